Background: an optimization exercise with open tools, aiming at small area and a short achievable clock period. Do not read the settings as production practice.
Where RTL was checked, it was by simulation tests only, not by an equivalence proof against the original.
Order is by start time. A run may have started before the one above it ended, and the first run may already hold edits.
The series may have gaps, and a smaller design here may also do less where the tests do not look.
No functional check of the RTL was part of runs 3 to 9, 11, 14 to 23, 35 to 37, 41, 44 and 46.

### run.sh
#!/bin/bash
# synth_recipe.tcl (not shown) runs the flow's synth.tcl, then flattens the netlist and writes it again
# the make line also repeats each setting of config.mk as NAME=value (left out here)
make -C /OpenROAD-flow-scripts/flow DESIGN_CONFIG=/design/flow/config.mk WORK_HOME=/design/flow/orfs CLKGATE_MAP_FILE= SYNTH_SCRIPT=/design/flow/synth_recipe.tcl finish
### config.mk
export PLATFORM = sky130hd
export DESIGN_NAME = thresholding
export DESIGN_NICKNAME = thresholding
export VERILOG_FILES = /design/flow/design.v
export SDC_FILE = /design/flow/constraint.sdc
export NUM_CORES = 4
export LEC_CHECK = 0
export CAP_MARGIN = 20
export CORE_MARGIN = 2
export CORE_UTILIZATION = 40
export SLEW_MARGIN = 20
### constraint.sdc
create_clock -name core_clock -period 14.0 [get_ports {clk}]
set_input_delay 2.8000 -clock core_clock [delete_from_list [all_inputs] [get_ports {clk}]]
set_output_delay 2.8000 -clock core_clock [all_outputs]
set_load 0.01 [all_outputs]
### design.v
`timescale 1ns / 1ps
module thresholding(
    input wire clk, reset, enable,
    input wire signed [11 : 0] sig,
    output reg signed [11 : 0] y,
    output reg done,
    output reg [11 : 0] id
    );
parameter N = 2048, W = 13, threshold = 84, MEAN = 958;
localparam IDLE = 1'b0,
           WAIT = 2'b1,
           WORKING = 1'b1;
reg signed [11 : 0] d [0 : W - 1];  
reg signed [11 : 0] th;
reg signed [16 : 0] sum;
reg signed [11 : 0] curr_avg;
wire signed [11 : 0] din_curr_avg;
wire signed [16 : 0] din_sum;
reg state;
wire signed [11 : 0] mean;
wire signed [11 : 0] sig_diff;
assign din_curr_avg = din_sum/W;
assign mean = MEAN;
assign sig_diff = sig - mean;
assign din_sum = (sum + sig_diff - d[W - 1]);
integer i, j;
always @ (posedge clk)
begin
    if(reset) begin
        for(i = 0; i < W; i = i + 1) begin
            d[i] <= 12'b0;
        end
        sum <= 17'b0;
        curr_avg <= 12'b0;
        th <= threshold;
        state <= IDLE;
        done <= 1'b0;
        id <= 12'b0;
    end
    else begin
        case(state)
        IDLE: begin
            if(enable == 1'b1) begin
                state <= WORKING;
                id <= 12'b111111111111;
            end
            done <= 1'b0;
        end
        WORKING: begin
            sum <= din_sum;
            curr_avg <= din_curr_avg;
            for(j = 1; j < W; j = j + 1) begin
                d[j] <= d[j - 1];
            end
            d[0] <= sig_diff;
            if(sig_diff >= th + curr_avg) begin
                y <= sig_diff;
            end
            else begin
                y <= 12'b0;
            end
            done <= 1'b1;
            id = id + 1;
            if(id == 2047)
                state <= IDLE;
        end
        endcase
    end
end
endmodule
==> flow_metrics.env, run 1 <==
export IMPL_outcome="no timing/DRC/antenna violations"
export IMPL_grt_usage=0.193
export IMPL_yosys_top_cells_area="dfxtp_1, mux2i_1, nor2_1"
export IMPL_yosys_most_used_dff="dfxtp_1"
export IMPL_yosysWarnings=2
export IMPL_cts_root_buffer="clkbuf_16"
export IMPL_place_congestion=0.890
export IMPL_endpoint="curr_avg[10]"
export IMPL_area_delta_synth_final_pct=30.9
export IMPL_met3_usage=0.0175
export IMPL_first_iter_violations=686
export IMPL_seq_area_um2=4350
export IMPL_cts_made_buffers=23
export IMPL_netlist_area_leader_share=0.299
export IMPL_synth_edff_count=12
export IMPL_fmax_ghz=0.0749
export IMPL_hpwlAfterDp_um=25800
export IMPL_fin_area_um2=17400
export IMPL_dieArea_um2=34800
export IMPL_cp_max_fo=9
export IMPL_worstSetupEndpointType="register"
export IMPL_row_count=66
export IMPL_place_area_um2=16000
export IMPL_gr_total_overflow=0
export IMPL_grt_pass1_wl_um=57300
export IMPL_slowest_stage="clkdlybuf4s50_1"
export IMPL_grt_pass1_vias=11325
export IMPL_timing_final_crit_share=0.954
export IMPL_syn_num_nets=1603
export IMPL_hold_viol=0
export IMPL_use_met1=0.269
export IMPL_cp_data_required_time_ps=14440
export IMPL_cts_tree="built"
export IMPL_n_fill_cell=3087
export IMPL_io_buffer_count=39
export IMPL_r2r_cells=53
export IMPL_synth_distinct_cells=109
export IMPL_dp_cells=2208
export IMPL_multi_input_area_um2=8910
export IMPL_max_stage_delay_ps=550
export IMPL_path_class="in -> reg"
export IMPL_cp_start_kind="primary input"
export IMPL_clk_pin_slew_ps=60
export IMPL_r2r_start="sum[1]"
export IMPL_clock_latency_ps=510
export IMPL_avgSynthCellArea_um2=8.69
export IMPL_relSlewSlack=0.189
export IMPL_startpoint="sig[8]"
export IMPL_wl_per_cell_um=15.6
export IMPL_top_usage_layer="met2"
export IMPL_drv_slew=0
export IMPL_grt_max_degree=153
export IMPL_yosys_area_top_type="dfxtp_1"
export IMPL_antenna_cells=0
export IMPL_wirelength_um=35200
export IMPL_cts_buffer_depth=3
export IMPL_yosysSeqAreaShare=0.326
export IMPL_die_height_um=187
export IMPL_hp_class="reg -> reg"
export IMPL_start_util=0.408
export IMPL_ys_seq_elements=211
export IMPL_vias=12017
export IMPL_layout_drive_gt1_share=0.251
export IMPL_detail_route_antenna_nets=0
export IMPL_arrival_ps=13790
export IMPL_worst_path_most_repeated_cell="buf_4"
export IMPL_netlist_area_um2=13300
export IMPL_nNetsFinal=1874
export IMPL_first_pass_iters=5
export IMPL_r2r_slack_ps=3160
export IMPL_grt_use_met2=0.331
export IMPL_antenna_found_initial=1
export IMPL_htree_num_levels=1
export IMPL_drv_cap=0
export IMPL_drcViolationCount=0
export IMPL_setup_violations=0
export IMPL_min_period_ps=13350
export IMPL_async_reset_ff_frac=0
export IMPL_die_w_um=187
export IMPL_ios=40
export IMPL_stdcell_count=2260
export IMPL_worst_pin_slew_ps=1210
export IMPL_design_core_area_um2=32700
export IMPL_reg2reg_to="curr_avg[10]"
export IMPL_fin_skew_ps=9.57
export IMPL_synthCells=1533
export IMPL_cts_sinks=211
export IMPL_vias_per_cell=5.32
==> worst max-delay path: cells and delay by family <==
kind	cells	cell delay [ps]
compound gates	20	4140
mux	3	590
xor+xnor	2	390
buf+inv	13	2340
simple gates	13	2200
fa+ha+maj	5	1310
==> worst min-delay path by stage <==
stage | end | depth (start not counted) | from
final | d[0][1] | 2 | d[0][1]
after floorplan | d[0][1] | 2 | d[0][1]
after detailed placement | d[0][1] | 2 | d[0][1]
after global routing | d[0][1] | 2 | d[0][1]
after global placement | d[0][1] | 2 | d[0][1]
after CTS | d[0][1] | 2 | d[0][1]
==> per-layer routing <==
layer / wire length, µm / up-vias
met5: 0 / -
met4: 504 / 0
met3: 1040 / 39
met2: 16900 / 176
met1: 16800 / 5725
li1: - / 6077
==> area by class of cell <==
class,count,area share
Tap cell,442,0.0317
Multi-Input combinational cell,1161,0.511
Clock buffer,35,0.0385
Inverter,75,0.0161
Sequential cell,211,0.249
Timing Repair Buffer,332,0.152
Clock inverter,4,0.00143
==> kinds of logic (layout without fill, tap and decap cells) <==
family,after synthesis,after routing,synth area share
compound gates,334,334,0.195
xor+xnor,74,74,0.0498
fa+ha+maj,58,58,0.0629
buf+inv,161,446,0.0487
flops,211,211,0.326
mux,186,186,0.140
simple gates,509,509,0.177
==> Yosys cell counts (5+ instances only) <==
master	number
nand2b_1	8
mux2i_1	180
nor2_1	256
a211oi_2	7
inv_1	75
a211oi_1	41
buf_1	20
nand3_1	45
a311oi_1	6
a21oi_1	49
o21ai_1	8
a221o_1	5
clkbuf_1	46
or3_1	9
nor2b_1	11
edfxtp_1	12
a211o_1	7
ha_1	39
nor3_1	32
nand2_1	60
a21o_1	12
dfxtp_1	199
o21a_1	9
nand4_1	13
buf_2	15
a31oi_1	17
o2111ai_1	7
o21ai_0	44
and3_1	12
fa_1	16
xnor2_1	41
or2_1	5
o211ai_1	17
nor3b_1	5
xor2_1	31
nor4_1	12
and2_1	19
==> per-stage QoR <==
| stage | utilization | TNS (ps) | setup slack (ps) | hold slack (ps) |
|---|---|---|---|---|
| 4_1_cts | 0.513 | 0 | 13.9 | 480 |
| 5_1_grt | 0.533 | -11.6 | -11.6 | 498 |
| 6_report | 0.533 | 0 | 649 | 482 |
| 3_5_place_dp | 0.490 | -3690 | -583 | 472 |
| 3_3_place_gp | 0.490 | -2190 | -411 | 470 |
| 2_1_floorplan | - | 0 | 161 | 456 |
==> cell usage in the layout, fill, tap and decap left out, types with 9 or more instances in the layout <==
| cell | count |
|---|---|
| o211ai_1 | 17 |
| nand3_1 | 42 |
| a211oi_1 | 37 |
| inv_1 | 75 |
| edfxtp_1 | 12 |
| and2_1 | 17 |
| xnor2_1 | 39 |
| ha_1 | 34 |
| nor2b_1 | 11 |
| o21a_1 | 9 |
| clkbuf_16 | 24 |
| and3_1 | 10 |
| or3_1 | 9 |
| o21ai_1 | 16 |
| a21oi_1 | 44 |
| mux2i_1 | 179 |
| nor3_1 | 26 |
| dfxtp_1 | 198 |
| nor2_1 | 249 |
| a211oi_2 | 10 |
| nand2_1 | 58 |
| a31oi_1 | 15 |
| xor2_1 | 25 |
| fa_1 | 16 |
| clkdlybuf4s50_1 | 31 |
| a21o_1 | 11 |
| nand4_1 | 13 |
| o21ai_0 | 35 |
| buf_4 | 286 |
==> registers in the layout, indices dropped and copies added (netlist names) <==
register / count
sum: 17
d: 156
done: 1
id: 12
y: 12
curr_avg: 12
state: 1
==> timing repair <==
item,CTS,global route
resized for setup,8,114
setup buffers,2,11
pin swaps,2,34
hold buffers,0,0
setup endpoints to repair,5,12
Power of run 1 is not shown: default switching activity piles up to over one toggle a cycle in this logic, so the estimate is an artifact.
==> run 2, diff against run 1 <==
==> design.v (replaced) <==
module thresholding(
    input wire clk, reset, enable,
    input wire signed [11 : 0] sig,
    output wire signed [11 : 0] y,
    output reg done,
    output reg [11 : 0] id
    );
localparam W = 13;
reg signed [11 : 0] d [0 : W - 1];    
reg signed [16 : 0] t;                
reg first;                            
reg ysel;                             
wire idle = (id == 12'd2047);
wire working = ~idle;
wire signed [11 : 0] x = sig - 12'sd958;
wire wrapx = (sig < -12'sd1090);
wire late = ~id[11] & (id[10 : 4] != 7'd0 || id[3 : 0] >= 4'd11);
wire valid = ~first | late;
wire signed [11 : 0] d12 = valid ? d[W - 1] : 12'sd0;
wire signed [16 : 0] s = t + d[0];
wire signed [19 : 0] s20 = s;
wire signed [19 : 0] k = (s >= 17'sd25532) ? s20 - 20'sd39714 :
                         (s >= 17'sd0)     ? s20 + 20'sd13534 :
                                             s20 + 20'sd13546;
wire signed [19 : 0] kw = wrapx ? k - 20'sd53248 : k;
wire signed [19 : 0] sig20 = sig;
wire signed [19 : 0] diff = (sig20 <<< 3) + (sig20 <<< 2) + sig20 - kw;
wire cond = ~diff[19];
assign y = ysel ? d[0] : 12'sd0;
integer j;
always @(posedge clk) begin
    if (reset) begin
        d[0] <= 12'sd0;
        t <= 17'sd0;
        first <= 1'b1;
        done <= 1'b0;
        id <= 12'd2047;
    end else begin
        done <= working;
        if (working) begin
            id <= id + 12'd1;
            t <= t + d[0] - d12;
            for (j = 1; j < W; j = j + 1)
                d[j] <= d[j - 1];
            d[0] <= x;
            if (late)
                first <= 1'b0;
        end else begin
            id <= {enable, 11'h7ff};
        end
    end
    ysel <= cond;
end
endmodule
==> flow_metrics.env, run 2 <==
export IMPL_synthCells=773
export IMPL_grt_usage=0.148
export IMPL_antenna_found_initial=0
export IMPL_gr_total_overflow=0
export IMPL_area_delta_synth_final_pct=14.3
export IMPL_yosysMostFrequentCell="edfxtp_1"
export IMPL_start_util=0.408
export IMPL_netlist_area_um2=9600
export IMPL_worst_pin_slew_ps=1000
export IMPL_multi_input_area_um2=4200
export IMPL_synth_edff_count=144
export IMPL_netlist_area_leader_share=0.450
export IMPL_synth_distinct_cells=80
export IMPL_clk_pin_slew_ps=70
export IMPL_cts_sinks=188
export IMPL_min_period_ps=7760
export IMPL_timing_final_crit_share=0.554
export IMPL_first_iter_violations=278
export IMPL_layout_drive_gt1_share=0.0958
export IMPL_hpwlAfterDp_um=12600
export IMPL_grt_max_degree=85
export IMPL_worst_path_most_repeated_cell="a21oi_1"
export IMPL_clock_latency_ps=430
export IMPL_vias_per_cell=5.00
export IMPL_yosys_top_cells_area="edfxtp_1, dfxtp_1, ha_1"
export IMPL_hp_class="reg -> reg"
export IMPL_worstSetupEndpointType="register"
export IMPL_outcome="no timing/DRC/antenna violations"
export IMPL_largest_reg_flops=156
export IMPL_relSlewSlack=0.332
export IMPL_layout_commonest_cell="edfxtp_1"
export IMPL_highest_signal_layer="met4"
export IMPL_syn_num_nets=881
export IMPL_first_pass_iters=5
export IMPL_max_stage_delay_ps=520
export IMPL_slowest_stage="fa_1"
export IMPL_hold_viol=0
export IMPL_wl_met3_um=587
export IMPL_n_fill_cell=2204
export IMPL_die_height_um=159
export IMPL_cp_max_fo=5
export IMPL_yosysWarnings=2
export IMPL_cts_root_buffer="clkbuf_16"
export IMPL_wl_per_cell_um=15.5
export IMPL_htree_num_levels=4
export IMPL_drv_slew=0
export IMPL_detail_route_antenna_nets=0
export IMPL_cts_buffer_depth=2
export IMPL_arrival_ps=8080
export IMPL_fmax_ghz=0.129
export IMPL_cts_resized=0
export IMPL_ios=40
export IMPL_wl_met1_um=9290
export IMPL_reg_top3="d: 156 flops, t: 17 flops, id: 12 flops"
export IMPL_grt_pass1_vias=5609
export IMPL_fin_skew_ps=8.99
export IMPL_cts_made_buffers=17
export IMPL_regMostFlops="d"
export IMPL_yosysSeqAreaShare=0.542
export IMPL_setup_violations=0
export IMPL_place_congestion=0.807
export IMPL_async_reset_ff_frac=0
export IMPL_yosys_most_used_dff="edfxtp_1"
export IMPL_row_count=56
export IMPL_design_core_area_um2=23500
export IMPL_ys_seq_elements=188
export IMPL_grt_pass1_wl_um=29600
export IMPL_cp_start_kind="register"
export IMPL_seq_area_um2=5200
export IMPL_most_common_layout_cells="edfxtp_1, nand2_1, ha_1"
export IMPL_dieArea_um2=25300
export IMPL_yosys_area_top_type="edfxtp_1"
export IMPL_drv_cap=0
export IMPL_io_buffer_count=39
export IMPL_vias=5775
export IMPL_holdBufCountCts=0
export IMPL_setup_tns_final_ps=0
export IMPL_nNetsFinal=930
export IMPL_holdWs_ps=416
export IMPL_drcViolationCount=0
export IMPL_cts_post_setup_buffers_inserted=0
export IMPL_cts_tree="built"
export IMPL_wirelength_um=17900
export IMPL_antenna_cells=0
export IMPL_synth_commonest_cells="edfxtp_1, nand2_1, ha_1"
export IMPL_path_class="reg -> reg"
export IMPL_route_met2_wl_um=7980
export IMPL_avgSynthCellArea_um2=12.4
export IMPL_rsz0062_at_grt="no"
export IMPL_die_w_um=159
export IMPL_cp_data_required_time_ps=14320
## run 2: kinds of logic (layout without fill, tap and decap cells)
| kind of cell | after synthesis | after routing | share of synthesized area |
|---|---|---|---|
| xor gates and xnor gates | 60 | 60 | 0.0632 |
| muxes | 2 | 2 | 0.00222 |
| and+or+nand+nor | 213 | 213 | 0.108 |
| adders and majority gates | 93 | 93 | 0.140 |
| buffers and inverters | 56 | 118 | 0.0220 |
| AOI/OAI and AO/OA | 161 | 161 | 0.123 |
| DFF | 188 | 188 | 0.542 |
## run 2: layer usage
metal | up-vias | global-route usage
met5 | - | 0
met4 | 0 | 0.0347
met3 | 6 | 0.0306
met2 | 92 | 0.219
met1 | 2756 | 0.223
li1 | 2921 | -
## run 2: metrics by stage
stage	cell area [µm²]	setup WS, ps	instances	util
6_report	11000	6240	1154	0.466
4_1_cts	11000	6190	1154	0.466
5_1_grt	11000	5570	1154	0.466
2_1_floorplan	9600	6270	773	-
3_3_place_gp	10400	6350	1122	0.441
3_5_place_dp	10400	6210	1122	0.441
## run 2: worst max-delay path, delay by kind of cell, from the launching register on
family / cells / cell delay, ps
AOI/OAI and AO/OA: 18 / 3140
adders and majority gates: 7 / 2390
xor gates and xnor gates: 5 / 950
and+or+nand+nor: 4 / 580
DFF: 1 / 360
buffers and inverters: 3 / 230
## run 2: cell type report
| cell class | instances | area share |
|---|---|---|
| Sequential cell | 188 | 0.474 |
| Multi-Input combinational cell | 529 | 0.382 |
| Clock buffer | 18 | 0.0400 |
| Timing Repair Buffer | 45 | 0.0397 |
| Tap cell | 319 | 0.0364 |
| Inverter | 41 | 0.0140 |
| Clock inverter | 14 | 0.0131 |
## run 2: path summary, 6_finish.rpt
check                           startpoint        to  slack [ps]  cells after the start
worst max-delay path               d[0][0]      ysel        6240                     37
worst min-delay path              d[7][11]  d[8][11]         420                      0
worst max register to register     d[0][0]      ysel        6240                     37
worst min register to register    d[7][11]  d[8][11]         420                      0
Power of run 2 is left out for the same reason.
==> run 3, diff against run 2 <==
==> design.v (replaced) <==
module thresholding(
    input wire clk, reset, enable,
    input wire signed [11 : 0] sig,
    output wire signed [11 : 0] y,
    output reg done,
    output reg [11 : 0] id
    );
localparam W = 13;
reg signed [11 : 0] d [0 : W - 1];    
reg signed [16 : 0] s;                
reg first;                            
reg ysel;                             
wire idle = (id == 12'd2047);
wire working = ~idle;
wire signed [11 : 0] x = sig - 12'sd958;
wire wrapx = (sig < -12'sd1090);
wire late = ~id[11] & (id[10 : 4] != 7'd0 || id[3 : 0] >= 4'd11);
wire valid = ~first | late;
wire signed [11 : 0] d12 = valid ? d[W - 1] : 12'sd0;
wire f0 = ~s[16];
wire fw = (s >= 17'sd25532);
wire signed [16 : 0] c = -17'sd13545 + (f0 ? 17'sd12 : 17'sd0)
                         + (fw ? 17'sd53248 : 17'sd0) + (wrapx ? 17'sd53248 : 17'sd0);
wire signed [16 : 0] sig17 = sig;
wire signed [16 : 0] diff = (sig17 <<< 3) + (sig17 <<< 2) + sig17 + ~s + c;
wire cond = ~diff[16];
assign y = ysel ? d[0] : 12'sd0;
integer j;
always @(posedge clk) begin
    if (reset) begin
        d[0] <= 12'sd0;
        s <= 17'sd0;
        first <= 1'b1;
        done <= 1'b0;
        id <= 12'd2047;
    end else begin
        done <= working;
        if (working) begin
            id <= id + 12'd1;
            s <= s + x - d12;
            for (j = 1; j < W; j = j + 1)
                d[j] <= d[j - 1];
            d[0] <= x;
            if (late)
                first <= 1'b0;
        end else begin
            id <= {enable, 11'h7ff};
        end
    end
    ysel <= cond;
end
endmodule
==> flow_metrics.env, run 3 <==
export IMPL_outcome="no timing/DRC/antenna violations"
export IMPL_netlist_area_um2=8930
export IMPL_relSlewSlack=0.407
export IMPL_grt_usage=0.144
export IMPL_arrival_ps=6970
export IMPL_cp_start_kind="primary input"
export IMPL_clock_latency_ps=430
export IMPL_hpwlAfterDp_um=10700
export IMPL_start_util=0.408
export IMPL_reg_top3="d: 156 flops, s: 17 flops, id: 12 flops"
export IMPL_fin_skew_ps=5.74
export IMPL_avgSynthCellArea_um2=13.6
export IMPL_async_reset_ff_frac=0
export IMPL_path_class="in -> reg"
export IMPL_io_buffer_count=39
export IMPL_crit_family="compound AO/OA/AOI/OAI gates"
export IMPL_first_iter_violations=336
export IMPL_synthCells=655
export IMPL_setup_violations=0
export IMPL_yosys_area_top_type="edfxtp_1"
export IMPL_layout_drive_gt1_share=0.0711
export IMPL_cts_root_buffer="clkbuf_16"
export IMPL_wirelength_um=15800
export IMPL_detail_route_antenna_nets=0
export IMPL_fmax_ghz=0.150
export IMPL_timing_final_crit_share=0.475
export IMPL_most_common_layout_cells="edfxtp_1, inv_1, ha_1"
export IMPL_row_count=54
export IMPL_cp_max_fo=7
export IMPL_first_pass_iters=4
export IMPL_ios=40
export IMPL_syn_num_nets=777
export IMPL_yosys_top_cells_area="edfxtp_1, dfxtp_1, fa_1"
export IMPL_htree_num_levels=4
export IMPL_holdBufCountCts=0
export IMPL_ys_seq_elements=188
export IMPL_yosysWarnings=2
export IMPL_yosysMostFrequentCell="edfxtp_1"
export IMPL_clk_pin_slew_ps=70
export IMPL_cts_made_buffers=17
export IMPL_drv_slew=0
export IMPL_grt_pass1_wl_um=26800
export IMPL_worst_pin_slew_ps=883
export IMPL_cts_resized=0
export IMPL_cts_buffer_depth=2
export IMPL_critPathBufInv=2
export IMPL_drv_cap=0
export IMPL_cp_num_cells=15
export IMPL_die_height_um=153
export IMPL_synth_edff_count=144
export IMPL_hold_viol=0
export IMPL_rsz0062_at_grt="no"
export IMPL_slowest_stage="xnor2_1"
export IMPL_synth_commonest_cells="edfxtp_1, inv_1, ha_1"
export IMPL_r2r_cells=15
export IMPL_yosysSeqAreaShare=0.583
export IMPL_grt_pass1_vias=5218
export IMPL_design_core_area_um2=21900
export IMPL_dieArea_um2=23500
export IMPL_vias=4862
export IMPL_area_delta_synth_final_pct=14.6
export IMPL_regMostFlops="d"
export IMPL_yosys_most_used_dff="edfxtp_1"
export IMPL_crit_chain="clkdlybuf4s50_1 -> ha_1 -> a31oi_1 -> nor2b_1 -> a21oi_1 -> xnor2_1 -> fa_1 -> inv_1 -> ha_1 -> a21o_1 -> a21o_1 -> a21oi_1 -> o21ai_1 -> xor2_1 -> a22o_1"
export IMPL_cts_sinks=188
export IMPL_vias_per_cell=4.88
export IMPL_antenna_cells=0
export IMPL_netlist_area_leader_share=0.484
export IMPL_min_path_cells=0
export IMPL_drcViolationCount=0
export IMPL_max_stage_delay_ps=720
export IMPL_largest_reg_flops=156
export IMPL_hp_class="reg -> reg"
export IMPL_wl_per_cell_um=15.8
export IMPL_grt_max_degree=95
export IMPL_antenna_found_initial=1
export IMPL_place_congestion=0.818
export IMPL_cp_data_required_time_ps=14320
export IMPL_synth_distinct_cells=54
export IMPL_worstSetupEndpointType="register"
export IMPL_gr_total_overflow=0
export IMPL_die_w_um=153
export IMPL_nNetsFinal=826
export IMPL_cts_tree="built"
export IMPL_cts_post_setup_buffers_inserted=0
export IMPL_setup_tns_final_ps=0
export IMPL_n_fill_cell=1966
export IMPL_layout_commonest_cell="edfxtp_1"
export IMPL_min_period_ps=6650
==> run 3: cell count changes after synthesis, sizes merged, moves of 8 or more <==
cell and delta:
inv +43, nor2 -13, nor3 -12, xnor2 -15, fa +19, a21oi -20, nand2 -39, xor2 -8
o21ai -17
==> run 3: cells by family (layout without fill, tap and decap cells) <==
group,Yosys count,count (layout),share of synthesized area
and+or+nand+nor,135,135,0.0771
xor gates and xnor gates,36,36,0.0353
adders and majority gates,107,107,0.186
DFF,188,188,0.583
buffers and inverters,97,159,0.0447
muxes,2,2,0.00224
AOI/OAI and AO/OA,90,90,0.0715
==> run 3: layout make-up <==
class / count / area, µm² / area share
clock buffer: 19 / 433 / 0.0423
clock inverter: 13 / 163 / 0.0159
sequential: 188 / 5200 / 0.509
inverter: 84 / 315 / 0.0308
tap: 280 / 350 / 0.0343
timing repair buffer: 43 / 424 / 0.0415
multi-input combinational: 370 / 3340 / 0.326
==> run 3: per-stage QoR <==
stage	setup slack, ps	hold slack, ps	cell area [µm²]	utilization	cells
final	7350	420	10200	0.467	997
after global routing	6900	420	10200	0.467	997
after CTS	7360	420	10200	0.467	997
after detailed placement	6910	405	9630	0.440	965
after global placement	7050	395	9630	0.440	965
after floorplan	6130	400	8930	-	655
==> run 3: worst paths after layout <==
check	from	endpoint	slack (ps)
worst min-delay path	d[4][6]	d[5][6]	420
worst max register to register	id[0]	s[16]	9760
worst max-delay path	sig[1]	s[16]	7350
worst min register to register	d[4][6]	d[5][6]	420
==> run 3: routing by layer <==
layer | GRT usage | wire (µm)
met5 | 0 | 0
met4 | 0.0424 | 212
met3 | 0.0329 | 509
met2 | 0.237 | 7750
met1 | 0.190 | 7300
Power of run 3 is not shown: the default activity estimate is doubtful for this run.
==> run 4, diff against run 3 <==
--- a/config.mk
+++ b/config.mk
@@ -6,4 +6,5 @@
 export NUM_CORES = 4
 export LEC_CHECK = 0
+export ABC_CLOCK_PERIOD_IN_PS = 4000
 export CAP_MARGIN = 20
 export CORE_MARGIN = 2
==> flow_metrics.env, run 4 <==
export IMPL_cts_buffer_depth=2
export IMPL_first_iter_violations=336
export IMPL_fin_skew_ps=5.74
export IMPL_largest_reg_flops=156
export IMPL_grt_usage=0.144
export IMPL_gr_total_overflow=0
export IMPL_nNetsFinal=826
export IMPL_ios=40
export IMPL_hold_viol=0
export IMPL_vias_per_cell=4.88
export IMPL_area_delta_synth_final_pct=14.6
export IMPL_start_util=0.408
export IMPL_drcViolationCount=0
export IMPL_cts_resized=0
export IMPL_max_stage_delay_ps=720
export IMPL_detail_route_antenna_nets=0
export IMPL_yosysMostFrequentCell="edfxtp_1"
export IMPL_dieArea_um2=23500
export IMPL_yosysSeqAreaShare=0.583
export IMPL_yosysWarnings=2
export IMPL_grt_pass1_wl_um=26800
export IMPL_wirelength_um=15800
export IMPL_outcome="no timing/DRC/antenna violations"
export IMPL_grt_max_degree=95
export IMPL_cts_sinks=188
export IMPL_synthCells=655
export IMPL_clock_latency_ps=430
export IMPL_netlist_area_um2=8930
export IMPL_synth_distinct_cells=54
export IMPL_cts_post_setup_buffers_inserted=0
export IMPL_drv_cap=0
export IMPL_arrival_ps=6970
export IMPL_cts_tree="built"
export IMPL_min_period_ps=6650
export IMPL_io_buffer_count=39
export IMPL_cp_max_fo=7
export IMPL_yosys_most_used_dff="edfxtp_1"
export IMPL_design_core_area_um2=21900
export IMPL_ys_seq_elements=188
export IMPL_htree_num_levels=4
export IMPL_cp_start_kind="primary input"
export IMPL_setup_violations=0
export IMPL_most_common_layout_cells="edfxtp_1, inv_1, ha_1"
export IMPL_slowest_stage="xnor2_1"
export IMPL_drv_slew=0
export IMPL_grt_pass1_vias=5218
export IMPL_place_congestion=0.818
export IMPL_timing_final_crit_share=0.475
export IMPL_cts_root_buffer="clkbuf_16"
export IMPL_cp_data_required_time_ps=14320
export IMPL_setup_tns_final_ps=0
export IMPL_clk_pin_slew_ps=70
export IMPL_antenna_found_initial=1
export IMPL_relSlewSlack=0.407
export IMPL_crit_family="compound AO/OA/AOI/OAI gates"
export IMPL_reg_top3="d: 156 flops, s: 17 flops, id: 12 flops"
export IMPL_synth_edff_count=144
export IMPL_avgSynthCellArea_um2=13.6
export IMPL_netlist_area_leader_share=0.484
export IMPL_row_count=54
export IMPL_cts_made_buffers=17
export IMPL_async_reset_ff_frac=0
export IMPL_yosys_area_top_type="edfxtp_1"
export IMPL_syn_num_nets=777
export IMPL_critPathBufInv=2
export IMPL_die_height_um=153
export IMPL_antenna_cells=0
export IMPL_yosys_top_cells_area="edfxtp_1, dfxtp_1, fa_1"
export IMPL_regMostFlops="d"
export IMPL_wl_per_cell_um=15.8
export IMPL_crit_chain="clkdlybuf4s50_1 -> ha_1 -> a31oi_1 -> nor2b_1 -> a21oi_1 -> xnor2_1 -> fa_1 -> inv_1 -> ha_1 -> a21o_1 -> a21o_1 -> a21oi_1 -> o21ai_1 -> xor2_1 -> a22o_1"
export IMPL_hpwlAfterDp_um=10700
export IMPL_fmax_ghz=0.150
export IMPL_synth_commonest_cells="edfxtp_1, inv_1, ha_1"
export IMPL_path_class="in -> reg"
export IMPL_rsz0062_at_grt="no"
export IMPL_worst_pin_slew_ps=883
export IMPL_layout_commonest_cell="edfxtp_1"
export IMPL_die_w_um=153
export IMPL_hp_class="reg -> reg"
export IMPL_vias=4862
export IMPL_layout_drive_gt1_share=0.0711
export IMPL_holdBufCountCts=0
export IMPL_worstSetupEndpointType="register"
export IMPL_first_pass_iters=4
[run 4: cell counts in the layout (fill, tap and decap cells not counted)]
No cell type changed its count.
[run 4: path summary, 6_finish.rpt]
check                  to  startpoint  cells past startpoint  slack [ps]
hold reg to reg   d[5][6]     d[4][6]                      0         420
setup reg to reg    s[16]       id[0]                     15        9760
setup / recovery    s[16]      sig[1]                     15        7350
hold / removal    d[5][6]     d[4][6]                      0         420
[run 4: cells by family after synthesis]
group	Yosys count	share of synthesized area
xor gates and xnor gates	36	0.0353
muxes	2	0.00224
buffers and inverters	97	0.0447
and+or+nand+nor	135	0.0771
adders and majority gates	107	0.186
DFF	188	0.583
AOI/OAI and AO/OA	90	0.0715
[run 4: final cells by class]
cell class | instances | area (µm²)
timing repair buffer | 43 | 424
clock inverter | 13 | 163
fill | 1966 | 11700
tap | 280 | 350
sequential | 188 | 5200
inverter | 84 | 315
multi-input combinational | 370 | 3340
clock buffer | 19 | 433
[run 4: stage by stage]
step	hold WS [ps]	worst slack [ps]	area [µm²]	cells	util
global placement	395	7050	9630	965	0.440
floorplan	400	6130	8930	655	-
global route	420	6900	10200	997	0.467
detailed placement	405	6910	9630	965	0.440
CTS	420	7360	10200	997	0.467
finish	420	7350	10200	997	0.467
[run 4: worst reg2reg max path, stage by stage, from the launching register on]
cell     delay [ps]
dfxtp_1         340
ha_1            260
o21ai_0         200
and3_1          210
o21ai_1         280
and2_1          320
fa_1            490
inv_1            80
fa_1            470
a211o_1         340
a21oi_2         200
o21ai_1         160
a21oi_2         270
o21ai_1         120
xor2_1          170
a22o_1          230
[run 4: per-layer routing]
metal / part of all wire / track usage
met5: 0 / 0
met4: 0.013 / 0.0424
met3: 0.032 / 0.0329
met2: 0.49 / 0.237
met1: 0.46 / 0.190
Power of run 4 is not shown: the default activity estimate is doubtful for this run.
==> run 5, diff against run 4 <==
--- a/config.mk
+++ b/config.mk
@@ -6,5 +6,5 @@
 export NUM_CORES = 4
 export LEC_CHECK = 0
-export ABC_CLOCK_PERIOD_IN_PS = 4000
+export ABC_CLOCK_PERIOD_IN_PS = 2000
 export CAP_MARGIN = 20
 export CORE_MARGIN = 2
==> flow_metrics.env, run 5 <==
export IMPL_route_met2_wl_um=7750
export IMPL_cts_sinks=188
export IMPL_cts_made_buffers=17
export IMPL_first_iter_violations=336
export IMPL_synth_distinct_cells=54
export IMPL_yosys_most_used_dff="edfxtp_1"
export IMPL_dpl_worst_slack_ps=6910
export IMPL_arrival_ps=6970
export IMPL_drv_slew=0
export IMPL_hp_class="reg -> reg"
export IMPL_ios=40
export IMPL_holdWs_ps=420
export IMPL_holdBufCountCts=0
export IMPL_yosys_area_top_type="edfxtp_1"
export IMPL_synthCells=655
export IMPL_cp_max_fo=7
export IMPL_drv_cap=0
export IMPL_hpwlAfterDp_um=10700
export IMPL_worstSetupEndpointType="register"
export IMPL_fin_skew_ps=5.74
export IMPL_layout_drive_gt1_share=0.0711
export IMPL_setup_tns_final_ps=0
export IMPL_grt_usage=0.144
export IMPL_rsz0062_at_grt="no"
export IMPL_antenna_cells=0
export IMPL_gr_total_overflow=0
export IMPL_largest_reg_flops=156
export IMPL_path_class="in -> reg"
export IMPL_wl_met3_um=509
export IMPL_cts_root_buffer="clkbuf_16"
export IMPL_yosysWarnings=2
export IMPL_cts_post_setup_buffers_inserted=0
export IMPL_outcome="no timing/DRC/antenna violations"
export IMPL_io_buffer_count=39
export IMPL_ys_seq_elements=188
export IMPL_yosysMostFrequentCell="edfxtp_1"
export IMPL_n_fill_cell=1966
export IMPL_place_congestion=0.818
export IMPL_multi_input_area_um2=3340
export IMPL_dieArea_um2=23500
export IMPL_fmax_ghz=0.150
export IMPL_cts_resized=0
export IMPL_reg_top3="d: 156 flops, s: 17 flops, id: 12 flops"
export IMPL_vias=4862
export IMPL_highest_signal_layer="met4"
export IMPL_clock_latency_ps=430
export IMPL_yosysSeqAreaShare=0.583
export IMPL_drcViolationCount=0
export IMPL_async_reset_ff_frac=0
export IMPL_grt_pass1_vias=5218
export IMPL_row_count=54
export IMPL_worst_pin_slew_ps=883
export IMPL_most_common_layout_cells="edfxtp_1, inv_1, ha_1"
export IMPL_htree_num_levels=4
export IMPL_synth_edff_count=144
export IMPL_yosys_top_cells_area="edfxtp_1, dfxtp_1, fa_1"
export IMPL_area_delta_synth_final_pct=14.6
export IMPL_fin_ws_ps=7350
export IMPL_die_w_um=153
export IMPL_clk_pin_slew_ps=70
export IMPL_cp_start_kind="primary input"
export IMPL_synth_commonest_cells="edfxtp_1, inv_1, ha_1"
export IMPL_cts_tree="built"
export IMPL_syn_num_nets=777
export IMPL_hold_viol=0
export IMPL_avgSynthCellArea_um2=13.6
export IMPL_cp_data_required_time_ps=14320
export IMPL_nNetsFinal=826
export IMPL_seq_area_um2=5200
export IMPL_grt_pass1_wl_um=26800
export IMPL_setup_violations=0
export IMPL_grt_max_degree=95
export IMPL_cts_buffer_depth=2
export IMPL_start_util=0.408
export IMPL_layout_commonest_cell="edfxtp_1"
export IMPL_regMostFlops="d"
export IMPL_antenna_found_initial=1
export IMPL_relSlewSlack=0.407
export IMPL_timing_final_crit_share=0.475
export IMPL_die_height_um=153
export IMPL_netlist_area_um2=8930
export IMPL_wl_met1_um=7300
export IMPL_design_core_area_um2=21900
export IMPL_wl_per_cell_um=15.8
export IMPL_min_period_ps=6650
export IMPL_first_pass_iters=4
export IMPL_wirelength_um=15800
export IMPL_detail_route_antenna_nets=0
export IMPL_netlist_area_leader_share=0.484
export IMPL_vias_per_cell=4.88
export IMPL_fin_area_um2=10200
export IMPL_place_area_um2=9630
[run 5: cell counts after synthesis]
Identical to the previous run, type by type.
[run 5: per-layer routing]
metal | GRT usage | vias up
li1 | - | 2361
met2 | 0.237 | 74
met4 | 0.0424 | 0
met5 | 0 | -
met1 | 0.190 | 2409
met3 | 0.0329 | 18
[run 5: path summary, 6_finish.rpt]
path | from | to | slack, ps | cells after the start
max | sig[1] | s[16] | 7350 | 15
min | d[4][6] | d[5][6] | 420 | 0
max reg2reg | id[0] | s[16] | 9760 | 15
min reg2reg | d[4][6] | d[5][6] | 420 | 0
[run 5: cell families after synthesis]
| kind of cell | share of synthesized area |
|---|---|
| xor+xnor | 0.0353 |
| mux | 0.00224 |
| compound gates | 0.0715 |
| simple gates | 0.0771 |
| fa+ha+maj | 0.186 |
| flops | 0.583 |
| buf+inv | 0.0447 |
[run 5: final cells by class]
class | instances | area share
clock inverter | 13 | 0.0159
clock buffer | 19 | 0.0423
sequential | 188 | 0.509
timing repair buffer | 43 | 0.0415
inverter | 84 | 0.0308
tap | 280 | 0.0343
multi-input combinational | 370 | 0.326
[run 5: metrics by stage]
stage,util,cells
6_report,0.467,997
5_1_grt,0.467,997
4_1_cts,0.467,997
3_5_place_dp,0.440,965
3_3_place_gp,0.440,965
2_1_floorplan,-,655
[run 5: critical path, cell delays in order]
cell	delay, ps
clkdlybuf4s50_1	690
ha_1	280
a31oi_1	140
nor2b_1	210
a21oi_1	140
xnor2_1	720
fa_1	550
inv_1	70
ha_1	290
a21o_1	210
a21o_1	180
a21oi_1	170
o21ai_1	110
xor2_1	170
a22o_1	230
Power of run 5 is not shown: the default activity estimate is doubtful for this run.
==> run 6, diff against run 5 <==
==> design.v (replaced) <==
module thresholding(
    input wire clk, reset, enable,
    input wire signed [11 : 0] sig,
    output wire signed [11 : 0] y,
    output reg done,
    output reg [11 : 0] id
    );
localparam W = 13;
reg signed [11 : 0] d [0 : W - 1];    
reg signed [15 : 0] s;                
reg first;                            
reg ysel;                             
wire idle = (id == 12'd2047);
wire working = ~idle;
wire signed [11 : 0] x = sig - 12'sd958;
wire wrapx = (sig < -12'sd1090);
wire u = sig[11] & ~wrapx;
wire signed [16 : 0] su = {{5{u}}, sig};
wire late = ~id[11] & (id[10 : 4] != 7'd0 || id[3 : 0] >= 4'd12);
wire valid = ~first | late;
wire signed [15 : 0] d12 = valid ? d[W - 1] : 12'sd0;
wire signed [15 : 0] p = s - d12 - 16'sd958;
wire signed [15 : 0] s_next = p + su[15 : 0];
wire f0 = ~s[15];
wire fw = (s >= 16'sd25532);
wire signed [16 : 0] c = -17'sd13545 + (f0 ? 17'sd12 : 17'sd0) + (fw ? 17'sd53248 : 17'sd0);
wire signed [16 : 0] v = {~s[15], ~s} + c;
wire signed [16 : 0] diff = (su <<< 3) + (su <<< 2) + su + v;
wire cond = ~diff[16];
assign y = ysel ? d[0] : 12'sd0;
integer j;
always @(posedge clk) begin
    if (working) begin
        for (j = 1; j < W; j = j + 1)
            d[j] <= d[j - 1];
        d[0] <= x;
    end
    if (reset) begin
        s <= 16'sd0;
        first <= 1'b1;
        done <= 1'b0;
        id <= 12'd2047;
    end else begin
        done <= working;
        if (working) begin
            id <= id + 12'd1;
            s <= s_next;
            if (late)
                first <= 1'b0;
        end else begin
            id <= {enable, 11'h7ff};
        end
    end
    ysel <= cond;
end
endmodule
--- a/config.mk
+++ b/config.mk
@@ -6,5 +6,4 @@
 export NUM_CORES = 4
 export LEC_CHECK = 0
-export ABC_CLOCK_PERIOD_IN_PS = 2000
 export CAP_MARGIN = 20
 export CORE_MARGIN = 2
==> flow_metrics.env, run 6 <==
export IMPL_outcome="no timing/DRC/antenna violations"
export IMPL_detail_route_antenna_nets=0
export IMPL_ios=40
export IMPL_slowest_stage="clkdlybuf4s50_1"
export IMPL_r2r_cells=16
export IMPL_cts_tree="built"
export IMPL_avgSynthCellArea_um2=14.6
export IMPL_synthCells=601
export IMPL_fin_skew_ps=22.3
export IMPL_yosysMostFrequentCell="edfxtp_1"
export IMPL_max_stage_delay_ps=760
export IMPL_cts_made_buffers=17
export IMPL_drv_slew=0
export IMPL_syn_num_nets=729
export IMPL_place_congestion=0.839
export IMPL_wirelength_um=15100
export IMPL_reg_top3="d: 156 flops, s: 16 flops, id: 12 flops"
export IMPL_setup_tns_final_ps=0
export IMPL_n_fill_cell=1898
export IMPL_timing_final_crit_share=0.502
export IMPL_yosys_top_cells_area="edfxtp_1, ha_1, fa_1"
export IMPL_path_class="in -> reg"
export IMPL_nNetsFinal=782
export IMPL_rsz0062_at_grt="no"
export IMPL_layout_drive_gt1_share=0.0645
export IMPL_first_iter_violations=240
export IMPL_wl_per_cell_um=16.0
export IMPL_design_core_area_um2=21700
export IMPL_synth_distinct_cells=52
export IMPL_min_period_ps=7030
export IMPL_htree_num_levels=4
export IMPL_cts_resized=0
export IMPL_grt_usage=0.139
export IMPL_vias_per_cell=4.89
export IMPL_reg2reg_to="s[9]"
export IMPL_synth_commonest_cells="edfxtp_1, ha_1, inv_1"
export IMPL_hpwlAfterDp_um=10600
export IMPL_grt_max_degree=100
export IMPL_r2r_slack_ps=9380
export IMPL_clk_pin_slew_ps=80
export IMPL_row_count=54
export IMPL_io_buffer_count=39
export IMPL_regMostFlops="d"
export IMPL_worst_path_most_repeated_cell="inv_1"
export IMPL_die_w_um=152
export IMPL_synth_edff_count=156
export IMPL_hp_class="reg -> reg"
export IMPL_setup_violations=0
export IMPL_hold_viol=0
export IMPL_holdBufCountCts=0
export IMPL_die_height_um=152
export IMPL_dieArea_um2=23100
export IMPL_clock_latency_ps=440
export IMPL_yosys_area_top_type="edfxtp_1"
export IMPL_gr_total_overflow=0
export IMPL_cp_data_required_time_ps=14330
export IMPL_grt_pass1_vias=4907
export IMPL_drv_cap=0
export IMPL_fmax_ghz=0.142
export IMPL_largest_reg_flops=156
export IMPL_r2r_start="id[8]"
export IMPL_netlist_area_um2=8760
export IMPL_worst_pin_slew_ps=884
export IMPL_yosys_most_used_dff="edfxtp_1"
export IMPL_most_common_layout_cells="edfxtp_1, ha_1, inv_1"
export IMPL_vias=4629
export IMPL_cts_buffer_depth=2
export IMPL_ys_seq_elements=187
export IMPL_arrival_ps=7360
export IMPL_start_util=0.404
export IMPL_async_reset_ff_frac=0
export IMPL_endpoint="ysel"
export IMPL_first_pass_iters=4
export IMPL_antenna_found_initial=0
export IMPL_cts_root_buffer="clkbuf_16"
export IMPL_area_delta_synth_final_pct=14.9
export IMPL_netlist_area_leader_share=0.534
export IMPL_relSlewSlack=0.408
export IMPL_cts_post_setup_buffers_inserted=0
export IMPL_drcViolationCount=0
export IMPL_cp_start_kind="primary input"
export IMPL_cp_max_fo=7
export IMPL_layout_commonest_cell="edfxtp_1"
export IMPL_grt_pass1_wl_um=25300
export IMPL_crit_chain="clkdlybuf4s50_1 -> ha_1 -> nand4_2 -> o211ai_4 -> inv_1 -> fa_1 -> inv_1 -> fa_1 -> inv_1 -> fa_1 -> inv_1 -> ha_1 -> a21o_1 -> a21o_1 -> a21oi_1 -> o21ai_0 -> a211oi_1"
export IMPL_startpoint="sig[3]"
export IMPL_yosysWarnings=2
export IMPL_yosysSeqAreaShare=0.605
export IMPL_antenna_cells=0
export IMPL_cts_sinks=187
export IMPL_worstSetupEndpointType="register"
==> run 6: cell types whose count changed in the layout (fill, tap and decap cells not counted), moves of 4 or more <==
cell	before	now
a211oi_2	7	0
nor2b_1	7	1
nor2_1	30	17
dfxtp_1	44	31
ha_1	64	72
inv_8	2	6
and2_1	23	17
a21o_1	9	14
and3_1	6	2
a21oi_1	29	21
inv_1	84	68
xnor2_1	27	22
edfxtp_1	144	156
==> run 6: worst min-delay path by stage <==
stage / start / end / slack (ps) / cells after the start
finish: d[10][6] / d[11][6] / 420 / 0
global route: d[9][1] / d[10][1] / 420 / 0
CTS: d[4][5] / d[5][5] / 420 / 0
detailed placement: d[10][4] / d[11][4] / 400 / 0
global placement: d[4][1] / d[5][1] / 400 / 0
floorplan: d[9][0] / d[10][0] / 400 / 0
==> run 6: kinds of logic after synthesis <==
family,synth area share
DFF,0.605
adders and majority gates,0.196
and+or+nand+nor,0.0640
AOI/OAI and AO/OA,0.0658
buffers and inverters,0.0334
xor gates and xnor gates,0.0340
muxes,0.00114
==> run 6: area by class of cell <==
cell class	instances	area [µm²]	share of cell area
Tap cell	280	350	0.0348
Clock inverter	15	150	0.0149
Inverter	69	264	0.0262
Multi-Input combinational cell	338	3170	0.315
Sequential cell	187	5310	0.527
Timing Repair Buffer	41	409	0.0406
Clock buffer	17	425	0.0422
==> run 6: layer usage <==
layer,vias up,wire length (µm),GRT usage,share of wire
met5,-,0,0,0
met2,78,7010,0.215,0.46
met1,2296,7290,0.194,0.48
met4,0,208,0.0490,0.014
met3,12,619,0.0331,0.041
li1,2243,-,-,-
==> run 6: per-stage QoR <==
| step | std cells | hold slack [ps] | setup slack, ps | util | area, µm² |
|---|---|---|---|---|---|
| after floorplan | 601 | 400 | 7670 | - | 8760 |
| after global placement | 915 | 401 | 6760 | 0.438 | 9490 |
| after detailed placement | 915 | 405 | 6520 | 0.438 | 9490 |
| after CTS | 947 | 418 | 6980 | 0.464 | 10100 |
| after global routing | 947 | 423 | 6680 | 0.464 | 10100 |
| final | 947 | 417 | 6970 | 0.464 | 10100 |
==> run 6: critical path: cells and delay by family <==
| family | cells | cell delay, ps |
|---|---|---|
| buffers and inverters | 5 | 1120 |
| and+or+nand+nor | 1 | 170 |
| AOI/OAI and AO/OA | 6 | 1260 |
| adders and majority gates | 5 | 2010 |
Power of run 6 is not shown: the default activity estimate is doubtful for this run.
==> run 7, diff against run 6 <==
--- a/config.mk
+++ b/config.mk
@@ -9,3 +9,4 @@
 export CORE_MARGIN = 2
 export CORE_UTILIZATION = 40
+export CTS_BUF_LIST = sky130_fd_sc_hd__clkbuf_8
 export SLEW_MARGIN = 20
==> flow_metrics.env, run 7 <==
export IMPL_min_period_ps=6970
export IMPL_grt_usage=0.138
export IMPL_first_pass_iters=4
export IMPL_synth_distinct_cells=52
export IMPL_hpwlAfterDp_um=10600
export IMPL_layout_drive_gt1_share=0.0645
export IMPL_crit_chain="clkdlybuf4s50_1 -> ha_1 -> nand4_2 -> o211ai_4 -> inv_1 -> fa_1 -> inv_1 -> fa_1 -> inv_1 -> fa_1 -> inv_1 -> ha_1 -> a21o_1 -> a21o_1 -> a21oi_1 -> o21ai_0 -> a211oi_1"
export IMPL_max_stage_delay_ps=760
export IMPL_fin_skew_ps=27.3
export IMPL_dieArea_um2=23100
export IMPL_wirelength_um=15200
export IMPL_drv_cap=0
export IMPL_async_reset_ff_frac=0
export IMPL_cp_data_required_time_ps=14370
export IMPL_worst_path_most_repeated_cell="inv_1"
export IMPL_yosys_top_cells_area="edfxtp_1, ha_1, fa_1"
export IMPL_largest_reg_flops=156
export IMPL_ys_seq_elements=187
export IMPL_yosysWarnings=2
export IMPL_grt_pass1_vias=4885
export IMPL_startpoint="sig[3]"
export IMPL_r2r_start="id[8]"
export IMPL_area_delta_synth_final_pct=12.7
export IMPL_yosysSeqAreaShare=0.605
export IMPL_grt_max_degree=100
export IMPL_io_buffer_count=39
export IMPL_syn_num_nets=729
export IMPL_r2r_slack_ps=9400
export IMPL_path_class="in -> reg"
export IMPL_worst_pin_slew_ps=896
export IMPL_synth_commonest_cells="edfxtp_1, ha_1, inv_1"
export IMPL_layout_commonest_cell="edfxtp_1"
export IMPL_netlist_area_um2=8760
export IMPL_r2r_cells=16
export IMPL_ios=40
export IMPL_cp_max_fo=7
export IMPL_cts_root_buffer="clkbuf_8"
export IMPL_holdBufCountCts=0
export IMPL_reg2reg_to="s[9]"
export IMPL_arrival_ps=7340
export IMPL_detail_route_antenna_nets=0
export IMPL_grt_pass1_wl_um=25300
export IMPL_clock_latency_ps=460
export IMPL_antenna_found_initial=0
export IMPL_hold_viol=0
export IMPL_timing_final_crit_share=0.498
export IMPL_vias=4665
export IMPL_die_height_um=152
export IMPL_place_congestion=0.839
export IMPL_wl_per_cell_um=16.0
export IMPL_setup_violations=0
export IMPL_multi_input_area_um2=3170
export IMPL_cts_sinks=187
export IMPL_n_fill_cell=1925
export IMPL_clk_pin_slew_ps=110
export IMPL_drcViolationCount=0
export IMPL_fmax_ghz=0.144
export IMPL_regMostFlops="d"
export IMPL_rsz0062_at_grt="no"
export IMPL_cts_made_buffers=17
export IMPL_synth_edff_count=156
export IMPL_start_util=0.404
export IMPL_drv_slew=0
export IMPL_nNetsFinal=782
export IMPL_synthCells=601
export IMPL_cp_start_kind="primary input"
export IMPL_avgSynthCellArea_um2=14.6
export IMPL_reg_top3="d: 156 flops, s: 16 flops, id: 12 flops"
export IMPL_relSlewSlack=0.401
export IMPL_setup_tns_final_ps=0
export IMPL_yosys_area_top_type="edfxtp_1"
export IMPL_gr_total_overflow=0
export IMPL_design_core_area_um2=21700
export IMPL_cts_buffer_depth=2
export IMPL_holdWs_ps=413
export IMPL_outcome="no timing/DRC/antenna violations"
export IMPL_row_count=54
export IMPL_vias_per_cell=4.93
export IMPL_yosys_most_used_dff="edfxtp_1"
export IMPL_slowest_stage="clkdlybuf4s50_1"
export IMPL_hp_class="reg -> reg"
export IMPL_antenna_cells=0
export IMPL_most_common_layout_cells="edfxtp_1, ha_1, inv_1"
export IMPL_yosysMostFrequentCell="edfxtp_1"
export IMPL_cts_tree="built"
export IMPL_first_iter_violations=295
export IMPL_seq_area_um2=5310
export IMPL_worstSetupEndpointType="register"
export IMPL_htree_num_levels=4
export IMPL_endpoint="ysel"
export IMPL_netlist_area_leader_share=0.534
export IMPL_cts_post_setup_buffers_inserted=0
export IMPL_die_w_um=152
export IMPL_cts_resized=0
==> run 7: cell counts after synthesis <==
Identical to the previous run, type by type.
==> run 7: worst max-delay path: cells and delay by family <==
family	cells	cell delay [ps]
adders and majority gates	5	2010
buffers and inverters	5	1120
and+or+nand+nor	1	170
AOI/OAI and AO/OA	6	1230
==> run 7: final cells by class <==
type,count,share of cell area
clock buffers,17,0.0237
flip-flops and latches,187,0.537
multi-input cells,338,0.321
well taps,280,0.0355
repair buffers,41,0.0414
inverters,69,0.0267
clock inverters,15,0.0152
==> run 7: cells by family (layout without fill, tap and decap cells) <==
family                   count (synthesis)  in the layout  share of synthesized area
buffers and inverters                   76            142                     0.0334
AO/OA/AOI/OAI                           81             81                     0.0658
AND/OR/NAND/NOR                        109            109                     0.0640
adder cells (fa/ha/maj)                113            113                      0.196
multiplexers                             1              1                    0.00114
XOR/XNOR                                34             34                     0.0340
flip-flops                             187            187                      0.605
==> run 7: how the worst min path moves through the flow <==
stage              from  endpoint  slack (ps)  cells past startpoint
2_1_floorplan   d[9][0]  d[10][0]         400                      0
3_3_place_gp    d[4][1]   d[5][1]         400                      0
3_5_place_dp   d[10][4]  d[11][4]         400                      0
4_1_cts        d[11][9]  d[12][9]         420                      0
5_1_grt        d[11][9]  d[12][9]         420                      0
6_report       d[11][9]  d[12][9]         410                      0
==> run 7: per-layer routing <==
metal | wire length (µm) | GRT usage | vias up | share of wire
met5 | 0 | 0 | - | 0
met4 | 263 | 0.0432 | 0 | 0.017
met3 | 572 | 0.0334 | 19 | 0.038
met2 | 6940 | 0.215 | 94 | 0.46
met1 | 7410 | 0.194 | 2313 | 0.49
li1 | - | - | 2239 | -
==> run 7: through the flow <==
step	util	std cells	setup slack, ps	area [µm²]
after floorplan	-	601	7670	8760
after global placement	0.438	915	6760	9490
after detailed placement	0.438	915	6520	9490
after CTS	0.455	947	7030	9880
after global routing	0.456	947	6740	9880
final	0.456	947	7030	9880
Power of run 7 is not shown: the default activity estimate is doubtful for this run.
==> run 8, diff against run 7 <==
==> flow/run.sh (new file) <==
#!/bin/bash
set -euo pipefail
bash standard.sh "BUFFER_PORTS_ARGS=-buffer_cell sky130_fd_sc_hd__buf_2" finish > standard.log 2>&1
==> standard.sh (new file) <==
#!/bin/bash
# synth_recipe.tcl (not shown) runs the flow's synth.tcl, then flattens the netlist and writes it again
# the make line also repeats each setting of config.mk as NAME=value (left out here)
make -C /OpenROAD-flow-scripts/flow DESIGN_CONFIG=/design/flow/config.mk WORK_HOME=/design/flow/orfs CLKGATE_MAP_FILE= SYNTH_SCRIPT=/design/flow/synth_recipe.tcl "${@:-finish}"
--- a/config.mk
+++ b/config.mk
@@ -9,4 +9,3 @@
 export CORE_MARGIN = 2
 export CORE_UTILIZATION = 40
-export CTS_BUF_LIST = sky130_fd_sc_hd__clkbuf_8
 export SLEW_MARGIN = 20
removed: run.sh
==> flow_metrics.env, run 8 <==
export IMPL_fin_ws_ps=7580
export IMPL_synth_distinct_cells=52
export IMPL_dpl_worst_slack_ps=7140
export IMPL_relSlewSlack=0.316
export IMPL_fin_skew_ps=15.5
export IMPL_outcome="no timing/DRC/antenna violations"
export IMPL_regMostFlops="d"
export IMPL_path_class="in -> reg"
export IMPL_cts_tree="built"
export IMPL_hpwlAfterDp_um=10700
export IMPL_yosysSeqAreaShare=0.605
export IMPL_netlist_area_um2=8760
export IMPL_cts_root_buffer="clkbuf_16"
export IMPL_setup_tns_final_ps=0
export IMPL_synth_commonest_cells="edfxtp_1, ha_1, inv_1"
export IMPL_io_buffer_count=39
export IMPL_ios=40
export IMPL_area_delta_synth_final_pct=13.2
export IMPL_reg2reg_to="s[9]"
export IMPL_cts_made_buffers=17
export IMPL_clk_pin_slew_ps=80
export IMPL_vias=4648
export IMPL_yosys_area_top_type="edfxtp_1"
export IMPL_post_route_util=0.458
export IMPL_hp_start="d[3][11]"
export IMPL_nNetsFinal=782
export IMPL_grt_pass1_vias=4788
export IMPL_fmax_ghz=0.156
export IMPL_ys_seq_elements=187
export IMPL_grt_usage=0.138
export IMPL_cp_start_kind="primary input"
export IMPL_max_stage_delay_ps=510
export IMPL_layout_commonest_cell="edfxtp_1"
export IMPL_antenna_found_initial=0
export IMPL_fin_area_um2=9920
export IMPL_antenna_cells=0
export IMPL_layout_drive_gt1_share=0.124
export IMPL_largest_reg_flops=156
export IMPL_slowest_stage="fa_1"
export IMPL_yosys_most_used_dff="edfxtp_1"
export IMPL_most_common_layout_cells="edfxtp_1, ha_1, inv_1"
export IMPL_arrival_ps=6710
export IMPL_crit_chain="buf_2 -> ha_1 -> nand4_2 -> o211ai_4 -> inv_1 -> fa_1 -> inv_1 -> fa_1 -> inv_1 -> fa_1 -> inv_1 -> ha_1 -> a21o_1 -> a21o_1 -> a21oi_1 -> a31oi_1 -> o21ai_0 -> a211oi_1"
export IMPL_hp_class="reg -> reg"
export IMPL_grt_max_degree=87
export IMPL_die_height_um=152
export IMPL_min_period_ps=6420
export IMPL_detail_route_antenna_nets=0
export IMPL_gr_total_overflow=0
export IMPL_dieArea_um2=23100
export IMPL_synth_edff_count=156
export IMPL_vias_per_cell=4.91
export IMPL_clock_latency_ps=430
export IMPL_netlist_area_leader_share=0.534
export IMPL_place_congestion=0.865
export IMPL_yosysMostFrequentCell="edfxtp_1"
export IMPL_cts_buffer_depth=2
export IMPL_htree_num_levels=4
export IMPL_rsz0062_at_grt="no"
export IMPL_drv_cap=0
export IMPL_cts_post_setup_buffers_inserted=0
export IMPL_cts_sinks=187
export IMPL_min_path_cells=0
export IMPL_grt_pass1_wl_um=25200
export IMPL_r2r_cells=16
export IMPL_worst_pin_slew_ps=1030
export IMPL_timing_final_crit_share=0.458
export IMPL_cp_max_fo=7
export IMPL_drcViolationCount=0
export IMPL_holdPathEnd="d[4][11]"
export IMPL_first_pass_iters=7
export IMPL_setup_violations=0
export IMPL_reg_top3="d: 156 flops, s: 16 flops, id: 12 flops"
export IMPL_place_area_um2=9300
export IMPL_cts_resized=0
export IMPL_r2r_start="id[8]"
export IMPL_holdBufCountCts=0
export IMPL_syn_num_nets=729
export IMPL_worstSetupEndpointType="register"
export IMPL_drv_slew=0
export IMPL_r2r_slack_ps=9280
export IMPL_wl_per_cell_um=16.2
export IMPL_hold_viol=0
export IMPL_design_core_area_um2=21700
export IMPL_row_count=54
export IMPL_yosys_top_cells_area="edfxtp_1, ha_1, fa_1"
export IMPL_async_reset_ff_frac=0
export IMPL_cp_data_required_time_ps=14290
export IMPL_synthCells=601
export IMPL_avgSynthCellArea_um2=14.6
export IMPL_yosysWarnings=2
export IMPL_first_iter_violations=240
export IMPL_worst_path_most_repeated_cell="inv_1"
export IMPL_wirelength_um=15300
export IMPL_die_w_um=152
export IMPL_start_util=0.404
-- run 8: cell counts after synthesis --
Identical to the previous run, type by type.
-- run 8: layout make-up --
class,count,area (µm²)
Clock inverter,15,199
Sequential cell,187,5310
Timing Repair Buffer,41,210
Fill cell,1904,11800
Inverter,69,264
Clock buffer,17,425
Tap cell,280,350
Multi-Input combinational cell,338,3170
-- run 8: worst max-delay path by stage --
stage                     startpoint  endpoint  depth (start not counted)
after floorplan              sig[10]      ysel                         18
after global placement        sig[3]      ysel                         18
after detailed placement      sig[3]      ysel                         18
after CTS                     sig[3]      ysel                         18
after global routing         sig[10]      ysel                         18
final                         sig[3]      ysel                         18
-- run 8: cell families (layout without fill, tap and decap cells) --
family,count (synthesis),in the layout,synth area share
muxes,1,1,0.00114
adders and majority gates,113,113,0.196
buffers and inverters,76,142,0.0334
and+or+nand+nor,109,109,0.0640
AOI/OAI and AO/OA,81,81,0.0658
DFF,187,187,0.605
xor gates and xnor gates,34,34,0.0340
-- run 8: worst max-delay path, delay by kind of cell --
kind | cells | cell delay, ps
simple gates | 1 | 160
buf+inv | 5 | 580
fa+ha+maj | 5 | 1980
compound gates | 7 | 1170
-- run 8: per-layer routing --
layer / vias up / routed length [µm] / GRT usage
met2: 83 / 7050 / 0.216
met3: 13 / 580 / 0.0342
met1: 2309 / 7520 / 0.193
met4: 0 / 167 / 0.0392
li1: 2243 / - / -
met5: - / 0 / 0
-- run 8: per-stage QoR --
step | hold slack, ps | std cells
2_1_floorplan | 400 | 601
3_3_place_gp | 401 | 915
3_5_place_dp | 405 | 915
4_1_cts | 416 | 947
5_1_grt | 423 | 947
6_report | 413 | 947
Power of run 8 is not shown: the default activity estimate is doubtful for this run.
==> run 9, diff against run 8 <==
==> design.v (replaced) <==
module thresholding(
    input wire clk, reset, enable,
    input wire signed [11 : 0] sig,
    output wire signed [11 : 0] y,
    output reg done,
    output reg [11 : 0] id
    );
localparam W = 13;
reg signed [11 : 0] d [0 : W - 1];    
reg [16 : 0] n;                       
reg first;                            
reg ysel;                             
wire idle = (id == 12'd2047);
wire working = ~idle;
wire signed [11 : 0] x = sig - 12'sd958;
wire wrapx = (sig[11] == 1'b1) && (sig[10 : 0] < 11'd958);    
wire [12 : 0] sp = {wrapx, ~sig[11], sig[10 : 0]};
wire f0 = (n <= 17'd90902);           
wire fw = (n <= 17'd65370);           
wire [13 : 0] spf = {wrapx & fw, wrapx ^ fw, ~sig[11], sig[10 : 0]};    
wire [16 : 0] r0 = {3'b000, spf};
wire [16 : 0] r2 = {1'b0, spf, 2'b00};
wire [16 : 0] r3 = {spf, 3'b000};
wire [16 : 0] l1c = {r3[16 : 3], f0, r3[1 : 0]};
wire [16 : 0] s1 = r0 ^ r2 ^ l1c;
wire [17 : 0] c1 = {(r0 & r2) | (r0 & l1c) | (r2 & l1c), 1'b0};
wire [16 : 0] l2b = {c1[16 : 3], f0, f0, f0};
wire [16 : 0] s2 = s1 ^ l2b ^ n;
wire [17 : 0] c2 = {(s1 & l2b) | (s1 & n) | (l2b & n), 1'b0};
wire [16 : 0] dsum = s2 + c2[16 : 0] + {16'd0, f0};
wire cond = ~dsum[16];
wire late = ~id[11] & (id[10 : 4] != 7'd0 || id[3 : 0] >= 4'd12);
wire valid = ~first | late;
wire [11 : 0] d12b = valid ? {~d[W - 1][11], d[W - 1][10 : 0]} : 12'h800;
localparam [16 : 0] KU = 17'd123839;
wire [16 : 0] ea = n ^ {5'd0, d12b} ^ KU;
wire [17 : 0] eb = {(n & {5'd0, d12b}) | (n & KU) | ({5'd0, d12b} & KU), 1'b0};
wire [16 : 0] nsp = {4'b0000, ~sp};
wire [16 : 0] ua = ea ^ eb[16 : 0] ^ nsp;
wire [17 : 0] ub = {(ea & eb[16 : 0]) | (ea & nsp) | (eb[16 : 0] & nsp), 1'b0};
wire [16 : 0] n_next = ua + ub[16 : 0];
assign y = ysel ? d[0] : 12'sd0;
integer j;
always @(posedge clk) begin
    if (working) begin
        for (j = 1; j < W; j = j + 1)
            d[j] <= d[j - 1];
        d[0] <= x;
    end
    if (reset) begin
        n <= 17'd90902;
        first <= 1'b1;
        done <= 1'b0;
        id <= 12'd2047;
    end else begin
        done <= working;
        if (working) begin
            id <= id + 12'd1;
            n <= n_next;
            if (late)
                first <= 1'b0;
        end else begin
            id <= {enable, 11'h7ff};
        end
    end
    ysel <= cond;
end
endmodule
--- a/config.mk
+++ b/config.mk
@@ -9,3 +9,4 @@
 export CORE_MARGIN = 2
 export CORE_UTILIZATION = 40
+export CTS_BUF_LIST = sky130_fd_sc_hd__clkbuf_8
 export SLEW_MARGIN = 20
==> flow_metrics.env, run 9 <==
export IMPL_layout_commonest_cell="edfxtp_1"
export IMPL_regMostFlops="d"
export IMPL_timing_final_crit_share=0.438
export IMPL_setup_violations=0
export IMPL_area_delta_synth_final_pct=11.2
export IMPL_multi_input_area_um2=3010
export IMPL_antenna_found_initial=0
export IMPL_antenna_cells=0
export IMPL_row_count=53
export IMPL_reg_top3="d: 156 flops, n: 17 flops, id: 12 flops"
export IMPL_r2r_cells=18
export IMPL_netlist_area_leader_share=0.543
export IMPL_cts_post_setup_buffers_inserted=0
export IMPL_syn_num_nets=723
export IMPL_synth_edff_count=156
export IMPL_first_iter_violations=305
export IMPL_gr_total_overflow=0
export IMPL_path_class="in -> reg"
export IMPL_worst_pin_slew_ps=787
export IMPL_cts_made_buffers=17
export IMPL_max_stage_delay_ps=490
export IMPL_ios=40
export IMPL_yosys_most_used_dff="edfxtp_1"
export IMPL_wl_per_cell_um=15.7
export IMPL_cp_max_fo=6
export IMPL_worstSetupEndpointType="register"
export IMPL_fmax_ghz=0.163
export IMPL_post_route_util=0.455
export IMPL_grt_usage=0.142
export IMPL_relSlewSlack=0.476
export IMPL_grt_pass1_vias=4756
export IMPL_design_core_area_um2=21100
export IMPL_synth_commonest_cells="edfxtp_1, inv_1, ha_1"
export IMPL_vias=4721
export IMPL_detail_route_antenna_nets=0
export IMPL_netlist_area_um2=8630
export IMPL_setup_tns_final_ps=0
export IMPL_hp_class="reg -> reg"
export IMPL_async_reset_ff_frac=0
export IMPL_clock_latency_ps=470
export IMPL_most_common_layout_cells="edfxtp_1, inv_1, ha_1"
export IMPL_yosysMostFrequentCell="edfxtp_1"
export IMPL_arrival_ps=6530
export IMPL_start_util=0.409
export IMPL_clk_pin_slew_ps=110
export IMPL_io_buffer_count=39
export IMPL_cts_resized=0
export IMPL_n_fill_cell=1886
export IMPL_cts_root_buffer="clkbuf_8"
export IMPL_synth_distinct_cells=52
export IMPL_nNetsFinal=773
export IMPL_yosysWarnings=2
export IMPL_cp_data_required_time_ps=14400
export IMPL_seq_area_um2=5330
export IMPL_grt_max_degree=95
export IMPL_min_path_cells=0
export IMPL_synthCells=612
export IMPL_vias_per_cell=4.97
export IMPL_cp_start_kind="primary input"
export IMPL_cts_sinks=188
export IMPL_crit_chain="buf_2 -> ha_1 -> nand3_1 -> o21a_1 -> nor2_1 -> nor2_1 -> ha_1 -> inv_1 -> ha_1 -> inv_1 -> fa_1 -> inv_1 -> fa_1 -> ha_1 -> a211o_1 -> o211ai_1 -> a21oi_1 -> a211o_1 -> xnor2_1"
export IMPL_ys_seq_elements=188
export IMPL_largest_reg_flops=156
export IMPL_holdWs_ps=427
export IMPL_yosys_area_top_type="edfxtp_1"
export IMPL_place_congestion=0.831
export IMPL_die_height_um=151
export IMPL_cts_buffer_depth=2
export IMPL_grt_pass1_wl_um=24400
export IMPL_worst_path_most_repeated_cell="ha_1"
export IMPL_yosys_top_cells_area="edfxtp_1, fa_1, ha_1"
export IMPL_holdBufCountCts=0
export IMPL_outcome="no timing/DRC/antenna violations"
export IMPL_drcViolationCount=0
export IMPL_drv_slew=0
export IMPL_dieArea_um2=22800
export IMPL_htree_num_levels=4
export IMPL_first_pass_iters=4
export IMPL_rsz0062_at_grt="no"
export IMPL_die_w_um=151
export IMPL_min_period_ps=6140
export IMPL_layout_drive_gt1_share=0.117
export IMPL_hold_viol=0
export IMPL_slowest_stage="fa_1"
export IMPL_hpwlAfterDp_um=10700
export IMPL_yosysSeqAreaShare=0.617
export IMPL_avgSynthCellArea_um2=14.1
export IMPL_wirelength_um=14900
export IMPL_cts_tree="built"
export IMPL_drv_cap=0
export IMPL_fin_skew_ps=9.88
==> run 9: changes by cell type after synthesis, moves of 5 or more <==
cell,change
ha_1,-15
nand2_1,+10
o21ai_0,+10
nand3_1,+8
a21o_1,-7
o21a_1,+5
==> run 9: worst paths after layout <==
check	from	endpoint	slack, ps
worst max-delay path	sig[1]	ysel	7860
worst max register to register	id[9]	n[11]	9470
worst min-delay path	d[3][4]	d[4][4]	430
worst min register to register	d[3][4]	d[4][4]	430
==> run 9: layout make-up <==
type | instances | area share
clock buffers | 17 | 0.0244
clock inverters | 15 | 0.0218
inverters | 66 | 0.0264
multi-input cells | 348 | 0.314
flip-flops and latches | 188 | 0.555
well taps | 275 | 0.0359
repair buffers | 41 | 0.0223
==> run 9: cells by family (layout without fill, tap and decap cells) <==
| group | count (synthesis) | after routing | share of synthesized area |
|---|---|---|---|
| flip-flops | 188 | 188 | 0.617 |
| buffers and inverters | 76 | 139 | 0.0335 |
| XOR/XNOR | 31 | 31 | 0.0315 |
| AND/OR/NAND/NOR | 138 | 138 | 0.0802 |
| adder cells (fa/ha/maj) | 96 | 96 | 0.173 |
| AO/OA/AOI/OAI | 83 | 83 | 0.0644 |
==> run 9: stage by stage <==
step	cells	setup slack (ps)	cell area [µm²]
after CTS	950	7870	9590
after global routing	950	7600	9590
after detailed placement	918	7380	9150
after global placement	918	7530	9150
after floorplan	612	7930	8630
final	950	7860	9590
==> run 9: critical path: cells and delay by family <==
family,cells,cell delay (ps)
xor+xnor,1,170
buf+inv,4,400
fa+ha+maj,6,1990
compound gates,5,890
simple gates,3,290
==> run 9: per-layer routing <==
metal / GRT usage / wire length, µm
met5: 0 / 0
met4: 0.0369 / 129
met3: 0.0349 / 745
met2: 0.213 / 6850
met1: 0.209 / 7220
Power of run 9 is not shown: the default activity estimate is doubtful for this run.
==> run 10, diff against run 9 <==
==> design.v (replaced) <==
module thresholding(
    input wire clk, reset, enable,
    input wire signed [11 : 0] sig,
    output wire signed [11 : 0] y,
    output reg done,
    output reg [11 : 0] id
    );
localparam W = 13;
function lt_const11(input [10 : 0] a, input [10 : 0] k);
    integer i;
    reg r;
    begin
        r = 1'b0;
        for (i = 0; i < 11; i = i + 1)
            r = k[i] ? (~a[i] | r) : (~a[i] & r);
        lt_const11 = r;
    end
endfunction
function le_const17(input [16 : 0] a, input [16 : 0] k);
    integer i;
    reg r;
    begin
        r = 1'b1;
        for (i = 0; i < 17; i = i + 1)
            r = k[i] ? (~a[i] | r) : (~a[i] & r);
        le_const17 = r;
    end
endfunction
function [11 : 0] add_const12(input [11 : 0] a, input [11 : 0] k);
    integer i, j, m;
    reg c, t;
    begin
        for (i = 0; i < 12; i = i + 1) begin
            c = 1'b0;
            for (j = 0; j < i; j = j + 1) begin
                if (k[j]) begin
                    t = 1'b1;
                    for (m = i - 1; m > j; m = m - 1)
                        if (!k[m]) t = t & a[m];
                    t = t & a[j];
                    c = c | t;
                end
            end
            add_const12[i] = a[i] ^ k[i] ^ c;
        end
    end
endfunction
reg signed [11 : 0] d [0 : W - 1];    
reg [16 : 0] n;                       
reg first;                            
reg ysel;                             
wire idle = ~id[11] & (&id[10 : 0]);
wire working = ~idle;
reg [11 : 0] id_inc;
reg id_c;
integer k;
always @* begin
    id_c = 1'b1;
    for (k = 0; k < 12; k = k + 1) begin
        id_inc[k] = id[k] ^ id_c;
        id_c = id_c & id[k];
    end
end
wire [11 : 0] x = add_const12(sig, 12'd3138);                
wire wrapx = sig[11] & lt_const11(sig[10 : 0], 11'd958);      
wire [12 : 0] sp = {wrapx, ~sig[11], sig[10 : 0]};
wire f0 = le_const17(n, 17'd90902);           
wire fw = le_const17(n, 17'd65370);           
function cmp_ge(input [13 : 0] spf, input [16 : 0] nn, input f);
    reg [16 : 0] r0, r2, r3, l1c, s1, l2b, s2, cg, cp;
    reg [17 : 0] c1, c2;
    reg [15 : 0] tg, tp;
    integer lv, b;
    begin
        r0 = {3'b000, spf};
        r2 = {1'b0, spf, 2'b00};
        r3 = {spf, 3'b000};
        l1c = {r3[16 : 3], f, r3[1 : 0]};
        s1 = r0 ^ r2 ^ l1c;
        c1 = {(r0 & r2) | (r0 & l1c) | (r2 & l1c), 1'b0};
        l2b = {c1[16 : 3], f, f, f};
        s2 = s1 ^ l2b ^ nn;
        c2 = {(s1 & l2b) | (s1 & nn) | (l2b & nn), 1'b0};
        cg = s2 & c2[16 : 0];
        cp = s2 ^ c2[16 : 0];
        tg = cg[15 : 0];
        tp = cp[15 : 0];
        tg[0] = cg[0] | (cp[0] & f);
        for (lv = 1; lv < 5; lv = lv + 1)
            for (b = 0; b < (16 >> lv); b = b + 1) begin
                tg[b] = tg[2 * b + 1] | (tp[2 * b + 1] & tg[2 * b]);
                tp[b] = tp[2 * b + 1] & tp[2 * b];
            end
        cmp_ge = ~(cp[16] ^ tg[0]);
    end
endfunction
wire cond0 = cmp_ge({1'b0, fw, ~sig[11], sig[10 : 0]}, n, f0);
wire cond1 = cmp_ge({fw, ~fw, ~sig[11], sig[10 : 0]}, n, f0);
wire cond = wrapx ? cond1 : cond0;
wire late = ~id[11] & ((|id[10 : 4]) | (id[3] & id[2]));
wire valid = ~first | late;
wire [11 : 0] d12b = valid ? {~d[W - 1][11], d[W - 1][10 : 0]} : 12'h800;
localparam [16 : 0] KU = 17'd123839;
wire [16 : 0] ea = n ^ {5'd0, d12b} ^ KU;
wire [17 : 0] eb = {(n & {5'd0, d12b}) | (n & KU) | ({5'd0, d12b} & KU), 1'b0};
wire [16 : 0] nsp = {4'b0000, ~sp};
wire [16 : 0] ua = ea ^ eb[16 : 0] ^ nsp;
wire [17 : 0] ub = {(ea & eb[16 : 0]) | (ea & nsp) | (eb[16 : 0] & nsp), 1'b0};
wire [16 : 0] n_next = ua + ub[16 : 0];
assign y = ysel ? d[0] : 12'sd0;
integer j;
always @(posedge clk) begin
    if (working) begin
        for (j = 1; j < W; j = j + 1)
            d[j] <= d[j - 1];
        d[0] <= x;
    end
    if (reset) begin
        n <= 17'd90902;
        first <= 1'b1;
        done <= 1'b0;
        id <= 12'd2047;
    end else begin
        done <= working;
        if (working) begin
            id <= id_inc;
            n <= n_next;
            if (late)
                first <= 1'b0;
        end else begin
            id <= {enable, 11'h7ff};
        end
    end
    ysel <= cond;
end
endmodule
==> flow_metrics.env, run 10 <==
export IMPL_outcome="no timing/DRC/antenna violations"
export IMPL_synth_commonest_cells="edfxtp_1, inv_1, ha_1"
export IMPL_worst_pin_slew_ps=1060
export IMPL_ys_seq_elements=188
export IMPL_n_fill_cell=1973
export IMPL_dpl_worst_slack_ps=8010
export IMPL_antenna_found_initial=0
export IMPL_vias_per_cell=4.93
export IMPL_r2r_slack_ps=9530
export IMPL_syn_num_nets=755
export IMPL_hpwlAfterDp_um=11300
export IMPL_grt_pass1_wl_um=25900
export IMPL_ios=40
export IMPL_cp_start_kind="primary input"
export IMPL_fin_ws_ps=8460
export IMPL_rsz0062_at_grt="no"
export IMPL_antenna_cells=0
export IMPL_gr_total_overflow=0
export IMPL_regMostFlops="d"
export IMPL_use_met1=0.199
export IMPL_start_util=0.407
export IMPL_grt_pass1_vias=4941
export IMPL_synth_distinct_cells=46
export IMPL_max_stage_delay_ps=560
export IMPL_setup_violations=0
export IMPL_async_reset_ff_frac=0
export IMPL_row_count=54
export IMPL_wl_per_cell_um=16.4
export IMPL_grt_usage=0.143
export IMPL_avgSynthCellArea_um2=14.2
export IMPL_synthCells=626
export IMPL_io_buffer_count=39
export IMPL_cp_data_required_time_ps=14360
export IMPL_layout_commonest_cell="edfxtp_1"
export IMPL_timing_final_crit_share=0.396
export IMPL_crit_chain="buf_2 -> inv_1 -> fa_1 -> ha_1 -> inv_1 -> fa_1 -> nor2b_1 -> o21ai_0 -> a21o_1 -> a211oi_1 -> o31a_1 -> o21ai_2 -> xnor2_1 -> a22o_1"
export IMPL_cts_tree="built"
export IMPL_fin_skew_ps=29.3
export IMPL_cts_root_buffer="clkbuf_8"
export IMPL_grt_use_met2=0.222
export IMPL_die_height_um=153
export IMPL_critPathBufInv=3
export IMPL_drv_cap=0
export IMPL_yosysSeqAreaShare=0.599
export IMPL_relSlewSlack=0.292
export IMPL_htree_num_levels=4
export IMPL_first_iter_violations=251
export IMPL_netlist_area_leader_share=0.527
export IMPL_die_w_um=153
export IMPL_hold_viol=0
export IMPL_worstSetupEndpointType="register"
export IMPL_yosys_most_used_dff="edfxtp_1"
export IMPL_design_core_area_um2=21800
export IMPL_drcViolationCount=0
export IMPL_top_usage_layer="met2"
export IMPL_most_common_layout_cells="edfxtp_1, inv_1, ha_1"
export IMPL_netlist_area_um2=8890
export IMPL_met3_usage=0.0346
export IMPL_wirelength_um=15900
export IMPL_hp_class="reg -> reg"
export IMPL_synth_edff_count=156
export IMPL_slowest_stage="fa_1"
export IMPL_grt_max_degree=90
export IMPL_cts_post_setup_buffers_inserted=0
export IMPL_cp_max_fo=5
export IMPL_clk_pin_slew_ps=120
export IMPL_yosysMostFrequentCell="edfxtp_1"
export IMPL_setup_tns_final_ps=0
export IMPL_area_delta_synth_final_pct=10.9
export IMPL_place_congestion=0.831
export IMPL_yosysWarnings=2
export IMPL_cts_resized=0
export IMPL_cts_made_buffers=17
export IMPL_holdBufCountCts=0
export IMPL_min_period_ps=5540
export IMPL_clock_latency_ps=470
export IMPL_drv_slew=0
export IMPL_arrival_ps=5900
export IMPL_yosys_area_top_type="edfxtp_1"
export IMPL_detail_route_antenna_nets=0
export IMPL_fmax_ghz=0.181
export IMPL_nNetsFinal=807
export IMPL_first_pass_iters=4
export IMPL_yosys_top_cells_area="edfxtp_1, ha_1, fa_1"
export IMPL_cts_sinks=188
export IMPL_largest_reg_flops=156
export IMPL_crit_family="compound AO/OA/AOI/OAI gates"
export IMPL_reg_top3="d: 156 flops, n: 17 flops, id: 12 flops"
export IMPL_vias=4791
export IMPL_dieArea_um2=23400
export IMPL_path_class="in -> reg"
export IMPL_cts_buffer_depth=2
export IMPL_layout_drive_gt1_share=0.126
## run 10: cell types whose count changed after synthesis, moves of 4 or more
cell	delta
mux2i_1	+7
nand3_1	-6
fa_1	+4
or3_1	+7
ha_1	+14
nor2_1	+14
xnor2_1	-10
a21oi_1	+4
o31ai_1	-4
inv_1	+15
nand2_1	-29
nand4_1	-5
## run 10: through the flow
| step | area (µm²) | cells | hold WS, ps | utilization |
|---|---|---|---|---|
| detailed placement | 9430 | 939 | 394 | 0.432 |
| CTS | 9860 | 971 | 420 | 0.452 |
| finish | 9860 | 971 | 417 | 0.452 |
| global route | 9860 | 971 | 423 | 0.452 |
| floorplan | 8890 | 626 | 400 | - |
| global placement | 9430 | 939 | 389 | 0.432 |
## run 10: layout make-up
cell class                 count  area [µm²]  area share
clock buffer                  17         234      0.0237
clock inverter                15         193      0.0195
inverter                      81         309      0.0313
multi-input combinational    348        3230       0.328
sequential                   188        5330       0.540
tap                          280         350      0.0355
timing repair buffer          42         218      0.0221
## run 10: metal layers
metal | wire [µm] | share of wire
met1 | 7720 | 0.48
met2 | 7400 | 0.46
met3 | 678 | 0.043
met4 | 142 | 0.0089
met5 | 0 | 0
## run 10: path summary, 6_finish.rpt
| kind | from | to | depth (start not counted) |
|---|---|---|---|
| setup reg to reg | id[5] | n[15] | 20 |
| hold reg to reg | d[10][9] | d[11][9] | 0 |
| hold / removal | d[10][9] | d[11][9] | 0 |
| setup / recovery | sig[1] | n[15] | 14 |
## run 10: worst reg2reg max path, stage by stage (launching register included)
cell      delay, ps
dfxtp_1         350
nor4_1          300
nand2_1          80
nor4_1          230
o21ai_0         130
buf_4           210
nand2_1         130
ha_1            150
inv_1            50
fa_1            500
ha_1            210
inv_1            80
fa_1            430
nor2b_1         150
o21ai_0         160
a21o_1          230
a211oi_1        350
o31a_1          220
o21ai_2          70
xnor2_1         120
a22o_1          220
## run 10: cell families after synthesis
family          count (synthesis)  share of synthesized area
fa+ha+maj                     114                      0.197
xor+xnor                       22                     0.0217
compound gates                 85                     0.0659
mux                             7                    0.00788
buf+inv                        90                     0.0380
flops                         188                      0.599
simple gates                  120                     0.0711
Power of run 10 is not shown: the default activity estimate is doubtful for this run.
==> run 11, diff against run 10 <==
--- a/design.v
+++ b/design.v
@@ -47,7 +47,7 @@
 endfunction
 reg signed [11 : 0] d [0 : W - 1];    
-reg [16 : 0] n;                       
+reg [16 : 0] m;                       
 reg first;                            
-reg ysel;                             
+reg [7 : 0] grp;                      
 wire idle = ~id[11] & (&id[10 : 0]);
 wire working = ~idle;
@@ -64,8 +64,12 @@
 wire [11 : 0] x = add_const12(sig, 12'd3138);                
 wire wrapx = sig[11] & lt_const11(sig[10 : 0], 11'd958);      
-wire [12 : 0] sp = {wrapx, ~sig[11], sig[10 : 0]};
+wire [16 : 0] n = m + {{5{~d[0][11]}}, ~d[0]} + 17'd1;       
 wire f0 = le_const17(n, 17'd90902);           
 wire fw = le_const17(n, 17'd65370);           
-function cmp_ge(input [13 : 0] spf, input [16 : 0] nn, input f);
+wire late = ~id[11] & ((|id[10 : 4]) | (id[3] & id[2]));
+wire valid = ~first | late;
+wire [11 : 0] d12 = valid ? d[W - 1] : 12'd0;
+wire [16 : 0] m_next = n + {{5{d12[11]}}, d12};
+function [7 : 0] cmp_grp(input [13 : 0] spf, input [16 : 0] nn, input f);
     reg [16 : 0] r0, r2, r3, l1c, s1, l2b, s2, cg, cp;
     reg [17 : 0] c1, c2;
@@ -87,25 +91,16 @@
         tp = cp[15 : 0];
         tg[0] = cg[0] | (cp[0] & f);
-        for (lv = 1; lv < 5; lv = lv + 1)
+        for (lv = 1; lv < 3; lv = lv + 1)
             for (b = 0; b < (16 >> lv); b = b + 1) begin
                 tg[b] = tg[2 * b + 1] | (tp[2 * b + 1] & tg[2 * b]);
                 tp[b] = tp[2 * b + 1] & tp[2 * b];
             end
-        cmp_ge = ~(cp[16] ^ tg[0]);
+        cmp_grp = {cp[16], tg[3], tp[3], tg[2], tp[2], tg[1], tp[1], tg[0]};
     end
 endfunction
-wire cond0 = cmp_ge({1'b0, fw, ~sig[11], sig[10 : 0]}, n, f0);
-wire cond1 = cmp_ge({fw, ~fw, ~sig[11], sig[10 : 0]}, n, f0);
-wire cond = wrapx ? cond1 : cond0;
-wire late = ~id[11] & ((|id[10 : 4]) | (id[3] & id[2]));
-wire valid = ~first | late;
-wire [11 : 0] d12b = valid ? {~d[W - 1][11], d[W - 1][10 : 0]} : 12'h800;
-localparam [16 : 0] KU = 17'd123839;
-wire [16 : 0] ea = n ^ {5'd0, d12b} ^ KU;
-wire [17 : 0] eb = {(n & {5'd0, d12b}) | (n & KU) | ({5'd0, d12b} & KU), 1'b0};
-wire [16 : 0] nsp = {4'b0000, ~sp};
-wire [16 : 0] ua = ea ^ eb[16 : 0] ^ nsp;
-wire [17 : 0] ub = {(ea & eb[16 : 0]) | (ea & nsp) | (eb[16 : 0] & nsp), 1'b0};
-wire [16 : 0] n_next = ua + ub[16 : 0];
+wire [7 : 0] grp0 = cmp_grp({1'b0, fw, ~sig[11], sig[10 : 0]}, n, f0);
+wire [7 : 0] grp1 = cmp_grp({fw, ~fw, ~sig[11], sig[10 : 0]}, n, f0);
+wire c16 = grp[6] | (grp[5] & (grp[4] | (grp[3] & (grp[2] | (grp[1] & grp[0])))));
+wire ysel = ~(grp[7] ^ c16);
 assign y = ysel ? d[0] : 12'sd0;
 integer j;
@@ -114,8 +109,11 @@
         for (j = 1; j < W; j = j + 1)
             d[j] <= d[j - 1];
+    end
+    if (reset)
+        d[0] <= 12'sd0;
+    else if (working)
         d[0] <= x;
-    end
     if (reset) begin
-        n <= 17'd90902;
+        m <= 17'd90902;
         first <= 1'b1;
         done <= 1'b0;
@@ -125,5 +123,5 @@
         if (working) begin
             id <= id_inc;
-            n <= n_next;
+            m <= m_next;
             if (late)
                 first <= 1'b0;
@@ -132,5 +130,5 @@
         end
     end
-    ysel <= cond;
+    grp <= wrapx ? grp1 : grp0;
 end
 endmodule
==> flow_metrics.env, run 11 <==
export IMPL_slowest_stage="o31ai_1"
export IMPL_drv_cap=0
export IMPL_htree_num_levels=4
export IMPL_yosysMostFrequentCell="edfxtp_1"
export IMPL_cts_made_buffers=17
export IMPL_clock_latency_ps=470
export IMPL_max_stage_delay_ps=630
export IMPL_rsz0062_at_grt="no"
export IMPL_vias=5734
export IMPL_regMostFlops="d"
export IMPL_yosysWarnings=2
export IMPL_arrival_ps=5900
export IMPL_largest_reg_flops=156
export IMPL_yosys_top_cells_area="edfxtp_1, dfxtp_1, ha_1"
export IMPL_cts_post_setup_buffers_inserted=0
export IMPL_clk_pin_slew_ps=110
export IMPL_cts_resized=0
export IMPL_holdBufCountCts=0
export IMPL_nNetsFinal=924
export IMPL_setup_tns_final_ps=0
export IMPL_min_period_ps=5540
export IMPL_path_class="reg -> reg"
export IMPL_cts_buffer_depth=2
export IMPL_antenna_found_initial=0
export IMPL_hp_class="reg -> reg"
export IMPL_layout_commonest_cell="edfxtp_1"
export IMPL_cts_tree="built"
export IMPL_synth_distinct_cells=70
export IMPL_first_pass_iters=5
export IMPL_cp_data_required_time_ps=14370
export IMPL_yosys_most_used_dff="edfxtp_1"
export IMPL_timing_final_crit_share=0.396
export IMPL_avgSynthCellArea_um2=12.7
export IMPL_n_fill_cell=2169
export IMPL_detail_route_antenna_nets=0
export IMPL_ios=40
export IMPL_outcome="no timing/DRC/antenna violations"
export IMPL_yosysSeqAreaShare=0.558
export IMPL_async_reset_ff_frac=0
export IMPL_cp_start_kind="register"
export IMPL_relSlewSlack=0.372
export IMPL_wl_per_cell_um=16.0
export IMPL_synthCells=756
export IMPL_crit_chain="inv_1 -> ha_1 -> fa_1 -> nor2b_1 -> o22ai_1 -> xnor2_1 -> a31oi_1 -> o21ai_0 -> nand4b_1 -> o31ai_1 -> inv_1 -> fa_1 -> fa_1 -> inv_1 -> ha_1 -> a21o_1 -> a21o_1 -> a211oi_1 -> a21oi_1"
export IMPL_syn_num_nets=877
export IMPL_vias_per_cell=5.05
export IMPL_grt_pass1_vias=5662
export IMPL_die_height_um=159
export IMPL_ys_seq_elements=195
export IMPL_netlist_area_um2=9570
export IMPL_setup_violations=0
export IMPL_synth_edff_count=144
export IMPL_hpwlAfterDp_um=12700
export IMPL_cts_sinks=195
export IMPL_layout_drive_gt1_share=0.123
export IMPL_worst_pin_slew_ps=943
export IMPL_fin_skew_ps=13.6
export IMPL_grt_pass1_wl_um=30200
export IMPL_wirelength_um=18200
export IMPL_cp_max_fo=5
export IMPL_most_common_layout_cells="edfxtp_1, ha_1, inv_1"
export IMPL_place_congestion=0.879
export IMPL_cts_root_buffer="clkbuf_8"
export IMPL_drcViolationCount=0
export IMPL_netlist_area_leader_share=0.452
export IMPL_grt_max_degree=104
export IMPL_antenna_cells=0
export IMPL_synth_commonest_cells="edfxtp_1, ha_1, inv_1"
export IMPL_area_delta_synth_final_pct=10.3
export IMPL_min_path_cells=1
export IMPL_yosys_area_top_type="edfxtp_1"
export IMPL_r2r_cells=19
export IMPL_grt_usage=0.152
export IMPL_reg_top3="d: 156 flops, m: 17 flops, id: 12 flops"
export IMPL_die_w_um=159
export IMPL_gr_total_overflow=0
export IMPL_fmax_ghz=0.181
export IMPL_design_core_area_um2=23500
export IMPL_row_count=56
export IMPL_drv_slew=0
export IMPL_start_util=0.408
export IMPL_io_buffer_count=39
export IMPL_dieArea_um2=25200
export IMPL_first_iter_violations=412
export IMPL_hold_viol=0
export IMPL_worstSetupEndpointType="register"
## run 11: changes by cell type in the layout (fill, tap and decap cells not counted), sizes merged, moves of 6 or more
cell / delta
fa: -11
a211oi: +10
a21o: +8
dfxtp: +19
xnor2: +6
nor3: +7
and2: -10
edfxtp: -12
nand2: +16
nor2b: +21
nor2: +28
a211o: +6
a21oi: +14
## run 11: worst paths after layout
check                           startpoint  endpoint  slack [ps]
worst min register to register       id[0]     id[0]         410
worst min-delay path                 id[0]     id[0]         410
worst max register to register        m[0]    grp[6]        8460
worst max-delay path                  m[0]    grp[6]        8460
## run 11: metrics by stage
| step | hold WS, ps | cells | setup slack, ps | area, µm² | utilization |
|---|---|---|---|---|---|
| floorplan | 400 | 756 | 8290 | 9570 | - |
| global placement | 386 | 1103 | 8650 | 10200 | 0.433 |
| detailed placement | 395 | 1103 | 8510 | 10200 | 0.433 |
| CTS | 421 | 1135 | 8480 | 10600 | 0.450 |
| global route | 417 | 1135 | 8160 | 10600 | 0.450 |
| finish | 415 | 1135 | 8460 | 10600 | 0.450 |
## run 11: metal layers
layer / wire, µm / GRT usage
met4: 127 / 0.0325
met2: 8090 / 0.229
met1: 9280 / 0.223
met5: 0 / 0
met3: 683 / 0.0353
## run 11: cells by family after synthesis
family / Yosys count / synth area share
fa+ha+maj: 106 / 0.164
mux: 2 / 0.00209
xor+xnor: 31 / 0.0306
simple gates: 189 / 0.101
flops: 195 / 0.558
compound gates: 141 / 0.108
buf+inv: 92 / 0.0361
## run 11: critical path, delay by kind of cell, from the launching register on
kind	cells	cell delay [ps]
fa+ha+maj	5	1950
compound gates	8	1870
simple gates	2	530
xor+xnor	1	380
buf+inv	3	370
flops	1	340
## run 11: final cells by class
cell class | instances | area (µm²) | share of cell area
Clock buffer | 17 | 234 | 0.0222
Multi-Input combinational cell | 469 | 3880 | 0.368
Inverter | 76 | 290 | 0.0275
Tap cell | 319 | 399 | 0.0378
Sequential cell | 195 | 5350 | 0.506
Clock inverter | 15 | 170 | 0.0161
Timing Repair Buffer | 44 | 233 | 0.0220
Power of run 11 is not shown: default switching activity piles up to over one toggle a cycle in this logic, so the estimate is an artifact.
==> run 12, diff against run 11 <==
==> design.v: back to that of run 10 <==
==> flow/run.sh (replaced) <==
#!/bin/bash
set -euo pipefail
bash standard.sh "BUFFER_PORTS_ARGS=-buffer_cell sky130_fd_sc_hd__buf_2" SETUP_SLACK_MARGIN=9.6 finish > standard.log 2>&1
==> flow_metrics.env, run 12 <==
export IMPL_outcome="no timing/DRC/antenna violations"
export IMPL_design_core_area_um2=21800
export IMPL_wl_per_cell_um=16.7
export IMPL_yosysWarnings=2
export IMPL_worstSetupEndpointType="register"
export IMPL_reg_top3="d: 156 flops, n: 17 flops, id: 12 flops"
export IMPL_grt_pass1_wl_um=26800
export IMPL_syn_num_nets=755
export IMPL_ys_seq_elements=188
export IMPL_rsz0062_at_grt="yes"
export IMPL_fmax_ghz=0.195
export IMPL_yosys_most_used_dff="edfxtp_1"
export IMPL_netlist_area_leader_share=0.527
export IMPL_clock_latency_ps=460
export IMPL_hpwlAfterDp_um=11600
export IMPL_async_reset_ff_frac=0
export IMPL_dieArea_um2=23400
export IMPL_holdBufCountCts=0
export IMPL_min_path_cells=1
export IMPL_ios=40
export IMPL_area_delta_synth_final_pct=18.8
export IMPL_synth_commonest_cells="edfxtp_1, inv_1, ha_1"
export IMPL_most_common_layout_cells="edfxtp_1, inv_1, ha_1"
export IMPL_relSlewSlack=0.319
export IMPL_vias_per_cell=4.94
export IMPL_setup_violations=0
export IMPL_regMostFlops="d"
export IMPL_clk_pin_slew_ps=110
export IMPL_io_buffer_count=39
export IMPL_vias=4964
export IMPL_htree_num_levels=4
export IMPL_yosysMostFrequentCell="edfxtp_1"
export IMPL_synth_edff_count=156
export IMPL_wirelength_um=16800
export IMPL_setup_tns_final_ps=0
export IMPL_synth_distinct_cells=46
export IMPL_min_period_ps=5130
export IMPL_cp_start_kind="primary input"
export IMPL_layout_drive_gt1_share=0.239
export IMPL_avgSynthCellArea_um2=14.2
export IMPL_cts_sinks=188
export IMPL_timing_final_crit_share=0.367
export IMPL_start_util=0.407
export IMPL_drv_slew=0
export IMPL_grt_max_degree=84
export IMPL_nNetsFinal=842
export IMPL_synthCells=626
export IMPL_die_w_um=153
export IMPL_first_iter_violations=281
export IMPL_cts_buffer_depth=2
export IMPL_drv_cap=0
export IMPL_die_height_um=153
export IMPL_yosys_area_top_type="edfxtp_1"
export IMPL_worst_pin_slew_ps=1020
export IMPL_r2r_cells=20
export IMPL_r2r_slack_ps=9880
export IMPL_fin_skew_ps=16.0
export IMPL_post_route_util=0.484
export IMPL_antenna_found_initial=0
export IMPL_hold_viol=0
export IMPL_cts_root_buffer="clkbuf_8"
export IMPL_grt_usage=0.147
export IMPL_cts_made_buffers=17
export IMPL_largest_reg_flops=156
export IMPL_row_count=54
export IMPL_drcViolationCount=0
export IMPL_path_class="in -> reg"
export IMPL_n_fill_cell=1875
export IMPL_gr_total_overflow=0
export IMPL_cp_max_fo=6
export IMPL_netlist_area_um2=8890
export IMPL_yosys_top_cells_area="edfxtp_1, ha_1, fa_1"
export IMPL_detail_route_antenna_nets=0
export IMPL_antenna_cells=0
export IMPL_place_congestion=0.831
export IMPL_cts_tree="built"
export IMPL_grt_pass1_vias=5001
export IMPL_cp_data_required_time_ps=14340
export IMPL_hp_class="reg -> reg"
export IMPL_arrival_ps=5480
export IMPL_layout_commonest_cell="edfxtp_1"
export IMPL_yosysSeqAreaShare=0.599
export IMPL_first_pass_iters=4
run 12: layer usage:
layer / vias up / global-route usage / wire, µm
met5: - / 0 / 0
met4: 0 / 0.0525 / 362
met3: 18 / 0.0380 / 712
met2: 100 / 0.228 / 8020
met1: 2457 / 0.203 / 7700
li1: 2389 / - / -
run 12: area by class of cell:
cell class                 instances  area [µm²]  share of cell area
multi-input combinational        348        3570               0.338
clock buffer                      17         234              0.0221
timing repair buffer              77         568              0.0538
inverter                          81         349              0.0330
sequential                       188        5330               0.504
tap                              280         350              0.0332
clock inverter                    14         170              0.0161
run 12: worst paths after layout:
kind | from | end
worst min register to register | id[0] | id[0]
worst max register to register | id[5] | n[15]
worst max-delay path | sig[2] | ysel
worst min-delay path | id[0] | id[0]
run 12: cell families (layout without fill, tap and decap cells):
family                     count (synthesis)  after routing  synth area share
DFF                                      188            188             0.599
and+or+nand+nor                          120            120            0.0711
adders and majority gates                114            114             0.197
buffers and inverters                     90            189            0.0380
AOI/OAI and AO/OA                         85             85            0.0659
xor gates and xnor gates                  22             22            0.0217
muxes                                      7              7           0.00788
run 12: per-stage QoR:
| stage | hold WS [ps] | cells | worst slack (ps) | area (µm²) |
|---|---|---|---|---|
| final | 410 | 1005 | 8870 | 10600 |
| after global routing | 432 | 1005 | 8820 | 10600 |
| after CTS | 415 | 990 | 8910 | 10300 |
| after detailed placement | 388 | 939 | 8250 | 9580 |
| after global placement | 386 | 939 | 8340 | 9580 |
| after floorplan | 400 | 626 | 8710 | 9040 |
run 12: what timing repair did:
item	CTS	global route
hold endpoints to repair	0	0
resized for setup	39	28
pin swaps	19	21
setup endpoints to repair	12	14
buffers inserted	20	15
run 12: worst max-delay path: stages:
cell and delay [ps]:
buf_8 130, fa_1 530, fa_1 430, ha_1 310, a211o_1 280, a21oi_2 190
nand2_1 90, a41oi_2 180, o211ai_1 110, a31oi_1 200, xnor2_1 150, mux2i_1 90
Power of run 12 is left out for the same reason.
==> run 13, diff against run 12 <==
==> flow/run.sh (replaced) <==
#!/bin/bash
set -euo pipefail
bash standard.sh "BUFFER_PORTS_ARGS=-buffer_cell sky130_fd_sc_hd__buf_2" SETUP_SLACK_MARGIN=9.0 finish > standard.log 2>&1
==> flow_metrics.env, run 13 <==
export IMPL_place_congestion=0.886
export IMPL_wl_met1_um=8020
export IMPL_wirelength_um=16000
export IMPL_worst_pin_slew_ps=958
export IMPL_cp_max_fo=6
export IMPL_drv_slew=0
export IMPL_yosysMostFrequentCell="edfxtp_1"
export IMPL_grt_usage=0.143
export IMPL_drv_cap=0
export IMPL_yosysWarnings=2
export IMPL_dieArea_um2=23400
export IMPL_highest_signal_layer="met4"
export IMPL_fin_skew_ps=21.7
export IMPL_cts_made_buffers=17
export IMPL_netlist_area_um2=8890
export IMPL_r2r_slack_ps=9990
export IMPL_rsz0062_at_grt="yes"
export IMPL_vias_per_cell=4.85
export IMPL_io_buffer_count=39
export IMPL_die_w_um=153
export IMPL_grt_pass1_vias=4922
export IMPL_synth_commonest_cells="edfxtp_1, inv_1, ha_1"
export IMPL_cts_sinks=188
export IMPL_first_pass_iters=4
export IMPL_cp_data_required_time_ps=14350
export IMPL_relSlewSlack=0.361
export IMPL_wl_met3_um=569
export IMPL_max_stage_delay_ps=550
export IMPL_slowest_stage="fa_1"
export IMPL_netlist_area_leader_share=0.527
export IMPL_startpoint="sig[2]"
export IMPL_yosys_area_top_type="edfxtp_1"
export IMPL_area_delta_synth_final_pct=16.6
export IMPL_clock_latency_ps=460
export IMPL_cts_root_buffer="clkbuf_8"
export IMPL_yosysSeqAreaShare=0.599
export IMPL_clk_pin_slew_ps=100
export IMPL_grt_pass1_wl_um=26100
export IMPL_outcome="no timing/DRC/antenna violations"
export IMPL_vias=4803
export IMPL_drcViolationCount=0
export IMPL_htree_num_levels=4
export IMPL_row_count=54
export IMPL_layout_commonest_cell="edfxtp_1"
export IMPL_syn_num_nets=755
export IMPL_detail_route_antenna_nets=0
export IMPL_crit_chain="buf_12 -> fa_1 -> fa_1 -> ha_4 -> a211o_1 -> a21oi_2 -> nand2_1 -> a41oi_2 -> o211ai_1 -> a31oi_1 -> xnor2_1 -> mux2i_1"
export IMPL_synth_distinct_cells=46
export IMPL_wl_per_cell_um=16.2
export IMPL_route_met2_wl_um=7410
export IMPL_worstSetupEndpointType="register"
export IMPL_antenna_cells=0
export IMPL_endpoint="ysel"
export IMPL_synth_edff_count=156
export IMPL_worst_path_most_repeated_cell="fa_1"
export IMPL_cp_start_kind="primary input"
export IMPL_start_util=0.407
export IMPL_path_class="in -> reg"
export IMPL_first_iter_violations=271
export IMPL_r2r_cells=20
export IMPL_antenna_found_initial=0
export IMPL_hp_class="reg -> reg"
export IMPL_regMostFlops="d"
export IMPL_setup_tns_final_ps=0
export IMPL_ios=40
export IMPL_async_reset_ff_frac=0
export IMPL_largest_reg_flops=156
export IMPL_cp_num_cells=12
export IMPL_timing_final_crit_share=0.361
export IMPL_crit_family="adder cells"
export IMPL_design_core_area_um2=21800
export IMPL_fmax_ghz=0.198
export IMPL_die_height_um=153
export IMPL_hpwlAfterDp_um=11300
export IMPL_nNetsFinal=826
export IMPL_yosys_most_used_dff="edfxtp_1"
export IMPL_ys_seq_elements=188
export IMPL_reg2reg_to="n[15]"
export IMPL_avgSynthCellArea_um2=14.2
export IMPL_n_fill_cell=1883
export IMPL_layout_drive_gt1_share=0.208
export IMPL_min_period_ps=5060
export IMPL_synthCells=626
export IMPL_r2r_start="id[5]"
export IMPL_gr_total_overflow=0
export IMPL_setup_violations=0
export IMPL_yosys_top_cells_area="edfxtp_1, ha_1, fa_1"
export IMPL_hold_viol=0
export IMPL_cts_buffer_depth=2
export IMPL_most_common_layout_cells="edfxtp_1, inv_1, ha_1"
export IMPL_arrival_ps=5410
export IMPL_grt_max_degree=82
export IMPL_critPathBufInv=1
export IMPL_cts_tree="built"
export IMPL_reg_top3="d: 156 flops, n: 17 flops, id: 12 flops"
[run 13: area by class of cell]
class,instances,area [µm²],share of cell area
multi-input combinational,348,3500,0.337
inverter,81,339,0.0327
tap,280,350,0.0338
clock buffer,17,234,0.0226
sequential,188,5330,0.514
timing repair buffer,61,428,0.0413
clock inverter,15,193,0.0186
[run 13: through the flow]
| stage | setup slack (ps) | utilization | cell area, µm² | std cells | hold slack [ps] |
|---|---|---|---|---|---|
| 5_1_grt | 8850 | 0.475 | 10400 | 990 | 433 |
| 2_1_floorplan | 8710 | - | 9000 | 626 | 400 |
| 4_1_cts | 8880 | 0.466 | 10200 | 978 | 420 |
| 6_report | 8940 | 0.475 | 10400 | 990 | 420 |
| 3_3_place_gp | 8350 | 0.437 | 9540 | 939 | 401 |
| 3_5_place_dp | 8310 | 0.437 | 9540 | 939 | 399 |
[run 13: logic make-up (layout without fill, tap and decap cells)]
group / count (synthesis) / after routing / synth area share
simple gates: 120 / 120 / 0.0711
compound gates: 85 / 85 / 0.0659
mux: 7 / 7 / 0.00788
xor+xnor: 22 / 22 / 0.0217
flops: 188 / 188 / 0.599
buf+inv: 90 / 174 / 0.0380
fa+ha+maj: 114 / 114 / 0.197
[run 13: worst min-delay path by stage]
stage,from,to,slack [ps],depth (start not counted)
finish,d[9][6],d[10][6],420,0
detailed placement,id[0],id[0],400,1
CTS,d[6][5],d[7][5],420,0
floorplan,d[9][0],d[10][0],400,0
global placement,id[0],id[0],400,1
global route,d[6][5],d[7][5],430,0
[run 13: repair_timing]
action	4_1_cts	5_1_grt
gates resized for setup	29	28
hold buffers	0	0
endpoints found under the setup margin	5	6
pin swaps	25	26
setup buffers	7	12
[run 13: routing by layer]
layer	global-route usage	vias up
met5	0	-
met4	0.0282	0
met3	0.0318	2
met2	0.217	75
met1	0.213	2375
li1	-	2351
Power of run 13 is not shown: the default activity estimate is doubtful for this run.
==> run 14, diff against run 13 <==
==> design.v: back to that of run 11 <==
==> flow_metrics.env, run 14 <==
export IMPL_dieArea_um2=25200
export IMPL_timing_final_crit_share=0.349
export IMPL_setup_tns_final_ps=0
export IMPL_drv_cap=0
export IMPL_cp_max_fo=7
export IMPL_synthCells=756
export IMPL_grt_usage=0.151
export IMPL_cts_made_buffers=17
export IMPL_ios=40
export IMPL_fmax_ghz=0.205
export IMPL_synth_distinct_cells=70
export IMPL_netlist_area_leader_share=0.452
export IMPL_drv_slew=0
export IMPL_vias_per_cell=4.99
export IMPL_yosysWarnings=2
export IMPL_hold_viol=0
export IMPL_layout_drive_gt1_share=0.148
export IMPL_crit_chain="a21o_1 -> a21o_1 -> a21oi_1 -> xnor2_2 -> buf_4 -> nor2b_1 -> buf_2"
export IMPL_die_height_um=159
export IMPL_cp_data_required_time_ps=11200
export IMPL_relSlewSlack=0.307
export IMPL_largest_reg_flops=156
export IMPL_slowest_stage="dfxtp_1"
export IMPL_nNetsFinal=930
export IMPL_row_count=56
export IMPL_clk_pin_slew_ps=110
export IMPL_synth_commonest_cells="edfxtp_1, ha_1, inv_1"
export IMPL_area_delta_synth_final_pct=11.8
export IMPL_most_common_layout_cells="edfxtp_1, ha_1, inv_1"
export IMPL_crit_family="compound AO/OA/AOI/OAI gates"
export IMPL_antenna_found_initial=0
export IMPL_r2r_cells=18
export IMPL_clock_latency_ps=480
export IMPL_yosys_area_top_type="edfxtp_1"
export IMPL_post_route_util=0.456
export IMPL_ys_seq_elements=195
export IMPL_place_congestion=0.876
export IMPL_grt_max_degree=87
export IMPL_yosysSeqAreaShare=0.558
export IMPL_cts_sinks=195
export IMPL_max_stage_delay_ps=310
export IMPL_holdWs_ps=413
export IMPL_yosysMostFrequentCell="edfxtp_1"
export IMPL_netlist_area_um2=9570
export IMPL_r2r_slack_ps=9300
export IMPL_avgSynthCellArea_um2=12.7
export IMPL_regMostFlops="d"
export IMPL_yosys_top_cells_area="edfxtp_1, dfxtp_1, ha_1"
export IMPL_dp_cells=1103
export IMPL_cts_tree="built"
export IMPL_r2r_start="d[0][2]"
export IMPL_detail_route_antenna_nets=0
export IMPL_vias=5688
export IMPL_grt_pass1_wl_um=29900
export IMPL_reg_top3="d: 156 flops, m: 17 flops, id: 12 flops"
export IMPL_stdcell_count=1141
export IMPL_first_iter_violations=422
export IMPL_async_reset_ff_frac=0
export IMPL_hpwlAfterDp_um=12800
export IMPL_rsz0062_at_grt="no"
export IMPL_hp_class="reg -> reg"
export IMPL_grt_pass1_vias=5627
export IMPL_yosys_most_used_dff="edfxtp_1"
export IMPL_arrival_ps=2080
export IMPL_reg2reg_to="grp[6]"
export IMPL_path_class="reg -> out"
export IMPL_layout_commonest_cell="edfxtp_1"
export IMPL_first_pass_iters=5
export IMPL_setup_violations=0
export IMPL_worst_pin_slew_ps=1040
export IMPL_endpoint="y[0]"
export IMPL_antenna_cells=0
export IMPL_cp_start_kind="register"
export IMPL_cts_buffer_depth=2
export IMPL_worstSetupEndpointType="output pin"
export IMPL_wl_per_cell_um=16.1
export IMPL_die_w_um=159
export IMPL_htree_num_levels=4
export IMPL_cp_num_cells=7
export IMPL_synth_edff_count=144
export IMPL_gr_total_overflow=0
export IMPL_critPathBufInv=2
export IMPL_cts_root_buffer="clkbuf_8"
export IMPL_worst_path_most_repeated_cell="a21o_1"
export IMPL_startpoint="grp[1]"
export IMPL_fin_skew_ps=24.4
export IMPL_outcome="no timing/DRC/antenna violations"
export IMPL_io_buffer_count=39
export IMPL_min_period_ps=4880
export IMPL_syn_num_nets=877
export IMPL_design_core_area_um2=23500
export IMPL_start_util=0.408
export IMPL_drcViolationCount=0
export IMPL_wirelength_um=18400
## run 14: cell types whose count changed after synthesis, sizes merged, moves of 8 or more
cell    previous run  this run
nor2              30        58
nor2b              3        24
edfxtp           156       144
dfxtp             32        51
a211oi             6        16
a21oi             24        38
nand2             21        37
fa                43        32
and2              14         4
a21o               6        14
## run 14: through the flow
stage          setup slack, ps  instance area, µm²
2_1_floorplan             9030                9580
3_3_place_gp              8710               10200
3_5_place_dp              8640               10200
4_1_cts                   8920               10600
5_1_grt                   9000               10700
6_report                  9120               10700
## run 14: final cells by class
| cell class | count | area (µm²) |
|---|---|---|
| Fill cell | 2198 | 12800 |
| Sequential cell | 195 | 5350 |
| Multi-Input combinational cell | 469 | 3980 |
| Tap cell | 319 | 399 |
| Inverter | 76 | 294 |
| Timing Repair Buffer | 50 | 278 |
| Clock buffer | 17 | 234 |
| Clock inverter | 15 | 180 |
## run 14: how the worst min path moves through the flow
stage / start / to / slack (ps) / cells after the start
finish: id[0] / id[0] / 410 / 1
global route: d[11][8] / d[12][8] / 420 / 0
CTS: d[11][8] / d[12][8] / 420 / 0
detailed placement: id[0] / id[0] / 390 / 1
global placement: id[0] / id[0] / 390 / 1
floorplan: d[9][0] / d[10][0] / 400 / 0
## run 14: routing by layer
metal	part of all wire	GRT usage
met5	0	0
met2	0.45	0.230
met3	0.036	0.0266
met4	0.0037	0.0417
met1	0.51	0.221
## run 14: logic make-up (layout without fill, tap and decap cells)
group | Yosys count | in the layout | synth area share
flip-flops | 195 | 195 | 0.558
AO/OA/AOI/OAI | 141 | 141 | 0.108
adder cells (fa/ha/maj) | 106 | 106 | 0.164
buffers and inverters | 92 | 158 | 0.0361
AND/OR/NAND/NOR | 189 | 189 | 0.101
XOR/XNOR | 31 | 31 | 0.0306
multiplexers | 2 | 2 | 0.00209
## run 14: repair_timing
item	in CTS	in global routing
endpoints found under the setup margin	13	1
pin swaps	1	4
cloned	0	0
hold endpoints to repair	0	0
gates resized for setup	3	12
buffers inserted	1	5
hold buffers	0	0
Power of run 14 is left out: the tool's default activity adds up to more than one toggle a clock period on the data nets, which glitch-free logic cannot reach.
==> run 15, diff against run 14 <==
==> flow/run.sh (replaced) <==
#!/bin/bash
set -euo pipefail
bash standard.sh "BUFFER_PORTS_ARGS=-buffer_cell sky130_fd_sc_hd__buf_2" SETUP_SLACK_MARGIN=9.5 finish > standard.log 2>&1
==> flow_metrics.env, run 15 <==
export IMPL_outcome="no timing/DRC/antenna violations"
export IMPL_area_delta_synth_final_pct=15.6
export IMPL_netlist_area_um2=9570
export IMPL_worstSetupEndpointType="output pin"
export IMPL_multi_input_area_um2=4190
export IMPL_cp_data_required_time_ps=11200
export IMPL_yosys_most_used_dff="edfxtp_1"
export IMPL_cp_start_kind="register"
export IMPL_hp_class="reg -> reg"
export IMPL_antenna_cells=0
export IMPL_fin_skew_ps=19.4
export IMPL_hpwlAfterDp_um=12600
export IMPL_htree_num_levels=4
export IMPL_drv_slew=0
export IMPL_nNetsFinal=940
export IMPL_fmax_ghz=0.211
export IMPL_worst_pin_slew_ps=944
export IMPL_async_reset_ff_frac=0
export IMPL_yosysMostFrequentCell="edfxtp_1"
export IMPL_regMostFlops="d"
export IMPL_largest_reg_flops=156
export IMPL_detail_route_antenna_nets=0
export IMPL_min_period_ps=4740
export IMPL_cts_tree="built"
export IMPL_start_util=0.408
export IMPL_path_class="reg -> out"
export IMPL_slowest_stage="dfxtp_2"
export IMPL_crit_chain="a21o_1 -> a21o_1 -> a21oi_4 -> buf_6 -> xnor2_4 -> buf_12 -> nor2_4 -> buf_6"
export IMPL_holdBufCountCts=0
export IMPL_max_stage_delay_ps=340
export IMPL_drv_cap=0
export IMPL_setup_violations=0
export IMPL_cts_buffer_depth=2
export IMPL_yosys_top_cells_area="edfxtp_1, dfxtp_1, ha_1"
export IMPL_clock_latency_ps=470
export IMPL_wl_per_cell_um=16.2
export IMPL_first_iter_violations=403
export IMPL_dieArea_um2=25200
export IMPL_die_w_um=159
export IMPL_cts_made_buffers=17
export IMPL_reg_top3="d: 156 flops, m: 17 flops, id: 12 flops"
export IMPL_dpl_worst_slack_ps=8630
export IMPL_synth_commonest_cells="edfxtp_1, ha_1, inv_1"
export IMPL_yosysSeqAreaShare=0.558
export IMPL_ios=40
export IMPL_cts_root_buffer="clkbuf_8"
export IMPL_first_pass_iters=5
export IMPL_layout_drive_gt1_share=0.201
export IMPL_setup_tns_final_ps=0
export IMPL_row_count=56
export IMPL_netlist_area_leader_share=0.452
export IMPL_seq_area_um2=5350
export IMPL_yosys_area_top_type="edfxtp_1"
export IMPL_gr_total_overflow=0
export IMPL_antenna_found_initial=0
export IMPL_syn_num_nets=877
export IMPL_grt_max_degree=99
export IMPL_ys_seq_elements=195
export IMPL_grt_pass1_vias=5890
export IMPL_rsz0062_at_grt="yes"
export IMPL_arrival_ps=1940
export IMPL_die_height_um=159
export IMPL_synth_distinct_cells=70
export IMPL_timing_final_crit_share=0.338
export IMPL_hold_viol=0
export IMPL_synth_top_family_by_area="adder cells"
export IMPL_synth_edff_count=144
export IMPL_layout_commonest_cell="edfxtp_1"
export IMPL_relSlewSlack=0.371
export IMPL_synthXorXnorAreaFrac=0.0306
export IMPL_synthCells=756
export IMPL_clk_pin_slew_ps=110
export IMPL_most_common_layout_cells="edfxtp_1, inv_1, ha_1"
export IMPL_avgSynthCellArea_um2=12.7
export IMPL_synth_compound_area_frac=0.108
export IMPL_grt_usage=0.153
export IMPL_yosys_area_share_simple=0.101
export IMPL_place_congestion=0.859
export IMPL_muxShareOfSynthArea=0.00209
export IMPL_grt_pass1_wl_um=30700
export IMPL_r2r_slack_ps=9390
export IMPL_cts_sinks=195
export IMPL_cp_max_fo=6
export IMPL_synth_adder_area_share=0.164
export IMPL_drcViolationCount=0
export IMPL_wirelength_um=18700
export IMPL_fin_ws_ps=9260
export IMPL_yosysWarnings=2
export IMPL_io_buffer_count=39
export IMPL_vias=5796
export IMPL_design_core_area_um2=23500
export IMPL_n_fill_cell=2097
export IMPL_vias_per_cell=5.04
## run 15: cell counts after synthesis
No cell type changed its count.
## run 15: cell type report
class	instances	area share
Multi-Input combinational cell	470	0.379
Timing Repair Buffer	59	0.0388
Inverter	76	0.0266
Clock inverter	15	0.0148
Clock buffer	17	0.0211
Tap cell	319	0.0361
Sequential cell	195	0.484
## run 15: final timing paths
kind / startpoint / to / cells past startpoint
setup / recovery: grp[0] / y[1] / 8
hold / removal: d[6][5] / d[7][5] / 0
setup reg to reg: m[0] / grp[6] / 19
hold reg to reg: d[6][5] / d[7][5] / 0
## run 15: metal layers
layer	global-route usage	part of all wire
met1	0.223	0.50
met2	0.232	0.45
met3	0.0353	0.043
met4	0.0371	0.013
met5	0	0
## run 15: timing repair
action / CTS / global route
gates cloned: 1 / 0
endpoints found under the setup margin: 15 / 16
setup buffers: 7 / 9
resized for setup: 48 / 26
pin swaps: 7 / 12
## run 15: kinds of logic after synthesis
logic type | after synthesis
fa+ha+maj | 106
flops | 195
mux | 2
compound gates | 141
xor+xnor | 31
simple gates | 189
buf+inv | 92
## run 15: critical path: cells and delay by family (launching register included)
kind,cells,cell delay [ps]
compound gates,3,530
xor+xnor,1,80
buf+inv,3,410
flops,1,340
simple gates,1,110
## run 15: stage by stage
stage                     hold WS (ps)   util  instances  instance area [µm²]
after floorplan                    400      -        756                 9610
after global placement             389  0.434       1102                10200
after detailed placement           396  0.434       1102                10200
after CTS                          416  0.464       1142                10900
after global routing               419  0.471       1151                11100
final                              411  0.471       1151                11100
Power of run 15 is left out for the same reason.
==> run 16, diff against run 15 <==
--- a/config.mk
+++ b/config.mk
@@ -10,3 +10,5 @@
 export CORE_UTILIZATION = 40
 export CTS_BUF_LIST = sky130_fd_sc_hd__clkbuf_8
+export CTS_CLUSTER_DIAMETER = 200
+export CTS_CLUSTER_SIZE = 60
 export SLEW_MARGIN = 20
==> flow_metrics.env, run 16 <==
export IMPL_fin_area_um2=11100
export IMPL_hp_start="d[6][5]"
export IMPL_hp_class="reg -> reg"
export IMPL_clock_latency_ps=470
export IMPL_syn_num_nets=877
export IMPL_outcome="no timing/DRC/antenna violations"
export IMPL_n_fill_cell=2097
export IMPL_gr_total_overflow=0
export IMPL_use_met1=0.223
export IMPL_r2r_cells=19
export IMPL_grt_pass1_vias=5890
export IMPL_post_route_util=0.471
export IMPL_dieArea_um2=25200
export IMPL_synth_commonest_cells="edfxtp_1, ha_1, inv_1"
export IMPL_netlist_area_leader_share=0.452
export IMPL_holdBufCountCts=0
export IMPL_setup_violations=0
export IMPL_min_period_ps=4740
export IMPL_most_common_layout_cells="edfxtp_1, inv_1, ha_1"
export IMPL_synth_edff_count=144
export IMPL_die_height_um=159
export IMPL_detail_route_antenna_nets=0
export IMPL_io_buffer_count=39
export IMPL_start_util=0.408
export IMPL_place_congestion=0.859
export IMPL_area_delta_synth_final_pct=15.6
export IMPL_yosysMostFrequentCell="edfxtp_1"
export IMPL_fmax_ghz=0.211
export IMPL_met3_usage=0.0353
export IMPL_r2r_start="m[0]"
export IMPL_row_count=56
export IMPL_cp_data_required_time_ps=11200
export IMPL_regMostFlops="d"
export IMPL_drv_slew=0
export IMPL_antenna_cells=0
export IMPL_layout_drive_gt1_share=0.201
export IMPL_grt_pass1_wl_um=30700
export IMPL_yosys_most_used_dff="edfxtp_1"
export IMPL_grt_max_degree=99
export IMPL_cts_tree="built"
export IMPL_reg_top3="d: 156 flops, m: 17 flops, id: 12 flops"
export IMPL_rsz0062_at_grt="yes"
export IMPL_antenna_found_initial=0
export IMPL_place_area_um2=10200
export IMPL_wl_per_cell_um=16.2
export IMPL_relSlewSlack=0.371
export IMPL_path_class="reg -> out"
export IMPL_min_path_cells=0
export IMPL_r2r_slack_ps=9390
export IMPL_cp_max_fo=6
export IMPL_drv_cap=0
export IMPL_yosys_area_top_type="edfxtp_1"
export IMPL_vias=5796
export IMPL_avgSynthCellArea_um2=12.7
export IMPL_reg2reg_to="grp[6]"
export IMPL_nNetsFinal=940
export IMPL_synthCells=756
export IMPL_hold_viol=0
export IMPL_cts_sinks=195
export IMPL_holdPathEnd="d[7][5]"
export IMPL_worstSetupEndpointType="output pin"
export IMPL_cts_buffer_depth=2
export IMPL_timing_final_crit_share=0.338
export IMPL_grt_use_met2=0.232
export IMPL_grt_usage=0.153
export IMPL_largest_reg_flops=156
export IMPL_yosysSeqAreaShare=0.558
export IMPL_wirelength_um=18700
export IMPL_htree_num_levels=4
export IMPL_fin_skew_ps=19.4
export IMPL_design_core_area_um2=23500
export IMPL_synth_distinct_cells=70
export IMPL_cp_start_kind="register"
export IMPL_netlist_area_um2=9570
export IMPL_yosys_top_cells_area="edfxtp_1, dfxtp_1, ha_1"
export IMPL_cts_made_buffers=17
export IMPL_vias_per_cell=5.04
export IMPL_ys_seq_elements=195
export IMPL_ios=40
export IMPL_setup_tns_final_ps=0
export IMPL_first_pass_iters=5
export IMPL_clk_pin_slew_ps=110
export IMPL_async_reset_ff_frac=0
export IMPL_yosysWarnings=2
export IMPL_hpwlAfterDp_um=12600
export IMPL_die_w_um=159
export IMPL_layout_commonest_cell="edfxtp_1"
export IMPL_cts_root_buffer="clkbuf_8"
export IMPL_worst_pin_slew_ps=944
export IMPL_top_usage_layer="met2"
export IMPL_arrival_ps=1940
export IMPL_drcViolationCount=0
export IMPL_first_iter_violations=403
-- run 16: metal layers --
metal	vias to the layer above	routed length (µm)
li1	2848	-
met1	2834	9280
met2	98	8320
met3	16	808
met4	0	243
met5	-	0
-- run 16: critical path, cell delays in order (launching register included) --
cell	delay, ps
dfxtp_2	340
a21o_1	180
a21o_1	190
a21oi_4	160
buf_6	140
xnor2_4	80
buf_12	160
nor2_4	110
buf_6	110
-- run 16: timing repair --
item / in CTS / in global routing
resized for setup: 48 / 26
endpoints found under the setup margin: 15 / 16
pin swaps: 7 / 12
buffers inserted: 7 / 9
gates cloned: 1 / 0
-- run 16: layout make-up --
cell class	instances	area [µm²]	share of cell area
flip-flops and latches	195	5350	0.484
clock inverters	15	164	0.0148
inverters	76	294	0.0266
well taps	319	399	0.0361
repair buffers	59	429	0.0388
multi-input cells	470	4190	0.379
clock buffers	17	234	0.0211
-- run 16: logic make-up after synthesis --
kind of cell             count (synthesis)  share of synthesized area
AO/OA/AOI/OAI                          141                      0.108
multiplexers                             2                    0.00209
AND/OR/NAND/NOR                        189                      0.101
flip-flops                             195                      0.558
XOR/XNOR                                31                     0.0306
buffers and inverters                   92                     0.0361
adder cells (fa/ha/maj)                106                      0.164
-- run 16: how the worst max path moves through the flow --
stage          slack, ps     end  startpoint
2_1_floorplan       9080  grp[6]     sig[10]
3_3_place_gp        8690  grp[6]        m[0]
3_5_place_dp        8630  grp[6]        m[0]
4_1_cts             9260    y[0]      grp[0]
5_1_grt             9170  grp[6]        m[0]
6_report            9260    y[1]      grp[0]
-- run 16: stage by stage --
stage	hold WS (ps)	setup slack (ps)	instances
3_3_place_gp	389	8690	1102
6_report	411	9260	1151
4_1_cts	416	9260	1142
3_5_place_dp	396	8630	1102
5_1_grt	419	9170	1151
2_1_floorplan	400	9080	756
Power of run 16 is left out for the same reason.
==> run 17, diff against run 16 <==
--- a/config.mk
+++ b/config.mk
@@ -8,7 +8,5 @@
 export CAP_MARGIN = 20
 export CORE_MARGIN = 2
-export CORE_UTILIZATION = 40
+export CORE_UTILIZATION = 60
 export CTS_BUF_LIST = sky130_fd_sc_hd__clkbuf_8
-export CTS_CLUSTER_DIAMETER = 200
-export CTS_CLUSTER_SIZE = 60
 export SLEW_MARGIN = 20
==> flow_metrics.env, run 17 <==
export IMPL_drcViolationCount=0
export IMPL_fin_ws_ps=9220
export IMPL_area_delta_synth_final_pct=13.1
export IMPL_grt_pass1_vias=5813
export IMPL_path_class="reg -> out"
export IMPL_avgSynthCellArea_um2=12.7
export IMPL_rsz0062_at_grt="yes"
export IMPL_post_route_util=0.689
export IMPL_min_period_ps=4780
export IMPL_synth_distinct_cells=70
export IMPL_yosysSeqAreaShare=0.558
export IMPL_gr_total_overflow=0
export IMPL_ys_seq_elements=195
export IMPL_r2r_slack_ps=9360
export IMPL_antenna_found_initial=0
export IMPL_netlist_area_um2=9570
export IMPL_yosys_most_used_dff="edfxtp_1"
export IMPL_hpwlAfterDp_um=13100
export IMPL_drv_cap=0
export IMPL_place_congestion=0.909
export IMPL_cts_buffer_depth=2
export IMPL_grt_pass1_wl_um=29200
export IMPL_first_iter_violations=386
export IMPL_detail_route_antenna_nets=0
export IMPL_hold_viol=0
export IMPL_outcome="no timing/DRC/antenna violations"
export IMPL_row_count=46
export IMPL_grt_usage=0.229
export IMPL_cts_root_buffer="clkbuf_8"
export IMPL_place_area_um2=10100
export IMPL_yosysWarnings=2
export IMPL_antenna_cells=0
export IMPL_netlist_area_leader_share=0.452
export IMPL_die_height_um=130
export IMPL_fmax_ghz=0.209
export IMPL_worstSetupEndpointType="output pin"
export IMPL_cp_start_kind="register"
export IMPL_setup_violations=0
export IMPL_reg_top3="d: 156 flops, m: 17 flops, id: 12 flops"
export IMPL_ios=40
export IMPL_start_util=0.609
export IMPL_design_core_area_um2=15700
export IMPL_hp_class="reg -> reg"
export IMPL_cts_sinks=195
export IMPL_regMostFlops="d"
export IMPL_yosys_area_top_type="edfxtp_1"
export IMPL_synth_edff_count=144
export IMPL_relSlewSlack=0.402
export IMPL_drv_slew=0
export IMPL_clock_latency_ps=470
export IMPL_syn_num_nets=877
export IMPL_nNetsFinal=934
export IMPL_grt_max_degree=97
export IMPL_cp_max_fo=4
export IMPL_die_w_um=130
export IMPL_htree_num_levels=4
export IMPL_yosys_top_cells_area="edfxtp_1, dfxtp_1, ha_1"
export IMPL_clk_pin_slew_ps=100
export IMPL_cp_data_required_time_ps=11200
export IMPL_vias_per_cell=5.60
export IMPL_fin_area_um2=10800
export IMPL_wl_per_cell_um=17.9
export IMPL_worst_pin_slew_ps=898
export IMPL_largest_reg_flops=156
export IMPL_synthCells=756
export IMPL_synth_commonest_cells="edfxtp_1, ha_1, inv_1"
export IMPL_first_pass_iters=4
export IMPL_setup_tns_final_ps=0
export IMPL_wirelength_um=18700
export IMPL_layout_commonest_cell="edfxtp_1"
export IMPL_layout_drive_gt1_share=0.183
export IMPL_timing_final_crit_share=0.341
export IMPL_yosysMostFrequentCell="edfxtp_1"
export IMPL_fin_skew_ps=13.7
export IMPL_cts_tree="built"
export IMPL_io_buffer_count=39
export IMPL_arrival_ps=1980
export IMPL_vias=5834
export IMPL_dieArea_um2=17000
export IMPL_cts_made_buffers=17
export IMPL_dpl_worst_slack_ps=8560
export IMPL_async_reset_ff_frac=0
export IMPL_most_common_layout_cells="edfxtp_1, inv_1, ha_1"
run 17: cell counts after synthesis:
Identical to the previous run, type by type.
run 17: worst paths after layout:
path / start / endpoint / depth (start not counted)
max: grp[1] / y[6] / 7
min reg2reg: d[3][0] / d[4][0] / 0
min: d[3][0] / d[4][0] / 0
max reg2reg: d[0][7] / grp[6] / 18
run 17: cell type report:
type	count	area, µm²
Fill cell	1158	4890
Multi-Input combinational cell	469	4120
Clock inverter	15	220
Tap cell	216	270
Clock buffer	17	234
Sequential cell	195	5350
Timing Repair Buffer	54	339
Inverter	76	294
run 17: kinds of logic (layout without fill, tap and decap cells):
logic type	after synthesis	in the layout	synth area share
adders and majority gates	106	106	0.164
AOI/OAI and AO/OA	141	141	0.108
muxes	2	2	0.00209
xor gates and xnor gates	31	31	0.0306
and+or+nand+nor	189	189	0.101
buffers and inverters	92	162	0.0361
DFF	195	195	0.558
run 17: per-stage QoR:
step	cells	hold slack, ps
2_1_floorplan	756	400
3_3_place_gp	1000	383
3_5_place_dp	1000	398
4_1_cts	1036	417
5_1_grt	1042	421
6_report	1042	417
run 17: metal layers:
layer | vias up | track usage | routed length [µm]
met1 | 2853 | 0.310 | 8540
li1 | 2832 | - | -
met3 | 31 | 0.0500 | 837
met4 | 0 | 0.0860 | 351
met5 | - | 0 | 0
met2 | 118 | 0.366 | 8970
run 17: timing repair:
item,4_1_cts,5_1_grt
buffers inserted,4,6
endpoints found under the hold margin,0,0
gates resized for setup,19,32
endpoints found under the setup margin,16,17
pin swaps,7,14
hold buffers,0,0
run 17: critical path: stages (launching register included):
cell     delay, ps
dfxtp_1        310
a21o_1         200
a21o_1         240
a21oi_4        220
xnor2_4        160
buf_4          190
nor2_1          50
buf_2          130
Power of run 17 is left out for the same reason.
==> run 18, diff against run 17 <==
--- a/design.v
+++ b/design.v
@@ -46,5 +46,5 @@
     end
 endfunction
-reg signed [11 : 0] d [0 : W - 1];    
+reg [11 : 0] dn [0 : W - 1];          
 reg [16 : 0] m;                       
 reg first;                            
@@ -64,54 +64,55 @@
 wire [11 : 0] x = add_const12(sig, 12'd3138);                
 wire wrapx = sig[11] & lt_const11(sig[10 : 0], 11'd958);      
-wire [16 : 0] n = m + {{5{~d[0][11]}}, ~d[0]} + 17'd1;       
+wire [11 : 0] spl = {~sig[11], sig[10 : 0]};                  
+wire [16 : 0] n = m + {{5{dn[0][11]}}, dn[0]} + 17'd1;       
 wire f0 = le_const17(n, 17'd90902);           
 wire fw = le_const17(n, 17'd65370);           
 wire late = ~id[11] & ((|id[10 : 4]) | (id[3] & id[2]));
 wire valid = ~first | late;
-wire [11 : 0] d12 = valid ? d[W - 1] : 12'd0;
-wire [16 : 0] m_next = n + {{5{d12[11]}}, d12};
-function [7 : 0] cmp_grp(input [13 : 0] spf, input [16 : 0] nn, input f);
-    reg [16 : 0] r0, r2, r3, l1c, s1, l2b, s2, cg, cp;
-    reg [17 : 0] c1, c2;
-    reg [15 : 0] tg, tp;
-    integer lv, b;
+wire [11 : 0] x12 = valid ? ~dn[W - 1] : 12'd0;
+wire [16 : 0] m_next = n + {{5{x12[11]}}, x12};
+wire [16 : 0] r0 = {5'd0, spl};
+wire [16 : 0] r2 = {3'd0, spl, 2'b00};
+wire [16 : 0] r3 = {2'd0, spl, 3'b000};
+wire [16 : 0] l1a = {1'b0, fw, fw, 1'b0, fw, spl};
+wire [16 : 0] l1c = {r3[16 : 3], f0, 2'b00};
+wire [16 : 0] s1 = l1a ^ r2 ^ l1c;
+wire [17 : 0] c1 = {(l1a & r2) | (l1a & l1c) | (r2 & l1c), 1'b0};
+wire [16 : 0] l2b = {c1[16 : 3], f0, f0, f0};
+wire [16 : 0] s2 = s1 ^ l2b ^ n;
+wire [16 : 0] c2 = {(s1[15 : 0] & l2b[15 : 0]) | (s1[15 : 0] & n[15 : 0]) | (l2b[15 : 0] & n[15 : 0]), 1'b0};
+wire [16 : 0] cg = s2 & c2;
+wire [16 : 0] cp = s2 ^ c2;
+function [1 : 0] grp4(input [3 : 0] g, input [3 : 0] p);
     begin
-        r0 = {3'b000, spf};
-        r2 = {1'b0, spf, 2'b00};
-        r3 = {spf, 3'b000};
-        l1c = {r3[16 : 3], f, r3[1 : 0]};
-        s1 = r0 ^ r2 ^ l1c;
-        c1 = {(r0 & r2) | (r0 & l1c) | (r2 & l1c), 1'b0};
-        l2b = {c1[16 : 3], f, f, f};
-        s2 = s1 ^ l2b ^ nn;
-        c2 = {(s1 & l2b) | (s1 & nn) | (l2b & nn), 1'b0};
-        cg = s2 & c2[16 : 0];
-        cp = s2 ^ c2[16 : 0];
-        tg = cg[15 : 0];
-        tp = cp[15 : 0];
-        tg[0] = cg[0] | (cp[0] & f);
-        for (lv = 1; lv < 3; lv = lv + 1)
-            for (b = 0; b < (16 >> lv); b = b + 1) begin
-                tg[b] = tg[2 * b + 1] | (tp[2 * b + 1] & tg[2 * b]);
-                tp[b] = tp[2 * b + 1] & tp[2 * b];
-            end
-        cmp_grp = {cp[16], tg[3], tp[3], tg[2], tp[2], tg[1], tp[1], tg[0]};
+        grp4[1] = g[3] | (p[3] & (g[2] | (p[2] & (g[1] | (p[1] & g[0])))));
+        grp4[0] = &p;
     end
 endfunction
-wire [7 : 0] grp0 = cmp_grp({1'b0, fw, ~sig[11], sig[10 : 0]}, n, f0);
-wire [7 : 0] grp1 = cmp_grp({fw, ~fw, ~sig[11], sig[10 : 0]}, n, f0);
+wire [1 : 0] q0 = grp4({cg[3 : 1], cg[0] | (cp[0] & f0)}, cp[3 : 0]);
+wire [1 : 0] q1 = grp4(cg[7 : 4], cp[7 : 4]);
+wire [1 : 0] q2 = grp4(cg[11 : 8], cp[11 : 8]);
+wire [4 : 0] ha = s2[16 : 12];
+wire [4 : 0] hb = c2[16 : 12];
+wire [4 : 0] hk = 5'b01101;
+wire [4 : 0] wa = ha ^ hb ^ hk;
+wire [4 : 0] wb = {(ha[3 : 0] & hb[3 : 0]) | (ha[3 : 0] & hk[3 : 0]) | (hb[3 : 0] & hk[3 : 0]), 1'b0};
+wire [1 : 0] q3n = grp4(cg[15 : 12], cp[15 : 12]);
+wire [1 : 0] q3w = grp4(wa[3 : 0] & wb[3 : 0], wa[3 : 0] ^ wb[3 : 0]);
+wire t16n = cp[16];
+wire t16w = wa[4] ^ wb[4];
 wire c16 = grp[6] | (grp[5] & (grp[4] | (grp[3] & (grp[2] | (grp[1] & grp[0])))));
 wire ysel = ~(grp[7] ^ c16);
-assign y = ysel ? d[0] : 12'sd0;
+assign y = ysel ? ~dn[0] : 12'd0;
 integer j;
 always @(posedge clk) begin
     if (working) begin
         for (j = 1; j < W; j = j + 1)
-            d[j] <= d[j - 1];
+            dn[j] <= dn[j - 1];
     end
     if (reset)
-        d[0] <= 12'sd0;
+        dn[0] <= 12'hfff;
     else if (working)
-        d[0] <= x;
+        dn[0] <= ~x;
     if (reset) begin
         m <= 17'd90902;
@@ -130,5 +131,5 @@
         end
     end
-    grp <= wrapx ? grp1 : grp0;
+    grp <= {wrapx ? t16w : t16n, wrapx ? q3w : q3n, q2, q1, q0[1]};
 end
 endmodule
--- a/config.mk
+++ b/config.mk
@@ -8,5 +8,5 @@
 export CAP_MARGIN = 20
 export CORE_MARGIN = 2
-export CORE_UTILIZATION = 60
+export CORE_UTILIZATION = 40
 export CTS_BUF_LIST = sky130_fd_sc_hd__clkbuf_8
 export SLEW_MARGIN = 20
==> flow_metrics.env, run 18 <==
export IMPL_outcome="no timing/DRC/antenna violations"
export IMPL_startpoint="grp[0]"
export IMPL_grt_usage=0.161
export IMPL_yosysMostFrequentCell="edfxtp_1"
export IMPL_cp_data_required_time_ps=11200
export IMPL_cts_tree="built"
export IMPL_wl_per_cell_um=16.8
export IMPL_vias=6139
export IMPL_layout_commonest_cell="edfxtp_1"
export IMPL_reg2reg_to="grp[6]"
export IMPL_fin_skew_ps=21.1
export IMPL_clock_latency_ps=480
export IMPL_setup_violations=0
export IMPL_cts_root_buffer="clkbuf_8"
export IMPL_path_class="reg -> out"
export IMPL_ys_seq_elements=195
export IMPL_dieArea_um2=25300
export IMPL_die_height_um=159
export IMPL_n_fill_cell=2183
export IMPL_ios=40
export IMPL_avgSynthCellArea_um2=12.2
export IMPL_drv_cap=0
export IMPL_yosysWarnings=2
export IMPL_netlist_area_leader_share=0.449
export IMPL_cp_start_kind="register"
export IMPL_synth_distinct_cells=77
export IMPL_yosysSeqAreaShare=0.555
export IMPL_first_pass_iters=4
export IMPL_htree_num_levels=4
export IMPL_fin_area_um2=11200
export IMPL_synth_commonest_cells="edfxtp_1, ha_1, inv_1"
export IMPL_drcViolationCount=0
export IMPL_hold_viol=0
export IMPL_holdWs_ps=412
export IMPL_design_core_area_um2=23500
export IMPL_place_congestion=0.917
export IMPL_r2r_cells=19
export IMPL_cts_buffer_depth=2
export IMPL_die_w_um=159
export IMPL_reg_top3="dn: 156 flops, m: 17 flops, id: 12 flops"
export IMPL_hpwlAfterDp_um=13400
export IMPL_largest_reg_flops=156
export IMPL_io_buffer_count=39
export IMPL_wirelength_um=20000
export IMPL_first_iter_violations=433
export IMPL_area_delta_synth_final_pct=16.5
export IMPL_min_period_ps=4730
export IMPL_timing_final_crit_share=0.338
export IMPL_antenna_found_initial=0
export IMPL_grt_pass1_wl_um=32000
export IMPL_seq_area_um2=5360
export IMPL_async_reset_ff_frac=0
export IMPL_regMostFlops="dn"
export IMPL_yosys_top_cells_area="edfxtp_1, dfxtp_1, ha_1"
export IMPL_cts_made_buffers=17
export IMPL_r2r_slack_ps=9490
export IMPL_clk_pin_slew_ps=100
export IMPL_most_common_layout_cells="edfxtp_1, inv_1, ha_1"
export IMPL_cts_sinks=195
export IMPL_arrival_ps=1930
export IMPL_worstSetupEndpointType="output pin"
export IMPL_antenna_cells=0
export IMPL_multi_input_area_um2=4330
export IMPL_nNetsFinal=967
export IMPL_r2r_start="dn[0][2]"
export IMPL_cp_max_fo=5
export IMPL_setup_tns_final_ps=0
export IMPL_fmax_ghz=0.211
export IMPL_layout_drive_gt1_share=0.216
export IMPL_endpoint="y[2]"
export IMPL_detail_route_antenna_nets=0
export IMPL_relSlewSlack=0.363
export IMPL_yosys_area_top_type="edfxtp_1"
export IMPL_drv_slew=0
export IMPL_row_count=56
export IMPL_worst_pin_slew_ps=955
export IMPL_yosys_most_used_dff="edfxtp_1"
export IMPL_syn_num_nets=904
export IMPL_vias_per_cell=5.18
export IMPL_grt_pass1_vias=5945
export IMPL_gr_total_overflow=0
export IMPL_place_area_um2=10200
export IMPL_hp_class="reg -> reg"
export IMPL_netlist_area_um2=9630
export IMPL_synthCells=790
export IMPL_synth_edff_count=144
export IMPL_rsz0062_at_grt="yes"
export IMPL_grt_max_degree=92
export IMPL_start_util=0.409
==> run 18: cells by family after synthesis <==
kind of cell             count (synthesis)  share of synthesized area
XOR/XNOR                                27                     0.0260
flip-flops                             195                      0.555
multiplexers                             3                    0.00312
AND/OR/NAND/NOR                        213                      0.111
buffers and inverters                   93                     0.0388
AO/OA/AOI/OAI                          159                      0.116
adder cells (fa/ha/maj)                100                      0.150
==> run 18: timing repair <==
item / CTS / global route
cloned: 1 / 0
pin swaps: 20 / 28
buffers inserted: 13 / 9
gates resized for setup: 70 / 31
hold buffers: 0 / 0
setup endpoints to repair: 17 / 17
==> run 18: area by class of cell <==
type | count | area share
inverters | 71 | 0.0245
repair buffers | 66 | 0.0399
flip-flops and latches | 195 | 0.478
well taps | 319 | 0.0356
multi-input cells | 502 | 0.386
clock buffers | 17 | 0.0208
clock inverters | 15 | 0.0156
==> run 18: worst min-delay path by stage <==
| stage | to | start | cells past startpoint | slack, ps |
|---|---|---|---|---|
| floorplan | dn[10][0] | dn[9][0] | 0 | 400 |
| global placement | id[0] | id[0] | 1 | 390 |
| detailed placement | id[0] | id[0] | 1 | 400 |
| CTS | id[0] | id[0] | 1 | 420 |
| global route | dn[7][7] | dn[6][7] | 0 | 420 |
| finish | id[0] | id[0] | 1 | 410 |
==> run 18: through the flow <==
step	setup WS (ps)	instances	util
finish	9270	1185	0.477
global route	9180	1185	0.477
CTS	9230	1176	0.468
detailed placement	8790	1130	0.433
global placement	8880	1130	0.433
floorplan	9320	790	-
==> run 18: routing by layer <==
layer / global-route usage / wire [µm] / vias up
met3: 0.0333 / 892 / 17
li1: - / - / 3024
met1: 0.230 / 9700 / 2957
met5: 0 / 0 / -
met4: 0.0446 / 250 / 0
met2: 0.250 / 9110 / 141
==> run 18: worst max-delay path: stages, from the launching register on <==
cell	delay [ps]
dfxtp_1	310
a21o_1	180
a21o_1	200
a21oi_4	180
xnor2_4	180
buf_6	220
nor2_2	60
buf_2	140
Power of run 18 is left out for the same reason.
==> run 19, diff against run 18 <==
--- a/config.mk
+++ b/config.mk
@@ -8,5 +8,5 @@
 export CAP_MARGIN = 20
 export CORE_MARGIN = 2
-export CORE_UTILIZATION = 40
+export CORE_UTILIZATION = 60
 export CTS_BUF_LIST = sky130_fd_sc_hd__clkbuf_8
 export SLEW_MARGIN = 20
==> flow_metrics.env, run 19 <==
export IMPL_synthCells=790
export IMPL_timing_final_crit_share=0.340
export IMPL_cts_made_buffers=17
export IMPL_worstSetupEndpointType="output pin"
export IMPL_crit_family="compound AO/OA/AOI/OAI gates"
export IMPL_grt_usage=0.237
export IMPL_first_iter_violations=486
export IMPL_synth_edff_count=144
export IMPL_synth_distinct_cells=77
export IMPL_layout_commonest_cell="edfxtp_1"
export IMPL_place_congestion=0.913
export IMPL_netlist_area_um2=9630
export IMPL_vias_per_cell=5.84
export IMPL_cp_max_fo=5
export IMPL_use_met1=0.327
export IMPL_vias=6324
export IMPL_rsz0062_at_grt="yes"
export IMPL_drcViolationCount=0
export IMPL_ys_seq_elements=195
export IMPL_wl_per_cell_um=17.8
export IMPL_hp_start="dn[1][8]"
export IMPL_cts_root_buffer="clkbuf_8"
export IMPL_yosysMostFrequentCell="edfxtp_1"
export IMPL_row_count=46
export IMPL_gr_total_overflow=0
export IMPL_r2r_start="m[0]"
export IMPL_setup_tns_final_ps=0
export IMPL_setup_violations=0
export IMPL_met3_usage=0.0497
export IMPL_arrival_ps=1960
export IMPL_io_buffer_count=39
export IMPL_most_common_layout_cells="edfxtp_1, inv_1, ha_1"
export IMPL_outcome="no timing/DRC/antenna violations"
export IMPL_synth_commonest_cells="edfxtp_1, ha_1, inv_1"
export IMPL_drv_slew=0
export IMPL_yosys_most_used_dff="edfxtp_1"
export IMPL_clock_latency_ps=490
export IMPL_fin_area_um2=11100
export IMPL_dieArea_um2=17100
export IMPL_async_reset_ff_frac=0
export IMPL_cts_sinks=195
export IMPL_stdcell_count=1083
export IMPL_path_class="reg -> out"
export IMPL_fmax_ghz=0.210
export IMPL_antenna_cells=0
export IMPL_r2r_slack_ps=9390
export IMPL_hpwlAfterDp_um=13000
export IMPL_die_height_um=131
export IMPL_design_core_area_um2=15800
export IMPL_syn_num_nets=904
export IMPL_cts_buffer_depth=2
export IMPL_largest_reg_flops=156
export IMPL_avgSynthCellArea_um2=12.2
export IMPL_antenna_found_initial=0
export IMPL_cts_tree="built"
export IMPL_reg_top3="dn: 156 flops, m: 17 flops, id: 12 flops"
export IMPL_holdBufCountCts=0
export IMPL_critPathBufInv=2
export IMPL_yosys_area_top_type="edfxtp_1"
export IMPL_area_delta_synth_final_pct=15.5
export IMPL_nNetsFinal=968
export IMPL_reg2reg_to="grp[6]"
export IMPL_cp_data_required_time_ps=11200
export IMPL_start_util=0.611
export IMPL_holdPathEnd="dn[2][8]"
export IMPL_grt_pass1_wl_um=30600
export IMPL_drv_cap=0
export IMPL_grt_max_degree=90
export IMPL_min_period_ps=4760
export IMPL_max_stage_delay_ps=310
export IMPL_min_path_cells=0
export IMPL_cp_start_kind="register"
export IMPL_ios=40
export IMPL_grt_pass1_vias=6036
export IMPL_wirelength_um=19200
export IMPL_layout_drive_gt1_share=0.217
export IMPL_yosysWarnings=2
export IMPL_first_pass_iters=7
export IMPL_htree_num_levels=4
export IMPL_detail_route_antenna_nets=0
export IMPL_worst_pin_slew_ps=956
export IMPL_die_w_um=131
export IMPL_hp_class="reg -> reg"
export IMPL_r2r_cells=19
export IMPL_worst_path_most_repeated_cell="a21o_1"
export IMPL_holdWs_ps=412
export IMPL_regMostFlops="dn"
export IMPL_grt_use_met2=0.384
export IMPL_place_area_um2=10100
export IMPL_hold_viol=0
export IMPL_slowest_stage="dfxtp_1"
export IMPL_yosys_top_cells_area="edfxtp_1, dfxtp_1, ha_1"
export IMPL_clk_pin_slew_ps=110
export IMPL_top_usage_layer="met2"
export IMPL_yosysSeqAreaShare=0.555
export IMPL_crit_chain="a21o_1 -> a21o_1 -> a21oi_4 -> xnor2_4 -> buf_8 -> nor2_2 -> buf_2"
export IMPL_relSlewSlack=0.362
export IMPL_fin_skew_ps=18.3
export IMPL_netlist_area_leader_share=0.449
export IMPL_dp_cells=1027
==> run 19: logic make-up after synthesis <==
group,after synthesis,share of synthesized area
xor+xnor,27,0.0260
simple gates,213,0.111
compound gates,159,0.116
buf+inv,93,0.0388
mux,3,0.00312
fa+ha+maj,100,0.150
flops,195,0.555
==> run 19: metal layers <==
layer | part of all wire | vias up
met1 | 0.47 | 3099
met2 | 0.47 | 167
met3 | 0.047 | 30
li1 | - | 3028
met4 | 0.015 | 0
met5 | 0 | -
==> run 19: worst max-delay path by stage <==
| stage | start | to | slack, ps | cells past startpoint |
|---|---|---|---|---|
| 2_1_floorplan | sig[9] | grp[6] | 9320 | 9 |
| 3_3_place_gp | sig[1] | grp[7] | 8910 | 10 |
| 3_5_place_dp | sig[1] | grp[7] | 8800 | 10 |
| 4_1_cts | grp[1] | y[0] | 9260 | 7 |
| 5_1_grt | dn[0][0] | grp[6] | 9140 | 23 |
| 6_report | grp[1] | y[0] | 9240 | 7 |
==> run 19: through the flow <==
step                      worst slack, ps   util
after floorplan                      9320      -
final                                9240  0.705
after global routing                 9140  0.705
after global placement               8910  0.639
after CTS                            9260  0.688
after detailed placement             8800  0.639
==> run 19: worst register-to-register path, delay by kind of cell (launching register included) <==
kind | cells | cell delay, ps
AOI/OAI and AO/OA | 8 | 1340
DFF | 1 | 350
and+or+nand+nor | 2 | 740
adders and majority gates | 6 | 1820
buffers and inverters | 3 | 250
==> run 19: area by class of cell <==
class / count / area [µm²]
tap: 216 / 270
sequential: 195 / 5360
fill: 1136 / 4640
inverter: 71 / 275
clock buffer: 17 / 234
timing repair buffer: 67 / 459
clock inverter: 15 / 205
multi-input combinational: 502 / 4320
==> run 19: what timing repair did <==
item | 4_1_cts | 5_1_grt
buffers inserted | 14 | 9
gates cloned | 1 | 0
pin swaps | 16 | 22
resized for setup | 53 | 48
setup endpoints to repair | 16 | 16
Power of run 19 is left out for the same reason.
==> run 20, diff against run 19 <==
--- a/design.v
+++ b/design.v
@@ -47,5 +47,6 @@
 endfunction
 reg [11 : 0] dn [0 : W - 1];          
-reg [16 : 0] m;                       
+reg [16 : 0] nl;                      
+reg [11 : 0] x13;                     
 reg first;                            
 reg [7 : 0] grp;                      
@@ -65,11 +66,10 @@
 wire wrapx = sig[11] & lt_const11(sig[10 : 0], 11'd958);      
 wire [11 : 0] spl = {~sig[11], sig[10 : 0]};                  
-wire [16 : 0] n = m + {{5{dn[0][11]}}, dn[0]} + 17'd1;       
+wire [16 : 0] n = nl + {{5{x13[11]}}, x13} + {{5{dn[0][11]}}, dn[0]} + 17'd1;    
 wire f0 = le_const17(n, 17'd90902);           
 wire fw = le_const17(n, 17'd65370);           
 wire late = ~id[11] & ((|id[10 : 4]) | (id[3] & id[2]));
 wire valid = ~first | late;
-wire [11 : 0] x12 = valid ? ~dn[W - 1] : 12'd0;
-wire [16 : 0] m_next = n + {{5{x12[11]}}, x12};
+wire [11 : 0] x12 = (valid & ~reset) ? ~dn[W - 1] : 12'd0;
 wire [16 : 0] r0 = {5'd0, spl};
 wire [16 : 0] r2 = {3'd0, spl, 2'b00};
@@ -115,6 +115,8 @@
     else if (working)
         dn[0] <= ~x;
+    if (reset | working)
+        x13 <= x12;
     if (reset) begin
-        m <= 17'd90902;
+        nl <= 17'd90902;
         first <= 1'b1;
         done <= 1'b0;
@@ -124,5 +126,5 @@
         if (working) begin
             id <= id_inc;
-            m <= m_next;
+            nl <= n;
             if (late)
                 first <= 1'b0;
--- a/config.mk
+++ b/config.mk
@@ -8,5 +8,5 @@
 export CAP_MARGIN = 20
 export CORE_MARGIN = 2
-export CORE_UTILIZATION = 60
+export CORE_UTILIZATION = 40
 export CTS_BUF_LIST = sky130_fd_sc_hd__clkbuf_8
 export SLEW_MARGIN = 20
==> flow_metrics.env, run 20 <==
export IMPL_async_reset_ff_frac=0
export IMPL_synthCells=667
export IMPL_yosysSeqAreaShare=0.617
export IMPL_place_area_um2=9870
export IMPL_first_iter_violations=292
export IMPL_detail_route_antenna_nets=0
export IMPL_cts_made_buffers=35
export IMPL_r2r_slack_ps=8960
export IMPL_htree_num_levels=2
export IMPL_reg_top3="dn: 156 flops, nl: 17 flops"
export IMPL_seq_area_um2=5720
export IMPL_drcViolationCount=0
export IMPL_design_core_area_um2=22700
export IMPL_holdPathEnd="dn[10][9]"
export IMPL_vias=5451
export IMPL_grt_max_degree=92
export IMPL_setup_tns_final_ps=0
export IMPL_layout_drive_gt1_share=0.254
export IMPL_syn_num_nets=780
export IMPL_ios=40
export IMPL_clk_pin_slew_ps=60
export IMPL_netlist_area_um2=9250
export IMPL_path_class="reg -> reg"
export IMPL_yosysWarnings=2
export IMPL_worstSetupEndpointType="register"
export IMPL_worst_pin_slew_ps=861
export IMPL_yosys_top_cells_area="edfxtp_1, dfxtp_1, fa_1"
export IMPL_cp_start_kind="register"
export IMPL_drv_slew=0
export IMPL_cts_root_buffer="clkbuf_8"
export IMPL_yosys_area_top_type="edfxtp_1"
export IMPL_hold_viol=0
export IMPL_first_pass_iters=4
export IMPL_wl_per_cell_um=17.1
export IMPL_hpwlAfterDp_um=11800
export IMPL_cp_data_required_time_ps=14380
export IMPL_wirelength_um=18300
export IMPL_antenna_found_initial=0
export IMPL_cts_tree="built"
export IMPL_post_route_util=0.490
export IMPL_most_common_layout_cells="edfxtp_1, inv_1, nand2_1"
export IMPL_drv_cap=0
export IMPL_fin_skew_ps=32.8
export IMPL_arrival_ps=5410
export IMPL_start_util=0.407
export IMPL_die_height_um=156
export IMPL_layout_commonest_cell="edfxtp_1"
export IMPL_relSlewSlack=0.417
export IMPL_grt_pass1_vias=5657
export IMPL_nNetsFinal=873
export IMPL_timing_final_crit_share=0.360
export IMPL_synth_distinct_cells=61
export IMPL_row_count=55
export IMPL_multi_input_area_um2=3750
export IMPL_largest_reg_flops=156
export IMPL_regMostFlops="dn"
export IMPL_n_fill_cell=2007
export IMPL_min_path_cells=0
export IMPL_area_delta_synth_final_pct=20.2
export IMPL_r2r_cells=20
export IMPL_place_congestion=0.963
export IMPL_holdBufCountCts=0
export IMPL_outcome="no timing/DRC/antenna violations"
export IMPL_grt_pass1_wl_um=29600
export IMPL_vias_per_cell=5.10
export IMPL_die_w_um=156
export IMPL_setup_violations=0
export IMPL_io_buffer_count=39
export IMPL_fmax_ghz=0.199
export IMPL_synth_commonest_cells="edfxtp_1, ha_1, nor2_1"
export IMPL_cts_buffer_depth=3
export IMPL_avgSynthCellArea_um2=13.9
export IMPL_yosysMostFrequentCell="edfxtp_1"
export IMPL_cp_max_fo=5
export IMPL_antenna_cells=0
export IMPL_hp_class="reg -> reg"
export IMPL_r2r_start="x13[5]"
export IMPL_synth_edff_count=156
export IMPL_grt_usage=0.156
export IMPL_yosys_most_used_dff="edfxtp_1"
export IMPL_cts_sinks=207
export IMPL_fin_area_um2=11100
export IMPL_clock_latency_ps=530
export IMPL_ys_seq_elements=207
export IMPL_dieArea_um2=24400
export IMPL_min_period_ps=5040
export IMPL_reg2reg_to="grp[6]"
export IMPL_hp_start="dn[9][9]"
export IMPL_rsz0062_at_grt="yes"
export IMPL_netlist_area_leader_share=0.506
export IMPL_gr_total_overflow=0
[run 20: cell types whose count changed after synthesis, moves of 5 or more]
| cell | delta |
|---|---|
| inv_1 | -21 |
| a21oi_1 | -15 |
| ha_1 | -15 |
| fa_1 | +14 |
| nor2_1 | -14 |
| edfxtp_1 | +12 |
| nand3_1 | -10 |
| nor3_1 | -7 |
| a211oi_1 | -6 |
| a21o_1 | -5 |
| nor2b_1 | -5 |
| xor2_1 | -5 |
[run 20: cell type report]
type	instances	share of cell area
clock buffers	36	0.0445
clock inverters	25	0.00934
inverters	50	0.0173
multi-input cells	395	0.337
flip-flops and latches	207	0.514
well taps	285	0.0321
repair buffers	71	0.0458
[run 20: per-layer routing]
metal  vias to the layer above  global-route usage  part of all wire
li1                       2591                   -                 -
met1                      2680               0.213              0.45
met2                       128               0.240              0.46
met3                        52              0.0342             0.051
met4                         0              0.0699             0.037
met5                         -                   0                 0
[run 20: cells by family after synthesis]
kind of cell,after synthesis,share of synthesized area
DFF,207,0.617
and+or+nand+nor,168,0.0868
AOI/OAI and AO/OA,106,0.0834
adders and majority gates,98,0.165
buffers and inverters,65,0.0264
xor gates and xnor gates,22,0.0208
muxes,1,0.00108
[run 20: worst max-delay path, cell delays in order (launching register included)]
cell and delay [ps]:
edfxtp_1 440, fa_1 480, ha_2 400, o211ai_1 170, o211ai_2 250, nand2_2 130, a22oi_2 210, xnor2_2 110
or4_4 560, nor3_4 230, a21o_1 180, fa_2 430, fa_1 550, inv_1 60, ha_2 170, a21oi_2 110
nor2_1 40, nor2_1 120, nor2_1 60, o21ai_1 100, o21ai_1 80
[run 20: worst max-delay path by stage]
| stage | from | cells after the start | slack, ps | endpoint |
|---|---|---|---|---|
| finish | x13[5] | 20 | 8960 | grp[6] |
| global route | x13[5] | 20 | 8780 | grp[6] |
| CTS | x13[1] | 18 | 9000 | grp[6] |
| detailed placement | x13[1] | 18 | 8630 | grp[6] |
| global placement | x13[1] | 18 | 8710 | grp[6] |
| floorplan | x13[1] | 18 | 9150 | grp[6] |
[run 20: repair_timing]
| action | in CTS | in global routing |
|---|---|---|
| endpoints found under the hold margin | 0 | 0 |
| resized for setup | 43 | 43 |
| setup endpoints to repair | 18 | 18 |
| pin swaps | 36 | 29 |
| buffers inserted | 22 | 6 |
[run 20: stage by stage]
step | hold slack (ps) | instances | setup WS (ps)
final | 402 | 1069 | 8960
after global routing | 423 | 1069 | 8780
after CTS | 406 | 1063 | 9000
after detailed placement | 405 | 980 | 8630
after global placement | 401 | 980 | 8710
after floorplan | 400 | 667 | 9150
Power of run 20 is left out for the same reason.
==> run 21, diff against run 20 <==
--- a/design.v
+++ b/design.v
@@ -17,12 +17,12 @@
     end
 endfunction
-function le_const17(input [16 : 0] a, input [16 : 0] k);
+function le_const16(input [15 : 0] a, input [15 : 0] k);
     integer i;
     reg r;
     begin
         r = 1'b1;
-        for (i = 0; i < 17; i = i + 1)
+        for (i = 0; i < 16; i = i + 1)
             r = k[i] ? (~a[i] | r) : (~a[i] & r);
-        le_const17 = r;
+        le_const16 = r;
     end
 endfunction
@@ -67,6 +67,6 @@
 wire [11 : 0] spl = {~sig[11], sig[10 : 0]};                  
 wire [16 : 0] n = nl + {{5{x13[11]}}, x13} + {{5{dn[0][11]}}, dn[0]} + 17'd1;    
-wire f0 = le_const17(n, 17'd90902);           
-wire fw = le_const17(n, 17'd65370);           
+wire f0 = ~n[16] | le_const16(n[15 : 0], 16'd25366);          
+wire fw = ~n[16] & ~((&n[15 : 8]) & ~le_const16({8'd0, n[7 : 0]}, 16'd90));    
 wire late = ~id[11] & ((|id[10 : 4]) | (id[3] & id[2]));
 wire valid = ~first | late;
@@ -103,6 +103,7 @@
 wire t16w = wa[4] ^ wb[4];
 wire c16 = grp[6] | (grp[5] & (grp[4] | (grp[3] & (grp[2] | (grp[1] & grp[0])))));
-wire ysel = ~(grp[7] ^ c16);
-assign y = ysel ? ~dn[0] : 12'd0;
+wire [11 : 0] y_c0 = grp[7] ? 12'd0 : ~dn[0];
+wire [11 : 0] y_c1 = grp[7] ? ~dn[0] : 12'd0;
+assign y = c16 ? y_c1 : y_c0;
 integer j;
 always @(posedge clk) begin
==> flow_metrics.env, run 21 <==
export IMPL_drcViolationCount=0
export IMPL_cts_made_buffers=36
export IMPL_start_util=0.407
export IMPL_cp_data_required_time_ps=14370
export IMPL_regMostFlops="dn"
export IMPL_stdcell_count=1137
export IMPL_io_buffer_count=39
export IMPL_yosys_top_cells_area="edfxtp_1, dfxtp_1, fa_1"
export IMPL_cts_buffer_depth=3
export IMPL_grt_usage=0.162
export IMPL_relSlewSlack=0.314
export IMPL_clock_latency_ps=520
export IMPL_layout_commonest_cell="edfxtp_1"
export IMPL_hold_viol=0
export IMPL_place_area_um2=10100
export IMPL_die_height_um=159
export IMPL_setup_tns_final_ps=0
export IMPL_critPathBufInv=1
export IMPL_outcome="no timing/DRC/antenna violations"
export IMPL_path_class="reg -> reg"
export IMPL_dp_cells=1045
export IMPL_clk_pin_slew_ps=60
export IMPL_grt_pass1_wl_um=31400
export IMPL_arrival_ps=5640
export IMPL_cp_max_fo=4
export IMPL_most_common_layout_cells="edfxtp_1, inv_1, nor2_1, dfxtp_1"
export IMPL_synthCells=705
export IMPL_nNetsFinal=903
export IMPL_design_core_area_um2=23500
export IMPL_startpoint="x13[4]"
export IMPL_wl_per_cell_um=17.0
export IMPL_fin_ws_ps=8730
export IMPL_timing_final_crit_share=0.377
export IMPL_detail_route_antenna_nets=0
export IMPL_wirelength_um=19400
export IMPL_yosys_area_top_type="edfxtp_1"
export IMPL_min_period_ps=5270
export IMPL_r2r_cells=17
export IMPL_drv_slew=0
export IMPL_cp_start_kind="register"
export IMPL_first_pass_iters=5
export IMPL_fin_skew_ps=18.8
export IMPL_htree_num_levels=2
export IMPL_cts_tree="built"
export IMPL_layout_drive_gt1_share=0.263
export IMPL_ys_seq_elements=207
export IMPL_reg_top3="dn: 156 flops, nl: 17 flops"
export IMPL_netlist_area_leader_share=0.490
export IMPL_ios=40
export IMPL_worstSetupEndpointType="register"
export IMPL_dpl_worst_slack_ps=8610
export IMPL_crit_chain="fa_1 -> ha_4 -> a21o_4 -> a221o_1 -> a2111oi_4 -> nor3_4 -> nor3_2 -> nand4_1 -> or3_4 -> o21a_1 -> ha_4 -> fa_2 -> ha_4 -> buf_4 -> and3_4 -> a211oi_4 -> a21oi_1"
export IMPL_drv_cap=0
export IMPL_grt_pass1_vias=5996
export IMPL_synth_edff_count=156
export IMPL_crit_family="adder cells"
export IMPL_first_iter_violations=485
export IMPL_yosysWarnings=2
export IMPL_setup_violations=0
export IMPL_yosysSeqAreaShare=0.597
export IMPL_vias=5779
export IMPL_max_stage_delay_ps=600
export IMPL_fmax_ghz=0.190
export IMPL_async_reset_ff_frac=0
export IMPL_row_count=56
export IMPL_worst_pin_slew_ps=1030
export IMPL_grt_max_degree=87
export IMPL_hpwlAfterDp_um=12100
export IMPL_r2r_start="x13[4]"
export IMPL_reg2reg_to="grp[6]"
export IMPL_netlist_area_um2=9550
export IMPL_avgSynthCellArea_um2=13.5
export IMPL_area_delta_synth_final_pct=20.6
export IMPL_dieArea_um2=25100
export IMPL_synth_commonest_cells="edfxtp_1, ha_1, nor2_1"
export IMPL_r2r_slack_ps=8730
export IMPL_vias_per_cell=5.08
export IMPL_largest_reg_flops=156
export IMPL_gr_total_overflow=0
export IMPL_worst_path_most_repeated_cell="ha_4"
export IMPL_hp_class="reg -> reg"
export IMPL_yosys_most_used_dff="edfxtp_1"
export IMPL_holdBufCountCts=0
export IMPL_fin_area_um2=11500
export IMPL_cts_sinks=207
export IMPL_cp_num_cells=17
export IMPL_synth_distinct_cells=66
export IMPL_antenna_found_initial=0
export IMPL_antenna_cells=0
export IMPL_syn_num_nets=818
export IMPL_slowest_stage="fa_2"
export IMPL_die_w_um=159
export IMPL_place_congestion=0.854
export IMPL_rsz0062_at_grt="yes"
export IMPL_cts_root_buffer="clkbuf_8"
export IMPL_endpoint="grp[6]"
export IMPL_yosysMostFrequentCell="edfxtp_1"
run 21: logic make-up after synthesis:
family                     synth area share
buffers and inverters                0.0304
muxes                               0.00210
and+or+nand+nor                       0.103
xor gates and xnor gates             0.0174
AOI/OAI and AO/OA                    0.0900
adders and majority gates             0.160
DFF                                   0.597
run 21: final cells by class:
type / instances / area [µm²]
clock inverters: 27 / 146
repair buffers: 68 / 494
flip-flops and latches: 207 / 5720
multi-input cells: 426 / 4030
fillers: 2053 / 12000
well taps: 319 / 399
inverters: 51 / 199
clock buffers: 39 / 537
run 21: worst min path at each step:
stage | startpoint | to | cells after the start | slack (ps)
after floorplan | dn[9][0] | dn[10][0] | 0 | 400
after global placement | id[0] | id[0] | 1 | 390
after detailed placement | id[0] | id[0] | 1 | 400
after CTS | dn[3][5] | dn[4][5] | 0 | 420
after global routing | dn[8][10] | dn[9][10] | 0 | 420
final | dn[7][4] | dn[8][4] | 0 | 420
run 21: timing repair:
action,CTS,global route
cloned,1,0
resized for setup,68,35
endpoints found under the setup margin,18,18
buffers inserted,16,9
hold endpoints to repair,0,0
pin swaps,26,24
run 21: layer usage:
metal | GRT usage | vias to the layer above | wire [µm]
li1 | - | 2736 | -
met1 | 0.206 | 2887 | 8500
met2 | 0.277 | 113 | 9600
met3 | 0.0294 | 43 | 701
met4 | 0.0631 | 0 | 569
met5 | 0 | - | 0
run 21: per-stage QoR:
stage,hold WS [ps],utilization
global route,419,0.491
finish,417,0.491
detailed placement,404,0.432
CTS,418,0.480
floorplan,400,-
global placement,385,0.432
Power of run 21 is left out for the same reason.
==> run 22, diff against run 21 <==
==> flow/run.sh (replaced) <==
#!/bin/bash
set -euo pipefail
bash standard.sh "BUFFER_PORTS_ARGS=-buffer_cell sky130_fd_sc_hd__buf_2" SETUP_SLACK_MARGIN=9.2 finish > standard.log 2>&1
==> flow_metrics.env, run 22 <==
export IMPL_setup_tns_final_ps=0
export IMPL_rsz0062_at_grt="yes"
export IMPL_yosys_area_top_type="edfxtp_1"
export IMPL_wirelength_um=19300
export IMPL_vias=5786
export IMPL_drv_slew=0
export IMPL_path_class="reg -> reg"
export IMPL_row_count=56
export IMPL_hp_class="reg -> reg"
export IMPL_holdBufCountCts=0
export IMPL_detail_route_antenna_nets=0
export IMPL_yosysSeqAreaShare=0.597
export IMPL_async_reset_ff_frac=0
export IMPL_vias_per_cell=5.08
export IMPL_gr_total_overflow=0
export IMPL_ys_seq_elements=207
export IMPL_dp_cells=1045
export IMPL_grt_max_degree=97
export IMPL_n_fill_cell=2090
export IMPL_startpoint="x13[1]"
export IMPL_ios=40
export IMPL_worst_pin_slew_ps=854
export IMPL_min_period_ps=5240
export IMPL_r2r_slack_ps=8760
export IMPL_layout_drive_gt1_share=0.246
export IMPL_netlist_area_um2=9550
export IMPL_start_util=0.407
export IMPL_timing_final_crit_share=0.375
export IMPL_fin_skew_ps=13.5
export IMPL_area_delta_synth_final_pct=19.9
export IMPL_io_buffer_count=39
export IMPL_yosys_most_used_dff="edfxtp_1"
export IMPL_synth_distinct_cells=66
export IMPL_syn_num_nets=818
export IMPL_cp_data_required_time_ps=14430
export IMPL_reg_top3="dn: 156 flops, nl: 17 flops"
export IMPL_clk_pin_slew_ps=70
export IMPL_cts_made_buffers=35
export IMPL_drv_cap=0
export IMPL_grt_pass1_wl_um=31400
export IMPL_largest_reg_flops=156
export IMPL_cp_max_fo=4
export IMPL_slowest_stage="fa_1"
export IMPL_cts_sinks=207
export IMPL_cp_start_kind="register"
export IMPL_arrival_ps=5680
export IMPL_dieArea_um2=25100
export IMPL_die_w_um=159
export IMPL_htree_num_levels=2
export IMPL_max_stage_delay_ps=530
export IMPL_outcome="no timing/DRC/antenna violations"
export IMPL_place_congestion=0.884
export IMPL_clock_latency_ps=520
export IMPL_avgSynthCellArea_um2=13.5
export IMPL_setup_violations=0
export IMPL_die_height_um=159
export IMPL_yosysMostFrequentCell="edfxtp_1"
export IMPL_antenna_found_initial=0
export IMPL_cts_root_buffer="clkbuf_8"
export IMPL_yosysWarnings=2
export IMPL_synth_edff_count=156
export IMPL_hold_viol=0
export IMPL_relSlewSlack=0.430
export IMPL_grt_usage=0.160
export IMPL_stdcell_count=1140
export IMPL_fmax_ghz=0.191
export IMPL_design_core_area_um2=23500
export IMPL_cts_buffer_depth=3
export IMPL_synthCells=705
export IMPL_first_iter_violations=367
export IMPL_grt_pass1_vias=6048
export IMPL_r2r_start="x13[1]"
export IMPL_cts_tree="built"
export IMPL_worstSetupEndpointType="register"
export IMPL_min_path_cells=0
export IMPL_worst_path_most_repeated_cell="buf_6"
export IMPL_synth_commonest_cells="edfxtp_1, ha_1, nor2_1"
export IMPL_drcViolationCount=0
export IMPL_first_pass_iters=5
export IMPL_hpwlAfterDp_um=12000
export IMPL_r2r_cells=29
export IMPL_regMostFlops="dn"
export IMPL_nNetsFinal=909
export IMPL_layout_commonest_cell="edfxtp_1"
export IMPL_hp_start="dn[7][6]"
export IMPL_most_common_layout_cells="edfxtp_1, inv_1, ha_1, dfxtp_1, nor2_1"
export IMPL_yosys_top_cells_area="edfxtp_1, dfxtp_1, fa_1"
export IMPL_antenna_cells=0
export IMPL_wl_per_cell_um=16.9
export IMPL_netlist_area_leader_share=0.490
## run 22: cell types whose count changed in the layout (fill, tap and decap cells not counted), moves of 4 or more
cell / previous run / this run
clkinv_2: 8 / 2
ha_1: 39 / 47
ha_4: 11 / 3
buf_4: 24 / 15
inv_2: 5 / 1
buf_6: 15 / 30
## run 22: cell families after synthesis
group           Yosys count  share of synthesized area
xor+xnor                 19                     0.0174
flops                   207                      0.597
simple gates            187                      0.103
mux                       2                    0.00210
buf+inv                  72                     0.0304
compound gates          120                     0.0900
fa+ha+maj                98                      0.160
## run 22: worst max-delay path, delay by kind of cell (launching register included)
kind / cells / cell delay (ps)
flip-flops: 1 / 410
buffers and inverters: 19 / 1990
AO/OA/AOI/OAI: 5 / 1420
adder cells (fa/ha/maj): 2 / 900
AND/OR/NAND/NOR: 3 / 430
## run 22: routing by layer
metal,up-vias,global-route usage,wire (µm)
met3,59,0.0329,830
met2,130,0.257,9050
met4,0,0.0729,786
li1,2744,-,-
met1,2853,0.211,8660
met5,-,0,0
## run 22: cell type report
class	count	area (µm²)	area share
inverter	51	199	0.0174
multi-input combinational	426	3860	0.337
timing repair buffer	75	601	0.0525
sequential	207	5710	0.499
tap	319	399	0.0349
clock buffer	40	551	0.0481
clock inverter	22	124	0.0108
## run 22: metrics by stage
step,util,cell area (µm²),setup slack (ps),hold WS (ps)
2_1_floorplan,-,9570,8960,400
3_3_place_gp,0.430,10100,8700,385
4_1_cts,0.478,11200,8810,414
6_report,0.488,11400,8760,408
3_5_place_dp,0.430,10100,8500,402
5_1_grt,0.488,11400,8560,421
## run 22: what timing repair did
action	CTS	global route
hold endpoints to repair	0	0
resized for setup	61	42
pin swaps	20	15
setup endpoints to repair	16	18
cloned	1	0
buffers inserted	26	6
## run 22: final timing paths
kind,endpoint
setup / recovery,grp[7]
hold / removal,dn[8][6]
setup reg to reg,grp[7]
hold reg to reg,dn[8][6]
Power of run 22 is left out for the same reason.
==> run 23, diff against run 22 <==
==> flow/run.sh (replaced) <==
#!/bin/bash
set -euo pipefail
bash standard.sh "BUFFER_PORTS_ARGS=-buffer_cell sky130_fd_sc_hd__buf_2" SETUP_SLACK_MARGIN=9.5 finish > standard.log 2>&1
--- a/config.mk
+++ b/config.mk
@@ -8,5 +8,5 @@
 export CAP_MARGIN = 20
 export CORE_MARGIN = 2
-export CORE_UTILIZATION = 40
+export CORE_UTILIZATION = 60
 export CTS_BUF_LIST = sky130_fd_sc_hd__clkbuf_8
 export SLEW_MARGIN = 20
==> flow_metrics.env, run 23 <==
export IMPL_outcome="no timing/DRC/antenna violations"
export IMPL_worstSetupEndpointType="register"
export IMPL_hold_viol=0
export IMPL_drv_slew=0
export IMPL_ios=40
export IMPL_cts_sinks=207
export IMPL_timing_final_crit_share=0.371
export IMPL_antenna_found_initial=0
export IMPL_htree_num_levels=2
export IMPL_crit_family="adder cells"
export IMPL_slowest_stage="fa_1"
export IMPL_hpwlAfterDp_um=12000
export IMPL_first_iter_violations=310
export IMPL_hp_class="reg -> reg"
export IMPL_synth_compound_area_frac=0.0900
export IMPL_worst_pin_slew_ps=1030
export IMPL_synth_edff_count=156
export IMPL_regMostFlops="dn"
export IMPL_antenna_cells=0
export IMPL_io_buffer_count=39
export IMPL_yosys_area_top_type="edfxtp_1"
export IMPL_layout_drive_gt1_share=0.260
export IMPL_synth_top_family_by_area="adder cells"
export IMPL_yosysMostFrequentCell="edfxtp_1"
export IMPL_avgSynthCellArea_um2=13.5
export IMPL_cts_buffer_depth=3
export IMPL_clk_pin_slew_ps=60
export IMPL_cts_root_buffer="clkbuf_8"
export IMPL_area_delta_synth_final_pct=19.4
export IMPL_cp_start_kind="register"
export IMPL_fin_skew_ps=26.7
export IMPL_setup_tns_final_ps=0
export IMPL_clock_latency_ps=520
export IMPL_holdBufCountCts=0
export IMPL_die_height_um=130
export IMPL_hp_start="dn[11][11]"
export IMPL_reg2reg_to="grp[6]"
export IMPL_syn_num_nets=818
export IMPL_wl_per_cell_um=18.6
export IMPL_met3_usage=0.0463
export IMPL_relSlewSlack=0.313
export IMPL_r2r_cells=18
export IMPL_muxShareOfSynthArea=0.00210
export IMPL_yosys_area_share_simple=0.103
export IMPL_layout_commonest_cell="edfxtp_1"
export IMPL_drv_cap=0
export IMPL_min_period_ps=5200
export IMPL_crit_chain="fa_1 -> ha_4 -> a21o_4 -> a221o_2 -> a2111oi_4 -> nor3_2 -> nor3_2 -> nand4_1 -> or3_4 -> o21ai_2 -> fa_1 -> fa_1 -> ha_2 -> inv_2 -> ha_4 -> a21o_1 -> a211oi_2 -> a21oi_1"
export IMPL_worst_path_most_repeated_cell="fa_1"
export IMPL_cp_data_required_time_ps=14360
export IMPL_netlist_area_um2=9550
export IMPL_cts_tree="built"
export IMPL_synthCells=705
export IMPL_place_congestion=0.920
export IMPL_drcViolationCount=0
export IMPL_setup_violations=0
export IMPL_dieArea_um2=16900
export IMPL_most_common_layout_cells="edfxtp_1, inv_1, dfxtp_1"
export IMPL_die_w_um=130
export IMPL_yosys_top_cells_area="edfxtp_1, dfxtp_1, fa_1"
export IMPL_detail_route_antenna_nets=0
export IMPL_netlist_area_leader_share=0.490
export IMPL_row_count=46
export IMPL_grt_usage=0.232
export IMPL_holdPathEnd="dn[12][11]"
export IMPL_ys_seq_elements=207
export IMPL_cp_max_fo=4
export IMPL_synth_distinct_cells=66
export IMPL_grt_max_degree=87
export IMPL_design_core_area_um2=15700
export IMPL_gr_total_overflow=0
export IMPL_critPathBufInv=1
export IMPL_grt_pass1_wl_um=29800
export IMPL_largest_reg_flops=156
export IMPL_yosys_most_used_dff="edfxtp_1"
export IMPL_path_class="reg -> reg"
export IMPL_fmax_ghz=0.192
export IMPL_max_stage_delay_ps=610
export IMPL_cts_made_buffers=34
export IMPL_wirelength_um=19200
export IMPL_async_reset_ff_frac=0
export IMPL_grt_use_met2=0.377
export IMPL_yosysSeqAreaShare=0.597
export IMPL_synth_commonest_cells="edfxtp_1, ha_1, nor2_1"
export IMPL_vias_per_cell=5.59
export IMPL_arrival_ps=5560
export IMPL_r2r_start="x13[4]"
export IMPL_min_path_cells=0
export IMPL_nNetsFinal=905
export IMPL_top_usage_layer="met2"
export IMPL_start_util=0.608
export IMPL_synth_adder_area_share=0.160
export IMPL_vias=5772
export IMPL_yosysWarnings=2
export IMPL_first_pass_iters=4
export IMPL_rsz0062_at_grt="yes"
export IMPL_grt_pass1_vias=5717
export IMPL_synthXorXnorAreaFrac=0.0174
export IMPL_reg_top3="dn: 156 flops, nl: 17 flops"
export IMPL_use_met1=0.313
export IMPL_r2r_slack_ps=8800
run 23: cell counts after synthesis:
No cell type changed its count.
run 23: kinds of logic after synthesis:
logic type | after synthesis
DFF | 207
and+or+nand+nor | 187
AOI/OAI and AO/OA | 120
adders and majority gates | 98
buffers and inverters | 72
xor gates and xnor gates | 19
muxes | 2
run 23: cell type report:
class	count	area (µm²)
clock inverter	24	168
inverter	51	196
fill	1078	4300
tap	216	270
clock buffer	36	495
sequential	207	5710
timing repair buffer	72	515
multi-input combinational	426	4050
run 23: repair_timing:
action	in CTS	in global routing
buffers inserted	17	12
pin swaps	22	25
endpoints found under the setup margin	18	18
resized for setup	65	36
gates cloned	1	0
run 23: worst max-delay path by stage:
| stage | startpoint | endpoint | slack [ps] | depth (start not counted) |
|---|---|---|---|---|
| 2_1_floorplan | x13[11] | grp[6] | 9050 | 19 |
| 3_3_place_gp | dn[0][4] | grp[6] | 8800 | 18 |
| 3_5_place_dp | dn[0][4] | grp[6] | 8680 | 18 |
| 4_1_cts | x13[1] | grp[6] | 8810 | 18 |
| 5_1_grt | dn[0][1] | grp[6] | 8590 | 20 |
| 6_report | x13[4] | grp[6] | 8800 | 18 |
run 23: worst register-to-register path, stage by stage, from the launching register on:
cell and delay [ps]:
edfxtp_1 400, fa_1 610, ha_4 230, a21o_4 240, a221o_2 400, a2111oi_4 370, nor3_2 110, nor3_2 230
nand4_1 170, or3_4 370, o21ai_2 130, fa_1 460, fa_1 560, ha_2 190, inv_2 40, ha_4 150
a21o_1 180, a211oi_2 180, a21oi_1 60
run 23: routing by layer:
layer | wire length (µm) | vias to the layer above | share of wire
li1 | - | 2741 | -
met3 | 876 | 29 | 0.046
met5 | 0 | - | 0
met2 | 9490 | 122 | 0.49
met4 | 475 | 0 | 0.025
met1 | 8390 | 2880 | 0.44
run 23: metrics by stage:
stage | hold WS (ps) | instance area [µm²] | setup slack, ps | std cells | util
floorplan | 400 | 9630 | 9050 | 705 | -
global placement | 385 | 10000 | 8800 | 942 | 0.637
detailed placement | 391 | 10000 | 8680 | 942 | 0.637
CTS | 406 | 11100 | 8810 | 1020 | 0.709
global route | 418 | 11400 | 8590 | 1032 | 0.726
finish | 399 | 11400 | 8800 | 1032 | 0.726
Power of run 23 is left out for the same reason.
==> run 24, diff against run 23 <==
--- a/design.v
+++ b/design.v
@@ -72,16 +72,19 @@
 wire valid = ~first | late;
 wire [11 : 0] x12 = (valid & ~reset) ? ~dn[W - 1] : 12'd0;
-wire [16 : 0] r0 = {5'd0, spl};
-wire [16 : 0] r2 = {3'd0, spl, 2'b00};
-wire [16 : 0] r3 = {2'd0, spl, 3'b000};
-wire [16 : 0] l1a = {1'b0, fw, fw, 1'b0, fw, spl};
-wire [16 : 0] l1c = {r3[16 : 3], f0, 2'b00};
-wire [16 : 0] s1 = l1a ^ r2 ^ l1c;
-wire [17 : 0] c1 = {(l1a & r2) | (l1a & l1c) | (r2 & l1c), 1'b0};
-wire [16 : 0] l2b = {c1[16 : 3], f0, f0, f0};
-wire [16 : 0] s2 = s1 ^ l2b ^ n;
-wire [16 : 0] c2 = {(s1[15 : 0] & l2b[15 : 0]) | (s1[15 : 0] & n[15 : 0]) | (l2b[15 : 0] & n[15 : 0]), 1'b0};
-wire [16 : 0] cg = s2 & c2;
-wire [16 : 0] cp = s2 ^ c2;
+function [33 : 0] csa(input [11 : 0] sl, input [16 : 0] nn, input f);
+    reg [16 : 0] r0, r2, r3, s1, l2b, s2, c2;
+    reg [17 : 0] c1;
+    begin
+        r0 = {5'd0, sl};
+        r2 = {3'd0, sl, 2'b00};
+        r3 = {2'd0, sl, f, 2'b00};            
+        s1 = r0 ^ r2 ^ r3;
+        c1 = {(r0 & r2) | (r0 & r3) | (r2 & r3), 1'b0};
+        l2b = {c1[16 : 3], f, f, f};          
+        s2 = s1 ^ l2b ^ nn;
+        c2 = {(s1[15 : 0] & l2b[15 : 0]) | (s1[15 : 0] & nn[15 : 0]) | (l2b[15 : 0] & nn[15 : 0]), 1'b0};
+        csa = {s2, c2};
+    end
+endfunction
 function [1 : 0] grp4(input [3 : 0] g, input [3 : 0] p);
     begin
@@ -90,16 +93,37 @@
     end
 endfunction
-wire [1 : 0] q0 = grp4({cg[3 : 1], cg[0] | (cp[0] & f0)}, cp[3 : 0]);
-wire [1 : 0] q1 = grp4(cg[7 : 4], cp[7 : 4]);
-wire [1 : 0] q2 = grp4(cg[11 : 8], cp[11 : 8]);
-wire [4 : 0] ha = s2[16 : 12];
-wire [4 : 0] hb = c2[16 : 12];
-wire [4 : 0] hk = 5'b01101;
-wire [4 : 0] wa = ha ^ hb ^ hk;
-wire [4 : 0] wb = {(ha[3 : 0] & hb[3 : 0]) | (ha[3 : 0] & hk[3 : 0]) | (hb[3 : 0] & hk[3 : 0]), 1'b0};
-wire [1 : 0] q3n = grp4(cg[15 : 12], cp[15 : 12]);
-wire [1 : 0] q3w = grp4(wa[3 : 0] & wb[3 : 0], wa[3 : 0] ^ wb[3 : 0]);
-wire t16n = cp[16];
-wire t16w = wa[4] ^ wb[4];
+function [2 : 0] low_grp(input [7 : 0] a, input [7 : 0] b, input cin);
+    reg [7 : 0] g, p;
+    reg [1 : 0] q0, q1;
+    begin
+        g = a & b;
+        p = a ^ b;
+        q0 = grp4({g[3 : 1], g[0] | (p[0] & cin)}, p[3 : 0]);
+        q1 = grp4(g[7 : 4], p[7 : 4]);
+        low_grp = {q0[1], q1};
+    end
+endfunction
+function [2 : 0] top_grp(input [4 : 0] a, input [4 : 0] b, input [4 : 0] k);
+    reg [4 : 0] ta, tb;
+    reg [1 : 0] q;
+    begin
+        ta = a ^ b ^ k;
+        tb = {(a[3 : 0] & b[3 : 0]) | (a[3 : 0] & k[3 : 0]) | (b[3 : 0] & k[3 : 0]), 1'b0};
+        q = grp4(ta[3 : 0] & tb[3 : 0], ta[3 : 0] ^ tb[3 : 0]);
+        top_grp = {ta[4] ^ tb[4], q};
+    end
+endfunction
+wire [33 : 0] cs0 = csa(spl, n, 1'b0);
+wire [33 : 0] cs1 = csa(spl, n, 1'b1);
+wire [16 : 0] s2 = cs0[33 : 17];
+wire [16 : 0] c2 = cs0[16 : 0];
+wire [2 : 0] lo0 = low_grp(cs0[24 : 17], cs0[7 : 0], 1'b0);
+wire [2 : 0] lo1 = low_grp(cs1[24 : 17], cs1[7 : 0], 1'b1);
+wire [1 : 0] mid = grp4(s2[11 : 8] & c2[11 : 8], s2[11 : 8] ^ c2[11 : 8]);
+wire [2 : 0] top0 = top_grp(s2[16 : 12], c2[16 : 12], 5'd0);
+wire [2 : 0] top1 = top_grp(s2[16 : 12], c2[16 : 12], 5'd13);
+wire [2 : 0] top2 = top_grp(s2[16 : 12], c2[16 : 12], 5'd26);
+wire [2 : 0] top = (wrapx & fw) ? top2 : (wrapx | fw) ? top1 : top0;
+wire [2 : 0] lo = f0 ? lo1 : lo0;
 wire c16 = grp[6] | (grp[5] & (grp[4] | (grp[3] & (grp[2] | (grp[1] & grp[0])))));
 wire [11 : 0] y_c0 = grp[7] ? 12'd0 : ~dn[0];
@@ -134,5 +158,5 @@
         end
     end
-    grp <= {wrapx ? t16w : t16n, wrapx ? q3w : q3n, q2, q1, q0[1]};
+    grp <= {top, mid, lo[1 : 0], lo[2]};
 end
 endmodule
--- a/config.mk
+++ b/config.mk
@@ -8,5 +8,5 @@
 export CAP_MARGIN = 20
 export CORE_MARGIN = 2
-export CORE_UTILIZATION = 60
+export CORE_UTILIZATION = 40
 export CTS_BUF_LIST = sky130_fd_sc_hd__clkbuf_8
 export SLEW_MARGIN = 20
==> flow_metrics.env, run 24 <==
export IMPL_outcome="no timing/DRC/antenna violations"
export IMPL_ys_seq_elements=207
export IMPL_holdWs_ps=401
export IMPL_dieArea_um2=25100
export IMPL_crit_chain="a21o_1 -> a21o_1 -> a21oi_4 -> xnor2_4 -> buf_4 -> buf_6 -> nor2_4 -> buf_6"
export IMPL_cts_buffer_depth=3
export IMPL_cp_start_kind="register"
export IMPL_yosysWarnings=2
export IMPL_ios=40
export IMPL_antenna_cells=0
export IMPL_cts_root_buffer="clkbuf_8"
export IMPL_detail_route_antenna_nets=0
export IMPL_wirelength_um=17200
export IMPL_stdcell_count=1126
export IMPL_wl_per_cell_um=15.3
export IMPL_layout_drive_gt1_share=0.177
export IMPL_holdBufCountCts=0
export IMPL_slowest_stage="dfxtp_1"
export IMPL_most_common_layout_cells="edfxtp_1, inv_1, ha_1"
export IMPL_first_iter_violations=238
export IMPL_yosysSeqAreaShare=0.597
export IMPL_yosys_area_top_type="edfxtp_1"
export IMPL_fin_skew_ps=46.6
export IMPL_synth_edff_count=156
export IMPL_cts_made_buffers=35
export IMPL_grt_usage=0.145
export IMPL_dp_cells=1055
export IMPL_worstSetupEndpointType="output pin"
export IMPL_synth_commonest_cells="edfxtp_1, ha_1, inv_1"
export IMPL_clk_pin_slew_ps=60
export IMPL_grt_pass1_wl_um=28200
export IMPL_yosysMostFrequentCell="edfxtp_1"
export IMPL_multi_input_area_um2=3710
export IMPL_yosys_most_used_dff="edfxtp_1"
export IMPL_rsz0062_at_grt="yes"
export IMPL_yosys_top_cells_area="edfxtp_1, dfxtp_1, ha_1"
export IMPL_setup_violations=0
export IMPL_avgSynthCellArea_um2=13.5
export IMPL_first_pass_iters=4
export IMPL_clock_latency_ps=540
export IMPL_netlist_area_um2=9560
export IMPL_reg_top3="dn: 156 flops, nl: 17 flops"
export IMPL_cts_sinks=207
export IMPL_die_height_um=159
export IMPL_row_count=56
export IMPL_area_delta_synth_final_pct=16.6
export IMPL_io_buffer_count=39
export IMPL_grt_pass1_vias=5398
export IMPL_path_class="reg -> out"
export IMPL_regMostFlops="dn"
export IMPL_hp_class="reg -> reg"
export IMPL_largest_reg_flops=156
export IMPL_start_util=0.407
export IMPL_relSlewSlack=0.487
export IMPL_hold_viol=0
export IMPL_drv_cap=0
export IMPL_n_fill_cell=2102
export IMPL_timing_final_crit_share=0.344
export IMPL_drcViolationCount=0
export IMPL_async_reset_ff_frac=0
export IMPL_nNetsFinal=908
export IMPL_synthCells=710
export IMPL_synth_distinct_cells=61
export IMPL_max_stage_delay_ps=300
export IMPL_syn_num_nets=835
export IMPL_drv_slew=0
export IMPL_vias=5440
export IMPL_cp_data_required_time_ps=11200
export IMPL_setup_tns_final_ps=0
export IMPL_layout_commonest_cell="edfxtp_1"
export IMPL_seq_area_um2=5710
export IMPL_grt_max_degree=91
export IMPL_arrival_ps=2020
export IMPL_htree_num_levels=2
export IMPL_netlist_area_leader_share=0.490
export IMPL_vias_per_cell=4.83
export IMPL_design_core_area_um2=23500
export IMPL_hpwlAfterDp_um=11400
export IMPL_cts_tree="built"
export IMPL_worst_pin_slew_ps=770
export IMPL_gr_total_overflow=0
export IMPL_min_period_ps=4820
export IMPL_die_w_um=159
export IMPL_antenna_found_initial=0
export IMPL_fmax_ghz=0.207
export IMPL_place_congestion=0.852
export IMPL_cp_max_fo=5
## run 24: cell count changes in the layout (fill, tap and decap cells not counted), moves of 5 or more
cell | previous run | this run
o211ai_1 | 1 | 7
nor2_1 | 47 | 57
ha_1 | 36 | 69
nor2_4 | 9 | 3
xor2_1 | 4 | 10
inv_1 | 58 | 71
buf_4 | 28 | 10
buf_6 | 12 | 4
ha_2 | 8 | 0
mux2i_1 | 2 | 7
a21o_1 | 11 | 6
ha_4 | 14 | 5
o21ai_0 | 16 | 11
## run 24: area by class of cell
class | count | area share
clock inverters | 22 | 0.0143
flip-flops and latches | 207 | 0.512
inverters | 68 | 0.0247
well taps | 319 | 0.0358
repair buffers | 52 | 0.0328
multi-input cells | 419 | 0.332
clock buffers | 39 | 0.0482
## run 24: worst paths after layout
kind,start,end,cells after the start,slack [ps]
min reg2reg,dn[7][11],dn[8][11],0,400
max,grp[1],y[0],8,9180
min,dn[7][11],dn[8][11],0,400
max reg2reg,dn[0][1],grp[6],16,9720
## run 24: cells by family (layout without fill, tap and decap cells)
kind of cell	Yosys count	after routing	synth area share
muxes	8	8	0.00851
xor gates and xnor gates	25	25	0.0237
DFF	207	207	0.597
and+or+nand+nor	167	167	0.0846
AOI/OAI and AO/OA	109	109	0.0808
buffers and inverters	84	181	0.0331
adders and majority gates	110	110	0.172
## run 24: metal layers
| metal | global-route usage | part of all wire | up-vias | wire, µm |
|---|---|---|---|---|
| li1 | - | - | 2676 | - |
| met1 | 0.198 | 0.47 | 2635 | 8140 |
| met2 | 0.227 | 0.45 | 93 | 7800 |
| met3 | 0.0338 | 0.050 | 36 | 856 |
| met4 | 0.0532 | 0.022 | 0 | 386 |
| met5 | 0 | 0 | - | 0 |
## run 24: repair_timing
action                     4_1_cts  5_1_grt
setup buffers                    2        6
gates resized for setup         14       26
gates cloned                     1        0
setup endpoints to repair       13       14
pin swaps                        3        8
## run 24: per-stage QoR
stage | instance area, µm² | setup slack, ps | util
floorplan | 9640 | 9190 | -
global placement | 10200 | 8870 | 0.434
detailed placement | 10200 | 8860 | 0.434
CTS | 11000 | 9150 | 0.467
global route | 11100 | 9070 | 0.475
finish | 11100 | 9180 | 0.475
## run 24: critical path, delay by kind of cell, from the launching register on
kind / cells / cell delay [ps]
AOI/OAI and AO/OA: 3 / 550
buffers and inverters: 3 / 390
DFF: 1 / 300
xor gates and xnor gates: 1 / 160
and+or+nand+nor: 1 / 90
Power of run 24 is left out for the same reason.
==> run 25, diff against run 24 <==
==> flow/run.sh (replaced) <==
#!/bin/bash
set -euo pipefail
bash standard.sh "BUFFER_PORTS_ARGS=-buffer_cell sky130_fd_sc_hd__buf_2" SETUP_SLACK_MARGIN=9.3 finish > standard.log 2>&1
==> flow_metrics.env, run 25 <==
export IMPL_netlist_area_um2=9560
export IMPL_async_reset_ff_frac=0
export IMPL_drv_slew=0
export IMPL_yosysSeqAreaShare=0.597
export IMPL_grt_pass1_wl_um=27900
export IMPL_synth_distinct_cells=61
export IMPL_worstSetupEndpointType="output pin"
export IMPL_syn_num_nets=835
export IMPL_dieArea_um2=25100
export IMPL_r2r_start="dn[0][2]"
export IMPL_synth_edff_count=156
export IMPL_area_delta_synth_final_pct=15.3
export IMPL_first_pass_iters=4
export IMPL_reg2reg_to="grp[6]"
export IMPL_outcome="no timing/DRC/antenna violations"
export IMPL_vias_per_cell=4.87
export IMPL_holdPathEnd="dn[5][3]"
export IMPL_hp_start="dn[4][3]"
export IMPL_cts_root_buffer="clkbuf_8"
export IMPL_layout_commonest_cell="edfxtp_1"
export IMPL_setup_violations=0
export IMPL_largest_reg_flops=156
export IMPL_grt_max_degree=85
export IMPL_gr_total_overflow=0
export IMPL_holdWs_ps=414
export IMPL_timing_final_crit_share=0.339
export IMPL_min_path_cells=0
export IMPL_hold_viol=0
export IMPL_netlist_area_leader_share=0.490
export IMPL_relSlewSlack=0.341
export IMPL_die_height_um=159
export IMPL_synth_commonest_cells="edfxtp_1, ha_1, inv_1"
export IMPL_drcViolationCount=0
export IMPL_yosysWarnings=2
export IMPL_wirelength_um=17100
export IMPL_yosys_area_top_type="edfxtp_1"
export IMPL_grt_usage=0.144
export IMPL_detail_route_antenna_nets=0
export IMPL_hpwlAfterDp_um=11300
export IMPL_fmax_ghz=0.211
export IMPL_cts_buffer_depth=3
export IMPL_antenna_found_initial=0
export IMPL_fin_skew_ps=19.0
export IMPL_yosys_top_cells_area="edfxtp_1, dfxtp_1, ha_1"
export IMPL_startpoint="grp[0]"
export IMPL_row_count=56
export IMPL_synthCells=710
export IMPL_r2r_cells=17
export IMPL_min_period_ps=4740
export IMPL_ys_seq_elements=207
export IMPL_cts_sinks=207
export IMPL_reg_top3="dn: 156 flops, nl: 17 flops"
export IMPL_hp_class="reg -> reg"
export IMPL_rsz0062_at_grt="yes"
export IMPL_holdBufCountCts=0
export IMPL_vias=5473
export IMPL_io_buffer_count=39
export IMPL_arrival_ps=1940
export IMPL_antenna_cells=0
export IMPL_n_fill_cell=2102
export IMPL_clock_latency_ps=520
export IMPL_most_common_layout_cells="edfxtp_1, inv_1, ha_1"
export IMPL_cts_tree="built"
export IMPL_first_iter_violations=298
export IMPL_wl_per_cell_um=15.2
export IMPL_cp_start_kind="register"
export IMPL_cp_data_required_time_ps=11200
export IMPL_regMostFlops="dn"
export IMPL_path_class="reg -> out"
export IMPL_die_w_um=159
export IMPL_start_util=0.407
export IMPL_layout_drive_gt1_share=0.160
export IMPL_clk_pin_slew_ps=60
export IMPL_r2r_slack_ps=9690
export IMPL_avgSynthCellArea_um2=13.5
export IMPL_worst_pin_slew_ps=988
export IMPL_yosysMostFrequentCell="edfxtp_1"
export IMPL_grt_pass1_vias=5359
export IMPL_design_core_area_um2=23500
export IMPL_drv_cap=0
export IMPL_htree_num_levels=2
export IMPL_place_congestion=0.787
export IMPL_cp_max_fo=5
export IMPL_nNetsFinal=901
export IMPL_cts_made_buffers=36
export IMPL_yosys_most_used_dff="edfxtp_1"
export IMPL_ios=40
export IMPL_post_route_util=0.470
export IMPL_setup_tns_final_ps=0
-- run 25: cell counts after synthesis --
No cell type changed its count.
-- run 25: critical path, cell delays in order (launching register included) --
cell and delay, ps:
dfxtp_1 300, a21o_1 170, a21o_1 180, a21oi_4 210
xnor2_4 190, buf_8 190, nor2_4 50, buf_2 140
-- run 25: cell families (layout without fill, tap and decap cells) --
family | after synthesis | count (layout) | share of synthesized area
buffers and inverters | 84 | 178 | 0.0331
DFF | 207 | 207 | 0.597
muxes | 8 | 8 | 0.00851
xor gates and xnor gates | 25 | 25 | 0.0237
AOI/OAI and AO/OA | 109 | 109 | 0.0808
and+or+nand+nor | 167 | 167 | 0.0846
adders and majority gates | 110 | 110 | 0.172
-- run 25: repair_timing --
action	4_1_cts	5_1_grt
gates cloned	1	0
pin swaps	5	8
gates resized for setup	17	12
buffers inserted	1	0
hold endpoints to repair	0	0
endpoints found under the setup margin	12	13
-- run 25: metrics by stage --
step | cell area (µm²) | cells | setup WS (ps)
after floorplan | 9600 | 710 | 9160
after global placement | 10200 | 1055 | 8890
after detailed placement | 10200 | 1055 | 8850
after CTS | 11000 | 1123 | 9210
after global routing | 11000 | 1123 | 9170
final | 11000 | 1123 | 9260
-- run 25: how the worst max path moves through the flow --
stage,endpoint,slack [ps],cells past startpoint
after floorplan,grp[6],9160,13
after global placement,grp[6],8890,14
after detailed placement,grp[6],8850,15
after CTS,y[5],9210,7
after global routing,y[2],9170,7
final,y[2],9260,7
-- run 25: cell type report --
type                            count  area [µm²]  area share
Sequential cell                   207        5710       0.518
Multi-Input combinational cell    419        3640       0.331
Clock buffer                       44         606      0.0549
Tap cell                          319         399      0.0362
Inverter                           68         265      0.0241
Timing Repair Buffer               44         259      0.0235
Clock inverter                     22         145      0.0132
-- run 25: per-layer routing --
metal	global-route usage	up-vias	wire (µm)
li1	-	2671	-
met1	0.196	2693	8250
met2	0.231	80	7880
met3	0.0318	29	643
met4	0.0450	0	340
met5	0	-	0
Power of run 25 is left out for the same reason.
==> run 26, diff against run 25 <==
--- a/config.mk
+++ b/config.mk
@@ -10,3 +10,5 @@
 export CORE_UTILIZATION = 40
 export CTS_BUF_LIST = sky130_fd_sc_hd__clkbuf_8
+export CTS_CLUSTER_DIAMETER = 60
+export CTS_CLUSTER_SIZE = 20
 export SLEW_MARGIN = 20
==> flow_metrics.env, run 26 <==
export IMPL_cts_root_buffer="clkbuf_8"
export IMPL_die_w_um=159
export IMPL_avgSynthCellArea_um2=13.5
export IMPL_fin_ws_ps=9240
export IMPL_design_core_area_um2=23500
export IMPL_io_buffer_count=39
export IMPL_place_congestion=0.787
export IMPL_top_usage_layer="met2"
export IMPL_layout_commonest_cell="edfxtp_1"
export IMPL_start_util=0.407
export IMPL_worstSetupEndpointType="output pin"
export IMPL_largest_reg_flops=156
export IMPL_first_iter_violations=299
export IMPL_holdBufCountCts=0
export IMPL_use_met1=0.199
export IMPL_outcome="no timing/DRC/antenna violations"
export IMPL_yosysMostFrequentCell="edfxtp_1"
export IMPL_cp_start_kind="register"
export IMPL_htree_num_levels=1
export IMPL_clock_latency_ps=520
export IMPL_netlist_area_um2=9560
export IMPL_hold_viol=0
export IMPL_netlist_area_leader_share=0.490
export IMPL_hp_class="reg -> reg"
export IMPL_seq_area_um2=5710
export IMPL_vias=5348
export IMPL_most_common_layout_cells="edfxtp_1, ha_1, inv_1"
export IMPL_wl_per_cell_um=15.3
export IMPL_gr_total_overflow=0
export IMPL_cp_max_fo=5
export IMPL_place_area_um2=10200
export IMPL_detail_route_antenna_nets=0
export IMPL_synth_edff_count=156
export IMPL_die_height_um=159
export IMPL_fin_skew_ps=24.4
export IMPL_rsz0062_at_grt="yes"
export IMPL_hpwlAfterDp_um=11300
export IMPL_setup_tns_final_ps=0
export IMPL_arrival_ps=1960
export IMPL_setup_violations=0
export IMPL_yosys_area_top_type="edfxtp_1"
export IMPL_stdcell_count=1086
export IMPL_relSlewSlack=0.347
export IMPL_antenna_found_initial=0
export IMPL_timing_final_crit_share=0.340
export IMPL_fin_area_um2=10600
export IMPL_drv_slew=0
export IMPL_synth_commonest_cells="edfxtp_1, ha_1, inv_1"
export IMPL_multi_input_area_um2=3640
export IMPL_dieArea_um2=25100
export IMPL_reg_top3="dn: 156 flops, nl: 17 flops"
export IMPL_synthCells=710
export IMPL_yosys_top_cells_area="edfxtp_1, dfxtp_1, ha_1"
export IMPL_met3_usage=0.0191
export IMPL_async_reset_ff_frac=0
export IMPL_regMostFlops="dn"
export IMPL_worst_pin_slew_ps=980
export IMPL_row_count=56
export IMPL_drcViolationCount=0
export IMPL_vias_per_cell=4.92
export IMPL_grt_use_met2=0.223
export IMPL_grt_pass1_vias=5121
export IMPL_syn_num_nets=835
export IMPL_wirelength_um=16600
export IMPL_layout_drive_gt1_share=0.133
export IMPL_drv_cap=0
export IMPL_n_fill_cell=2144
export IMPL_r2r_slack_ps=9700
export IMPL_dpl_worst_slack_ps=8850
export IMPL_yosysSeqAreaShare=0.597
export IMPL_ios=40
export IMPL_ys_seq_elements=207
export IMPL_dp_cells=1055
export IMPL_synth_distinct_cells=61
export IMPL_cts_sinks=207
export IMPL_path_class="reg -> out"
export IMPL_clk_pin_slew_ps=110
export IMPL_grt_pass1_wl_um=27100
export IMPL_grt_max_degree=85
export IMPL_grt_usage=0.139
export IMPL_cp_data_required_time_ps=11200
export IMPL_first_pass_iters=4
export IMPL_yosysWarnings=2
export IMPL_fmax_ghz=0.210
export IMPL_yosys_most_used_dff="edfxtp_1"
export IMPL_cts_buffer_depth=3
export IMPL_cts_made_buffers=17
export IMPL_min_period_ps=4760
export IMPL_area_delta_synth_final_pct=11.1
export IMPL_antenna_cells=0
export IMPL_cts_tree="built"
export IMPL_nNetsFinal=882
-- run 26: cell type report --
cell class	instances	share of cell area
flip-flops and latches	207	0.537
multi-input cells	419	0.343
well taps	319	0.0376
inverters	68	0.0247
repair buffers	44	0.0244
clock buffers	18	0.0233
clock inverters	11	0.00978
-- run 26: logic make-up after synthesis --
group,count (synthesis),synth area share
flops,207,0.597
mux,8,0.00851
simple gates,167,0.0846
fa+ha+maj,110,0.172
xor+xnor,25,0.0237
buf+inv,84,0.0331
compound gates,109,0.0808
-- run 26: metal layers --
metal,vias up,share of wire
li1,2613,-
met1,2636,0.49
met2,70,0.46
met3,29,0.028
met4,0,0.025
met5,-,0
-- run 26: metrics by stage --
stage,hold WS (ps),utilization
global route,404,0.453
detailed placement,395,0.433
finish,414,0.453
floorplan,400,-
global placement,390,0.433
CTS,408,0.451
-- run 26: path summary, 6_finish.rpt --
kind,cells after the start,startpoint,endpoint
max,7,grp[0],y[2]
min,0,dn[9][11],dn[10][11]
max reg2reg,17,dn[0][2],grp[6]
min reg2reg,0,dn[9][11],dn[10][11]
-- run 26: worst max-delay path: stages, from the launching register on --
cell	delay, ps
dfxtp_1	310
a21o_1	170
a21o_1	180
a21oi_4	210
xnor2_4	180
buf_8	190
nor2_4	50
buf_2	140
-- run 26: what timing repair did --
| item | 4_1_cts | 5_1_grt |
|---|---|---|
| endpoints found under the setup margin | 12 | 13 |
| gates resized for setup | 17 | 11 |
| setup buffers | 1 | 0 |
| cloned | 1 | 0 |
| pin swaps | 5 | 8 |
Power of run 26 is left out for the same reason.
==> run 27, diff against run 26 <==
--- a/config.mk
+++ b/config.mk
@@ -10,5 +10,5 @@
 export CORE_UTILIZATION = 40
 export CTS_BUF_LIST = sky130_fd_sc_hd__clkbuf_8
-export CTS_CLUSTER_DIAMETER = 60
-export CTS_CLUSTER_SIZE = 20
+export CTS_CLUSTER_DIAMETER = 50
+export CTS_CLUSTER_SIZE = 16
 export SLEW_MARGIN = 20
==> flow_metrics.env, run 27 <==
export IMPL_synthCells=710
export IMPL_path_class="reg -> out"
export IMPL_hold_viol=0
export IMPL_ys_seq_elements=207
export IMPL_clk_pin_slew_ps=90
export IMPL_vias_per_cell=4.89
export IMPL_grt_pass1_vias=5268
export IMPL_fin_skew_ps=35.5
export IMPL_nNetsFinal=888
export IMPL_grt_max_degree=85
export IMPL_min_period_ps=4770
export IMPL_fmax_ghz=0.210
export IMPL_netlist_area_leader_share=0.490
export IMPL_reg2reg_to="grp[6]"
export IMPL_cts_buffer_depth=3
export IMPL_antenna_found_initial=0
export IMPL_place_congestion=0.787
export IMPL_ios=40
export IMPL_cts_root_buffer="clkbuf_8"
export IMPL_post_route_util=0.462
export IMPL_r2r_cells=17
export IMPL_timing_final_crit_share=0.341
export IMPL_io_buffer_count=39
export IMPL_setup_violations=0
export IMPL_yosys_most_used_dff="edfxtp_1"
export IMPL_wl_per_cell_um=15.2
export IMPL_cp_data_required_time_ps=11200
export IMPL_layout_commonest_cell="edfxtp_1"
export IMPL_gr_total_overflow=0
export IMPL_design_core_area_um2=23500
export IMPL_grt_usage=0.140
export IMPL_startpoint="grp[0]"
export IMPL_first_iter_violations=333
export IMPL_cp_start_kind="register"
export IMPL_syn_num_nets=835
export IMPL_drv_cap=0
export IMPL_drv_slew=0
export IMPL_r2r_start="dn[0][2]"
export IMPL_layout_drive_gt1_share=0.150
export IMPL_drcViolationCount=0
export IMPL_r2r_slack_ps=9710
export IMPL_yosysWarnings=2
export IMPL_hpwlAfterDp_um=11300
export IMPL_setup_tns_final_ps=0
export IMPL_htree_num_levels=1
export IMPL_antenna_cells=0
export IMPL_synth_commonest_cells="edfxtp_1, ha_1, inv_1"
export IMPL_relSlewSlack=0.342
export IMPL_cts_tree="built"
export IMPL_holdBufCountCts=0
export IMPL_cts_sinks=207
export IMPL_n_fill_cell=2125
export IMPL_dieArea_um2=25100
export IMPL_worstSetupEndpointType="output pin"
export IMPL_largest_reg_flops=156
export IMPL_yosysSeqAreaShare=0.597
export IMPL_die_height_um=159
export IMPL_regMostFlops="dn"
export IMPL_avgSynthCellArea_um2=13.5
export IMPL_synth_edff_count=156
export IMPL_hp_start="id[0]"
export IMPL_yosys_area_top_type="edfxtp_1"
export IMPL_start_util=0.407
export IMPL_clock_latency_ps=540
export IMPL_detail_route_antenna_nets=0
export IMPL_yosysMostFrequentCell="edfxtp_1"
export IMPL_most_common_layout_cells="edfxtp_1, ha_1, inv_1"
export IMPL_async_reset_ff_frac=0
export IMPL_die_w_um=159
export IMPL_cp_max_fo=5
export IMPL_holdWs_ps=407
export IMPL_rsz0062_at_grt="yes"
export IMPL_grt_pass1_wl_um=27500
export IMPL_area_delta_synth_final_pct=13.6
export IMPL_row_count=56
export IMPL_synth_distinct_cells=61
export IMPL_vias=5370
export IMPL_outcome="no timing/DRC/antenna violations"
export IMPL_min_path_cells=1
export IMPL_netlist_area_um2=9560
export IMPL_yosys_top_cells_area="edfxtp_1, dfxtp_1, ha_1"
export IMPL_arrival_ps=1970
export IMPL_reg_top3="dn: 156 flops, nl: 17 flops"
export IMPL_first_pass_iters=4
export IMPL_hp_class="reg -> reg"
export IMPL_cts_made_buffers=23
export IMPL_worst_pin_slew_ps=986
export IMPL_holdPathEnd="id[0]"
export IMPL_wirelength_um=16700
-- run 27: cell types whose count changed in the layout (fill, tap and decap cells not counted) --
cell and change:
clkinv_8 +2, inv_8 +1, a211oi_1 -1, bufinv_16 +4, clkinv_1 +1, inv_1 -3
buf_4 +1, clkbuf_8 +6, inv_4 +1, inv_12 -2, buf_6 -1, clkinv_4 +1
inv_6 +1, a211oi_2 +1
-- run 27: logic make-up (layout without fill, tap and decap cells) --
family,Yosys count,count (layout),synth area share
mux,8,8,0.00851
fa+ha+maj,110,110,0.172
xor+xnor,25,25,0.0237
buf+inv,84,153,0.0331
simple gates,167,167,0.0846
compound gates,109,109,0.0808
flops,207,207,0.597
-- run 27: worst max path at each step --
stage	endpoint	slack, ps	cells past startpoint
2_1_floorplan	grp[6]	9160	13
3_3_place_gp	grp[6]	8890	14
3_5_place_dp	grp[6]	8850	15
4_1_cts	y[5]	9180	7
5_1_grt	y[2]	9130	7
6_report	y[2]	9230	7
-- run 27: repair_timing --
action | in CTS | in global routing
endpoints found under the setup margin | 12 | 13
pin swaps | 5 | 7
buffers inserted | 1 | 0
gates cloned | 1 | 0
gates resized for setup | 17 | 11
-- run 27: metrics by stage --
step	setup slack, ps	instances	area [µm²]
2_1_floorplan	9160	710	9600
3_3_place_gp	8890	1055	10200
3_5_place_dp	8850	1055	10200
4_1_cts	9180	1098	10800
5_1_grt	9130	1098	10900
6_report	9230	1098	10900
-- run 27: cell type report --
class,count,area (µm²),area share
Clock buffer,24,330,0.0304
Sequential cell,207,5710,0.526
Clock inverter,17,251,0.0232
Tap cell,319,399,0.0368
Multi-Input combinational cell,419,3650,0.336
Inverter,68,263,0.0242
Timing Repair Buffer,44,255,0.0235
-- run 27: layer usage --
layer	track usage	wire [µm]	vias to the layer above
li1	-	-	2637
met1	0.197	7960	2633
met2	0.228	7780	74
met3	0.0218	671	26
met4	0.0365	321	0
met5	0	0	-
-- run 27: worst max-delay path, stage by stage (launching register included) --
cell	delay, ps
dfxtp_1	310
a21o_1	170
a21o_1	180
a21oi_4	210
xnor2_4	190
buf_8	190
nor2_4	50
buf_2	140
Power of run 27 is left out for the same reason.
==> run 28, diff against run 27 <==
--- a/config.mk
+++ b/config.mk
@@ -6,9 +6,10 @@
 export NUM_CORES = 4
 export LEC_CHECK = 0
+export ABC_AREA = 1
 export CAP_MARGIN = 20
 export CORE_MARGIN = 2
 export CORE_UTILIZATION = 40
 export CTS_BUF_LIST = sky130_fd_sc_hd__clkbuf_8
-export CTS_CLUSTER_DIAMETER = 50
-export CTS_CLUSTER_SIZE = 16
+export CTS_CLUSTER_DIAMETER = 60
+export CTS_CLUSTER_SIZE = 20
 export SLEW_MARGIN = 20
==> flow_metrics.env, run 28 <==
export IMPL_layout_commonest_cell="edfxtp_1"
export IMPL_max_stage_delay_ps=320
export IMPL_r2r_cells=24
export IMPL_cts_root_buffer="clkbuf_8"
export IMPL_multi_input_area_um2=3550
export IMPL_fin_skew_ps=27.2
export IMPL_r2r_slack_ps=10060
export IMPL_antenna_found_initial=0
export IMPL_grt_pass1_vias=5655
export IMPL_ios=40
export IMPL_hp_class="reg -> reg"
export IMPL_die_w_um=160
export IMPL_reg2reg_to="grp[6]"
export IMPL_yosysWarnings=2
export IMPL_die_height_um=160
export IMPL_largest_reg_flops=156
export IMPL_holdBufCountCts=0
export IMPL_n_fill_cell=2252
export IMPL_drcViolationCount=0
export IMPL_grt_pass1_wl_um=29800
export IMPL_holdPathEnd="dn[9][9]"
export IMPL_cp_num_cells=10
export IMPL_cts_tree="built"
export IMPL_worstSetupEndpointType="output pin"
export IMPL_most_common_layout_cells="edfxtp_1, inv_1, nand2_1"
export IMPL_yosys_top_cells_area="edfxtp_1, dfxtp_1, ha_1"
export IMPL_fin_area_um2=10900
export IMPL_slowest_stage="dfxtp_1"
export IMPL_synth_commonest_cells="edfxtp_1, inv_1, nand2_1"
export IMPL_cts_made_buffers=17
export IMPL_first_iter_violations=322
export IMPL_area_delta_synth_final_pct=11.0
export IMPL_reg_top3="dn: 156 flops, nl: 17 flops"
export IMPL_outcome="no timing/DRC/antenna violations"
export IMPL_yosysMostFrequentCell="edfxtp_1"
export IMPL_top_usage_layer="met2"
export IMPL_layout_drive_gt1_share=0.141
export IMPL_first_pass_iters=5
export IMPL_wirelength_um=17800
export IMPL_crit_chain="a21oi_2 -> nor2_1 -> o21ai_1 -> nand2_1 -> xnor2_2 -> clkinvlp_4 -> buf_12 -> buf_4 -> nor2_1 -> buf_2"
export IMPL_clock_latency_ps=530
export IMPL_detail_route_antenna_nets=0
export IMPL_vias=5721
export IMPL_gr_total_overflow=0
export IMPL_relSlewSlack=0.343
export IMPL_cts_buffer_depth=3
export IMPL_arrival_ps=2090
export IMPL_met3_usage=0.0217
export IMPL_netlist_area_um2=9780
export IMPL_htree_num_levels=1
export IMPL_cts_sinks=207
export IMPL_grt_usage=0.145
export IMPL_grt_max_degree=82
export IMPL_row_count=57
export IMPL_fmax_ghz=0.205
export IMPL_min_period_ps=4890
export IMPL_wl_per_cell_um=14.5
export IMPL_worst_path_most_repeated_cell="nor2_1"
export IMPL_place_congestion=0.850
export IMPL_worst_pin_slew_ps=985
export IMPL_yosys_most_used_dff="edfxtp_1"
export IMPL_cp_max_fo=9
export IMPL_antenna_cells=0
export IMPL_ys_seq_elements=207
export IMPL_dieArea_um2=25700
export IMPL_synthCells=838
export IMPL_timing_final_crit_share=0.349
export IMPL_seq_area_um2=5710
export IMPL_hp_start="dn[8][9]"
export IMPL_syn_num_nets=963
export IMPL_setup_violations=0
export IMPL_place_area_um2=10400
export IMPL_regMostFlops="dn"
export IMPL_rsz0062_at_grt="yes"
export IMPL_synth_distinct_cells=44
export IMPL_design_core_area_um2=24200
export IMPL_use_met1=0.209
export IMPL_critPathBufInv=4
export IMPL_avgSynthCellArea_um2=11.7
export IMPL_grt_use_met2=0.232
export IMPL_yosys_area_top_type="edfxtp_1"
export IMPL_io_buffer_count=39
export IMPL_hpwlAfterDp_um=12700
export IMPL_min_path_cells=0
export IMPL_r2r_start="dn[0][0]"
export IMPL_cp_data_required_time_ps=11200
export IMPL_netlist_area_leader_share=0.479
export IMPL_synth_edff_count=156
export IMPL_hold_viol=0
export IMPL_vias_per_cell=4.66
export IMPL_nNetsFinal=1020
export IMPL_path_class="reg -> out"
export IMPL_async_reset_ff_frac=0
export IMPL_clk_pin_slew_ps=110
export IMPL_start_util=0.405
export IMPL_cp_start_kind="register"
export IMPL_crit_family="buffers and inverters"
export IMPL_drv_cap=0
export IMPL_drv_slew=0
export IMPL_setup_tns_final_ps=0
export IMPL_yosysSeqAreaShare=0.583
## run 28: changes by cell type after synthesis, moves of 11 or more
cell	change
inv_1	+77
nand2_1	+87
nand2_2	+14
nand3_1	+40
nor2_1	-16
o22ai_1	+14
or3_1	-11
## run 28: worst reg2reg max path: stages, from the launching register on
cell and delay, ps:
dfxtp_1 410, inv_1 60, ha_1 260, inv_1 50
ha_1 220, inv_1 80, fa_1 430, inv_1 120
nand3_1 110, nand2_2 110, nand2_1 70, nand2_1 80
nand2_1 90, nand3_1 110, nand2_2 120, xnor2_1 210
inv_1 60, ha_1 340, xnor2_1 220, inv_1 100
a22o_1 210, a21oi_1 140, nand3_1 80, nand3_1 90
nand2_1 50
## run 28: kinds of logic after synthesis
| kind of cell | share of synthesized area |
|---|---|
| buf+inv | 0.0600 |
| compound gates | 0.0473 |
| xor+xnor | 0.0132 |
| fa+ha+maj | 0.168 |
| flops | 0.583 |
| simple gates | 0.128 |
## run 28: how the worst max path moves through the flow
stage / from / end / slack [ps]
finish: grp[1] / y[11] / 9110
global route: grp[1] / y[9] / 8930
CTS: grp[1] / y[9] / 9050
detailed placement: sig[11] / grp[6] / 8960
global placement: sig[11] / grp[6] / 9020
floorplan: sig[11] / grp[6] / 9300
## run 28: layer usage
metal | vias to the layer above | wire, µm
li1 | 2898 | -
met5 | - | 0
met3 | 28 | 677
met2 | 92 | 8050
met1 | 2703 | 8640
met4 | 0 | 413
## run 28: area by class of cell
| cell class | instances | area share |
|---|---|---|
| Timing Repair Buffer | 46 | 0.0257 |
| Sequential cell | 207 | 0.525 |
| Multi-Input combinational cell | 475 | 0.327 |
| Tap cell | 324 | 0.0373 |
| Clock buffer | 19 | 0.0241 |
| Clock inverter | 10 | 0.00899 |
| Inverter | 148 | 0.0515 |
## run 28: through the flow
step           utilization  std cells  hold WS, ps  setup slack [ps]
6_report             0.449       1229          423              9110
4_1_cts              0.449       1229          425              9050
3_5_place_dp         0.431       1197          400              8960
2_1_floorplan            -        838          400              9300
5_1_grt              0.449       1229          438              8930
3_3_place_gp         0.431       1197          394              9020
## run 28: repair_timing
action	CTS	global route
endpoints found under the setup margin	12	12
setup buffers	3	0
resized for setup	7	1
pin swaps	2	2
endpoints found under the hold margin	0	0
Power of run 28 is left out for the same reason.
==> run 29, diff against run 28 <==
--- a/config.mk
+++ b/config.mk
@@ -6,10 +6,10 @@
 export NUM_CORES = 4
 export LEC_CHECK = 0
-export ABC_AREA = 1
 export CAP_MARGIN = 20
 export CORE_MARGIN = 2
-export CORE_UTILIZATION = 40
+export CORE_UTILIZATION = 55
 export CTS_BUF_LIST = sky130_fd_sc_hd__clkbuf_8
 export CTS_CLUSTER_DIAMETER = 60
 export CTS_CLUSTER_SIZE = 20
+export PLACE_DENSITY = 0.8
 export SLEW_MARGIN = 20
==> flow_metrics.env, run 29 <==
export IMPL_start_util=0.558
export IMPL_antenna_cells=0
export IMPL_yosysWarnings=2
export IMPL_worst_pin_slew_ps=912
export IMPL_hp_class="reg -> reg"
export IMPL_dieArea_um2=18400
export IMPL_r2r_cells=16
export IMPL_detail_route_antenna_nets=0
export IMPL_cp_data_required_time_ps=11200
export IMPL_die_height_um=136
export IMPL_ys_seq_elements=207
export IMPL_seq_area_um2=5710
export IMPL_fmax_ghz=0.210
export IMPL_vias_per_cell=5.53
export IMPL_fin_skew_ps=32.9
export IMPL_yosys_most_used_dff="edfxtp_1"
export IMPL_min_path_cells=0
export IMPL_clk_pin_slew_ps=120
export IMPL_worstSetupEndpointType="output pin"
export IMPL_grt_usage=0.187
export IMPL_yosys_area_top_type="edfxtp_1"
export IMPL_vias=5480
export IMPL_hold_viol=0
export IMPL_layout_commonest_cell="edfxtp_1"
export IMPL_r2r_slack_ps=9710
export IMPL_outcome="no timing/DRC/antenna violations"
export IMPL_cts_sinks=207
export IMPL_synth_edff_count=156
export IMPL_fin_ws_ps=9230
export IMPL_netlist_area_um2=9560
export IMPL_io_buffer_count=39
export IMPL_gr_total_overflow=0
export IMPL_muxShareOfSynthArea=0.00851
export IMPL_drv_cap=0
export IMPL_cts_root_buffer="clkbuf_8"
export IMPL_wl_per_cell_um=16.8
export IMPL_yosysSeqAreaShare=0.597
export IMPL_area_delta_synth_final_pct=9.86
export IMPL_yosys_top_cells_area="edfxtp_1, dfxtp_1, ha_1"
export IMPL_place_congestion=0.921
export IMPL_row_count=48
export IMPL_layout_drive_gt1_share=0.131
export IMPL_hpwlAfterDp_um=11600
export IMPL_cp_max_fo=5
export IMPL_first_iter_violations=248
export IMPL_dpl_worst_slack_ps=8810
export IMPL_setup_violations=0
export IMPL_grt_pass1_vias=5539
export IMPL_reg_top3="dn: 156 flops, nl: 17 flops"
export IMPL_regMostFlops="dn"
export IMPL_timing_final_crit_share=0.340
export IMPL_synth_distinct_cells=61
export IMPL_die_w_um=136
export IMPL_drv_slew=0
export IMPL_synthXorXnorAreaFrac=0.0237
export IMPL_async_reset_ff_frac=0
export IMPL_avgSynthCellArea_um2=13.5
export IMPL_htree_num_levels=1
export IMPL_synth_top_family_by_area="adder cells"
export IMPL_antenna_found_initial=0
export IMPL_multi_input_area_um2=3650
export IMPL_cts_made_buffers=16
export IMPL_drcViolationCount=0
export IMPL_synthCells=710
export IMPL_cp_start_kind="register"
export IMPL_arrival_ps=1970
export IMPL_wirelength_um=16600
export IMPL_path_class="reg -> out"
export IMPL_synth_commonest_cells="edfxtp_1, ha_1, inv_1"
export IMPL_design_core_area_um2=17100
export IMPL_first_pass_iters=5
export IMPL_syn_num_nets=835
export IMPL_most_common_layout_cells="edfxtp_1, ha_1, inv_1"
export IMPL_min_period_ps=4770
export IMPL_rsz0062_at_grt="yes"
export IMPL_n_fill_cell=1321
export IMPL_largest_reg_flops=156
export IMPL_netlist_area_leader_share=0.490
export IMPL_yosys_area_share_simple=0.0846
export IMPL_cts_buffer_depth=3
export IMPL_grt_pass1_wl_um=27000
export IMPL_yosysMostFrequentCell="edfxtp_1"
export IMPL_clock_latency_ps=520
export IMPL_synth_adder_area_share=0.172
export IMPL_nNetsFinal=881
export IMPL_ios=40
export IMPL_setup_tns_final_ps=0
export IMPL_synth_compound_area_frac=0.0808
export IMPL_relSlewSlack=0.392
export IMPL_cts_tree="built"
export IMPL_grt_max_degree=111
[run 29: critical path: stages, from the launching register on]
cell and delay [ps]:
dfxtp_1 320, a21o_1 180, a21o_1 180, a21oi_4 170
xnor2_4 200, buf_6 200, nor2_1 50, buf_2 150
[run 29: cell type report]
cell class                 instances  area share
timing repair buffer              44      0.0260
inverter                          68      0.0253
tap                              225      0.0268
multi-input combinational        419       0.348
sequential                       207       0.543
clock inverter                    10     0.00727
clock buffer                      18      0.0236
[run 29: logic make-up after synthesis]
family,count (synthesis)
adders and majority gates,110
DFF,207
buffers and inverters,84
AOI/OAI and AO/OA,109
muxes,8
and+or+nand+nor,167
xor gates and xnor gates,25
[run 29: final timing paths]
check             start          to
min          dn[11][10]  dn[12][10]
max reg2reg    dn[0][7]      grp[6]
min reg2reg  dn[11][10]  dn[12][10]
max              grp[1]        y[6]
[run 29: metal layers]
layer	up-vias	global-route usage	wire length, µm	part of all wire
li1	2610	-	-	-
met1	2727	0.253	7230	0.43
met2	109	0.312	8140	0.49
met3	34	0.0324	880	0.053
met4	0	0.0544	404	0.024
met5	-	0	0	0
[run 29: repair_timing]
item,4_1_cts,5_1_grt
buffers inserted,1,0
endpoints found under the setup margin,12,14
hold buffers,0,0
pin swaps,3,9
resized for setup,8,23
gates cloned,1,0
[run 29: per-stage QoR]
stage / hold WS, ps / cells / cell area (µm²) / util
after floorplan: 400 / 710 / 9600 / -
after global placement: 383 / 961 / 10000 / 0.586
after detailed placement: 390 / 961 / 10000 / 0.586
after CTS: 414 / 991 / 10400 / 0.608
after global routing: 417 / 991 / 10500 / 0.613
final: 408 / 991 / 10500 / 0.613
Power of run 29 is left out for the same reason.
==> run 30, diff against run 29 <==
==> flow/run.sh (replaced) <==
#!/bin/bash
set -euo pipefail
bash standard.sh "BUFFER_PORTS_ARGS=-buffer_cell sky130_fd_sc_hd__buf_2" SETUP_SLACK_MARGIN=9.0 finish > standard.log 2>&1
--- a/config.mk
+++ b/config.mk
@@ -8,8 +8,7 @@
 export CAP_MARGIN = 20
 export CORE_MARGIN = 2
-export CORE_UTILIZATION = 55
+export CORE_UTILIZATION = 40
 export CTS_BUF_LIST = sky130_fd_sc_hd__clkbuf_8
 export CTS_CLUSTER_DIAMETER = 60
 export CTS_CLUSTER_SIZE = 20
-export PLACE_DENSITY = 0.8
 export SLEW_MARGIN = 20
==> flow_metrics.env, run 30 <==
export IMPL_htree_num_levels=1
export IMPL_grt_pass1_vias=5190
export IMPL_path_class="reg -> out"
export IMPL_grt_max_degree=89
export IMPL_grt_pass1_wl_um=27000
export IMPL_antenna_cells=0
export IMPL_post_route_util=0.447
export IMPL_ys_seq_elements=207
export IMPL_timing_final_crit_share=0.346
export IMPL_relSlewSlack=0.355
export IMPL_crit_chain="a21o_1 -> a21o_1 -> a21oi_2 -> xnor2_2 -> buf_6 -> nor2_1 -> buf_2"
export IMPL_cts_buffer_depth=3
export IMPL_regMostFlops="dn"
export IMPL_arrival_ps=2040
export IMPL_setup_tns_final_ps=0
export IMPL_fmax_ghz=0.207
export IMPL_cts_made_buffers=17
export IMPL_synth_distinct_cells=61
export IMPL_cp_data_required_time_ps=11200
export IMPL_yosys_area_top_type="edfxtp_1"
export IMPL_critPathBufInv=2
export IMPL_yosysWarnings=2
export IMPL_holdBufCountCts=0
export IMPL_cts_root_buffer="clkbuf_8"
export IMPL_hp_class="reg -> reg"
export IMPL_area_delta_synth_final_pct=9.85
export IMPL_hold_viol=0
export IMPL_cts_sinks=207
export IMPL_yosysSeqAreaShare=0.597
export IMPL_die_height_um=159
export IMPL_avgSynthCellArea_um2=13.5
export IMPL_crit_family="compound AO/OA/AOI/OAI gates"
export IMPL_rsz0062_at_grt="no"
export IMPL_dieArea_um2=25100
export IMPL_vias=5277
export IMPL_netlist_area_leader_share=0.490
export IMPL_detail_route_antenna_nets=0
export IMPL_fin_skew_ps=27.5
export IMPL_cp_max_fo=9
export IMPL_vias_per_cell=4.86
export IMPL_io_buffer_count=39
export IMPL_worst_pin_slew_ps=968
export IMPL_synth_commonest_cells="edfxtp_1, ha_1, inv_1"
export IMPL_n_fill_cell=2172
export IMPL_clk_pin_slew_ps=110
export IMPL_wl_per_cell_um=15.3
export IMPL_drv_slew=0
export IMPL_layout_commonest_cell="edfxtp_1"
export IMPL_syn_num_nets=835
export IMPL_layout_drive_gt1_share=0.107
export IMPL_cts_tree="built"
export IMPL_drcViolationCount=0
export IMPL_setup_violations=0
export IMPL_place_congestion=0.807
export IMPL_wirelength_um=16600
export IMPL_row_count=56
export IMPL_most_common_layout_cells="edfxtp_1, ha_1, inv_1"
export IMPL_slowest_stage="dfxtp_1"
export IMPL_grt_usage=0.137
export IMPL_die_w_um=159
export IMPL_cts_post_setup_buffers_inserted=0
export IMPL_yosys_most_used_dff="edfxtp_1"
export IMPL_synth_edff_count=156
export IMPL_async_reset_ff_frac=0
export IMPL_yosysMostFrequentCell="edfxtp_1"
export IMPL_ios=40
export IMPL_netlist_area_um2=9560
export IMPL_start_util=0.407
export IMPL_worst_path_most_repeated_cell="a21o_1"
export IMPL_clock_latency_ps=530
export IMPL_largest_reg_flops=156
export IMPL_design_core_area_um2=23500
export IMPL_gr_total_overflow=0
export IMPL_min_period_ps=4840
export IMPL_hpwlAfterDp_um=11500
export IMPL_outcome="no timing/DRC/antenna violations"
export IMPL_cp_start_kind="register"
export IMPL_drv_cap=0
export IMPL_worstSetupEndpointType="output pin"
export IMPL_first_pass_iters=4
export IMPL_nNetsFinal=880
export IMPL_reg_top3="dn: 156 flops, nl: 17 flops"
export IMPL_max_stage_delay_ps=310
export IMPL_first_iter_violations=362
export IMPL_synthCells=710
export IMPL_yosys_top_cells_area="edfxtp_1, dfxtp_1, ha_1"
export IMPL_antenna_found_initial=0
-- run 30: cell counts after synthesis --
Identical to the previous run, type by type.
-- run 30: stage by stage --
stage / setup slack [ps] / cells / cell area [µm²] / hold WS, ps
after floorplan: 9020 / 710 / 9560 / 400
after global placement: 8700 / 1055 / 10100 / 392
after detailed placement: 8680 / 1055 / 10100 / 404
after CTS: 9020 / 1085 / 10500 / 404
after global routing: 9010 / 1085 / 10500 / 420
final: 9160 / 1085 / 10500 / 405
-- run 30: worst reg2reg max path, delay by kind of cell, from the launching register on --
family / cells / cell delay, ps
AOI/OAI and AO/OA: 7 / 1440
xor gates and xnor gates: 1 / 400
adders and majority gates: 5 / 1710
buffers and inverters: 1 / 140
DFF: 1 / 420
muxes: 1 / 120
and+or+nand+nor: 2 / 180
-- run 30: final timing paths --
| kind | from | slack, ps | to | cells past startpoint |
|---|---|---|---|---|
| hold / removal | dn[5][11] | 410 | dn[6][11] | 0 |
| setup reg to reg | x13[1] | 9490 | grp[6] | 17 |
| setup / recovery | grp[1] | 9160 | y[5] | 7 |
| hold reg to reg | dn[5][11] | 410 | dn[6][11] | 0 |
-- run 30: what timing repair did --
item | 4_1_cts | 5_1_grt
resized for setup | 2 | 1
cloned | 0 | 0
hold endpoints to repair | 0 | 0
setup endpoints to repair | 9 | 9
-- run 30: kinds of logic after synthesis --
logic type,share of synthesized area
DFF,0.597
AOI/OAI and AO/OA,0.0808
muxes,0.00851
adders and majority gates,0.172
buffers and inverters,0.0331
xor gates and xnor gates,0.0237
and+or+nand+nor,0.0846
-- run 30: final cells by class --
class | count | area [µm²] | area share
clock buffers | 19 | 262 | 0.0249
clock inverters | 11 | 103 | 0.00977
inverters | 68 | 260 | 0.0248
multi-input cells | 419 | 3550 | 0.338
flip-flops and latches | 207 | 5710 | 0.544
well taps | 319 | 399 | 0.0380
repair buffers | 42 | 221 | 0.0211
-- run 30: per-layer routing --
metal / global-route usage / wire (µm) / share of wire / vias to the layer above
li1: - / - / - / 2611
met1: 0.199 / 8320 / 0.50 / 2574
met4: 0.0390 / 437 / 0.026 / 0
met3: 0.0196 / 451 / 0.027 / 27
met2: 0.216 / 7360 / 0.44 / 65
met5: 0 / 0 / 0 / -
Power of run 30 is left out for the same reason.
==> run 31, diff against run 30 <==
==> flow/run.sh (replaced) <==
#!/bin/bash
set -euo pipefail
bash standard.sh "BUFFER_PORTS_ARGS=-buffer_cell sky130_fd_sc_hd__buf_2" SETUP_SLACK_MARGIN=9.6 finish > standard.log 2>&1
==> flow_metrics.env, run 31 <==
export IMPL_syn_num_nets=835
export IMPL_cts_sinks=207
export IMPL_die_height_um=159
export IMPL_outcome="no timing/DRC/antenna violations"
export IMPL_cts_made_buffers=19
export IMPL_worst_pin_slew_ps=940
export IMPL_clk_pin_slew_ps=120
export IMPL_synth_distinct_cells=61
export IMPL_dieArea_um2=25100
export IMPL_ios=40
export IMPL_async_reset_ff_frac=0
export IMPL_cp_data_required_time_ps=11200
export IMPL_vias_per_cell=4.93
export IMPL_die_w_um=159
export IMPL_clock_latency_ps=540
export IMPL_hp_start="dn[6][3]"
export IMPL_layout_drive_gt1_share=0.176
export IMPL_htree_num_levels=1
export IMPL_synth_commonest_cells="edfxtp_1, ha_1, inv_1"
export IMPL_r2r_start="x13[7]"
export IMPL_first_iter_violations=308
export IMPL_detail_route_antenna_nets=0
export IMPL_yosysWarnings=2
export IMPL_n_fill_cell=2118
export IMPL_avgSynthCellArea_um2=13.5
export IMPL_gr_total_overflow=0
export IMPL_worstSetupEndpointType="output pin"
export IMPL_drv_slew=0
export IMPL_grt_max_degree=89
export IMPL_cts_root_buffer="clkbuf_8"
export IMPL_drv_cap=0
export IMPL_synthCells=710
export IMPL_antenna_cells=0
export IMPL_fin_skew_ps=26.8
export IMPL_startpoint="grp[1]"
export IMPL_hpwlAfterDp_um=11400
export IMPL_regMostFlops="dn"
export IMPL_rsz0062_at_grt="yes"
export IMPL_nNetsFinal=891
export IMPL_grt_pass1_wl_um=27600
export IMPL_grt_pass1_vias=5163
export IMPL_holdBufCountCts=0
export IMPL_netlist_area_leader_share=0.490
export IMPL_synth_edff_count=156
export IMPL_setup_tns_final_ps=0
export IMPL_timing_final_crit_share=0.342
export IMPL_cts_tree="built"
export IMPL_wirelength_um=17100
export IMPL_most_common_layout_cells="edfxtp_1, ha_1, inv_1, nor2_1, dfxtp_1"
export IMPL_netlist_area_um2=9560
export IMPL_setup_violations=0
export IMPL_post_route_util=0.466
export IMPL_grt_usage=0.141
export IMPL_reg_top3="dn: 156 flops, nl: 17 flops"
export IMPL_antenna_found_initial=0
export IMPL_seq_area_um2=5710
export IMPL_cp_start_kind="register"
export IMPL_wl_per_cell_um=15.6
export IMPL_yosys_top_cells_area="edfxtp_1, dfxtp_1, ha_1"
export IMPL_dpl_worst_slack_ps=8860
export IMPL_first_pass_iters=4
export IMPL_ys_seq_elements=207
export IMPL_multi_input_area_um2=3770
export IMPL_layout_commonest_cell="edfxtp_1"
export IMPL_path_class="reg -> out"
export IMPL_largest_reg_flops=156
export IMPL_design_core_area_um2=23500
export IMPL_arrival_ps=1990
export IMPL_drcViolationCount=0
export IMPL_yosys_most_used_dff="edfxtp_1"
export IMPL_hold_viol=0
export IMPL_area_delta_synth_final_pct=14.5
export IMPL_vias=5418
export IMPL_fmax_ghz=0.209
export IMPL_io_buffer_count=39
export IMPL_start_util=0.407
export IMPL_fin_ws_ps=9210
export IMPL_yosysSeqAreaShare=0.597
export IMPL_yosys_area_top_type="edfxtp_1"
export IMPL_cts_buffer_depth=3
export IMPL_min_period_ps=4790
export IMPL_yosysMostFrequentCell="edfxtp_1"
export IMPL_hp_class="reg -> reg"
export IMPL_relSlewSlack=0.374
export IMPL_place_congestion=0.838
export IMPL_cp_max_fo=5
export IMPL_row_count=56
[run 31: cell count changes in the layout (fill, tap and decap cells not counted), sizes merged]
cell,previous run,this run
clkinv,1,5
inv,77,75
clkinvlp,1,2
bufinv,0,1
buf,42,51
[run 31: critical path, stage by stage, from the launching register on]
cell and delay [ps]:
dfxtp_1 310, a21o_1 170, a21o_1 180, a21oi_4 190
xnor2_4 210, buf_6 200, nor2_1 50, buf_2 150
[run 31: metal layers]
metal	global-route usage	vias to the layer above	routed length [µm]
li1	-	2641	-
met1	0.206	2664	8170
met2	0.222	89	7860
met3	0.0234	24	798
met4	0.0322	0	258
met5	0	-	0
[run 31: per-stage QoR]
step                hold slack, ps  cells  area (µm²)
floorplan                      400    710        9640
global placement               390   1055       10200
detailed placement             392   1055       10200
CTS                            406   1094       10800
global route                   401   1098       10900
finish                         404   1098       10900
[run 31: timing repair]
item / in CTS / in global routing
buffers inserted: 4 / 4
gates resized for setup: 32 / 20
pin swaps: 13 / 9
endpoints found under the setup margin: 14 / 15
gates cloned: 1 / 0
[run 31: layout make-up]
cell class / instances / area share
multi-input cells: 419 / 0.345
clock buffers: 19 / 0.0239
repair buffers: 51 / 0.0313
flip-flops and latches: 207 / 0.522
well taps: 319 / 0.0365
inverters: 68 / 0.0249
clock inverters: 15 / 0.0165
[run 31: cell families after synthesis]
kind of cell               Yosys count  synth area share
AOI/OAI and AO/OA                  109            0.0808
xor gates and xnor gates            25            0.0237
adders and majority gates          110             0.172
buffers and inverters               84            0.0331
DFF                                207             0.597
muxes                                8           0.00851
and+or+nand+nor                    167            0.0846
[run 31: final timing paths]
kind                                  to  slack (ps)  cells past startpoint
worst max-delay path                y[8]        9210                      7
worst min-delay path            dn[7][3]         400                      0
worst max register to register    grp[6]        9770                     16
worst min register to register  dn[7][3]         400                      0
Power of run 31 is left out for the same reason.
==> run 32, diff against run 31 <==
--- a/design.v
+++ b/design.v
@@ -50,5 +50,5 @@
 reg [11 : 0] x13;                     
 reg first;                            
-reg [7 : 0] grp;                      
+reg [5 : 0] grp;                      
 wire idle = ~id[11] & (&id[10 : 0]);
 wire working = ~idle;
@@ -93,5 +93,5 @@
     end
 endfunction
-function [2 : 0] low_grp(input [7 : 0] a, input [7 : 0] b, input cin);
+function low_grp(input [7 : 0] a, input [7 : 0] b, input cin);
     reg [7 : 0] g, p;
     reg [1 : 0] q0, q1;
@@ -101,5 +101,5 @@
         q0 = grp4({g[3 : 1], g[0] | (p[0] & cin)}, p[3 : 0]);
         q1 = grp4(g[7 : 4], p[7 : 4]);
-        low_grp = {q0[1], q1};
+        low_grp = q1[1] | (q1[0] & q0[1]);
     end
 endfunction
@@ -118,6 +118,6 @@
 wire [16 : 0] s2 = cs0[33 : 17];
 wire [16 : 0] c2 = cs0[16 : 0];
-wire [2 : 0] lo0 = low_grp(cs0[24 : 17], cs0[7 : 0], 1'b0);
-wire [2 : 0] lo1 = low_grp(cs1[24 : 17], cs1[7 : 0], 1'b1);
+wire lo0 = low_grp(cs0[24 : 17], cs0[7 : 0], 1'b0);
+wire lo1 = low_grp(cs1[24 : 17], cs1[7 : 0], 1'b1);
 wire [1 : 0] mid = grp4(s2[11 : 8] & c2[11 : 8], s2[11 : 8] ^ c2[11 : 8]);
 wire [2 : 0] top0 = top_grp(s2[16 : 12], c2[16 : 12], 5'd0);
@@ -125,8 +125,8 @@
 wire [2 : 0] top2 = top_grp(s2[16 : 12], c2[16 : 12], 5'd26);
 wire [2 : 0] top = (wrapx & fw) ? top2 : (wrapx | fw) ? top1 : top0;
-wire [2 : 0] lo = f0 ? lo1 : lo0;
-wire c16 = grp[6] | (grp[5] & (grp[4] | (grp[3] & (grp[2] | (grp[1] & grp[0])))));
-wire [11 : 0] y_c0 = grp[7] ? 12'd0 : ~dn[0];
-wire [11 : 0] y_c1 = grp[7] ? ~dn[0] : 12'd0;
+wire lo = f0 ? lo1 : lo0;
+wire c16 = grp[4] | (grp[3] & (grp[2] | (grp[1] & grp[0])));
+wire [11 : 0] y_c0 = grp[5] ? 12'd0 : ~dn[0];
+wire [11 : 0] y_c1 = grp[5] ? ~dn[0] : 12'd0;
 assign y = c16 ? y_c1 : y_c0;
 integer j;
@@ -158,5 +158,5 @@
         end
     end
-    grp <= {top, mid, lo[1 : 0], lo[2]};
+    grp <= {top, mid, lo};
 end
 endmodule
==> flow/run.sh (replaced) <==
#!/bin/bash
set -euo pipefail
bash standard.sh "BUFFER_PORTS_ARGS=-buffer_cell sky130_fd_sc_hd__buf_2" SETUP_SLACK_MARGIN=9.5 finish > standard.log 2>&1
==> flow_metrics.env, run 32 <==
export IMPL_setup_tns_final_ps=0
export IMPL_arrival_ps=1830
export IMPL_clk_pin_slew_ps=110
export IMPL_layout_drive_gt1_share=0.167
export IMPL_hpwlAfterDp_um=12200
export IMPL_synth_commonest_cells="edfxtp_1, ha_1, inv_1"
export IMPL_nNetsFinal=896
export IMPL_dieArea_um2=25400
export IMPL_multi_input_area_um2=3860
export IMPL_antenna_cells=0
export IMPL_n_fill_cell=2132
export IMPL_hold_viol=0
export IMPL_grt_max_degree=108
export IMPL_netlist_area_leader_share=0.485
export IMPL_yosysMostFrequentCell="edfxtp_1"
export IMPL_die_w_um=159
export IMPL_design_core_area_um2=23600
export IMPL_yosys_most_used_dff="edfxtp_1"
export IMPL_ios=40
export IMPL_first_iter_violations=318
export IMPL_area_delta_synth_final_pct=12.6
export IMPL_layout_commonest_cell="edfxtp_1"
export IMPL_drv_slew=0
export IMPL_worstSetupEndpointType="output pin"
export IMPL_largest_reg_flops=156
export IMPL_seq_area_um2=5670
export IMPL_r2r_cells=14
export IMPL_grt_usage=0.143
export IMPL_max_stage_delay_ps=340
export IMPL_regMostFlops="dn"
export IMPL_vias_per_cell=5.04
export IMPL_htree_num_levels=1
export IMPL_min_path_cells=0
export IMPL_avgSynthCellArea_um2=13.4
export IMPL_cts_made_buffers=18
export IMPL_holdBufCountCts=0
export IMPL_slowest_stage="dfxtp_2"
export IMPL_min_period_ps=4630
export IMPL_detail_route_antenna_nets=0
export IMPL_path_class="reg -> out"
export IMPL_die_height_um=159
export IMPL_synth_edff_count=156
export IMPL_place_area_um2=10300
export IMPL_gr_total_overflow=0
export IMPL_antenna_found_initial=0
export IMPL_yosys_area_top_type="edfxtp_1"
export IMPL_crit_family="buffers and inverters"
export IMPL_synthCells=720
export IMPL_grt_pass1_wl_um=29800
export IMPL_clock_latency_ps=530
export IMPL_reg2reg_to="grp[4]"
export IMPL_drv_cap=0
export IMPL_stdcell_count=1102
export IMPL_relSlewSlack=0.383
export IMPL_syn_num_nets=845
export IMPL_critPathBufInv=3
export IMPL_outcome="no timing/DRC/antenna violations"
export IMPL_cp_data_required_time_ps=11200
export IMPL_yosysSeqAreaShare=0.586
export IMPL_most_common_layout_cells="edfxtp_1, ha_1, inv_1"
export IMPL_cts_sinks=205
export IMPL_worst_pin_slew_ps=926
export IMPL_wirelength_um=17900
export IMPL_hp_start="dn[8][7]"
export IMPL_row_count=56
export IMPL_first_pass_iters=4
export IMPL_rsz0062_at_grt="yes"
export IMPL_cts_root_buffer="clkbuf_8"
export IMPL_io_buffer_count=39
export IMPL_grt_pass1_vias=5731
export IMPL_yosys_top_cells_area="edfxtp_1, dfxtp_1, ha_1"
export IMPL_netlist_area_um2=9670
export IMPL_async_reset_ff_frac=0
export IMPL_reg_top3="dn: 156 flops, nl: 17 flops"
export IMPL_crit_chain="a21o_1 -> a21oi_2 -> xnor2_2 -> buf_4 -> buf_6 -> nor2_1 -> buf_2"
export IMPL_cp_start_kind="register"
export IMPL_drcViolationCount=0
export IMPL_holdPathEnd="dn[9][7]"
export IMPL_setup_violations=0
export IMPL_cts_tree="built"
export IMPL_place_congestion=0.896
export IMPL_dp_cells=1062
export IMPL_synth_distinct_cells=68
export IMPL_cts_buffer_depth=3
export IMPL_start_util=0.409
export IMPL_fmax_ghz=0.216
export IMPL_r2r_start="dn[0][2]"
export IMPL_yosysWarnings=2
export IMPL_cp_max_fo=4
export IMPL_vias=5557
export IMPL_fin_area_um2=10900
export IMPL_fin_skew_ps=28.1
export IMPL_timing_final_crit_share=0.330
export IMPL_r2r_slack_ps=9730
export IMPL_hp_class="reg -> reg"
export IMPL_wl_per_cell_um=16.3
export IMPL_ys_seq_elements=205
[run 32: cell types whose count changed in the layout (fill, tap and decap cells not counted), sizes merged, moves of 3 or more]
cell | before | now
nand3 | 3 | 9
a21o | 6 | 16
a211oi | 4 | 7
or3 | 11 | 14
inv | 75 | 70
nand3b | 8 | 5
o211ai | 7 | 4
nor2 | 63 | 58
[run 32: metrics by stage]
| stage | hold slack (ps) | setup slack [ps] | util |
|---|---|---|---|
| after floorplan | 400 | 9260 | - |
| after global placement | 385 | 9020 | 0.438 |
| after detailed placement | 404 | 8960 | 0.438 |
| after CTS | 404 | 9350 | 0.457 |
| after global routing | 418 | 9270 | 0.461 |
| final | 408 | 9370 | 0.461 |
[run 32: repair_timing]
item                                    in CTS  in global routing
buffers inserted                             2                  5
endpoints found under the setup margin      12                 15
gates cloned                                 1                  0
hold endpoints to repair                     0                  0
pin swaps                                    3                 12
gates resized for setup                      8                 24
[run 32: final cells by class]
type / instances / share of cell area
clock inverter: 13 / 0.0126
timing repair buffer: 50 / 0.0295
inverter: 60 / 0.0218
tap: 319 / 0.0367
sequential: 205 / 0.521
multi-input combinational: 436 / 0.354
clock buffer: 19 / 0.0240
[run 32: routing by layer]
layer  wire length (µm)  global-route usage  vias up
met2               8570               0.246       98
met4                333              0.0351        0
li1                   -                   -     2678
met3                615              0.0206       23
met5                  0                   0        -
met1               8420               0.192     2758
[run 32: logic make-up (layout without fill, tap and decap cells)]
logic type	Yosys count	in the layout	synth area share
AO/OA/AOI/OAI	117	117	0.0902
XOR/XNOR	23	23	0.0216
adder cells (fa/ha/maj)	110	110	0.170
buffers and inverters	79	142	0.0320
flip-flops	205	205	0.586
multiplexers	6	6	0.00673
AND/OR/NAND/NOR	180	180	0.0929
[run 32: how the worst max path moves through the flow]
stage	startpoint	endpoint	slack, ps	cells after the start
floorplan	sig[3]	grp[0]	9260	10
global placement	sig[3]	grp[0]	9020	11
detailed placement	sig[11]	grp[4]	8960	12
CTS	grp[0]	y[6]	9350	7
global route	grp[1]	y[6]	9270	7
finish	grp[0]	y[6]	9370	7
[run 32: worst reg2reg max path: stages, from the launching register on]
cell and delay, ps:
dfxtp_1 470, fa_1 470, ha_1 370, nor2b_4 170, o31ai_1 350, a21oi_1 180, or3_1 350, and2_1 230
fa_2 470, ha_4 340, ha_4 140, a22o_1 140, a21oi_1 70, or3_1 350, o211ai_1 80
Power of run 32 is left out for the same reason.
==> run 33, diff against run 32 <==
==> flow/run.sh (replaced) <==
#!/bin/bash
set -euo pipefail
bash standard.sh "BUFFER_PORTS_ARGS=-buffer_cell sky130_fd_sc_hd__buf_2" SETUP_SLACK_MARGIN=9.1 finish > standard.log 2>&1
==> flow_metrics.env, run 33 <==
export IMPL_dieArea_um2=25400
export IMPL_cp_max_fo=10
export IMPL_synth_commonest_cells="edfxtp_1, ha_1, inv_1"
export IMPL_die_w_um=159
export IMPL_yosys_area_top_type="edfxtp_1"
export IMPL_path_class="reg -> out"
export IMPL_setup_tns_final_ps=0
export IMPL_timing_final_crit_share=0.339
export IMPL_hold_viol=0
export IMPL_yosysWarnings=2
export IMPL_r2r_cells=14
export IMPL_cts_sinks=205
export IMPL_drv_cap=0
export IMPL_async_reset_ff_frac=0
export IMPL_cp_start_kind="register"
export IMPL_synthCells=720
export IMPL_wirelength_um=16900
export IMPL_outcome="no timing/DRC/antenna violations"
export IMPL_ys_seq_elements=205
export IMPL_htree_num_levels=1
export IMPL_cts_buffer_depth=3
export IMPL_row_count=56
export IMPL_fin_area_um2=10600
export IMPL_vias=5407
export IMPL_layout_commonest_cell="edfxtp_1"
export IMPL_synth_distinct_cells=68
export IMPL_hp_class="reg -> reg"
export IMPL_relSlewSlack=0.485
export IMPL_multi_input_area_um2=3700
export IMPL_reg_top3="dn: 156 flops, nl: 17 flops"
export IMPL_hpwlAfterDp_um=11800
export IMPL_yosysMostFrequentCell="edfxtp_1"
export IMPL_fmax_ghz=0.211
export IMPL_ios=40
export IMPL_gr_total_overflow=0
export IMPL_start_util=0.409
export IMPL_antenna_cells=0
export IMPL_clk_pin_slew_ps=110
export IMPL_crit_chain="a21o_1 -> a21oi_1 -> xnor2_2 -> buf_4 -> nor2_1 -> buf_2"
export IMPL_min_path_cells=0
export IMPL_cts_root_buffer="clkbuf_8"
export IMPL_clock_latency_ps=520
export IMPL_grt_pass1_wl_um=27900
export IMPL_layout_drive_gt1_share=0.121
export IMPL_n_fill_cell=2177
export IMPL_antenna_found_initial=0
export IMPL_grt_usage=0.136
export IMPL_setup_violations=0
export IMPL_max_stage_delay_ps=310
export IMPL_synth_edff_count=156
export IMPL_seq_area_um2=5670
export IMPL_grt_pass1_vias=5270
export IMPL_worst_pin_slew_ps=773
export IMPL_cp_data_required_time_ps=11200
export IMPL_most_common_layout_cells="edfxtp_1, ha_1, inv_1"
export IMPL_rsz0062_at_grt="no"
export IMPL_area_delta_synth_final_pct=9.76
export IMPL_arrival_ps=1950
export IMPL_drcViolationCount=0
export IMPL_vias_per_cell=4.94
export IMPL_netlist_area_leader_share=0.485
export IMPL_cts_made_buffers=18
export IMPL_min_period_ps=4750
export IMPL_regMostFlops="dn"
export IMPL_avgSynthCellArea_um2=13.4
export IMPL_fin_skew_ps=22.3
export IMPL_wl_per_cell_um=15.4
export IMPL_netlist_area_um2=9670
export IMPL_slowest_stage="dfxtp_1"
export IMPL_first_pass_iters=4
export IMPL_largest_reg_flops=156
export IMPL_syn_num_nets=845
export IMPL_holdBufCountCts=0
export IMPL_io_buffer_count=39
export IMPL_grt_max_degree=70
export IMPL_cts_tree="built"
export IMPL_cts_resized=1
export IMPL_detail_route_antenna_nets=0
export IMPL_design_core_area_um2=23600
export IMPL_yosysSeqAreaShare=0.586
export IMPL_drv_slew=0
export IMPL_yosys_most_used_dff="edfxtp_1"
export IMPL_place_congestion=0.815
export IMPL_die_height_um=159
export IMPL_first_iter_violations=368
export IMPL_worstSetupEndpointType="output pin"
export IMPL_place_area_um2=10200
export IMPL_nNetsFinal=889
export IMPL_yosys_top_cells_area="edfxtp_1, dfxtp_1, ha_1"
export IMPL_cts_post_setup_buffers_inserted=0
==> run 33: metal layers <==
layer,share of wire,routed length (µm),vias to the layer above,global-route usage
met5,0,0,-,0
met1,0.48,8110,2650,0.197
met3,0.038,641,22,0.0237
met2,0.46,7810,69,0.216
met4,0.018,311,0,0.0314
li1,-,-,2666,-
==> run 33: area by class of cell <==
| cell class | instances | area share |
|---|---|---|
| clock inverter | 13 | 0.0120 |
| timing repair buffer | 43 | 0.0212 |
| inverter | 60 | 0.0217 |
| multi-input combinational | 436 | 0.349 |
| clock buffer | 19 | 0.0246 |
| sequential | 205 | 0.534 |
| tap | 319 | 0.0376 |
==> run 33: logic make-up (layout without fill, tap and decap cells) <==
| family | Yosys count | count (layout) | synth area share |
|---|---|---|---|
| flops | 205 | 205 | 0.586 |
| simple gates | 180 | 180 | 0.0929 |
| compound gates | 117 | 117 | 0.0902 |
| fa+ha+maj | 110 | 110 | 0.170 |
| buf+inv | 79 | 135 | 0.0320 |
| xor+xnor | 23 | 23 | 0.0216 |
| mux | 6 | 6 | 0.00673 |
==> run 33: through the flow <==
step           hold WS [ps]  worst slack, ps  std cells  utilization
4_1_cts                 403             9180       1095        0.449
6_report                405             9250       1095        0.449
5_1_grt                 396             9110       1095        0.449
3_3_place_gp            386             8950       1063        0.432
3_5_place_dp            391             8900       1063        0.432
2_1_floorplan           400             9180        720            -
==> run 33: path summary, 6_finish.rpt <==
kind | startpoint | endpoint | slack [ps]
setup / recovery | grp[1] | y[2] | 9250
hold / removal | dn[3][0] | dn[4][0] | 400
setup reg to reg | x13[11] | grp[3] | 9430
hold reg to reg | dn[3][0] | dn[4][0] | 400
==> run 33: worst max-delay path: cells and delay by family (launching register included) <==
family / cells / cell delay, ps
buffers and inverters: 2 / 430
flip-flops: 1 / 310
XOR/XNOR: 1 / 210
AND/OR/NAND/NOR: 1 / 100
AO/OA/AOI/OAI: 2 / 390
Power of run 33 is left out for the same reason.
==> run 34, diff against run 33 <==
==> flow/run.sh (replaced) <==
#!/bin/bash
set -euo pipefail
bash standard.sh "BUFFER_PORTS_ARGS=-buffer_cell sky130_fd_sc_hd__buf_2" SETUP_SLACK_MARGIN=9.3 finish > standard.log 2>&1
==> flow_metrics.env, run 34 <==
export IMPL_place_congestion=0.832
export IMPL_hold_viol=0
export IMPL_synth_commonest_cells="edfxtp_1, ha_1, inv_1"
export IMPL_netlist_area_leader_share=0.485
export IMPL_timing_final_crit_share=0.329
export IMPL_grt_pass1_vias=5299
export IMPL_setup_violations=0
export IMPL_yosysMostFrequentCell="edfxtp_1"
export IMPL_cp_data_required_time_ps=11200
export IMPL_wl_per_cell_um=15.9
export IMPL_setup_tns_final_ps=0
export IMPL_fin_skew_ps=38.0
export IMPL_rsz0062_at_grt="yes"
export IMPL_synth_top_family_by_area="adder cells"
export IMPL_yosys_most_used_dff="edfxtp_1"
export IMPL_synthCells=720
export IMPL_layout_commonest_cell="edfxtp_1"
export IMPL_syn_num_nets=845
export IMPL_multi_input_area_um2=3760
export IMPL_regMostFlops="dn"
export IMPL_cts_sinks=205
export IMPL_largest_reg_flops=156
export IMPL_start_util=0.409
export IMPL_synth_distinct_cells=68
export IMPL_clk_pin_slew_ps=120
export IMPL_ys_seq_elements=205
export IMPL_yosys_area_share_simple=0.0929
export IMPL_min_period_ps=4610
export IMPL_vias=5410
export IMPL_io_buffer_count=39
export IMPL_yosysWarnings=2
export IMPL_area_delta_synth_final_pct=10.5
export IMPL_layout_drive_gt1_share=0.144
export IMPL_nNetsFinal=894
export IMPL_reg_top3="dn: 156 flops, nl: 17 flops"
export IMPL_grt_use_met2=0.224
export IMPL_antenna_found_initial=0
export IMPL_fmax_ghz=0.217
export IMPL_yosys_top_cells_area="edfxtp_1, dfxtp_1, ha_1"
export IMPL_cp_start_kind="register"
export IMPL_vias_per_cell=4.92
export IMPL_wirelength_um=17500
export IMPL_drcViolationCount=0
export IMPL_grt_pass1_wl_um=28400
export IMPL_cts_made_buffers=17
export IMPL_ios=40
export IMPL_drv_cap=0
export IMPL_grt_usage=0.139
export IMPL_first_iter_violations=326
export IMPL_cts_root_buffer="clkbuf_8"
export IMPL_use_met1=0.201
export IMPL_hpwlAfterDp_um=11800
export IMPL_cts_tree="built"
export IMPL_cts_buffer_depth=3
export IMPL_path_class="reg -> out"
export IMPL_row_count=56
export IMPL_yosysSeqAreaShare=0.586
export IMPL_cp_max_fo=5
export IMPL_first_pass_iters=5
export IMPL_top_usage_layer="met2"
export IMPL_worst_pin_slew_ps=913
export IMPL_muxShareOfSynthArea=0.00673
export IMPL_clock_latency_ps=520
export IMPL_dieArea_um2=25400
export IMPL_arrival_ps=1810
export IMPL_avgSynthCellArea_um2=13.4
export IMPL_n_fill_cell=2207
export IMPL_relSlewSlack=0.391
export IMPL_worstSetupEndpointType="output pin"
export IMPL_htree_num_levels=1
export IMPL_grt_max_degree=104
export IMPL_design_core_area_um2=23600
export IMPL_synthXorXnorAreaFrac=0.0216
export IMPL_most_common_layout_cells="edfxtp_1, ha_1, inv_1"
export IMPL_yosys_area_top_type="edfxtp_1"
export IMPL_outcome="no timing/DRC/antenna violations"
export IMPL_met3_usage=0.0195
export IMPL_async_reset_ff_frac=0
export IMPL_gr_total_overflow=0
export IMPL_antenna_cells=0
export IMPL_die_height_um=159
export IMPL_die_w_um=159
export IMPL_detail_route_antenna_nets=0
export IMPL_synth_edff_count=156
export IMPL_synth_adder_area_share=0.170
export IMPL_drv_slew=0
export IMPL_netlist_area_um2=9670
export IMPL_seq_area_um2=5670
export IMPL_synth_compound_area_frac=0.0902
export IMPL_hp_class="reg -> reg"
[run 34: cell counts after synthesis]
Identical to the previous run, type by type.
[run 34: worst max-delay path, stage by stage (launching register included)]
cell     delay [ps]
dfxtp_1         310
a21o_1          180
a21oi_2         170
xnor2_2         120
buf_4           170
buf_8           150
nor2_1           50
buf_2           140
[run 34: repair_timing]
item / in CTS / in global routing
setup endpoints to repair: 10 / 10
hold buffers: 0 / 0
setup buffers: 2 / 4
pin swaps: 1 / 1
gates resized for setup: 7 / 8
cloned: 1 / 0
[run 34: logic make-up after synthesis]
| group | count (synthesis) |
|---|---|
| DFF | 205 |
| and+or+nand+nor | 180 |
| AOI/OAI and AO/OA | 117 |
| adders and majority gates | 110 |
| buffers and inverters | 79 |
| xor gates and xnor gates | 23 |
| muxes | 6 |
[run 34: cell type report]
type / instances / area share
Inverter: 60 / 0.0215
Sequential cell: 205 / 0.530
Multi-Input combinational cell: 436 / 0.352
Clock inverter: 13 / 0.0108
Tap cell: 319 / 0.0374
Timing Repair Buffer: 49 / 0.0267
Clock buffer: 17 / 0.0219
[run 34: final timing paths]
check / slack [ps] / cells past startpoint / endpoint / from
worst max-delay path: 9390 / 7 / y[6] / grp[1]
worst min-delay path: 410 / 1 / id[0] / id[0]
worst max register to register: 9560 / 14 / grp[3] / x13[11]
worst min register to register: 410 / 1 / id[0] / id[0]
[run 34: metrics by stage]
step	hold slack (ps)	std cells	setup slack [ps]	instance area [µm²]	util
2_1_floorplan	400	720	9260	9690	-
3_3_place_gp	388	1062	9010	10200	0.433
3_5_place_dp	386	1062	8960	10200	0.433
4_1_cts	415	1095	9300	10600	0.450
5_1_grt	433	1099	9270	10700	0.453
6_report	412	1099	9390	10700	0.453
[run 34: per-layer routing]
layer,vias to the layer above,wire [µm]
li1,2668,-
met4,0,323
met5,-,0
met1,2649,8590
met3,23,501
met2,70,8060
Power of run 34 is left out for the same reason.
==> run 35, diff against run 34 <==
--- a/design.v
+++ b/design.v
@@ -48,5 +48,5 @@
 reg [11 : 0] dn [0 : W - 1];          
 reg [16 : 0] nl;                      
-reg [11 : 0] x13;                     
+reg [11 : 0] x13b;                    
 reg first;                            
 reg [5 : 0] grp;                      
@@ -66,10 +66,10 @@
 wire wrapx = sig[11] & lt_const11(sig[10 : 0], 11'd958);      
 wire [11 : 0] spl = {~sig[11], sig[10 : 0]};                  
-wire [16 : 0] n = nl + {{5{x13[11]}}, x13} + {{5{dn[0][11]}}, dn[0]} + 17'd1;    
+wire [16 : 0] n = nl + {5'd0, x13b} + {5'd0, ~dn[0][11], dn[0][10 : 0]} + 17'h1f001;
 wire f0 = ~n[16] | le_const16(n[15 : 0], 16'd25366);          
 wire fw = ~n[16] & ~((&n[15 : 8]) & ~le_const16({8'd0, n[7 : 0]}, 16'd90));    
 wire late = ~id[11] & ((|id[10 : 4]) | (id[3] & id[2]));
 wire valid = ~first | late;
-wire [11 : 0] x12 = (valid & ~reset) ? ~dn[W - 1] : 12'd0;
+wire [11 : 0] x12b = (valid & ~reset) ? {dn[W - 1][11], ~dn[W - 1][10 : 0]} : 12'h800;
 function [33 : 0] csa(input [11 : 0] sl, input [16 : 0] nn, input f);
     reg [16 : 0] r0, r2, r3, s1, l2b, s2, c2;
@@ -141,5 +141,5 @@
         dn[0] <= ~x;
     if (reset | working)
-        x13 <= x12;
+        x13b <= x12b;
     if (reset) begin
         nl <= 17'd90902;
--- a/config.mk
+++ b/config.mk
@@ -10,5 +10,5 @@
 export CORE_UTILIZATION = 40
 export CTS_BUF_LIST = sky130_fd_sc_hd__clkbuf_8
-export CTS_CLUSTER_DIAMETER = 60
-export CTS_CLUSTER_SIZE = 20
+export CTS_CLUSTER_DIAMETER = 55
+export CTS_CLUSTER_SIZE = 18
 export SLEW_MARGIN = 20
==> flow_metrics.env, run 35 <==
export IMPL_outcome="no timing/DRC/antenna violations"
export IMPL_ios=40
export IMPL_rsz0062_at_grt="yes"
export IMPL_synth_commonest_cells="edfxtp_1, ha_1, inv_1"
export IMPL_area_delta_synth_final_pct=10.9
export IMPL_start_util=0.406
export IMPL_synth_edff_count=156
export IMPL_cts_sinks=205
export IMPL_timing_final_crit_share=0.344
export IMPL_muxShareOfSynthArea=0.00317
export IMPL_layout_drive_gt1_share=0.121
export IMPL_die_height_um=158
export IMPL_hpwlAfterDp_um=11900
export IMPL_cts_post_setup_buffers_inserted=0
export IMPL_antenna_cells=0
export IMPL_place_congestion=0.843
export IMPL_synth_distinct_cells=64
export IMPL_reg_top3="dn: 156 flops, nl: 17 flops"
export IMPL_htree_num_levels=1
export IMPL_wl_per_cell_um=15.8
export IMPL_fin_skew_ps=28.9
export IMPL_regMostFlops="dn"
export IMPL_drv_cap=0
export IMPL_synthXorXnorAreaFrac=0.0185
export IMPL_yosysMostFrequentCell="edfxtp_1"
export IMPL_clk_pin_slew_ps=100
export IMPL_avgSynthCellArea_um2=13.1
export IMPL_io_buffer_count=39
export IMPL_drv_slew=0
export IMPL_holdBufCountCts=0
export IMPL_design_core_area_um2=23300
export IMPL_synth_top_family_by_area="adder cells"
export IMPL_yosys_most_used_dff="edfxtp_1"
export IMPL_synth_adder_area_share=0.166
export IMPL_path_class="in -> reg"
export IMPL_min_period_ps=4820
export IMPL_fmax_ghz=0.208
export IMPL_cp_start_kind="primary input"
export IMPL_setup_violations=0
export IMPL_yosys_area_share_simple=0.0943
export IMPL_grt_usage=0.144
export IMPL_cp_max_fo=6
export IMPL_max_stage_delay_ps=600
export IMPL_nNetsFinal=892
export IMPL_cts_buffer_depth=3
export IMPL_netlist_area_leader_share=0.494
export IMPL_gr_total_overflow=0
export IMPL_worstSetupEndpointType="register"
export IMPL_cts_tree="built"
export IMPL_grt_pass1_wl_um=28000
export IMPL_slowest_stage="fa_2"
export IMPL_synthCells=726
export IMPL_detail_route_antenna_nets=0
export IMPL_wirelength_um=17400
export IMPL_n_fill_cell=2136
export IMPL_die_w_um=158
export IMPL_clock_latency_ps=530
export IMPL_yosys_area_top_type="edfxtp_1"
export IMPL_largest_reg_flops=156
export IMPL_arrival_ps=5230
export IMPL_row_count=56
export IMPL_relSlewSlack=0.346
export IMPL_worst_pin_slew_ps=981
export IMPL_yosysSeqAreaShare=0.598
export IMPL_hold_viol=0
export IMPL_first_iter_violations=252
export IMPL_grt_pass1_vias=5292
export IMPL_yosysWarnings=2
export IMPL_antenna_found_initial=0
export IMPL_hp_class="reg -> reg"
export IMPL_ys_seq_elements=205
export IMPL_grt_max_degree=114
export IMPL_cts_made_buffers=19
export IMPL_most_common_layout_cells="edfxtp_1, ha_1, inv_1"
export IMPL_crit_chain="buf_4 -> fa_2 -> fa_1 -> ha_1 -> a21oi_2 -> nor2b_1 -> o21ai_1 -> or4b_1 -> a41o_1"
export IMPL_vias_per_cell=4.97
export IMPL_layout_commonest_cell="edfxtp_1"
export IMPL_netlist_area_um2=9480
export IMPL_synth_compound_area_frac=0.0858
export IMPL_cts_root_buffer="clkbuf_8"
export IMPL_setup_tns_final_ps=0
export IMPL_vias=5467
export IMPL_dieArea_um2=24900
export IMPL_syn_num_nets=848
export IMPL_cp_data_required_time_ps=14410
export IMPL_drcViolationCount=0
export IMPL_yosys_top_cells_area="edfxtp_1, dfxtp_1, ha_1"
export IMPL_async_reset_ff_frac=0
export IMPL_first_pass_iters=4
[run 35: changes by cell type after synthesis, moves of 3 or more]
cell      delta
a21o_1      -11
a21oi_1      -4
nand3b_1     -4
nand2_1     +10
o211ai_1    +13
nor3_1       +3
clkbuf_1     +3
o21ai_0      +9
inv_1        +4
fa_1         -5
a31oi_1      +3
o21ai_2      -3
a211o_1     -11
[run 35: timing repair]
item	in CTS	in global routing
endpoints found under the setup margin	1	4
resized for setup	3	6
pin swaps	4	5
[run 35: area by class of cell]
type | count | area, µm² | share of cell area
sequential | 205 | 5670 | 0.539
clock inverter | 14 | 128 | 0.0121
clock buffer | 19 | 262 | 0.0249
multi-input combinational | 436 | 3570 | 0.340
inverter | 65 | 249 | 0.0237
timing repair buffer | 43 | 236 | 0.0225
tap | 319 | 399 | 0.0380
[run 35: cell families after synthesis]
family / count (synthesis)
compound gates: 118
xor+xnor: 20
simple gates: 188
flops: 205
buf+inv: 85
fa+ha+maj: 107
mux: 3
[run 35: final timing paths]
path            from  endpoint  slack [ps]  depth (start not counted)
max           sig[1]    grp[0]        9180                          9
min            id[0]     id[0]         410                          1
max reg2reg  x13b[7]    grp[4]        9570                         15
min reg2reg    id[0]     id[0]         410                          1
[run 35: routing by layer]
metal / part of all wire / GRT usage / up-vias / routed length [µm]
li1: - / - / 2698 / -
met1: 0.50 / 0.207 / 2668 / 8630
met2: 0.45 / 0.226 / 75 / 7830
met3: 0.032 / 0.0241 / 26 / 562
met4: 0.020 / 0.0368 / 0 / 352
met5: 0 / 0 / - / 0
[run 35: worst max-delay path: cells and delay by family]
family	cells	cell delay, ps
buffers and inverters	1	140
AOI/OAI and AO/OA	3	490
adders and majority gates	3	1290
and+or+nand+nor	2	500
[run 35: metrics by stage]
step           instance area [µm²]  utilization  setup slack [ps]  cells  hold WS (ps)
2_1_floorplan                 9560            -              8950    726           400
3_3_place_gp                 10100        0.433              8660   1068           386
3_5_place_dp                 10100        0.433              8640   1068           390
4_1_cts                      10500        0.450              9220   1101           407
5_1_grt                      10500        0.451              9130   1101           417
6_report                     10500        0.451              9180   1101           407
Power of run 35 is left out for the same reason.
==> run 36, diff against run 35 <==
--- a/design.v
+++ b/design.v
@@ -125,6 +125,7 @@
 wire [2 : 0] top2 = top_grp(s2[16 : 12], c2[16 : 12], 5'd26);
 wire [2 : 0] top = (wrapx & fw) ? top2 : (wrapx | fw) ? top1 : top0;
-wire lo = f0 ? lo1 : lo0;
-wire c16 = grp[4] | (grp[3] & (grp[2] | (grp[1] & grp[0])));
+wire h0 = mid[1] | (mid[0] & lo0);
+wire h1 = mid[1] | (mid[0] & lo1);
+wire c16 = grp[4] | (grp[3] & (grp[0] ? grp[2] : grp[1]));
 wire [11 : 0] y_c0 = grp[5] ? 12'd0 : ~dn[0];
 wire [11 : 0] y_c1 = grp[5] ? ~dn[0] : 12'd0;
@@ -158,5 +159,5 @@
         end
     end
-    grp <= {top, mid, lo};
+    grp <= {top, h1, h0, f0};
 end
 endmodule
==> flow_metrics.env, run 36 <==
export IMPL_dieArea_um2=25000
export IMPL_largest_reg_flops=156
export IMPL_drcViolationCount=0
export IMPL_hold_viol=0
export IMPL_fin_ws_ps=9280
export IMPL_max_stage_delay_ps=330
export IMPL_cp_max_fo=8
export IMPL_regMostFlops="dn"
export IMPL_drv_slew=0
export IMPL_cts_tree="built"
export IMPL_grt_pass1_vias=5431
export IMPL_yosys_most_used_dff="edfxtp_1"
export IMPL_async_reset_ff_frac=0
export IMPL_relSlewSlack=0.489
export IMPL_grt_max_degree=90
export IMPL_yosys_area_top_type="edfxtp_1"
export IMPL_hpwlAfterDp_um=12200
export IMPL_gr_total_overflow=0
export IMPL_yosysMostFrequentCell="edfxtp_1"
export IMPL_startpoint="grp[0]"
export IMPL_start_util=0.407
export IMPL_min_period_ps=4720
export IMPL_r2r_cells=17
export IMPL_drv_cap=0
export IMPL_ios=40
export IMPL_clk_pin_slew_ps=110
export IMPL_arrival_ps=1920
export IMPL_row_count=56
export IMPL_clock_latency_ps=560
export IMPL_cp_start_kind="register"
export IMPL_layout_drive_gt1_share=0.181
export IMPL_cts_buffer_depth=3
export IMPL_htree_num_levels=1
export IMPL_antenna_found_initial=0
export IMPL_synthCells=715
export IMPL_ys_seq_elements=205
export IMPL_reg2reg_to="grp[4]"
export IMPL_cts_root_buffer="clkbuf_8"
export IMPL_crit_chain="mux2_4 -> a21oi_4 -> xnor2_4 -> buf_12 -> nor2_1 -> buf_2"
export IMPL_reg_top3="dn: 156 flops, nl: 17 flops"
export IMPL_most_common_layout_cells="edfxtp_1, ha_1, nand2_1"
export IMPL_yosysWarnings=2
export IMPL_detail_route_antenna_nets=0
export IMPL_timing_final_crit_share=0.337
export IMPL_endpoint="y[11]"
export IMPL_avgSynthCellArea_um2=13.3
export IMPL_area_delta_synth_final_pct=15.7
export IMPL_worstSetupEndpointType="output pin"
export IMPL_antenna_cells=0
export IMPL_die_w_um=158
export IMPL_hp_class="reg -> reg"
export IMPL_io_buffer_count=39
export IMPL_yosys_top_cells_area="edfxtp_1, dfxtp_1, ha_1"
export IMPL_yosysSeqAreaShare=0.595
export IMPL_first_pass_iters=6
export IMPL_wirelength_um=17800
export IMPL_grt_pass1_wl_um=28500
export IMPL_path_class="reg -> out"
export IMPL_fmax_ghz=0.212
export IMPL_synth_distinct_cells=65
export IMPL_design_core_area_um2=23400
export IMPL_setup_violations=0
export IMPL_nNetsFinal=891
export IMPL_wl_per_cell_um=16.1
export IMPL_cts_made_buffers=23
export IMPL_synth_edff_count=156
export IMPL_netlist_area_leader_share=0.492
export IMPL_cp_data_required_time_ps=11200
export IMPL_netlist_area_um2=9520
export IMPL_synth_commonest_cells="edfxtp_1, ha_1, nand2_1"
export IMPL_die_height_um=158
export IMPL_outcome="no timing/DRC/antenna violations"
export IMPL_rsz0062_at_grt="yes"
export IMPL_r2r_slack_ps=9560
export IMPL_dpl_worst_slack_ps=8760
export IMPL_slowest_stage="dfxtp_2"
export IMPL_n_fill_cell=2128
export IMPL_worst_pin_slew_ps=766
export IMPL_vias_per_cell=5.04
export IMPL_setup_tns_final_ps=0
export IMPL_r2r_start="dn[0][0]"
export IMPL_first_iter_violations=254
export IMPL_place_congestion=0.818
export IMPL_vias=5570
export IMPL_grt_usage=0.145
export IMPL_layout_commonest_cell="edfxtp_1"
export IMPL_fin_skew_ps=33.1
export IMPL_cts_sinks=205
export IMPL_syn_num_nets=837
export IMPL_holdBufCountCts=0
==> run 36: cell count changes after synthesis, sizes merged, moves of 4 or more <==
cell,change
a21o,+9
a41o,-4
o211ai,-4
nand2b,-6
a211o,+4
and2,-4
nand2,+8
nor2,-12
o21ai,-7
nand3,+4
==> run 36: kinds of logic (layout without fill, tap and decap cells) <==
logic type | Yosys count | after routing | synth area share
multiplexers | 7 | 7 | 0.00776
flip-flops | 205 | 205 | 0.595
AND/OR/NAND/NOR | 181 | 181 | 0.0941
AO/OA/AOI/OAI | 113 | 113 | 0.0848
XOR/XNOR | 21 | 21 | 0.0193
buffers and inverters | 81 | 152 | 0.0327
adder cells (fa/ha/maj) | 107 | 107 | 0.166
==> run 36: critical path: cells and delay by family, from the launching register on <==
kind	cells	cell delay, ps
simple gates	1	40
mux	1	300
compound gates	1	180
xor+xnor	1	190
flops	1	330
buf+inv	2	330
==> run 36: worst min-delay path by stage <==
stage,to,cells after the start,from
after global routing,dn[4][0],0,dn[3][0]
after CTS,dn[2][11],0,dn[1][11]
final,dn[2][2],0,dn[1][2]
after floorplan,dn[10][0],0,dn[9][0]
after global placement,id[0],1,id[0]
after detailed placement,id[0],1,id[0]
==> run 36: final cells by class <==
class	count	area, µm²	share of cell area
multi-input cells	429	3810	0.346
clock inverters	19	233	0.0211
clock buffers	23	317	0.0287
inverters	62	241	0.0219
repair buffers	48	350	0.0318
flip-flops and latches	205	5670	0.514
well taps	319	399	0.0362
==> run 36: repair_timing <==
action,CTS,global route
pin swaps,2,9
gates cloned,0,0
resized for setup,25,17
endpoints found under the setup margin,12,14
setup buffers,1,3
==> run 36: routing by layer <==
metal,vias up,global-route usage,part of all wire
met1,2777,0.198,0.46
li1,2678,-,-
met2,72,0.237,0.48
met5,-,0,0
met3,43,0.0255,0.030
met4,0,0.0476,0.027
==> run 36: stage by stage <==
step,hold WS (ps),cell area (µm²),instances,utilization
2_1_floorplan,400,9690,715,-
3_3_place_gp,381,10200,1058,0.437
3_5_place_dp,400,10200,1058,0.437
4_1_cts,418,10900,1101,0.466
5_1_grt,417,11000,1105,0.471
6_report,412,11000,1105,0.471
Power of run 36 is left out for the same reason.
==> run 37, diff against run 36 <==
--- a/config.mk
+++ b/config.mk
@@ -8,7 +8,8 @@
 export CAP_MARGIN = 20
 export CORE_MARGIN = 2
-export CORE_UTILIZATION = 40
+export CORE_UTILIZATION = 60
 export CTS_BUF_LIST = sky130_fd_sc_hd__clkbuf_8
-export CTS_CLUSTER_DIAMETER = 55
-export CTS_CLUSTER_SIZE = 18
+export CTS_CLUSTER_DIAMETER = 60
+export CTS_CLUSTER_SIZE = 20
+export PLACE_DENSITY = 0.75
 export SLEW_MARGIN = 20
==> flow_metrics.env, run 37 <==
export IMPL_slowest_stage="dfxtp_2"
export IMPL_area_delta_synth_final_pct=11.7
export IMPL_cp_max_fo=5
export IMPL_gr_total_overflow=0
export IMPL_yosys_most_used_dff="edfxtp_1"
export IMPL_drcViolationCount=0
export IMPL_arrival_ps=1940
export IMPL_place_area_um2=10100
export IMPL_clock_latency_ps=510
export IMPL_antenna_found_initial=0
export IMPL_outcome="no timing/DRC/antenna violations"
export IMPL_most_common_layout_cells="edfxtp_1, ha_1, nand2_1"
export IMPL_largest_reg_flops=156
export IMPL_stdcell_count=989
export IMPL_fin_skew_ps=22.7
export IMPL_dieArea_um2=16900
export IMPL_setup_violations=0
export IMPL_yosysMostFrequentCell="edfxtp_1"
export IMPL_critPathBufInv=2
export IMPL_ys_seq_elements=205
export IMPL_wirelength_um=17200
export IMPL_hold_viol=0
export IMPL_avgSynthCellArea_um2=13.3
export IMPL_first_pass_iters=5
export IMPL_synth_edff_count=156
export IMPL_hpwlAfterDp_um=11700
export IMPL_htree_num_levels=1
export IMPL_netlist_area_leader_share=0.492
export IMPL_yosysWarnings=2
export IMPL_cts_root_buffer="clkbuf_8"
export IMPL_synth_distinct_cells=65
export IMPL_die_w_um=130
export IMPL_cts_made_buffers=16
export IMPL_min_path_cells=1
export IMPL_crit_chain="mux2_4 -> a21oi_4 -> xnor2_4 -> buf_6 -> nor2_1 -> buf_2"
export IMPL_cp_num_cells=6
export IMPL_r2r_cells=18
export IMPL_synth_commonest_cells="edfxtp_1, ha_1, nand2_1"
export IMPL_ios=40
export IMPL_route_met2_wl_um=8400
export IMPL_cts_buffer_depth=3
export IMPL_regMostFlops="dn"
export IMPL_layout_commonest_cell="edfxtp_1"
export IMPL_grt_usage=0.209
export IMPL_r2r_slack_ps=9510
export IMPL_setup_tns_final_ps=0
export IMPL_vias_per_cell=5.62
export IMPL_async_reset_ff_frac=0
export IMPL_drv_slew=0
export IMPL_max_stage_delay_ps=340
export IMPL_detail_route_antenna_nets=0
export IMPL_min_period_ps=4740
export IMPL_worst_pin_slew_ps=805
export IMPL_start_util=0.606
export IMPL_relSlewSlack=0.463
export IMPL_r2r_start="dn[0][0]"
export IMPL_worstSetupEndpointType="output pin"
export IMPL_drv_cap=0
export IMPL_cts_tree="built"
export IMPL_crit_family="buffers and inverters"
export IMPL_hp_start="id[0]"
export IMPL_dp_cells=955
export IMPL_path_class="reg -> out"
export IMPL_cp_start_kind="register"
export IMPL_io_buffer_count=39
export IMPL_fin_area_um2=10600
export IMPL_grt_max_degree=93
export IMPL_design_core_area_um2=15700
export IMPL_vias=5560
export IMPL_synthCells=715
export IMPL_yosysSeqAreaShare=0.595
export IMPL_row_count=46
export IMPL_yosys_area_top_type="edfxtp_1"
export IMPL_holdPathEnd="id[0]"
export IMPL_syn_num_nets=837
export IMPL_wl_met1_um=7650
export IMPL_highest_signal_layer="met4"
export IMPL_cts_sinks=205
export IMPL_rsz0062_at_grt="yes"
export IMPL_wl_met3_um=669
export IMPL_timing_final_crit_share=0.339
export IMPL_hp_class="reg -> reg"
export IMPL_holdWs_ps=410
export IMPL_holdBufCountCts=0
export IMPL_reg_top3="dn: 156 flops, nl: 17 flops"
export IMPL_grt_pass1_wl_um=27400
export IMPL_first_iter_violations=412
export IMPL_grt_pass1_vias=5458
export IMPL_place_congestion=0.839
export IMPL_fmax_ghz=0.211
export IMPL_antenna_cells=0
export IMPL_die_height_um=130
export IMPL_clk_pin_slew_ps=100
export IMPL_reg2reg_to="grp[4]"
export IMPL_yosys_top_cells_area="edfxtp_1, dfxtp_1, ha_1"
export IMPL_cp_data_required_time_ps=11200
export IMPL_wl_per_cell_um=17.4
export IMPL_netlist_area_um2=9520
export IMPL_nNetsFinal=886
export IMPL_layout_drive_gt1_share=0.160
[run 37: how the worst max path moves through the flow]
| stage | startpoint | slack (ps) | end |
|---|---|---|---|
| finish | grp[0] | 9260 | y[3] |
| global route | grp[0] | 9200 | y[3] |
| CTS | grp[0] | 9240 | y[3] |
| detailed placement | sig[3] | 8640 | grp[2] |
| global placement | sig[3] | 8800 | grp[2] |
| floorplan | sig[3] | 9040 | grp[2] |
[run 37: repair_timing]
item | CTS | global route
buffers inserted | 2 | 4
cloned | 1 | 0
pin swaps | 11 | 17
gates resized for setup | 21 | 12
setup endpoints to repair | 14 | 14
[run 37: per-stage QoR]
stage,util,setup WS (ps)
CTS,0.671,9240
global placement,0.643,8800
detailed placement,0.643,8640
finish,0.677,9260
global route,0.677,9200
floorplan,-,9040
[run 37: worst register-to-register path: cells and delay by family, from the launching register on]
family | cells | cell delay, ps
DFF | 1 | 430
and+or+nand+nor | 2 | 150
adders and majority gates | 6 | 1900
xor gates and xnor gates | 1 | 320
buffers and inverters | 2 | 110
AOI/OAI and AO/OA | 5 | 1110
muxes | 2 | 360
[run 37: cell families (layout without fill, tap and decap cells)]
group | after synthesis | after routing | synth area share
xor gates and xnor gates | 21 | 21 | 0.0193
adders and majority gates | 107 | 107 | 0.166
and+or+nand+nor | 181 | 181 | 0.0941
AOI/OAI and AO/OA | 113 | 113 | 0.0848
DFF | 205 | 205 | 0.595
buffers and inverters | 81 | 139 | 0.0327
muxes | 7 | 7 | 0.00776
[run 37: final cells by class]
| cell class | instances | area [µm²] |
|---|---|---|
| Tap cell | 216 | 270 |
| Sequential cell | 205 | 5670 |
| Fill cell | 1143 | 5080 |
| Clock inverter | 10 | 105 |
| Inverter | 62 | 241 |
| Timing Repair Buffer | 50 | 329 |
| Multi-Input combinational cell | 429 | 3790 |
| Clock buffer | 17 | 234 |
[run 37: per-layer routing]
metal / track usage / vias up
li1: - / 2665
met1: 0.285 / 2761
met2: 0.354 / 100
met3: 0.0336 / 34
met4: 0.0582 / 0
met5: 0 / -
Power of run 37 is left out for the same reason.
==> run 38, diff against run 37 <==
--- a/design.v
+++ b/design.v
@@ -48,5 +48,5 @@
 reg [11 : 0] dn [0 : W - 1];          
 reg [16 : 0] nl;                      
-reg [11 : 0] x13b;                    
+reg [11 : 0] x13;                     
 reg first;                            
 reg [5 : 0] grp;                      
@@ -66,10 +66,10 @@
 wire wrapx = sig[11] & lt_const11(sig[10 : 0], 11'd958);      
 wire [11 : 0] spl = {~sig[11], sig[10 : 0]};                  
-wire [16 : 0] n = nl + {5'd0, x13b} + {5'd0, ~dn[0][11], dn[0][10 : 0]} + 17'h1f001;
+wire [16 : 0] n = nl + {{5{x13[11]}}, x13} + {{5{dn[0][11]}}, dn[0]} + 17'd1;    
 wire f0 = ~n[16] | le_const16(n[15 : 0], 16'd25366);          
 wire fw = ~n[16] & ~((&n[15 : 8]) & ~le_const16({8'd0, n[7 : 0]}, 16'd90));    
 wire late = ~id[11] & ((|id[10 : 4]) | (id[3] & id[2]));
 wire valid = ~first | late;
-wire [11 : 0] x12b = (valid & ~reset) ? {dn[W - 1][11], ~dn[W - 1][10 : 0]} : 12'h800;
+wire [11 : 0] x12 = (valid & ~reset) ? ~dn[W - 1] : 12'd0;
 function [33 : 0] csa(input [11 : 0] sl, input [16 : 0] nn, input f);
     reg [16 : 0] r0, r2, r3, s1, l2b, s2, c2;
@@ -125,7 +125,6 @@
 wire [2 : 0] top2 = top_grp(s2[16 : 12], c2[16 : 12], 5'd26);
 wire [2 : 0] top = (wrapx & fw) ? top2 : (wrapx | fw) ? top1 : top0;
-wire h0 = mid[1] | (mid[0] & lo0);
-wire h1 = mid[1] | (mid[0] & lo1);
-wire c16 = grp[4] | (grp[3] & (grp[0] ? grp[2] : grp[1]));
+wire lo = f0 ? lo1 : lo0;
+wire c16 = grp[4] | (grp[3] & (grp[2] | (grp[1] & grp[0])));
 wire [11 : 0] y_c0 = grp[5] ? 12'd0 : ~dn[0];
 wire [11 : 0] y_c1 = grp[5] ? ~dn[0] : 12'd0;
@@ -142,5 +141,5 @@
         dn[0] <= ~x;
     if (reset | working)
-        x13b <= x12b;
+        x13 <= x12;
     if (reset) begin
         nl <= 17'd90902;
@@ -159,5 +158,5 @@
         end
     end
-    grp <= {top, h1, h0, f0};
+    grp <= {top, mid, lo};
 end
 endmodule
==> flow_metrics.env, run 38 <==
export IMPL_clock_latency_ps=510
export IMPL_holdBufCountCts=0
export IMPL_drcViolationCount=0
export IMPL_htree_num_levels=1
export IMPL_nNetsFinal=888
export IMPL_synth_adder_area_share=0.170
export IMPL_rsz0062_at_grt="yes"
export IMPL_slowest_stage="dfxtp_1"
export IMPL_antenna_found_initial=0
export IMPL_fin_ws_ps=9370
export IMPL_ys_seq_elements=205
export IMPL_yosys_area_share_simple=0.0929
export IMPL_cts_sinks=205
export IMPL_synth_compound_area_frac=0.0902
export IMPL_yosys_top_cells_area="edfxtp_1, dfxtp_1, ha_1"
export IMPL_muxShareOfSynthArea=0.00673
export IMPL_first_iter_violations=267
export IMPL_die_height_um=131
export IMPL_die_w_um=131
export IMPL_arrival_ps=1830
export IMPL_synth_edff_count=156
export IMPL_fin_skew_ps=22.2
export IMPL_setup_violations=0
export IMPL_layout_drive_gt1_share=0.127
export IMPL_layout_commonest_cell="edfxtp_1"
export IMPL_grt_pass1_vias=5522
export IMPL_yosysWarnings=2
export IMPL_synth_distinct_cells=68
export IMPL_cts_root_buffer="clkbuf_8"
export IMPL_yosysMostFrequentCell="edfxtp_1"
export IMPL_fmax_ghz=0.216
export IMPL_cp_start_kind="register"
export IMPL_io_buffer_count=39
export IMPL_grt_max_degree=99
export IMPL_worst_pin_slew_ps=834
export IMPL_start_util=0.611
export IMPL_synth_top_family_by_area="adder cells"
export IMPL_first_pass_iters=4
export IMPL_async_reset_ff_frac=0
export IMPL_timing_final_crit_share=0.330
export IMPL_cts_tree="built"
export IMPL_most_common_layout_cells="edfxtp_1, ha_1, inv_1"
export IMPL_yosys_most_used_dff="edfxtp_1"
export IMPL_wirelength_um=17300
export IMPL_synthXorXnorAreaFrac=0.0216
export IMPL_largest_reg_flops=156
export IMPL_worstSetupEndpointType="output pin"
export IMPL_gr_total_overflow=0
export IMPL_row_count=46
export IMPL_cp_data_required_time_ps=11200
export IMPL_place_congestion=0.949
export IMPL_n_fill_cell=1182
export IMPL_area_delta_synth_final_pct=8.48
export IMPL_grt_usage=0.209
export IMPL_cts_buffer_depth=3
export IMPL_yosys_area_top_type="edfxtp_1"
export IMPL_hpwlAfterDp_um=11800
export IMPL_outcome="no timing/DRC/antenna violations"
export IMPL_synthCells=720
export IMPL_netlist_area_leader_share=0.485
export IMPL_avgSynthCellArea_um2=13.4
export IMPL_min_period_ps=4630
export IMPL_hp_class="reg -> reg"
export IMPL_netlist_area_um2=9670
export IMPL_critPathBufInv=2
export IMPL_design_core_area_um2=15800
export IMPL_detail_route_antenna_nets=0
export IMPL_place_area_um2=10100
export IMPL_regMostFlops="dn"
export IMPL_clk_pin_slew_ps=100
export IMPL_yosysSeqAreaShare=0.586
export IMPL_fin_area_um2=10500
export IMPL_crit_chain="a21o_1 -> a21oi_4 -> xnor2_4 -> buf_6 -> nor2_1 -> buf_2"
export IMPL_path_class="reg -> out"
export IMPL_reg_top3="dn: 156 flops, nl: 17 flops"
export IMPL_grt_pass1_wl_um=27500
export IMPL_drv_slew=0
export IMPL_setup_tns_final_ps=0
export IMPL_vias_per_cell=5.57
export IMPL_wl_per_cell_um=17.5
export IMPL_dpl_worst_slack_ps=8970
export IMPL_drv_cap=0
export IMPL_relSlewSlack=0.444
export IMPL_ios=40
export IMPL_hold_viol=0
export IMPL_cp_max_fo=5
export IMPL_dieArea_um2=17100
export IMPL_antenna_cells=0
export IMPL_syn_num_nets=845
export IMPL_synth_commonest_cells="edfxtp_1, ha_1, inv_1"
export IMPL_crit_family="compound AO/OA/AOI/OAI gates"
export IMPL_vias=5506
export IMPL_max_stage_delay_ps=310
export IMPL_cts_made_buffers=16
==> run 38: cell types whose count changed after synthesis, moves of 4 or more <==
cell      before  now
a211o_1        4   11
and2_1         1    5
o211ai_1      13    4
nand2b_1       3   11
nand2_1       61   43
fa_1          32   36
nor2_1        46   58
nand3b_1       1    5
nand3_1       14    9
==> run 38: worst register-to-register path, cell delays in order (launching register included) <==
cell	delay (ps)
dfxtp_1	590
fa_1	490
ha_1	350
and2_1	250
a21o_1	230
a31o_1	220
or3_1	360
and2_1	250
fa_1	490
ha_1	340
inv_1	70
ha_1	280
and4b_1	170
mux2i_1	130
mux2i_1	90
==> run 38: timing repair <==
| action | CTS | global route |
|---|---|---|
| endpoints found under the hold margin | 0 | 0 |
| gates resized for setup | 3 | 5 |
| setup buffers | 0 | 1 |
| gates cloned | 0 | 1 |
| setup endpoints to repair | 9 | 9 |
==> run 38: layer usage <==
layer  track usage  part of all wire
met5             0                 0
met4        0.0676             0.029
met3        0.0342             0.040
met2         0.343              0.48
met1         0.288              0.46
==> run 38: cells by family after synthesis <==
| kind of cell | after synthesis |
|---|---|
| AND/OR/NAND/NOR | 180 |
| XOR/XNOR | 23 |
| AO/OA/AOI/OAI | 117 |
| buffers and inverters | 79 |
| multiplexers | 6 |
| flip-flops | 205 |
| adder cells (fa/ha/maj) | 110 |
==> run 38: worst paths after layout <==
path | from | to | depth (start not counted) | slack [ps]
max | grp[1] | y[11] | 6 | 9370
min | id[0] | id[0] | 1 | 410
max reg2reg | dn[0][11] | grp[3] | 14 | 9560
min reg2reg | id[0] | id[0] | 1 | 410
==> run 38: stage by stage <==
step                cells  utilization  hold WS, ps
floorplan             720            -          400
global placement      959        0.638          381
detailed placement    959        0.638          391
CTS                   987        0.660          415
global route          989        0.662          430
finish                989        0.662          407
==> run 38: cell type report <==
class | instances | area [µm²] | share of cell area
clock buffers | 17 | 234 | 0.0223
multi-input cells | 436 | 3750 | 0.358
clock inverters | 11 | 95.1 | 0.00907
well taps | 216 | 270 | 0.0258
inverters | 60 | 230 | 0.0220
repair buffers | 44 | 240 | 0.0229
flip-flops and latches | 205 | 5670 | 0.540
Power of run 38 is left out for the same reason.
==> run 39, diff against run 38 <==
--- a/design.v
+++ b/design.v
@@ -127,7 +127,6 @@
 wire lo = f0 ? lo1 : lo0;
 wire c16 = grp[4] | (grp[3] & (grp[2] | (grp[1] & grp[0])));
-wire [11 : 0] y_c0 = grp[5] ? 12'd0 : ~dn[0];
-wire [11 : 0] y_c1 = grp[5] ? ~dn[0] : 12'd0;
-assign y = c16 ? y_c1 : y_c0;
+wire ysel = ~(grp[5] ^ c16);
+assign y = ysel ? ~dn[0] : 12'd0;
 integer j;
 always @(posedge clk) begin
--- a/config.mk
+++ b/config.mk
@@ -8,8 +8,7 @@
 export CAP_MARGIN = 20
 export CORE_MARGIN = 2
-export CORE_UTILIZATION = 60
+export CORE_UTILIZATION = 40
 export CTS_BUF_LIST = sky130_fd_sc_hd__clkbuf_8
 export CTS_CLUSTER_DIAMETER = 60
 export CTS_CLUSTER_SIZE = 20
-export PLACE_DENSITY = 0.75
 export SLEW_MARGIN = 20
==> flow_metrics.env, run 39 <==
export IMPL_drv_cap=0
export IMPL_yosysWarnings=2
export IMPL_r2r_cells=14
export IMPL_cts_sinks=205
export IMPL_yosys_top_cells_area="edfxtp_1, dfxtp_1, ha_1"
export IMPL_die_height_um=159
export IMPL_synthCells=720
export IMPL_row_count=56
export IMPL_first_iter_violations=348
export IMPL_cts_buffer_depth=3
export IMPL_reg2reg_to="grp[3]"
export IMPL_async_reset_ff_frac=0
export IMPL_reg_top3="dn: 156 flops, nl: 17 flops"
export IMPL_clk_pin_slew_ps=120
export IMPL_yosys_area_top_type="edfxtp_1"
export IMPL_vias_per_cell=4.96
export IMPL_synthXorXnorAreaFrac=0.0216
export IMPL_worst_pin_slew_ps=873
export IMPL_drv_slew=0
export IMPL_grt_usage=0.139
export IMPL_gr_total_overflow=0
export IMPL_io_buffer_count=39
export IMPL_crit_chain="a21o_1 -> a21oi_4 -> xnor2_4 -> buf_6 -> nor2_2 -> buf_2"
export IMPL_cp_data_required_time_ps=11200
export IMPL_muxShareOfSynthArea=0.00673
export IMPL_regMostFlops="dn"
export IMPL_synth_compound_area_frac=0.0902
export IMPL_hpwlAfterDp_um=12100
export IMPL_min_period_ps=4590
export IMPL_avgSynthCellArea_um2=13.4
export IMPL_fin_skew_ps=27.2
export IMPL_netlist_area_um2=9670
export IMPL_critPathBufInv=2
export IMPL_detail_route_antenna_nets=0
export IMPL_relSlewSlack=0.418
export IMPL_timing_final_crit_share=0.328
export IMPL_rsz0062_at_grt="yes"
export IMPL_netlist_area_leader_share=0.485
export IMPL_slowest_stage="dfxtp_1"
export IMPL_htree_num_levels=1
export IMPL_r2r_slack_ps=9540
export IMPL_grt_pass1_vias=5319
export IMPL_r2r_start="x13[11]"
export IMPL_start_util=0.409
export IMPL_hp_class="reg -> reg"
export IMPL_place_congestion=0.826
export IMPL_cp_max_fo=5
export IMPL_cp_start_kind="register"
export IMPL_ios=40
export IMPL_synth_edff_count=156
export IMPL_synth_top_family_by_area="adder cells"
export IMPL_hold_viol=0
export IMPL_wirelength_um=17700
export IMPL_nNetsFinal=894
export IMPL_syn_num_nets=845
export IMPL_yosys_most_used_dff="edfxtp_1"
export IMPL_synth_adder_area_share=0.170
export IMPL_cts_root_buffer="clkbuf_8"
export IMPL_multi_input_area_um2=3760
export IMPL_outcome="no timing/DRC/antenna violations"
export IMPL_hp_start="dn[11][0]"
export IMPL_yosys_area_share_simple=0.0929
export IMPL_clock_latency_ps=530
export IMPL_yosysMostFrequentCell="edfxtp_1"
export IMPL_layout_drive_gt1_share=0.143
export IMPL_drcViolationCount=0
export IMPL_area_delta_synth_final_pct=11.1
export IMPL_setup_tns_final_ps=0
export IMPL_yosysSeqAreaShare=0.586
export IMPL_grt_pass1_wl_um=28300
export IMPL_min_path_cells=0
export IMPL_worstSetupEndpointType="output pin"
export IMPL_setup_violations=0
export IMPL_holdBufCountCts=0
export IMPL_vias=5454
export IMPL_fmax_ghz=0.218
export IMPL_synth_distinct_cells=68
export IMPL_first_pass_iters=4
export IMPL_seq_area_um2=5670
export IMPL_antenna_found_initial=0
export IMPL_max_stage_delay_ps=310
export IMPL_ys_seq_elements=205
export IMPL_design_core_area_um2=23600
export IMPL_antenna_cells=0
export IMPL_most_common_layout_cells="edfxtp_1, ha_1, inv_1"
export IMPL_path_class="reg -> out"
export IMPL_holdPathEnd="dn[12][0]"
export IMPL_crit_family="compound AO/OA/AOI/OAI gates"
export IMPL_wl_per_cell_um=16.1
export IMPL_cts_tree="built"
export IMPL_synth_commonest_cells="edfxtp_1, ha_1, inv_1"
export IMPL_die_w_um=159
export IMPL_dieArea_um2=25400
export IMPL_largest_reg_flops=156
export IMPL_cts_made_buffers=18
export IMPL_layout_commonest_cell="edfxtp_1"
export IMPL_n_fill_cell=2198
export IMPL_arrival_ps=1790
export IMPL_grt_max_degree=100
## run 39: cell counts after synthesis
No cell type changed its count.
## run 39: through the flow
stage          instances  instance area [µm²]  hold slack, ps  utilization  worst slack (ps)
4_1_cts             1094                10700             401        0.452              9300
3_5_place_dp        1062                10200             395        0.433              8970
2_1_floorplan        720                 9690             400            -              9260
3_3_place_gp        1062                10200             388        0.433              9000
5_1_grt             1100                10700             404        0.455              9280
6_report            1100                10700             404        0.455              9410
## run 39: area by class of cell
class	count	share of cell area
Timing Repair Buffer	48	0.0252
Multi-Input combinational cell	436	0.350
Inverter	60	0.0214
Clock inverter	13	0.0143
Clock buffer	19	0.0243
Sequential cell	205	0.528
Tap cell	319	0.0372
## run 39: worst max path at each step
| stage | startpoint | to | slack (ps) | cells past startpoint |
|---|---|---|---|---|
| detailed placement | sig[10] | grp[3] | 8970 | 12 |
| finish | grp[1] | y[2] | 9410 | 6 |
| CTS | grp[0] | y[3] | 9300 | 6 |
| global placement | sig[10] | grp[4] | 9000 | 12 |
| floorplan | sig[3] | grp[0] | 9260 | 10 |
| global route | x13[11] | grp[4] | 9280 | 16 |
## run 39: timing repair
item | CTS | global route
pin swaps | 0 | 2
setup endpoints to repair | 10 | 12
setup buffers | 0 | 5
gates resized for setup | 5 | 7
gates cloned | 0 | 1
## run 39: cell families after synthesis
| logic type | count (synthesis) |
|---|---|
| fa+ha+maj | 110 |
| compound gates | 117 |
| mux | 6 |
| flops | 205 |
| buf+inv | 79 |
| xor+xnor | 23 |
| simple gates | 180 |
## run 39: layer usage
layer  vias up  track usage  wire [µm]
li1       2677            -          -
met3        24       0.0214        525
met1      2684        0.197       8500
met5         -            0          0
met4         0       0.0347        384
met2        69        0.226       8250
Power of run 39 is left out for the same reason.
==> run 40, diff against run 39 <==
--- a/config.mk
+++ b/config.mk
@@ -9,6 +9,6 @@
 export CORE_MARGIN = 2
 export CORE_UTILIZATION = 40
-export CTS_BUF_LIST = sky130_fd_sc_hd__clkbuf_8
-export CTS_CLUSTER_DIAMETER = 60
-export CTS_CLUSTER_SIZE = 20
+export CTS_BUF_LIST = sky130_fd_sc_hd__clkbuf_4 sky130_fd_sc_hd__clkbuf_8
+export CTS_CLUSTER_DIAMETER = 40
+export CTS_CLUSTER_SIZE = 12
 export SLEW_MARGIN = 20
==> flow_metrics.env, run 40 <==
export IMPL_r2r_cells=14
export IMPL_first_iter_violations=308
export IMPL_first_pass_iters=4
export IMPL_most_common_layout_cells="edfxtp_1, ha_1, inv_1"
export IMPL_cts_made_buffers=29
export IMPL_yosys_most_used_dff="edfxtp_1"
export IMPL_cts_root_buffer="clkbuf_8"
export IMPL_htree_num_levels=1
export IMPL_cp_max_fo=5
export IMPL_fin_skew_ps=15.7
export IMPL_n_fill_cell=2179
export IMPL_drv_slew=0
export IMPL_antenna_found_initial=0
export IMPL_synth_commonest_cells="edfxtp_1, ha_1, inv_1"
export IMPL_max_stage_delay_ps=320
export IMPL_cp_start_kind="register"
export IMPL_ios=40
export IMPL_drv_cap=0
export IMPL_crit_chain="a21o_1 -> a21oi_4 -> xnor2_4 -> buf_8 -> nor2_2 -> buf_2"
export IMPL_synth_distinct_cells=68
export IMPL_critPathBufInv=2
export IMPL_min_period_ps=4650
export IMPL_wirelength_um=18000
export IMPL_wl_per_cell_um=16.1
export IMPL_yosys_area_top_type="edfxtp_1"
export IMPL_endpoint="y[0]"
export IMPL_grt_pass1_wl_um=29200
export IMPL_setup_violations=0
export IMPL_outcome="no timing/DRC/antenna violations"
export IMPL_worst_pin_slew_ps=858
export IMPL_yosysSeqAreaShare=0.586
export IMPL_place_congestion=0.826
export IMPL_area_delta_synth_final_pct=14.5
export IMPL_yosysWarnings=2
export IMPL_r2r_slack_ps=9540
export IMPL_yosysMostFrequentCell="edfxtp_1"
export IMPL_reg_top3="dn: 156 flops, nl: 17 flops"
export IMPL_ys_seq_elements=205
export IMPL_relSlewSlack=0.428
export IMPL_clock_latency_ps=560
export IMPL_fmax_ghz=0.215
export IMPL_detail_route_antenna_nets=0
export IMPL_dieArea_um2=25400
export IMPL_startpoint="grp[0]"
export IMPL_layout_commonest_cell="edfxtp_1"
export IMPL_synth_edff_count=156
export IMPL_die_w_um=159
export IMPL_layout_drive_gt1_share=0.184
export IMPL_slowest_stage="dfxtp_2"
export IMPL_seq_area_um2=5670
export IMPL_cts_sinks=205
export IMPL_path_class="reg -> out"
export IMPL_nNetsFinal=905
export IMPL_multi_input_area_um2=3810
export IMPL_avgSynthCellArea_um2=13.4
export IMPL_hpwlAfterDp_um=12100
export IMPL_io_buffer_count=39
export IMPL_netlist_area_um2=9670
export IMPL_drcViolationCount=0
export IMPL_timing_final_crit_share=0.332
export IMPL_largest_reg_flops=156
export IMPL_start_util=0.409
export IMPL_cts_buffer_depth=3
export IMPL_design_core_area_um2=23600
export IMPL_worstSetupEndpointType="output pin"
export IMPL_gr_total_overflow=0
export IMPL_clk_pin_slew_ps=70
export IMPL_die_height_um=159
export IMPL_min_path_cells=1
export IMPL_vias_per_cell=4.94
export IMPL_holdBufCountCts=0
export IMPL_cts_tree="built"
export IMPL_row_count=56
export IMPL_crit_family="compound AO/OA/AOI/OAI gates"
export IMPL_r2r_start="x13[11]"
export IMPL_synthCells=720
export IMPL_reg2reg_to="grp[3]"
export IMPL_setup_tns_final_ps=0
export IMPL_cp_num_cells=6
export IMPL_vias=5540
export IMPL_hold_viol=0
export IMPL_grt_usage=0.144
export IMPL_hp_class="reg -> reg"
export IMPL_antenna_cells=0
export IMPL_regMostFlops="dn"
export IMPL_async_reset_ff_frac=0
export IMPL_arrival_ps=1850
export IMPL_grt_max_degree=100
export IMPL_cp_data_required_time_ps=11200
export IMPL_grt_pass1_vias=5507
export IMPL_syn_num_nets=845
export IMPL_netlist_area_leader_share=0.485
export IMPL_yosys_top_cells_area="edfxtp_1, dfxtp_1, ha_1"
export IMPL_rsz0062_at_grt="yes"
run 40: changes by cell type in the layout (fill, tap and decap cells not counted), moves of 4 or more:
cell / change
nor2_1: -8
nor2_4: +5
inv_1: -4
clkbuf_8: +10
inv_6: +4
buf_6: +4
clkbuf_4: +8
buf_2: -6
run 40: worst min path at each step:
stage,end,slack (ps),from
after floorplan,dn[10][0],400,dn[9][0]
after global placement,id[0],390,id[0]
after detailed placement,id[0],400,id[0]
after CTS,id[0],410,id[0]
after global routing,dn[9][6],400,dn[8][6]
final,id[0],410,id[0]
run 40: logic make-up (layout without fill, tap and decap cells):
kind of cell	count (synthesis)	in the layout	synth area share
flops	205	205	0.586
simple gates	180	180	0.0929
compound gates	117	117	0.0902
fa+ha+maj	110	110	0.170
buf+inv	79	162	0.0320
xor+xnor	23	23	0.0216
mux	6	6	0.00673
run 40: metal layers:
metal | vias up | GRT usage | wire (µm)
li1 | 2711 | - | -
met1 | 2700 | 0.199 | 8480
met2 | 98 | 0.233 | 8440
met3 | 31 | 0.0274 | 720
met4 | 0 | 0.0421 | 386
met5 | - | 0 | 0
run 40: final cells by class:
cell class,count,share of cell area
Sequential cell,205,0.512
Multi-Input combinational cell,436,0.344
Clock buffer,37,0.0415
Tap cell,319,0.0361
Timing Repair Buffer,48,0.0289
Inverter,60,0.0208
Clock inverter,17,0.0170
run 40: through the flow:
stage / std cells / setup WS, ps / utilization / hold slack [ps] / instance area [µm²]
global route: 1122 / 9260 / 0.469 / 404 / 11100
floorplan: 720 / 9260 / - / 400 / 9690
CTS: 1118 / 9320 / 0.463 / 414 / 10900
detailed placement: 1062 / 8970 / 0.433 / 395 / 10200
finish: 1122 / 9350 / 0.469 / 407 / 11100
global placement: 1062 / 9000 / 0.433 / 388 / 10200
run 40: repair_timing:
item | CTS | global route
cloned | 1 | 0
setup buffers | 1 | 4
pin swaps | 2 | 3
hold endpoints to repair | 0 | 0
setup endpoints to repair | 10 | 10
resized for setup | 9 | 26
Power of run 40 is left out for the same reason.
==> run 41, diff against run 40 <==
--- a/design.v
+++ b/design.v
@@ -48,5 +48,5 @@
 reg [11 : 0] dn [0 : W - 1];          
 reg [16 : 0] nl;                      
-reg [11 : 0] x13;                     
+reg [11 : 0] x13b;                    
 reg first;                            
 reg [5 : 0] grp;                      
@@ -66,10 +66,10 @@
 wire wrapx = sig[11] & lt_const11(sig[10 : 0], 11'd958);      
 wire [11 : 0] spl = {~sig[11], sig[10 : 0]};                  
-wire [16 : 0] n = nl + {{5{x13[11]}}, x13} + {{5{dn[0][11]}}, dn[0]} + 17'd1;    
+wire [16 : 0] n = nl + {5'd0, x13b} + {5'd0, ~dn[0][11], dn[0][10 : 0]} + 17'h1f001;
 wire f0 = ~n[16] | le_const16(n[15 : 0], 16'd25366);          
 wire fw = ~n[16] & ~((&n[15 : 8]) & ~le_const16({8'd0, n[7 : 0]}, 16'd90));    
 wire late = ~id[11] & ((|id[10 : 4]) | (id[3] & id[2]));
 wire valid = ~first | late;
-wire [11 : 0] x12 = (valid & ~reset) ? ~dn[W - 1] : 12'd0;
+wire [11 : 0] x12b = (valid & ~reset) ? {dn[W - 1][11], ~dn[W - 1][10 : 0]} : 12'h800;
 function [33 : 0] csa(input [11 : 0] sl, input [16 : 0] nn, input f);
     reg [16 : 0] r0, r2, r3, s1, l2b, s2, c2;
@@ -140,5 +140,5 @@
         dn[0] <= ~x;
     if (reset | working)
-        x13 <= x12;
+        x13b <= x12b;
     if (reset) begin
         nl <= 17'd90902;
==> flow/run.sh (replaced) <==
#!/bin/bash
set -euo pipefail
bash standard.sh "BUFFER_PORTS_ARGS=-buffer_cell sky130_fd_sc_hd__buf_1" SETUP_SLACK_MARGIN=9.3 finish > standard.log 2>&1
--- a/config.mk
+++ b/config.mk
@@ -9,6 +9,6 @@
 export CORE_MARGIN = 2
 export CORE_UTILIZATION = 40
-export CTS_BUF_LIST = sky130_fd_sc_hd__clkbuf_4 sky130_fd_sc_hd__clkbuf_8
-export CTS_CLUSTER_DIAMETER = 40
-export CTS_CLUSTER_SIZE = 12
+export CTS_BUF_LIST = sky130_fd_sc_hd__clkbuf_8
+export CTS_CLUSTER_DIAMETER = 60
+export CTS_CLUSTER_SIZE = 20
 export SLEW_MARGIN = 20
==> flow_metrics.env, run 41 <==
export IMPL_start_util=0.408
export IMPL_holdPathEnd="dn[5][2]"
export IMPL_rsz0062_at_grt="yes"
export IMPL_layout_commonest_cell="edfxtp_1"
export IMPL_timing_final_crit_share=0.326
export IMPL_nNetsFinal=889
export IMPL_relSlewSlack=0.395
export IMPL_cts_sinks=205
export IMPL_most_common_layout_cells="edfxtp_1, ha_1, inv_1"
export IMPL_yosysMostFrequentCell="edfxtp_1"
export IMPL_yosys_most_used_dff="edfxtp_1"
export IMPL_die_height_um=159
export IMPL_synth_edff_count=156
export IMPL_clock_latency_ps=530
export IMPL_place_congestion=0.793
export IMPL_hold_viol=0
export IMPL_reg2reg_to="grp[3]"
export IMPL_outcome="no timing/DRC/antenna violations"
export IMPL_antenna_found_initial=0
export IMPL_synth_distinct_cells=70
export IMPL_r2r_cells=17
export IMPL_hpwlAfterDp_um=12000
export IMPL_antenna_cells=0
export IMPL_cts_made_buffers=18
export IMPL_arrival_ps=4980
export IMPL_fmax_ghz=0.219
export IMPL_reg_top3="dn: 156 flops, nl: 17 flops"
export IMPL_fin_skew_ps=26.9
export IMPL_min_period_ps=4570
export IMPL_holdBufCountCts=0
export IMPL_netlist_area_leader_share=0.488
export IMPL_drv_slew=0
export IMPL_syn_num_nets=843
export IMPL_yosys_top_cells_area="edfxtp_1, dfxtp_1, ha_1"
export IMPL_cp_max_fo=6
export IMPL_seq_area_um2=5670
export IMPL_regMostFlops="dn"
export IMPL_setup_tns_final_ps=0
export IMPL_ys_seq_elements=205
export IMPL_r2r_slack_ps=9680
export IMPL_multi_input_area_um2=3720
export IMPL_area_delta_synth_final_pct=10.7
export IMPL_wl_per_cell_um=15.7
export IMPL_grt_max_degree=92
export IMPL_drcViolationCount=0
export IMPL_worst_pin_slew_ps=908
export IMPL_clk_pin_slew_ps=120
export IMPL_yosys_area_top_type="edfxtp_1"
export IMPL_grt_pass1_wl_um=27800
export IMPL_detail_route_antenna_nets=0
export IMPL_n_fill_cell=2181
export IMPL_grt_usage=0.135
export IMPL_first_pass_iters=4
export IMPL_path_class="in -> reg"
export IMPL_worstSetupEndpointType="register"
export IMPL_cp_start_kind="primary input"
export IMPL_hp_class="reg -> reg"
export IMPL_netlist_area_um2=9610
export IMPL_vias_per_cell=4.99
export IMPL_first_iter_violations=297
export IMPL_die_w_um=159
export IMPL_setup_violations=0
export IMPL_synthCells=721
export IMPL_r2r_start="dn[0][0]"
export IMPL_ios=40
export IMPL_async_reset_ff_frac=0
export IMPL_yosysWarnings=2
export IMPL_cts_root_buffer="clkbuf_8"
export IMPL_gr_total_overflow=0
export IMPL_row_count=56
export IMPL_cts_buffer_depth=3
export IMPL_hp_start="dn[4][2]"
export IMPL_layout_drive_gt1_share=0.113
export IMPL_io_buffer_count=39
export IMPL_synth_commonest_cells="edfxtp_1, ha_1, inv_1"
export IMPL_avgSynthCellArea_um2=13.3
export IMPL_cts_tree="built"
export IMPL_yosysSeqAreaShare=0.590
export IMPL_cp_data_required_time_ps=14410
export IMPL_wirelength_um=17200
export IMPL_vias=5476
export IMPL_largest_reg_flops=156
export IMPL_htree_num_levels=1
export IMPL_dieArea_um2=25300
export IMPL_drv_cap=0
export IMPL_min_path_cells=0
export IMPL_design_core_area_um2=23500
export IMPL_grt_pass1_vias=5323
run 41: changes by cell type after synthesis, sizes merged, moves of 4 or more:
cell | previous run | this run
fa | 36 | 31
nor3 | 6 | 11
a211oi | 7 | 3
inv | 60 | 64
run 41: cells by family after synthesis:
| family | share of synthesized area |
|---|---|
| AO/OA/AOI/OAI | 0.0883 |
| adder cells (fa/ha/maj) | 0.164 |
| buffers and inverters | 0.0332 |
| flip-flops | 0.590 |
| XOR/XNOR | 0.0182 |
| AND/OR/NAND/NOR | 0.0987 |
| multiplexers | 0.00808 |
run 41: per-layer routing:
metal / vias to the layer above / global-route usage / part of all wire
met1: 2682 / 0.188 / 0.47
met5: - / 0 / 0
met3: 23 / 0.0190 / 0.033
met4: 0 / 0.0314 / 0.019
met2: 86 / 0.228 / 0.47
li1: 2685 / - / -
run 41: what timing repair did:
action | in CTS | in global routing
hold endpoints to repair | 0 | 0
resized for setup | 10 | 10
setup endpoints to repair | 12 | 11
buffers inserted | 0 | 1
pin swaps | 1 | 2
run 41: how the worst max path moves through the flow:
stage                 from  endpoint
floorplan           sig[3]    grp[0]
global placement    sig[3]    grp[0]
detailed placement  sig[0]    grp[0]
CTS                 grp[0]      y[4]
global route        sig[8]    grp[4]
finish              sig[9]    grp[3]
run 41: through the flow:
| step | setup slack [ps] | cell area, µm² | utilization | instances | hold WS [ps] |
|---|---|---|---|---|---|
| finish | 9430 | 10600 | 0.452 | 1098 | 402 |
| CTS | 9300 | 10600 | 0.451 | 1097 | 400 |
| global placement | 8860 | 10200 | 0.432 | 1065 | 388 |
| detailed placement | 8820 | 10200 | 0.432 | 1065 | 400 |
| floorplan | 9260 | 9680 | - | 721 | 400 |
| global route | 9300 | 10600 | 0.452 | 1098 | 413 |
run 41: final cells by class:
type	instances	share of cell area
multi-input cells	434	0.350
clock inverters	14	0.0134
inverters	64	0.0231
well taps	319	0.0375
clock buffers	18	0.0233
repair buffers	44	0.0195
flip-flops and latches	205	0.533
run 41: worst max-delay path: stages:
cell	delay (ps)
buf_1	330
fa_2	530
ha_1	180
nand2b_1	150
ha_1	230
ha_1	300
nand4_1	100
mux2i_1	70
mux2_4	290
Power of run 41 is left out for the same reason.
==> run 42, diff against run 41 <==
--- a/design.v
+++ b/design.v
@@ -48,5 +48,5 @@
 reg [11 : 0] dn [0 : W - 1];          
 reg [16 : 0] nl;                      
-reg [11 : 0] x13b;                    
+reg [11 : 0] x13;                     
 reg first;                            
 reg [5 : 0] grp;                      
@@ -66,10 +66,10 @@
 wire wrapx = sig[11] & lt_const11(sig[10 : 0], 11'd958);      
 wire [11 : 0] spl = {~sig[11], sig[10 : 0]};                  
-wire [16 : 0] n = nl + {5'd0, x13b} + {5'd0, ~dn[0][11], dn[0][10 : 0]} + 17'h1f001;
+wire [16 : 0] n = nl + {{5{x13[11]}}, x13} + {{5{dn[0][11]}}, dn[0]} + 17'd1;    
 wire f0 = ~n[16] | le_const16(n[15 : 0], 16'd25366);          
 wire fw = ~n[16] & ~((&n[15 : 8]) & ~le_const16({8'd0, n[7 : 0]}, 16'd90));    
 wire late = ~id[11] & ((|id[10 : 4]) | (id[3] & id[2]));
 wire valid = ~first | late;
-wire [11 : 0] x12b = (valid & ~reset) ? {dn[W - 1][11], ~dn[W - 1][10 : 0]} : 12'h800;
+wire [11 : 0] x12 = (valid & ~reset) ? ~dn[W - 1] : 12'd0;
 function [33 : 0] csa(input [11 : 0] sl, input [16 : 0] nn, input f);
     reg [16 : 0] r0, r2, r3, s1, l2b, s2, c2;
@@ -127,6 +127,7 @@
 wire lo = f0 ? lo1 : lo0;
 wire c16 = grp[4] | (grp[3] & (grp[2] | (grp[1] & grp[0])));
-wire ysel = ~(grp[5] ^ c16);
-assign y = ysel ? ~dn[0] : 12'd0;
+wire [11 : 0] y_c0 = grp[5] ? 12'd0 : ~dn[0];
+wire [11 : 0] y_c1 = grp[5] ? ~dn[0] : 12'd0;
+assign y = c16 ? y_c1 : y_c0;
 integer j;
 always @(posedge clk) begin
@@ -140,5 +141,5 @@
         dn[0] <= ~x;
     if (reset | working)
-        x13b <= x12b;
+        x13 <= x12;
     if (reset) begin
         nl <= 17'd90902;
==> flow_metrics.env, run 42 <==
export IMPL_outcome="no timing/DRC/antenna violations"
export IMPL_crit_family="buffers and inverters"
export IMPL_regMostFlops="dn"
export IMPL_yosysWarnings=2
export IMPL_wirelength_um=17400
export IMPL_synth_distinct_cells=68
export IMPL_fin_skew_ps=36.0
export IMPL_critPathBufInv=3
export IMPL_arrival_ps=1810
export IMPL_clock_latency_ps=520
export IMPL_cts_made_buffers=16
export IMPL_fin_area_um2=10600
export IMPL_synth_edff_count=156
export IMPL_vias=5435
export IMPL_yosys_area_top_type="edfxtp_1"
export IMPL_dieArea_um2=25400
export IMPL_multi_input_area_um2=3760
export IMPL_drv_cap=0
export IMPL_io_buffer_count=39
export IMPL_holdBufCountCts=0
export IMPL_area_delta_synth_final_pct=10.2
export IMPL_gr_total_overflow=0
export IMPL_r2r_slack_ps=9470
export IMPL_n_fill_cell=2216
export IMPL_holdWs_ps=416
export IMPL_reg_top3="dn: 156 flops, nl: 17 flops"
export IMPL_cts_sinks=205
export IMPL_fin_ws_ps=9390
export IMPL_place_area_um2=10200
export IMPL_netlist_area_um2=9670
export IMPL_path_class="reg -> out"
export IMPL_yosysMostFrequentCell="edfxtp_1"
export IMPL_hp_start="id[0]"
export IMPL_grt_use_met2=0.220
export IMPL_seq_area_um2=5670
export IMPL_vias_per_cell=4.95
export IMPL_cp_max_fo=5
export IMPL_antenna_cells=0
export IMPL_top_usage_layer="met2"
export IMPL_worst_pin_slew_ps=916
export IMPL_setup_tns_final_ps=0
export IMPL_slowest_stage="dfxtp_1"
export IMPL_crit_chain="a21o_1 -> a21oi_2 -> xnor2_2 -> buf_12 -> buf_8 -> nor2_1 -> buf_2"
export IMPL_cts_root_buffer="clkbuf_8"
export IMPL_met3_usage=0.0206
export IMPL_wl_per_cell_um=15.9
export IMPL_grt_pass1_wl_um=28400
export IMPL_min_period_ps=4610
export IMPL_drcViolationCount=0
export IMPL_fmax_ghz=0.217
export IMPL_largest_reg_flops=156
export IMPL_synth_commonest_cells="edfxtp_1, ha_1, inv_1"
export IMPL_most_common_layout_cells="edfxtp_1, ha_1, inv_1"
export IMPL_yosys_top_cells_area="edfxtp_1, dfxtp_1, ha_1"
export IMPL_die_w_um=159
export IMPL_yosys_most_used_dff="edfxtp_1"
export IMPL_first_iter_violations=348
export IMPL_r2r_cells=14
export IMPL_place_congestion=0.813
export IMPL_die_height_um=159
export IMPL_layout_commonest_cell="edfxtp_1"
export IMPL_syn_num_nets=845
export IMPL_rsz0062_at_grt="yes"
export IMPL_drv_slew=0
export IMPL_nNetsFinal=894
export IMPL_reg2reg_to="grp[3]"
export IMPL_async_reset_ff_frac=0
export IMPL_row_count=56
export IMPL_antenna_found_initial=0
export IMPL_max_stage_delay_ps=330
export IMPL_use_met1=0.200
export IMPL_dpl_worst_slack_ps=8770
export IMPL_holdPathEnd="id[0]"
export IMPL_grt_usage=0.139
export IMPL_cp_start_kind="register"
export IMPL_ys_seq_elements=205
export IMPL_worstSetupEndpointType="output pin"
export IMPL_grt_pass1_vias=5329
export IMPL_netlist_area_leader_share=0.485
export IMPL_design_core_area_um2=23600
export IMPL_detail_route_antenna_nets=0
export IMPL_synthCells=720
export IMPL_hp_class="reg -> reg"
export IMPL_hold_viol=0
export IMPL_min_path_cells=1
export IMPL_cp_data_required_time_ps=11200
export IMPL_layout_drive_gt1_share=0.110
export IMPL_setup_violations=0
export IMPL_start_util=0.409
export IMPL_grt_max_degree=93
export IMPL_timing_final_crit_share=0.329
export IMPL_cts_tree="built"
export IMPL_clk_pin_slew_ps=120
export IMPL_avgSynthCellArea_um2=13.4
export IMPL_ios=40
export IMPL_first_pass_iters=5
export IMPL_htree_num_levels=1
export IMPL_r2r_start="x13[11]"
export IMPL_yosysSeqAreaShare=0.586
export IMPL_cts_buffer_depth=3
export IMPL_relSlewSlack=0.389
export IMPL_hpwlAfterDp_um=11900
-- run 42: logic make-up after synthesis --
| kind of cell | count (synthesis) | share of synthesized area |
|---|---|---|
| flops | 205 | 0.586 |
| simple gates | 180 | 0.0929 |
| compound gates | 117 | 0.0902 |
| fa+ha+maj | 110 | 0.170 |
| buf+inv | 79 | 0.0320 |
| xor+xnor | 23 | 0.0216 |
| mux | 6 | 0.00673 |
-- run 42: area by class of cell --
cell class	instances	area share
multi-input combinational	436	0.353
clock inverter	11	0.00823
tap	319	0.0375
inverter	60	0.0216
timing repair buffer	50	0.0256
clock buffer	17	0.0220
sequential	205	0.532
-- run 42: what timing repair did --
| item | in CTS | in global routing |
|---|---|---|
| pin swaps | 1 | 3 |
| endpoints found under the setup margin | 12 | 14 |
| buffers inserted | 1 | 5 |
| resized for setup | 4 | 30 |
| gates cloned | 1 | 0 |
-- run 42: worst max-delay path by stage --
stage / from / cells after the start / endpoint / slack (ps)
after floorplan: sig[3] / 10 / grp[0] / 9260
after detailed placement: sig[8] / 12 / grp[3] / 8770
after global routing: sig[9] / 12 / grp[3] / 9250
final: grp[0] / 7 / y[9] / 9390
after global placement: sig[8] / 12 / grp[3] / 8870
after CTS: sig[8] / 12 / grp[3] / 9300
-- run 42: layer usage --
metal,share of wire,vias up
met3,0.032,30
li1,-,2665
met4,0.027,0
met2,0.46,76
met5,0,-
met1,0.48,2664
-- run 42: worst register-to-register path, delay by kind of cell (launching register included) --
family | cells | cell delay, ps
mux | 2 | 250
buf+inv | 1 | 100
simple gates | 4 | 1010
fa+ha+maj | 5 | 2020
compound gates | 2 | 480
flops | 1 | 540
-- run 42: per-stage QoR --
| step | cells | utilization |
|---|---|---|
| 2_1_floorplan | 720 | - |
| 3_3_place_gp | 1063 | 0.432 |
| 3_5_place_dp | 1063 | 0.432 |
| 4_1_cts | 1093 | 0.447 |
| 5_1_grt | 1098 | 0.451 |
| 6_report | 1098 | 0.451 |
Power of run 42 is left out for the same reason.
==> run 43, diff against run 42 <==
--- a/design.v
+++ b/design.v
@@ -127,7 +127,6 @@
 wire lo = f0 ? lo1 : lo0;
 wire c16 = grp[4] | (grp[3] & (grp[2] | (grp[1] & grp[0])));
-wire [11 : 0] y_c0 = grp[5] ? 12'd0 : ~dn[0];
-wire [11 : 0] y_c1 = grp[5] ? ~dn[0] : 12'd0;
-assign y = c16 ? y_c1 : y_c0;
+wire ysel = ~(grp[5] ^ c16);
+assign y = ysel ? ~dn[0] : 12'd0;
 integer j;
 always @(posedge clk) begin
==> flow_metrics.env, run 43 <==
export IMPL_arrival_ps=1750
export IMPL_dp_cells=1063
export IMPL_holdBufCountCts=0
export IMPL_vias_per_cell=4.94
export IMPL_yosysSeqAreaShare=0.586
export IMPL_cts_tree="built"
export IMPL_start_util=0.409
export IMPL_wl_per_cell_um=15.6
export IMPL_fmax_ghz=0.220
export IMPL_clock_latency_ps=530
export IMPL_design_core_area_um2=23600
export IMPL_hpwlAfterDp_um=11700
export IMPL_synth_edff_count=156
export IMPL_cts_made_buffers=18
export IMPL_wirelength_um=17100
export IMPL_cp_start_kind="register"
export IMPL_gr_total_overflow=0
export IMPL_cts_buffer_depth=3
export IMPL_drv_cap=0
export IMPL_route_met2_wl_um=7840
export IMPL_highest_signal_layer="met4"
export IMPL_layout_commonest_cell="edfxtp_1"
export IMPL_area_delta_synth_final_pct=10.5
export IMPL_cp_max_fo=10
export IMPL_reg_top3="dn: 156 flops, nl: 17 flops"
export IMPL_netlist_area_leader_share=0.485
export IMPL_htree_num_levels=1
export IMPL_antenna_found_initial=0
export IMPL_layout_drive_gt1_share=0.106
export IMPL_hold_viol=0
export IMPL_first_iter_violations=339
export IMPL_outcome="no timing/DRC/antenna violations"
export IMPL_min_period_ps=4550
export IMPL_cts_sinks=205
export IMPL_fin_area_um2=10700
export IMPL_rsz0062_at_grt="no"
export IMPL_cts_root_buffer="clkbuf_8"
export IMPL_dieArea_um2=25400
export IMPL_setup_tns_final_ps=0
export IMPL_setup_violations=0
export IMPL_netlist_area_um2=9670
export IMPL_synthCells=720
export IMPL_wl_met3_um=581
export IMPL_synth_commonest_cells="edfxtp_1, ha_1, inv_1"
export IMPL_grt_usage=0.135
export IMPL_grt_max_degree=99
export IMPL_stdcell_count=1099
export IMPL_syn_num_nets=845
export IMPL_path_class="reg -> out"
export IMPL_async_reset_ff_frac=0
export IMPL_yosys_area_top_type="edfxtp_1"
export IMPL_worst_pin_slew_ps=843
export IMPL_ios=40
export IMPL_relSlewSlack=0.438
export IMPL_most_common_layout_cells="edfxtp_1, ha_1, inv_1"
export IMPL_drcViolationCount=0
export IMPL_antenna_cells=0
export IMPL_n_fill_cell=2211
export IMPL_yosys_most_used_dff="edfxtp_1"
export IMPL_synth_distinct_cells=68
export IMPL_cp_data_required_time_ps=11200
export IMPL_clk_pin_slew_ps=110
export IMPL_yosysWarnings=2
export IMPL_yosysMostFrequentCell="edfxtp_1"
export IMPL_regMostFlops="dn"
export IMPL_io_buffer_count=39
export IMPL_detail_route_antenna_nets=0
export IMPL_place_area_um2=10200
export IMPL_hp_class="reg -> reg"
export IMPL_worstSetupEndpointType="output pin"
export IMPL_timing_final_crit_share=0.325
export IMPL_nNetsFinal=893
export IMPL_grt_pass1_wl_um=27800
export IMPL_grt_pass1_vias=5238
export IMPL_largest_reg_flops=156
export IMPL_ys_seq_elements=205
export IMPL_row_count=56
export IMPL_place_congestion=0.824
export IMPL_vias=5424
export IMPL_first_pass_iters=4
export IMPL_fin_skew_ps=38.7
export IMPL_drv_slew=0
export IMPL_yosys_top_cells_area="edfxtp_1, dfxtp_1, ha_1"
export IMPL_die_w_um=159
export IMPL_die_height_um=159
export IMPL_avgSynthCellArea_um2=13.4
export IMPL_wl_met1_um=8370
## run 43: cell families after synthesis
| group | count (synthesis) | share of synthesized area |
|---|---|---|
| XOR/XNOR | 23 | 0.0216 |
| flip-flops | 205 | 0.586 |
| buffers and inverters | 79 | 0.0320 |
| adder cells (fa/ha/maj) | 110 | 0.170 |
| AND/OR/NAND/NOR | 180 | 0.0929 |
| multiplexers | 6 | 0.00673 |
| AO/OA/AOI/OAI | 117 | 0.0902 |
## run 43: final cells by class
cell class	instances	area, µm²	share of cell area
sequential	205	5670	0.531
multi-input combinational	436	3750	0.351
clock buffer	19	262	0.0245
clock inverter	13	154	0.0144
tap	319	399	0.0374
timing repair buffer	47	220	0.0206
inverter	60	230	0.0216
## run 43: through the flow
| step | setup WS [ps] | utilization | hold slack, ps |
|---|---|---|---|
| 2_1_floorplan | 9260 | - | 400 |
| 3_3_place_gp | 8860 | 0.432 | 391 |
| 3_5_place_dp | 8750 | 0.432 | 400 |
| 4_1_cts | 9380 | 0.450 | 397 |
| 5_1_grt | 9310 | 0.452 | 411 |
| 6_report | 9450 | 0.452 | 411 |
## run 43: path summary, 6_finish.rpt
check	from	end	slack, ps	cells past startpoint
hold reg to reg	dn[11][10]	dn[12][10]	410	0
hold / removal	dn[11][10]	dn[12][10]	410	0
setup reg to reg	x13[11]	grp[3]	9560	14
setup / recovery	grp[0]	y[2]	9450	6
## run 43: layer usage
| metal | up-vias | track usage |
|---|---|---|
| li1 | 2668 | - |
| met1 | 2655 | 0.195 |
| met2 | 72 | 0.216 |
| met3 | 29 | 0.0206 |
| met4 | 0 | 0.0326 |
| met5 | - | 0 |
## run 43: timing repair
item | CTS | global route
setup buffers | 1 | 3
gates resized for setup | 6 | 10
cloned | 0 | 0
pin swaps | 1 | 0
setup endpoints to repair | 11 | 4
## run 43: worst max-delay path: stages (launching register included)
cell and delay [ps]:
dfxtp_1 320, a21o_1 160, a21oi_2 180, xnor2_2 100, buf_6 160, nor2_2 140, buf_1 170
Power of run 43 is left out for the same reason.
==> run 44, diff against run 43 <==
--- a/design.v
+++ b/design.v
@@ -48,5 +48,5 @@
 reg [11 : 0] dn [0 : W - 1];          
 reg [16 : 0] nl;                      
-reg [11 : 0] x13;                     
+reg [11 : 0] x13b;                    
 reg first;                            
 reg [5 : 0] grp;                      
@@ -66,10 +66,10 @@
 wire wrapx = sig[11] & lt_const11(sig[10 : 0], 11'd958);      
 wire [11 : 0] spl = {~sig[11], sig[10 : 0]};                  
-wire [16 : 0] n = nl + {{5{x13[11]}}, x13} + {{5{dn[0][11]}}, dn[0]} + 17'd1;    
+wire [16 : 0] n = nl + {5'd0, x13b} + {5'd0, ~dn[0][11], dn[0][10 : 0]} + 17'h1f001;
 wire f0 = ~n[16] | le_const16(n[15 : 0], 16'd25366);          
 wire fw = ~n[16] & ~((&n[15 : 8]) & ~le_const16({8'd0, n[7 : 0]}, 16'd90));    
 wire late = ~id[11] & ((|id[10 : 4]) | (id[3] & id[2]));
 wire valid = ~first | late;
-wire [11 : 0] x12 = (valid & ~reset) ? ~dn[W - 1] : 12'd0;
+wire [11 : 0] x12b = (valid & ~reset) ? {dn[W - 1][11], ~dn[W - 1][10 : 0]} : 12'h800;
 function [33 : 0] csa(input [11 : 0] sl, input [16 : 0] nn, input f);
     reg [16 : 0] r0, r2, r3, s1, l2b, s2, c2;
@@ -140,5 +140,5 @@
         dn[0] <= ~x;
     if (reset | working)
-        x13 <= x12;
+        x13b <= x12b;
     if (reset) begin
         nl <= 17'd90902;
--- a/config.mk
+++ b/config.mk
@@ -8,7 +8,8 @@
 export CAP_MARGIN = 20
 export CORE_MARGIN = 2
-export CORE_UTILIZATION = 40
+export CORE_UTILIZATION = 60
 export CTS_BUF_LIST = sky130_fd_sc_hd__clkbuf_8
 export CTS_CLUSTER_DIAMETER = 60
 export CTS_CLUSTER_SIZE = 20
+export PLACE_DENSITY = 0.75
 export SLEW_MARGIN = 20
==> flow_metrics.env, run 44 <==
export IMPL_outcome="no timing/DRC/antenna violations"
export IMPL_syn_num_nets=843
export IMPL_hp_class="reg -> reg"
export IMPL_path_class="in -> reg"
export IMPL_place_area_um2=10000
export IMPL_dieArea_um2=17000
export IMPL_die_height_um=131
export IMPL_yosysMostFrequentCell="edfxtp_1"
export IMPL_design_core_area_um2=15800
export IMPL_r2r_start="dn[0][0]"
export IMPL_grt_usage=0.208
export IMPL_grt_pass1_vias=5506
export IMPL_reg_top3="dn: 156 flops, nl: 17 flops"
export IMPL_grt_max_degree=90
export IMPL_arrival_ps=4980
export IMPL_yosys_top_cells_area="edfxtp_1, dfxtp_1, ha_1"
export IMPL_antenna_found_initial=0
export IMPL_cts_post_setup_buffers_inserted=0
export IMPL_seq_area_um2=5670
export IMPL_regMostFlops="dn"
export IMPL_startpoint="sig[11]"
export IMPL_cts_root_buffer="clkbuf_8"
export IMPL_place_congestion=0.868
export IMPL_cts_sinks=205
export IMPL_grt_pass1_wl_um=27700
export IMPL_yosysWarnings=2
export IMPL_cts_tree="built"
export IMPL_clk_pin_slew_ps=130
export IMPL_dp_cells=962
export IMPL_cts_made_buffers=16
export IMPL_yosys_most_used_dff="edfxtp_1"
export IMPL_io_buffer_count=39
export IMPL_netlist_area_um2=9610
export IMPL_setup_violations=0
export IMPL_vias_per_cell=5.61
export IMPL_die_w_um=131
export IMPL_n_fill_cell=1168
export IMPL_worst_pin_slew_ps=927
export IMPL_netlist_area_leader_share=0.488
export IMPL_first_iter_violations=385
export IMPL_cp_data_required_time_ps=14390
export IMPL_vias=5549
export IMPL_cp_start_kind="primary input"
export IMPL_antenna_cells=0
export IMPL_min_period_ps=4590
export IMPL_first_pass_iters=4
export IMPL_relSlewSlack=0.382
export IMPL_setup_tns_final_ps=0
export IMPL_endpoint="grp[3]"
export IMPL_multi_input_area_um2=3720
export IMPL_fin_skew_ps=24.8
export IMPL_hold_viol=0
export IMPL_avgSynthCellArea_um2=13.3
export IMPL_drcViolationCount=0
export IMPL_stdcell_count=990
export IMPL_nNetsFinal=886
export IMPL_hpwlAfterDp_um=12000
export IMPL_gr_total_overflow=0
export IMPL_synthCells=721
export IMPL_fin_ws_ps=9410
export IMPL_clock_latency_ps=510
export IMPL_holdBufCountCts=0
export IMPL_start_util=0.609
export IMPL_largest_reg_flops=156
export IMPL_detail_route_antenna_nets=0
export IMPL_wl_per_cell_um=17.5
export IMPL_synth_commonest_cells="edfxtp_1, ha_1, inv_1"
export IMPL_fin_area_um2=10400
export IMPL_yosysSeqAreaShare=0.590
export IMPL_synth_edff_count=156
export IMPL_timing_final_crit_share=0.328
export IMPL_ios=40
export IMPL_r2r_cells=17
export IMPL_area_delta_synth_final_pct=8.43
export IMPL_worstSetupEndpointType="register"
export IMPL_async_reset_ff_frac=0
export IMPL_synth_distinct_cells=70
export IMPL_cp_max_fo=4
export IMPL_reg2reg_to="grp[3]"
export IMPL_fmax_ghz=0.218
export IMPL_dpl_worst_slack_ps=8850
export IMPL_cts_buffer_depth=3
export IMPL_drv_cap=0
export IMPL_r2r_slack_ps=9730
export IMPL_layout_commonest_cell="edfxtp_1"
export IMPL_drv_slew=0
export IMPL_rsz0062_at_grt="yes"
export IMPL_ys_seq_elements=205
export IMPL_wirelength_um=17300
export IMPL_layout_drive_gt1_share=0.0982
export IMPL_row_count=46
export IMPL_most_common_layout_cells="edfxtp_1, ha_1, inv_1"
export IMPL_htree_num_levels=1
export IMPL_yosys_area_top_type="edfxtp_1"
run 44: cell count changes in the layout (fill, tap and decap cells not counted), sizes merged, moves of 4 or more:
cell / previous run / this run
a211oi: 7 / 3
buf: 40 / 34
fa: 36 / 31
inv: 67 / 73
nor3: 6 / 11
run 44: worst min-delay path by stage:
| stage | depth (start not counted) | slack (ps) | startpoint | to |
|---|---|---|---|---|
| 3_5_place_dp | 1 | 400 | id[0] | id[0] |
| 5_1_grt | 0 | 430 | dn[8][8] | dn[9][8] |
| 6_report | 0 | 420 | dn[10][7] | dn[11][7] |
| 4_1_cts | 0 | 420 | dn[10][7] | dn[11][7] |
| 3_3_place_gp | 1 | 380 | id[0] | id[0] |
| 2_1_floorplan | 0 | 400 | dn[9][0] | dn[10][0] |
run 44: kinds of logic after synthesis:
group | synth area share
flops | 0.590
simple gates | 0.0987
compound gates | 0.0883
fa+ha+maj | 0.164
buf+inv | 0.0332
xor+xnor | 0.0182
mux | 0.00808
run 44: repair_timing:
item / CTS / global route
gates resized for setup: 2 / 13
pin swaps: 0 / 0
endpoints found under the setup margin: 10 / 15
run 44: metal layers:
metal	vias to the layer above	global-route usage	routed length [µm]	share of wire
li1	2682	-	-	-
met4	0	0.0795	567	0.033
met1	2717	0.279	7880	0.46
met5	-	0	0	0
met2	110	0.348	8230	0.48
met3	40	0.0305	595	0.034
run 44: metrics by stage:
step / hold slack, ps / utilization
final: 416 / 0.660
after global placement: 382 / 0.637
after CTS: 423 / 0.658
after detailed placement: 399 / 0.637
after global routing: 435 / 0.660
after floorplan: 400 / -
run 44: worst max-delay path, stage by stage:
cell and delay, ps:
buf_1 200, inv_2 120, fa_2 350, fa_2 380, ha_4 300, inv_1 50
ha_1 280, nand4b_1 120, mux2i_1 90, mux2_4 280
run 44: cell type report:
class	count	area share
inverter	64	0.0235
timing repair buffer	43	0.0184
sequential	205	0.544
multi-input combinational	434	0.357
clock inverter	11	0.00829
tap	216	0.0259
clock buffer	17	0.0225
Power of run 44 is left out for the same reason.
==> run 45, diff against run 44 <==
--- a/design.v
+++ b/design.v
@@ -48,5 +48,5 @@
 reg [11 : 0] dn [0 : W - 1];          
 reg [16 : 0] nl;                      
-reg [11 : 0] x13b;                    
+reg [11 : 0] x13;                     
 reg first;                            
 reg [5 : 0] grp;                      
@@ -66,10 +66,10 @@
 wire wrapx = sig[11] & lt_const11(sig[10 : 0], 11'd958);      
 wire [11 : 0] spl = {~sig[11], sig[10 : 0]};                  
-wire [16 : 0] n = nl + {5'd0, x13b} + {5'd0, ~dn[0][11], dn[0][10 : 0]} + 17'h1f001;
+wire [16 : 0] n = nl + {{5{x13[11]}}, x13} + {{5{dn[0][11]}}, dn[0]} + 17'd1;    
 wire f0 = ~n[16] | le_const16(n[15 : 0], 16'd25366);          
 wire fw = ~n[16] & ~((&n[15 : 8]) & ~le_const16({8'd0, n[7 : 0]}, 16'd90));    
 wire late = ~id[11] & ((|id[10 : 4]) | (id[3] & id[2]));
 wire valid = ~first | late;
-wire [11 : 0] x12b = (valid & ~reset) ? {dn[W - 1][11], ~dn[W - 1][10 : 0]} : 12'h800;
+wire [11 : 0] x12 = (valid & ~reset) ? ~dn[W - 1] : 12'd0;
 function [33 : 0] csa(input [11 : 0] sl, input [16 : 0] nn, input f);
     reg [16 : 0] r0, r2, r3, s1, l2b, s2, c2;
@@ -140,5 +140,5 @@
         dn[0] <= ~x;
     if (reset | working)
-        x13b <= x12b;
+        x13 <= x12;
     if (reset) begin
         nl <= 17'd90902;
==> flow/run.sh (replaced) <==
#!/bin/bash
set -euo pipefail
bash standard.sh "BUFFER_PORTS_ARGS=-buffer_cell sky130_fd_sc_hd__buf_1" SETUP_SLACK_MARGIN=9.4 finish > standard.log 2>&1
--- a/config.mk
+++ b/config.mk
@@ -8,8 +8,7 @@
 export CAP_MARGIN = 20
 export CORE_MARGIN = 2
-export CORE_UTILIZATION = 60
+export CORE_UTILIZATION = 40
 export CTS_BUF_LIST = sky130_fd_sc_hd__clkbuf_8
 export CTS_CLUSTER_DIAMETER = 60
 export CTS_CLUSTER_SIZE = 20
-export PLACE_DENSITY = 0.75
 export SLEW_MARGIN = 20
==> flow_metrics.env, run 45 <==
export IMPL_hp_class="reg -> reg"
export IMPL_synth_compound_area_frac=0.0902
export IMPL_first_iter_violations=322
export IMPL_vias_per_cell=4.93
export IMPL_worst_pin_slew_ps=934
export IMPL_clk_pin_slew_ps=120
export IMPL_io_buffer_count=39
export IMPL_crit_chain="a21o_1 -> a21oi_2 -> xnor2_2 -> buf_6 -> nor2_2 -> clkbuf_2"
export IMPL_area_delta_synth_final_pct=11.3
export IMPL_startpoint="grp[0]"
export IMPL_grt_pass1_wl_um=28400
export IMPL_seq_area_um2=5670
export IMPL_cts_sinks=205
export IMPL_n_fill_cell=2191
export IMPL_regMostFlops="dn"
export IMPL_r2r_start="dn[0][2]"
export IMPL_dp_cells=1063
export IMPL_yosysMostFrequentCell="edfxtp_1"
export IMPL_grt_max_degree=91
export IMPL_path_class="reg -> out"
export IMPL_place_congestion=0.849
export IMPL_syn_num_nets=845
export IMPL_ios=40
export IMPL_die_height_um=159
export IMPL_grt_usage=0.139
export IMPL_cp_max_fo=6
export IMPL_htree_num_levels=1
export IMPL_max_stage_delay_ps=340
export IMPL_netlist_area_leader_share=0.485
export IMPL_most_common_layout_cells="edfxtp_1, ha_1, inv_1"
export IMPL_post_route_util=0.456
export IMPL_hp_start="dn[1][3]"
export IMPL_netlist_area_um2=9670
export IMPL_synth_edff_count=156
export IMPL_crit_family="flip-flops"
export IMPL_yosys_most_used_dff="edfxtp_1"
export IMPL_relSlewSlack=0.377
export IMPL_cp_start_kind="register"
export IMPL_yosysSeqAreaShare=0.586
export IMPL_nNetsFinal=890
export IMPL_holdWs_ps=399
export IMPL_drv_cap=0
export IMPL_dieArea_um2=25400
export IMPL_wl_per_cell_um=15.8
export IMPL_outcome="no timing/DRC/antenna violations"
export IMPL_synth_adder_area_share=0.170
export IMPL_row_count=56
export IMPL_fin_skew_ps=28.0
export IMPL_cts_tree="built"
export IMPL_hpwlAfterDp_um=11900
export IMPL_cts_made_buffers=17
export IMPL_first_pass_iters=4
export IMPL_die_w_um=159
export IMPL_antenna_found_initial=0
export IMPL_stdcell_count=1094
export IMPL_cp_data_required_time_ps=11200
export IMPL_design_core_area_um2=23600
export IMPL_cts_buffer_depth=3
export IMPL_wirelength_um=17300
export IMPL_setup_violations=0
export IMPL_timing_final_crit_share=0.327
export IMPL_drcViolationCount=0
export IMPL_rsz0062_at_grt="yes"
export IMPL_ys_seq_elements=205
export IMPL_worstSetupEndpointType="output pin"
export IMPL_grt_pass1_vias=5263
export IMPL_multi_input_area_um2=3870
export IMPL_setup_tns_final_ps=0
export IMPL_avgSynthCellArea_um2=13.4
export IMPL_synth_distinct_cells=68
export IMPL_antenna_cells=0
export IMPL_gr_total_overflow=0
export IMPL_layout_commonest_cell="edfxtp_1"
export IMPL_arrival_ps=1780
export IMPL_clock_latency_ps=510
export IMPL_synthXorXnorAreaFrac=0.0216
export IMPL_cts_root_buffer="clkbuf_8"
export IMPL_muxShareOfSynthArea=0.00673
export IMPL_holdBufCountCts=0
export IMPL_detail_route_antenna_nets=0
export IMPL_hold_viol=0
export IMPL_critPathBufInv=2
export IMPL_synth_top_family_by_area="adder cells"
export IMPL_r2r_slack_ps=9720
export IMPL_synthCells=720
export IMPL_layout_drive_gt1_share=0.138
export IMPL_min_period_ps=4580
export IMPL_yosys_top_cells_area="edfxtp_1, dfxtp_1, ha_1"
export IMPL_fmax_ghz=0.218
export IMPL_yosys_area_share_simple=0.0929
export IMPL_largest_reg_flops=156
export IMPL_yosysWarnings=2
export IMPL_drv_slew=0
export IMPL_start_util=0.409
export IMPL_vias=5397
export IMPL_async_reset_ff_frac=0
export IMPL_slowest_stage="dfxtp_2"
export IMPL_yosys_area_top_type="edfxtp_1"
export IMPL_reg_top3="dn: 156 flops, nl: 17 flops"
export IMPL_synth_commonest_cells="edfxtp_1, ha_1, inv_1"
==> run 45: path summary, 6_finish.rpt <==
check | to | cells after the start
hold reg to reg | dn[2][3] | 0
setup reg to reg | grp[4] | 16
hold / removal | dn[2][3] | 0
setup / recovery | y[1] | 6
==> run 45: metrics by stage <==
step / cell area [µm²] / setup WS, ps
after floorplan: 9810 / 9260
after global placement: 10300 / 8890
final: 10800 / 9420
after CTS: 10700 / 9370
after detailed placement: 10300 / 8840
after global routing: 10800 / 9340
==> run 45: metal layers <==
layer	GRT usage	part of all wire
met4	0.0285	0.017
met1	0.203	0.49
met5	0	0
met2	0.220	0.46
met3	0.0221	0.032
==> run 45: area by class of cell <==
class,instances,share of cell area
Sequential cell,205,0.527
Multi-Input combinational cell,436,0.360
Tap cell,319,0.0371
Timing Repair Buffer,45,0.0222
Inverter,60,0.0221
Clock buffer,17,0.0218
Clock inverter,12,0.0104
==> run 45: logic make-up (layout without fill, tap and decap cells) <==
kind of cell,Yosys count,after routing
XOR/XNOR,23,23
adder cells (fa/ha/maj),110,110
flip-flops,205,205
AO/OA/AOI/OAI,117,117
multiplexers,6,6
AND/OR/NAND/NOR,180,180
buffers and inverters,79,134
==> run 45: repair_timing <==
action	4_1_cts	5_1_grt
pin swaps	0	4
buffers inserted	0	1
cloned	0	1
endpoints found under the setup margin	13	15
gates resized for setup	4	43
Power of run 45 is left out for the same reason.
==> run 46, diff against run 45 <==
--- a/design.v
+++ b/design.v
@@ -48,5 +48,5 @@
 reg [11 : 0] dn [0 : W - 1];          
 reg [16 : 0] nl;                      
-reg [11 : 0] x13;                     
+reg [11 : 0] x13b;                    
 reg first;                            
 reg [5 : 0] grp;                      
@@ -66,10 +66,10 @@
 wire wrapx = sig[11] & lt_const11(sig[10 : 0], 11'd958);      
 wire [11 : 0] spl = {~sig[11], sig[10 : 0]};                  
-wire [16 : 0] n = nl + {{5{x13[11]}}, x13} + {{5{dn[0][11]}}, dn[0]} + 17'd1;    
+wire [16 : 0] n = nl + {5'd0, x13b} + {5'd0, ~dn[0][11], dn[0][10 : 0]} + 17'h1f001;
 wire f0 = ~n[16] | le_const16(n[15 : 0], 16'd25366);          
 wire fw = ~n[16] & ~((&n[15 : 8]) & ~le_const16({8'd0, n[7 : 0]}, 16'd90));    
 wire late = ~id[11] & ((|id[10 : 4]) | (id[3] & id[2]));
 wire valid = ~first | late;
-wire [11 : 0] x12 = (valid & ~reset) ? ~dn[W - 1] : 12'd0;
+wire [11 : 0] x12b = (valid & ~reset) ? {dn[W - 1][11], ~dn[W - 1][10 : 0]} : 12'h800;
 function [33 : 0] csa(input [11 : 0] sl, input [16 : 0] nn, input f);
     reg [16 : 0] r0, r2, r3, s1, l2b, s2, c2;
@@ -140,5 +140,5 @@
         dn[0] <= ~x;
     if (reset | working)
-        x13 <= x12;
+        x13b <= x12b;
     if (reset) begin
         nl <= 17'd90902;
==> flow/run.sh (replaced) <==
#!/bin/bash
set -euo pipefail
bash standard.sh "BUFFER_PORTS_ARGS=-buffer_cell sky130_fd_sc_hd__buf_1" SETUP_SLACK_MARGIN=9.3 finish > standard.log 2>&1
--- a/config.mk
+++ b/config.mk
@@ -8,5 +8,5 @@
 export CAP_MARGIN = 20
 export CORE_MARGIN = 2
-export CORE_UTILIZATION = 40
+export CORE_UTILIZATION = 50
 export CTS_BUF_LIST = sky130_fd_sc_hd__clkbuf_8
 export CTS_CLUSTER_DIAMETER = 60
==> flow_metrics.env, run 46 <==
export IMPL_outcome="no timing/DRC/antenna violations"
export IMPL_drv_cap=0
export IMPL_yosys_most_used_dff="edfxtp_1"
export IMPL_drv_slew=0
export IMPL_yosysMostFrequentCell="edfxtp_1"
export IMPL_async_reset_ff_frac=0
export IMPL_grt_pass1_vias=5523
export IMPL_drcViolationCount=0
export IMPL_min_period_ps=4590
export IMPL_setup_violations=0
export IMPL_avgSynthCellArea_um2=13.3
export IMPL_vias=5475
export IMPL_wirelength_um=17300
export IMPL_syn_num_nets=843
export IMPL_clock_latency_ps=520
export IMPL_cts_sinks=205
export IMPL_synth_edff_count=156
export IMPL_layout_commonest_cell="edfxtp_1"
export IMPL_clk_pin_slew_ps=110
export IMPL_antenna_cells=0
export IMPL_worstSetupEndpointType="output pin"
export IMPL_timing_final_crit_share=0.328
export IMPL_layout_drive_gt1_share=0.0996
export IMPL_cts_buffer_depth=3
export IMPL_yosys_top_cells_area="edfxtp_1, dfxtp_1, ha_1"
export IMPL_place_congestion=0.842
export IMPL_arrival_ps=1790
export IMPL_largest_reg_flops=156
export IMPL_crit_chain="a21o_1 -> a21oi_4 -> xnor2_4 -> buf_8 -> nor2_1 -> buf_1"
export IMPL_slowest_stage="dfxtp_1"
export IMPL_nNetsFinal=885
export IMPL_cp_max_fo=9
export IMPL_io_buffer_count=39
export IMPL_wl_per_cell_um=17.2
export IMPL_first_pass_iters=5
export IMPL_dieArea_um2=20300
export IMPL_row_count=50
export IMPL_first_iter_violations=301
export IMPL_max_stage_delay_ps=330
export IMPL_yosys_area_top_type="edfxtp_1"
export IMPL_synth_commonest_cells="edfxtp_1, ha_1, inv_1"
export IMPL_most_common_layout_cells="edfxtp_1, ha_1, inv_1"
export IMPL_cts_tree="built"
export IMPL_die_height_um=143
export IMPL_netlist_area_um2=9610
export IMPL_yosysSeqAreaShare=0.590
export IMPL_hp_class="reg -> reg"
export IMPL_netlist_area_leader_share=0.488
export IMPL_grt_pass1_wl_um=28300
export IMPL_htree_num_levels=1
export IMPL_grt_usage=0.177
export IMPL_setup_tns_final_ps=0
export IMPL_cts_made_buffers=16
export IMPL_hold_viol=0
export IMPL_vias_per_cell=5.44
export IMPL_cp_start_kind="register"
export IMPL_ys_seq_elements=205
export IMPL_cp_data_required_time_ps=11200
export IMPL_design_core_area_um2=18800
export IMPL_start_util=0.512
export IMPL_path_class="reg -> out"
export IMPL_synthCells=721
export IMPL_cts_root_buffer="clkbuf_8"
export IMPL_grt_max_degree=106
export IMPL_cts_post_setup_buffers_inserted=0
export IMPL_ios=40
export IMPL_rsz0062_at_grt="no"
export IMPL_area_delta_synth_final_pct=8.65
export IMPL_gr_total_overflow=0
export IMPL_relSlewSlack=0.415
export IMPL_antenna_found_initial=0
export IMPL_worst_pin_slew_ps=874
export IMPL_hpwlAfterDp_um=11900
export IMPL_fin_skew_ps=27.0
export IMPL_synth_distinct_cells=70
export IMPL_fmax_ghz=0.218
export IMPL_regMostFlops="dn"
export IMPL_die_w_um=143
export IMPL_reg_top3="dn: 156 flops, nl: 17 flops"
export IMPL_yosysWarnings=2
export IMPL_detail_route_antenna_nets=0
-- run 46: cell count changes in the layout (fill, tap and decap cells not counted), moves of 5 or more --
cell and delta:
nor3_1 +5, ha_1 +6, buf_1 +11, nor2_2 -5, nor2_1 +8, buf_2 -5, inv_1 +7
-- run 46: kinds of logic after synthesis --
family | after synthesis | share of synthesized area
AOI/OAI and AO/OA | 116 | 0.0883
adders and majority gates | 107 | 0.164
buffers and inverters | 82 | 0.0332
and+or+nand+nor | 184 | 0.0987
muxes | 7 | 0.00808
xor gates and xnor gates | 20 | 0.0182
DFF | 205 | 0.590
-- run 46: what timing repair did --
| item | CTS | global route |
|---|---|---|
| pin swaps | 0 | 2 |
| gates resized for setup | 5 | 12 |
| hold buffers | 0 | 0 |
| setup endpoints to repair | 12 | 12 |
| endpoints found under the hold margin | 0 | 0 |
-- run 46: metrics by stage --
stage	instance area (µm²)	setup WS [ps]	cells	hold WS, ps	utilization
2_1_floorplan	9680	9260	721	400	-
3_3_place_gp	10100	8910	979	386	0.536
3_5_place_dp	10100	8840	979	394	0.536
4_1_cts	10400	9320	1007	421	0.555
5_1_grt	10400	9300	1007	423	0.556
6_report	10400	9410	1007	414	0.556
-- run 46: cell type report --
class | count | area (µm²)
Clock buffer | 17 | 234
Clock inverter | 11 | 86.3
Fill cell | 1584 | 8330
Inverter | 64 | 245
Multi-Input combinational cell | 434 | 3720
Sequential cell | 205 | 5670
Tap cell | 234 | 293
Timing Repair Buffer | 42 | 190
-- run 46: path summary, 6_finish.rpt --
kind         cells past startpoint  endpoint      from  slack (ps)
max                              6      y[8]    grp[0]        9410
min                              1     id[0]     id[0]         410
max reg2reg                     19    grp[4]  dn[0][0]        9690
min reg2reg                      1     id[0]     id[0]         410
-- run 46: critical path, delay by kind of cell, from the launching register on --
family	cells	cell delay, ps
and+or+nand+nor	1	50
xor gates and xnor gates	1	190
AOI/OAI and AO/OA	2	370
buffers and inverters	2	330
DFF	1	330
-- run 46: per-layer routing --
layer,global-route usage,vias up,share of wire
li1,-,2666,-
met1,0.237,2683,0.46
met2,0.294,89,0.48
met3,0.0273,37,0.030
met4,0.0651,0,0.034
met5,0,-,0
Power of run 46 is left out for the same reason.
==> run 47, diff against run 46 <==
--- a/design.v
+++ b/design.v
@@ -48,5 +48,5 @@
 reg [11 : 0] dn [0 : W - 1];          
 reg [16 : 0] nl;                      
-reg [11 : 0] x13b;                    
+reg [11 : 0] x13;                     
 reg first;                            
 reg [5 : 0] grp;                      
@@ -66,10 +66,10 @@
 wire wrapx = sig[11] & lt_const11(sig[10 : 0], 11'd958);      
 wire [11 : 0] spl = {~sig[11], sig[10 : 0]};                  
-wire [16 : 0] n = nl + {5'd0, x13b} + {5'd0, ~dn[0][11], dn[0][10 : 0]} + 17'h1f001;
+wire [16 : 0] n = nl + {{5{x13[11]}}, x13} + {{5{dn[0][11]}}, dn[0]} + 17'd1;    
 wire f0 = ~n[16] | le_const16(n[15 : 0], 16'd25366);          
 wire fw = ~n[16] & ~((&n[15 : 8]) & ~le_const16({8'd0, n[7 : 0]}, 16'd90));    
 wire late = ~id[11] & ((|id[10 : 4]) | (id[3] & id[2]));
 wire valid = ~first | late;
-wire [11 : 0] x12b = (valid & ~reset) ? {dn[W - 1][11], ~dn[W - 1][10 : 0]} : 12'h800;
+wire [11 : 0] x12 = (valid & ~reset) ? ~dn[W - 1] : 12'd0;
 function [33 : 0] csa(input [11 : 0] sl, input [16 : 0] nn, input f);
     reg [16 : 0] r0, r2, r3, s1, l2b, s2, c2;
@@ -140,5 +140,5 @@
         dn[0] <= ~x;
     if (reset | working)
-        x13b <= x12b;
+        x13 <= x12;
     if (reset) begin
         nl <= 17'd90902;
==> flow_metrics.env, run 47 <==
export IMPL_htree_num_levels=1
export IMPL_ys_seq_elements=205
export IMPL_path_class="reg -> out"
export IMPL_crit_family="compound AO/OA/AOI/OAI gates"
export IMPL_synthCells=720
export IMPL_reg_top3="dn: 156 flops, nl: 17 flops"
export IMPL_yosys_top_cells_area="edfxtp_1, dfxtp_1, ha_1"
export IMPL_grt_max_degree=88
export IMPL_setup_tns_final_ps=0
export IMPL_vias=5435
export IMPL_min_period_ps=4600
export IMPL_cts_root_buffer="clkbuf_8"
export IMPL_worst_pin_slew_ps=1040
export IMPL_die_w_um=143
export IMPL_grt_pass1_vias=5522
export IMPL_nNetsFinal=891
export IMPL_cts_made_buffers=19
export IMPL_synth_distinct_cells=68
export IMPL_grt_pass1_wl_um=28400
export IMPL_start_util=0.513
export IMPL_setup_violations=0
export IMPL_antenna_found_initial=0
export IMPL_critPathBufInv=2
export IMPL_cts_sinks=205
export IMPL_fmax_ghz=0.218
export IMPL_detail_route_antenna_nets=0
export IMPL_clock_latency_ps=540
export IMPL_yosysSeqAreaShare=0.586
export IMPL_dieArea_um2=20500
export IMPL_ios=40
export IMPL_gr_total_overflow=0
export IMPL_max_stage_delay_ps=310
export IMPL_worstSetupEndpointType="output pin"
export IMPL_hold_viol=0
export IMPL_yosys_area_top_type="edfxtp_1"
export IMPL_holdBufCountCts=0
export IMPL_dp_cells=1004
export IMPL_cts_tree="built"
export IMPL_largest_reg_flops=156
export IMPL_hpwlAfterDp_um=11800
export IMPL_antenna_cells=0
export IMPL_place_area_um2=10100
export IMPL_first_pass_iters=4
export IMPL_area_delta_synth_final_pct=9.52
export IMPL_row_count=50
export IMPL_drv_slew=0
export IMPL_grt_usage=0.177
export IMPL_avgSynthCellArea_um2=13.4
export IMPL_first_iter_violations=357
export IMPL_yosysMostFrequentCell="edfxtp_1"
export IMPL_slowest_stage="dfxtp_1"
export IMPL_layout_drive_gt1_share=0.0963
export IMPL_io_buffer_count=39
export IMPL_cp_max_fo=12
export IMPL_outcome="no timing/DRC/antenna violations"
export IMPL_regMostFlops="dn"
export IMPL_drcViolationCount=0
export IMPL_most_common_layout_cells="edfxtp_1, ha_1, inv_1"
export IMPL_arrival_ps=1800
export IMPL_yosys_most_used_dff="edfxtp_1"
export IMPL_wl_per_cell_um=16.5
export IMPL_yosysWarnings=2
export IMPL_die_height_um=143
export IMPL_hp_class="reg -> reg"
export IMPL_wirelength_um=17200
export IMPL_synth_edff_count=156
export IMPL_syn_num_nets=845
export IMPL_layout_commonest_cell="edfxtp_1"
export IMPL_n_fill_cell=1559
export IMPL_async_reset_ff_frac=0
export IMPL_fin_area_um2=10600
export IMPL_netlist_area_um2=9670
export IMPL_design_core_area_um2=18800
export IMPL_rsz0062_at_grt="yes"
export IMPL_relSlewSlack=0.304
export IMPL_clk_pin_slew_ps=90
export IMPL_stdcell_count=1039
export IMPL_fin_skew_ps=33.2
export IMPL_netlist_area_leader_share=0.485
export IMPL_cp_data_required_time_ps=11200
export IMPL_timing_final_crit_share=0.328
export IMPL_crit_chain="a21o_1 -> a21oi_1 -> xnor2_1 -> buf_6 -> nor2_1 -> buf_1"
export IMPL_vias_per_cell=5.23
export IMPL_place_congestion=0.858
export IMPL_drv_cap=0
export IMPL_cts_buffer_depth=3
export IMPL_cp_start_kind="register"
export IMPL_synth_commonest_cells="edfxtp_1, ha_1, inv_1"
export IMPL_holdWs_ps=420
run 47: timing repair:
action | 4_1_cts | 5_1_grt
buffers inserted | 0 | 1
gates resized for setup | 0 | 10
endpoints found under the setup margin | 0 | 14
run 47: worst paths after layout:
check,start,endpoint,slack (ps),depth (start not counted)
max,grp[1],y[0],9400,6
min,id[0],id[0],420,1
max reg2reg,x13[11],grp[3],9630,14
min reg2reg,id[0],id[0],420,1
run 47: kinds of logic after synthesis:
family,after synthesis,share of synthesized area
flip-flops,205,0.586
AND/OR/NAND/NOR,180,0.0929
AO/OA/AOI/OAI,117,0.0902
adder cells (fa/ha/maj),110,0.170
buffers and inverters,79,0.0320
XOR/XNOR,23,0.0216
multiplexers,6,0.00673
run 47: layer usage:
layer | routed length (µm) | vias to the layer above | global-route usage
met5 | 0 | - | 0
met4 | 386 | 0 | 0.0485
met3 | 510 | 27 | 0.0245
met2 | 8140 | 75 | 0.289
met1 | 8150 | 2675 | 0.249
li1 | - | 2658 | -
run 47: area by class of cell:
type                       instances  area (µm²)  area share
sequential                       205        5670       0.535
clock inverter                    13         151      0.0143
timing repair buffer              44         195      0.0184
clock buffer                      21         289      0.0273
inverter                          60         230      0.0217
multi-input combinational        436        3730       0.352
tap                              260         325      0.0307
run 47: through the flow:
stage               utilization  setup slack (ps)
floorplan                     -              9260
finish                    0.562              9400
global route              0.562              9290
global placement          0.537              8890
detailed placement        0.537              8770
CTS                       0.561              9310
Power of run 47 is left out for the same reason.
==> run 48, diff against run 47 <==
==> run.sh (new file) <==
#!/bin/bash
# synth_recipe.tcl (not shown) runs the flow's synth.tcl, then flattens the netlist and writes it again
# the make line also repeats each setting of config.mk as NAME=value (left out here)
make -C /OpenROAD-flow-scripts/flow DESIGN_CONFIG=/design/flow/config.mk WORK_HOME=/design/flow/orfs CLKGATE_MAP_FILE= SYNTH_SCRIPT=/design/flow/synth_recipe.tcl finish
--- a/config.mk
+++ b/config.mk
@@ -8,7 +8,8 @@
 export CAP_MARGIN = 20
 export CORE_MARGIN = 2
-export CORE_UTILIZATION = 50
+export CORE_UTILIZATION = 40
 export CTS_BUF_LIST = sky130_fd_sc_hd__clkbuf_8
 export CTS_CLUSTER_DIAMETER = 60
 export CTS_CLUSTER_SIZE = 20
+export SETUP_SLACK_MARGIN = 5
 export SLEW_MARGIN = 20
removed: flow/run.sh
removed: standard.sh
==> flow_metrics.env, run 48 <==
export IMPL_outcome="no timing/DRC/antenna violations"
export IMPL_cts_post_setup_buffers_inserted=0
export IMPL_cts_sinks=205
export IMPL_timing_final_crit_share=0.376
export IMPL_grt_pass1_vias=5582
export IMPL_hpwlAfterDp_um=12000
export IMPL_first_iter_violations=294
export IMPL_regMostFlops="dn"
export IMPL_layout_drive_gt1_share=0.0674
export IMPL_start_util=0.409
export IMPL_route_met2_wl_um=8100
export IMPL_ios=40
export IMPL_largest_reg_flops=156
export IMPL_drcViolationCount=0
export IMPL_yosysSeqAreaShare=0.586
export IMPL_place_area_um2=10400
export IMPL_detail_route_antenna_nets=0
export IMPL_cp_data_required_time_ps=11200
export IMPL_cts_buffer_depth=3
export IMPL_holdWs_ps=418
export IMPL_nNetsFinal=887
export IMPL_setup_violations=0
export IMPL_avgSynthCellArea_um2=13.4
export IMPL_grt_max_degree=93
export IMPL_wl_met1_um=8300
export IMPL_holdBufCountCts=0
export IMPL_area_delta_synth_final_pct=11.0
export IMPL_yosys_top_cells_area="edfxtp_1, dfxtp_1, ha_1"
export IMPL_multi_input_area_um2=3690
export IMPL_die_w_um=159
export IMPL_cts_tree="built"
export IMPL_io_buffer_count=39
export IMPL_cts_resized=0
export IMPL_rsz0062_at_grt="no"
export IMPL_highest_signal_layer="met4"
export IMPL_fin_skew_ps=31.9
export IMPL_relSlewSlack=0.414
export IMPL_grt_usage=0.139
export IMPL_worstSetupEndpointType="output pin"
export IMPL_synth_distinct_cells=68
export IMPL_layout_commonest_cell="edfxtp_1"
export IMPL_ys_seq_elements=205
export IMPL_async_reset_ff_frac=0
export IMPL_yosysWarnings=2
export IMPL_row_count=56
export IMPL_htree_num_levels=1
export IMPL_clock_latency_ps=530
export IMPL_arrival_ps=2460
export IMPL_cp_max_fo=9
export IMPL_most_common_layout_cells="edfxtp_1, ha_1, inv_1"
export IMPL_first_pass_iters=4
export IMPL_synthCells=720
export IMPL_n_fill_cell=2165
export IMPL_antenna_found_initial=0
export IMPL_path_class="reg -> out"
export IMPL_synth_commonest_cells="edfxtp_1, ha_1, inv_1"
export IMPL_fmax_ghz=0.190
export IMPL_cts_root_buffer="clkbuf_8"
export IMPL_cp_start_kind="register"
export IMPL_wirelength_um=17400
export IMPL_gr_total_overflow=0
export IMPL_netlist_area_leader_share=0.485
export IMPL_antenna_cells=0
export IMPL_clk_pin_slew_ps=120
export IMPL_grt_pass1_wl_um=29000
export IMPL_drv_cap=0
export IMPL_reg_top3="dn: 156 flops, nl: 17 flops"
export IMPL_synth_edff_count=156
export IMPL_yosysMostFrequentCell="edfxtp_1"
export IMPL_seq_area_um2=5670
export IMPL_design_core_area_um2=23600
export IMPL_hp_class="reg -> reg"
export IMPL_wl_met3_um=573
export IMPL_place_congestion=0.867
export IMPL_vias_per_cell=5.02
export IMPL_wl_per_cell_um=16.0
export IMPL_cts_made_buffers=16
export IMPL_dieArea_um2=25400
export IMPL_yosys_most_used_dff="edfxtp_1"
export IMPL_vias=5472
export IMPL_drv_slew=0
export IMPL_yosys_area_top_type="edfxtp_1"
export IMPL_min_period_ps=5260
export IMPL_hold_viol=0
export IMPL_fin_area_um2=10700
export IMPL_netlist_area_um2=9670
export IMPL_worst_pin_slew_ps=878
export IMPL_setup_tns_final_ps=0
export IMPL_die_height_um=159
export IMPL_syn_num_nets=845
==> run 48: cell counts after synthesis <==
Identical to the previous run, type by type.
==> run 48: area by class of cell <==
cell class / count / area share
flip-flops and latches: 205 / 0.528
repair buffers: 43 / 0.0392
multi-input cells: 436 / 0.344
clock inverters: 11 / 0.00770
inverters: 60 / 0.0215
clock buffers: 17 / 0.0218
well taps: 319 / 0.0372
==> run 48: per-layer routing <==
metal / track usage / up-vias
li1: - / 2648
met1: 0.194 / 2704
met2: 0.228 / 89
met3: 0.0224 / 31
met4: 0.0376 / 0
met5: 0 / -
==> run 48: worst paths after layout <==
kind         startpoint         to  slack (ps)  cells past startpoint
min           dn[4][11]  dn[5][11]         420                      0
max              grp[0]      y[11]        8740                      6
max reg2reg     x13[11]     grp[3]        9350                     14
min reg2reg   dn[4][11]  dn[5][11]         420                      0
==> run 48: logic make-up after synthesis <==
kind of cell | Yosys count | share of synthesized area
DFF | 205 | 0.586
and+or+nand+nor | 180 | 0.0929
AOI/OAI and AO/OA | 117 | 0.0902
adders and majority gates | 110 | 0.170
buffers and inverters | 79 | 0.0320
xor gates and xnor gates | 23 | 0.0216
muxes | 6 | 0.00673
==> run 48: critical path, stage by stage, from the launching register on <==
cell             delay, ps
dfxtp_1                330
a21o_1                 110
a21oi_1                 80
xnor2_1                560
buf_4                  320
nor2_1                  60
clkdlybuf4s50_1        490
==> run 48: per-stage QoR <==
stage           util  worst slack, ps  std cells
6_report       0.454             8740       1091
5_1_grt        0.454             8610       1091
4_1_cts        0.454             8690       1091
3_5_place_dp   0.441             8350       1063
3_3_place_gp   0.441             8480       1063
2_1_floorplan      -             8390        720
Power of run 48 is left out for the same reason.

## afterwards: timing with drivers on the ports
The flow's constraints put no driver on any port. The routed layouts listed below were extracted and timed again, unchanged, in two steps. Step 1 (the two cells are an assumption about what drives the block):
set clk [get_ports {clk}]
set_driving_cell -lib_cell sky130_fd_sc_hd__clkbuf_16 $clk
set_driving_cell -lib_cell sky130_fd_sc_hd__buf_2 [delete_from_list [all_inputs] $clk]
Step 2 also shifts input and output timing later by t, the mid clock arrival at the registers, as if the neighbouring blocks saw the same clock. a / b / c = no drivers / after step 1 / after step 2; a / b = the first two.
run | shift t [ns] | setup WS [ns] | worst hold slack (ns)
run 1 | 0.550 | 0.649 / 0.665 / 0.116 | 0.482 / 0.482 / 0.482
run 2 | 0.465 | 6.241 / 6.241 / 6.241 | 0.416 / 0.416 / 0.416
run 3 | 0.467 | 7.350 / 7.364 / 6.898 | 0.420 / 0.420 / 0.420
run 4 | 0.467 | 7.350 / 7.364 / 6.898 | 0.420 / 0.420 / 0.420
run 5 | 0.467 | 7.350 / 7.364 / 6.898 | 0.420 / 0.420 / 0.420
run 6 | 0.467 | 6.975 / 6.976 / 6.510 | 0.417 / 0.417 / 0.417
run 7 | 0.486 | 7.033 / 7.035 / 6.549 | 0.413 / 0.413 / 0.413
run 8 | 0.472 | 7.583 / 7.598 / 7.126 | 0.413 / 0.413 / 0.413
run 9 | 0.498 | 7.864 / 7.859 / 7.360 | 0.427 / 0.427 / 0.427
run 10 | 0.497 | 8.461 / 8.444 / 7.947 | 0.417 / 0.417 / 0.417
run 11 | 0.504 | 8.463 / 8.463 / 8.463 | 0.415 / 0.415 / 0.415
run 12 | 0.488 | 8.866 / 8.820 / 8.332 | 0.410 / 0.410 / 0.410
run 13 | 0.487 | 8.940 / 8.895 / 8.407 | 0.420 / 0.420 / 0.420
run 14 | 0.504 | 9.119 / 9.079 / 8.831 | 0.413 / 0.413 / 0.413
run 15 | 0.501 | 9.262 / 9.219 / 8.822 | 0.411 / 0.411 / 0.411
run 16 | 0.501 | 9.262 / 9.219 / 8.822 | 0.411 / 0.411 / 0.411
run 17 | 0.505 | 9.223 / 9.186 / 8.821 | 0.417 / 0.417 / 0.417
run 18 | 0.506 | 9.266 / 9.224 / 9.004 | 0.412 / 0.412 / 0.412
run 19 | 0.518 | 9.237 / 9.195 / 9.026 | 0.412 / 0.412 / 0.412
run 20 | 0.549 | 8.965 / 8.965 / 8.851 | 0.402 / 0.402 / 0.402
run 21 | 0.553 | 8.726 / 8.726 / 8.726 | 0.417 / 0.417 / 0.417
run 22 | 0.550 | 8.757 / 8.757 / 8.757 | 0.408 / 0.408 / 0.408
run 23 | 0.549 | 8.802 / 8.802 / 8.802 | 0.399 / 0.399 / 0.399
run 24 | 0.560 | 9.181 / 9.138 / 8.941 | 0.401 / 0.401 / 0.401
run 25 | 0.542 | 9.259 / 9.220 / 8.854 | 0.414 / 0.414 / 0.414
run 26 | 0.548 | 9.244 / 9.203 / 8.858 | 0.414 / 0.414 / 0.414
run 27 | 0.557 | 9.227 / 9.189 / 8.836 | 0.407 / 0.407 / 0.407
run 28 | 0.556 | 9.115 / 9.070 / 8.952 | 0.423 / 0.423 / 0.423
run 29 | 0.534 | 9.234 / 9.202 / 8.842 | 0.408 / 0.408 / 0.408
run 30 | 0.556 | 9.159 / 9.116 / 8.646 | 0.405 / 0.405 / 0.405
run 31 | 0.570 | 9.208 / 9.168 / 8.975 | 0.404 / 0.404 / 0.404
run 32 | 0.558 | 9.375 / 9.336 / 8.995 | 0.408 / 0.408 / 0.408
run 33 | 0.555 | 9.249 / 9.211 / 8.884 | 0.405 / 0.405 / 0.405
run 34 | 0.540 | 9.390 / 9.352 / 8.935 | 0.412 / 0.412 / 0.412
run 35 | 0.555 | 9.183 / 9.204 / 8.649 | 0.407 / 0.407 / 0.407
run 36 | 0.579 | 9.284 / 9.245 / 8.797 | 0.412 / 0.412 / 0.412
run 37 | 0.542 | 9.259 / 9.217 / 8.717 | 0.410 / 0.410 / 0.410
run 38 | 0.542 | 9.374 / 9.334 / 8.953 | 0.407 / 0.407 / 0.407
run 39 | 0.560 | 9.412 / 9.369 / 8.962 | 0.404 / 0.404 / 0.404
run 40 | 0.596 | 9.349 / 9.304 / 8.959 | 0.407 / 0.407 / 0.407
run 41 | 0.555 | 9.432 / 9.439 / 8.884 | 0.402 / 0.402 / 0.402
run 42 | 0.540 | 9.391 / 9.350 / 8.872 | 0.416 / 0.416 / 0.416
run 43 | 0.544 | 9.447 / 9.411 / 8.943 | 0.411 / 0.411 / 0.411
run 44 | 0.536 | 9.413 / 9.383 / 8.894 | 0.416 / 0.416 / 0.416
run 45 | 0.538 | 9.423 / 9.384 / 8.968 | 0.399 / 0.399 / 0.399
run 46 | 0.546 | 9.408 / 9.371 / 8.899 | 0.414 / 0.414 / 0.414
run 47 | 0.558 | 9.402 / 9.363 / 8.905 | 0.420 / 0.420 / 0.420
run 48 | 0.550 | 8.740 / 8.703 / 8.302 | 0.418 / 0.418 / 0.418
After both steps setup and hold are still met in every run listed. For run 41, which loses most, drivers alone change the setup slack by +0.007 ns; drivers and shift together by -0.548 ns.
